From an optimization exercise on the open Yosys and OpenROAD flow, aimed at small area and a short achievable clock period; shortcuts taken in it are not production practice.
At most, simulation tests tie the RTL to the original design; equivalence was not proved.
The runs stand in the order in which they began. Some may have run side by side, so a run need not build on the results above it, and the first need not be the original design.
Not every run is shown, and edits may drop behaviour that the tests do not exercise.
Function not checked in runs 10, 13, 14 and 17: the RTL went through the layout flow alone.
No driver is modelled on the clock port, so clocking that relies on it looks cheaper here than on a real chip.

==> flow/design.v <==
`timescale 1ns / 1ps
module baud_generator #(
    parameter CLOCK_FREQ = 50000000,   
    parameter DEFAULT_BAUD = 9600,     
    parameter OVERSAMPLING = 16        
) (
    input wire clk,                
    input wire rst_n,              
    input wire [15:0] baud_cfg,    
    output reg baud_tick           
);
    localparam DEFAULT_DIVIDER = CLOCK_FREQ / (DEFAULT_BAUD * OVERSAMPLING);
    reg [15:0] baud_divider;       
    reg [15:0] counter;            
    always @(posedge clk or negedge rst_n) begin
        if (!rst_n) begin
            baud_divider <= DEFAULT_DIVIDER;
        end else begin
            if (baud_cfg == 16'd0) begin
                baud_divider <= DEFAULT_DIVIDER;
            end else begin
                baud_divider <= CLOCK_FREQ / (baud_cfg * OVERSAMPLING);
            end
        end
    end
    always @(posedge clk or negedge rst_n) begin
        if (!rst_n) begin
            counter <= 16'd0;
            baud_tick <= 1'b0;
        end else begin
            baud_tick <= 1'b0;   
            if (counter >= baud_divider - 1) begin
                counter <= 16'd0;
                baud_tick <= 1'b1;   
            end else begin
                counter <= counter + 16'd1;
            end
        end
    end
endmodule
`timescale 1ns / 1ps
module uart_tx #(
    parameter DATA_WIDTH = 8,
    parameter STOP_BITS = 1,
    parameter PARITY_EN = 0,    
    parameter BAUD_DIV = 0      
) (
    input wire clk,                      
    input wire rst_n,                    
    input wire tx_start,                 
    input wire [DATA_WIDTH-1:0] tx_data, 
    input wire baud_tick,                
    output reg tx,                       
    output reg tx_busy,                  
    output reg tx_done                   
);
    localparam IDLE = 2'b00;
    localparam START = 2'b01;
    localparam DATA = 2'b10;
    localparam PARITY = 2'b11;
    localparam STOP = 3'b100;
    reg [2:0] state, next_state;   
    reg [DATA_WIDTH-1:0] tx_shift_reg;
    reg [3:0] bit_count;
    reg [3:0] stop_bit_count;
    reg parity_bit;
    reg [15:0] baud_counter;
    wire baud_pulse;
    generate
        if (BAUD_DIV > 0) begin
            always @(posedge clk or negedge rst_n) begin
                if (!rst_n) begin
                    baud_counter <= 0;
                end else begin
                    if (baud_counter >= BAUD_DIV - 1) begin
                        baud_counter <= 0;
                    end else begin
                        baud_counter <= baud_counter + 1'b1;
                    end
                end
            end
            assign baud_pulse = (baud_counter == 0);
        end else begin
            assign baud_pulse = baud_tick;
        end
    endgenerate
    always @(*) begin
        next_state = state;
        case (state)
            IDLE: begin
                if (tx_start)
                    next_state = START;
            end
            START: begin
                if (baud_pulse)
                    next_state = DATA;
            end
            DATA: begin
                if (baud_pulse && bit_count == DATA_WIDTH - 1)
                    next_state = (PARITY_EN > 0) ? PARITY : STOP;
            end
            PARITY: begin
                if (baud_pulse)
                    next_state = STOP;
            end
            STOP: begin
                if (baud_pulse && stop_bit_count == STOP_BITS - 1)
                    next_state = IDLE;
            end
            default: next_state = IDLE;
        endcase
    end
    always @(posedge clk or negedge rst_n) begin
        if (!rst_n) begin
            state <= IDLE;
        end else begin
            state <= next_state;
        end
    end
    always @(posedge clk or negedge rst_n) begin
        if (!rst_n) begin
            tx <= 1'b1;               
            tx_shift_reg <= 0;
            bit_count <= 0;
            stop_bit_count <= 0;
            parity_bit <= 0;
            tx_busy <= 0;
            tx_done <= 0;
        end else begin
            tx_done <= 0;   
            case (state)
                IDLE: begin
                    tx <= 1'b1;   
                    tx_busy <= 0;
                    if (tx_start) begin
                        tx_shift_reg <= tx_data;
                        tx_busy <= 1'b1;
                        if (PARITY_EN == 1) begin
                            parity_bit <= ^tx_data;
                        end else if (PARITY_EN == 2) begin
                            parity_bit <= ~(^tx_data);
                        end
                    end
                end
                START: begin
                    tx <= 1'b0;   
                    tx_busy <= 1'b1;
                    bit_count <= 0;
                    stop_bit_count <= 0;
                    if (baud_pulse) begin
                    end
                end
                DATA: begin
                    tx <= tx_shift_reg[0];   
                    tx_busy <= 1'b1;
                    if (baud_pulse) begin
                        tx_shift_reg <= {1'b0, tx_shift_reg[DATA_WIDTH-1:1]};
                        if (bit_count < DATA_WIDTH - 1) begin
                            bit_count <= bit_count + 1'b1;
                        end
                    end
                end
                PARITY: begin
                    tx <= parity_bit;
                    tx_busy <= 1'b1;
                end
                STOP: begin
                    tx <= 1'b1;   
                    tx_busy <= 1'b1;
                    if (baud_pulse) begin
                        if (stop_bit_count < STOP_BITS - 1) begin
                            stop_bit_count <= stop_bit_count + 1'b1;
                        end else begin
                            tx_done <= 1'b1;   
                        end
                    end
                end
                default: tx <= 1'b1;
            endcase
        end
    end
endmodule
`timescale 1ns / 1ps
module uart_rx #(
    parameter DATA_WIDTH = 8,
    parameter STOP_BITS = 1,
    parameter PARITY_EN = 0,    
    parameter BAUD_DIV = 0,     
    parameter SAMPLE_RATE = 16  
) (
    input wire clk,                      
    input wire rst_n,                    
    input wire rx,                       
    input wire baud_tick,                
    output reg [DATA_WIDTH-1:0] rx_data, 
    output reg rx_valid,                 
    output reg frame_error,              
    output reg parity_error,             
    output reg overrun_error             
);
    localparam IDLE = 3'b000;
    localparam START = 3'b001;
    localparam DATA = 3'b010;
    localparam PARITY = 3'b011;
    localparam STOP = 3'b100;
    reg [2:0] state, next_state;
    reg [DATA_WIDTH-1:0] rx_shift_reg;
    reg [3:0] bit_count;
    reg [3:0] stop_bit_count;
    reg [4:0] sample_count;   
    reg calculated_parity;
    reg rx_data_ready;
    reg rx_sync1, rx_sync2;
    always @(posedge clk or negedge rst_n) begin
        if (!rst_n) begin
            rx_sync1 <= 1'b1;
            rx_sync2 <= 1'b1;
        end else begin
            rx_sync1 <= rx;
            rx_sync2 <= rx_sync1;
        end
    end
    reg [15:0] baud_counter;
    wire baud_pulse;
    wire sample_pulse;
    generate
        if (BAUD_DIV > 0) begin
            always @(posedge clk or negedge rst_n) begin
                if (!rst_n) begin
                    baud_counter <= 0;
                end else begin
                    if (baud_counter >= (BAUD_DIV / SAMPLE_RATE) - 1) begin
                        baud_counter <= 0;
                    end else begin
                        baud_counter <= baud_counter + 1'b1;
                    end
                end
            end
            assign sample_pulse = (baud_counter == 0);
            reg [7:0] sample_counter;
            always @(posedge clk or negedge rst_n) begin
                if (!rst_n) begin
                    sample_counter <= 0;
                end else if (sample_pulse) begin
                    if (sample_counter >= SAMPLE_RATE - 1) begin
                        sample_counter <= 0;
                    end else begin
                        sample_counter <= sample_counter + 1'b1;
                    end
                end
            end
            assign baud_pulse = sample_pulse && (sample_counter == 0);
        end else begin
            assign sample_pulse = baud_tick;
            reg [7:0] sample_counter;
            always @(posedge clk or negedge rst_n) begin
                if (!rst_n) begin
                    sample_counter <= 0;
                end else if (sample_pulse) begin
                    if (sample_counter >= SAMPLE_RATE - 1) begin
                        sample_counter <= 0;
                    end else begin
                        sample_counter <= sample_counter + 1'b1;
                    end
                end
            end
            assign baud_pulse = sample_pulse && (sample_counter == 0);
        end
    endgenerate
    reg [2:0] rx_filter;
    reg rx_filtered;
    always @(posedge clk or negedge rst_n) begin
        if (!rst_n) begin
            rx_filter <= 3'b111;
            rx_filtered <= 1'b1;
        end else if (sample_pulse) begin
            rx_filter <= {rx_filter[1:0], rx_sync2};
            rx_filtered <= (rx_filter[2] & rx_filter[1]) | 
                           (rx_filter[2] & rx_filter[0]) | 
                           (rx_filter[1] & rx_filter[0]);
        end
    end
    always @(*) begin
        next_state = state;
        case (state)
            IDLE: begin
                if (sample_pulse && !rx_filtered)
                    next_state = START;
            end
            START: begin
                if (sample_pulse && sample_count == (SAMPLE_RATE/2) - 1) begin
                    if (rx_filtered)   
                        next_state = IDLE;
                    else               
                        next_state = DATA;
                end
            end
            DATA: begin
                if (baud_pulse && bit_count == DATA_WIDTH - 1)
                    next_state = (PARITY_EN > 0) ? PARITY : STOP;
            end
            PARITY: begin
                if (baud_pulse)
                    next_state = STOP;
            end
            STOP: begin
                if (baud_pulse && stop_bit_count == STOP_BITS - 1)
                    next_state = IDLE;
            end
            default: next_state = IDLE;
        endcase
    end
    always @(posedge clk or negedge rst_n) begin
        if (!rst_n) begin
            state <= IDLE;
        end else begin
            state <= next_state;
        end
    end
    always @(posedge clk or negedge rst_n) begin
        if (!rst_n) begin
            rx_shift_reg <= 0;
            rx_data <= 0;
            rx_valid <= 0;
            frame_error <= 0;
            parity_error <= 0;
            overrun_error <= 0;
            bit_count <= 0;
            stop_bit_count <= 0;
            sample_count <= 0;
            calculated_parity <= 0;
            rx_data_ready <= 0;
        end else begin
            rx_valid <= 0;   
            if (sample_pulse) begin
                if (state == IDLE) begin
                    sample_count <= 0;
                end else begin
                    sample_count <= sample_count + 1'b1;
                    if (sample_count >= SAMPLE_RATE - 1)
                        sample_count <= 0;
                end
            end
            case (state)
                IDLE: begin
                    frame_error <= 0;
                    parity_error <= 0;
                    if (rx_data_ready && rx_valid) begin
                        overrun_error <= 1'b1;
                    end
                    if (next_state == START) begin
                        bit_count <= 0;
                        stop_bit_count <= 0;
                        calculated_parity <= 0;
                    end
                end
                START: begin
                end
                DATA: begin
                    if (sample_pulse && sample_count == (SAMPLE_RATE/2) - 1) begin
                        rx_shift_reg <= {rx_filtered, rx_shift_reg[DATA_WIDTH-1:1]};
                        if (PARITY_EN == 1) begin
                            calculated_parity <= calculated_parity ^ rx_filtered;
                        end else if (PARITY_EN == 2) begin
                            calculated_parity <= calculated_parity ^ rx_filtered;
                        end
                    end
                    if (baud_pulse) begin
                        if (bit_count < DATA_WIDTH - 1) begin
                            bit_count <= bit_count + 1'b1;
                        end
                    end
                end
                PARITY: begin
                    if (sample_pulse && sample_count == (SAMPLE_RATE/2) - 1) begin
                        if (PARITY_EN == 1) begin
                            parity_error <= calculated_parity != rx_filtered;
                        end else if (PARITY_EN == 2) begin
                            parity_error <= calculated_parity == rx_filtered;
                        end
                    end
                end
                STOP: begin
                    if (sample_pulse && sample_count == (SAMPLE_RATE/2) - 1) begin
                        if (!rx_filtered) begin
                            frame_error <= 1'b1;   
                        end
                    end
                    if (baud_pulse) begin
                        if (stop_bit_count < STOP_BITS - 1) begin
                            stop_bit_count <= stop_bit_count + 1'b1;
                        end else begin
                            rx_data <= rx_shift_reg;
                            rx_valid <= 1'b1;
                            rx_data_ready <= 1'b1;
                            overrun_error <= 0;   
                        end
                    end
                end
                default: begin
                end
            endcase
        end
    end
endmodule
`timescale 1ns / 1ps
module uart_protocol_checker #(
    parameter DATA_WIDTH = 8
) (
    input wire clk,                       
    input wire rst_n,                     
    input wire rx_valid,                  
    input wire [DATA_WIDTH-1:0] rx_data,  
    input wire frame_error,               
    input wire parity_error,              
    input wire overrun_error,             
    output reg [7:0] frame_error_count,   
    output reg [7:0] parity_error_count,  
    output reg [7:0] overrun_error_count, 
    output reg [7:0] break_count,         
    output reg error_detected,            
    output reg [1:0] error_type,          
    output reg break_detected,            
    output reg [15:0] bytes_received,     
    output reg [15:0] packets_received,   
    input wire clear_stats                
);
    localparam BREAK_THRESHOLD = 10;      
    reg [7:0] zero_counter;               
    reg break_active;                     
    reg [3:0] idle_counter;               
    localparam PACKET_DELIMITER = 3;      
    reg prev_rx_valid;
    reg prev_frame_error;
    reg prev_parity_error;
    reg prev_overrun_error;
    always @(posedge clk or negedge rst_n) begin
        if (!rst_n) begin
            zero_counter <= 0;
            break_detected <= 1'b0;
            break_active <= 1'b0;
        end else begin
            break_detected <= 1'b0;
            if (rx_valid && (rx_data == 0) && frame_error) begin
                zero_counter <= zero_counter + 1'b1;
                if (zero_counter >= BREAK_THRESHOLD - 1 && !break_active) begin
                    break_detected <= 1'b1;   
                    break_active <= 1'b1;
                end
            end else if (rx_valid && ((rx_data != 0) || !frame_error)) begin
                zero_counter <= 0;
                break_active <= 1'b0;   
            end
        end
    end
    always @(posedge clk or negedge rst_n) begin
        if (!rst_n) begin
            idle_counter <= 0;
            packets_received <= 0;
        end else if (clear_stats) begin
            packets_received <= 0;
        end else begin
            if (rx_valid) begin
                if (rx_data == {DATA_WIDTH{1'b1}}) begin
                    if (idle_counter < PACKET_DELIMITER) begin
                        idle_counter <= idle_counter + 1'b1;
                    end
                end else begin
                    if (idle_counter >= PACKET_DELIMITER) begin
                        packets_received <= packets_received + 1'b1;
                    end
                    idle_counter <= 0;
                end
            end
        end
    end
    always @(posedge clk or negedge rst_n) begin
        if (!rst_n) begin
            frame_error_count <= 0;
            parity_error_count <= 0;
            overrun_error_count <= 0;
            break_count <= 0;
            bytes_received <= 0;
            error_detected <= 1'b0;
            error_type <= 2'b00;
            prev_rx_valid <= 1'b0;
            prev_frame_error <= 1'b0;
            prev_parity_error <= 1'b0;
            prev_overrun_error <= 1'b0;
        end else if (clear_stats) begin
            frame_error_count <= 0;
            parity_error_count <= 0;
            overrun_error_count <= 0;
            break_count <= 0;
            bytes_received <= 0;
        end else begin
            error_detected <= 1'b0;
            if (rx_valid && !prev_rx_valid) begin
                bytes_received <= bytes_received + 1'b1;
            end
            if (frame_error && !prev_frame_error) begin
                frame_error_count <= frame_error_count + 1'b1;
                error_detected <= 1'b1;
                error_type <= 2'b00;
            end
            if (parity_error && !prev_parity_error) begin
                parity_error_count <= parity_error_count + 1'b1;
                error_detected <= 1'b1;
                error_type <= 2'b01;
            end
            if (overrun_error && !prev_overrun_error) begin
                overrun_error_count <= overrun_error_count + 1'b1;
                error_detected <= 1'b1;
                error_type <= 2'b10;
            end
            if (break_detected) begin
                break_count <= break_count + 1'b1;
                error_detected <= 1'b1;
                error_type <= 2'b11;
            end
            prev_rx_valid <= rx_valid;
            prev_frame_error <= frame_error;
            prev_parity_error <= parity_error;
            prev_overrun_error <= overrun_error;
        end
    end
endmodule
`timescale 1ns / 1ps
module uart_top #(
    parameter CLOCK_FREQ = 50000000,   
    parameter DEFAULT_BAUD = 9600,     
    parameter DATA_WIDTH = 8,          
    parameter STOP_BITS = 1,           
    parameter PARITY_EN = 0,           
    parameter OVERSAMPLING = 16        
) (
    input wire clk,                      
    input wire rst_n,                    
    input wire rx,                       
    output wire tx,                      
    input wire tx_start,                 
    input wire [DATA_WIDTH-1:0] tx_data, 
    output wire tx_busy,                 
    output wire tx_done,                 
    output wire [DATA_WIDTH-1:0] rx_data, 
    output wire rx_valid,                
    input wire [15:0] baud_cfg,          
    output wire frame_error,             
    output wire parity_error,            
    output wire overrun_error,           
    output wire break_detected,          
    output wire [7:0] frame_error_count,   
    output wire [7:0] parity_error_count,  
    output wire [7:0] overrun_error_count, 
    output wire [7:0] break_count,         
    output wire [15:0] bytes_received,     
    output wire [15:0] packets_received,   
    input wire clear_stats                
);
    wire baud_tick;
    baud_generator #(
        .CLOCK_FREQ(CLOCK_FREQ),
        .DEFAULT_BAUD(DEFAULT_BAUD),
        .OVERSAMPLING(OVERSAMPLING)
    ) baud_gen (
        .clk(clk),
        .rst_n(rst_n),
        .baud_cfg(baud_cfg),
        .baud_tick(baud_tick)
    );
    uart_tx #(
        .DATA_WIDTH(DATA_WIDTH),
        .STOP_BITS(STOP_BITS),
        .PARITY_EN(PARITY_EN),
        .BAUD_DIV(0)   
    ) uart_transmitter (
        .clk(clk),
        .rst_n(rst_n),
        .tx_start(tx_start),
        .tx_data(tx_data),
        .baud_tick(baud_tick),
        .tx(tx),
        .tx_busy(tx_busy),
        .tx_done(tx_done)
    );
    uart_rx #(
        .DATA_WIDTH(DATA_WIDTH),
        .STOP_BITS(STOP_BITS),
        .PARITY_EN(PARITY_EN),
        .BAUD_DIV(0),   
        .SAMPLE_RATE(OVERSAMPLING)
    ) uart_receiver (
        .clk(clk),
        .rst_n(rst_n),
        .rx(rx),
        .baud_tick(baud_tick),
        .rx_data(rx_data),
        .rx_valid(rx_valid),
        .frame_error(frame_error),
        .parity_error(parity_error),
        .overrun_error(overrun_error)
    );
    uart_protocol_checker #(
        .DATA_WIDTH(DATA_WIDTH)
    ) protocol_checker (
        .clk(clk),
        .rst_n(rst_n),
        .rx_valid(rx_valid),
        .rx_data(rx_data),
        .frame_error(frame_error),
        .parity_error(parity_error),
        .overrun_error(overrun_error),
        .frame_error_count(frame_error_count),
        .parity_error_count(parity_error_count),
        .overrun_error_count(overrun_error_count),
        .break_count(break_count),
        .error_detected(),   
        .error_type(),       
        .break_detected(break_detected),
        .bytes_received(bytes_received),
        .packets_received(packets_received),
        .clear_stats(clear_stats)
    );
endmodule
==> flow/run.sh <==
#!/bin/bash
# synth_recipe.tcl (not shown) runs the flow's synth.tcl, then flattens the netlist and writes it again
# the make line also repeats each setting of config.mk as NAME=value (left out here)
make -C /OpenROAD-flow-scripts/flow DESIGN_CONFIG=/design/flow/config.mk WORK_HOME=/design/flow/orfs CLKGATE_MAP_FILE= SYNTH_SCRIPT=/design/flow/synth_recipe.tcl finish
==> flow/config.mk <==
export PLATFORM = sky130hd
export DESIGN_NAME = uart_top
export DESIGN_NICKNAME = uart_top
export VERILOG_FILES = /design/flow/design.v
export SDC_FILE = /design/flow/constraint.sdc
export NUM_CORES = 8
export LEC_CHECK = 0
export CAP_MARGIN = 20
export CORE_MARGIN = 2
export CORE_UTILIZATION = 40
export SLEW_MARGIN = 20
==> flow/constraint.sdc <==
create_clock -name core_clock -period 72.0 [get_ports {clk}]
set_input_delay 14.4000 -clock core_clock [delete_from_list [all_inputs] [get_ports {clk}]]
set_output_delay 14.4000 -clock core_clock [all_outputs]
set_load 0.01 [all_outputs]
==> notes.md, run 1 <==
Maximum clock frequency -> 0.0144 GHz
Final setup margin -> 2.72 ns
Compound-Gate Fraction of Synth Area -> 0.285
Clk latency of the worst-skew pair -> 0.46 ns
Post-synthesis sequential area ratio -> 0.155
Main combinational cell family by area after synthesis -> compound AO/OA/AOI/OAI gates
Setup-failing EPs final -> 0
Die Area -> 0.0711 mm²
Adder-Cell Fraction of Synth Area -> 0.152
Critical path class -> input pin to flop
Placer Congestion -> 0.934
Starting density of the core -> 0.403
Startpoint types -> input pin
# port buffers -> 99
Setup TNS -> 0 ns
Max Cap Viol -> 0
Synth area leader -> ha_1
Post-Syn Instances -> 3644
Vias in the first global route -> 25800
Global route total overflow -> 0
Post-Synth XOR/XNOR Area -> 0.0822
Avg Synthesized Cell Area -> 7.57 µm²
Worst Max-Slew Pin Slew -> 1.32 ns
Drt via density -> 5.79
WL/cell -> 17.8 µm
Worst setup EP type -> flop
CP max stage delay -> 0.59 ns
Most common cell in the synthesized netlist -> nor2_1
FP Rows -> 96
ANT nets after route -> 0
Initial antenna violation count -> 1
H-Tree Depth -> 4
Diode count -> 0
Ys async rst share -> 1.00
Critical-path top delay cell -> or4_4
Final period utilization -> 0.962
Ys Warns -> 4
Worst-path maximum fanout -> 14
Simple-gate portion of the synthesized area -> 0.232
Top cells by count, synth -> 399 x nor2_1, 334 x ha_1, 296 x nand2_1
Initial drt markers -> 2150
Slew Limit Fails -> 0
Dpl ws -> -1.35 ns
Hold Buf Count CTS -> 0
Routed WL -> 87.7 mm
Clock slew at reported path FFs -> 0.08 ns
HP Class -> flop to flop
Router iterations before antenna repair -> 6
Period minus WS final -> 69.28 ns
Seq cells post-synth -> 170
Largest net degree at the start of global routing -> 103
Sink Count -> 170
All-Layer GR Usage -> 0.231
P&R area growth vs syn -> 26.3%
Final #Nets -> 4406
Worst slew margin -> 0.114
Crit path top cell by count -> a21oi_2
Post-synthesis mux area share -> 0.0520
Vias -> 28600
Largest cells by area after synthesis -> ha_1 15%, dfrtp_1 14%, nor2_1 5.4%
Critical Path RT -> 72.35 ns
Primary FF master, synth -> dfrtp_1
Layout cells sized above 1 -> 0.220
Clock root buffer -> clkbuf_16
Setup Skew -> 0.0175 ns
Die Ht -> 267 µm
Hold Vio Cnt, Final -> 0
Core area -> 0.0685 mm²
Placed wire-length estimate -> 64.8 mm
EDFF count, synth -> 0
CTS tree -> yes
Clock buffer count from CTS -> 17
Worst path arrival time -> 69.64 ns
Non-Filler Instances -> 4938
Longest Clk Path Bufs -> 2
Syn Std Cell Area -> 0.0276 mm²
Final Cell Area -> 0.0348 mm²
DRC -> 0
Synth cell types -> 119
Status -> no timing/DRC/antenna violations
Synth top area share -> 0.152
Top-level I/O count -> 109
DP Area -> 0.0314 mm²
First-pass GRT wire length -> 134 mm
Delay-heaviest family, CP -> compound AO/OA/AOI/OAI gates
Die X -> 267 µm
Cell Count Post-Placement -> 4763
CP Buf/Inv Count -> 18
-- cell families after synthesis --
kind of cell	Yosys count
simple gates	1297
flops	170
buf+inv	284
other cells	1
xor+xnor	259
mux	131
compound gates	1167
fa+ha+maj	335
-- worst paths after layout --
check / endpoint / cells past startpoint / startpoint / slack [ns]
max in group asynchronous: protocol_checker.bytes_received[5] / 2 / rst_n / 56.49
hold reg to reg: uart_receiver.rx_sync2 / 0 / uart_receiver.rx_sync1 / 0.36
min in group asynchronous: uart_receiver.sample_count[2] / 1 / rst_n / 14.06
setup / recovery: baud_gen.baud_divider[0] / 308 / baud_cfg[13] / 2.72
setup reg to reg: baud_gen.counter[5] / 25 / baud_gen.baud_divider[0] / 68.10
hold / removal: uart_receiver.rx_sync2 / 0 / uart_receiver.rx_sync1 / 0.36
-- repair_timing --
| item | in CTS | in global routing |
|---|---|---|
| gates resized for setup | 30 | 329 |
| setup buffers | 9 | 131 |
| pin swaps | 12 | 219 |
| hold endpoints to repair | 0 | 0 |
| endpoints found under the setup margin | 1 | 2 |
| gates cloned | 0 | 3 |
-- layout make-up --
cell class / count / area [µm²]
Clock buffer: 17 / 425
Sequential cell: 170 / 4270
Fill cell: 6505 / 33600
Clock inverter: 15 / 211
Multi-Input combinational cell: 3200 / 24200
Tap cell: 882 / 1100
Timing Repair Buffer: 473 / 3930
Inverter: 181 / 686
-- worst reg2reg max path: cells and delay by family (launching register included) --
family	cells	cell delay [ns]
buffers and inverters	2	0.32
and+or+nand+nor	9	0.66
AOI/OAI and AO/OA	12	1.66
DFF	1	0.61
adders and majority gates	2	0.58
-- per-stage QoR --
| step | hold WS (ns) | utilization |
|---|---|---|
| 5_1_grt | 0.365 | 0.509 |
| 2_1_floorplan | 0.345 | - |
| 6_report | 0.362 | 0.509 |
| 3_3_place_gp | 0.352 | 0.459 |
| 3_5_place_dp | 0.348 | 0.459 |
| 4_1_cts | 0.363 | 0.471 |
-- routing by layer --
layer	share of wire	routed length, µm	up-vias	global-route usage
met5	0.00016	14	-	0
met3	0.050	4390	133	0.0194
met2	0.45	39200	780	0.376
met1	0.48	41800	13400	0.327
met4	0.026	2270	2	0.0578
li1	-	-	14300	-
-- layout by cell type, fill, tap and decap left out, types with 20 or more instances in the layout --
master and count:
o21ai_2 33, o21ai_0 188, nand2_1 288, nor2b_1 47
a31oi_1 25, and3_1 45, o211ai_1 38, nand2b_1 87
ha_4 46, nand4_1 36, ha_1 277, a21oi_2 43
mux2_2 74, xor2_1 111, dfrtp_1 159, a21oi_1 228
o31ai_1 37, a21o_1 91, clkdlybuf4s50_1 94, xnor2_1 148
nor2_1 380, nor4_1 20, o21ai_1 40, nand3_1 108
or3_1 29, o21a_1 101, buf_4 351, nor3_1 85
mux2i_1 36, a211oi_1 27, inv_1 174, o21bai_1 21
Power of run 1 is not shown: default switching activity piles up to over one toggle a cycle in this logic, so the estimate is an artifact.
==> run 2, diff against run 1 <==
==> flow/design.v (replaced) <==
`timescale 1ns / 1ps
module baud_generator (
    input wire clk,
    input wire rst_n,
    input wire [15:0] baud_cfg,
    output reg baud_tick
);
    reg [15:0] b;
    reg [15:0] c2;
    wire [17:0] m3;
    wire [16:0] mc;
    assign m3[0] = c2[0];
    assign m3[1] = c2[1] ^ c2[0];
    assign mc[1] = c2[1] & c2[0];
    assign m3[2] = c2[2] ^ c2[1] ^ mc[1];
    assign mc[2] = (c2[2] & c2[1]) | (c2[2] & mc[1]) | (c2[1] & mc[1]);
    assign m3[3] = c2[3] ^ c2[2] ^ mc[2];
    assign mc[3] = (c2[3] & c2[2]) | (c2[3] & mc[2]) | (c2[2] & mc[2]);
    assign m3[4] = c2[4] ^ c2[3] ^ mc[3];
    assign mc[4] = (c2[4] & c2[3]) | (c2[4] & mc[3]) | (c2[3] & mc[3]);
    assign m3[5] = c2[5] ^ c2[4] ^ mc[4];
    assign mc[5] = (c2[5] & c2[4]) | (c2[5] & mc[4]) | (c2[4] & mc[4]);
    assign m3[6] = c2[6] ^ c2[5] ^ mc[5];
    assign mc[6] = (c2[6] & c2[5]) | (c2[6] & mc[5]) | (c2[5] & mc[5]);
    assign m3[7] = c2[7] ^ c2[6] ^ mc[6];
    assign mc[7] = (c2[7] & c2[6]) | (c2[7] & mc[6]) | (c2[6] & mc[6]);
    assign m3[8] = c2[8] ^ c2[7] ^ mc[7];
    assign mc[8] = (c2[8] & c2[7]) | (c2[8] & mc[7]) | (c2[7] & mc[7]);
    assign m3[9] = c2[9] ^ c2[8] ^ mc[8];
    assign mc[9] = (c2[9] & c2[8]) | (c2[9] & mc[8]) | (c2[8] & mc[8]);
    assign m3[10] = c2[10] ^ c2[9] ^ mc[9];
    assign mc[10] = (c2[10] & c2[9]) | (c2[10] & mc[9]) | (c2[9] & mc[9]);
    assign m3[11] = c2[11] ^ c2[10] ^ mc[10];
    assign mc[11] = (c2[11] & c2[10]) | (c2[11] & mc[10]) | (c2[10] & mc[10]);
    assign m3[12] = c2[12] ^ c2[11] ^ mc[11];
    assign mc[12] = (c2[12] & c2[11]) | (c2[12] & mc[11]) | (c2[11] & mc[11]);
    assign m3[13] = c2[13] ^ c2[12] ^ mc[12];
    assign mc[13] = (c2[13] & c2[12]) | (c2[13] & mc[12]) | (c2[12] & mc[12]);
    assign m3[14] = c2[14] ^ c2[13] ^ mc[13];
    assign mc[14] = (c2[14] & c2[13]) | (c2[14] & mc[13]) | (c2[13] & mc[13]);
    assign m3[15] = c2[15] ^ c2[14] ^ mc[14];
    assign mc[15] = (c2[15] & c2[14]) | (c2[15] & mc[14]) | (c2[14] & mc[14]);
    assign m3[16] = c2[15] ^ mc[15];
    assign m3[17] = c2[15] & mc[15];
    localparam [143:0] KBT = 144'hbacaa89a48a0b6a9e4b28b68aaab6cb6ebc0;    
    wire b_small = (b[15:6] == 10'd0) && (b[5:4] != 2'b11);    
    wire [5:0] kb = !b_small ? 6'd0 : (b[5:0] >= 6'd24) ? b[5:0] : KBT[b[4:0] * 6 +: 6];
    wire e1_0 = (b[1:0] == 2'd1);
    wire e2_0 = (b[1:0] == 2'd2);
    wire e3_0 = (b[1:0] == 2'd3);
    wire p0_0 = (e1_0 & c2[0]) | (e3_0 & m3[0]);
    wire p0_1 = (e1_0 & c2[1]) | (e2_0 & c2[0]) | (e3_0 & m3[1]);
    wire p0_2 = (e1_0 & c2[2]) | (e2_0 & c2[1]) | (e3_0 & m3[2]);
    wire p0_3 = (e1_0 & c2[3]) | (e2_0 & c2[2]) | (e3_0 & m3[3]);
    wire p0_4 = (e1_0 & c2[4]) | (e2_0 & c2[3]) | (e3_0 & m3[4]);
    wire p0_5 = (e1_0 & c2[5]) | (e2_0 & c2[4]) | (e3_0 & m3[5]);
    wire p0_6 = (e1_0 & c2[6]) | (e2_0 & c2[5]) | (e3_0 & m3[6]);
    wire p0_7 = (e1_0 & c2[7]) | (e2_0 & c2[6]) | (e3_0 & m3[7]);
    wire p0_8 = (e1_0 & c2[8]) | (e2_0 & c2[7]) | (e3_0 & m3[8]);
    wire p0_9 = (e1_0 & c2[9]) | (e2_0 & c2[8]) | (e3_0 & m3[9]);
    wire p0_10 = (e1_0 & c2[10]) | (e2_0 & c2[9]) | (e3_0 & m3[10]);
    wire p0_11 = (e1_0 & c2[11]) | (e2_0 & c2[10]) | (e3_0 & m3[11]);
    wire p0_12 = (e1_0 & c2[12]) | (e2_0 & c2[11]) | (e3_0 & m3[12]);
    wire p0_13 = (e1_0 & c2[13]) | (e2_0 & c2[12]) | (e3_0 & m3[13]);
    wire p0_14 = (e1_0 & c2[14]) | (e2_0 & c2[13]) | (e3_0 & m3[14]);
    wire p0_15 = (e1_0 & c2[15]) | (e2_0 & c2[14]) | (e3_0 & m3[15]);
    wire p0_16 = (e2_0 & c2[15]) | (e3_0 & m3[16]);
    wire p0_17 = (e3_0 & m3[17]);
    wire e1_1 = (b[3:2] == 2'd1);
    wire e2_1 = (b[3:2] == 2'd2);
    wire e3_1 = (b[3:2] == 2'd3);
    wire p1_0 = (e1_1 & c2[0]) | (e3_1 & m3[0]);
    wire p1_1 = (e1_1 & c2[1]) | (e2_1 & c2[0]) | (e3_1 & m3[1]);
    wire p1_2 = (e1_1 & c2[2]) | (e2_1 & c2[1]) | (e3_1 & m3[2]);
    wire p1_3 = (e1_1 & c2[3]) | (e2_1 & c2[2]) | (e3_1 & m3[3]);
    wire p1_4 = (e1_1 & c2[4]) | (e2_1 & c2[3]) | (e3_1 & m3[4]);
    wire p1_5 = (e1_1 & c2[5]) | (e2_1 & c2[4]) | (e3_1 & m3[5]);
    wire p1_6 = (e1_1 & c2[6]) | (e2_1 & c2[5]) | (e3_1 & m3[6]);
    wire p1_7 = (e1_1 & c2[7]) | (e2_1 & c2[6]) | (e3_1 & m3[7]);
    wire p1_8 = (e1_1 & c2[8]) | (e2_1 & c2[7]) | (e3_1 & m3[8]);
    wire p1_9 = (e1_1 & c2[9]) | (e2_1 & c2[8]) | (e3_1 & m3[9]);
    wire p1_10 = (e1_1 & c2[10]) | (e2_1 & c2[9]) | (e3_1 & m3[10]);
    wire p1_11 = (e1_1 & c2[11]) | (e2_1 & c2[10]) | (e3_1 & m3[11]);
    wire p1_12 = (e1_1 & c2[12]) | (e2_1 & c2[11]) | (e3_1 & m3[12]);
    wire p1_13 = (e1_1 & c2[13]) | (e2_1 & c2[12]) | (e3_1 & m3[13]);
    wire p1_14 = (e1_1 & c2[14]) | (e2_1 & c2[13]) | (e3_1 & m3[14]);
    wire p1_15 = (e1_1 & c2[15]) | (e2_1 & c2[14]) | (e3_1 & m3[15]);
    wire p1_16 = (e2_1 & c2[15]) | (e3_1 & m3[16]);
    wire p1_17 = (e3_1 & m3[17]);
    wire e1_2 = (b[5:4] == 2'd1);
    wire e2_2 = (b[5:4] == 2'd2);
    wire e3_2 = (b[5:4] == 2'd3);
    wire p2_0 = (e1_2 & c2[0]) | (e3_2 & m3[0]);
    wire p2_1 = (e1_2 & c2[1]) | (e2_2 & c2[0]) | (e3_2 & m3[1]);
    wire p2_2 = (e1_2 & c2[2]) | (e2_2 & c2[1]) | (e3_2 & m3[2]);
    wire p2_3 = (e1_2 & c2[3]) | (e2_2 & c2[2]) | (e3_2 & m3[3]);
    wire p2_4 = (e1_2 & c2[4]) | (e2_2 & c2[3]) | (e3_2 & m3[4]);
    wire p2_5 = (e1_2 & c2[5]) | (e2_2 & c2[4]) | (e3_2 & m3[5]);
    wire p2_6 = (e1_2 & c2[6]) | (e2_2 & c2[5]) | (e3_2 & m3[6]);
    wire p2_7 = (e1_2 & c2[7]) | (e2_2 & c2[6]) | (e3_2 & m3[7]);
    wire p2_8 = (e1_2 & c2[8]) | (e2_2 & c2[7]) | (e3_2 & m3[8]);
    wire p2_9 = (e1_2 & c2[9]) | (e2_2 & c2[8]) | (e3_2 & m3[9]);
    wire p2_10 = (e1_2 & c2[10]) | (e2_2 & c2[9]) | (e3_2 & m3[10]);
    wire p2_11 = (e1_2 & c2[11]) | (e2_2 & c2[10]) | (e3_2 & m3[11]);
    wire p2_12 = (e1_2 & c2[12]) | (e2_2 & c2[11]) | (e3_2 & m3[12]);
    wire p2_13 = (e1_2 & c2[13]) | (e2_2 & c2[12]) | (e3_2 & m3[13]);
    wire p2_14 = (e1_2 & c2[14]) | (e2_2 & c2[13]) | (e3_2 & m3[14]);
    wire p2_15 = (e1_2 & c2[15]) | (e2_2 & c2[14]) | (e3_2 & m3[15]);
    wire p2_16 = (e2_2 & c2[15]) | (e3_2 & m3[16]);
    wire p2_17 = (e3_2 & m3[17]);
    wire e1_3 = (b[7:6] == 2'd1);
    wire e2_3 = (b[7:6] == 2'd2);
    wire e3_3 = (b[7:6] == 2'd3);
    wire p3_0 = (e1_3 & c2[0]) | (e3_3 & m3[0]);
    wire p3_1 = (e1_3 & c2[1]) | (e2_3 & c2[0]) | (e3_3 & m3[1]);
    wire p3_2 = (e1_3 & c2[2]) | (e2_3 & c2[1]) | (e3_3 & m3[2]);
    wire p3_3 = (e1_3 & c2[3]) | (e2_3 & c2[2]) | (e3_3 & m3[3]);
    wire p3_4 = (e1_3 & c2[4]) | (e2_3 & c2[3]) | (e3_3 & m3[4]);
    wire p3_5 = (e1_3 & c2[5]) | (e2_3 & c2[4]) | (e3_3 & m3[5]);
    wire p3_6 = (e1_3 & c2[6]) | (e2_3 & c2[5]) | (e3_3 & m3[6]);
    wire p3_7 = (e1_3 & c2[7]) | (e2_3 & c2[6]) | (e3_3 & m3[7]);
    wire p3_8 = (e1_3 & c2[8]) | (e2_3 & c2[7]) | (e3_3 & m3[8]);
    wire p3_9 = (e1_3 & c2[9]) | (e2_3 & c2[8]) | (e3_3 & m3[9]);
    wire p3_10 = (e1_3 & c2[10]) | (e2_3 & c2[9]) | (e3_3 & m3[10]);
    wire p3_11 = (e1_3 & c2[11]) | (e2_3 & c2[10]) | (e3_3 & m3[11]);
    wire p3_12 = (e1_3 & c2[12]) | (e2_3 & c2[11]) | (e3_3 & m3[12]);
    wire p3_13 = (e1_3 & c2[13]) | (e2_3 & c2[12]) | (e3_3 & m3[13]);
    wire p3_14 = (e1_3 & c2[14]) | (e2_3 & c2[13]) | (e3_3 & m3[14]);
    wire p3_15 = (e1_3 & c2[15]) | (e2_3 & c2[14]) | (e3_3 & m3[15]);
    wire e1_4 = (b[9:8] == 2'd1);
    wire e2_4 = (b[9:8] == 2'd2);
    wire e3_4 = (b[9:8] == 2'd3);
    wire p4_0 = (e1_4 & c2[0]) | (e3_4 & m3[0]);
    wire p4_1 = (e1_4 & c2[1]) | (e2_4 & c2[0]) | (e3_4 & m3[1]);
    wire p4_2 = (e1_4 & c2[2]) | (e2_4 & c2[1]) | (e3_4 & m3[2]);
    wire p4_3 = (e1_4 & c2[3]) | (e2_4 & c2[2]) | (e3_4 & m3[3]);
    wire p4_4 = (e1_4 & c2[4]) | (e2_4 & c2[3]) | (e3_4 & m3[4]);
    wire p4_5 = (e1_4 & c2[5]) | (e2_4 & c2[4]) | (e3_4 & m3[5]);
    wire p4_6 = (e1_4 & c2[6]) | (e2_4 & c2[5]) | (e3_4 & m3[6]);
    wire p4_7 = (e1_4 & c2[7]) | (e2_4 & c2[6]) | (e3_4 & m3[7]);
    wire p4_8 = (e1_4 & c2[8]) | (e2_4 & c2[7]) | (e3_4 & m3[8]);
    wire p4_9 = (e1_4 & c2[9]) | (e2_4 & c2[8]) | (e3_4 & m3[9]);
    wire p4_10 = (e1_4 & c2[10]) | (e2_4 & c2[9]) | (e3_4 & m3[10]);
    wire p4_11 = (e1_4 & c2[11]) | (e2_4 & c2[10]) | (e3_4 & m3[11]);
    wire p4_12 = (e1_4 & c2[12]) | (e2_4 & c2[11]) | (e3_4 & m3[12]);
    wire p4_13 = (e1_4 & c2[13]) | (e2_4 & c2[12]) | (e3_4 & m3[13]);
    wire e1_5 = (b[11:10] == 2'd1);
    wire e2_5 = (b[11:10] == 2'd2);
    wire e3_5 = (b[11:10] == 2'd3);
    wire p5_0 = (e1_5 & c2[0]) | (e3_5 & m3[0]);
    wire p5_1 = (e1_5 & c2[1]) | (e2_5 & c2[0]) | (e3_5 & m3[1]);
    wire p5_2 = (e1_5 & c2[2]) | (e2_5 & c2[1]) | (e3_5 & m3[2]);
    wire p5_3 = (e1_5 & c2[3]) | (e2_5 & c2[2]) | (e3_5 & m3[3]);
    wire p5_4 = (e1_5 & c2[4]) | (e2_5 & c2[3]) | (e3_5 & m3[4]);
    wire p5_5 = (e1_5 & c2[5]) | (e2_5 & c2[4]) | (e3_5 & m3[5]);
    wire p5_6 = (e1_5 & c2[6]) | (e2_5 & c2[5]) | (e3_5 & m3[6]);
    wire p5_7 = (e1_5 & c2[7]) | (e2_5 & c2[6]) | (e3_5 & m3[7]);
    wire p5_8 = (e1_5 & c2[8]) | (e2_5 & c2[7]) | (e3_5 & m3[8]);
    wire p5_9 = (e1_5 & c2[9]) | (e2_5 & c2[8]) | (e3_5 & m3[9]);
    wire p5_10 = (e1_5 & c2[10]) | (e2_5 & c2[9]) | (e3_5 & m3[10]);
    wire p5_11 = (e1_5 & c2[11]) | (e2_5 & c2[10]) | (e3_5 & m3[11]);
    wire e1_6 = (b[13:12] == 2'd1);
    wire e2_6 = (b[13:12] == 2'd2);
    wire e3_6 = (b[13:12] == 2'd3);
    wire p6_0 = (e1_6 & c2[0]) | (e3_6 & m3[0]);
    wire p6_1 = (e1_6 & c2[1]) | (e2_6 & c2[0]) | (e3_6 & m3[1]);
    wire p6_2 = (e1_6 & c2[2]) | (e2_6 & c2[1]) | (e3_6 & m3[2]);
    wire p6_3 = (e1_6 & c2[3]) | (e2_6 & c2[2]) | (e3_6 & m3[3]);
    wire p6_4 = (e1_6 & c2[4]) | (e2_6 & c2[3]) | (e3_6 & m3[4]);
    wire p6_5 = (e1_6 & c2[5]) | (e2_6 & c2[4]) | (e3_6 & m3[5]);
    wire p6_6 = (e1_6 & c2[6]) | (e2_6 & c2[5]) | (e3_6 & m3[6]);
    wire p6_7 = (e1_6 & c2[7]) | (e2_6 & c2[6]) | (e3_6 & m3[7]);
    wire p6_8 = (e1_6 & c2[8]) | (e2_6 & c2[7]) | (e3_6 & m3[8]);
    wire p6_9 = (e1_6 & c2[9]) | (e2_6 & c2[8]) | (e3_6 & m3[9]);
    wire e1_7 = (b[15:14] == 2'd1);
    wire e2_7 = (b[15:14] == 2'd2);
    wire e3_7 = (b[15:14] == 2'd3);
    wire p7_0 = (e1_7 & c2[0]) | (e3_7 & m3[0]);
    wire p7_1 = (e1_7 & c2[1]) | (e2_7 & c2[0]) | (e3_7 & m3[1]);
    wire p7_2 = (e1_7 & c2[2]) | (e2_7 & c2[1]) | (e3_7 & m3[2]);
    wire p7_3 = (e1_7 & c2[3]) | (e2_7 & c2[2]) | (e3_7 & m3[3]);
    wire p7_4 = (e1_7 & c2[4]) | (e2_7 & c2[3]) | (e3_7 & m3[4]);
    wire p7_5 = (e1_7 & c2[5]) | (e2_7 & c2[4]) | (e3_7 & m3[5]);
    wire p7_6 = (e1_7 & c2[6]) | (e2_7 & c2[5]) | (e3_7 & m3[6]);
    wire p7_7 = (e1_7 & c2[7]) | (e2_7 & c2[6]) | (e3_7 & m3[7]);
    wire s1;
    wire k2;
    wire s3;
    wire k4;
    wire s5;
    wire k6;
    wire s7;
    wire k8;
    wire s9;
    wire k10;
    wire s11;
    wire k12;
    wire s13;
    wire k14;
    wire s15;
    wire k16;
    wire s17;
    wire k18;
    wire s19;
    wire k20;
    wire s21;
    wire k22;
    wire s23;
    wire k24;
    wire s25;
    wire k26;
    wire s27;
    wire k28;
    wire s29;
    wire k30;
    wire s31;
    wire k32;
    wire s33;
    wire k34;
    wire s35;
    wire k36;
    wire s37;
    wire k38;
    wire s39;
    wire k40;
    wire s41;
    wire k42;
    wire s43;
    wire k44;
    wire s45;
    wire k46;
    wire s47;
    wire k48;
    wire s49;
    wire k50;
    wire s51;
    wire k52;
    wire s53;
    wire k54;
    wire s55;
    wire k56;
    wire s57;
    wire k58;
    wire s59;
    wire k60;
    wire s61;
    wire k62;
    wire s63;
    wire k64;
    wire s65;
    wire k66;
    wire s67;
    wire k68;
    wire s69;
    wire k70;
    wire s71;
    wire k72;
    wire s73;
    wire k74;
    wire s75;
    wire k76;
    wire s77;
    wire k78;
    wire s79;
    wire k80;
    wire s81;
    wire k82;
    wire s83;
    wire k84;
    wire s85;
    wire k86;
    wire s87;
    wire k88;
    wire s89;
    wire k90;
    wire s91;
    wire k92;
    wire s93;
    wire k94;
    wire s95;
    wire k96;
    wire s97;
    wire k98;
    wire s99;
    wire k100;
    wire s101;
    wire k102;
    wire s103;
    wire k104;
    wire s105;
    wire k106;
    wire s107;
    wire k108;
    wire s109;
    wire k110;
    wire s111;
    wire k112;
    wire s113;
    wire k114;
    wire s115;
    wire k116;
    wire s117;
    wire k118;
    wire s119;
    wire k120;
    wire s121;
    wire k122;
    wire s123;
    wire k124;
    wire s125;
    wire k126;
    wire s127;
    wire k128;
    wire s129;
    wire k130;
    wire s131;
    wire k132;
    wire s133;
    wire k134;
    wire s135;
    wire k136;
    wire s137;
    wire k138;
    wire s139;
    wire k140;
    wire s141;
    wire k142;
    wire s143;
    wire k144;
    wire s145;
    wire k146;
    wire s147;
    wire k148;
    wire s149;
    wire k150;
    wire s151;
    wire k152;
    wire s153;
    wire k154;
    wire s155;
    wire k156;
    wire s157;
    wire k158;
    wire s159;
    wire k160;
    wire s161;
    wire k162;
    wire s163;
    wire k164;
    wire s165;
    wire k166;
    wire s167;
    wire k168;
    wire s169;
    wire k170;
    wire s171;
    wire k172;
    wire s173;
    wire k174;
    wire s175;
    wire k176;
    wire s177;
    wire k178;
    wire r179;
    wire r180;
    wire r181;
    wire r182;
    wire r183;
    wire r184;
    wire r185;
    wire r186;
    wire r187;
    wire r188;
    wire r189;
    wire r190;
    wire r191;
    wire r192;
    wire r193;
    wire r194;
    wire r195;
    wire r196;
    wire r197;
    wire r198;
    wire r199;
    wire r200;
    assign s1 = p0_12 ^ p1_10 ^ p2_8;
    assign k2 = (p0_12 & p1_10) | (p0_12 & p2_8) | (p1_10 & p2_8);
    assign s3 = p0_13 ^ p1_11 ^ p2_9;
    assign k4 = (p0_13 & p1_11) | (p0_13 & p2_9) | (p1_11 & p2_9);
    assign s5 = p0_14 ^ p1_12 ^ p2_10;
    assign k6 = (p0_14 & p1_12) | (p0_14 & p2_10) | (p1_12 & p2_10);
    assign s7 = p3_8 ^ p4_6 ^ p5_4;
    assign k8 = (p3_8 & p4_6) | (p3_8 & p5_4) | (p4_6 & p5_4);
    assign s9 = p0_15 ^ p1_13 ^ p2_11;
    assign k10 = (p0_15 & p1_13) | (p0_15 & p2_11) | (p1_13 & p2_11);
    assign s11 = p3_9 ^ p4_7 ^ p5_5;
    assign k12 = (p3_9 & p4_7) | (p3_9 & p5_5) | (p4_7 & p5_5);
    assign s13 = p0_16 ^ p1_14 ^ p2_12;
    assign k14 = (p0_16 & p1_14) | (p0_16 & p2_12) | (p1_14 & p2_12);
    assign s15 = p3_10 ^ p4_8 ^ p5_6;
    assign k16 = (p3_10 & p4_8) | (p3_10 & p5_6) | (p4_8 & p5_6);
    assign s17 = p6_4 ^ p7_2;
    assign k18 = p6_4 & p7_2;
    assign s19 = p0_17 ^ p1_15 ^ p2_13;
    assign k20 = (p0_17 & p1_15) | (p0_17 & p2_13) | (p1_15 & p2_13);
    assign s21 = p3_11 ^ p4_9 ^ p5_7;
    assign k22 = (p3_11 & p4_9) | (p3_11 & p5_7) | (p4_9 & p5_7);
    assign s23 = p6_5 ^ p7_3 ^ kb[1];
    assign k24 = (p6_5 & p7_3) | (p6_5 & kb[1]) | (p7_3 & kb[1]);
    assign s25 = p1_16 ^ p2_14 ^ p3_12;
    assign k26 = (p1_16 & p2_14) | (p1_16 & p3_12) | (p2_14 & p3_12);
    assign s27 = p4_10 ^ p5_8 ^ p6_6;
    assign k28 = (p4_10 & p5_8) | (p4_10 & p6_6) | (p5_8 & p6_6);
    assign s29 = p7_4 ^ kb[2];
    assign k30 = p7_4 & kb[2];
    assign s31 = p1_17 ^ p2_15 ^ p3_13;
    assign k32 = (p1_17 & p2_15) | (p1_17 & p3_13) | (p2_15 & p3_13);
    assign s33 = p4_11 ^ p5_9 ^ p6_7;
    assign k34 = (p4_11 & p5_9) | (p4_11 & p6_7) | (p5_9 & p6_7);
    assign s35 = p7_5 ^ kb[3];
    assign k36 = p7_5 & kb[3];
    assign s37 = p2_16 ^ p3_14 ^ p4_12;
    assign k38 = (p2_16 & p3_14) | (p2_16 & p4_12) | (p3_14 & p4_12);
    assign s39 = p5_10 ^ p6_8 ^ p7_6;
    assign k40 = (p5_10 & p6_8) | (p5_10 & p7_6) | (p6_8 & p7_6);
    assign s41 = kb[4] ^ 1'b1;
    assign k42 = kb[4] & 1'b1;
    assign s43 = p2_17 ^ p3_15 ^ p4_13;
    assign k44 = (p2_17 & p3_15) | (p2_17 & p4_13) | (p3_15 & p4_13);
    assign s45 = p5_11 ^ p6_9 ^ p7_7;
    assign k46 = (p5_11 & p6_9) | (p5_11 & p7_7) | (p6_9 & p7_7);
    assign s47 = p0_6 ^ p1_4;
    assign k48 = p0_6 & p1_4;
    assign s49 = p0_7 ^ p1_5 ^ p2_3;
    assign k50 = (p0_7 & p1_5) | (p0_7 & p2_3) | (p1_5 & p2_3);
    assign s51 = p0_8 ^ p1_6 ^ p2_4;
    assign k52 = (p0_8 & p1_6) | (p0_8 & p2_4) | (p1_6 & p2_4);
    assign s53 = p0_9 ^ p1_7 ^ p2_5;
    assign k54 = (p0_9 & p1_7) | (p0_9 & p2_5) | (p1_7 & p2_5);
    assign s55 = p0_10 ^ p1_8 ^ p2_6;
    assign k56 = (p0_10 & p1_8) | (p0_10 & p2_6) | (p1_8 & p2_6);
    assign s57 = p3_4 ^ p4_2;
    assign k58 = p3_4 & p4_2;
    assign s59 = p0_11 ^ p1_9 ^ p2_7;
    assign k60 = (p0_11 & p1_9) | (p0_11 & p2_7) | (p1_9 & p2_7);
    assign s61 = p3_5 ^ p4_3 ^ p5_1;
    assign k62 = (p3_5 & p4_3) | (p3_5 & p5_1) | (p4_3 & p5_1);
    assign s63 = s1 ^ p3_6 ^ p4_4;
    assign k64 = (s1 & p3_6) | (s1 & p4_4) | (p3_6 & p4_4);
    assign s65 = p5_2 ^ p6_0 ^ 1'b1;
    assign k66 = (p5_2 & p6_0) | (p5_2 & 1'b1) | (p6_0 & 1'b1);
    assign s67 = s3 ^ p3_7 ^ p4_5;
    assign k68 = (s3 & p3_7) | (s3 & p4_5) | (p3_7 & p4_5);
    assign s69 = p5_3 ^ p6_1 ^ k2;
    assign k70 = (p5_3 & p6_1) | (p5_3 & k2) | (p6_1 & k2);
    assign s71 = s5 ^ s7 ^ p6_2;
    assign k72 = (s5 & s7) | (s5 & p6_2) | (s7 & p6_2);
    assign s73 = p7_0 ^ 1'b1 ^ k4;
    assign k74 = (p7_0 & 1'b1) | (p7_0 & k4) | (1'b1 & k4);
    assign s75 = s9 ^ s11 ^ p6_3;
    assign k76 = (s9 & s11) | (s9 & p6_3) | (s11 & p6_3);
    assign s77 = p7_1 ^ k6 ^ k8;
    assign k78 = (p7_1 & k6) | (p7_1 & k8) | (k6 & k8);
    assign s79 = s13 ^ s15 ^ s17;
    assign k80 = (s13 & s15) | (s13 & s17) | (s15 & s17);
    assign s81 = kb[0] ^ k10 ^ k12;
    assign k82 = (kb[0] & k10) | (kb[0] & k12) | (k10 & k12);
    assign s83 = s19 ^ s21 ^ s23;
    assign k84 = (s19 & s21) | (s19 & s23) | (s21 & s23);
    assign s85 = k14 ^ k16 ^ k18;
    assign k86 = (k14 & k16) | (k14 & k18) | (k16 & k18);
    assign s87 = s25 ^ s27 ^ s29;
    assign k88 = (s25 & s27) | (s25 & s29) | (s27 & s29);
    assign s89 = k20 ^ k22 ^ k24;
    assign k90 = (k20 & k22) | (k20 & k24) | (k22 & k24);
    assign s91 = s31 ^ s33 ^ s35;
    assign k92 = (s31 & s33) | (s31 & s35) | (s33 & s35);
    assign s93 = k26 ^ k28 ^ k30;
    assign k94 = (k26 & k28) | (k26 & k30) | (k28 & k30);
    assign s95 = s37 ^ s39 ^ s41;
    assign k96 = (s37 & s39) | (s37 & s41) | (s39 & s41);
    assign s97 = k32 ^ k34 ^ k36;
    assign k98 = (k32 & k34) | (k32 & k36) | (k34 & k36);
    assign s99 = s43 ^ s45 ^ kb[5];
    assign k100 = (s43 & s45) | (s43 & kb[5]) | (s45 & kb[5]);
    assign s101 = k38 ^ k40 ^ k42;
    assign k102 = (k38 & k40) | (k38 & k42) | (k40 & k42);
    assign s103 = p0_4 ^ p1_2;
    assign k104 = p0_4 & p1_2;
    assign s105 = p0_5 ^ p1_3 ^ p2_1;
    assign k106 = (p0_5 & p1_3) | (p0_5 & p2_1) | (p1_3 & p2_1);
    assign s107 = s47 ^ p2_2 ^ p3_0;
    assign k108 = (s47 & p2_2) | (s47 & p3_0) | (p2_2 & p3_0);
    assign s109 = s49 ^ p3_1 ^ 1'b1;
    assign k110 = (s49 & p3_1) | (s49 & 1'b1) | (p3_1 & 1'b1);
    assign s111 = s51 ^ p3_2 ^ p4_0;
    assign k112 = (s51 & p3_2) | (s51 & p4_0) | (p3_2 & p4_0);
    assign s113 = s53 ^ p3_3 ^ p4_1;
    assign k114 = (s53 & p3_3) | (s53 & p4_1) | (p3_3 & p4_1);
    assign s115 = s55 ^ s57 ^ p5_0;
    assign k116 = (s55 & s57) | (s55 & p5_0) | (s57 & p5_0);
    assign s117 = s59 ^ s61 ^ k56;
    assign k118 = (s59 & s61) | (s59 & k56) | (s61 & k56);
    assign s119 = s63 ^ s65 ^ k60;
    assign k120 = (s63 & s65) | (s63 & k60) | (s65 & k60);
    assign s121 = s67 ^ s69 ^ k64;
    assign k122 = (s67 & s69) | (s67 & k64) | (s69 & k64);
    assign s123 = s71 ^ s73 ^ k68;
    assign k124 = (s71 & s73) | (s71 & k68) | (s73 & k68);
    assign s125 = s75 ^ s77 ^ k72;
    assign k126 = (s75 & s77) | (s75 & k72) | (s77 & k72);
    assign s127 = s79 ^ s81 ^ k76;
    assign k128 = (s79 & s81) | (s79 & k76) | (s81 & k76);
    assign s129 = s83 ^ s85 ^ k80;
    assign k130 = (s83 & s85) | (s83 & k80) | (s85 & k80);
    assign s131 = s87 ^ s89 ^ k84;
    assign k132 = (s87 & s89) | (s87 & k84) | (s89 & k84);
    assign s133 = s91 ^ s93 ^ k88;
    assign k134 = (s91 & s93) | (s91 & k88) | (s93 & k88);
    assign s135 = s95 ^ s97 ^ k92;
    assign k136 = (s95 & s97) | (s95 & k92) | (s97 & k92);
    assign s137 = s99 ^ s101 ^ k96;
    assign k138 = (s99 & s101) | (s99 & k96) | (s101 & k96);
    assign s139 = p0_2 ^ p1_0;
    assign k140 = p0_2 & p1_0;
    assign s141 = p0_3 ^ p1_1;
    assign k142 = p0_3 & p1_1;
    assign s143 = s103 ^ p2_0 ^ 1'b1;
    assign k144 = (s103 & p2_0) | (s103 & 1'b1) | (p2_0 & 1'b1);
    assign s145 = s105 ^ 1'b1 ^ k104;
    assign k146 = (s105 & 1'b1) | (s105 & k104) | (1'b1 & k104);
    assign s147 = s107 ^ 1'b1 ^ k106;
    assign k148 = (s107 & 1'b1) | (s107 & k106) | (1'b1 & k106);
    assign s149 = s109 ^ k48 ^ k108;
    assign k150 = (s109 & k48) | (s109 & k108) | (k48 & k108);
    assign s151 = s111 ^ k50 ^ k110;
    assign k152 = (s111 & k50) | (s111 & k110) | (k50 & k110);
    assign s153 = s113 ^ k52 ^ k112;
    assign k154 = (s113 & k52) | (s113 & k112) | (k52 & k112);
    assign s155 = s115 ^ k54 ^ k114;
    assign k156 = (s115 & k54) | (s115 & k114) | (k54 & k114);
    assign s157 = s117 ^ k58 ^ k116;
    assign k158 = (s117 & k58) | (s117 & k116) | (k58 & k116);
    assign s159 = s119 ^ k62 ^ k118;
    assign k160 = (s119 & k62) | (s119 & k118) | (k62 & k118);
    assign s161 = s121 ^ k66 ^ k120;
    assign k162 = (s121 & k66) | (s121 & k120) | (k66 & k120);
    assign s163 = s123 ^ k70 ^ k122;
    assign k164 = (s123 & k70) | (s123 & k122) | (k70 & k122);
    assign s165 = s125 ^ k74 ^ k124;
    assign k166 = (s125 & k74) | (s125 & k124) | (k74 & k124);
    assign s167 = s127 ^ k78 ^ k126;
    assign k168 = (s127 & k78) | (s127 & k126) | (k78 & k126);
    assign s169 = s129 ^ k82 ^ k128;
    assign k170 = (s129 & k82) | (s129 & k128) | (k82 & k128);
    assign s171 = s131 ^ k86 ^ k130;
    assign k172 = (s131 & k86) | (s131 & k130) | (k86 & k130);
    assign s173 = s133 ^ k90 ^ k132;
    assign k174 = (s133 & k90) | (s133 & k132) | (k90 & k132);
    assign s175 = s135 ^ k94 ^ k134;
    assign k176 = (s135 & k94) | (s135 & k134) | (k94 & k134);
    assign s177 = s137 ^ k98 ^ k136;
    assign k178 = (s137 & k98) | (s137 & k136) | (k98 & k136);
    assign r179 = p0_0 & 1'b1;
    assign r180 = (p0_1 & 1'b1) | (p0_1 & r179) | (1'b1 & r179);
    assign r181 = (s139 & 1'b1) | (s139 & r180) | (1'b1 & r180);
    assign r182 = (s141 & k140) | (s141 & r181) | (k140 & r181);
    assign r183 = (s143 & k142) | (s143 & r182) | (k142 & r182);
    assign r184 = (s145 & k144) | (s145 & r183) | (k144 & r183);
    assign r185 = (s147 & k146) | (s147 & r184) | (k146 & r184);
    assign r186 = (s149 & k148) | (s149 & r185) | (k148 & r185);
    assign r187 = (s151 & k150) | (s151 & r186) | (k150 & r186);
    assign r188 = (s153 & k152) | (s153 & r187) | (k152 & r187);
    assign r189 = (s155 & k154) | (s155 & r188) | (k154 & r188);
    assign r190 = (s157 & k156) | (s157 & r189) | (k156 & r189);
    assign r191 = (s159 & k158) | (s159 & r190) | (k158 & r190);
    assign r192 = (s161 & k160) | (s161 & r191) | (k160 & r191);
    assign r193 = (s163 & k162) | (s163 & r192) | (k162 & r192);
    assign r194 = (s165 & k164) | (s165 & r193) | (k164 & r193);
    assign r195 = (s167 & k166) | (s167 & r194) | (k166 & r194);
    assign r196 = (s169 & k168) | (s169 & r195) | (k168 & r195);
    assign r197 = (s171 & k170) | (s171 & r196) | (k170 & r196);
    assign r198 = (s173 & k172) | (s173 & r197) | (k172 & r197);
    assign r199 = (s175 & k174) | (s175 & r198) | (k174 & r198);
    assign r200 = (s177 & k176) | (s177 & r199) | (k176 & r199);
    wire gt = r200;
    wire hi = ((e2_3 & c2[15]) | (e3_3 & m3[16])) | ((e3_3 & m3[17])) | ((e1_4 & c2[14]) | (e2_4 & c2[13]) | (e3_4 & m3[14])) | ((e1_4 & c2[15]) | (e2_4 & c2[14]) | (e3_4 & m3[15])) | ((e2_4 & c2[15]) | (e3_4 & m3[16])) | ((e3_4 & m3[17])) | ((e1_5 & c2[12]) | (e2_5 & c2[11]) | (e3_5 & m3[12])) | ((e1_5 & c2[13]) | (e2_5 & c2[12]) | (e3_5 & m3[13])) | ((e1_5 & c2[14]) | (e2_5 & c2[13]) | (e3_5 & m3[14])) | ((e1_5 & c2[15]) | (e2_5 & c2[14]) | (e3_5 & m3[15])) | ((e2_5 & c2[15]) | (e3_5 & m3[16])) | ((e3_5 & m3[17])) | ((e1_6 & c2[10]) | (e2_6 & c2[9]) | (e3_6 & m3[10])) | ((e1_6 & c2[11]) | (e2_6 & c2[10]) | (e3_6 & m3[11])) | ((e1_6 & c2[12]) | (e2_6 & c2[11]) | (e3_6 & m3[12])) | ((e1_6 & c2[13]) | (e2_6 & c2[12]) | (e3_6 & m3[13])) | ((e1_6 & c2[14]) | (e2_6 & c2[13]) | (e3_6 & m3[14])) | ((e1_6 & c2[15]) | (e2_6 & c2[14]) | (e3_6 & m3[15])) | ((e2_6 & c2[15]) | (e3_6 & m3[16])) | ((e3_6 & m3[17])) | ((e1_7 & c2[8]) | (e2_7 & c2[7]) | (e3_7 & m3[8])) | ((e1_7 & c2[9]) | (e2_7 & c2[8]) | (e3_7 & m3[9])) | ((e1_7 & c2[10]) | (e2_7 & c2[9]) | (e3_7 & m3[10])) | ((e1_7 & c2[11]) | (e2_7 & c2[10]) | (e3_7 & m3[11])) | ((e1_7 & c2[12]) | (e2_7 & c2[11]) | (e3_7 & m3[12])) | ((e1_7 & c2[13]) | (e2_7 & c2[12]) | (e3_7 & m3[13])) | ((e1_7 & c2[14]) | (e2_7 & c2[13]) | (e3_7 & m3[14])) | ((e1_7 & c2[15]) | (e2_7 & c2[14]) | (e3_7 & m3[15])) | ((e2_7 & c2[15]) | (e3_7 & m3[16])) | ((e3_7 & m3[17])) | k44 | k46 | k100 | k102 | k138 | k178;
    wire cond = hi | gt | ((b == 16'd0) & (c2 > 16'd325));
    always @(posedge clk) b <= baud_cfg;
    always @(posedge clk or negedge rst_n) begin
        if (!rst_n) begin
            c2 <= 16'd2;
            baud_tick <= 1'b0;
        end else begin
            baud_tick <= cond;
            c2 <= cond ? 16'd2 : c2 + 16'd1;
        end
    end
endmodule
`timescale 1ns / 1ps
module uart_tx (
    input wire clk,
    input wire rst_n,
    input wire tx_start,
    input wire [7:0] tx_data,
    input wire baud_tick,
    output reg tx,
    output reg tx_busy,
    output reg tx_done
);
    localparam [3:0] IDLE = 4'd6, START = 4'd7, STOP = 4'd0;
    reg [3:0] state;
    reg [7:0] data;            
    wire idle = (state == IDLE);
    wire stop = (state == STOP);
    always @(posedge clk)
        if (idle && tx_start) data <= tx_data;
    always @(posedge clk or negedge rst_n) begin
        if (!rst_n) begin
            state   <= IDLE;
            tx      <= 1'b1;
            tx_busy <= 1'b0;
            tx_done <= 1'b0;
        end else begin
            tx_busy <= !idle || tx_start;
            tx_done <= stop && baud_tick;
            tx      <= state[3] ? data[state[2:0]] : (state != START);
            if (idle) begin
                if (tx_start) state <= START;
            end else if (baud_tick) begin
                state <= stop ? IDLE : state + 4'd1;
            end
        end
    end
endmodule
`timescale 1ns / 1ps
module uart_rx (
    input wire clk,
    input wire rst_n,
    input wire rx,
    input wire baud_tick,
    output reg [7:0] rx_data,
    output reg rx_valid,
    output reg frame_error,
    output wire parity_error,
    output reg overrun_error
);
    localparam [3:0] IDLE = 4'd6, START = 4'd7, STOP = 4'd0;
    assign parity_error = 1'b0;
    reg rx_sync1, rx_sync2;
    reg [2:0] rx_filter;
    reg rx_filtered;
    reg [3:0] div16;           
    reg [3:0] sample_count;    
    reg [3:0] state;
    reg [6:0] shift_lo;        
    reg shift_hi;
    wire baud_pulse = baud_tick && (div16 == 4'd0);
    wire mid = baud_tick && (sample_count == 4'd7);
    wire idle = (state == IDLE);
    wire stop = (state == STOP);
    wire data_st = state[3];
    always @(posedge clk) begin
        rx_sync1 <= rx;
        rx_sync2 <= rx_sync1;
        if (baud_tick)
            sample_count <= idle ? 4'd0 : sample_count + 4'd1;
        if (data_st && mid)
            shift_lo <= {shift_hi, shift_lo[6:1]};
    end
    always @(posedge clk or negedge rst_n) begin
        if (!rst_n) begin
            rx_filter     <= 3'b111;
            rx_filtered   <= 1'b1;
            div16         <= 4'd0;
            state         <= IDLE;
            shift_hi      <= 1'b0;
            rx_data       <= 8'd0;
            rx_valid      <= 1'b0;
            frame_error   <= 1'b0;
            overrun_error <= 1'b0;
        end else begin
            if (baud_tick) begin
                div16       <= div16 + 4'd1;
                rx_filter   <= {rx_filter[1:0], rx_sync2};
                rx_filtered <= (rx_filter[2] & rx_filter[1]) |
                               (rx_filter[2] & rx_filter[0]) |
                               (rx_filter[1] & rx_filter[0]);
            end
            if (data_st && mid)
                shift_hi <= rx_filtered;
            rx_valid <= stop && baud_pulse;
            if (stop && baud_pulse) begin
                rx_data       <= {shift_hi, shift_lo};
                overrun_error <= 1'b0;
            end else if (rx_valid) begin
                overrun_error <= 1'b1;
            end
            if (idle)
                frame_error <= 1'b0;
            else if (stop && mid && !rx_filtered)
                frame_error <= 1'b1;
            case (state)
                IDLE:    if (baud_tick && !rx_filtered) state <= START;
                START:   if (mid) state <= rx_filtered ? IDLE : 4'd8;
                STOP:    if (baud_pulse) state <= IDLE;
                default: if (baud_pulse) state <= state + 4'd1;    
            endcase
        end
    end
endmodule
`timescale 1ns / 1ps
module uart_protocol_checker (
    input wire clk,
    input wire rst_n,
    input wire rx_valid,
    input wire [7:0] rx_data,
    input wire frame_error,
    input wire overrun_error,
    output reg [7:0] frame_error_count,
    output wire [7:0] parity_error_count,
    output reg [7:0] overrun_error_count,
    output reg [7:0] break_count,
    output reg break_detected,
    output reg [15:0] bytes_received,
    output reg [15:0] packets_received,
    input wire clear_stats
);
    assign parity_error_count = 8'd0;
    reg [3:0] zeros;
    reg [1:0] idle_count;      
    reg prev_rx_valid, prev_frame_error, prev_overrun_error;
    wire zero_frame = (rx_data == 8'd0) && frame_error;
    always @(posedge clk or negedge rst_n) begin
        if (!rst_n) begin
            zeros          <= 4'd0;
            break_detected <= 1'b0;
        end else begin
            break_detected <= rx_valid && zero_frame && (zeros == 4'd9);
            if (rx_valid) begin
                if (!zero_frame)
                    zeros <= 4'd0;
                else if (zeros != 4'd10)
                    zeros <= zeros + 4'd1;
            end
        end
    end
    always @(posedge clk or negedge rst_n) begin
        if (!rst_n) begin
            idle_count          <= 2'd0;
            packets_received    <= 16'd0;
            frame_error_count   <= 8'd0;
            overrun_error_count <= 8'd0;
            break_count         <= 8'd0;
            bytes_received      <= 16'd0;
            prev_rx_valid       <= 1'b0;
            prev_frame_error    <= 1'b0;
            prev_overrun_error  <= 1'b0;
        end else if (clear_stats) begin
            packets_received    <= 16'd0;
            frame_error_count   <= 8'd0;
            overrun_error_count <= 8'd0;
            break_count         <= 8'd0;
            bytes_received      <= 16'd0;
        end else begin
            if (rx_valid) begin
                if (rx_data == 8'hFF) begin
                    if (idle_count != 2'd3) idle_count <= idle_count + 2'd1;
                end else begin
                    if (idle_count == 2'd3) packets_received <= packets_received + 16'd1;
                    idle_count <= 2'd0;
                end
            end
            if (rx_valid && !prev_rx_valid)
                bytes_received <= bytes_received + 16'd1;
            if (frame_error && !prev_frame_error)
                frame_error_count <= frame_error_count + 8'd1;
            if (overrun_error && !prev_overrun_error)
                overrun_error_count <= overrun_error_count + 8'd1;
            if (break_detected)
                break_count <= break_count + 8'd1;
            prev_rx_valid      <= rx_valid;
            prev_frame_error   <= frame_error;
            prev_overrun_error <= overrun_error;
        end
    end
endmodule
`timescale 1ns / 1ps
module uart_top #(
    parameter CLOCK_FREQ = 50000000,
    parameter DEFAULT_BAUD = 9600,
    parameter DATA_WIDTH = 8,
    parameter STOP_BITS = 1,
    parameter PARITY_EN = 0,
    parameter OVERSAMPLING = 16
) (
    input wire clk,
    input wire rst_n,
    input wire rx,
    output wire tx,
    input wire tx_start,
    input wire [DATA_WIDTH-1:0] tx_data,
    output wire tx_busy,
    output wire tx_done,
    output wire [DATA_WIDTH-1:0] rx_data,
    output wire rx_valid,
    input wire [15:0] baud_cfg,
    output wire frame_error,
    output wire parity_error,
    output wire overrun_error,
    output wire break_detected,
    output wire [7:0] frame_error_count,
    output wire [7:0] parity_error_count,
    output wire [7:0] overrun_error_count,
    output wire [7:0] break_count,
    output wire [15:0] bytes_received,
    output wire [15:0] packets_received,
    input wire clear_stats
);
    wire baud_tick;
    baud_generator baud_gen (
        .clk(clk),
        .rst_n(rst_n),
        .baud_cfg(baud_cfg),
        .baud_tick(baud_tick)
    );
    uart_tx uart_transmitter (
        .clk(clk),
        .rst_n(rst_n),
        .tx_start(tx_start),
        .tx_data(tx_data),
        .baud_tick(baud_tick),
        .tx(tx),
        .tx_busy(tx_busy),
        .tx_done(tx_done)
    );
    uart_rx uart_receiver (
        .clk(clk),
        .rst_n(rst_n),
        .rx(rx),
        .baud_tick(baud_tick),
        .rx_data(rx_data),
        .rx_valid(rx_valid),
        .frame_error(frame_error),
        .parity_error(parity_error),
        .overrun_error(overrun_error)
    );
    uart_protocol_checker protocol_checker (
        .clk(clk),
        .rst_n(rst_n),
        .rx_valid(rx_valid),
        .rx_data(rx_data),
        .frame_error(frame_error),
        .overrun_error(overrun_error),
        .frame_error_count(frame_error_count),
        .parity_error_count(parity_error_count),
        .overrun_error_count(overrun_error_count),
        .break_count(break_count),
        .break_detected(break_detected),
        .bytes_received(bytes_received),
        .packets_received(packets_received),
        .clear_stats(clear_stats)
    );
endmodule
==> notes.md, run 2 <==
Placed wire-length estimate -> 21.7 mm (-67%)
Avg Synthesized Cell Area -> 9.03 µm² (+19%)
Setup slack, reg-to-reg -> 60.31 ns (-7.79 ns)
Post-synthesis sequential area ratio -> 0.314 (+0.159)
Register area -> 0.00380 mm² (-11%)
P&R area growth vs syn -> 14.9%
Fill count -> 2819 (-57%)
Post-CTS Resized -> 0 (-100%)
Post-synthesis mux area share -> 0.0237 (-0.0284)
Status -> no timing/DRC/antenna violations
Post-Synth XOR/XNOR Area -> 0.0427 (-0.0396)
# port buffers -> 99 (unchanged)
Max Cap Viol -> 0 (unchanged)
Setup-failing EPs final -> 0 (unchanged)
EDFF count, synth -> 19 (+19)
Worst-case reg-to-reg path depth -> 29 (+16%)
Vias -> 9986 (-65%)
CP max stage delay -> 0.61 ns (+0.02 ns)
Hold Buf Count CTS -> 0 (unchanged)
Sink Count -> 151 (-11%)
Metal2 WL -> 14.1 mm (-64%)
FP Rows -> 63 (-34%)
Final period utilization -> 0.222 (-0.741)
Setup bufs post-CTS -> 0 (-9)
Critical path class -> flop to output port
Max Used Layer -> met4
Critical Path RT -> 57.60 ns (-14.75 ns)
Simple-gate portion of the synthesized area -> 0.166 (-0.0665)
Vias in the first global route -> 9583 (-63%)
Critical-path top delay cell -> clkdlybuf4s50_1
Core area -> 0.0297 mm² (-57%)
Slew Limit Fails -> 0 (unchanged)
Top-level I/O count -> 109 (unchanged)
RSZ-0062 raised after global routing -> false
RR Startpoint -> baud_gen.c2[1]
Routed WL -> 30.9 mm (-65%)
Top cells by count, synth -> 161 x nor2_1, 105 x a21oi_1, 104 x dfrtp_1
Setup Skew -> 0.0168 ns (-0.000660 ns)
Clk latency of the worst-skew pair -> 0.43 ns (-0.03 ns)
Compound-Gate Fraction of Synth Area -> 0.173 (-0.112)
Final setup margin -> 56.03 ns (+53.32 ns)
Worst setup EP type -> output port
Hold Path End -> uart_receiver.rx_sync2
Ys Warns -> 4 (unchanged)
Drt via density -> 5.59 (-3.4%)
Hold Vio Cnt, Final -> 0 (unchanged)
Worst-path maximum fanout -> 10 (-4)
DRC -> 0 (unchanged)
Starting density of the core -> 0.407 (+0.00458)
Worst Max-Slew Pin Slew -> 1.00 ns (-0.313 ns)
Setup TNS -> 0 ns (unchanged)
CTS tree -> yes
Synth top area share -> 0.215 (+0.0634)
Clock root buffer -> clkbuf_16
Router iterations before antenna repair -> 6 (unchanged)
Min-Delay Path Depth -> 0 (unchanged)
Multi-input logic area -> 0.00754 mm² (-69%)
Startpoint types -> flop
Layout cells sized above 1 -> 0.0666 (-0.153)
Reg-to-reg critical path endpoint -> baud_gen.c2[7]
Worst slew margin -> 0.330 (+0.216)
Post-Syn Instances -> 1341 (-63%)
Most common cell in the synthesized netlist -> nor2_1
Final Hold Slack -> 0.329 ns (-0.0333 ns)
Commonest non-fill, non-tap cell in the layout -> nor2_1
Die Ht -> 178 µm (-33%)
Main combinational cell family by area after synthesis -> adder cells
Placer Congestion -> 0.829 (-11%)
All-Layer GR Usage -> 0.203 (-0.0273)
Initial drt markers -> 1002 (-53%)
Primary FF master, synth -> dfrtp_1
Period minus WS final -> 15.97 ns (-53.32 ns)
Min-Delay Startpoint -> uart_receiver.rx_sync1
HP Class -> flop to flop
Met3 wire len -> 2.20 mm (-50%)
DP Area -> 0.0133 mm² (-57%)
CP Buf/Inv Count -> 1 (-17)
Largest cells by area after synthesis -> dfrtp_1 21%, fa_1 14%, ha_1 6.8%
Seq cells post-synth -> 151 (-11%)
WL/cell -> 17.3 µm (-2.5%)
WL met1 -> 13.8 mm (-67%)
Die X -> 178 µm (-33%)
Ordered list of cells on the worst path -> clkdlybuf4s50_1
Adder-Cell Fraction of Synth Area -> 0.215 (+0.0627)
Syn Std Cell Area -> 0.0121 mm² (-56%)
Final Cell Area -> 0.0139 mm² (-60%)
Clock buffer count from CTS -> 17 (unchanged)
Dpl ws -> 56.03 ns (+57.38 ns)
H-Tree Depth -> 4 (unchanged)
Longest Clk Path Bufs -> 2 (unchanged)
Ys async rst share -> 0.755 (-0.245)
Maximum clock frequency -> 0.0626 GHz (+330%)
Global route total overflow -> 0 (unchanged)
Worst path arrival time -> 1.57 ns (-68.07 ns)
Initial antenna violation count -> 0 (-1)
Most frequent cells in the layout -> 161 x nor2_1, 104 x a21oi_1, 104 x dfrtp_1
First-pass GRT wire length -> 51.0 mm (-62%)
Synth area leader -> dfrtp_1
Clock slew at reported path FFs -> 0.06 ns (-0.02 ns)
Synth cell types -> 61 (-49%)
Die Area -> 0.0317 mm² (-55%)
Final #Nets -> 1565 (-64%)
Largest net degree at the start of global routing -> 62 (-40%)
Diode count -> 0 (unchanged)
ANT nets after route -> 0 (unchanged)
Delay-heaviest family, CP -> buffers and inverters
==> run 2: metal layers <==
metal  up-vias  track usage
li1       4698            -
met1      4825        0.281
met2       407        0.323
met3        56       0.0377
met4         0       0.0659
met5         -            0
==> run 2: kinds of logic after synthesis <==
group	Yosys count
flops	151
simple gates	424
mux	23
other cells	1
buf+inv	203
xor+xnor	59
fa+ha+maj	156
compound gates	324
==> run 2: per-stage QoR <==
| stage | std cells | util |
|---|---|---|
| 6_report | 1786 | 0.468 |
| 5_1_grt | 1786 | 0.468 |
| 4_1_cts | 1786 | 0.468 |
| 3_5_place_dp | 1754 | 0.449 |
| 3_3_place_gp | 1754 | 0.449 |
| 2_1_floorplan | 1349 | - |
==> run 2: area by class of cell <==
type | instances | share of cell area
multi-input combinational | 995 | 0.542
clock inverter | 10 | 0.00584
tap | 390 | 0.0351
clock buffer | 22 | 0.0349
timing repair buffer | 124 | 0.0842
sequential | 151 | 0.273
inverter | 94 | 0.0254
==> run 2: worst max path at each step <==
stage,startpoint,end,slack [ns],depth (start not counted)
after floorplan,clear_stats,protocol_checker.frame_error_count[5],56.61,4
after global placement,clear_stats,protocol_checker.frame_error_count[7],56.03,5
after detailed placement,clear_stats,protocol_checker.frame_error_count[5],56.03,5
after CTS,uart_receiver.rx_valid,rx_valid,56.01,1
after global routing,uart_receiver.rx_valid,rx_valid,55.96,1
final,uart_receiver.rx_valid,rx_valid,56.03,1
Power of run 2 is not shown: the default activity estimate is doubtful for this run.
==> run 3, diff against run 2 <==
--- a/flow/design.v
+++ b/flow/design.v
@@ -423,8 +423,6 @@
     assign k38 = (p2_16 & p3_14) | (p2_16 & p4_12) | (p3_14 & p4_12);
     assign s39 = p5_10 ^ p6_8 ^ p7_6;
     assign k40 = (p5_10 & p6_8) | (p5_10 & p7_6) | (p6_8 & p7_6);
-    assign s41 = kb[4] ^ 1'b1;
-    assign k42 = kb[4] & 1'b1;
     assign s43 = p2_17 ^ p3_15 ^ p4_13;
     assign k44 = (p2_17 & p3_15) | (p2_17 & p4_13) | (p3_15 & p4_13);
     assign s45 = p5_11 ^ p6_9 ^ p7_7;
@@ -477,14 +475,14 @@
     assign k92 = (s31 & s33) | (s31 & s35) | (s33 & s35);
     assign s93 = k26 ^ k28 ^ k30;
     assign k94 = (k26 & k28) | (k26 & k30) | (k28 & k30);
-    assign s95 = s37 ^ s39 ^ s41;
-    assign k96 = (s37 & s39) | (s37 & s41) | (s39 & s41);
+    assign s95 = s37 ^ s39 ^ ~kb[4];
+    assign k96 = (s37 & s39) | (s37 & ~kb[4]) | (s39 & ~kb[4]);
     assign s97 = k32 ^ k34 ^ k36;
     assign k98 = (k32 & k34) | (k32 & k36) | (k34 & k36);
     assign s99 = s43 ^ s45 ^ kb[5];
     assign k100 = (s43 & s45) | (s43 & kb[5]) | (s45 & kb[5]);
-    assign s101 = k38 ^ k40 ^ k42;
-    assign k102 = (k38 & k40) | (k38 & k42) | (k40 & k42);
+    assign s101 = k38 ^ k40 ^ kb[4];
+    assign k102 = (k38 & k40) | (k38 & kb[4]) | (k40 & kb[4]);
     assign s103 = p0_4 ^ p1_2;
     assign k104 = p0_4 & p1_2;
     assign s105 = p0_5 ^ p1_3 ^ p2_1;
@@ -585,8 +583,8 @@
     assign r200 = (s177 & k176) | (s177 & r199) | (k176 & r199);
     wire gt = r200;
     wire hi = ((e2_3 & c2[15]) | (e3_3 & m3[16])) | ((e3_3 & m3[17])) | ((e1_4 & c2[14]) | (e2_4 & c2[13]) | (e3_4 & m3[14])) | ((e1_4 & c2[15]) | (e2_4 & c2[14]) | (e3_4 & m3[15])) | ((e2_4 & c2[15]) | (e3_4 & m3[16])) | ((e3_4 & m3[17])) | ((e1_5 & c2[12]) | (e2_5 & c2[11]) | (e3_5 & m3[12])) | ((e1_5 & c2[13]) | (e2_5 & c2[12]) | (e3_5 & m3[13])) | ((e1_5 & c2[14]) | (e2_5 & c2[13]) | (e3_5 & m3[14])) | ((e1_5 & c2[15]) | (e2_5 & c2[14]) | (e3_5 & m3[15])) | ((e2_5 & c2[15]) | (e3_5 & m3[16])) | ((e3_5 & m3[17])) | ((e1_6 & c2[10]) | (e2_6 & c2[9]) | (e3_6 & m3[10])) | ((e1_6 & c2[11]) | (e2_6 & c2[10]) | (e3_6 & m3[11])) | ((e1_6 & c2[12]) | (e2_6 & c2[11]) | (e3_6 & m3[12])) | ((e1_6 & c2[13]) | (e2_6 & c2[12]) | (e3_6 & m3[13])) | ((e1_6 & c2[14]) | (e2_6 & c2[13]) | (e3_6 & m3[14])) | ((e1_6 & c2[15]) | (e2_6 & c2[14]) | (e3_6 & m3[15])) | ((e2_6 & c2[15]) | (e3_6 & m3[16])) | ((e3_6 & m3[17])) | ((e1_7 & c2[8]) | (e2_7 & c2[7]) | (e3_7 & m3[8])) | ((e1_7 & c2[9]) | (e2_7 & c2[8]) | (e3_7 & m3[9])) | ((e1_7 & c2[10]) | (e2_7 & c2[9]) | (e3_7 & m3[10])) | ((e1_7 & c2[11]) | (e2_7 & c2[10]) | (e3_7 & m3[11])) | ((e1_7 & c2[12]) | (e2_7 & c2[11]) | (e3_7 & m3[12])) | ((e1_7 & c2[13]) | (e2_7 & c2[12]) | (e3_7 & m3[13])) | ((e1_7 & c2[14]) | (e2_7 & c2[13]) | (e3_7 & m3[14])) | ((e1_7 & c2[15]) | (e2_7 & c2[14]) | (e3_7 & m3[15])) | ((e2_7 & c2[15]) | (e3_7 & m3[16])) | ((e3_7 & m3[17])) | k44 | k46 | k100 | k102 | k138 | k178;
-    wire cond = hi | gt | ((b == 16'd0) & (c2 > 16'd325));
-    always @(posedge clk) b <= baud_cfg;
+    wire cond = hi | gt;
+    always @(posedge clk) b <= (baud_cfg == 16'd0) ? 16'd9600 : baud_cfg;
     always @(posedge clk or negedge rst_n) begin
         if (!rst_n) begin
             c2 <= 16'd2;
==> flow/flow/run.sh (new file) <==
#!/bin/bash
# Own flow: the standard flow (standard.sh, unchanged synthesis and steps), with the
# port buffers that buffer_ports inserts chosen explicitly as the smallest buffer.
# make's full output goes to standard.log; ORFS keeps each step's log under orfs/logs.
export BUFFER_PORTS_ARGS="-buffer_cell sky130_fd_sc_hd__buf_1"
bash standard.sh > standard.log 2>&1
==> flow/standard.sh (new file) <==
#!/bin/bash
# synth_recipe.tcl (not shown) runs the flow's synth.tcl, then flattens the netlist and writes it again
# the make line also repeats each setting of config.mk as NAME=value (left out here)
make -C /OpenROAD-flow-scripts/flow DESIGN_CONFIG=/design/flow/config.mk WORK_HOME=/design/flow/orfs CLKGATE_MAP_FILE= SYNTH_SCRIPT=/design/flow/synth_recipe.tcl "${@:-finish}"
--- a/flow/config.mk
+++ b/flow/config.mk
@@ -5,7 +5,9 @@
 export SDC_FILE = /design/flow/constraint.sdc
 export NUM_CORES = 8
 export LEC_CHECK = 0
+export ABC_AREA = 1
 export CAP_MARGIN = 20
 export CORE_MARGIN = 2
 export CORE_UTILIZATION = 40
+export CTS_BUF_LIST = sky130_fd_sc_hd__clkbuf_8
 export SLEW_MARGIN = 20
removed: flow/run.sh
==> notes.md, run 3 <==
Status -> no timing/DRC/antenna violations
Most frequent cells in the layout -> 234 x nand2_1, 233 x inv_1, 104 x dfrtp_1
Placer Congestion -> 1.04 (+26%)
Ys Warns -> 4 (unchanged)
Die Area -> 0.0303 mm² (-4.5%)
Worst slew margin -> 0.290 (-0.0400)
Ys async rst share -> 0.755 (unchanged)
Hold Buf Count CTS -> 0 (unchanged)
Layout cells sized above 1 -> 0.0510 (-0.0156)
Critical-path top delay cell -> dfrtp_1
Non-Filler Instances -> 1834 (+2.7%)
P&R area growth vs syn -> 8.22%
Critical path class -> flop to output port
Min-Delay Startpoint -> uart_receiver.rx_sync1
Clk latency of the worst-skew pair -> 0.45 ns (+0.02 ns)
Min-Delay Path Depth -> 0 (unchanged)
Slew Limit Fails -> 0 (unchanged)
Setup slack, reg-to-reg -> 61.01 ns (+0.70 ns)
H-Tree Depth -> 4 (unchanged)
Largest net degree at the start of global routing -> 65 (+4.8%)
Core area -> 0.0285 mm² (-3.9%)
Clock root buffer -> clkbuf_8
Worst-path maximum fanout -> 7 (-3)
Seq cells post-synth -> 151 (unchanged)
Avg Synthesized Cell Area -> 8.41 µm² (-6.9%)
RSZ-0062 raised after global routing -> false
Primary FF master, synth -> dfrtp_1
# port buffers -> 99 (unchanged)
Vias in the first global route -> 9631 (+0.50%)
Sink Count -> 151 (unchanged)
Routed WL -> 32.7 mm (+5.6%)
Post-Syn Instances -> 1374 (+2.5%)
Period minus WS final -> 15.52 ns (-0.443 ns)
Reg-to-reg critical path endpoint -> baud_gen.c2[5]
WL/cell -> 17.8 µm (+2.9%)
Setup-failing EPs final -> 0 (unchanged)
Ordered list of cells on the worst path -> buf_1
Setup Skew -> 0.0144 ns (-0.00241 ns)
Cell Count Post-Placement -> 1802 (+2.7%)
Longest Clk Path Bufs -> 2 (unchanged)
Global route total overflow -> 0 (unchanged)
Initial drt markers -> 1116 (+11%)
Placed wire-length estimate -> 24.2 mm (+12%)
Die X -> 174 µm (-2.3%)
Top-level I/O count -> 109 (unchanged)
HP Class -> flop to flop
Worst path arrival time -> 1.12 ns (-0.45 ns)
Maximum clock frequency -> 0.0644 GHz (+2.9%)
Most common cell in the synthesized netlist -> nand2_1
Final period utilization -> 0.216 (-0.00615)
Hold Path End -> uart_receiver.rx_sync2
Core Util, Final -> 0.438 (-0.0304)
Synth top area share -> 0.225 (+0.0104)
Clock buffer count from CTS -> 17 (unchanged)
Delay-heaviest family, CP -> flip-flops
Worst setup path start -> protocol_checker.break_detected
EDFF count, synth -> 19 (unchanged)
First-pass GRT wire length -> 52.4 mm (+2.8%)
Worst-case reg-to-reg path depth -> 30 (+3.4%)
FP Rows -> 62 (-1.6%)
All-Layer GR Usage -> 0.219 (+0.0157)
Setup bufs post-CTS -> 0 (unchanged)
Initial antenna violation count -> 0 (unchanged)
RR Startpoint -> baud_gen.c2[0]
CP max stage delay -> 0.50 ns (-0.11 ns)
Drt via density -> 5.42 (-3.0%)
CP Buf/Inv Count -> 1 (unchanged)
Synth area leader -> dfrtp_1
CTS tree -> yes
Starting density of the core -> 0.405 (-0.00281)
Diode count -> 0 (unchanged)
Setup TNS -> 0 ns (unchanged)
Die Ht -> 174 µm (-2.3%)
Router iterations before antenna repair -> 6 (unchanged)
Top cells by count, synth -> 234 x nand2_1, 232 x inv_1, 104 x dfrtp_1
DRC -> 0 (unchanged)
Synth cell types -> 53 (-13%)
Final #Nets -> 1606 (+2.6%)
Largest cells by area after synthesis -> dfrtp_1 23%, fa_1 15%, nand2_1 7.6%
Startpoint types -> flop
Syn Std Cell Area -> 0.0116 mm² (-4.6%)
Post-synthesis sequential area ratio -> 0.329 (+0.0151)
Vias -> 9948 (-0.38%)
Post-CTS Resized -> 0 (unchanged)
Clock slew at reported path FFs -> 0.09 ns (+0.03 ns)
Max Cap Viol -> 0 (unchanged)
Hold Vio Cnt, Final -> 0 (unchanged)
Worst setup EP type -> output port
Worst Max-Slew Pin Slew -> 1.06 ns (+0.0581 ns)
Critical Path RT -> 57.60 ns (about the same)
Commonest non-fill, non-tap cell in the layout -> nand2_1
ANT nets after route -> 0 (unchanged)
==> run 3: changes by cell type in the layout (fill, tap and decap cells not counted), sizes merged, moves of 30 or more <==
cell	delta
inv	+141
nand2	+141
clkdlybuf4s50	-97
buf	+78
o221ai	+77
a22o	-67
nor2	-49
a22oi	-30
o22ai	+30
==> run 3: metal layers <==
layer	track usage	wire, µm	up-vias	part of all wire
li1	-	-	4679	-
met1	0.308	14300	4695	0.44
met2	0.340	14500	489	0.44
met3	0.0451	2900	85	0.089
met4	0.0697	893	0	0.027
met5	0	0	-	0
==> run 3: worst max-delay path by stage <==
stage          cells past startpoint                              to  slack [ns]
3_3_place_gp                       6  protocol_checker.idle_count[0]       56.12
4_1_cts                            1                  break_detected       56.42
3_5_place_dp                       7  protocol_checker.idle_count[0]       56.07
5_1_grt                            7  protocol_checker.idle_count[0]       56.37
2_1_floorplan                      7       uart_transmitter.state[2]       56.66
6_report                           1                  break_detected       56.48
==> run 3: through the flow <==
stage	setup slack (ns)	hold WS [ns]	area, µm²
final	56.48	0.344	12500
after global routing	56.37	0.357	12500
after CTS	56.42	0.351	12500
after detailed placement	56.07	0.330	12200
after global placement	56.12	0.312	12200
after floorplan	56.66	0.310	11600
==> run 3: cell type report <==
cell class                      count  area [µm²]
Sequential cell                   151        3800
Clock buffer                       17         234
Timing Repair Buffer              106         428
Fill cell                        2904       16000
Tap cell                          384         480
Multi-Input combinational cell    920        6550
Inverter                          241         905
Clock inverter                     15         105
==> run 3: kinds of logic after synthesis <==
| logic type | after synthesis | synth area share |
|---|---|---|
| buffers and inverters | 311 | 0.107 |
| multiplexers | 3 | 0.00271 |
| AO/OA/AOI/OAI | 287 | 0.161 |
| other | 1 | 0.000325 |
| XOR/XNOR | 20 | 0.0152 |
| adder cells (fa/ha/maj) | 140 | 0.208 |
| AND/OR/NAND/NOR | 461 | 0.178 |
| flip-flops | 151 | 0.329 |
Power of run 3 is not shown: the default activity estimate is doubtful for this run.
==> run 4, diff against run 3 <==
--- a/flow/config.mk
+++ b/flow/config.mk
@@ -10,4 +10,6 @@
 export CORE_MARGIN = 2
 export CORE_UTILIZATION = 40
 export CTS_BUF_LIST = sky130_fd_sc_hd__clkbuf_8
+export CTS_CLUSTER_DIAMETER = 100
+export CTS_CLUSTER_SIZE = 30
 export SLEW_MARGIN = 20
==> notes.md, run 4 <==
Synth area leader -> dfrtp_1
Worst Max-Slew Pin Slew -> 1.06 ns (unchanged)
Stages on the worst setup path -> 1 (unchanged)
ANT nets after route -> 0 (unchanged)
First-pass GRT wire length -> 52.4 mm (unchanged)
Layout cells sized above 1 -> 0.0510 (unchanged)
Die Ht -> 174 µm (unchanged)
Register area -> 0.00380 mm² (unchanged)
Maximum clock frequency -> 0.0644 GHz (unchanged)
Status -> no timing/DRC/antenna violations
Seq cells post-synth -> 151 (unchanged)
Worst-path maximum fanout -> 7 (unchanged)
Initial antenna violation count -> 0 (unchanged)
HP Class -> flop to flop
Post-synthesis sequential area ratio -> 0.329 (unchanged)
P&R area growth vs syn -> 8.22% (unchanged)
Sink Count -> 151 (unchanged)
Main combinational cell family by area after synthesis -> adder cells
Top-level I/O count -> 109 (unchanged)
Final period utilization -> 0.216 (unchanged)
H-Tree Depth -> 4 (unchanged)
Worst setup EP type -> output port
Period minus WS final -> 15.52 ns (unchanged)
Initial drt markers -> 1116 (unchanged)
Vias in the first global route -> 9631 (unchanged)
Most common cell in the synthesized netlist -> nand2_1
Commonest non-fill, non-tap cell in the layout -> nand2_1
Clock buffer count from CTS -> 17 (unchanged)
Router iterations before antenna repair -> 6 (unchanged)
Setup-failing EPs final -> 0 (unchanged)
Starting density of the core -> 0.405 (unchanged)
Die Area -> 0.0303 mm² (unchanged)
Multi-input logic area -> 0.00655 mm² (unchanged)
Min-Delay Path Depth -> 0 (unchanged)
Setup Skew -> 0.0144 ns (unchanged)
Critical-path top delay cell -> dfrtp_1
Setup TNS -> 0 ns (unchanged)
Hold Vio Cnt, Final -> 0 (unchanged)
Post-synthesis mux area share -> 0.00271 (unchanged)
Worst slew margin -> 0.290 (unchanged)
Ys Warns -> 4 (unchanged)
Routed WL -> 32.7 mm (unchanged)
Global route total overflow -> 0 (unchanged)
Simple-gate portion of the synthesized area -> 0.178 (unchanged)
Startpoint types -> flop
Top cells by count, synth -> 234 x nand2_1, 232 x inv_1, 104 x dfrtp_1
Diode count -> 0 (unchanged)
Critical path class -> flop to output port
Clock root buffer -> clkbuf_8
Final Cell Area -> 0.0125 mm² (unchanged)
# port buffers -> 99 (unchanged)
DP Area -> 0.0122 mm² (unchanged)
Most frequent cells in the layout -> 234 x nand2_1, 233 x inv_1, 104 x dfrtp_1
WL/cell -> 17.8 µm (unchanged)
Syn Std Cell Area -> 0.0116 mm² (unchanged)
Min-Delay Startpoint -> uart_receiver.rx_sync1
Avg Synthesized Cell Area -> 8.41 µm² (unchanged)
Fill count -> 2904 (unchanged)
Synth top area share -> 0.225 (unchanged)
All-Layer GR Usage -> 0.219 (unchanged)
Post-CTS Resized -> 0 (unchanged)
Max Cap Viol -> 0 (unchanged)
Post-Synth XOR/XNOR Area -> 0.0152 (unchanged)
RR Startpoint -> baud_gen.c2[0]
Delay-heaviest family, CP -> flip-flops
Final #Nets -> 1606 (unchanged)
Ordered list of cells on the worst path -> buf_1
Primary FF master, synth -> dfrtp_1
Hold Buf Count CTS -> 0 (unchanged)
CP max stage delay -> 0.50 ns (about the same)
Largest cells by area after synthesis -> dfrtp_1 23%, fa_1 15%, nand2_1 7.6%
Vias -> 9948 (unchanged)
Ys async rst share -> 0.755 (unchanged)
Placer Congestion -> 1.04 (unchanged)
Core area -> 0.0285 mm² (unchanged)
Slew Limit Fails -> 0 (unchanged)
Drt via density -> 5.42 (unchanged)
Die X -> 174 µm (unchanged)
Synth cell types -> 53 (unchanged)
Longest Clk Path Bufs -> 2 (unchanged)
Largest net degree at the start of global routing -> 65 (unchanged)
Compound-Gate Fraction of Synth Area -> 0.161 (unchanged)
Worst-case reg-to-reg path depth -> 30 (unchanged)
Adder-Cell Fraction of Synth Area -> 0.208 (unchanged)
Clock slew at reported path FFs -> 0.09 ns (about the same)
CTS tree -> yes
Worst path arrival time -> 1.12 ns (about the same)
FP Rows -> 62 (unchanged)
RSZ-0062 raised after global routing -> false
Critical Path RT -> 57.60 ns (about the same)
Setup bufs post-CTS -> 0 (unchanged)
CP Buf/Inv Count -> 1 (unchanged)
Placed wire-length estimate -> 24.2 mm (unchanged)
Post-Syn Instances -> 1374 (unchanged)
Clk latency of the worst-skew pair -> 0.45 ns (about the same)
Worst setup path start -> protocol_checker.break_detected
EDFF count, synth -> 19 (unchanged)
DRC -> 0 (unchanged)
run 4: area by class of cell:
| class | count | share of cell area |
|---|---|---|
| inverter | 241 | 0.0724 |
| multi-input combinational | 920 | 0.524 |
| clock buffer | 17 | 0.0187 |
| sequential | 151 | 0.304 |
| timing repair buffer | 106 | 0.0342 |
| tap | 384 | 0.0384 |
| clock inverter | 15 | 0.00841 |
run 4: logic make-up after synthesis:
logic type / Yosys count
AND/OR/NAND/NOR: 461
multiplexers: 3
XOR/XNOR: 20
other: 1
adder cells (fa/ha/maj): 140
flip-flops: 151
AO/OA/AOI/OAI: 287
buffers and inverters: 311
run 4: path summary, 6_finish.rpt:
check | to | slack (ns)
worst max-delay path | break_detected | 56.48
worst min-delay path | uart_receiver.rx_sync2 | 0.34
worst max register to register | baud_gen.c2[5] | 61.01
worst min register to register | uart_receiver.rx_sync2 | 0.34
max in group asynchronous | baud_gen.c2[13] | 56.73
min in group asynchronous | protocol_checker.packets_received[12] | 14.08
run 4: per-stage QoR:
step	instances	worst slack (ns)	util	hold WS [ns]
3_5_place_dp	1802	56.07	0.426	0.330
3_3_place_gp	1802	56.12	0.426	0.312
2_1_floorplan	1382	56.66	-	0.310
6_report	1834	56.48	0.438	0.344
5_1_grt	1834	56.37	0.438	0.357
4_1_cts	1834	56.42	0.438	0.351
run 4: routing by layer:
layer  vias to the layer above  part of all wire  GRT usage
li1                       4679                 -          -
met1                      4695              0.44      0.308
met2                       489              0.44      0.340
met3                        85             0.089     0.0451
met4                         0             0.027     0.0697
met5                         -                 0          0
Power of run 4 is not shown: the default activity estimate is doubtful for this run.
==> run 5, diff against run 4 <==
--- a/flow/flow/run.sh
+++ b/flow/flow/run.sh
@@ -3,4 +3,5 @@
 # port buffers that buffer_ports inserts chosen explicitly as the smallest buffer.
 # make's full output goes to standard.log; ORFS keeps each step's log under orfs/logs.
 export BUFFER_PORTS_ARGS="-buffer_cell sky130_fd_sc_hd__buf_1"
+export CTS_ARGS="-sink_clustering_enable -repair_clock_nets -buf_list sky130_fd_sc_hd__clkbuf_8 -sink_clustering_size 30 -sink_clustering_max_diameter 100 -dont_use_dummy_load"
 bash standard.sh > standard.log 2>&1
==> notes.md, run 5 <==
Sink Count -> 151 (unchanged)
Ys async rst share -> 0.755 (unchanged)
Worst setup EP type -> output port
Post-Synth XOR/XNOR Area -> 0.0152 (unchanged)
RR Startpoint -> baud_gen.c2[0]
Avg Synthesized Cell Area -> 8.41 µm² (unchanged)
Worst path arrival time -> 1.12 ns (about the same)
Router iterations before antenna repair -> 8 (+2)
Simple-gate portion of the synthesized area -> 0.178 (unchanged)
Post-synthesis sequential area ratio -> 0.329 (unchanged)
Layout cells sized above 1 -> 0.0446 (-0.00644)
Routed WL -> 32.5 mm (-0.44%)
Hold Path End -> uart_receiver.rx_sync2
HP Class -> flop to flop
Synth area leader -> dfrtp_1
Non-Filler Instances -> 1819 (-0.82%)
Core area -> 0.0285 mm² (unchanged)
Adder-Cell Fraction of Synth Area -> 0.208 (unchanged)
Startpoint types -> flop
Clk latency of the worst-skew pair -> 0.45 ns (about the same)
Worst slew margin -> 0.278 (-0.0117)
Initial antenna violation count -> 0 (unchanged)
Post-synthesis mux area share -> 0.00271 (unchanged)
Final period utilization -> 0.215 (about the same)
Most frequent cells in the layout -> 234 x nand2_1, 232 x inv_1, 104 x dfrtp_1
Vias in the first global route -> 9602 (-0.30%)
Placer Congestion -> 1.04 (unchanged)
Vias -> 9944 (-0.040%)
RSZ-0062 raised after global routing -> false
Delay-heaviest family, CP -> flip-flops
Worst-path maximum fanout -> 7 (unchanged)
Slew Limit Fails -> 0 (unchanged)
Largest net degree at the start of global routing -> 65 (unchanged)
Top-level I/O count -> 109 (unchanged)
Die X -> 174 µm (unchanged)
Min-Delay Path Depth -> 0 (unchanged)
Compound-Gate Fraction of Synth Area -> 0.161 (unchanged)
CP Buf/Inv Count -> 1 (unchanged)
Cell Count Post-Placement -> 1802 (unchanged)
Die Ht -> 174 µm (unchanged)
All-Layer GR Usage -> 0.218 (-0.00114)
Final #Nets -> 1606 (unchanged)
P&R area growth vs syn -> 7.31%
Most common cell in the synthesized netlist -> nand2_1
Syn Std Cell Area -> 0.0116 mm² (unchanged)
Reg-to-reg critical path endpoint -> baud_gen.c2[5]
Period minus WS final -> 15.52 ns (-0.00780 ns)
First-pass GRT wire length -> 52.2 mm (-0.53%)
Initial drt markers -> 1041 (-6.7%)
Clock slew at reported path FFs -> 0.08 ns (about the same)
# port buffers -> 99 (unchanged)
Status -> no timing/DRC/antenna violations
Setup Skew -> 0.0366 ns (+0.0223 ns)
Placed wire-length estimate -> 24.2 mm (unchanged)
Worst Max-Slew Pin Slew -> 1.08 ns (+0.0137 ns)
Critical-path top delay cell -> dfrtp_1
Top cells by count, synth -> 234 x nand2_1, 232 x inv_1, 104 x dfrtp_1
Synth top area share -> 0.225 (unchanged)
Global route total overflow -> 0 (unchanged)
Setup slack, reg-to-reg -> 61.03 ns (+0.02 ns)
Commonest non-fill, non-tap cell in the layout -> nand2_1
Largest cells by area after synthesis -> dfrtp_1 23%, fa_1 15%, nand2_1 7.6%
DRC -> 0 (unchanged)
Longest Clk Path Bufs -> 2 (unchanged)
EDFF count, synth -> 19 (unchanged)
Hold Buf Count CTS -> 0 (unchanged)
Ordered list of cells on the worst path -> buf_1
Starting density of the core -> 0.405 (unchanged)
CP max stage delay -> 0.49 ns (about the same)
Diode count -> 0 (unchanged)
Critical Path RT -> 57.60 ns (about the same)
Final setup margin -> 56.48 ns (+0.00780 ns)
Post-Syn Instances -> 1374 (unchanged)
Worst-case reg-to-reg path depth -> 30 (unchanged)
Primary FF master, synth -> dfrtp_1
Min-Delay Startpoint -> uart_receiver.rx_sync1
Dpl ws -> 56.07 ns (unchanged)
Hold Vio Cnt, Final -> 0 (unchanged)
Setup bufs post-CTS -> 0 (unchanged)
Post-CTS Resized -> 0 (unchanged)
Synth cell types -> 53 (unchanged)
Critical path class -> flop to output port
Max Cap Viol -> 0 (unchanged)
Clock root buffer -> clkbuf_8
H-Tree Depth -> 4 (unchanged)
FP Rows -> 62 (unchanged)
Die Area -> 0.0303 mm² (unchanged)
ANT nets after route -> 0 (unchanged)
Clock buffer count from CTS -> 17 (unchanged)
WL/cell -> 17.9 µm (+0.38%)
Main combinational cell family by area after synthesis -> adder cells
Final Hold Slack -> 0.343 ns (-0.00172 ns)
Maximum clock frequency -> 0.0645 GHz (about the same)
Drt via density -> 5.47 (+0.78%)
Setup-failing EPs final -> 0 (unchanged)
Seq cells post-synth -> 151 (unchanged)
Setup TNS -> 0 ns (unchanged)
CTS tree -> yes
Ys Warns -> 4 (unchanged)
[run 5: cell counts after synthesis]
Identical to the previous run, type by type.
[run 5: area by class of cell]
type	count	area [µm²]
clock buffers	17	234
repair buffers	106	428
multi-input cells	920	6550
inverters	241	905
flip-flops and latches	151	3800
well taps	384	480
fillers	2916	16200
[run 5: through the flow]
stage	util	cell area (µm²)
after floorplan	-	11600
after global placement	0.426	12200
after detailed placement	0.426	12200
after CTS	0.434	12400
after global routing	0.434	12400
final	0.434	12400
[run 5: worst register-to-register path, delay by kind of cell (launching register included)]
family	cells	cell delay (ns)
fa+ha+maj	17	7.78
flops	1	0.78
simple gates	8	1.57
buf+inv	2	0.29
compound gates	3	0.50
[run 5: cell families (layout without fill, tap and decap cells)]
kind of cell	after synthesis	after routing
and+or+nand+nor	461	461
adders and majority gates	140	140
AOI/OAI and AO/OA	287	287
DFF	151	151
other	1	9
buffers and inverters	311	364
muxes	3	3
xor gates and xnor gates	20	20
[run 5: worst max-delay path by stage]
stage	start	endpoint	slack [ns]	cells past startpoint
finish	protocol_checker.break_detected	break_detected	56.48	1
global route	clear_stats	protocol_checker.idle_count[0]	56.35	7
CTS	protocol_checker.break_detected	break_detected	56.42	1
detailed placement	clear_stats	protocol_checker.idle_count[0]	56.07	7
global placement	clear_stats	protocol_checker.idle_count[0]	56.12	6
floorplan	tx_start	uart_transmitter.state[2]	56.66	7
[run 5: routing by layer]
layer,GRT usage,share of wire,vias to the layer above,wire [µm]
met5,0,0,-,0
met4,0.0728,0.027,0,888
met3,0.0418,0.091,85,2970
met2,0.340,0.44,525,14400
met1,0.306,0.44,4670,14300
li1,-,-,4664,-
Power of run 5 is not shown: the default activity estimate is doubtful for this run.
==> run 6, diff against run 5 <==
--- a/flow/design.v
+++ b/flow/design.v
@@ -42,9 +42,16 @@
     assign mc[15] = (c2[15] & c2[14]) | (c2[15] & mc[14]) | (c2[14] & mc[14]);
     assign m3[16] = c2[15] ^ mc[15];
     assign m3[17] = c2[15] & mc[15];
-    localparam [143:0] KBT = 144'hbacaa89a48a0b6a9e4b28b68aaab6cb6ebc0;    
-    wire b_small = (b[15:6] == 10'd0) && (b[5:4] != 2'b11);    
-    wire [5:0] kb = !b_small ? 6'd0 : (b[5:0] >= 6'd24) ? b[5:0] : KBT[b[4:0] * 6 +: 6];
+    localparam [31:0] KBT0 = 32'h0000a22a;
+    localparam [31:0] KBT1 = 32'h00aa60c6;
+    localparam [31:0] KBT2 = 32'h00ccba3e;
+    localparam [31:0] KBT3 = 32'h00f0cffe;
+    localparam [31:0] KBT4 = 32'h00000000;
+    localparam [31:0] KBT5 = 32'h00fffffe;
+    wire b_small = (b[15:6] == 10'd0) && !(b[5] && b[4]);    
+    wire b_ge24 = b[5] || (b[4] && b[3]);
+    wire [5:0] kb_tab = {KBT5[b[4:0]], KBT4[b[4:0]], KBT3[b[4:0]], KBT2[b[4:0]], KBT1[b[4:0]], KBT0[b[4:0]]};
+    wire [5:0] kb = !b_small ? 6'd0 : b_ge24 ? b[5:0] : kb_tab;
     wire e1_0 = (b[1:0] == 2'd1);
     wire e2_0 = (b[1:0] == 2'd2);
     wire e3_0 = (b[1:0] == 2'd3);
@@ -584,6 +591,14 @@
     wire gt = r200;
     wire hi = ((e2_3 & c2[15]) | (e3_3 & m3[16])) | ((e3_3 & m3[17])) | ((e1_4 & c2[14]) | (e2_4 & c2[13]) | (e3_4 & m3[14])) | ((e1_4 & c2[15]) | (e2_4 & c2[14]) | (e3_4 & m3[15])) | ((e2_4 & c2[15]) | (e3_4 & m3[16])) | ((e3_4 & m3[17])) | ((e1_5 & c2[12]) | (e2_5 & c2[11]) | (e3_5 & m3[12])) | ((e1_5 & c2[13]) | (e2_5 & c2[12]) | (e3_5 & m3[13])) | ((e1_5 & c2[14]) | (e2_5 & c2[13]) | (e3_5 & m3[14])) | ((e1_5 & c2[15]) | (e2_5 & c2[14]) | (e3_5 & m3[15])) | ((e2_5 & c2[15]) | (e3_5 & m3[16])) | ((e3_5 & m3[17])) | ((e1_6 & c2[10]) | (e2_6 & c2[9]) | (e3_6 & m3[10])) | ((e1_6 & c2[11]) | (e2_6 & c2[10]) | (e3_6 & m3[11])) | ((e1_6 & c2[12]) | (e2_6 & c2[11]) | (e3_6 & m3[12])) | ((e1_6 & c2[13]) | (e2_6 & c2[12]) | (e3_6 & m3[13])) | ((e1_6 & c2[14]) | (e2_6 & c2[13]) | (e3_6 & m3[14])) | ((e1_6 & c2[15]) | (e2_6 & c2[14]) | (e3_6 & m3[15])) | ((e2_6 & c2[15]) | (e3_6 & m3[16])) | ((e3_6 & m3[17])) | ((e1_7 & c2[8]) | (e2_7 & c2[7]) | (e3_7 & m3[8])) | ((e1_7 & c2[9]) | (e2_7 & c2[8]) | (e3_7 & m3[9])) | ((e1_7 & c2[10]) | (e2_7 & c2[9]) | (e3_7 & m3[10])) | ((e1_7 & c2[11]) | (e2_7 & c2[10]) | (e3_7 & m3[11])) | ((e1_7 & c2[12]) | (e2_7 & c2[11]) | (e3_7 & m3[12])) | ((e1_7 & c2[13]) | (e2_7 & c2[12]) | (e3_7 & m3[13])) | ((e1_7 & c2[14]) | (e2_7 & c2[13]) | (e3_7 & m3[14])) | ((e1_7 & c2[15]) | (e2_7 & c2[14]) | (e3_7 & m3[15])) | ((e2_7 & c2[15]) | (e3_7 & m3[16])) | ((e3_7 & m3[17])) | k44 | k46 | k100 | k102 | k138 | k178;
     wire cond = hi | gt;
+    wire [16:0] c2_t;
+    wire [15:0] c2_inc;
+    assign c2_t[0] = 1'b1;
+    genvar gi;
+    generate for (gi = 0; gi < 16; gi = gi + 1) begin : g_inc
+        assign c2_inc[gi] = c2[gi] ^ c2_t[gi];
+        assign c2_t[gi + 1] = c2[gi] & c2_t[gi];
+    end endgenerate
     always @(posedge clk) b <= (baud_cfg == 16'd0) ? 16'd9600 : baud_cfg;
     always @(posedge clk or negedge rst_n) begin
         if (!rst_n) begin
@@ -591,7 +606,7 @@
             baud_tick <= 1'b0;
         end else begin
             baud_tick <= cond;
-            c2 <= cond ? 16'd2 : c2 + 16'd1;
+            c2 <= cond ? 16'd2 : c2_inc;
         end
     end
 endmodule
@@ -611,6 +626,10 @@
     reg [7:0] data;            
     wire idle = (state == IDLE);
     wire stop = (state == STOP);
+    wire [3:0] state_inc = {state[3] ^ (state[2] & state[1] & state[0]),
+                            state[2] ^ (state[1] & state[0]),
+                            state[1] ^ state[0],
+                            ~state[0]};
     always @(posedge clk)
         if (idle && tx_start) data <= tx_data;
     always @(posedge clk or negedge rst_n) begin
@@ -626,7 +645,7 @@
             if (idle) begin
                 if (tx_start) state <= START;
             end else if (baud_tick) begin
-                state <= stop ? IDLE : state + 4'd1;
+                state <= stop ? IDLE : state_inc;
             end
         end
     end
@@ -658,11 +677,15 @@
     wire idle = (state == IDLE);
     wire stop = (state == STOP);
     wire data_st = state[3];
+    function [3:0] inc4;
+        input [3:0] x;
+        inc4 = {x[3] ^ (x[2] & x[1] & x[0]), x[2] ^ (x[1] & x[0]), x[1] ^ x[0], ~x[0]};
+    endfunction
     always @(posedge clk) begin
         rx_sync1 <= rx;
         rx_sync2 <= rx_sync1;
         if (baud_tick)
-            sample_count <= idle ? 4'd0 : sample_count + 4'd1;
+            sample_count <= idle ? 4'd0 : inc4(sample_count);
         if (data_st && mid)
             shift_lo <= {shift_hi, shift_lo[6:1]};
     end
@@ -679,7 +702,7 @@
             overrun_error <= 1'b0;
         end else begin
             if (baud_tick) begin
-                div16       <= div16 + 4'd1;
+                div16       <= inc4(div16);
                 rx_filter   <= {rx_filter[1:0], rx_sync2};
                 rx_filtered <= (rx_filter[2] & rx_filter[1]) |
                                (rx_filter[2] & rx_filter[0]) |
@@ -702,7 +725,7 @@
                 IDLE:    if (baud_tick && !rx_filtered) state <= START;
                 START:   if (mid) state <= rx_filtered ? IDLE : 4'd8;
                 STOP:    if (baud_pulse) state <= IDLE;
-                default: if (baud_pulse) state <= state + 4'd1;    
+                default: if (baud_pulse) state <= inc4(state);    
             endcase
         end
     end
@@ -725,10 +748,37 @@
     input wire clear_stats
 );
     assign parity_error_count = 8'd0;
+    function [7:0] inc8;
+        input [7:0] x;
+        input en;
+        integer i;
+        reg c;
+        begin
+            c = en;
+            for (i = 0; i < 8; i = i + 1) begin
+                inc8[i] = x[i] ^ c;
+                c = c & x[i];
+            end
+        end
+    endfunction
+    function [15:0] inc16;
+        input [15:0] x;
+        input en;
+        integer i;
+        reg c;
+        begin
+            c = en;
+            for (i = 0; i < 16; i = i + 1) begin
+                inc16[i] = x[i] ^ c;
+                c = c & x[i];
+            end
+        end
+    endfunction
     reg [3:0] zeros;
     reg [1:0] idle_count;      
     reg prev_rx_valid, prev_frame_error, prev_overrun_error;
     wire zero_frame = (rx_data == 8'd0) && frame_error;
+    wire ff_frame = (rx_data == 8'hFF);
     always @(posedge clk or negedge rst_n) begin
         if (!rst_n) begin
             zeros          <= 4'd0;
@@ -739,10 +789,14 @@
                 if (!zero_frame)
                     zeros <= 4'd0;
                 else if (zeros != 4'd10)
-                    zeros <= zeros + 4'd1;
+                    zeros <= {zeros[3] ^ (zeros[2] & zeros[1] & zeros[0]),
+                              zeros[2] ^ (zeros[1] & zeros[0]),
+                              zeros[1] ^ zeros[0],
+                              ~zeros[0]};
             end
         end
     end
+    wire pkt_inc = rx_valid && !ff_frame && (idle_count == 2'd3);
     always @(posedge clk or negedge rst_n) begin
         if (!rst_n) begin
             idle_count          <= 2'd0;
@@ -762,21 +816,16 @@
             bytes_received      <= 16'd0;
         end else begin
             if (rx_valid) begin
-                if (rx_data == 8'hFF) begin
-                    if (idle_count != 2'd3) idle_count <= idle_count + 2'd1;
-                end else begin
-                    if (idle_count == 2'd3) packets_received <= packets_received + 16'd1;
+                if (ff_frame)
+                    idle_count <= {idle_count[1] | idle_count[0], idle_count[1] | ~idle_count[0]};
+                else
                     idle_count <= 2'd0;
-                end
             end
-            if (rx_valid && !prev_rx_valid)
-                bytes_received <= bytes_received + 16'd1;
-            if (frame_error && !prev_frame_error)
-                frame_error_count <= frame_error_count + 8'd1;
-            if (overrun_error && !prev_overrun_error)
-                overrun_error_count <= overrun_error_count + 8'd1;
-            if (break_detected)
-                break_count <= break_count + 8'd1;
+            packets_received    <= inc16(packets_received, pkt_inc);
+            bytes_received      <= inc16(bytes_received, rx_valid && !prev_rx_valid);
+            frame_error_count   <= inc8(frame_error_count, frame_error && !prev_frame_error);
+            overrun_error_count <= inc8(overrun_error_count, overrun_error && !prev_overrun_error);
+            break_count         <= inc8(break_count, break_detected);
             prev_rx_valid      <= rx_valid;
             prev_frame_error   <= frame_error;
             prev_overrun_error <= overrun_error;
==> flow/flow/run.sh (replaced) <==
#!/bin/bash
# Own flow: the standard flow (standard.sh: unchanged synthesis and steps) with
#  - the port buffers that buffer_ports inserts chosen as the smallest buffer, and
#  - clock tree synthesis without dummy loads.
# make's full output goes to standard.log; ORFS keeps each step's log under orfs/logs.
export BUFFER_PORTS_ARGS="-buffer_cell sky130_fd_sc_hd__buf_1"
export CTS_ARGS="-sink_clustering_enable -repair_clock_nets -buf_list sky130_fd_sc_hd__clkbuf_8 -sink_clustering_size 30 -sink_clustering_max_diameter 100 -dont_use_dummy_load"
bash standard.sh > standard.log 2>&1
==> notes.md, run 6 <==
Drt via density -> 5.33 (-2.5%)
Delay-heaviest family, CP -> flip-flops
Initial drt markers -> 1069 (+2.7%)
Ordered list of cells on the worst path -> buf_1
Initial antenna violation count -> 0 (unchanged)
Longest Clk Path Bufs -> 2 (unchanged)
HP Class -> flop to flop
CP Buf/Inv Count -> 1 (unchanged)
CTS tree -> yes
Worst-path maximum fanout -> 1 (-6)
Final period utilization -> 0.215 (about the same)
H-Tree Depth -> 4 (unchanged)
Synth cell types -> 44 (-17%)
Syn Std Cell Area -> 0.0112 mm² (-3.2%)
Post-synthesis sequential area ratio -> 0.339 (+0.0107)
Setup Skew -> 0.0265 ns (-0.0101 ns)
Worst path arrival time -> 1.10 ns (-0.02 ns)
Core Util, Final -> 0.436 (+0.00144)
CP max stage delay -> 0.52 ns (+0.03 ns)
Hold Buf Count CTS -> 0 (unchanged)
Period minus WS final -> 15.50 ns (-0.0103 ns)
Post-Syn Instances -> 1266 (-7.9%)
All-Layer GR Usage -> 0.208 (-0.0100)
Seq cells post-synth -> 151 (unchanged)
Router iterations before antenna repair -> 6 (-2)
Setup TNS -> 0 ns (unchanged)
Status -> no timing/DRC/antenna violations
WL/cell -> 17.4 µm (-2.6%)
Hold Vio Cnt, Final -> 0 (unchanged)
Clk latency of the worst-skew pair -> 0.46 ns (about the same)
Most common cell in the synthesized netlist -> inv_1
Ys async rst share -> 0.755 (unchanged)
Clock slew at reported path FFs -> 0.07 ns (about the same)
Final #Nets -> 1543 (-3.9%)
Worst setup EP type -> output port
Ys Warns -> 4 (unchanged)
Primary FF master, synth -> dfrtp_1
Commonest non-fill, non-tap cell in the layout -> inv_1
# port buffers -> 99 (unchanged)
ANT nets after route -> 0 (unchanged)
Critical-path top delay cell -> dfstp_2
Largest net degree at the start of global routing -> 72 (+11%)
DRC -> 0 (unchanged)
Placed wire-length estimate -> 22.6 mm (-6.9%)
Worst Max-Slew Pin Slew -> 1.04 ns (-0.0321 ns)
Setup-failing EPs final -> 0 (unchanged)
Final Cell Area -> 0.0120 mm² (-2.9%)
Die Ht -> 171 µm (-1.6%)
Layout cells sized above 1 -> 0.0377 (-0.00689)
Post-CTS Resized -> 0 (unchanged)
EDFF count, synth -> 19 (unchanged)
Most frequent cells in the layout -> 248 x inv_1, 198 x nand2_1, 117 x nor2_1
Slew Limit Fails -> 0 (unchanged)
Vias in the first global route -> 8606 (-10%)
Die Area -> 0.0293 mm² (-3.1%)
Vias -> 9084 (-8.6%)
Top-level I/O count -> 109 (unchanged)
Avg Synthesized Cell Area -> 8.84 µm² (+5.1%)
RSZ-0062 raised after global routing -> false
FP Rows -> 61 (-1.6%)
Sink Count -> 151 (unchanged)
Worst slew margin -> 0.302 (+0.0239)
Synth top area share -> 0.233 (+0.00733)
Top cells by count, synth -> 248 x inv_1, 198 x nand2_1, 117 x nor2_1
Synth area leader -> dfrtp_1
DP Area -> 0.0118 mm² (-3.0%)
Diode count -> 0 (unchanged)
Starting density of the core -> 0.405 (about the same)
Placer Congestion -> 1.01 (-2.9%)
Critical Path RT -> 57.60 ns (about the same)
Setup bufs post-CTS -> 0 (unchanged)
Critical path class -> flop to output port
Clock root buffer -> clkbuf_8
First-pass GRT wire length -> 46.6 mm (-11%)
Max Cap Viol -> 0 (unchanged)
Global route total overflow -> 0 (unchanged)
Die X -> 171 µm (-1.6%)
Maximum clock frequency -> 0.0645 GHz (about the same)
P&R area growth vs syn -> 7.59%
Clock buffer count from CTS -> 17 (unchanged)
Routed WL -> 29.7 mm (-8.7%)
Core area -> 0.0276 mm² (-3.2%)
Startpoint types -> flop
Largest cells by area after synthesis -> dfrtp_1 23%, fa_1 16%, ha_1 11%
==> run 6: cell types whose count changed after synthesis, sizes merged, moves of 13 or more <==
cell and change:
nor3 -28, a21oi -39, o21ai -32, ha +45, nand2 -37, inv +13
nand3 -21, nor2 +14
==> run 6: metal layers <==
metal  part of all wire  up-vias  global-route usage
met2               0.44      456               0.315
met1               0.43     4323               0.286
li1                   -     4217                   -
met4              0.042        0              0.0929
met3              0.083       88              0.0460
met5                  0        -                   0
==> run 6: path summary, 6_finish.rpt <==
path	from	endpoint	slack [ns]	cells after the start
setup / recovery	uart_transmitter.tx	tx	56.50	1
hold / removal	uart_receiver.rx_sync1	uart_receiver.rx_sync2	0.33	0
setup reg to reg	baud_gen.c2[0]	baud_gen.c2[15]	61.17	30
hold reg to reg	uart_receiver.rx_sync1	uart_receiver.rx_sync2	0.33	0
max in group asynchronous	rst_n	uart_receiver.div16[1]	56.67	2
min in group asynchronous	rst_n	protocol_checker.bytes_received[12]	13.99	1
==> run 6: logic make-up (layout without fill, tap and decap cells) <==
group,count (synthesis),after routing,share of synthesized area
compound gates,212,212,0.132
fa+ha+maj,186,186,0.266
flops,151,151,0.339
simple gates,375,375,0.137
buf+inv,328,380,0.115
other cells,1,9,0.000335
xor+xnor,13,13,0.0102
==> run 6: worst reg2reg max path: cells and delay by family, from the launching register on <==
kind	cells	cell delay, ns
AND/OR/NAND/NOR	7	1.18
buffers and inverters	2	0.24
flip-flops	1	0.78
adder cells (fa/ha/maj)	19	8.20
AO/OA/AOI/OAI	2	0.35
==> run 6: layout make-up <==
type | count | area [µm²]
well taps | 378 | 473
flip-flops and latches | 151 | 3800
fillers | 2784 | 15600
repair buffers | 106 | 429
clock buffers | 17 | 234
multi-input cells | 795 | 6140
inverters | 257 | 965
==> run 6: stage by stage <==
step                hold WS (ns)  worst slack, ns  cells
detailed placement         0.321            56.09   1687
global placement           0.320            56.12   1687
finish                     0.333            56.50   1704
CTS                        0.337            56.45   1704
global route               0.346            56.39   1704
floorplan                  0.310            56.59   1274
Power of run 6 is not shown: the default activity estimate is doubtful for this run.
==> run 7, diff against run 6 <==
==> flow/flow/run.sh (replaced) <==
#!/bin/bash
export BUFFER_PORTS_ARGS="-buffer_cell sky130_fd_sc_hd__buf_1"
export CTS_ARGS="-sink_clustering_enable -repair_clock_nets -buf_list {sky130_fd_sc_hd__clkbuf_4 sky130_fd_sc_hd__clkbuf_8} -sink_clustering_size 30 -sink_clustering_max_diameter 100 -dont_use_dummy_load"
bash standard.sh > standard.log 2>&1
==> notes.md, run 7 <==
Status -> no timing/DRC/antenna violations
Die Area -> 0.0293 mm² (unchanged)
Worst setup EP type -> output port
Setup Skew -> 0.0265 ns (unchanged)
Ys async rst share -> 0.755 (unchanged)
Post-synthesis sequential area ratio -> 0.339 (unchanged)
Critical Path RT -> 57.60 ns (about the same)
Drt via density -> 5.33 (unchanged)
Final Cell Area -> 0.0120 mm² (unchanged)
Period minus WS final -> 15.50 ns (unchanged)
Most frequent cells in the layout -> 248 x inv_1, 198 x nand2_1, 117 x nor2_1
Avg Synthesized Cell Area -> 8.84 µm² (unchanged)
Compound-Gate Fraction of Synth Area -> 0.132 (unchanged)
P&R area growth vs syn -> 7.59% (unchanged)
Core area -> 0.0276 mm² (unchanged)
Largest cells by area after synthesis -> dfrtp_1 23%, fa_1 16%, ha_1 11%
DRC -> 0 (unchanged)
Setup bufs post-CTS -> 0 (unchanged)
Placed wire-length estimate -> 22.6 mm (unchanged)
Simple-gate portion of the synthesized area -> 0.137 (unchanged)
Layout cells sized above 1 -> 0.0377 (unchanged)
Synth cell types -> 44 (unchanged)
Vias in the first global route -> 8606 (unchanged)
All-Layer GR Usage -> 0.208 (unchanged)
Max Cap Viol -> 0 (unchanged)
Commonest non-fill, non-tap cell in the layout -> inv_1
Clk latency of the worst-skew pair -> 0.46 ns (about the same)
Min-Delay Startpoint -> uart_receiver.rx_sync1
Global route total overflow -> 0 (unchanged)
RR Startpoint -> baud_gen.c2[0]
Syn Std Cell Area -> 0.0112 mm² (unchanged)
ANT nets after route -> 0 (unchanged)
Worst Max-Slew Pin Slew -> 1.04 ns (unchanged)
Synth area leader -> dfrtp_1
Worst path arrival time -> 1.10 ns (about the same)
CP Buf/Inv Count -> 1 (unchanged)
Slew Limit Fails -> 0 (unchanged)
Initial drt markers -> 1069 (unchanged)
CP max stage delay -> 0.52 ns (about the same)
Initial antenna violation count -> 0 (unchanged)
Synth top area share -> 0.233 (unchanged)
Worst setup path start -> uart_transmitter.tx
Worst slew margin -> 0.302 (unchanged)
Ys Warns -> 4 (unchanged)
Reg-to-reg critical path endpoint -> baud_gen.c2[15]
Final period utilization -> 0.215 (unchanged)
Sink Count -> 151 (unchanged)
Post-CTS Resized -> 0 (unchanged)
CTS tree -> yes
# port buffers -> 99 (unchanged)
Vias -> 9084 (unchanged)
DP Area -> 0.0118 mm² (unchanged)
Most common cell in the synthesized netlist -> inv_1
Setup TNS -> 0 ns (unchanged)
Startpoint types -> flop
FP Rows -> 61 (unchanged)
H-Tree Depth -> 4 (unchanged)
First-pass GRT wire length -> 46.6 mm (unchanged)
Clock root buffer -> clkbuf_8
HP Class -> flop to flop
Clock buffer count from CTS -> 17 (unchanged)
Setup-failing EPs final -> 0 (unchanged)
Post-synthesis mux area share -> 0 (unchanged)
Starting density of the core -> 0.405 (unchanged)
Final Hold Slack -> 0.333 ns (unchanged)
Post-Syn Instances -> 1266 (unchanged)
Delay-heaviest family, CP -> flip-flops
Main combinational cell family by area after synthesis -> adder cells
Seq cells post-synth -> 151 (unchanged)
Primary FF master, synth -> dfrtp_1
Post-Synth XOR/XNOR Area -> 0.0102 (unchanged)
Top cells by count, synth -> 248 x inv_1, 198 x nand2_1, 117 x nor2_1
Diode count -> 0 (unchanged)
Hold Vio Cnt, Final -> 0 (unchanged)
Die X -> 171 µm (unchanged)
Capture point of the critical path -> tx
Worst-path maximum fanout -> 1 (unchanged)
RSZ-0062 raised after global routing -> false
Critical-path top delay cell -> dfstp_2
Stages on the worst setup path -> 1 (unchanged)
Final #Nets -> 1543 (unchanged)
Worst-case reg-to-reg path depth -> 30 (unchanged)
Routed WL -> 29.7 mm (unchanged)
Placer Congestion -> 1.01 (unchanged)
Router iterations before antenna repair -> 6 (unchanged)
Largest net degree at the start of global routing -> 72 (unchanged)
Top-level I/O count -> 109 (unchanged)
Die Ht -> 171 µm (unchanged)
EDFF count, synth -> 19 (unchanged)
Critical path class -> flop to output port
Longest Clk Path Bufs -> 2 (unchanged)
Ordered list of cells on the worst path -> buf_1
Clock slew at reported path FFs -> 0.07 ns (about the same)
WL/cell -> 17.4 µm (unchanged)
Adder-Cell Fraction of Synth Area -> 0.266 (unchanged)
Fill count -> 2784 (unchanged)
Setup slack, reg-to-reg -> 61.17 ns (about the same)
Maximum clock frequency -> 0.0645 GHz (unchanged)
Hold Buf Count CTS -> 0 (unchanged)
run 7: kinds of logic (layout without fill, tap and decap cells):
kind of cell	Yosys count	count (layout)
simple gates	375	375
buf+inv	328	380
compound gates	212	212
fa+ha+maj	186	186
flops	151	151
xor+xnor	13	13
other cells	1	9
run 7: layout make-up:
type	count	area, µm²	area share
flip-flops and latches	151	3800	0.315
clock buffers	17	234	0.0194
repair buffers	106	429	0.0357
well taps	378	473	0.0393
multi-input cells	795	6140	0.510
inverters	257	965	0.0801
run 7: how the worst min path moves through the flow:
stage	cells past startpoint	slack [ns]	endpoint
3_3_place_gp	0	0.32	uart_receiver.rx_sync2
5_1_grt	0	0.35	uart_receiver.rx_sync2
6_report	0	0.33	uart_receiver.rx_sync2
3_5_place_dp	0	0.32	uart_receiver.rx_sync2
2_1_floorplan	0	0.31	uart_receiver.rx_sync2
4_1_cts	0	0.34	uart_receiver.rx_sync2
run 7: stage by stage:
step / util / setup slack, ns / std cells
6_report: 0.436 / 56.50 / 1704
5_1_grt: 0.436 / 56.39 / 1704
4_1_cts: 0.436 / 56.45 / 1704
3_5_place_dp: 0.427 / 56.09 / 1687
3_3_place_gp: 0.427 / 56.12 / 1687
2_1_floorplan: - / 56.59 / 1274
run 7: layer usage:
metal  routed length (µm)  vias to the layer above  track usage  part of all wire
met5                    0                        -            0                 0
met3                 2460                       88       0.0460             0.083
met1                12800                     4323        0.286              0.43
met2                13200                      456        0.315              0.44
met4                 1240                        0       0.0929             0.042
li1                     -                     4217            -                 -
Power of run 7 is not shown: the default activity estimate is doubtful for this run.
==> run 8, diff against run 7 <==
==> flow/flow/run.sh (replaced) <==
#!/bin/bash
export BUFFER_PORTS_ARGS="-buffer_cell sky130_fd_sc_hd__buf_1"
export CTS_ARGS="-sink_clustering_enable -repair_clock_nets -buf_list sky130_fd_sc_hd__clkbuf_16 -sink_clustering_size 100 -sink_clustering_max_diameter 1000 -dont_use_dummy_load"
bash standard.sh > standard.log 2>&1
==> notes.md, run 8 <==
Critical path class -> flop to output port
Synth top area share -> 0.233 (unchanged)
Top-level I/O count -> 109 (unchanged)
Clock buffer count from CTS -> 17 (unchanged)
Non-Filler Instances -> 1704 (unchanged)
Final Cell Area -> 0.0122 mm² (+1.6%)
First-pass GRT wire length -> 46.9 mm (+0.65%)
Hold Vio Cnt, Final -> 0 (unchanged)
Slew Limit Fails -> 0 (unchanged)
Worst Max-Slew Pin Slew -> 1.11 ns (+0.0719 ns)
Synth area leader -> dfrtp_1
Longest Clk Path Bufs -> 2 (unchanged)
# port buffers -> 99 (unchanged)
Routed WL -> 29.8 mm (+0.46%)
RSZ-0062 raised after global routing -> false
DP Area -> 0.0118 mm² (unchanged)
Maximum clock frequency -> 0.0646 GHz (+0.19%)
Most frequent cells in the layout -> 248 x inv_1, 198 x nand2_1, 117 x nor2_1
Max Cap Viol -> 0 (unchanged)
EDFF count, synth -> 19 (unchanged)
Final #Nets -> 1543 (unchanged)
Worst slew margin -> 0.254 (-0.0481)
Initial drt markers -> 926 (-13%)
Primary FF master, synth -> dfrtp_1
Commonest non-fill, non-tap cell in the layout -> inv_1
Register area -> 0.00380 mm² (unchanged)
Fill count -> 2762 (-0.79%)
Initial antenna violation count -> 0 (unchanged)
Setup bufs post-CTS -> 0 (unchanged)
Die Ht -> 171 µm (unchanged)
Top cells by count, synth -> 248 x inv_1, 198 x nand2_1, 117 x nor2_1
H-Tree Depth -> 4 (unchanged)
Layout cells sized above 1 -> 0.0377 (unchanged)
Startpoint types -> flop
Placed wire-length estimate -> 22.6 mm (unchanged)
Die Area -> 0.0293 mm² (unchanged)
All-Layer GR Usage -> 0.209 (+0.00129)
Worst-path maximum fanout -> 1 (unchanged)
Starting density of the core -> 0.405 (unchanged)
Syn Std Cell Area -> 0.0112 mm² (unchanged)
Delay-heaviest family, CP -> flip-flops
CTS tree -> yes
Core area -> 0.0276 mm² (unchanged)
Final period utilization -> 0.215 (-0.000408)
CP Buf/Inv Count -> 1 (unchanged)
Drt via density -> 5.31 (-0.48%)
Largest cells by area after synthesis -> dfrtp_1 23%, fa_1 16%, ha_1 11%
ANT nets after route -> 0 (unchanged)
Setup TNS -> 0 ns (unchanged)
CP max stage delay -> 0.51 ns (about the same)
Post-synthesis sequential area ratio -> 0.339 (unchanged)
Diode count -> 0 (unchanged)
Router iterations before antenna repair -> 5 (-1)
Setup-failing EPs final -> 0 (unchanged)
Ys Warns -> 4 (unchanged)
Placer Congestion -> 1.01 (unchanged)
Multi-input logic area -> 0.00614 mm² (unchanged)
Most common cell in the synthesized netlist -> inv_1
Critical-path top delay cell -> dfstp_2
Vias -> 9040 (-0.48%)
Clock root buffer -> clkbuf_16
P&R area growth vs syn -> 9.31%
Clock slew at reported path FFs -> 0.05 ns (-0.02 ns)
Vias in the first global route -> 8659 (+0.62%)
Largest net degree at the start of global routing -> 72 (unchanged)
Post-CTS Resized -> 0 (unchanged)
Seq cells post-synth -> 151 (unchanged)
Ys async rst share -> 0.755 (unchanged)
Critical Path RT -> 57.60 ns (about the same)
Hold Buf Count CTS -> 0 (unchanged)
Status -> no timing/DRC/antenna violations
Cell Count Post-Placement -> 1687 (unchanged)
Clk latency of the worst-skew pair -> 0.42 ns (-0.04 ns)
Core Util, Final -> 0.443 (+0.00693)
Sink Count -> 151 (unchanged)
DRC -> 0 (unchanged)
Post-Syn Instances -> 1266 (unchanged)
Global route total overflow -> 0 (unchanged)
Worst path arrival time -> 1.08 ns (-0.02 ns)
FP Rows -> 61 (unchanged)
WL/cell -> 17.5 µm (+0.46%)
Period minus WS final -> 15.48 ns (-0.0294 ns)
Avg Synthesized Cell Area -> 8.84 µm² (unchanged)
HP Class -> flop to flop
Setup Skew -> 0.0205 ns (-0.00606 ns)
Ordered list of cells on the worst path -> buf_1
Synth cell types -> 44 (unchanged)
Worst setup EP type -> output port
Die X -> 171 µm (unchanged)
run 8: cell counts after synthesis:
No cell type changed its count.
run 8: logic make-up (layout without fill, tap and decap cells):
group | after synthesis | after routing | share of synthesized area
AND/OR/NAND/NOR | 375 | 375 | 0.137
buffers and inverters | 328 | 380 | 0.115
AO/OA/AOI/OAI | 212 | 212 | 0.132
adder cells (fa/ha/maj) | 186 | 186 | 0.266
flip-flops | 151 | 151 | 0.339
XOR/XNOR | 13 | 13 | 0.0102
other | 1 | 9 | 0.000335
run 8: layer usage:
layer | part of all wire | vias up | GRT usage
met4 | 0.044 | 0 | 0.103
met1 | 0.43 | 4305 | 0.287
li1 | - | 4215 | -
met5 | 0 | - | 0
met2 | 0.45 | 433 | 0.319
met3 | 0.082 | 87 | 0.0396
run 8: final cells by class:
class / count / share of cell area
flip-flops and latches: 151 / 0.310
repair buffers: 106 / 0.0351
well taps: 378 / 0.0387
inverters: 257 / 0.0789
multi-input cells: 795 / 0.502
clock buffers: 17 / 0.0348
run 8: metrics by stage:
| stage | setup WS (ns) | hold WS (ns) |
|---|---|---|
| CTS | 56.50 | 0.334 |
| finish | 56.52 | 0.330 |
| global route | 56.35 | 0.341 |
| floorplan | 56.59 | 0.310 |
| global placement | 56.12 | 0.320 |
| detailed placement | 56.09 | 0.321 |
run 8: path summary, 6_finish.rpt:
path / end / cells past startpoint / slack (ns) / start
worst max-delay path: tx / 1 / 56.52 / uart_transmitter.tx
worst min-delay path: uart_receiver.rx_sync2 / 0 / 0.33 / uart_receiver.rx_sync1
worst max register to register: baud_gen.c2[0] / 38 / 61.20 / baud_gen.c2[0]
worst min register to register: uart_receiver.rx_sync2 / 0 / 0.33 / uart_receiver.rx_sync1
max in group asynchronous: uart_receiver.div16[1] / 2 / 56.66 / rst_n
min in group asynchronous: protocol_checker.bytes_received[12] / 1 / 14.01 / rst_n
Power of run 8 is not shown: the default activity estimate is doubtful for this run.
==> run 9, diff against run 8 <==
==> flow/flow/run.sh (replaced) <==
#!/bin/bash
export BUFFER_PORTS_ARGS="-buffer_cell sky130_fd_sc_hd__buf_1"
export CTS_ARGS="-sink_clustering_enable -repair_clock_nets -buf_list sky130_fd_sc_hd__clkbuf_8 -root_buf sky130_fd_sc_hd__clkbuf_16 -sink_clustering_size 20 -sink_clustering_max_diameter 200 -sink_clustering_levels 1 -dont_use_dummy_load"
bash standard.sh > standard.log 2>&1
==> notes.md, run 9 <==
Largest net degree at the start of global routing -> 72 (unchanged)
Die X -> 171 µm (unchanged)
Router iterations before antenna repair -> 6 (+1)
ANT nets after route -> 0 (unchanged)
Placed wire-length estimate -> 22.6 mm (unchanged)
Routed WL -> 29.7 mm (-0.33%)
Clk latency of the worst-skew pair -> 0.38 ns (-0.04 ns)
Post-CTS Resized -> 0 (unchanged)
Startpoint types -> input pin
Max Cap Viol -> 0 (unchanged)
RR Startpoint -> baud_gen.c2[0]
Global route total overflow -> 0 (unchanged)
Worst path arrival time -> 15.79 ns (+14.71 ns)
Most frequent cells in the layout -> 248 x inv_1, 198 x nand2_1, 117 x nor2_1
Vias in the first global route -> 8616 (-0.50%)
CP Buf/Inv Count -> 1 (unchanged)
Final Cell Area -> 0.0120 mm² (-1.5%)
Setup slack, reg-to-reg -> 61.15 ns (-0.05 ns)
Worst Max-Slew Pin Slew -> 1.10 ns (-0.0116 ns)
Post-synthesis sequential area ratio -> 0.339 (unchanged)
Seq cells post-synth -> 151 (unchanged)
HP Class -> flop to flop
Worst-path maximum fanout -> 4 (+3)
Top-level I/O count -> 109 (unchanged)
Syn Std Cell Area -> 0.0112 mm² (unchanged)
Clock root buffer -> clkbuf_16
CTS tree -> yes
# port buffers -> 99 (unchanged)
WL/cell -> 17.4 µm (-0.33%)
CP max stage delay -> 0.84 ns (+0.33 ns)
Primary FF master, synth -> dfrtp_1
Delay-heaviest family, CP -> simple AND/OR/NAND/NOR gates
H-Tree Depth -> 4 (unchanged)
Final #Nets -> 1543 (unchanged)
Avg Synthesized Cell Area -> 8.84 µm² (unchanged)
Post-Syn Instances -> 1266 (unchanged)
Largest cells by area after synthesis -> dfrtp_1 23%, fa_1 16%, ha_1 11%
Critical path class -> input pin to flop
Synth cell types -> 44 (unchanged)
First-pass GRT wire length -> 46.7 mm (-0.60%)
RSZ-0062 raised after global routing -> false
Layout cells sized above 1 -> 0.0377 (unchanged)
Worst slew margin -> 0.262 (+0.00777)
Sink Count -> 151 (unchanged)
Worst setup path start -> baud_cfg[1]
Initial antenna violation count -> 0 (unchanged)
Vias -> 9080 (+0.44%)
Ys async rst share -> 0.755 (unchanged)
Maximum clock frequency -> 0.0645 GHz (-0.13%)
Period minus WS final -> 15.50 ns (+0.0209 ns)
DRC -> 0 (unchanged)
FP Rows -> 61 (unchanged)
Commonest non-fill, non-tap cell in the layout -> inv_1
Starting density of the core -> 0.405 (unchanged)
Ordered list of cells on the worst path -> buf_1 -> nor4_1 -> nand4_1 -> nand2_1
Most common cell in the synthesized netlist -> inv_1
Worst setup EP type -> flop
Fill count -> 2784 (+0.80%)
Setup Skew -> 0.0268 ns (+0.00628 ns)
Placer Congestion -> 1.01 (unchanged)
Setup-failing EPs final -> 0 (unchanged)
P&R area growth vs syn -> 7.69%
Synth top area share -> 0.233 (unchanged)
Clock buffer count from CTS -> 17 (unchanged)
EDFF count, synth -> 19 (unchanged)
DP Area -> 0.0118 mm² (unchanged)
All-Layer GR Usage -> 0.208 (-0.00109)
Longest Clk Path Bufs -> 2 (unchanged)
Critical Path RT -> 72.30 ns (+14.70 ns)
Initial drt markers -> 1038 (+12%)
Diode count -> 0 (unchanged)
Clock slew at reported path FFs -> 0.06 ns (about the same)
Setup bufs post-CTS -> 0 (unchanged)
Min-Delay Startpoint -> uart_receiver.rx_sync1
Status -> no timing/DRC/antenna violations
Core area -> 0.0276 mm² (unchanged)
Critical-path top delay cell -> nor4_1
Synth area leader -> dfrtp_1
Hold Buf Count CTS -> 0 (unchanged)
Ys Warns -> 4 (unchanged)
Final period utilization -> 0.215 (+0.000290)
Drt via density -> 5.33 (+0.44%)
Slew Limit Fails -> 0 (unchanged)
Top cells by count, synth -> 248 x inv_1, 198 x nand2_1, 117 x nor2_1
Die Area -> 0.0293 mm² (unchanged)
Die Ht -> 171 µm (unchanged)
Final Hold Slack -> 0.332 ns (+0.00248 ns)
Setup TNS -> 0 ns (unchanged)
Hold Vio Cnt, Final -> 0 (unchanged)
-- run 9: cell counts after synthesis --
Identical to the previous run, type by type.
-- run 9: final timing paths --
check                                                      end  depth (start not counted)
hold reg to reg                         uart_receiver.rx_sync2                          0
hold / removal                          uart_receiver.rx_sync2                          0
max in group asynchronous               uart_receiver.div16[1]                          2
setup reg to reg                               baud_gen.c2[15]                         38
min in group asynchronous  protocol_checker.bytes_received[12]                          1
setup / recovery                                baud_gen.b[10]                          4
-- run 9: cell families after synthesis --
logic type,after synthesis,synth area share
other cells,1,0.000335
fa+ha+maj,186,0.266
buf+inv,328,0.115
simple gates,375,0.137
flops,151,0.339
xor+xnor,13,0.0102
compound gates,212,0.132
-- run 9: per-stage QoR --
| stage | setup slack (ns) | utilization | std cells |
|---|---|---|---|
| after floorplan | 56.59 | - | 1274 |
| after CTS | 56.50 | 0.436 | 1704 |
| after global placement | 56.12 | 0.427 | 1687 |
| final | 56.50 | 0.436 | 1704 |
| after detailed placement | 56.09 | 0.427 | 1687 |
| after global routing | 56.30 | 0.436 | 1704 |
-- run 9: area by class of cell --
type,instances,area [µm²],share of cell area
clock buffer,17,245,0.0204
inverter,257,965,0.0801
multi-input combinational,795,6140,0.510
sequential,151,3800,0.315
tap,378,473,0.0393
timing repair buffer,106,429,0.0356
-- run 9: metal layers --
| layer | vias up | part of all wire | wire length [µm] | global-route usage |
|---|---|---|---|---|
| li1 | 4215 | - | - | - |
| met1 | 4311 | 0.42 | 12600 | 0.286 |
| met2 | 469 | 0.45 | 13200 | 0.316 |
| met3 | 85 | 0.090 | 2670 | 0.0458 |
| met4 | 0 | 0.042 | 1260 | 0.0929 |
| met5 | - | 0 | 0 | 0 |
Power of run 9 is not shown: the default activity estimate is doubtful for this run.
==> run 10, diff against run 9 <==
--- a/flow/design.v
+++ b/flow/design.v
@@ -5,7 +5,8 @@
     input wire [15:0] baud_cfg,
     output reg baud_tick
 );
-    reg [15:0] b;
+    reg [15:0] br;             
+    wire [15:0] b = br | ((br == 16'd0) ? 16'd9600 : 16'd0);
     reg [15:0] c2;
     wire [17:0] m3;
     wire [16:0] mc;
@@ -599,7 +600,7 @@
         assign c2_inc[gi] = c2[gi] ^ c2_t[gi];
         assign c2_t[gi + 1] = c2[gi] & c2_t[gi];
     end endgenerate
-    always @(posedge clk) b <= (baud_cfg == 16'd0) ? 16'd9600 : baud_cfg;
+    always @(posedge clk) br <= baud_cfg;
     always @(posedge clk or negedge rst_n) begin
         if (!rst_n) begin
             c2 <= 16'd2;
==> flow/flow/run.sh (replaced) <==
#!/bin/bash
# Own flow: the standard flow (standard.sh: unchanged synthesis and steps) with
#  - the port buffers that buffer_ports inserts chosen as the smallest buffer, and
#  - clock tree synthesis without dummy loads.
# make's full output goes to standard.log; ORFS keeps each step's log under orfs/logs.
export BUFFER_PORTS_ARGS="-buffer_cell sky130_fd_sc_hd__buf_1"
export CTS_ARGS="-sink_clustering_enable -repair_clock_nets -buf_list sky130_fd_sc_hd__clkbuf_8 -sink_clustering_size 30 -sink_clustering_max_diameter 100 -dont_use_dummy_load"
bash standard.sh > standard.log 2>&1
==> notes.md, run 10 <==
Reg-to-reg critical path endpoint -> baud_gen.c2[2]
Ys async rst share -> 0.755 (unchanged)
Final period utilization -> 0.216 (+0.000504)
Hold Vio Cnt, Final -> 0 (unchanged)
Core area -> 0.0277 mm² (+0.28%)
Largest net degree at the start of global routing -> 83 (+15%)
Commonest non-fill, non-tap cell in the layout -> inv_1
FP Rows -> 61 (unchanged)
Starting density of the core -> 0.405 (about the same)
RR Startpoint -> baud_gen.c2[0]
Seq cells post-synth -> 151 (unchanged)
Worst Max-Slew Pin Slew -> 0.882 ns (-0.221 ns)
Worst slew margin -> 0.410 (+0.148)
CTS tree -> yes
P&R area growth vs syn -> 7.80%
Global route total overflow -> 0 (unchanged)
WL/cell -> 16.9 µm (-3.4%)
Final #Nets -> 1551 (+0.52%)
Layout cells sized above 1 -> 0.0435 (+0.00577)
Clock slew at reported path FFs -> 0.09 ns (+0.03 ns)
CP max stage delay -> 0.53 ns (-0.31 ns)
Non-Filler Instances -> 1712 (+0.47%)
Worst-case reg-to-reg path depth -> 32 (-16%)
Worst-path maximum fanout -> 1 (-3)
Synth area leader -> dfrtp_1
Die X -> 172 µm (+0.16%)
Clk latency of the worst-skew pair -> 0.45 ns (+0.07 ns)
Largest cells by area after synthesis -> dfrtp_1 23%, fa_1 16%, ha_1 11%
Critical Path RT -> 57.60 ns (-14.70 ns)
Clock root buffer -> clkbuf_8
Setup-failing EPs final -> 0 (unchanged)
Drt via density -> 5.25 (-1.5%)
ANT nets after route -> 0 (unchanged)
Ys Warns -> 4 (unchanged)
Router iterations before antenna repair -> 6 (unchanged)
Longest Clk Path Bufs -> 2 (unchanged)
Syn Std Cell Area -> 0.0112 mm² (+0.34%)
Clock buffer count from CTS -> 17 (unchanged)
Delay-heaviest family, CP -> flip-flops
Top-level I/O count -> 109 (unchanged)
Worst path arrival time -> 1.13 ns (-14.66 ns)
Placed wire-length estimate -> 21.8 mm (-3.2%)
Hold Buf Count CTS -> 0 (unchanged)
Top cells by count, synth -> 245 x inv_1, 188 x nand2_1, 117 x nor2_1
Startpoint types -> flop
Sink Count -> 151 (unchanged)
Max Cap Viol -> 0 (unchanged)
Most common cell in the synthesized netlist -> inv_1
Min-Delay Path Depth -> 0 (unchanged)
Min-Delay Startpoint -> uart_receiver.rx_sync1
Synth cell types -> 48 (+9.1%)
Initial antenna violation count -> 0 (unchanged)
Synth top area share -> 0.232 (-0.000778)
Status -> no timing/DRC/antenna violations
Routed WL -> 28.9 mm (-2.9%)
Vias in the first global route -> 8750 (+1.6%)
First-pass GRT wire length -> 47.1 mm (+0.86%)
Most frequent cells in the layout -> 245 x inv_1, 188 x nand2_1, 117 x nor2_1
Die Ht -> 172 µm (+0.16%)
Cell Count Post-Placement -> 1695 (+0.47%)
RSZ-0062 raised after global routing -> false
Fill count -> 2775 (-0.32%)
HP Class -> flop to flop
Primary FF master, synth -> dfrtp_1
Maximum clock frequency -> 0.0644 GHz (-0.23%)
Ordered list of cells on the worst path -> buf_1
Slew Limit Fails -> 0 (unchanged)
Setup Skew -> 0.0324 ns (+0.00568 ns)
# port buffers -> 99 (unchanged)
Setup slack, reg-to-reg -> 61.48 ns (+0.33 ns)
EDFF count, synth -> 19 (unchanged)
Die Area -> 0.0294 mm² (+0.33%)
Post-Syn Instances -> 1262 (-0.32%)
Critical path class -> flop to output port
CP Buf/Inv Count -> 1 (unchanged)
Final Hold Slack -> 0.332 ns (+0.000236 ns)
H-Tree Depth -> 4 (unchanged)
Vias -> 8986 (-1.0%)
Setup bufs post-CTS -> 0 (unchanged)
Period minus WS final -> 15.53 ns (+0.0363 ns)
Post-synthesis sequential area ratio -> 0.338 (-0.00113)
Placer Congestion -> 0.966 (-4.3%)
Setup TNS -> 0 ns (unchanged)
Diode count -> 0 (unchanged)
All-Layer GR Usage -> 0.207 (-0.000848)
Hold Path End -> uart_receiver.rx_sync2
Worst setup EP type -> output port
Critical-path top delay cell -> dfstp_2
Post-CTS Resized -> 0 (unchanged)
Initial drt markers -> 938 (-9.6%)
Avg Synthesized Cell Area -> 8.89 µm² (+0.65%)
DRC -> 0 (unchanged)
run 10: cell count changes in the layout (fill, tap and decap cells not counted), moves of 4 or more:
| cell | previous run | this run |
|---|---|---|
| o22ai_1 | 34 | 40 |
| nand3_1 | 18 | 25 |
| nor2_4 | 0 | 4 |
| nand2_1 | 198 | 188 |
| o221ai_1 | 80 | 70 |
| a21oi_1 | 41 | 46 |
| nor4_1 | 10 | 2 |
| nor3_1 | 6 | 11 |
run 10: cell type report:
type / instances / area [µm²] / area share
Inverter: 260 / 978 / 0.0809
Clock buffer: 17 / 234 / 0.0193
Multi-Input combinational cell: 799 / 6180 / 0.511
Tap cell: 378 / 473 / 0.0391
Timing Repair Buffer: 107 / 440 / 0.0364
Sequential cell: 151 / 3800 / 0.314
run 10: worst max-delay path by stage:
stage,startpoint,to,slack [ns],depth (start not counted)
2_1_floorplan,tx_start,uart_transmitter.state[2],56.66,7
3_3_place_gp,rst_n,protocol_checker.break_count[6],56.11,2
3_5_place_dp,rst_n,protocol_checker.overrun_error_count[6],56.10,2
4_1_cts,uart_transmitter.tx,tx,56.43,1
5_1_grt,uart_transmitter.tx,tx,56.40,1
6_report,uart_transmitter.tx,tx,56.47,1
run 10: logic make-up (layout without fill, tap and decap cells):
| logic type | count (synthesis) | count (layout) | synth area share |
|---|---|---|---|
| other cells | 1 | 9 | 0.000334 |
| buf+inv | 320 | 384 | 0.114 |
| flops | 151 | 151 | 0.338 |
| fa+ha+maj | 186 | 186 | 0.266 |
| compound gates | 217 | 217 | 0.131 |
| simple gates | 373 | 373 | 0.140 |
| xor+xnor | 14 | 14 | 0.0109 |
run 10: stage by stage:
step	utilization	cell area, µm²	setup slack (ns)
after detailed placement	0.428	11900	56.10
after CTS	0.437	12100	56.43
after global routing	0.437	12100	56.40
after global placement	0.428	11900	56.11
final	0.437	12100	56.47
after floorplan	-	11300	56.66
run 10: routing by layer:
metal / wire, µm / global-route usage / vias up / part of all wire
li1: - / - / 4228 / -
met1: 12300 / 0.281 / 4278 / 0.43
met2: 13200 / 0.322 / 405 / 0.46
met3: 2270 / 0.0433 / 75 / 0.079
met4: 1080 / 0.0888 / 0 / 0.037
met5: 0 / 0 / - / 0
Power of run 10 is not shown: the default activity estimate is doubtful for this run.
==> run 11, diff against run 10 <==
--- a/flow/design.v
+++ b/flow/design.v
@@ -5,8 +5,7 @@
     input wire [15:0] baud_cfg,
     output reg baud_tick
 );
-    reg [15:0] br;             
-    wire [15:0] b = br | ((br == 16'd0) ? 16'd9600 : 16'd0);
+    reg [15:0] b;
     reg [15:0] c2;
     wire [17:0] m3;
     wire [16:0] mc;
@@ -600,7 +599,7 @@
         assign c2_inc[gi] = c2[gi] ^ c2_t[gi];
         assign c2_t[gi + 1] = c2[gi] & c2_t[gi];
     end endgenerate
-    always @(posedge clk) br <= baud_cfg;
+    always @(posedge clk) b <= (baud_cfg == 16'd0) ? 16'd9600 : baud_cfg;
     always @(posedge clk or negedge rst_n) begin
         if (!rst_n) begin
             c2 <= 16'd2;
--- a/flow/config.mk
+++ b/flow/config.mk
@@ -8,7 +8,7 @@
 export ABC_AREA = 1
 export CAP_MARGIN = 20
 export CORE_MARGIN = 2
-export CORE_UTILIZATION = 40
+export CORE_UTILIZATION = 60
 export CTS_BUF_LIST = sky130_fd_sc_hd__clkbuf_8
 export CTS_CLUSTER_DIAMETER = 100
 export CTS_CLUSTER_SIZE = 30
==> notes.md, run 11 <==
Hold Buf Count CTS -> 0 (unchanged)
Worst Max-Slew Pin Slew -> 1.24 ns (+0.353 ns)
Top-level I/O count -> 109 (unchanged)
Longest Clk Path Bufs -> 2 (unchanged)
Die Ht -> 141 µm (-18%)
CP Buf/Inv Count -> 1 (unchanged)
CP max stage delay -> 0.52 ns (about the same)
Layout cells sized above 1 -> 0.0377 (-0.00577)
Critical path class -> flop to output port
Router iterations before antenna repair -> 5 (-1)
Setup Skew -> 0.0389 ns (+0.00642 ns)
Final Cell Area -> 0.0119 mm² (-2.1%)
# port buffers -> 99 (unchanged)
Ys Warns -> 4 (unchanged)
Primary FF master, synth -> dfrtp_1
Sink Count -> 151 (unchanged)
Commonest non-fill, non-tap cell in the layout -> inv_1
ANT nets after route -> 0 (unchanged)
Placer Congestion -> 1.07 (+11%)
Setup-failing EPs final -> 0 (unchanged)
Synth area leader -> dfrtp_1
Maximum clock frequency -> 0.0645 GHz (+0.19%)
Initial drt markers -> 937 (-0.11%)
DRC -> 0 (unchanged)
Post-CTS Resized -> 0 (unchanged)
Status -> no timing/DRC/antenna violations
Placed wire-length estimate -> 22.0 mm (+0.53%)
Ys async rst share -> 0.755 (unchanged)
FP Rows -> 49 (-20%)
Ordered list of cells on the worst path -> buf_1
Setup bufs post-CTS -> 0 (unchanged)
Hold Vio Cnt, Final -> 0 (unchanged)
Clock root buffer -> clkbuf_8
Die X -> 141 µm (-18%)
DP Area -> 0.0116 mm² (-2.1%)
Clock buffer count from CTS -> 17 (unchanged)
First-pass GRT wire length -> 47.2 mm (+0.25%)
Worst path arrival time -> 1.10 ns (-0.03 ns)
Largest net degree at the start of global routing -> 69 (-17%)
Vias in the first global route -> 8850 (+1.1%)
H-Tree Depth -> 4 (unchanged)
HP Class -> flop to flop
Clock slew at reported path FFs -> 0.06 ns (-0.03 ns)
Setup TNS -> 0 ns (unchanged)
Delay-heaviest family, CP -> flip-flops
Final period utilization -> 0.215 (-0.000411)
Slew Limit Fails -> 0 (unchanged)
Critical-path top delay cell -> dfstp_2
Die Area -> 0.0198 mm² (-33%)
Seq cells post-synth -> 151 (unchanged)
Startpoint types -> flop
Worst setup EP type -> output port
Diode count -> 0 (unchanged)
RSZ-0062 raised after global routing -> false
Most frequent cells in the layout -> 248 x inv_1, 198 x nand2_1, 117 x nor2_1
Routed WL -> 29.3 mm (+1.5%)
Critical Path RT -> 57.60 ns (about the same)
Top cells by count, synth -> 248 x inv_1, 198 x nand2_1, 117 x nor2_1
Final #Nets -> 1543 (-0.52%)
Initial antenna violation count -> 0 (unchanged)
All-Layer GR Usage -> 0.308 (+0.101)
Post-synthesis sequential area ratio -> 0.339 (+0.00113)
Most common cell in the synthesized netlist -> inv_1
Drt via density -> 5.83 (+11%)
WL/cell -> 18.8 µm (+12%)
Avg Synthesized Cell Area -> 8.84 µm² (-0.65%)
Largest cells by area after synthesis -> dfrtp_1 23%, fa_1 16%, ha_1 11%
Starting density of the core -> 0.616 (+0.211)
Worst-path maximum fanout -> 1 (unchanged)
Synth top area share -> 0.233 (+0.000778)
EDFF count, synth -> 19 (unchanged)
Worst slew margin -> 0.174 (-0.236)
Syn Std Cell Area -> 0.0112 mm² (-0.33%)
CTS tree -> yes
Synth cell types -> 44 (-8.3%)
Max Cap Viol -> 0 (unchanged)
Post-Syn Instances -> 1266 (+0.32%)
Vias -> 9072 (+0.96%)
Core area -> 0.0181 mm² (-34%)
Clk latency of the worst-skew pair -> 0.45 ns (about the same)
Global route total overflow -> 0 (unchanged)
Period minus WS final -> 15.50 ns (-0.0296 ns)
P&R area growth vs syn -> 5.94%
==> run 11: cell types whose count changed in the layout (fill, tap and decap cells not counted), moves of 4 or more <==
cell,before,now
nand2_1,188,198
o221ai_1,70,80
nor4_1,2,10
nand3_1,25,18
o22ai_1,40,34
a21oi_1,46,41
nor3_1,11,6
nor2_4,4,0
==> run 11: cell type report <==
type                       instances  area, µm²
clock buffer                      17        234
fill                            1612       6300
inverter                         257        965
multi-input combinational        795       6140
sequential                       151       3800
tap                              229        287
timing repair buffer             106        429
==> run 11: final timing paths <==
| kind | from | endpoint | slack [ns] | cells after the start |
|---|---|---|---|---|
| setup / recovery | uart_transmitter.tx | tx | 56.50 | 1 |
| min in group asynchronous | rst_n | protocol_checker.packets_received[15] | 13.98 | 1 |
| hold reg to reg | uart_receiver.rx_sync1 | uart_receiver.rx_sync2 | 0.33 | 0 |
| setup reg to reg | baud_gen.c2[0] | baud_gen.c2[3] | 61.04 | 30 |
| max in group asynchronous | rst_n | baud_gen.c2[8] | 56.66 | 2 |
| hold / removal | uart_receiver.rx_sync1 | uart_receiver.rx_sync2 | 0.33 | 0 |
==> run 11: through the flow <==
step,setup slack [ns],std cells,hold slack [ns],utilization
global placement,56.14,1538,0.313,0.640
detailed placement,56.13,1538,0.319,0.640
CTS,56.47,1555,0.334,0.653
floorplan,56.59,1274,0.310,-
finish,56.50,1555,0.333,0.653
global route,56.38,1555,0.342,0.653
==> run 11: cells by family (layout without fill, tap and decap cells) <==
group / after synthesis / in the layout / synth area share
AOI/OAI and AO/OA: 212 / 212 / 0.132
xor gates and xnor gates: 13 / 13 / 0.0102
adders and majority gates: 186 / 186 / 0.266
buffers and inverters: 328 / 380 / 0.115
DFF: 151 / 151 / 0.339
other: 1 / 9 / 0.000335
and+or+nand+nor: 375 / 375 / 0.137
==> run 11: layer usage <==
metal | GRT usage | up-vias | share of wire
li1 | - | 4212 | -
met3 | 0.0858 | 88 | 0.11
met4 | 0.114 | 0 | 0.035
met5 | 0 | - | 0
met1 | 0.441 | 4233 | 0.43
met2 | 0.452 | 539 | 0.43
Power of run 11 is not shown: the default activity estimate is doubtful for this run.
==> run 12, diff against run 11 <==
--- a/flow/config.mk
+++ b/flow/config.mk
@@ -8,7 +8,7 @@
 export ABC_AREA = 1
 export CAP_MARGIN = 20
 export CORE_MARGIN = 2
-export CORE_UTILIZATION = 60
+export CORE_UTILIZATION = 75
 export CTS_BUF_LIST = sky130_fd_sc_hd__clkbuf_8
 export CTS_CLUSTER_DIAMETER = 100
 export CTS_CLUSTER_SIZE = 30
==> notes.md, run 12 <==
Sink Count -> 151 (unchanged)
Delay-heaviest family, CP -> flip-flops
Ys async rst share -> 0.755 (unchanged)
Core Util, Final -> 0.812 (+0.159)
Largest net degree at the start of global routing -> 70 (+1.4%)
Worst setup path start -> uart_transmitter.tx
Worst Max-Slew Pin Slew -> 1.02 ns (-0.217 ns)
Syn Std Cell Area -> 0.0112 mm² (unchanged)
Critical-path top delay cell -> dfstp_2
Diode count -> 0 (unchanged)
Critical path class -> flop to output port
Die Ht -> 126 µm (-10%)
Setup-failing EPs final -> 0 (unchanged)
FP Rows -> 44 (-10%)
Clock root buffer -> clkbuf_8
Max Cap Viol -> 0 (unchanged)
Period minus WS final -> 15.50 ns (+0.000200 ns)
Ys Warns -> 4 (unchanged)
Routed WL -> 32.3 mm (+10%)
DRC -> 0 (unchanged)
Synth area leader -> dfrtp_1
Worst slew margin -> 0.304 (+0.130)
CTS tree -> yes
Setup bufs post-CTS -> 0 (unchanged)
Layout cells sized above 1 -> 0.0385 (+0.000754)
Drt via density -> 6.50 (+11%)
Clock slew at reported path FFs -> 0.06 ns (about the same)
HP Class -> flop to flop
RR Startpoint -> baud_gen.c2[0]
EDFF count, synth -> 19 (unchanged)
Clock buffer count from CTS -> 17 (unchanged)
Initial drt markers -> 1431 (+53%)
Maximum clock frequency -> 0.0645 GHz (about the same)
Largest cells by area after synthesis -> dfrtp_1 23%, fa_1 16%, ha_1 11%
Global route total overflow -> 0 (unchanged)
Synth cell types -> 44 (unchanged)
First-pass GRT wire length -> 52.0 mm (+10%)
Longest Clk Path Bufs -> 2 (unchanged)
Stages on the worst setup path -> 1 (unchanged)
ANT nets after route -> 0 (unchanged)
# port buffers -> 99 (unchanged)
Status -> no timing/DRC/antenna violations
CP max stage delay -> 0.52 ns (about the same)
Die Area -> 0.0159 mm² (-19%)
Commonest non-fill, non-tap cell in the layout -> inv_1
Most common cell in the synthesized netlist -> inv_1
Dpl ws -> 56.19 ns (+0.0550 ns)
Top cells by count, synth -> 248 x inv_1, 198 x nand2_1, 117 x nor2_1
Router iterations before antenna repair -> 9 (+4)
Ordered list of cells on the worst path -> buf_1
Vias in the first global route -> 10200 (+15%)
Most frequent cells in the layout -> 248 x inv_1, 198 x nand2_1, 116 x nor2_1
Core area -> 0.0145 mm² (-20%)
Synth top area share -> 0.233 (unchanged)
Die X -> 126 µm (-10%)
Critical Path RT -> 57.60 ns (about the same)
Top-level I/O count -> 109 (unchanged)
WL/cell -> 21.4 µm (+14%)
Placer Congestion -> 1.04 (-2.9%)
Worst-path maximum fanout -> 1 (unchanged)
Final setup margin -> 56.50 ns (-0.000200 ns)
Clk latency of the worst-skew pair -> 0.47 ns (+0.02 ns)
All-Layer GR Usage -> 0.423 (+0.114)
Initial antenna violation count -> 0 (unchanged)
CP Buf/Inv Count -> 1 (unchanged)
Startpoint types -> flop
Min-Delay Path Depth -> 0 (unchanged)
Hold Buf Count CTS -> 0 (unchanged)
Worst setup EP type -> output port
RSZ-0062 raised after global routing -> false
Worst-case reg-to-reg path depth -> 30 (unchanged)
P&R area growth vs syn -> 5.45%
Hold Vio Cnt, Final -> 0 (unchanged)
Avg Synthesized Cell Area -> 8.84 µm² (unchanged)
Post-Syn Instances -> 1266 (unchanged)
Primary FF master, synth -> dfrtp_1
Setup TNS -> 0 ns (unchanged)
Post-synthesis sequential area ratio -> 0.339 (unchanged)
Starting density of the core -> 0.770 (+0.153)
Min-Delay Startpoint -> uart_receiver.rx_sync1
Final period utilization -> 0.215 (about the same)
Vias -> 9815 (+8.2%)
Slew Limit Fails -> 0 (unchanged)
Post-CTS Resized -> 0 (unchanged)
Final #Nets -> 1543 (unchanged)
Placed wire-length estimate -> 23.8 mm (+8.2%)
Seq cells post-synth -> 151 (unchanged)
Worst path arrival time -> 1.10 ns (about the same)
Setup Skew -> 0.0382 ns (-0.000648 ns)
H-Tree Depth -> 4 (unchanged)
-- run 12: cell counts after synthesis --
Identical to the previous run, type by type.
-- run 12: worst register-to-register path, delay by kind of cell (launching register included) --
kind | cells | cell delay (ns)
fa+ha+maj | 19 | 8.31
simple gates | 7 | 1.40
flops | 1 | 0.83
compound gates | 2 | 0.33
buf+inv | 2 | 0.23
-- run 12: area by class of cell --
type	count	area (µm²)
Clock buffer	17	234
Sequential cell	151	3800
Inverter	257	965
Tap cell	184	230
Timing Repair Buffer	106	429
Fill cell	875	2740
Multi-Input combinational cell	795	6140
-- run 12: logic make-up after synthesis --
group,Yosys count,synth area share
other cells,1,0.000335
xor+xnor,13,0.0102
buf+inv,328,0.115
flops,151,0.339
simple gates,375,0.137
fa+ha+maj,186,0.266
compound gates,212,0.132
-- run 12: through the flow --
stage | cell area (µm²) | hold WS [ns] | instances
6_report | 11800 | 0.326 | 1510
5_1_grt | 11800 | 0.347 | 1510
4_1_cts | 11800 | 0.327 | 1510
3_5_place_dp | 11600 | 0.312 | 1493
3_3_place_gp | 11600 | 0.313 | 1493
2_1_floorplan | 11200 | 0.310 | 1274
-- run 12: layer usage --
metal	wire, µm	GRT usage	part of all wire	vias up
met5	0	0	0	-
met4	1890	0.202	0.058	0
met3	4040	0.124	0.12	208
met2	14800	0.683	0.46	788
met1	11600	0.526	0.36	4601
li1	-	-	-	4218
-- run 12: worst paths after layout --
kind / to / slack [ns]
min in group asynchronous: protocol_checker.packets_received[7] / 13.97
worst max-delay path: tx / 56.50
worst max register to register: baud_gen.c2[0] / 60.85
max in group asynchronous: uart_receiver.div16[1] / 56.72
worst min register to register: uart_receiver.rx_sync2 / 0.33
worst min-delay path: uart_receiver.rx_sync2 / 0.33
Power of run 12 is not shown: the default activity estimate is doubtful for this run.
==> run 13, diff against run 12 <==
--- a/flow/design.v
+++ b/flow/design.v
@@ -134,6 +134,7 @@
     wire p3_13 = (e1_3 & c2[13]) | (e2_3 & c2[12]) | (e3_3 & m3[13]);
     wire p3_14 = (e1_3 & c2[14]) | (e2_3 & c2[13]) | (e3_3 & m3[14]);
     wire p3_15 = (e1_3 & c2[15]) | (e2_3 & c2[14]) | (e3_3 & m3[15]);
+    wire p3_16 = (e2_3 & c2[15]) | (e3_3 & m3[16]);
     wire e1_4 = (b[9:8] == 2'd1);
     wire e2_4 = (b[9:8] == 2'd2);
     wire e3_4 = (b[9:8] == 2'd3);
@@ -151,6 +152,7 @@
     wire p4_11 = (e1_4 & c2[11]) | (e2_4 & c2[10]) | (e3_4 & m3[11]);
     wire p4_12 = (e1_4 & c2[12]) | (e2_4 & c2[11]) | (e3_4 & m3[12]);
     wire p4_13 = (e1_4 & c2[13]) | (e2_4 & c2[12]) | (e3_4 & m3[13]);
+    wire p4_14 = (e1_4 & c2[14]) | (e2_4 & c2[13]) | (e3_4 & m3[14]);
     wire e1_5 = (b[11:10] == 2'd1);
     wire e2_5 = (b[11:10] == 2'd2);
     wire e3_5 = (b[11:10] == 2'd3);
@@ -166,6 +168,7 @@
     wire p5_9 = (e1_5 & c2[9]) | (e2_5 & c2[8]) | (e3_5 & m3[9]);
     wire p5_10 = (e1_5 & c2[10]) | (e2_5 & c2[9]) | (e3_5 & m3[10]);
     wire p5_11 = (e1_5 & c2[11]) | (e2_5 & c2[10]) | (e3_5 & m3[11]);
+    wire p5_12 = (e1_5 & c2[12]) | (e2_5 & c2[11]) | (e3_5 & m3[12]);
     wire e1_6 = (b[13:12] == 2'd1);
     wire e2_6 = (b[13:12] == 2'd2);
     wire e3_6 = (b[13:12] == 2'd3);
@@ -179,6 +182,7 @@
     wire p6_7 = (e1_6 & c2[7]) | (e2_6 & c2[6]) | (e3_6 & m3[7]);
     wire p6_8 = (e1_6 & c2[8]) | (e2_6 & c2[7]) | (e3_6 & m3[8]);
     wire p6_9 = (e1_6 & c2[9]) | (e2_6 & c2[8]) | (e3_6 & m3[9]);
+    wire p6_10 = (e1_6 & c2[10]) | (e2_6 & c2[9]) | (e3_6 & m3[10]);
     wire e1_7 = (b[15:14] == 2'd1);
     wire e2_7 = (b[15:14] == 2'd2);
     wire e3_7 = (b[15:14] == 2'd3);
@@ -190,6 +194,7 @@
     wire p7_5 = (e1_7 & c2[5]) | (e2_7 & c2[4]) | (e3_7 & m3[5]);
     wire p7_6 = (e1_7 & c2[6]) | (e2_7 & c2[5]) | (e3_7 & m3[6]);
     wire p7_7 = (e1_7 & c2[7]) | (e2_7 & c2[6]) | (e3_7 & m3[7]);
+    wire p7_8 = (e1_7 & c2[8]) | (e2_7 & c2[7]) | (e3_7 & m3[8]);
     wire s1;
     wire k2;
     wire s3;
@@ -368,16 +373,16 @@
     wire k176;
     wire s177;
     wire k178;
-    wire r179;
-    wire r180;
-    wire r181;
-    wire r182;
-    wire r183;
-    wire r184;
-    wire r185;
-    wire r186;
-    wire r187;
-    wire r188;
+    wire s179;
+    wire k180;
+    wire s181;
+    wire k182;
+    wire s183;
+    wire k184;
+    wire s185;
+    wire k186;
+    wire s187;
+    wire k188;
     wire r189;
     wire r190;
     wire r191;
@@ -390,6 +395,17 @@
     wire r198;
     wire r199;
     wire r200;
+    wire r201;
+    wire r202;
+    wire r203;
+    wire r204;
+    wire r205;
+    wire r206;
+    wire r207;
+    wire r208;
+    wire r209;
+    wire r210;
+    wire r211;
     assign s1 = p0_12 ^ p1_10 ^ p2_8;
     assign k2 = (p0_12 & p1_10) | (p0_12 & p2_8) | (p1_10 & p2_8);
     assign s3 = p0_13 ^ p1_11 ^ p2_9;
@@ -434,162 +450,173 @@
     assign k44 = (p2_17 & p3_15) | (p2_17 & p4_13) | (p3_15 & p4_13);
     assign s45 = p5_11 ^ p6_9 ^ p7_7;
     assign k46 = (p5_11 & p6_9) | (p5_11 & p7_7) | (p6_9 & p7_7);
-    assign s47 = p0_6 ^ p1_4;
-    assign k48 = p0_6 & p1_4;
-    assign s49 = p0_7 ^ p1_5 ^ p2_3;
-    assign k50 = (p0_7 & p1_5) | (p0_7 & p2_3) | (p1_5 & p2_3);
-    assign s51 = p0_8 ^ p1_6 ^ p2_4;
-    assign k52 = (p0_8 & p1_6) | (p0_8 & p2_4) | (p1_6 & p2_4);
-    assign s53 = p0_9 ^ p1_7 ^ p2_5;
-    assign k54 = (p0_9 & p1_7) | (p0_9 & p2_5) | (p1_7 & p2_5);
-    assign s55 = p0_10 ^ p1_8 ^ p2_6;
-    assign k56 = (p0_10 & p1_8) | (p0_10 & p2_6) | (p1_8 & p2_6);
-    assign s57 = p3_4 ^ p4_2;
-    assign k58 = p3_4 & p4_2;
-    assign s59 = p0_11 ^ p1_9 ^ p2_7;
-    assign k60 = (p0_11 & p1_9) | (p0_11 & p2_7) | (p1_9 & p2_7);
-    assign s61 = p3_5 ^ p4_3 ^ p5_1;
-    assign k62 = (p3_5 & p4_3) | (p3_5 & p5_1) | (p4_3 & p5_1);
-    assign s63 = s1 ^ p3_6 ^ p4_4;
-    assign k64 = (s1 & p3_6) | (s1 & p4_4) | (p3_6 & p4_4);
-    assign s65 = p5_2 ^ p6_0 ^ 1'b1;
-    assign k66 = (p5_2 & p6_0) | (p5_2 & 1'b1) | (p6_0 & 1'b1);
-    assign s67 = s3 ^ p3_7 ^ p4_5;
-    assign k68 = (s3 & p3_7) | (s3 & p4_5) | (p3_7 & p4_5);
-    assign s69 = p5_3 ^ p6_1 ^ k2;
-    assign k70 = (p5_3 & p6_1) | (p5_3 & k2) | (p6_1 & k2);
-    assign s71 = s5 ^ s7 ^ p6_2;
-    assign k72 = (s5 & s7) | (s5 & p6_2) | (s7 & p6_2);
-    assign s73 = p7_0 ^ 1'b1 ^ k4;
-    assign k74 = (p7_0 & 1'b1) | (p7_0 & k4) | (1'b1 & k4);
-    assign s75 = s9 ^ s11 ^ p6_3;
-    assign k76 = (s9 & s11) | (s9 & p6_3) | (s11 & p6_3);
-    assign s77 = p7_1 ^ k6 ^ k8;
-    assign k78 = (p7_1 & k6) | (p7_1 & k8) | (k6 & k8);
-    assign s79 = s13 ^ s15 ^ s17;
-    assign k80 = (s13 & s15) | (s13 & s17) | (s15 & s17);
-    assign s81 = kb[0] ^ k10 ^ k12;
-    assign k82 = (kb[0] & k10) | (kb[0] & k12) | (k10 & k12);
-    assign s83 = s19 ^ s21 ^ s23;
-    assign k84 = (s19 & s21) | (s19 & s23) | (s21 & s23);
-    assign s85 = k14 ^ k16 ^ k18;
-    assign k86 = (k14 & k16) | (k14 & k18) | (k16 & k18);
-    assign s87 = s25 ^ s27 ^ s29;
-    assign k88 = (s25 & s27) | (s25 & s29) | (s27 & s29);
-    assign s89 = k20 ^ k22 ^ k24;
-    assign k90 = (k20 & k22) | (k20 & k24) | (k22 & k24);
-    assign s91 = s31 ^ s33 ^ s35;
-    assign k92 = (s31 & s33) | (s31 & s35) | (s33 & s35);
-    assign s93 = k26 ^ k28 ^ k30;
-    assign k94 = (k26 & k28) | (k26 & k30) | (k28 & k30);
-    assign s95 = s37 ^ s39 ^ ~kb[4];
-    assign k96 = (s37 & s39) | (s37 & ~kb[4]) | (s39 & ~kb[4]);
-    assign s97 = k32 ^ k34 ^ k36;
-    assign k98 = (k32 & k34) | (k32 & k36) | (k34 & k36);
-    assign s99 = s43 ^ s45 ^ kb[5];
-    assign k100 = (s43 & s45) | (s43 & kb[5]) | (s45 & kb[5]);
-    assign s101 = k38 ^ k40 ^ kb[4];
-    assign k102 = (k38 & k40) | (k38 & kb[4]) | (k40 & kb[4]);
-    assign s103 = p0_4 ^ p1_2;
-    assign k104 = p0_4 & p1_2;
-    assign s105 = p0_5 ^ p1_3 ^ p2_1;
-    assign k106 = (p0_5 & p1_3) | (p0_5 & p2_1) | (p1_3 & p2_1);
-    assign s107 = s47 ^ p2_2 ^ p3_0;
-    assign k108 = (s47 & p2_2) | (s47 & p3_0) | (p2_2 & p3_0);
-    assign s109 = s49 ^ p3_1 ^ 1'b1;
-    assign k110 = (s49 & p3_1) | (s49 & 1'b1) | (p3_1 & 1'b1);
-    assign s111 = s51 ^ p3_2 ^ p4_0;
-    assign k112 = (s51 & p3_2) | (s51 & p4_0) | (p3_2 & p4_0);
-    assign s113 = s53 ^ p3_3 ^ p4_1;
-    assign k114 = (s53 & p3_3) | (s53 & p4_1) | (p3_3 & p4_1);
-    assign s115 = s55 ^ s57 ^ p5_0;
-    assign k116 = (s55 & s57) | (s55 & p5_0) | (s57 & p5_0);
-    assign s117 = s59 ^ s61 ^ k56;
-    assign k118 = (s59 & s61) | (s59 & k56) | (s61 & k56);
-    assign s119 = s63 ^ s65 ^ k60;
-    assign k120 = (s63 & s65) | (s63 & k60) | (s65 & k60);
-    assign s121 = s67 ^ s69 ^ k64;
-    assign k122 = (s67 & s69) | (s67 & k64) | (s69 & k64);
-    assign s123 = s71 ^ s73 ^ k68;
-    assign k124 = (s71 & s73) | (s71 & k68) | (s73 & k68);
-    assign s125 = s75 ^ s77 ^ k72;
-    assign k126 = (s75 & s77) | (s75 & k72) | (s77 & k72);
-    assign s127 = s79 ^ s81 ^ k76;
-    assign k128 = (s79 & s81) | (s79 & k76) | (s81 & k76);
-    assign s129 = s83 ^ s85 ^ k80;
-    assign k130 = (s83 & s85) | (s83 & k80) | (s85 & k80);
-    assign s131 = s87 ^ s89 ^ k84;
-    assign k132 = (s87 & s89) | (s87 & k84) | (s89 & k84);
-    assign s133 = s91 ^ s93 ^ k88;
-    assign k134 = (s91 & s93) | (s91 & k88) | (s93 & k88);
-    assign s135 = s95 ^ s97 ^ k92;
-    assign k136 = (s95 & s97) | (s95 & k92) | (s97 & k92);
-    assign s137 = s99 ^ s101 ^ k96;
-    assign k138 = (s99 & s101) | (s99 & k96) | (s101 & k96);
-    assign s139 = p0_2 ^ p1_0;
-    assign k140 = p0_2 & p1_0;
-    assign s141 = p0_3 ^ p1_1;
-    assign k142 = p0_3 & p1_1;
-    assign s143 = s103 ^ p2_0 ^ 1'b1;
-    assign k144 = (s103 & p2_0) | (s103 & 1'b1) | (p2_0 & 1'b1);
-    assign s145 = s105 ^ 1'b1 ^ k104;
-    assign k146 = (s105 & 1'b1) | (s105 & k104) | (1'b1 & k104);
-    assign s147 = s107 ^ 1'b1 ^ k106;
-    assign k148 = (s107 & 1'b1) | (s107 & k106) | (1'b1 & k106);
-    assign s149 = s109 ^ k48 ^ k108;
-    assign k150 = (s109 & k48) | (s109 & k108) | (k48 & k108);
-    assign s151 = s111 ^ k50 ^ k110;
-    assign k152 = (s111 & k50) | (s111 & k110) | (k50 & k110);
-    assign s153 = s113 ^ k52 ^ k112;
-    assign k154 = (s113 & k52) | (s113 & k112) | (k52 & k112);
-    assign s155 = s115 ^ k54 ^ k114;
-    assign k156 = (s115 & k54) | (s115 & k114) | (k54 & k114);
-    assign s157 = s117 ^ k58 ^ k116;
-    assign k158 = (s117 & k58) | (s117 & k116) | (k58 & k116);
-    assign s159 = s119 ^ k62 ^ k118;
-    assign k160 = (s119 & k62) | (s119 & k118) | (k62 & k118);
-    assign s161 = s121 ^ k66 ^ k120;
-    assign k162 = (s121 & k66) | (s121 & k120) | (k66 & k120);
-    assign s163 = s123 ^ k70 ^ k122;
-    assign k164 = (s123 & k70) | (s123 & k122) | (k70 & k122);
-    assign s165 = s125 ^ k74 ^ k124;
-    assign k166 = (s125 & k74) | (s125 & k124) | (k74 & k124);
-    assign s167 = s127 ^ k78 ^ k126;
-    assign k168 = (s127 & k78) | (s127 & k126) | (k78 & k126);
-    assign s169 = s129 ^ k82 ^ k128;
-    assign k170 = (s129 & k82) | (s129 & k128) | (k82 & k128);
-    assign s171 = s131 ^ k86 ^ k130;
-    assign k172 = (s131 & k86) | (s131 & k130) | (k86 & k130);
-    assign s173 = s133 ^ k90 ^ k132;
-    assign k174 = (s133 & k90) | (s133 & k132) | (k90 & k132);
-    assign s175 = s135 ^ k94 ^ k134;
-    assign k176 = (s135 & k94) | (s135 & k134) | (k94 & k134);
-    assign s177 = s137 ^ k98 ^ k136;
-    assign k178 = (s137 & k98) | (s137 & k136) | (k98 & k136);
-    assign r179 = p0_0 & 1'b1;
-    assign r180 = (p0_1 & 1'b1) | (p0_1 & r179) | (1'b1 & r179);
-    assign r181 = (s139 & 1'b1) | (s139 & r180) | (1'b1 & r180);
-    assign r182 = (s141 & k140) | (s141 & r181) | (k140 & r181);
-    assign r183 = (s143 & k142) | (s143 & r182) | (k142 & r182);
-    assign r184 = (s145 & k144) | (s145 & r183) | (k144 & r183);
-    assign r185 = (s147 & k146) | (s147 & r184) | (k146 & r184);
-    assign r186 = (s149 & k148) | (s149 & r185) | (k148 & r185);
-    assign r187 = (s151 & k150) | (s151 & r186) | (k150 & r186);
-    assign r188 = (s153 & k152) | (s153 & r187) | (k152 & r187);
-    assign r189 = (s155 & k154) | (s155 & r188) | (k154 & r188);
-    assign r190 = (s157 & k156) | (s157 & r189) | (k156 & r189);
-    assign r191 = (s159 & k158) | (s159 & r190) | (k158 & r190);
-    assign r192 = (s161 & k160) | (s161 & r191) | (k160 & r191);
-    assign r193 = (s163 & k162) | (s163 & r192) | (k162 & r192);
-    assign r194 = (s165 & k164) | (s165 & r193) | (k164 & r193);
-    assign r195 = (s167 & k166) | (s167 & r194) | (k166 & r194);
-    assign r196 = (s169 & k168) | (s169 & r195) | (k168 & r195);
-    assign r197 = (s171 & k170) | (s171 & r196) | (k170 & r196);
-    assign r198 = (s173 & k172) | (s173 & r197) | (k172 & r197);
-    assign r199 = (s175 & k174) | (s175 & r198) | (k174 & r198);
-    assign r200 = (s177 & k176) | (s177 & r199) | (k176 & r199);
-    wire gt = r200;
-    wire hi = ((e2_3 & c2[15]) | (e3_3 & m3[16])) | ((e3_3 & m3[17])) | ((e1_4 & c2[14]) | (e2_4 & c2[13]) | (e3_4 & m3[14])) | ((e1_4 & c2[15]) | (e2_4 & c2[14]) | (e3_4 & m3[15])) | ((e2_4 & c2[15]) | (e3_4 & m3[16])) | ((e3_4 & m3[17])) | ((e1_5 & c2[12]) | (e2_5 & c2[11]) | (e3_5 & m3[12])) | ((e1_5 & c2[13]) | (e2_5 & c2[12]) | (e3_5 & m3[13])) | ((e1_5 & c2[14]) | (e2_5 & c2[13]) | (e3_5 & m3[14])) | ((e1_5 & c2[15]) | (e2_5 & c2[14]) | (e3_5 & m3[15])) | ((e2_5 & c2[15]) | (e3_5 & m3[16])) | ((e3_5 & m3[17])) | ((e1_6 & c2[10]) | (e2_6 & c2[9]) | (e3_6 & m3[10])) | ((e1_6 & c2[11]) | (e2_6 & c2[10]) | (e3_6 & m3[11])) | ((e1_6 & c2[12]) | (e2_6 & c2[11]) | (e3_6 & m3[12])) | ((e1_6 & c2[13]) | (e2_6 & c2[12]) | (e3_6 & m3[13])) | ((e1_6 & c2[14]) | (e2_6 & c2[13]) | (e3_6 & m3[14])) | ((e1_6 & c2[15]) | (e2_6 & c2[14]) | (e3_6 & m3[15])) | ((e2_6 & c2[15]) | (e3_6 & m3[16])) | ((e3_6 & m3[17])) | ((e1_7 & c2[8]) | (e2_7 & c2[7]) | (e3_7 & m3[8])) | ((e1_7 & c2[9]) | (e2_7 & c2[8]) | (e3_7 & m3[9])) | ((e1_7 & c2[10]) | (e2_7 & c2[9]) | (e3_7 & m3[10])) | ((e1_7 & c2[11]) | (e2_7 & c2[10]) | (e3_7 & m3[11])) | ((e1_7 & c2[12]) | (e2_7 & c2[11]) | (e3_7 & m3[12])) | ((e1_7 & c2[13]) | (e2_7 & c2[12]) | (e3_7 & m3[13])) | ((e1_7 & c2[14]) | (e2_7 & c2[13]) | (e3_7 & m3[14])) | ((e1_7 & c2[15]) | (e2_7 & c2[14]) | (e3_7 & m3[15])) | ((e2_7 & c2[15]) | (e3_7 & m3[16])) | ((e3_7 & m3[17])) | k44 | k46 | k100 | k102 | k138 | k178;
+    assign s47 = p3_16 ^ p4_14 ^ p5_12;
+    assign k48 = (p3_16 & p4_14) | (p3_16 & p5_12) | (p4_14 & p5_12);
+    assign s49 = p0_6 ^ p1_4;
+    assign k50 = p0_6 & p1_4;
+    assign s51 = p0_7 ^ p1_5 ^ p2_3;
+    assign k52 = (p0_7 & p1_5) | (p0_7 & p2_3) | (p1_5 & p2_3);
+    assign s53 = p0_8 ^ p1_6 ^ p2_4;
+    assign k54 = (p0_8 & p1_6) | (p0_8 & p2_4) | (p1_6 & p2_4);
+    assign s55 = p0_9 ^ p1_7 ^ p2_5;
+    assign k56 = (p0_9 & p1_7) | (p0_9 & p2_5) | (p1_7 & p2_5);
+    assign s57 = p0_10 ^ p1_8 ^ p2_6;
+    assign k58 = (p0_10 & p1_8) | (p0_10 & p2_6) | (p1_8 & p2_6);
+    assign s59 = p3_4 ^ p4_2;
+    assign k60 = p3_4 & p4_2;
+    assign s61 = p0_11 ^ p1_9 ^ p2_7;
+    assign k62 = (p0_11 & p1_9) | (p0_11 & p2_7) | (p1_9 & p2_7);
+    assign s63 = p3_5 ^ p4_3 ^ p5_1;
+    assign k64 = (p3_5 & p4_3) | (p3_5 & p5_1) | (p4_3 & p5_1);
+    assign s65 = s1 ^ p3_6 ^ p4_4;
+    assign k66 = (s1 & p3_6) | (s1 & p4_4) | (p3_6 & p4_4);
+    assign s67 = p5_2 ^ p6_0 ^ 1'b1;
+    assign k68 = (p5_2 & p6_0) | (p5_2 & 1'b1) | (p6_0 & 1'b1);
+    assign s69 = s3 ^ p3_7 ^ p4_5;
+    assign k70 = (s3 & p3_7) | (s3 & p4_5) | (p3_7 & p4_5);
+    assign s71 = p5_3 ^ p6_1 ^ k2;
+    assign k72 = (p5_3 & p6_1) | (p5_3 & k2) | (p6_1 & k2);
+    assign s73 = s5 ^ s7 ^ p6_2;
+    assign k74 = (s5 & s7) | (s5 & p6_2) | (s7 & p6_2);
+    assign s75 = p7_0 ^ 1'b1 ^ k4;
+    assign k76 = (p7_0 & 1'b1) | (p7_0 & k4) | (1'b1 & k4);
+    assign s77 = s9 ^ s11 ^ p6_3;
+    assign k78 = (s9 & s11) | (s9 & p6_3) | (s11 & p6_3);
+    assign s79 = p7_1 ^ k6 ^ k8;
+    assign k80 = (p7_1 & k6) | (p7_1 & k8) | (k6 & k8);
+    assign s81 = s13 ^ s15 ^ s17;
+    assign k82 = (s13 & s15) | (s13 & s17) | (s15 & s17);
+    assign s83 = kb[0] ^ k10 ^ k12;
+    assign k84 = (kb[0] & k10) | (kb[0] & k12) | (k10 & k12);
+    assign s85 = s19 ^ s21 ^ s23;
+    assign k86 = (s19 & s21) | (s19 & s23) | (s21 & s23);
+    assign s87 = k14 ^ k16 ^ k18;
+    assign k88 = (k14 & k16) | (k14 & k18) | (k16 & k18);
+    assign s89 = s25 ^ s27 ^ s29;
+    assign k90 = (s25 & s27) | (s25 & s29) | (s27 & s29);
+    assign s91 = k20 ^ k22 ^ k24;
+    assign k92 = (k20 & k22) | (k20 & k24) | (k22 & k24);
+    assign s93 = s31 ^ s33 ^ s35;
+    assign k94 = (s31 & s33) | (s31 & s35) | (s33 & s35);
+    assign s95 = k26 ^ k28 ^ k30;
+    assign k96 = (k26 & k28) | (k26 & k30) | (k28 & k30);
+    assign s97 = s37 ^ s39 ^ ~kb[4];
+    assign k98 = (s37 & s39) | (s37 & ~kb[4]) | (s39 & ~kb[4]);
+    assign s99 = k32 ^ k34 ^ k36;
+    assign k100 = (k32 & k34) | (k32 & k36) | (k34 & k36);
+    assign s101 = s43 ^ s45 ^ kb[5];
+    assign k102 = (s43 & s45) | (s43 & kb[5]) | (s45 & kb[5]);
+    assign s103 = k38 ^ k40 ^ kb[4];
+    assign k104 = (k38 & k40) | (k38 & kb[4]) | (k40 & kb[4]);
+    assign s105 = s47 ^ p6_10 ^ p7_8;
+    assign k106 = (s47 & p6_10) | (s47 & p7_8) | (p6_10 & p7_8);
+    assign s107 = 1'b1 ^ k44 ^ k46;
+    assign k108 = (1'b1 & k44) | (1'b1 & k46) | (k44 & k46);
+    assign s109 = p0_4 ^ p1_2;
+    assign k110 = p0_4 & p1_2;
+    assign s111 = p0_5 ^ p1_3 ^ p2_1;
+    assign k112 = (p0_5 & p1_3) | (p0_5 & p2_1) | (p1_3 & p2_1);
+    assign s113 = s49 ^ p2_2 ^ p3_0;
+    assign k114 = (s49 & p2_2) | (s49 & p3_0) | (p2_2 & p3_0);
+    assign s115 = s51 ^ p3_1 ^ 1'b1;
+    assign k116 = (s51 & p3_1) | (s51 & 1'b1) | (p3_1 & 1'b1);
+    assign s117 = s53 ^ p3_2 ^ p4_0;
+    assign k118 = (s53 & p3_2) | (s53 & p4_0) | (p3_2 & p4_0);
+    assign s119 = s55 ^ p3_3 ^ p4_1;
+    assign k120 = (s55 & p3_3) | (s55 & p4_1) | (p3_3 & p4_1);
+    assign s121 = s57 ^ s59 ^ p5_0;
+    assign k122 = (s57 & s59) | (s57 & p5_0) | (s59 & p5_0);
+    assign s123 = s61 ^ s63 ^ k58;
+    assign k124 = (s61 & s63) | (s61 & k58) | (s63 & k58);
+    assign s125 = s65 ^ s67 ^ k62;
+    assign k126 = (s65 & s67) | (s65 & k62) | (s67 & k62);
+    assign s127 = s69 ^ s71 ^ k66;
+    assign k128 = (s69 & s71) | (s69 & k66) | (s71 & k66);
+    assign s129 = s73 ^ s75 ^ k70;
+    assign k130 = (s73 & s75) | (s73 & k70) | (s75 & k70);
+    assign s131 = s77 ^ s79 ^ k74;
+    assign k132 = (s77 & s79) | (s77 & k74) | (s79 & k74);
+    assign s133 = s81 ^ s83 ^ k78;
+    assign k134 = (s81 & s83) | (s81 & k78) | (s83 & k78);
+    assign s135 = s85 ^ s87 ^ k82;
+    assign k136 = (s85 & s87) | (s85 & k82) | (s87 & k82);
+    assign s137 = s89 ^ s91 ^ k86;
+    assign k138 = (s89 & s91) | (s89 & k86) | (s91 & k86);
+    assign s139 = s93 ^ s95 ^ k90;
+    assign k140 = (s93 & s95) | (s93 & k90) | (s95 & k90);
+    assign s141 = s97 ^ s99 ^ k94;
+    assign k142 = (s97 & s99) | (s97 & k94) | (s99 & k94);
+    assign s143 = s101 ^ s103 ^ k98;
+    assign k144 = (s101 & s103) | (s101 & k98) | (s103 & k98);
+    assign s145 = s105 ^ s107 ^ k102;
+    assign k146 = (s105 & s107) | (s105 & k102) | (s107 & k102);
+    assign s147 = p0_2 ^ p1_0;
+    assign k148 = p0_2 & p1_0;
+    assign s149 = p0_3 ^ p1_1;
+    assign k150 = p0_3 & p1_1;
+    assign s151 = s109 ^ p2_0 ^ 1'b1;
+    assign k152 = (s109 & p2_0) | (s109 & 1'b1) | (p2_0 & 1'b1);
+    assign s153 = s111 ^ 1'b1 ^ k110;
+    assign k154 = (s111 & 1'b1) | (s111 & k110) | (1'b1 & k110);
+    assign s155 = s113 ^ 1'b1 ^ k112;
+    assign k156 = (s113 & 1'b1) | (s113 & k112) | (1'b1 & k112);
+    assign s157 = s115 ^ k50 ^ k114;
+    assign k158 = (s115 & k50) | (s115 & k114) | (k50 & k114);
+    assign s159 = s117 ^ k52 ^ k116;
+    assign k160 = (s117 & k52) | (s117 & k116) | (k52 & k116);
+    assign s161 = s119 ^ k54 ^ k118;
+    assign k162 = (s119 & k54) | (s119 & k118) | (k54 & k118);
+    assign s163 = s121 ^ k56 ^ k120;
+    assign k164 = (s121 & k56) | (s121 & k120) | (k56 & k120);
+    assign s165 = s123 ^ k60 ^ k122;
+    assign k166 = (s123 & k60) | (s123 & k122) | (k60 & k122);
+    assign s167 = s125 ^ k64 ^ k124;
+    assign k168 = (s125 & k64) | (s125 & k124) | (k64 & k124);
+    assign s169 = s127 ^ k68 ^ k126;
+    assign k170 = (s127 & k68) | (s127 & k126) | (k68 & k126);
+    assign s171 = s129 ^ k72 ^ k128;
+    assign k172 = (s129 & k72) | (s129 & k128) | (k72 & k128);
+    assign s173 = s131 ^ k76 ^ k130;
+    assign k174 = (s131 & k76) | (s131 & k130) | (k76 & k130);
+    assign s175 = s133 ^ k80 ^ k132;
+    assign k176 = (s133 & k80) | (s133 & k132) | (k80 & k132);
+    assign s177 = s135 ^ k84 ^ k134;
+    assign k178 = (s135 & k84) | (s135 & k134) | (k84 & k134);
+    assign s179 = s137 ^ k88 ^ k136;
+    assign k180 = (s137 & k88) | (s137 & k136) | (k88 & k136);
+    assign s181 = s139 ^ k92 ^ k138;
+    assign k182 = (s139 & k92) | (s139 & k138) | (k92 & k138);
+    assign s183 = s141 ^ k96 ^ k140;
+    assign k184 = (s141 & k96) | (s141 & k140) | (k96 & k140);
+    assign s185 = s143 ^ k100 ^ k142;
+    assign k186 = (s143 & k100) | (s143 & k142) | (k100 & k142);
+    assign s187 = s145 ^ k104 ^ k144;
+    assign k188 = (s145 & k104) | (s145 & k144) | (k104 & k144);
+    assign r189 = p0_0 & 1'b1;
+    assign r190 = (p0_1 & 1'b1) | (p0_1 & r189) | (1'b1 & r189);
+    assign r191 = (s147 & 1'b1) | (s147 & r190) | (1'b1 & r190);
+    assign r192 = (s149 & k148) | (s149 & r191) | (k148 & r191);
+    assign r193 = (s151 & k150) | (s151 & r192) | (k150 & r192);
+    assign r194 = (s153 & k152) | (s153 & r193) | (k152 & r193);
+    assign r195 = (s155 & k154) | (s155 & r194) | (k154 & r194);
+    assign r196 = (s157 & k156) | (s157 & r195) | (k156 & r195);
+    assign r197 = (s159 & k158) | (s159 & r196) | (k158 & r196);
+    assign r198 = (s161 & k160) | (s161 & r197) | (k160 & r197);
+    assign r199 = (s163 & k162) | (s163 & r198) | (k162 & r198);
+    assign r200 = (s165 & k164) | (s165 & r199) | (k164 & r199);
+    assign r201 = (s167 & k166) | (s167 & r200) | (k166 & r200);
+    assign r202 = (s169 & k168) | (s169 & r201) | (k168 & r201);
+    assign r203 = (s171 & k170) | (s171 & r202) | (k170 & r202);
+    assign r204 = (s173 & k172) | (s173 & r203) | (k172 & r203);
+    assign r205 = (s175 & k174) | (s175 & r204) | (k174 & r204);
+    assign r206 = (s177 & k176) | (s177 & r205) | (k176 & r205);
+    assign r207 = (s179 & k178) | (s179 & r206) | (k178 & r206);
+    assign r208 = (s181 & k180) | (s181 & r207) | (k180 & r207);
+    assign r209 = (s183 & k182) | (s183 & r208) | (k182 & r208);
+    assign r210 = (s185 & k184) | (s185 & r209) | (k184 & r209);
+    assign r211 = (s187 & k186) | (s187 & r210) | (k186 & r210);
+    wire gt = r211;
+    wire hi = (c2[7] & (|b[15:15])) | (c2[8] & (|b[15:14])) | (c2[9] & (|b[15:13])) | (c2[10] & (|b[15:12])) | (c2[11] & (|b[15:11])) | (c2[12] & (|b[15:10])) | (c2[13] & (|b[15:9])) | (c2[14] & (|b[15:8])) | (c2[15] & (|b[15:7])) | k48 | k106 | k108 | k146 | k188;
     wire cond = hi | gt;
     wire [16:0] c2_t;
     wire [15:0] c2_inc;
--- a/flow/config.mk
+++ b/flow/config.mk
@@ -8,7 +8,7 @@
 export ABC_AREA = 1
 export CAP_MARGIN = 20
 export CORE_MARGIN = 2
-export CORE_UTILIZATION = 75
+export CORE_UTILIZATION = 40
 export CTS_BUF_LIST = sky130_fd_sc_hd__clkbuf_8
 export CTS_CLUSTER_DIAMETER = 100
 export CTS_CLUSTER_SIZE = 30
==> notes.md, run 13 <==
Status -> no timing/DRC/antenna violations
Hold Buf Count CTS -> 0 (unchanged)
Hold Vio Cnt, Final -> 0 (unchanged)
Avg Synthesized Cell Area -> 8.93 µm² (+1.0%)
Core area -> 0.0278 mm² (+91%)
Critical Path RT -> 57.60 ns (about the same)
Startpoint types -> flop
Clock root buffer -> clkbuf_8
Placed wire-length estimate -> 22.0 mm (-7.4%)
Starting density of the core -> 0.407 (-0.363)
Min-Delay Path Depth -> 0 (unchanged)
FP Rows -> 61 (+39%)
Worst Max-Slew Pin Slew -> 0.993 ns (-0.0248 ns)
P&R area growth vs syn -> 7.82%
Layout cells sized above 1 -> 0.0457 (+0.00720)
Initial antenna violation count -> 0 (unchanged)
Synth top area share -> 0.230 (-0.00234)
Global route total overflow -> 0 (unchanged)
Worst-case reg-to-reg path depth -> 35 (+17%)
Worst slew margin -> 0.335 (+0.0316)
Final period utilization -> 0.215 (about the same)
H-Tree Depth -> 4 (unchanged)
Setup slack, reg-to-reg -> 61.13 ns (+0.28 ns)
Clk latency of the worst-skew pair -> 0.44 ns (-0.03 ns)
Slew Limit Fails -> 0 (unchanged)
Setup bufs post-CTS -> 0 (unchanged)
Max Cap Viol -> 0 (unchanged)
Top-level I/O count -> 109 (unchanged)
Final #Nets -> 1558 (+0.97%)
All-Layer GR Usage -> 0.200 (-0.222)
First-pass GRT wire length -> 46.0 mm (-11%)
Ys async rst share -> 0.755 (unchanged)
Post-Syn Instances -> 1266 (unchanged)
Fill count -> 2770 (+220%)
Seq cells post-synth -> 151 (unchanged)
Cell Count Post-Placement -> 1697 (+14%)
Largest net degree at the start of global routing -> 63 (-10%)
WL/cell -> 16.5 µm (-23%)
RR Startpoint -> baud_gen.c2[0]
Hold Path End -> uart_receiver.rx_sync2
Min-Delay Startpoint -> uart_receiver.rx_sync1
Commonest non-fill, non-tap cell in the layout -> inv_1
Vias in the first global route -> 8548 (-16%)
Vias -> 8884 (-9.5%)
HP Class -> flop to flop
CTS tree -> yes
Register area -> 0.00380 mm² (unchanged)
Die X -> 172 µm (+36%)
Die Area -> 0.0296 mm² (+86%)
Placer Congestion -> 0.989 (-4.9%)
Routed WL -> 28.2 mm (-13%)
Setup-failing EPs final -> 0 (unchanged)
Setup TNS -> 0 ns (unchanged)
CP max stage delay -> 0.53 ns (about the same)
Most frequent cells in the layout -> 252 x inv_1, 183 x nand2_1, 110 x nor2_1
Ordered list of cells on the worst path -> buf_1
Largest cells by area after synthesis -> dfrtp_1 23%, fa_1 16%, ha_1 11%
# port buffers -> 99 (unchanged)
Critical path class -> flop to output port
Multi-input logic area -> 0.00625 mm² (+1.7%)
Reg-to-reg critical path endpoint -> baud_gen.c2[15]
Period minus WS final -> 15.50 ns (-0.00710 ns)
Delay-heaviest family, CP -> flip-flops
DRC -> 0 (unchanged)
Synth area leader -> dfrtp_1
CP Buf/Inv Count -> 1 (unchanged)
Drt via density -> 5.18 (-20%)
Router iterations before antenna repair -> 6 (-3)
Worst-path maximum fanout -> 1 (unchanged)
Die Ht -> 172 µm (+36%)
Post-synthesis sequential area ratio -> 0.336 (-0.00342)
Most common cell in the synthesized netlist -> inv_1
Longest Clk Path Bufs -> 2 (unchanged)
Non-Filler Instances -> 1714 (+14%)
Worst setup EP type -> output port
Ys Warns -> 4 (unchanged)
Clock buffer count from CTS -> 17 (unchanged)
Synth cell types -> 46 (+4.5%)
Worst path arrival time -> 1.10 ns (about the same)
Initial drt markers -> 751 (-48%)
Primary FF master, synth -> dfrtp_1
Setup Skew -> 0.0371 ns (-0.00110 ns)
Maximum clock frequency -> 0.0645 GHz (about the same)
Top cells by count, synth -> 252 x inv_1, 183 x nand2_1, 110 x nor2_1
EDFF count, synth -> 19 (unchanged)
Critical-path top delay cell -> dfstp_2
Sink Count -> 151 (unchanged)
Worst setup path start -> uart_transmitter.tx
ANT nets after route -> 0 (unchanged)
RSZ-0062 raised after global routing -> false
Clock slew at reported path FFs -> 0.07 ns (about the same)
Diode count -> 0 (unchanged)
Post-CTS Resized -> 0 (unchanged)
Syn Std Cell Area -> 0.0113 mm² (+1.0%)
run 13: changes by cell type after synthesis, moves of 8 or more:
| cell | change |
|---|---|
| o22ai_1 | +20 |
| a21oi_1 | +17 |
| nand2_1 | -15 |
| nor2_4 | +9 |
| o21ai_0 | -8 |
| o221ai_1 | -18 |
run 13: per-layer routing:
metal,vias to the layer above,wire (µm),global-route usage
met4,0,897,0.0687
met2,400,12700,0.313
met1,4187,12100,0.271
met3,71,2480,0.0515
met5,-,0,0
li1,4226,-,-
run 13: worst max-delay path by stage:
stage	cells after the start	endpoint	slack, ns
2_1_floorplan	7	uart_transmitter.state[2]	56.66
3_3_place_gp	2	protocol_checker.overrun_error_count[6]	56.13
3_5_place_dp	2	baud_gen.c2[2]	56.11
4_1_cts	1	tx	56.47
5_1_grt	2	baud_gen.c2[12]	56.38
6_report	1	tx	56.50
run 13: final cells by class:
cell class | count | area share
clock buffer | 17 | 0.0192
inverter | 266 | 0.0819
multi-input combinational | 795 | 0.513
sequential | 151 | 0.312
tap | 378 | 0.0388
timing repair buffer | 107 | 0.0358
run 13: stage by stage:
step | setup WS, ns | area (µm²) | hold slack [ns] | utilization
2_1_floorplan | 56.66 | 11300 | 0.310 | -
3_3_place_gp | 56.13 | 12000 | 0.314 | 0.430
4_1_cts | 56.47 | 12200 | 0.327 | 0.439
5_1_grt | 56.38 | 12200 | 0.338 | 0.439
3_5_place_dp | 56.11 | 12000 | 0.312 | 0.430
6_report | 56.50 | 12200 | 0.327 | 0.439
run 13: logic make-up (layout without fill, tap and decap cells):
kind of cell	Yosys count	in the layout	share of synthesized area
flip-flops	151	151	0.336
buffers and inverters	328	390	0.114
AO/OA/AOI/OAI	222	222	0.132
XOR/XNOR	12	12	0.00930
other	1	9	0.000332
AND/OR/NAND/NOR	361	361	0.137
adder cells (fa/ha/maj)	191	191	0.272
Power of run 13 is not shown: the default activity estimate is doubtful for this run.
==> run 14, diff against run 13 <==
--- a/flow/design.v
+++ b/flow/design.v
@@ -134,7 +134,6 @@
     wire p3_13 = (e1_3 & c2[13]) | (e2_3 & c2[12]) | (e3_3 & m3[13]);
     wire p3_14 = (e1_3 & c2[14]) | (e2_3 & c2[13]) | (e3_3 & m3[14]);
     wire p3_15 = (e1_3 & c2[15]) | (e2_3 & c2[14]) | (e3_3 & m3[15]);
-    wire p3_16 = (e2_3 & c2[15]) | (e3_3 & m3[16]);
     wire e1_4 = (b[9:8] == 2'd1);
     wire e2_4 = (b[9:8] == 2'd2);
     wire e3_4 = (b[9:8] == 2'd3);
@@ -152,7 +151,6 @@
     wire p4_11 = (e1_4 & c2[11]) | (e2_4 & c2[10]) | (e3_4 & m3[11]);
     wire p4_12 = (e1_4 & c2[12]) | (e2_4 & c2[11]) | (e3_4 & m3[12]);
     wire p4_13 = (e1_4 & c2[13]) | (e2_4 & c2[12]) | (e3_4 & m3[13]);
-    wire p4_14 = (e1_4 & c2[14]) | (e2_4 & c2[13]) | (e3_4 & m3[14]);
     wire e1_5 = (b[11:10] == 2'd1);
     wire e2_5 = (b[11:10] == 2'd2);
     wire e3_5 = (b[11:10] == 2'd3);
@@ -168,7 +166,6 @@
     wire p5_9 = (e1_5 & c2[9]) | (e2_5 & c2[8]) | (e3_5 & m3[9]);
     wire p5_10 = (e1_5 & c2[10]) | (e2_5 & c2[9]) | (e3_5 & m3[10]);
     wire p5_11 = (e1_5 & c2[11]) | (e2_5 & c2[10]) | (e3_5 & m3[11]);
-    wire p5_12 = (e1_5 & c2[12]) | (e2_5 & c2[11]) | (e3_5 & m3[12]);
     wire e1_6 = (b[13:12] == 2'd1);
     wire e2_6 = (b[13:12] == 2'd2);
     wire e3_6 = (b[13:12] == 2'd3);
@@ -182,7 +179,6 @@
     wire p6_7 = (e1_6 & c2[7]) | (e2_6 & c2[6]) | (e3_6 & m3[7]);
     wire p6_8 = (e1_6 & c2[8]) | (e2_6 & c2[7]) | (e3_6 & m3[8]);
     wire p6_9 = (e1_6 & c2[9]) | (e2_6 & c2[8]) | (e3_6 & m3[9]);
-    wire p6_10 = (e1_6 & c2[10]) | (e2_6 & c2[9]) | (e3_6 & m3[10]);
     wire e1_7 = (b[15:14] == 2'd1);
     wire e2_7 = (b[15:14] == 2'd2);
     wire e3_7 = (b[15:14] == 2'd3);
@@ -194,7 +190,6 @@
     wire p7_5 = (e1_7 & c2[5]) | (e2_7 & c2[4]) | (e3_7 & m3[5]);
     wire p7_6 = (e1_7 & c2[6]) | (e2_7 & c2[5]) | (e3_7 & m3[6]);
     wire p7_7 = (e1_7 & c2[7]) | (e2_7 & c2[6]) | (e3_7 & m3[7]);
-    wire p7_8 = (e1_7 & c2[8]) | (e2_7 & c2[7]) | (e3_7 & m3[8]);
     wire s1;
     wire k2;
     wire s3;
@@ -373,16 +368,16 @@
     wire k176;
     wire s177;
     wire k178;
-    wire s179;
-    wire k180;
-    wire s181;
-    wire k182;
-    wire s183;
-    wire k184;
-    wire s185;
-    wire k186;
-    wire s187;
-    wire k188;
+    wire r179;
+    wire r180;
+    wire r181;
+    wire r182;
+    wire r183;
+    wire r184;
+    wire r185;
+    wire r186;
+    wire r187;
+    wire r188;
     wire r189;
     wire r190;
     wire r191;
@@ -395,17 +390,6 @@
     wire r198;
     wire r199;
     wire r200;
-    wire r201;
-    wire r202;
-    wire r203;
-    wire r204;
-    wire r205;
-    wire r206;
-    wire r207;
-    wire r208;
-    wire r209;
-    wire r210;
-    wire r211;
     assign s1 = p0_12 ^ p1_10 ^ p2_8;
     assign k2 = (p0_12 & p1_10) | (p0_12 & p2_8) | (p1_10 & p2_8);
     assign s3 = p0_13 ^ p1_11 ^ p2_9;
@@ -450,173 +434,162 @@
     assign k44 = (p2_17 & p3_15) | (p2_17 & p4_13) | (p3_15 & p4_13);
     assign s45 = p5_11 ^ p6_9 ^ p7_7;
     assign k46 = (p5_11 & p6_9) | (p5_11 & p7_7) | (p6_9 & p7_7);
-    assign s47 = p3_16 ^ p4_14 ^ p5_12;
-    assign k48 = (p3_16 & p4_14) | (p3_16 & p5_12) | (p4_14 & p5_12);
-    assign s49 = p0_6 ^ p1_4;
-    assign k50 = p0_6 & p1_4;
-    assign s51 = p0_7 ^ p1_5 ^ p2_3;
-    assign k52 = (p0_7 & p1_5) | (p0_7 & p2_3) | (p1_5 & p2_3);
-    assign s53 = p0_8 ^ p1_6 ^ p2_4;
-    assign k54 = (p0_8 & p1_6) | (p0_8 & p2_4) | (p1_6 & p2_4);
-    assign s55 = p0_9 ^ p1_7 ^ p2_5;
-    assign k56 = (p0_9 & p1_7) | (p0_9 & p2_5) | (p1_7 & p2_5);
-    assign s57 = p0_10 ^ p1_8 ^ p2_6;
-    assign k58 = (p0_10 & p1_8) | (p0_10 & p2_6) | (p1_8 & p2_6);
-    assign s59 = p3_4 ^ p4_2;
-    assign k60 = p3_4 & p4_2;
-    assign s61 = p0_11 ^ p1_9 ^ p2_7;
-    assign k62 = (p0_11 & p1_9) | (p0_11 & p2_7) | (p1_9 & p2_7);
-    assign s63 = p3_5 ^ p4_3 ^ p5_1;
-    assign k64 = (p3_5 & p4_3) | (p3_5 & p5_1) | (p4_3 & p5_1);
-    assign s65 = s1 ^ p3_6 ^ p4_4;
-    assign k66 = (s1 & p3_6) | (s1 & p4_4) | (p3_6 & p4_4);
-    assign s67 = p5_2 ^ p6_0 ^ 1'b1;
-    assign k68 = (p5_2 & p6_0) | (p5_2 & 1'b1) | (p6_0 & 1'b1);
-    assign s69 = s3 ^ p3_7 ^ p4_5;
-    assign k70 = (s3 & p3_7) | (s3 & p4_5) | (p3_7 & p4_5);
-    assign s71 = p5_3 ^ p6_1 ^ k2;
-    assign k72 = (p5_3 & p6_1) | (p5_3 & k2) | (p6_1 & k2);
-    assign s73 = s5 ^ s7 ^ p6_2;
-    assign k74 = (s5 & s7) | (s5 & p6_2) | (s7 & p6_2);
-    assign s75 = p7_0 ^ 1'b1 ^ k4;
-    assign k76 = (p7_0 & 1'b1) | (p7_0 & k4) | (1'b1 & k4);
-    assign s77 = s9 ^ s11 ^ p6_3;
-    assign k78 = (s9 & s11) | (s9 & p6_3) | (s11 & p6_3);
-    assign s79 = p7_1 ^ k6 ^ k8;
-    assign k80 = (p7_1 & k6) | (p7_1 & k8) | (k6 & k8);
-    assign s81 = s13 ^ s15 ^ s17;
-    assign k82 = (s13 & s15) | (s13 & s17) | (s15 & s17);
-    assign s83 = kb[0] ^ k10 ^ k12;
-    assign k84 = (kb[0] & k10) | (kb[0] & k12) | (k10 & k12);
-    assign s85 = s19 ^ s21 ^ s23;
-    assign k86 = (s19 & s21) | (s19 & s23) | (s21 & s23);
-    assign s87 = k14 ^ k16 ^ k18;
-    assign k88 = (k14 & k16) | (k14 & k18) | (k16 & k18);
-    assign s89 = s25 ^ s27 ^ s29;
-    assign k90 = (s25 & s27) | (s25 & s29) | (s27 & s29);
-    assign s91 = k20 ^ k22 ^ k24;
-    assign k92 = (k20 & k22) | (k20 & k24) | (k22 & k24);
-    assign s93 = s31 ^ s33 ^ s35;
-    assign k94 = (s31 & s33) | (s31 & s35) | (s33 & s35);
-    assign s95 = k26 ^ k28 ^ k30;
-    assign k96 = (k26 & k28) | (k26 & k30) | (k28 & k30);
-    assign s97 = s37 ^ s39 ^ ~kb[4];
-    assign k98 = (s37 & s39) | (s37 & ~kb[4]) | (s39 & ~kb[4]);
-    assign s99 = k32 ^ k34 ^ k36;
-    assign k100 = (k32 & k34) | (k32 & k36) | (k34 & k36);
-    assign s101 = s43 ^ s45 ^ kb[5];
-    assign k102 = (s43 & s45) | (s43 & kb[5]) | (s45 & kb[5]);
-    assign s103 = k38 ^ k40 ^ kb[4];
-    assign k104 = (k38 & k40) | (k38 & kb[4]) | (k40 & kb[4]);
-    assign s105 = s47 ^ p6_10 ^ p7_8;
-    assign k106 = (s47 & p6_10) | (s47 & p7_8) | (p6_10 & p7_8);
-    assign s107 = 1'b1 ^ k44 ^ k46;
-    assign k108 = (1'b1 & k44) | (1'b1 & k46) | (k44 & k46);
-    assign s109 = p0_4 ^ p1_2;
-    assign k110 = p0_4 & p1_2;
-    assign s111 = p0_5 ^ p1_3 ^ p2_1;
-    assign k112 = (p0_5 & p1_3) | (p0_5 & p2_1) | (p1_3 & p2_1);
-    assign s113 = s49 ^ p2_2 ^ p3_0;
-    assign k114 = (s49 & p2_2) | (s49 & p3_0) | (p2_2 & p3_0);
-    assign s115 = s51 ^ p3_1 ^ 1'b1;
-    assign k116 = (s51 & p3_1) | (s51 & 1'b1) | (p3_1 & 1'b1);
-    assign s117 = s53 ^ p3_2 ^ p4_0;
-    assign k118 = (s53 & p3_2) | (s53 & p4_0) | (p3_2 & p4_0);
-    assign s119 = s55 ^ p3_3 ^ p4_1;
-    assign k120 = (s55 & p3_3) | (s55 & p4_1) | (p3_3 & p4_1);
-    assign s121 = s57 ^ s59 ^ p5_0;
-    assign k122 = (s57 & s59) | (s57 & p5_0) | (s59 & p5_0);
-    assign s123 = s61 ^ s63 ^ k58;
-    assign k124 = (s61 & s63) | (s61 & k58) | (s63 & k58);
-    assign s125 = s65 ^ s67 ^ k62;
-    assign k126 = (s65 & s67) | (s65 & k62) | (s67 & k62);
-    assign s127 = s69 ^ s71 ^ k66;
-    assign k128 = (s69 & s71) | (s69 & k66) | (s71 & k66);
-    assign s129 = s73 ^ s75 ^ k70;
-    assign k130 = (s73 & s75) | (s73 & k70) | (s75 & k70);
-    assign s131 = s77 ^ s79 ^ k74;
-    assign k132 = (s77 & s79) | (s77 & k74) | (s79 & k74);
-    assign s133 = s81 ^ s83 ^ k78;
-    assign k134 = (s81 & s83) | (s81 & k78) | (s83 & k78);
-    assign s135 = s85 ^ s87 ^ k82;
-    assign k136 = (s85 & s87) | (s85 & k82) | (s87 & k82);
-    assign s137 = s89 ^ s91 ^ k86;
-    assign k138 = (s89 & s91) | (s89 & k86) | (s91 & k86);
-    assign s139 = s93 ^ s95 ^ k90;
-    assign k140 = (s93 & s95) | (s93 & k90) | (s95 & k90);
-    assign s141 = s97 ^ s99 ^ k94;
-    assign k142 = (s97 & s99) | (s97 & k94) | (s99 & k94);
-    assign s143 = s101 ^ s103 ^ k98;
-    assign k144 = (s101 & s103) | (s101 & k98) | (s103 & k98);
-    assign s145 = s105 ^ s107 ^ k102;
-    assign k146 = (s105 & s107) | (s105 & k102) | (s107 & k102);
-    assign s147 = p0_2 ^ p1_0;
-    assign k148 = p0_2 & p1_0;
-    assign s149 = p0_3 ^ p1_1;
-    assign k150 = p0_3 & p1_1;
-    assign s151 = s109 ^ p2_0 ^ 1'b1;
-    assign k152 = (s109 & p2_0) | (s109 & 1'b1) | (p2_0 & 1'b1);
-    assign s153 = s111 ^ 1'b1 ^ k110;
-    assign k154 = (s111 & 1'b1) | (s111 & k110) | (1'b1 & k110);
-    assign s155 = s113 ^ 1'b1 ^ k112;
-    assign k156 = (s113 & 1'b1) | (s113 & k112) | (1'b1 & k112);
-    assign s157 = s115 ^ k50 ^ k114;
-    assign k158 = (s115 & k50) | (s115 & k114) | (k50 & k114);
-    assign s159 = s117 ^ k52 ^ k116;
-    assign k160 = (s117 & k52) | (s117 & k116) | (k52 & k116);
-    assign s161 = s119 ^ k54 ^ k118;
-    assign k162 = (s119 & k54) | (s119 & k118) | (k54 & k118);
-    assign s163 = s121 ^ k56 ^ k120;
-    assign k164 = (s121 & k56) | (s121 & k120) | (k56 & k120);
-    assign s165 = s123 ^ k60 ^ k122;
-    assign k166 = (s123 & k60) | (s123 & k122) | (k60 & k122);
-    assign s167 = s125 ^ k64 ^ k124;
-    assign k168 = (s125 & k64) | (s125 & k124) | (k64 & k124);
-    assign s169 = s127 ^ k68 ^ k126;
-    assign k170 = (s127 & k68) | (s127 & k126) | (k68 & k126);
-    assign s171 = s129 ^ k72 ^ k128;
-    assign k172 = (s129 & k72) | (s129 & k128) | (k72 & k128);
-    assign s173 = s131 ^ k76 ^ k130;
-    assign k174 = (s131 & k76) | (s131 & k130) | (k76 & k130);
-    assign s175 = s133 ^ k80 ^ k132;
-    assign k176 = (s133 & k80) | (s133 & k132) | (k80 & k132);
-    assign s177 = s135 ^ k84 ^ k134;
-    assign k178 = (s135 & k84) | (s135 & k134) | (k84 & k134);
-    assign s179 = s137 ^ k88 ^ k136;
-    assign k180 = (s137 & k88) | (s137 & k136) | (k88 & k136);
-    assign s181 = s139 ^ k92 ^ k138;
-    assign k182 = (s139 & k92) | (s139 & k138) | (k92 & k138);
-    assign s183 = s141 ^ k96 ^ k140;
-    assign k184 = (s141 & k96) | (s141 & k140) | (k96 & k140);
-    assign s185 = s143 ^ k100 ^ k142;
-    assign k186 = (s143 & k100) | (s143 & k142) | (k100 & k142);
-    assign s187 = s145 ^ k104 ^ k144;
-    assign k188 = (s145 & k104) | (s145 & k144) | (k104 & k144);
-    assign r189 = p0_0 & 1'b1;
-    assign r190 = (p0_1 & 1'b1) | (p0_1 & r189) | (1'b1 & r189);
-    assign r191 = (s147 & 1'b1) | (s147 & r190) | (1'b1 & r190);
-    assign r192 = (s149 & k148) | (s149 & r191) | (k148 & r191);
-    assign r193 = (s151 & k150) | (s151 & r192) | (k150 & r192);
-    assign r194 = (s153 & k152) | (s153 & r193) | (k152 & r193);
-    assign r195 = (s155 & k154) | (s155 & r194) | (k154 & r194);
-    assign r196 = (s157 & k156) | (s157 & r195) | (k156 & r195);
-    assign r197 = (s159 & k158) | (s159 & r196) | (k158 & r196);
-    assign r198 = (s161 & k160) | (s161 & r197) | (k160 & r197);
-    assign r199 = (s163 & k162) | (s163 & r198) | (k162 & r198);
-    assign r200 = (s165 & k164) | (s165 & r199) | (k164 & r199);
-    assign r201 = (s167 & k166) | (s167 & r200) | (k166 & r200);
-    assign r202 = (s169 & k168) | (s169 & r201) | (k168 & r201);
-    assign r203 = (s171 & k170) | (s171 & r202) | (k170 & r202);
-    assign r204 = (s173 & k172) | (s173 & r203) | (k172 & r203);
-    assign r205 = (s175 & k174) | (s175 & r204) | (k174 & r204);
-    assign r206 = (s177 & k176) | (s177 & r205) | (k176 & r205);
-    assign r207 = (s179 & k178) | (s179 & r206) | (k178 & r206);
-    assign r208 = (s181 & k180) | (s181 & r207) | (k180 & r207);
-    assign r209 = (s183 & k182) | (s183 & r208) | (k182 & r208);
-    assign r210 = (s185 & k184) | (s185 & r209) | (k184 & r209);
-    assign r211 = (s187 & k186) | (s187 & r210) | (k186 & r210);
-    wire gt = r211;
-    wire hi = (c2[7] & (|b[15:15])) | (c2[8] & (|b[15:14])) | (c2[9] & (|b[15:13])) | (c2[10] & (|b[15:12])) | (c2[11] & (|b[15:11])) | (c2[12] & (|b[15:10])) | (c2[13] & (|b[15:9])) | (c2[14] & (|b[15:8])) | (c2[15] & (|b[15:7])) | k48 | k106 | k108 | k146 | k188;
+    assign s47 = p0_6 ^ p1_4;
+    assign k48 = p0_6 & p1_4;
+    assign s49 = p0_7 ^ p1_5 ^ p2_3;
+    assign k50 = (p0_7 & p1_5) | (p0_7 & p2_3) | (p1_5 & p2_3);
+    assign s51 = p0_8 ^ p1_6 ^ p2_4;
+    assign k52 = (p0_8 & p1_6) | (p0_8 & p2_4) | (p1_6 & p2_4);
+    assign s53 = p0_9 ^ p1_7 ^ p2_5;
+    assign k54 = (p0_9 & p1_7) | (p0_9 & p2_5) | (p1_7 & p2_5);
+    assign s55 = p0_10 ^ p1_8 ^ p2_6;
+    assign k56 = (p0_10 & p1_8) | (p0_10 & p2_6) | (p1_8 & p2_6);
+    assign s57 = p3_4 ^ p4_2;
+    assign k58 = p3_4 & p4_2;
+    assign s59 = p0_11 ^ p1_9 ^ p2_7;
+    assign k60 = (p0_11 & p1_9) | (p0_11 & p2_7) | (p1_9 & p2_7);
+    assign s61 = p3_5 ^ p4_3 ^ p5_1;
+    assign k62 = (p3_5 & p4_3) | (p3_5 & p5_1) | (p4_3 & p5_1);
+    assign s63 = s1 ^ p3_6 ^ p4_4;
+    assign k64 = (s1 & p3_6) | (s1 & p4_4) | (p3_6 & p4_4);
+    assign s65 = p5_2 ^ p6_0 ^ 1'b1;
+    assign k66 = (p5_2 & p6_0) | (p5_2 & 1'b1) | (p6_0 & 1'b1);
+    assign s67 = s3 ^ p3_7 ^ p4_5;
+    assign k68 = (s3 & p3_7) | (s3 & p4_5) | (p3_7 & p4_5);
+    assign s69 = p5_3 ^ p6_1 ^ k2;
+    assign k70 = (p5_3 & p6_1) | (p5_3 & k2) | (p6_1 & k2);
+    assign s71 = s5 ^ s7 ^ p6_2;
+    assign k72 = (s5 & s7) | (s5 & p6_2) | (s7 & p6_2);
+    assign s73 = p7_0 ^ 1'b1 ^ k4;
+    assign k74 = (p7_0 & 1'b1) | (p7_0 & k4) | (1'b1 & k4);
+    assign s75 = s9 ^ s11 ^ p6_3;
+    assign k76 = (s9 & s11) | (s9 & p6_3) | (s11 & p6_3);
+    assign s77 = p7_1 ^ k6 ^ k8;
+    assign k78 = (p7_1 & k6) | (p7_1 & k8) | (k6 & k8);
+    assign s79 = s13 ^ s15 ^ s17;
+    assign k80 = (s13 & s15) | (s13 & s17) | (s15 & s17);
+    assign s81 = kb[0] ^ k10 ^ k12;
+    assign k82 = (kb[0] & k10) | (kb[0] & k12) | (k10 & k12);
+    assign s83 = s19 ^ s21 ^ s23;
+    assign k84 = (s19 & s21) | (s19 & s23) | (s21 & s23);
+    assign s85 = k14 ^ k16 ^ k18;
+    assign k86 = (k14 & k16) | (k14 & k18) | (k16 & k18);
+    assign s87 = s25 ^ s27 ^ s29;
+    assign k88 = (s25 & s27) | (s25 & s29) | (s27 & s29);
+    assign s89 = k20 ^ k22 ^ k24;
+    assign k90 = (k20 & k22) | (k20 & k24) | (k22 & k24);
+    assign s91 = s31 ^ s33 ^ s35;
+    assign k92 = (s31 & s33) | (s31 & s35) | (s33 & s35);
+    assign s93 = k26 ^ k28 ^ k30;
+    assign k94 = (k26 & k28) | (k26 & k30) | (k28 & k30);
+    assign s95 = s37 ^ s39 ^ ~kb[4];
+    assign k96 = (s37 & s39) | (s37 & ~kb[4]) | (s39 & ~kb[4]);
+    assign s97 = k32 ^ k34 ^ k36;
+    assign k98 = (k32 & k34) | (k32 & k36) | (k34 & k36);
+    assign s99 = s43 ^ s45 ^ kb[5];
+    assign k100 = (s43 & s45) | (s43 & kb[5]) | (s45 & kb[5]);
+    assign s101 = k38 ^ k40 ^ kb[4];
+    assign k102 = (k38 & k40) | (k38 & kb[4]) | (k40 & kb[4]);
+    assign s103 = p0_4 ^ p1_2;
+    assign k104 = p0_4 & p1_2;
+    assign s105 = p0_5 ^ p1_3 ^ p2_1;
+    assign k106 = (p0_5 & p1_3) | (p0_5 & p2_1) | (p1_3 & p2_1);
+    assign s107 = s47 ^ p2_2 ^ p3_0;
+    assign k108 = (s47 & p2_2) | (s47 & p3_0) | (p2_2 & p3_0);
+    assign s109 = s49 ^ p3_1 ^ 1'b1;
+    assign k110 = (s49 & p3_1) | (s49 & 1'b1) | (p3_1 & 1'b1);
+    assign s111 = s51 ^ p3_2 ^ p4_0;
+    assign k112 = (s51 & p3_2) | (s51 & p4_0) | (p3_2 & p4_0);
+    assign s113 = s53 ^ p3_3 ^ p4_1;
+    assign k114 = (s53 & p3_3) | (s53 & p4_1) | (p3_3 & p4_1);
+    assign s115 = s55 ^ s57 ^ p5_0;
+    assign k116 = (s55 & s57) | (s55 & p5_0) | (s57 & p5_0);
+    assign s117 = s59 ^ s61 ^ k56;
+    assign k118 = (s59 & s61) | (s59 & k56) | (s61 & k56);
+    assign s119 = s63 ^ s65 ^ k60;
+    assign k120 = (s63 & s65) | (s63 & k60) | (s65 & k60);
+    assign s121 = s67 ^ s69 ^ k64;
+    assign k122 = (s67 & s69) | (s67 & k64) | (s69 & k64);
+    assign s123 = s71 ^ s73 ^ k68;
+    assign k124 = (s71 & s73) | (s71 & k68) | (s73 & k68);
+    assign s125 = s75 ^ s77 ^ k72;
+    assign k126 = (s75 & s77) | (s75 & k72) | (s77 & k72);
+    assign s127 = s79 ^ s81 ^ k76;
+    assign k128 = (s79 & s81) | (s79 & k76) | (s81 & k76);
+    assign s129 = s83 ^ s85 ^ k80;
+    assign k130 = (s83 & s85) | (s83 & k80) | (s85 & k80);
+    assign s131 = s87 ^ s89 ^ k84;
+    assign k132 = (s87 & s89) | (s87 & k84) | (s89 & k84);
+    assign s133 = s91 ^ s93 ^ k88;
+    assign k134 = (s91 & s93) | (s91 & k88) | (s93 & k88);
+    assign s135 = s95 ^ s97 ^ k92;
+    assign k136 = (s95 & s97) | (s95 & k92) | (s97 & k92);
+    assign s137 = s99 ^ s101 ^ k96;
+    assign k138 = (s99 & s101) | (s99 & k96) | (s101 & k96);
+    assign s139 = p0_2 ^ p1_0;
+    assign k140 = p0_2 & p1_0;
+    assign s141 = p0_3 ^ p1_1;
+    assign k142 = p0_3 & p1_1;
+    assign s143 = s103 ^ p2_0 ^ 1'b1;
+    assign k144 = (s103 & p2_0) | (s103 & 1'b1) | (p2_0 & 1'b1);
+    assign s145 = s105 ^ 1'b1 ^ k104;
+    assign k146 = (s105 & 1'b1) | (s105 & k104) | (1'b1 & k104);
+    assign s147 = s107 ^ 1'b1 ^ k106;
+    assign k148 = (s107 & 1'b1) | (s107 & k106) | (1'b1 & k106);
+    assign s149 = s109 ^ k48 ^ k108;
+    assign k150 = (s109 & k48) | (s109 & k108) | (k48 & k108);
+    assign s151 = s111 ^ k50 ^ k110;
+    assign k152 = (s111 & k50) | (s111 & k110) | (k50 & k110);
+    assign s153 = s113 ^ k52 ^ k112;
+    assign k154 = (s113 & k52) | (s113 & k112) | (k52 & k112);
+    assign s155 = s115 ^ k54 ^ k114;
+    assign k156 = (s115 & k54) | (s115 & k114) | (k54 & k114);
+    assign s157 = s117 ^ k58 ^ k116;
+    assign k158 = (s117 & k58) | (s117 & k116) | (k58 & k116);
+    assign s159 = s119 ^ k62 ^ k118;
+    assign k160 = (s119 & k62) | (s119 & k118) | (k62 & k118);
+    assign s161 = s121 ^ k66 ^ k120;
+    assign k162 = (s121 & k66) | (s121 & k120) | (k66 & k120);
+    assign s163 = s123 ^ k70 ^ k122;
+    assign k164 = (s123 & k70) | (s123 & k122) | (k70 & k122);
+    assign s165 = s125 ^ k74 ^ k124;
+    assign k166 = (s125 & k74) | (s125 & k124) | (k74 & k124);
+    assign s167 = s127 ^ k78 ^ k126;
+    assign k168 = (s127 & k78) | (s127 & k126) | (k78 & k126);
+    assign s169 = s129 ^ k82 ^ k128;
+    assign k170 = (s129 & k82) | (s129 & k128) | (k82 & k128);
+    assign s171 = s131 ^ k86 ^ k130;
+    assign k172 = (s131 & k86) | (s131 & k130) | (k86 & k130);
+    assign s173 = s133 ^ k90 ^ k132;
+    assign k174 = (s133 & k90) | (s133 & k132) | (k90 & k132);
+    assign s175 = s135 ^ k94 ^ k134;
+    assign k176 = (s135 & k94) | (s135 & k134) | (k94 & k134);
+    assign s177 = s137 ^ k98 ^ k136;
+    assign k178 = (s137 & k98) | (s137 & k136) | (k98 & k136);
+    assign r179 = p0_0 & 1'b1;
+    assign r180 = (p0_1 & 1'b1) | (p0_1 & r179) | (1'b1 & r179);
+    assign r181 = (s139 & 1'b1) | (s139 & r180) | (1'b1 & r180);
+    assign r182 = (s141 & k140) | (s141 & r181) | (k140 & r181);
+    assign r183 = (s143 & k142) | (s143 & r182) | (k142 & r182);
+    assign r184 = (s145 & k144) | (s145 & r183) | (k144 & r183);
+    assign r185 = (s147 & k146) | (s147 & r184) | (k146 & r184);
+    assign r186 = (s149 & k148) | (s149 & r185) | (k148 & r185);
+    assign r187 = (s151 & k150) | (s151 & r186) | (k150 & r186);
+    assign r188 = (s153 & k152) | (s153 & r187) | (k152 & r187);
+    assign r189 = (s155 & k154) | (s155 & r188) | (k154 & r188);
+    assign r190 = (s157 & k156) | (s157 & r189) | (k156 & r189);
+    assign r191 = (s159 & k158) | (s159 & r190) | (k158 & r190);
+    assign r192 = (s161 & k160) | (s161 & r191) | (k160 & r191);
+    assign r193 = (s163 & k162) | (s163 & r192) | (k162 & r192);
+    assign r194 = (s165 & k164) | (s165 & r193) | (k164 & r193);
+    assign r195 = (s167 & k166) | (s167 & r194) | (k166 & r194);
+    assign r196 = (s169 & k168) | (s169 & r195) | (k168 & r195);
+    assign r197 = (s171 & k170) | (s171 & r196) | (k170 & r196);
+    assign r198 = (s173 & k172) | (s173 & r197) | (k172 & r197);
+    assign r199 = (s175 & k174) | (s175 & r198) | (k174 & r198);
+    assign r200 = (s177 & k176) | (s177 & r199) | (k176 & r199);
+    wire gt = r200;
+    wire hi = ((e2_3 & (|c2[15:15])) | (e3_3 & (|m3[17:16]))) | ((e1_4 & (|c2[15:14])) | (e2_4 & (|c2[15:13])) | (e3_4 & (|m3[17:14]))) | ((e1_5 & (|c2[15:12])) | (e2_5 & (|c2[15:11])) | (e3_5 & (|m3[17:12]))) | ((e1_6 & (|c2[15:10])) | (e2_6 & (|c2[15:9])) | (e3_6 & (|m3[17:10]))) | ((e1_7 & (|c2[15:8])) | (e2_7 & (|c2[15:7])) | (e3_7 & (|m3[17:8]))) | k44 | k46 | k100 | k102 | k138 | k178;
     wire cond = hi | gt;
     wire [16:0] c2_t;
     wire [15:0] c2_inc;
==> notes.md, run 14 <==
Drt via density -> 5.20 (+0.25%)
Top cells by count, synth -> 254 x inv_1, 174 x nand2_1, 115 x nor2_1
Placed wire-length estimate -> 22.3 mm (+1.2%)
Worst setup EP type -> output port
Largest cells by area after synthesis -> dfrtp_1 23%, fa_1 16%, ha_1 12%
Die Ht -> 171 µm (-0.44%)
All-Layer GR Usage -> 0.208 (+0.00743)
Final setup margin -> 56.50 ns (-0.00120 ns)
Register area -> 0.00380 mm² (unchanged)
Worst Max-Slew Pin Slew -> 1.01 ns (+0.0154 ns)
Delay-heaviest family, CP -> flip-flops
Clock buffer count from CTS -> 17 (unchanged)
HP Class -> flop to flop
Setup Skew -> 0.0431 ns (+0.00601 ns)
Synth top area share -> 0.232 (+0.00206)
Startpoint types -> flop
Reg-to-reg critical path endpoint -> baud_gen.c2[15]
Critical-path top delay cell -> dfstp_2
Maximum clock frequency -> 0.0645 GHz (about the same)
RR Startpoint -> baud_gen.c2[0]
CP max stage delay -> 0.52 ns (about the same)
H-Tree Depth -> 4 (unchanged)
RSZ-0062 raised after global routing -> false
Setup TNS -> 0 ns (unchanged)
DRC -> 0 (unchanged)
EDFF count, synth -> 19 (unchanged)
Worst-path maximum fanout -> 1 (unchanged)
Clock slew at reported path FFs -> 0.07 ns (about the same)
# port buffers -> 99 (unchanged)
FP Rows -> 61 (unchanged)
Longest Clk Path Bufs -> 2 (unchanged)
ANT nets after route -> 0 (unchanged)
Worst path arrival time -> 1.10 ns (about the same)
Min-Delay Startpoint -> uart_receiver.rx_sync1
CTS tree -> yes
Setup-failing EPs final -> 0 (unchanged)
Layout cells sized above 1 -> 0.0400 (-0.00566)
Largest net degree at the start of global routing -> 70 (+11%)
Fill count -> 2710 (-2.2%)
Die X -> 171 µm (-0.44%)
Seq cells post-synth -> 151 (unchanged)
Max Cap Viol -> 0 (unchanged)
Synth area leader -> dfrtp_1
Initial antenna violation count -> 0 (unchanged)
Global route total overflow -> 0 (unchanged)
Status -> no timing/DRC/antenna violations
Commonest non-fill, non-tap cell in the layout -> inv_1
Clk latency of the worst-skew pair -> 0.47 ns (+0.03 ns)
Starting density of the core -> 0.404 (-0.00249)
WL/cell -> 17.1 µm (+3.6%)
DP Area -> 0.0119 mm² (-0.80%)
Most common cell in the synthesized netlist -> inv_1
Post-Syn Instances -> 1254 (-0.95%)
Final period utilization -> 0.215 (about the same)
Final #Nets -> 1551 (-0.45%)
Vias in the first global route -> 8645 (+1.1%)
P&R area growth vs syn -> 7.93%
Primary FF master, synth -> dfrtp_1
Post-CTS Resized -> 0 (unchanged)
Ys Warns -> 4 (unchanged)
Worst-case reg-to-reg path depth -> 35 (unchanged)
Sink Count -> 151 (unchanged)
Routed WL -> 29.1 mm (+3.0%)
Critical path class -> flop to output port
Critical Path RT -> 57.60 ns (about the same)
Hold Buf Count CTS -> 0 (unchanged)
Compound-Gate Fraction of Synth Area -> 0.131 (-0.000612)
Core area -> 0.0277 mm² (-0.27%)
Setup bufs post-CTS -> 0 (unchanged)
Top-level I/O count -> 109 (unchanged)
Post-Synth XOR/XNOR Area -> 0.0102 (+0.000865)
Cell Count Post-Placement -> 1686 (-0.65%)
Adder-Cell Fraction of Synth Area -> 0.276 (+0.00422)
Main combinational cell family by area after synthesis -> adder cells
Placer Congestion -> 1.00 (+1.2%)
Post-synthesis mux area share -> 0 (unchanged)
Setup slack, reg-to-reg -> 60.68 ns (-0.45 ns)
Worst slew margin -> 0.310 (-0.0252)
Hold Path End -> uart_receiver.rx_sync2
Router iterations before antenna repair -> 7 (+1)
Non-Filler Instances -> 1703 (-0.64%)
Dpl ws -> 56.10 ns (-0.00870 ns)
Period minus WS final -> 15.50 ns (+0.00120 ns)
Die Area -> 0.0294 mm² (-0.87%)
Multi-input logic area -> 0.00618 mm² (-1.1%)
Vias -> 8849 (-0.39%)
Hold Vio Cnt, Final -> 0 (unchanged)
Syn Std Cell Area -> 0.0112 mm² (-0.89%)
CP Buf/Inv Count -> 1 (unchanged)
First-pass GRT wire length -> 46.9 mm (+2.0%)
Ys async rst share -> 0.755 (unchanged)
Min-Delay Path Depth -> 0 (unchanged)
Final Cell Area -> 0.0121 mm² (-0.78%)
Slew Limit Fails -> 0 (unchanged)
Initial drt markers -> 877 (+17%)
Avg Synthesized Cell Area -> 8.93 µm² (about the same)
Most frequent cells in the layout -> 254 x inv_1, 174 x nand2_1, 115 x nor2_1
Post-synthesis sequential area ratio -> 0.339 (+0.00300)
Synth cell types -> 45 (-2.2%)
Ordered list of cells on the worst path -> buf_1
Diode count -> 0 (unchanged)
Clock root buffer -> clkbuf_8
Simple-gate portion of the synthesized area -> 0.131 (-0.00570)
[run 14: final cells by class]
| class | instances | share of cell area |
|---|---|---|
| multi-input combinational | 790 | 0.511 |
| sequential | 151 | 0.314 |
| inverter | 261 | 0.0810 |
| tap | 378 | 0.0391 |
| timing repair buffer | 106 | 0.0355 |
| clock buffer | 17 | 0.0194 |
[run 14: worst register-to-register path: cells and delay by family (launching register included)]
family / cells / cell delay [ns]
buf+inv: 6 / 0.38
simple gates: 6 / 1.25
compound gates: 3 / 1.09
flops: 1 / 0.62
fa+ha+maj: 20 / 7.87
[run 14: cells by family after synthesis]
| logic type | count (synthesis) |
|---|---|
| and+or+nand+nor | 353 |
| buffers and inverters | 321 |
| AOI/OAI and AO/OA | 220 |
| adders and majority gates | 195 |
| DFF | 151 |
| xor gates and xnor gates | 13 |
| other | 1 |
[run 14: worst max-delay path by stage]
stage / cells after the start / startpoint / end / slack (ns)
2_1_floorplan: 7 / tx_start / uart_transmitter.state[2] / 56.66
3_3_place_gp: 2 / rst_n / baud_gen.c2[2] / 56.12
3_5_place_dp: 2 / rst_n / baud_gen.c2[2] / 56.10
4_1_cts: 1 / uart_transmitter.tx / tx / 56.46
5_1_grt: 2 / rst_n / baud_gen.c2[6] / 56.43
6_report: 1 / uart_transmitter.tx / tx / 56.50
[run 14: metal layers]
metal,global-route usage,vias up,wire length [µm],part of all wire
li1,-,4199,-,-
met1,0.280,4200,12300,0.42
met2,0.332,387,13600,0.47
met3,0.0387,63,2300,0.079
met4,0.0803,0,874,0.030
met5,0,-,0,0
[run 14: per-stage QoR]
stage	hold WS, ns	utilization
floorplan	0.310	-
CTS	0.340	0.436
detailed placement	0.324	0.428
finish	0.335	0.436
global placement	0.313	0.428
global route	0.356	0.436
Power of run 14 is not shown: the default activity estimate is doubtful for this run.
==> run 15, diff against run 14 <==
--- a/flow/design.v
+++ b/flow/design.v
@@ -589,7 +589,7 @@
     assign r199 = (s175 & k174) | (s175 & r198) | (k174 & r198);
     assign r200 = (s177 & k176) | (s177 & r199) | (k176 & r199);
     wire gt = r200;
-    wire hi = ((e2_3 & (|c2[15:15])) | (e3_3 & (|m3[17:16]))) | ((e1_4 & (|c2[15:14])) | (e2_4 & (|c2[15:13])) | (e3_4 & (|m3[17:14]))) | ((e1_5 & (|c2[15:12])) | (e2_5 & (|c2[15:11])) | (e3_5 & (|m3[17:12]))) | ((e1_6 & (|c2[15:10])) | (e2_6 & (|c2[15:9])) | (e3_6 & (|m3[17:10]))) | ((e1_7 & (|c2[15:8])) | (e2_7 & (|c2[15:7])) | (e3_7 & (|m3[17:8]))) | k44 | k46 | k100 | k102 | k138 | k178;
+    wire hi = ((e2_3 & c2[15]) | (e3_3 & m3[16])) | ((e3_3 & m3[17])) | ((e1_4 & c2[14]) | (e2_4 & c2[13]) | (e3_4 & m3[14])) | ((e1_4 & c2[15]) | (e2_4 & c2[14]) | (e3_4 & m3[15])) | ((e2_4 & c2[15]) | (e3_4 & m3[16])) | ((e3_4 & m3[17])) | ((e1_5 & c2[12]) | (e2_5 & c2[11]) | (e3_5 & m3[12])) | ((e1_5 & c2[13]) | (e2_5 & c2[12]) | (e3_5 & m3[13])) | ((e1_5 & c2[14]) | (e2_5 & c2[13]) | (e3_5 & m3[14])) | ((e1_5 & c2[15]) | (e2_5 & c2[14]) | (e3_5 & m3[15])) | ((e2_5 & c2[15]) | (e3_5 & m3[16])) | ((e3_5 & m3[17])) | ((e1_6 & c2[10]) | (e2_6 & c2[9]) | (e3_6 & m3[10])) | ((e1_6 & c2[11]) | (e2_6 & c2[10]) | (e3_6 & m3[11])) | ((e1_6 & c2[12]) | (e2_6 & c2[11]) | (e3_6 & m3[12])) | ((e1_6 & c2[13]) | (e2_6 & c2[12]) | (e3_6 & m3[13])) | ((e1_6 & c2[14]) | (e2_6 & c2[13]) | (e3_6 & m3[14])) | ((e1_6 & c2[15]) | (e2_6 & c2[14]) | (e3_6 & m3[15])) | ((e2_6 & c2[15]) | (e3_6 & m3[16])) | ((e3_6 & m3[17])) | ((e1_7 & c2[8]) | (e2_7 & c2[7]) | (e3_7 & m3[8])) | ((e1_7 & c2[9]) | (e2_7 & c2[8]) | (e3_7 & m3[9])) | ((e1_7 & c2[10]) | (e2_7 & c2[9]) | (e3_7 & m3[10])) | ((e1_7 & c2[11]) | (e2_7 & c2[10]) | (e3_7 & m3[11])) | ((e1_7 & c2[12]) | (e2_7 & c2[11]) | (e3_7 & m3[12])) | ((e1_7 & c2[13]) | (e2_7 & c2[12]) | (e3_7 & m3[13])) | ((e1_7 & c2[14]) | (e2_7 & c2[13]) | (e3_7 & m3[14])) | ((e1_7 & c2[15]) | (e2_7 & c2[14]) | (e3_7 & m3[15])) | ((e2_7 & c2[15]) | (e3_7 & m3[16])) | ((e3_7 & m3[17])) | k44 | k46 | k100 | k102 | k138 | k178;
     wire cond = hi | gt;
     wire [16:0] c2_t;
     wire [15:0] c2_inc;
@@ -600,7 +600,7 @@
         assign c2_t[gi + 1] = c2[gi] & c2_t[gi];
     end endgenerate
     always @(posedge clk) b <= (baud_cfg == 16'd0) ? 16'd9600 : baud_cfg;
-    always @(posedge clk or negedge rst_n) begin
+    always @(posedge clk) begin
         if (!rst_n) begin
             c2 <= 16'd2;
             baud_tick <= 1'b0;
@@ -632,7 +632,7 @@
                             ~state[0]};
     always @(posedge clk)
         if (idle && tx_start) data <= tx_data;
-    always @(posedge clk or negedge rst_n) begin
+    always @(posedge clk) begin
         if (!rst_n) begin
             state   <= IDLE;
             tx      <= 1'b1;
@@ -689,7 +689,7 @@
         if (data_st && mid)
             shift_lo <= {shift_hi, shift_lo[6:1]};
     end
-    always @(posedge clk or negedge rst_n) begin
+    always @(posedge clk) begin
         if (!rst_n) begin
             rx_filter     <= 3'b111;
             rx_filtered   <= 1'b1;
@@ -779,7 +779,7 @@
     reg prev_rx_valid, prev_frame_error, prev_overrun_error;
     wire zero_frame = (rx_data == 8'd0) && frame_error;
     wire ff_frame = (rx_data == 8'hFF);
-    always @(posedge clk or negedge rst_n) begin
+    always @(posedge clk) begin
         if (!rst_n) begin
             zeros          <= 4'd0;
             break_detected <= 1'b0;
@@ -797,7 +797,7 @@
         end
     end
     wire pkt_inc = rx_valid && !ff_frame && (idle_count == 2'd3);
-    always @(posedge clk or negedge rst_n) begin
+    always @(posedge clk) begin
         if (!rst_n) begin
             idle_count          <= 2'd0;
             packets_received    <= 16'd0;
==> notes.md, run 15 <==
Status -> no timing/DRC/antenna violations
Ys Warns -> 4 (unchanged)
Cell Count Post-Placement -> 1656 (-1.8%)
CP max stage delay -> 0.40 ns (-0.12 ns)
Primary FF master, synth -> dfxtp_1
RSZ-0062 raised after global routing -> false
Worst setup EP type -> output port
Syn Std Cell Area -> 0.0107 mm² (-4.4%)
Startpoint types -> flop
Min-Delay Startpoint -> uart_receiver.rx_sync1
DRC -> 0 (unchanged)
Commonest non-fill, non-tap cell in the layout -> inv_1
Worst-path maximum fanout -> 5 (+4)
Hold Path End -> uart_receiver.rx_sync2
Initial antenna violation count -> 0 (unchanged)
Most common cell in the synthesized netlist -> inv_1
Worst-case reg-to-reg path depth -> 30 (-14%)
Die X -> 168 µm (-2.2%)
Hold Buf Count CTS -> 0 (unchanged)
Final #Nets -> 1555 (+0.26%)
CTS tree -> yes
Critical Path RT -> 57.60 ns (about the same)
Router iterations before antenna repair -> 5 (-2)
Critical-path top delay cell -> dfxtp_1
Slew Limit Fails -> 0 (unchanged)
Ys async rst share -> 0 (-0.755)
WL met1 -> 12.8 mm (+4.4%)
FP Rows -> 59 (-3.3%)
Worst slew margin -> 0.162 (-0.148)
Drt via density -> 5.34 (+2.8%)
# port buffers -> 99 (unchanged)
First-pass GRT wire length -> 45.9 mm (-2.3%)
Seq cells post-synth -> 151 (unchanged)
Vias in the first global route -> 8510 (-1.6%)
Core area -> 0.0262 mm² (-5.4%)
Die Area -> 0.0281 mm² (-4.3%)
Setup-failing EPs final -> 0 (unchanged)
Clock buffer count from CTS -> 17 (unchanged)
Reg-to-reg critical path endpoint -> baud_gen.c2[0]
Most frequent cells in the layout -> 246 x inv_1, 178 x nand2_1, 132 x dfxtp_1
Setup slack, reg-to-reg -> 60.94 ns (+0.26 ns)
Placed wire-length estimate -> 22.2 mm (-0.52%)
Top cells by count, synth -> 246 x inv_1, 179 x nand2_1, 132 x dfxtp_1
H-Tree Depth -> 4 (unchanged)
Sink Count -> 151 (unchanged)
Layout cells sized above 1 -> 0.0329 (-0.00712)
Placer Congestion -> 0.987 (-1.4%)
CP Buf/Inv Count -> 1 (unchanged)
Final Cell Area -> 0.0115 mm² (-5.0%)
Core Util, Final -> 0.438 (+0.00209)
Largest net degree at the start of global routing -> 57 (-19%)
Non-Filler Instances -> 1673 (-1.8%)
All-Layer GR Usage -> 0.208 (+0.000626)
Min-Delay Path Depth -> 0 (unchanged)
Clock slew at reported path FFs -> 0.08 ns (about the same)
Diode count -> 0 (unchanged)
EDFF count, synth -> 19 (unchanged)
RR Startpoint -> baud_gen.c2[0]
Met3 wire len -> 2.65 mm (+15%)
Routed WL -> 28.7 mm (-1.1%)
Avg Synthesized Cell Area -> 8.36 µm² (-6.4%)
Maximum clock frequency -> 0.0649 GHz (+0.50%)
Hold Vio Cnt, Final -> 0 (unchanged)
Setup Skew -> 0.0562 ns (+0.0131 ns)
Ordered list of cells on the worst path -> buf_1
Post-Syn Instances -> 1281 (+2.2%)
Worst Max-Slew Pin Slew -> 1.25 ns (+0.244 ns)
Setup TNS -> 0 ns (unchanged)
Top-level I/O count -> 109 (unchanged)
Setup bufs post-CTS -> 0 (unchanged)
Critical path class -> flop to output port
Starting density of the core -> 0.409 (+0.00436)
Final period utilization -> 0.214 (-0.00107)
Die Ht -> 168 µm (-2.2%)
Metal2 WL -> 12.6 mm (-7.3%)
Period minus WS final -> 15.42 ns (-0.0773 ns)
Post-synthesis sequential area ratio -> 0.300 (-0.0389)
Initial drt markers -> 980 (+12%)
Largest cells by area after synthesis -> dfxtp_1 25%, fa_1 16%, ha_1 12%
Worst path arrival time -> 1.02 ns (-0.08 ns)
Clock root buffer -> clkbuf_8
WL/cell -> 17.2 µm (+0.72%)
DP Area -> 0.0113 mm² (-5.1%)
Synth cell types -> 44 (-2.2%)
Global route total overflow -> 0 (unchanged)
Clk latency of the worst-skew pair -> 0.45 ns (-0.02 ns)
HP Class -> flop to flop
ANT nets after route -> 0 (unchanged)
Delay-heaviest family, CP -> flip-flops
Max Used Layer -> met4
Max Cap Viol -> 0 (unchanged)
P&R area growth vs syn -> 7.29%
Longest Clk Path Bufs -> 2 (unchanged)
Vias -> 8935 (+0.97%)
Synth top area share -> 0.247 (+0.0144)
Post-CTS Resized -> 0 (unchanged)
Synth area leader -> dfxtp_1
-- run 15: changes by cell type after synthesis, sizes merged, moves of 6 or more --
cell    before  now
clkbuf      47   58
ha         108   99
dfstp       10    0
inv        254  247
nand3       24   31
o221ai      60   78
dfxtp       18  132
dfrtp      104    0
nand2      177  183
o22ai       55   29
o21ai       20   33
-- run 15: worst reg2reg max path: cells and delay by family (launching register included) --
family	cells	cell delay, ns
AO/OA/AOI/OAI	2	0.43
flip-flops	1	0.64
AND/OR/NAND/NOR	7	1.36
buffers and inverters	2	0.25
adder cells (fa/ha/maj)	19	8.31
-- run 15: kinds of logic (layout without fill, tap and decap cells) --
logic type | count (synthesis) | after routing | synth area share
AO/OA/AOI/OAI | 227 | 227 | 0.145
flip-flops | 151 | 151 | 0.300
other | 1 | 9 | 0.000350
adder cells (fa/ha/maj) | 186 | 186 | 0.278
buffers and inverters | 327 | 376 | 0.120
XOR/XNOR | 9 | 9 | 0.00736
AND/OR/NAND/NOR | 380 | 380 | 0.150
-- run 15: layout make-up --
cell class / count / area [µm²]
repair buffers: 105 / 417
multi-input cells: 811 / 6250
clock buffers: 17 / 234
fillers: 2614 / 14700
well taps: 335 / 419
flip-flops and latches: 151 / 3210
inverters: 254 / 953
-- run 15: how the worst max path moves through the flow --
stage,from,endpoint,cells after the start
after CTS,uart_receiver.rx_valid,rx_valid,1
after detailed placement,rst_n,protocol_checker.bytes_received[2],4
after global placement,rst_n,protocol_checker.packets_received[15],4
final,uart_receiver.rx_valid,rx_valid,1
after global routing,rst_n,uart_receiver.rx_data[7],6
after floorplan,tx_start,uart_transmitter.state[2],7
-- run 15: metal layers --
layer	vias to the layer above	global-route usage
met2	412	0.321
met3	64	0.0482
li1	4292	-
met1	4167	0.292
met5	-	0
met4	0	0.0609
-- run 15: metrics by stage --
| step | hold slack, ns | setup slack [ns] |
|---|---|---|
| 2_1_floorplan | 0.310 | 56.56 |
| 3_3_place_gp | 0.314 | 56.20 |
| 3_5_place_dp | 0.315 | 56.16 |
| 4_1_cts | 0.335 | 56.54 |
| 5_1_grt | 0.348 | 56.41 |
| 6_report | 0.333 | 56.58 |
Power of run 15 is not shown: the default activity estimate is doubtful for this run.
==> run 16, diff against run 15 <==
==> flow/flow/run.sh (replaced) <==
#!/bin/bash
export BUFFER_PORTS_ARGS="-buffer_cell sky130_fd_sc_hd__buf_1"
export PRE_CTS_TCL="$PWD/flow/cts_tree.tcl"
export CTS_ARGS="-sink_clustering_enable -repair_clock_nets -buf_list sky130_fd_sc_hd__clkbuf_8 -dont_use_dummy_load"
bash standard.sh > standard.log 2>&1
==> flow/flow/cts_tree.tcl (new file) <==
# Build a two-level clock tree by hand: K leaf buffers at k-means cluster centres of
# the flip-flops, one root buffer at their centre, driven by the clock port.
proc my_cts {K leafcell rootcell} {
  set db [ord::get_db]
  set block [ord::get_db_block]
  set clknet [$block findNet clk]
  set sinks {}
  foreach it [$clknet getITerms] {
    set inst [$it getInst]
    lappend sinks [list $it {*}[$inst getLocation]]
  }
  set n [llength $sinks]
  # k-means on (x, y)
  set cent {}
  set sorted [lsort -real -index 1 $sinks]
  for {set k 0} {$k < $K} {incr k} {
    set s [lindex $sorted [expr {int(($k + 0.5) * $n / $K)}]]
    lappend cent [list [lindex $s 1] [lindex $s 2]]
  }
  for {set iter 0} {$iter < 50} {incr iter} {
    set assign {}
    foreach s $sinks {
      set best -1; set bd 1e30
      for {set k 0} {$k < $K} {incr k} {
        lassign [lindex $cent $k] cx cy
        set d [expr {abs([lindex $s 1] - $cx) + abs([lindex $s 2] - $cy)}]
        if {$d < $bd} { set bd $d; set best $k }
      }
      lappend assign $best
    }
    set newc {}
    for {set k 0} {$k < $K} {incr k} {
      set sx 0; set sy 0; set c 0
      foreach s $sinks a $assign { if {$a == $k} { set sx [expr {$sx + [lindex $s 1]}]; set sy [expr {$sy + [lindex $s 2]}]; incr c } }
      if {$c > 0} { lappend newc [list [expr {$sx / $c}] [expr {$sy / $c}]] } else { lappend newc [lindex $cent $k] }
    }
    set cent $newc
  }
  set leafm [$db findMaster $leafcell]
  set rootm [$db findMaster $rootcell]
  set rootnet [odb::dbNet_create $block "clk_root"]
  $rootnet setSigType CLOCK
  set names [list clk_root]
  set rx 0; set ry 0
  for {set k 0} {$k < $K} {incr k} {
    lassign [lindex $cent $k] cx cy
    set rx [expr {$rx + $cx / $K}]; set ry [expr {$ry + $cy / $K}]
    set inst [odb::dbInst_create $block $leafm "clk_leaf_$k"]
    $inst setLocation [expr {int($cx)}] [expr {int($cy)}]
    $inst setPlacementStatus PLACED
    set net [odb::dbNet_create $block "clk_leaf_net_$k"]
    $net setSigType CLOCK
    lappend names "clk_leaf_net_$k"
    [$inst findITerm A] connect $rootnet
    [$inst findITerm X] connect $net
    set cnt 0
    foreach s $sinks a $assign {
      if {$a == $k} { set it [lindex $s 0]; $it disconnect; $it connect $net; incr cnt }
    }
    puts "leaf $k: $cnt sinks"
  }
  set root [odb::dbInst_create $block $rootm "clk_root_buf"]
  $root setLocation [expr {int($rx)}] [expr {int($ry)}]
  $root setPlacementStatus PLACED
  [$root findITerm A] connect $clknet
  [$root findITerm X] connect $rootnet
  return $names
}

set nsinks [llength [[[ord::get_db_block] findNet clk] getITerms]]
set K [expr {($nsinks + 13) / 14}]
set tree_nets [my_cts $K sky130_fd_sc_hd__clkbuf_8 sky130_fd_sc_hd__clkbuf_16]
set_cts_config -skip_nets $tree_nets
==> notes.md, run 16 <==
Post-CTS Resized -> 0 (unchanged)
Initial antenna violation count -> 0 (unchanged)
EDFF count, synth -> 19 (unchanged)
Synth cell types -> 44 (unchanged)
Global route total overflow -> 0 (unchanged)
WL/cell -> 17.0 µm (-0.82%)
Max Cap Viol -> 0 (unchanged)
ANT nets after route -> 0 (unchanged)
# port buffers -> 99 (unchanged)
Met3 Track Usage GR -> 0.0303 (-0.0180)
Final setup margin -> 56.55 ns (-0.0325 ns)
Commonest non-fill, non-tap cell in the layout -> inv_1
Seq cells post-synth -> 151 (unchanged)
Placer Congestion -> 0.987 (unchanged)
Startpoint types -> input pin
Final #Nets -> 1550 (-0.32%)
Setup bufs post-CTS -> 0 (unchanged)
Largest net degree at the start of global routing -> 57 (unchanged)
Most frequent cells in the layout -> 246 x inv_1, 178 x nand2_1, 132 x dfxtp_1
GR Util met2 -> 0.320 (-0.00198)
Reg-to-reg critical path endpoint -> baud_gen.c2[2]
Drt via density -> 5.29 (-0.86%)
Status -> no timing/DRC/antenna violations
Core area -> 0.0262 mm² (unchanged)
RSZ-0062 raised after global routing -> false
Setup Skew -> 0.0345 ns (-0.0217 ns)
Final Hold Slack -> 0.329 ns (-0.00403 ns)
Top-level I/O count -> 109 (unchanged)
Dpl ws -> 56.16 ns (unchanged)
Period minus WS final -> 15.45 ns (+0.0325 ns)
Top cells by count, synth -> 246 x inv_1, 179 x nand2_1, 132 x dfxtp_1
Worst slew margin -> 0.167 (+0.00442)
All-Layer GR Usage -> 0.201 (-0.00692)
Layer with the highest usage -> met2
Worst-path maximum fanout -> 26 (+21)
Post-synthesis sequential area ratio -> 0.300 (unchanged)
Synth top area share -> 0.247 (unchanged)
Setup-failing EPs final -> 0 (unchanged)
Vias -> 8832 (-1.2%)
Placed wire-length estimate -> 22.2 mm (unchanged)
Die X -> 168 µm (unchanged)
Worst path arrival time -> 15.74 ns (+14.72 ns)
Hold Buf Count CTS -> 0 (unchanged)
Critical Path RT -> 72.29 ns (+14.69 ns)
Starting density of the core -> 0.409 (unchanged)
RR Startpoint -> baud_gen.c2[0]
First-pass GRT wire length -> 45.5 mm (-0.69%)
Ys async rst share -> 0 (unchanged)
Vias in the first global route -> 8459 (-0.60%)
Worst setup EP type -> flop
Setup slack, reg-to-reg -> 60.96 ns (+0.02 ns)
Most common cell in the synthesized netlist -> inv_1
Layout cells sized above 1 -> 0.0293 (-0.00363)
Final period utilization -> 0.215 (+0.000451)
Clock slew at reported path FFs -> 0.09 ns (about the same)
Worst-case reg-to-reg path depth -> 30 (unchanged)
P&R area growth vs syn -> 6.75%
Die Ht -> 168 µm (unchanged)
Ys Warns -> 4 (unchanged)
Worst Max-Slew Pin Slew -> 1.25 ns (-0.00660 ns)
Synth area leader -> dfxtp_1
Setup TNS -> 0 ns (unchanged)
Worst setup path start -> rst_n
Slew Limit Fails -> 0 (unchanged)
Maximum clock frequency -> 0.0647 GHz (-0.21%)
Avg Synthesized Cell Area -> 8.36 µm² (unchanged)
HP Class -> flop to flop
Router iterations before antenna repair -> 6 (+1)
Syn Std Cell Area -> 0.0107 mm² (unchanged)
FP Rows -> 59 (unchanged)
Critical path class -> input pin to flop
Capture point of the critical path -> uart_receiver.rx_data[0]
Clk latency of the worst-skew pair -> 0.38 ns (-0.07 ns)
Met1 GRT Util -> 0.289 (-0.00345)
Core Util, Final -> 0.436 (-0.00220)
Routed WL -> 28.4 mm (-1.1%)
Diode count -> 0 (unchanged)
Die Area -> 0.0281 mm² (unchanged)
Largest cells by area after synthesis -> dfxtp_1 25%, fa_1 16%, ha_1 12%
Post-Syn Instances -> 1281 (unchanged)
Hold Vio Cnt, Final -> 0 (unchanged)
Primary FF master, synth -> dfxtp_1
DRC -> 0 (unchanged)
Initial drt markers -> 992 (+1.2%)
[run 16: through the flow]
step | cells | area [µm²]
after floorplan | 1289 | 10700
after detailed placement | 1656 | 11300
after global placement | 1656 | 11300
after global routing | 1668 | 11400
final | 1668 | 11400
after CTS | 1668 | 11400
[run 16: worst max-delay path: stages]
cell,delay (ns)
buf_1,0.06
buf_4,0.28
inv_1,0.28
nor2_1,0.48
nand2_1,0.13
o21ai_0,0.09
[run 16: cell families after synthesis]
group           count (synthesis)  share of synthesized area
compound gates                227                      0.145
xor+xnor                        9                    0.00736
fa+ha+maj                     186                      0.278
buf+inv                       327                      0.120
flops                         151                      0.300
other cells                     1                   0.000350
simple gates                  380                      0.150
[run 16: layout make-up]
cell class	instances	area [µm²]
repair buffers	105	417
multi-input cells	811	6250
well taps	335	419
plain buffers	12	176
flip-flops and latches	151	3210
fillers	2620	14800
inverters	254	953
[run 16: worst min-delay path by stage]
stage,cells after the start,to,startpoint
after detailed placement,0,uart_receiver.rx_sync2,uart_receiver.rx_sync1
after global placement,0,uart_receiver.rx_sync2,uart_receiver.rx_sync1
after CTS,0,uart_receiver.rx_sync2,uart_receiver.rx_sync1
final,0,uart_receiver.rx_sync2,uart_receiver.rx_sync1
after floorplan,0,uart_receiver.rx_sync2,uart_receiver.rx_sync1
after global routing,0,uart_receiver.rx_sync2,uart_receiver.rx_sync1
[run 16: routing by layer]
| metal | vias to the layer above | routed length [µm] |
|---|---|---|
| li1 | 4282 | - |
| met1 | 4089 | 12500 |
| met2 | 406 | 12700 |
| met3 | 55 | 2610 |
| met4 | 0 | 679 |
| met5 | - | 0 |
Power of run 16 is not shown: the default activity estimate is doubtful for this run.
==> run 17, diff against run 16 <==
--- a/flow/design.v
+++ b/flow/design.v
@@ -681,6 +681,11 @@
         input [3:0] x;
         inc4 = {x[3] ^ (x[2] & x[1] & x[0]), x[2] ^ (x[1] & x[0]), x[1] ^ x[0], ~x[0]};
     endfunction
+    always @(posedge clk or negedge rst_n)
+        if (!rst_n)
+            rx_data <= 8'd0;
+        else if (stop && baud_pulse)
+            rx_data <= {shift_hi, shift_lo};
     always @(posedge clk) begin
         rx_sync1 <= rx;
         rx_sync2 <= rx_sync1;
@@ -696,7 +701,6 @@
             div16         <= 4'd0;
             state         <= IDLE;
             shift_hi      <= 1'b0;
-            rx_data       <= 8'd0;
             rx_valid      <= 1'b0;
             frame_error   <= 1'b0;
             overrun_error <= 1'b0;
@@ -712,7 +716,6 @@
                 shift_hi <= rx_filtered;
             rx_valid <= stop && baud_pulse;
             if (stop && baud_pulse) begin
-                rx_data       <= {shift_hi, shift_lo};
                 overrun_error <= 1'b0;
             end else if (rx_valid) begin
                 overrun_error <= 1'b1;
==> flow/flow/run.sh (replaced) <==
#!/bin/bash
# Own flow: the standard flow (standard.sh: unchanged synthesis and steps) with
#  - the port buffers that buffer_ports inserts chosen as the smallest buffer, and
#  - clock tree synthesis without dummy loads.
# make's full output goes to standard.log; ORFS keeps each step's log under orfs/logs.
export BUFFER_PORTS_ARGS="-buffer_cell sky130_fd_sc_hd__buf_1"
export CTS_ARGS="-sink_clustering_enable -repair_clock_nets -buf_list sky130_fd_sc_hd__clkbuf_8 -sink_clustering_size 30 -sink_clustering_max_diameter 100 -dont_use_dummy_load"
bash standard.sh > standard.log 2>&1
removed: flow/flow/cts_tree.tcl
==> notes.md, run 17 <==
Status -> no timing/DRC/antenna violations
Core area -> 0.0262 mm² (unchanged)
Most common cell in the synthesized netlist -> inv_1
Post-CTS Resized -> 0 (unchanged)
Clock slew at reported path FFs -> 0.09 ns (about the same)
Ys Warns -> 4 (unchanged)
CP max stage delay -> 0.41 ns (-0.07 ns)
Slew Limit Fails -> 0 (unchanged)
WL/cell -> 16.8 µm (-1.2%)
RSZ-0062 raised after global routing -> false
Clk latency of the worst-skew pair -> 0.44 ns (+0.06 ns)
Sink Count -> 151
HP Class -> flop to flop
Ordered list of cells on the worst path -> buf_1
Reg-to-reg critical path endpoint -> baud_gen.c2[12]
Hold Path End -> uart_receiver.rx_sync2
Setup bufs post-CTS -> 0 (unchanged)
Register area -> 0.00325 mm² (+1.2%)
FP Rows -> 59 (unchanged)
Router iterations before antenna repair -> 7 (+1)
# port buffers -> 99 (unchanged)
CTS tree -> yes
H-Tree Depth -> 4
Global route total overflow -> 0 (unchanged)
Setup Skew -> 0.0467 ns (+0.0121 ns)
Placer Congestion -> 0.973 (-1.4%)
Drt via density -> 5.35 (+1.0%)
Setup-failing EPs final -> 0 (unchanged)
All-Layer GR Usage -> 0.203 (+0.00198)
Initial drt markers -> 763 (-23%)
RR Startpoint -> baud_gen.c2[0]
Worst-case reg-to-reg path depth -> 30 (unchanged)
Layout cells sized above 1 -> 0.0315 (+0.00225)
Vias -> 8924 (+1.0%)
Maximum clock frequency -> 0.0648 GHz (+0.17%)
Placed wire-length estimate -> 21.8 mm (-1.8%)
Avg Synthesized Cell Area -> 8.39 µm² (+0.35%)
Worst Max-Slew Pin Slew -> 0.999 ns (-0.246 ns)
Min-Delay Path Depth -> 0 (unchanged)
CP Buf/Inv Count -> 1 (-2)
Post-Syn Instances -> 1280 (-0.078%)
Hold Vio Cnt, Final -> 0 (unchanged)
Worst-path maximum fanout -> 4 (-85%)
Die Ht -> 168 µm (+0.13%)
Period minus WS final -> 15.43 ns (-0.0269 ns)
Min-Delay Startpoint -> uart_receiver.rx_sync1
Setup slack, reg-to-reg -> 60.46 ns (-0.50 ns)
Max Cap Viol -> 0 (unchanged)
Setup TNS -> 0 ns (unchanged)
Top cells by count, synth -> 236 x inv_1, 194 x nand2_1, 124 x dfxtp_1
Ys async rst share -> 0.0530 (+0.0530)
DRC -> 0 (unchanged)
ANT nets after route -> 0 (unchanged)
Fill count -> 2635 (+0.57%)
Critical path class -> flop to output port
Largest cells by area after synthesis -> dfxtp_1 23%, fa_1 16%, ha_1 12%
Clock root buffer -> clkbuf_8
Hold Buf Count CTS -> 0 (unchanged)
Top-level I/O count -> 109 (unchanged)
First-pass GRT wire length -> 45.5 mm (about the same)
Worst path arrival time -> 1.03 ns (-14.71 ns)
Post-synthesis sequential area ratio -> 0.303 (+0.00292)
Startpoint types -> flop
Delay-heaviest family, CP -> flip-flops
Vias in the first global route -> 8488 (+0.34%)
P&R area growth vs syn -> 7.06%
Final #Nets -> 1550 (unchanged)
Most frequent cells in the layout -> 236 x inv_1, 193 x nand2_1, 124 x dfxtp_1
Synth area leader -> dfxtp_1
Final period utilization -> 0.214 (-0.000374)
Worst setup EP type -> output port
Die X -> 168 µm (+0.13%)
Commonest non-fill, non-tap cell in the layout -> inv_1
Primary FF master, synth -> dfxtp_1
Die Area -> 0.0282 mm² (+0.26%)
EDFF count, synth -> 19 (unchanged)
Starting density of the core -> 0.410 (+0.00110)
Critical Path RT -> 57.60 ns (-14.69 ns)
Seq cells post-synth -> 151 (unchanged)
Largest net degree at the start of global routing -> 57 (unchanged)
Longest Clk Path Bufs -> 2
Synth top area share -> 0.231 (-0.0156)
Worst slew margin -> 0.317 (+0.150)
Routed WL -> 28.1 mm (-1.2%)
Initial antenna violation count -> 1 (+1)
Synth cell types -> 44 (unchanged)
Diode count -> 0 (unchanged)
Critical-path top delay cell -> dfrtp_1
Multi-input logic area -> 0.00626 mm² (about the same)
Clock buffer count from CTS -> 17
Syn Std Cell Area -> 0.0107 mm² (+0.27%)
run 17: cell types whose count changed after synthesis, moves of 3 or more:
| cell | change |
|---|---|
| dfrtp_1 | +8 |
| nor4_1 | -3 |
| dfxtp_1 | -8 |
| inv_1 | -10 |
| clkinv_1 | +3 |
| o21ai_0 | -4 |
| nand2_1 | +15 |
| nand2_2 | -3 |
| a2111oi_0 | +3 |
| a21oi_1 | -3 |
| nand3_1 | -3 |
run 17: kinds of logic (layout without fill, tap and decap cells):
kind of cell               count (synthesis)  count (layout)  share of synthesized area
adders and majority gates                186             186                      0.278
buffers and inverters                    323             368                      0.118
AOI/OAI and AO/OA                        223             223                      0.144
and+or+nand+nor                          386             386                      0.150
DFF                                      151             151                      0.303
other                                      1               9                   0.000349
xor gates and xnor gates                  10              10                    0.00816
run 17: how the worst max path moves through the flow:
stage | start | to | slack (ns) | cells after the start
finish | uart_receiver.rx_data[4] | rx_data[4] | 56.57 | 1
detailed placement | rst_n | protocol_checker.packets_received[7] | 56.10 | 4
global route | rst_n | protocol_checker.break_count[0] | 56.41 | 4
CTS | uart_receiver.rx_valid | rx_valid | 56.52 | 1
global placement | rst_n | protocol_checker.packets_received[15] | 56.17 | 4
floorplan | tx_start | uart_transmitter.state[2] | 56.56 | 7
run 17: final cells by class:
type                            count  area share
Multi-Input combinational cell    814       0.544
Sequential cell                   151       0.283
Inverter                          248      0.0810
Tap cell                          335      0.0365
Timing Repair Buffer              103      0.0349
Clock buffer                       17      0.0204
run 17: routing by layer:
layer | vias up | wire length, µm | global-route usage
met5 | - | 12 | 0
met4 | 2 | 533 | 0.0484
met3 | 52 | 2600 | 0.0472
met2 | 421 | 13000 | 0.327
met1 | 4158 | 11900 | 0.279
li1 | 4291 | - | -
run 17: per-stage QoR:
step	utilization	setup WS, ns	cell area [µm²]	hold WS [ns]	std cells
6_report	0.439	56.57	11500	0.327	1668
5_1_grt	0.439	56.41	11500	0.335	1668
4_1_cts	0.438	56.52	11500	0.330	1667
3_5_place_dp	0.429	56.10	11200	0.313	1650
3_3_place_gp	0.429	56.17	11200	0.313	1650
2_1_floorplan	-	56.56	10800	0.310	1288
Power of run 17 is not shown: the default activity estimate is doubtful for this run.
==> run 18, diff against run 17 <==
--- a/flow/design.v
+++ b/flow/design.v
@@ -681,11 +681,6 @@
         input [3:0] x;
         inc4 = {x[3] ^ (x[2] & x[1] & x[0]), x[2] ^ (x[1] & x[0]), x[1] ^ x[0], ~x[0]};
     endfunction
-    always @(posedge clk or negedge rst_n)
-        if (!rst_n)
-            rx_data <= 8'd0;
-        else if (stop && baud_pulse)
-            rx_data <= {shift_hi, shift_lo};
     always @(posedge clk) begin
         rx_sync1 <= rx;
         rx_sync2 <= rx_sync1;
@@ -701,6 +696,7 @@
             div16         <= 4'd0;
             state         <= IDLE;
             shift_hi      <= 1'b0;
+            rx_data       <= 8'd0;
             rx_valid      <= 1'b0;
             frame_error   <= 1'b0;
             overrun_error <= 1'b0;
@@ -716,6 +712,7 @@
                 shift_hi <= rx_filtered;
             rx_valid <= stop && baud_pulse;
             if (stop && baud_pulse) begin
+                rx_data       <= {shift_hi, shift_lo};
                 overrun_error <= 1'b0;
             end else if (rx_valid) begin
                 overrun_error <= 1'b1;
--- a/flow/flow/run.sh
+++ b/flow/flow/run.sh
@@ -5,4 +5,5 @@
 # make's full output goes to standard.log; ORFS keeps each step's log under orfs/logs.
 export BUFFER_PORTS_ARGS="-buffer_cell sky130_fd_sc_hd__buf_1"
 export CTS_ARGS="-sink_clustering_enable -repair_clock_nets -buf_list sky130_fd_sc_hd__clkbuf_8 -sink_clustering_size 30 -sink_clustering_max_diameter 100 -dont_use_dummy_load"
+export SKIP_REPAIR_TIE_FANOUT=1
 bash standard.sh > standard.log 2>&1
==> notes.md, run 18 <==
CP max stage delay -> 0.42 ns (about the same)
Worst Max-Slew Pin Slew -> 1.10 ns (+0.102 ns)
Setup bufs post-CTS -> 0 (unchanged)
Most common cell in the synthesized netlist -> inv_1
Seq cells post-synth -> 151 (unchanged)
Cell Count Post-Placement -> 1647 (-0.18%)
Worst setup path start -> uart_receiver.rx_valid
Setup slack, reg-to-reg -> 60.83 ns (+0.37 ns)
H-Tree Depth -> 4 (unchanged)
Routed WL -> 28.5 mm (+1.4%)
Core area -> 0.0262 mm² (unchanged)
Router iterations before antenna repair -> 6 (-1)
Status -> no timing/DRC/antenna violations
Layout cells sized above 1 -> 0.0331 (+0.00160)
# port buffers -> 99 (unchanged)
Initial drt markers -> 865 (+13%)
Setup TNS -> 0 ns (unchanged)
Synth area leader -> dfxtp_1
Largest net degree at the start of global routing -> 57 (unchanged)
Hold Path End -> uart_receiver.rx_sync2
ANT nets after route -> 0 (unchanged)
Stages on the worst setup path -> 1 (unchanged)
RR Startpoint -> baud_gen.c2[0]
Clock buffer count from CTS -> 17 (unchanged)
Drt via density -> 5.34 (-0.22%)
Met1 GRT Util -> 0.281 (+0.00249)
Delay-heaviest family, CP -> flip-flops
Worst path arrival time -> 1.03 ns (about the same)
Sink Count -> 151 (unchanged)
Top cells by count, synth -> 246 x inv_1, 179 x nand2_1, 132 x dfxtp_1
GR Util met2 -> 0.318 (-0.00875)
Min-Delay Startpoint -> uart_receiver.rx_sync1
Critical path class -> flop to output port
RSZ-0062 raised after global routing -> false
Global route total overflow -> 0 (unchanged)
Placed wire-length estimate -> 22.2 mm (+1.9%)
Commonest non-fill, non-tap cell in the layout -> inv_1
HP Class -> flop to flop
Critical-path top delay cell -> dfxtp_1
Ys Warns -> 4 (unchanged)
Slew Limit Fails -> 0 (unchanged)
Min-Delay Path Depth -> 0 (unchanged)
Period minus WS final -> 15.43 ns (+0.00470 ns)
Layer with the highest usage -> met2
Worst slew margin -> 0.263 (-0.0536)
Top-level I/O count -> 109 (unchanged)
Non-Filler Instances -> 1664 (-0.24%)
Hold Buf Count CTS -> 0 (unchanged)
Met3 Track Usage GR -> 0.0596 (+0.0123)
Diode count -> 0 (unchanged)
Synth top area share -> 0.247 (+0.0156)
Synth cell types -> 44 (unchanged)
Worst-path maximum fanout -> 5 (+1)
Starting density of the core -> 0.409 (-0.00110)
EDFF count, synth -> 19 (unchanged)
Die Area -> 0.0281 mm² (-0.26%)
CTS tree -> yes
Clk latency of the worst-skew pair -> 0.46 ns (+0.02 ns)
Clock slew at reported path FFs -> 0.08 ns (about the same)
Clock root buffer -> clkbuf_8
Post-CTS Resized -> 0 (unchanged)
Die Ht -> 168 µm (-0.13%)
Post-Syn Instances -> 1281 (+0.078%)
Initial antenna violation count -> 0 (-1)
DP Area -> 0.0112 mm² (-0.32%)
Max Cap Viol -> 0 (unchanged)
First-pass GRT wire length -> 45.5 mm (about the same)
Final setup margin -> 56.57 ns (-0.00470 ns)
Vias in the first global route -> 8459 (-0.34%)
Fill count -> 2596 (-1.5%)
Avg Synthesized Cell Area -> 8.36 µm² (-0.35%)
Longest Clk Path Bufs -> 2 (unchanged)
Dpl ws -> 56.12 ns (+0.0244 ns)
Hold Vio Cnt, Final -> 0 (unchanged)
Maximum clock frequency -> 0.0648 GHz (about the same)
Reg-to-reg critical path endpoint -> baud_gen.c2[2]
Ys async rst share -> 0 (-0.0530)
DRC -> 0 (unchanged)
Final Cell Area -> 0.0115 mm² (-0.36%)
Post-synthesis sequential area ratio -> 0.300 (-0.00292)
Most frequent cells in the layout -> 246 x inv_1, 178 x nand2_1, 132 x dfxtp_1
Syn Std Cell Area -> 0.0107 mm² (-0.27%)
Primary FF master, synth -> dfxtp_1
FP Rows -> 59 (unchanged)
Placer Congestion -> 0.960 (-1.4%)
Final period utilization -> 0.214 (about the same)
Ordered list of cells on the worst path -> buf_1
Startpoint types -> flop
Worst-case reg-to-reg path depth -> 30 (unchanged)
Critical Path RT -> 57.60 ns (about the same)
CP Buf/Inv Count -> 1 (unchanged)
P&R area growth vs syn -> 6.96% (about the same)
Vias -> 8883 (-0.46%)
Setup-failing EPs final -> 0 (unchanged)
All-Layer GR Usage -> 0.206 (+0.00230)
Final #Nets -> 1546 (-0.26%)
Die X -> 168 µm (-0.13%)
Largest cells by area after synthesis -> dfxtp_1 25%, fa_1 16%, ha_1 12%
Setup Skew -> 0.0553 ns (+0.00864 ns)
Worst setup EP type -> output port
WL/cell -> 17.1 µm (+1.6%)
==> run 18: cell count changes after synthesis, moves of 4 or more <==
cell     change
inv_1       +10
dfxtp_1      +8
nand2_1     -15
o21ai_0      +4
dfrtp_1      -8
==> run 18: area by class of cell <==
cell class,count,area (µm²),share of cell area
Multi-Input combinational cell,803,6230,0.544
Sequential cell,151,3210,0.281
Inverter,254,953,0.0832
Tap cell,335,419,0.0366
Timing Repair Buffer,104,409,0.0357
Clock buffer,17,234,0.0204
==> run 18: cell families (layout without fill, tap and decap cells) <==
group | count (synthesis) | in the layout | share of synthesized area
compound gates | 227 | 227 | 0.145
xor+xnor | 9 | 9 | 0.00736
fa+ha+maj | 186 | 186 | 0.278
buf+inv | 327 | 375 | 0.120
flops | 151 | 151 | 0.300
other cells | 1 | 1 | 0.000350
simple gates | 380 | 380 | 0.150
==> run 18: worst max-delay path by stage <==
stage	to	slack (ns)
after CTS	rx_valid	56.54
after global routing	uart_receiver.rx_data[7]	56.39
final	rx_valid	56.57
after floorplan	uart_transmitter.state[2]	56.56
after global placement	protocol_checker.break_count[7]	56.20
after detailed placement	protocol_checker.packets_received[8]	56.12
==> run 18: routing by layer <==
| layer | routed length, µm | up-vias |
|---|---|---|
| met5 | 0 | - |
| met4 | 491 | 0 |
| met3 | 2730 | 44 |
| met2 | 12600 | 412 |
| met1 | 12700 | 4147 |
| li1 | - | 4280 |
==> run 18: metrics by stage <==
stage           util  hold WS, ns
6_report       0.437        0.334
2_1_floorplan      -        0.310
5_1_grt        0.437        0.350
3_5_place_dp   0.428        0.321
4_1_cts        0.437        0.340
3_3_place_gp   0.428        0.315
Power of run 18 is not shown: the default activity estimate is doubtful for this run.
==> run 19, diff against run 18 <==
--- a/flow/config.mk
+++ b/flow/config.mk
@@ -6,10 +6,10 @@
 export NUM_CORES = 8
 export LEC_CHECK = 0
 export ABC_AREA = 1
-export CAP_MARGIN = 20
+export CAP_MARGIN = 0
 export CORE_MARGIN = 2
 export CORE_UTILIZATION = 40
 export CTS_BUF_LIST = sky130_fd_sc_hd__clkbuf_8
 export CTS_CLUSTER_DIAMETER = 100
 export CTS_CLUSTER_SIZE = 30
-export SLEW_MARGIN = 20
+export SLEW_MARGIN = 0
==> notes.md, run 19 <==
Synth top area share -> 0.247 (unchanged)
Layout cells sized above 1 -> 0.0324 (-0.000752)
Hold Path End -> uart_receiver.rx_sync2
First-pass GRT wire length -> 45.5 mm (unchanged)
Setup TNS -> 0 ns (unchanged)
Die X -> 168 µm (unchanged)
Clk latency of the worst-skew pair -> 0.46 ns (about the same)
Ys Warns -> 4 (unchanged)
Starting density of the core -> 0.409 (unchanged)
Ys async rst share -> 0 (unchanged)
Top cells by count, synth -> 246 x inv_1, 179 x nand2_1, 132 x dfxtp_1
H-Tree Depth -> 4 (unchanged)
Placer Congestion -> 0.960 (unchanged)
Diode count -> 0 (unchanged)
Worst setup EP type -> output port
Worst Max-Slew Pin Slew -> 1.21 ns (+0.112 ns)
Most common cell in the synthesized netlist -> inv_1
Global route total overflow -> 0 (unchanged)
Longest Clk Path Bufs -> 2 (unchanged)
P&R area growth vs syn -> 6.89% (about the same)
Synth cell types -> 44 (unchanged)
Hold Vio Cnt, Final -> 0 (unchanged)
Setup Skew -> 0.0535 ns (-0.00182 ns)
# port buffers -> 99 (unchanged)
Router iterations before antenna repair -> 5 (-1)
Largest cells by area after synthesis -> dfxtp_1 25%, fa_1 16%, ha_1 12%
Reg-to-reg critical path endpoint -> baud_gen.c2[2]
Most frequent cells in the layout -> 246 x inv_1, 178 x nand2_1, 132 x dfxtp_1
Post-Syn Instances -> 1281 (unchanged)
Syn Std Cell Area -> 0.0107 mm² (unchanged)
All-Layer GR Usage -> 0.206 (unchanged)
Critical Path RT -> 57.60 ns (about the same)
Sink Count -> 151 (unchanged)
DRC -> 0 (unchanged)
Critical-path top delay cell -> dfxtp_1
Final period utilization -> 0.214 (about the same)
Hold Buf Count CTS -> 0 (unchanged)
Post-CTS Resized -> 0 (unchanged)
Avg Synthesized Cell Area -> 8.36 µm² (unchanged)
Maximum clock frequency -> 0.0648 GHz (about the same)
FP Rows -> 59 (unchanged)
Startpoint types -> flop
Vias -> 8928 (+0.51%)
Largest net degree at the start of global routing -> 57 (unchanged)
Synth area leader -> dfxtp_1
Clock root buffer -> clkbuf_8
Max Cap Viol -> 0 (unchanged)
EDFF count, synth -> 19 (unchanged)
Setup bufs post-CTS -> 0 (unchanged)
Final #Nets -> 1546 (unchanged)
Drt via density -> 5.37 (+0.51%)
ANT nets after route -> 0 (unchanged)
Placed wire-length estimate -> 22.2 mm (unchanged)
RSZ-0062 raised after global routing -> false
Core area -> 0.0262 mm² (unchanged)
Die Ht -> 168 µm (unchanged)
Final Hold Slack -> 0.335 ns (+0.000189 ns)
Worst-case reg-to-reg path depth -> 30 (unchanged)
Critical path class -> flop to output port
Commonest non-fill, non-tap cell in the layout -> inv_1
Primary FF master, synth -> dfxtp_1
Post-synthesis sequential area ratio -> 0.300 (unchanged)
Seq cells post-synth -> 151 (unchanged)
Fill count -> 2598 (+0.077%)
Slew Limit Fails -> 0 (unchanged)
CP Buf/Inv Count -> 1 (unchanged)
Top-level I/O count -> 109 (unchanged)
Setup-failing EPs final -> 0 (unchanged)
CTS tree -> yes
Status -> no timing/DRC/antenna violations
Min-Delay Startpoint -> uart_receiver.rx_sync1
RR Startpoint -> baud_gen.c2[0]
Clock slew at reported path FFs -> 0.08 ns (about the same)
Initial drt markers -> 805 (-6.9%)
HP Class -> flop to flop
Clock buffer count from CTS -> 17 (unchanged)
Die Area -> 0.0281 mm² (unchanged)
Vias in the first global route -> 8459 (unchanged)
Delay-heaviest family, CP -> flip-flops
Initial antenna violation count -> 0 (unchanged)
Min-Delay Path Depth -> 0 (unchanged)
CP max stage delay -> 0.42 ns (about the same)
Routed WL -> 28.4 mm (-0.22%)
Worst path arrival time -> 1.03 ns (about the same)
Worst-path maximum fanout -> 5 (unchanged)
Period minus WS final -> 15.43 ns (-0.00120 ns)
Worst slew margin -> 0.188 (-0.0747)
WL/cell -> 17.1 µm (-0.22%)
Setup slack, reg-to-reg -> 60.83 ns (about the same)
Ordered list of cells on the worst path -> buf_1
## run 19: cell counts after synthesis
No cell type changed its count.
## run 19: final cells by class
| type | instances | area (µm²) | share of cell area |
|---|---|---|---|
| Tap cell | 335 | 419 | 0.0366 |
| Inverter | 254 | 953 | 0.0833 |
| Sequential cell | 151 | 3210 | 0.281 |
| Clock buffer | 17 | 234 | 0.0204 |
| Multi-Input combinational cell | 803 | 6220 | 0.543 |
| Timing Repair Buffer | 104 | 409 | 0.0357 |
## run 19: cell families after synthesis
family / share of synthesized area
and+or+nand+nor: 0.150
DFF: 0.300
adders and majority gates: 0.278
buffers and inverters: 0.120
AOI/OAI and AO/OA: 0.145
xor gates and xnor gates: 0.00736
other: 0.000350
## run 19: how the worst max path moves through the flow
| stage | start | endpoint | slack (ns) | depth (start not counted) |
|---|---|---|---|---|
| after floorplan | tx_start | uart_transmitter.state[2] | 56.56 | 7 |
| after global placement | rst_n | protocol_checker.break_count[7] | 56.20 | 4 |
| after detailed placement | rst_n | protocol_checker.packets_received[8] | 56.12 | 4 |
| after CTS | uart_receiver.rx_valid | rx_valid | 56.54 | 1 |
| after global routing | rst_n | uart_receiver.rx_data[7] | 56.40 | 6 |
| final | uart_receiver.rx_valid | rx_valid | 56.57 | 1 |
## run 19: routing by layer
layer / vias to the layer above / part of all wire / global-route usage / routed length [µm]
met1: 4178 / 0.45 / 0.281 / 12700
met3: 48 / 0.094 / 0.0596 / 2680
li1: 4288 / - / - / -
met2: 414 / 0.44 / 0.318 / 12500
met4: 0 / 0.020 / 0.0575 / 563
met5: - / 0 / 0 / 0
## run 19: through the flow
stage                     instances  worst slack, ns  cell area [µm²]   util
after global routing           1664            56.40            11400  0.437
after CTS                      1664            56.54            11400  0.437
final                          1664            56.57            11400  0.437
after global placement         1647            56.20            11200  0.428
after detailed placement       1647            56.12            11200  0.428
after floorplan                1281            56.56            10700      -
Power of run 19 is not shown: the default activity estimate is doubtful for this run.
==> run 20, diff against run 19 <==
==> flow/flow/run.sh (replaced) <==
#!/bin/bash
# Own flow: the standard flow (standard.sh: unchanged synthesis and steps) with
#  - the port buffers that buffer_ports inserts chosen as the smallest buffer,
#  - clock tree synthesis without dummy loads, and
#  - the single tie-low cell from synthesis kept (it drives the constant outputs'
#    port buffers) instead of one tie cell per load.
# make's full output goes to standard.log; ORFS keeps each step's log under orfs/logs.
export BUFFER_PORTS_ARGS="-buffer_cell sky130_fd_sc_hd__buf_1"
export CTS_ARGS="-sink_clustering_enable -repair_clock_nets -buf_list sky130_fd_sc_hd__clkbuf_8 -sink_clustering_size 30 -sink_clustering_max_diameter 100 -dont_use_dummy_load"
export SKIP_REPAIR_TIE_FANOUT=1
bash standard.sh > standard.log 2>&1
--- a/flow/config.mk
+++ b/flow/config.mk
@@ -6,10 +6,10 @@
 export NUM_CORES = 8
 export LEC_CHECK = 0
 export ABC_AREA = 1
-export CAP_MARGIN = 0
+export CAP_MARGIN = 20
 export CORE_MARGIN = 2
 export CORE_UTILIZATION = 40
 export CTS_BUF_LIST = sky130_fd_sc_hd__clkbuf_8
 export CTS_CLUSTER_DIAMETER = 100
 export CTS_CLUSTER_SIZE = 30
-export SLEW_MARGIN = 0
+export SLEW_MARGIN = 20
==> notes.md, run 20 <==
Status -> no timing/DRC/antenna violations
Maximum clock frequency -> 0.0648 GHz (about the same)
Setup-failing EPs final -> 0 (unchanged)
Most common cell in the synthesized netlist -> inv_1
Router iterations before antenna repair -> 6 (+1)
Post-Syn Instances -> 1281 (unchanged)
Avg Synthesized Cell Area -> 8.36 µm² (unchanged)
Clock buffer count from CTS -> 17 (unchanged)
WL/cell -> 17.1 µm (+0.22%)
Min-Delay Startpoint -> uart_receiver.rx_sync1
Routed WL -> 28.5 mm (+0.22%)
Clock root buffer -> clkbuf_8
Hold Vio Cnt, Final -> 0 (unchanged)
Met3 Track Usage GR -> 0.0596 (unchanged)
Startpoint types -> flop
Critical-path top delay cell -> dfxtp_1
Critical path class -> flop to output port
Critical Path RT -> 57.60 ns (about the same)
Synth area leader -> dfxtp_1
Die Area -> 0.0281 mm² (unchanged)
Final #Nets -> 1546 (unchanged)
Clk latency of the worst-skew pair -> 0.46 ns (about the same)
Largest net degree at the start of global routing -> 57 (unchanged)
Worst setup path start -> uart_receiver.rx_valid
Ys Warns -> 4 (unchanged)
Die Ht -> 168 µm (unchanged)
All-Layer GR Usage -> 0.206 (unchanged)
Vias in the first global route -> 8459 (unchanged)
Most frequent cells in the layout -> 246 x inv_1, 178 x nand2_1, 132 x dfxtp_1
Initial antenna violation count -> 0 (unchanged)
Syn Std Cell Area -> 0.0107 mm² (unchanged)
Commonest non-fill, non-tap cell in the layout -> inv_1
Max Cap Viol -> 0 (unchanged)
RSZ-0062 raised after global routing -> false
RR Startpoint -> baud_gen.c2[0]
Die X -> 168 µm (unchanged)
Primary FF master, synth -> dfxtp_1
Top-level I/O count -> 109 (unchanged)
P&R area growth vs syn -> 6.96% (about the same)
H-Tree Depth -> 4 (unchanged)
Worst path arrival time -> 1.03 ns (about the same)
# port buffers -> 99 (unchanged)
Layout cells sized above 1 -> 0.0331 (+0.000752)
Drt via density -> 5.34 (-0.50%)
Hold Buf Count CTS -> 0 (unchanged)
Diode count -> 0 (unchanged)
HP Class -> flop to flop
Core area -> 0.0262 mm² (unchanged)
Slew Limit Fails -> 0 (unchanged)
Synth top area share -> 0.247 (unchanged)
CP max stage delay -> 0.42 ns (about the same)
Worst Max-Slew Pin Slew -> 1.10 ns (-0.112 ns)
Synth cell types -> 44 (unchanged)
ANT nets after route -> 0 (unchanged)
Top cells by count, synth -> 246 x inv_1, 179 x nand2_1, 132 x dfxtp_1
Setup bufs post-CTS -> 0 (unchanged)
Final Hold Slack -> 0.334 ns (-0.000189 ns)
Post-CTS Resized -> 0 (unchanged)
Seq cells post-synth -> 151 (unchanged)
Starting density of the core -> 0.409 (unchanged)
Met1 GRT Util -> 0.281 (unchanged)
Vias -> 8883 (-0.50%)
Ys async rst share -> 0 (unchanged)
CP Buf/Inv Count -> 1 (unchanged)
Clock slew at reported path FFs -> 0.08 ns (about the same)
DRC -> 0 (unchanged)
Placer Congestion -> 0.960 (unchanged)
Sink Count -> 151 (unchanged)
FP Rows -> 59 (unchanged)
EDFF count, synth -> 19 (unchanged)
Delay-heaviest family, CP -> flip-flops
Setup TNS -> 0 ns (unchanged)
CTS tree -> yes
Initial drt markers -> 865 (+7.5%)
Worst-path maximum fanout -> 5 (unchanged)
Worst setup EP type -> output port
Largest cells by area after synthesis -> dfxtp_1 25%, fa_1 16%, ha_1 12%
Dpl ws -> 56.12 ns (unchanged)
Ordered list of cells on the worst path -> buf_1
Final setup margin -> 56.57 ns (-0.00120 ns)
Placed wire-length estimate -> 22.2 mm (unchanged)
Period minus WS final -> 15.43 ns (+0.00120 ns)
GR Util met2 -> 0.318 (unchanged)
Longest Clk Path Bufs -> 2 (unchanged)
Global route total overflow -> 0 (unchanged)
Post-synthesis sequential area ratio -> 0.300 (unchanged)
Worst slew margin -> 0.263 (+0.0747)
Setup Skew -> 0.0553 ns (+0.00182 ns)
Layer with the highest usage -> met2
First-pass GRT wire length -> 45.5 mm (unchanged)
Final period utilization -> 0.214 (about the same)
==> run 20: cell counts after synthesis <==
No cell type changed its count.
==> run 20: area by class of cell <==
type / count / area [µm²]
sequential: 151 / 3210
fill: 2596 / 14800
tap: 335 / 419
multi-input combinational: 803 / 6230
timing repair buffer: 104 / 409
inverter: 254 / 953
clock buffer: 17 / 234
==> run 20: path summary, 6_finish.rpt <==
kind	endpoint	slack (ns)	depth (start not counted)
min	uart_receiver.rx_sync2	0.33	0
max	rx_valid	56.57	1
max reg2reg	baud_gen.c2[2]	60.83	30
min reg2reg	uart_receiver.rx_sync2	0.33	0
==> run 20: logic make-up (layout without fill, tap and decap cells) <==
logic type	Yosys count	after routing	share of synthesized area
AOI/OAI and AO/OA	227	227	0.145
xor gates and xnor gates	9	9	0.00736
adders and majority gates	186	186	0.278
buffers and inverters	327	375	0.120
DFF	151	151	0.300
other	1	1	0.000350
and+or+nand+nor	380	380	0.150
==> run 20: routing by layer <==
metal | share of wire | wire length, µm
met5 | 0 | 0
met4 | 0.017 | 491
met3 | 0.096 | 2730
met2 | 0.44 | 12600
met1 | 0.44 | 12700
==> run 20: metrics by stage <==
step,area (µm²),utilization,cells
final,11500,0.437,1664
after floorplan,10700,-,1281
after global placement,11200,0.428,1647
after detailed placement,11200,0.428,1647
after global routing,11500,0.437,1664
after CTS,11400,0.437,1664
Power of run 20 is not shown: the default activity estimate is doubtful for this run.
==> run 21, diff against run 20 <==
--- a/flow/design.v
+++ b/flow/design.v
@@ -600,7 +600,7 @@
         assign c2_t[gi + 1] = c2[gi] & c2_t[gi];
     end endgenerate
     always @(posedge clk) b <= (baud_cfg == 16'd0) ? 16'd9600 : baud_cfg;
-    always @(posedge clk) begin
+    always @(posedge clk or negedge rst_n) begin
         if (!rst_n) begin
             c2 <= 16'd2;
             baud_tick <= 1'b0;
@@ -632,7 +632,7 @@
                             ~state[0]};
     always @(posedge clk)
         if (idle && tx_start) data <= tx_data;
-    always @(posedge clk) begin
+    always @(posedge clk or negedge rst_n) begin
         if (!rst_n) begin
             state   <= IDLE;
             tx      <= 1'b1;
@@ -689,7 +689,7 @@
         if (data_st && mid)
             shift_lo <= {shift_hi, shift_lo[6:1]};
     end
-    always @(posedge clk) begin
+    always @(posedge clk or negedge rst_n) begin
         if (!rst_n) begin
             rx_filter     <= 3'b111;
             rx_filtered   <= 1'b1;
@@ -779,7 +779,7 @@
     reg prev_rx_valid, prev_frame_error, prev_overrun_error;
     wire zero_frame = (rx_data == 8'd0) && frame_error;
     wire ff_frame = (rx_data == 8'hFF);
-    always @(posedge clk) begin
+    always @(posedge clk or negedge rst_n) begin
         if (!rst_n) begin
             zeros          <= 4'd0;
             break_detected <= 1'b0;
@@ -797,7 +797,7 @@
         end
     end
     wire pkt_inc = rx_valid && !ff_frame && (idle_count == 2'd3);
-    always @(posedge clk) begin
+    always @(posedge clk or negedge rst_n) begin
         if (!rst_n) begin
             idle_count          <= 2'd0;
             packets_received    <= 16'd0;
==> notes.md, run 21 <==
Clock root buffer -> clkbuf_8
Clk latency of the worst-skew pair -> 0.45 ns (about the same)
Synth top area share -> 0.233 (-0.0141)
Vias in the first global route -> 8768 (+3.7%)
HP Class -> flop to flop
WL/cell -> 17.9 µm (+4.7%)
Critical-path top delay cell -> dfstp_2
Vias -> 8996 (+1.3%)
Core area -> 0.0276 mm² (+5.4%)
Initial drt markers -> 857 (-0.92%)
Final period utilization -> 0.216 (+0.00119)
Die Ht -> 171 µm (+2.2%)
DRC -> 0 (unchanged)
Worst Max-Slew Pin Slew -> 0.987 ns (-0.114 ns)
Max Cap Viol -> 0 (unchanged)
Critical Path RT -> 57.60 ns (about the same)
Worst path arrival time -> 1.12 ns (+0.09 ns)
# port buffers -> 99 (unchanged)
Placed wire-length estimate -> 23.0 mm (+3.6%)
Non-Filler Instances -> 1697 (+2.0%)
Die Area -> 0.0293 mm² (+4.4%)
Ys async rst share -> 0.755 (+0.755)
Hold Buf Count CTS -> 0 (unchanged)
Cell Count Post-Placement -> 1680 (+2.0%)
FP Rows -> 61 (+3.4%)
P&R area growth vs syn -> 7.40%
Setup-failing EPs final -> 0 (unchanged)
Most frequent cells in the layout -> 248 x inv_1, 198 x nand2_1, 117 x nor2_1
Most common cell in the synthesized netlist -> inv_1
Maximum clock frequency -> 0.0644 GHz (-0.55%)
Setup TNS -> 0 ns (unchanged)
Hold Vio Cnt, Final -> 0 (unchanged)
Post-Syn Instances -> 1266 (-1.2%)
Synth area leader -> dfrtp_1
RSZ-0062 raised after global routing -> false
H-Tree Depth -> 4 (unchanged)
Global route total overflow -> 0 (unchanged)
Routed WL -> 30.4 mm (+6.8%)
Status -> no timing/DRC/antenna violations
Commonest non-fill, non-tap cell in the layout -> inv_1
Delay-heaviest family, CP -> flip-flops
Clock buffer count from CTS -> 17 (unchanged)
Die X -> 171 µm (+2.2%)
Critical path class -> flop to output port
Syn Std Cell Area -> 0.0112 mm² (+4.5%)
ANT nets after route -> 0 (unchanged)
Seq cells post-synth -> 151 (unchanged)
Starting density of the core -> 0.405 (-0.00374)
Top cells by count, synth -> 248 x inv_1, 198 x nand2_1, 117 x nor2_1
Setup Skew -> 0.0433 ns (-0.0120 ns)
Slew Limit Fails -> 0 (unchanged)
Top-level I/O count -> 109 (unchanged)
Diode count -> 0 (unchanged)
Placer Congestion -> 0.993 (+3.5%)
Largest net degree at the start of global routing -> 63 (+11%)
Post-CTS Resized -> 0 (unchanged)
CP max stage delay -> 0.53 ns (+0.11 ns)
CTS tree -> yes
Primary FF master, synth -> dfrtp_1
Worst slew margin -> 0.339 (+0.0764)
Post-synthesis sequential area ratio -> 0.339 (+0.0393)
Period minus WS final -> 15.52 ns (+0.0860 ns)
Ys Warns -> 4 (unchanged)
EDFF count, synth -> 19 (unchanged)
Drt via density -> 5.30 (-0.70%)
Worst-path maximum fanout -> 1 (-4)
Sink Count -> 151 (unchanged)
Initial antenna violation count -> 0 (unchanged)
Ordered list of cells on the worst path -> buf_1
Avg Synthesized Cell Area -> 8.84 µm² (+5.7%)
All-Layer GR Usage -> 0.215 (+0.00969)
First-pass GRT wire length -> 48.2 mm (+5.8%)
Setup bufs post-CTS -> 0 (unchanged)
Longest Clk Path Bufs -> 2 (unchanged)
Synth cell types -> 44 (unchanged)
Startpoint types -> flop
Final #Nets -> 1536 (-0.65%)
Layout cells sized above 1 -> 0.0387 (+0.00556)
Worst setup EP type -> output port
Largest cells by area after synthesis -> dfrtp_1 23%, fa_1 16%, ha_1 11%
Clock slew at reported path FFs -> 0.08 ns (about the same)
CP Buf/Inv Count -> 1 (unchanged)
Setup slack, reg-to-reg -> 61.14 ns (+0.31 ns)
Router iterations before antenna repair -> 5 (-1)
run 21: cell count changes in the layout (fill, tap and decap cells not counted), moves of 5 or more:
| cell | change |
|---|---|
| nor3_1 | -6 |
| o22ai_1 | +5 |
| a21oi_1 | -15 |
| nand2_1 | +20 |
| dfxtp_1 | -114 |
| nand3_1 | -12 |
| dfrtp_1 | +104 |
| dfstp_2 | +10 |
run 21: logic make-up after synthesis:
family                   count (synthesis)  share of synthesized area
AND/OR/NAND/NOR                        375                      0.137
buffers and inverters                  328                      0.115
AO/OA/AOI/OAI                          212                      0.132
adder cells (fa/ha/maj)                186                      0.266
flip-flops                             151                      0.339
XOR/XNOR                                13                     0.0102
other                                    1                   0.000335
run 21: final cells by class:
class	count	area (µm²)
fillers	2813	15600
multi-input cells	787	6110
flip-flops and latches	151	3800
inverters	257	965
well taps	378	473
repair buffers	107	437
clock buffers	17	234
run 21: through the flow:
stage	util	area (µm²)	hold slack, ns	setup WS, ns
after global placement	0.426	11800	0.320	56.14
after floorplan	-	11200	0.310	56.59
final	0.435	12000	0.343	56.48
after CTS	0.435	12000	0.349	56.45
after global routing	0.435	12000	0.357	56.40
after detailed placement	0.426	11800	0.326	56.12
run 21: worst paths after layout:
path / cells past startpoint / from / end
max: 1 / uart_transmitter.tx / tx
min: 0 / uart_receiver.rx_sync1 / uart_receiver.rx_sync2
max reg2reg: 30 / baud_gen.c2[0] / baud_gen.c2[2]
min reg2reg: 0 / uart_receiver.rx_sync1 / uart_receiver.rx_sync2
max in group asynchronous: 2 / rst_n / uart_transmitter.state[3]
min in group asynchronous: 1 / rst_n / protocol_checker.bytes_received[12]
run 21: routing by layer:
| layer | routed length (µm) | track usage | vias up |
|---|---|---|---|
| met5 | 0 | 0 | - |
| met4 | 912 | 0.0744 | 0 |
| met3 | 2610 | 0.0460 | 59 |
| met2 | 13900 | 0.339 | 423 |
| met1 | 13000 | 0.296 | 4303 |
| li1 | - | - | 4211 |
Power of run 21 is not shown: the default activity estimate is doubtful for this run.

-- what the ideal ports hide --
The results above use ideal ports. As a check the final layouts listed here were re-extracted and re-timed, cells and wires unchanged.
Step 1 (the two cells are an assumption about what drives the block):
set clk [get_ports {clk}]
set_driving_cell -lib_cell sky130_fd_sc_hd__clkbuf_16 $clk
set_driving_cell -lib_cell sky130_fd_sc_hd__buf_2 [delete_from_list [all_inputs] $clk]
Step 2, shift: input delay + t, output delay - t, t = (earliest + latest rising clock arrival at the registers) / 2. This alone moves slack from input paths to output paths.
Slacks: ideal ports / drivers / drivers and shift; pairs: ideal ports / drivers.
run | shift t [ns] | setup slack, ns | hold WS [ns] | clock arrival spread, ns | worst slew at a driven data input, ns
run 1 | 0.509 | 2.717 / 2.751 / 2.242 | 0.362 / 0.362 / 0.362 | 0.022 / 0.022 | 0.12
run 2 | 0.468 | 56.034 / 55.983 / 56.023 | 0.329 / 0.329 / 0.329 | 0.018 / 0.018 | 0.03
run 3 | 0.486 | 56.477 / 56.436 / 56.068 | 0.344 / 0.344 / 0.344 | 0.020 / 0.020 | 0.07
run 4 | 0.486 | 56.477 / 56.436 / 56.068 | 0.344 / 0.344 / 0.344 | 0.020 / 0.020 | 0.07
run 5 | 0.472 | 56.485 / 56.444 / 56.096 | 0.343 / 0.343 / 0.343 | 0.042 / 0.042 | 0.07
run 6 | 0.481 | 56.495 / 56.457 / 56.127 | 0.333 / 0.333 / 0.333 | 0.027 / 0.027 | 0.04
run 7 | 0.481 | 56.495 / 56.457 / 56.127 | 0.333 / 0.333 / 0.333 | 0.027 / 0.027 | 0.04
run 8 | 0.456 | 56.525 / 56.482 / 56.099 | 0.330 / 0.330 / 0.330 | 0.021 / 0.021 | 0.05
run 9 | 0.409 | 56.504 / 56.526 / 56.116 | 0.332 / 0.332 / 0.332 | 0.028 / 0.027 | 0.04
run 10 | 0.479 | 56.467 / 56.425 / 56.380 | 0.332 / 0.332 / 0.332 | 0.036 / 0.035 | 0.06
run 11 | 0.471 | 56.497 / 56.455 / 56.210 | 0.333 / 0.333 / 0.333 | 0.042 / 0.042 | 0.03
run 12 | 0.487 | 56.497 / 56.456 / 56.211 | 0.326 / 0.326 / 0.326 | 0.038 / 0.039 | 0.03
run 13 | 0.463 | 56.504 / 56.465 / 56.143 | 0.327 / 0.327 / 0.327 | 0.041 / 0.041 | 0.04
run 14 | 0.484 | 56.503 / 56.462 / 56.240 | 0.335 / 0.335 / 0.335 | 0.058 / 0.058 | 0.04
run 15 | 0.464 | 56.580 / 56.540 / 56.149 | 0.333 / 0.333 / 0.333 | 0.056 / 0.057 | 0.06
run 16 | 0.397 | 56.547 / 56.563 / 56.165 | 0.329 / 0.329 / 0.329 | 0.035 / 0.035 | 0.06
run 17 | 0.463 | 56.574 / 56.535 / 56.144 | 0.327 / 0.327 / 0.327 | 0.063 / 0.063 | 0.05
run 18 | 0.469 | 56.570 / 56.529 / 56.146 | 0.334 / 0.334 / 0.334 | 0.056 / 0.055 | 0.08
run 19 | 0.473 | 56.571 / 56.530 / 56.143 | 0.335 / 0.335 / 0.335 | 0.054 / 0.054 | 0.08
run 20 | 0.469 | 56.570 / 56.529 / 56.146 | 0.334 / 0.334 / 0.334 | 0.056 / 0.055 | 0.08
run 21 | 0.471 | 56.484 / 56.445 / 56.228 | 0.343 / 0.343 / 0.343 | 0.047 / 0.047 | 0.04
After both steps every run listed still meets setup and hold. The setup slack of run 1, which loses most, moves by +0.034 ns with the drivers and by -0.475 ns with both steps. The worst setup slack also covers recovery checks on asynchronous resets.
